What follows belongs to an exercise in optimizing a design on an open flow for small area, a short achievable clock period and few clock cycles; a production flow would make more cautious choices.
RTL that was checked went through simulation tests only; none was proved equivalent to the original.
The runs stand in the order in which they began. Some may have run side by side, so a run need not build on the results above it, and the first need not be the original design.
Not every run is shown, and edits may drop behaviour that the tests do not exercise.
For runs 2 to 5, 10, 13, 22 to 24, 26, 34 to 36 and 42, only the layout was checked, not whether the RTL still works.

===== design/flow/design.v =====
module geofence( clk,reset,X,Y,valid,is_inside);
input clk;
input reset;  
input [9:0] X; 
input [9:0] Y;
output reg valid;  
output reg is_inside;  
parameter [2:0] IDLE = 3'd0,Geofence = 3'd1,Sort = 3'd2,Cal_IsInside = 3'd3,Delay1clk = 3'd4;
reg [2:0] state,next_state;
reg [9:0] object_X,object_Y;
reg [9:0] geofence_X[0:5],geofence_Y[0:5];
reg [2:0] geofence_counter,Cal_IsInside_counter;  
reg [1:0] inner_counter,outer_counter;  
wire [2:0] counter_A,counter_B,counter_cal_A,counter_cal_B;  
reg signed [10:0] vectorA_x,vectorB_x,vectorA_y,vectorB_y;
wire signed [20:0] AxBy,BxAy;
assign AxBy = vectorA_x*vectorB_y;
assign BxAy = vectorB_x*vectorA_y;
assign counter_A = inner_counter + 3'd1;  
assign counter_B = inner_counter + 3'd2;  
assign counter_cal_A = Cal_IsInside_counter; 
assign counter_cal_B = (Cal_IsInside_counter == 3'd5)? 3'd0 : Cal_IsInside_counter + 3'd1;
always @(posedge clk or posedge reset) begin
    if(reset) state <= IDLE;
    else state <= next_state;
end
always @(*) begin
    case(state)
        IDLE : next_state = Geofence;
        Geofence : next_state = (geofence_counter == 3'd6)? Sort : Geofence;
        Sort : next_state = (outer_counter == 2'd3)? Cal_IsInside : Sort;   
        Cal_IsInside : next_state = (Cal_IsInside_counter == 3'd6)? Delay1clk : Cal_IsInside;
        Delay1clk : next_state = IDLE;
        default : next_state = IDLE;
    endcase
end
always @(posedge clk) begin
    if(state == IDLE) {object_X,object_Y} <= {X,Y};
    else;
end
always @(posedge clk) begin
    if(state == Geofence) geofence_counter <= geofence_counter + 3'd1;
    else geofence_counter <= 3'd0;  
end
always @(posedge clk) begin
    if(state == Geofence) {geofence_X[geofence_counter],geofence_Y[geofence_counter]} <= {X,Y};
    else if(state == Sort) begin
        if(AxBy > BxAy) begin  
            geofence_X[counter_A] <= geofence_X[counter_B];
            geofence_Y[counter_A] <= geofence_Y[counter_B];
            geofence_X[counter_B] <= geofence_X[counter_A];
            geofence_Y[counter_B] <= geofence_Y[counter_A];
        end
        else;
    end
    else;
end
always @(posedge clk) begin
    if(state == Sort) inner_counter <= (inner_counter == (2'd3 - outer_counter))? 2'd0 : inner_counter + 2'd1;
    else inner_counter <= 2'd0; 
end
always @(posedge clk) begin
    if(state == Sort) begin
        if(inner_counter == (2'd3 - outer_counter)) outer_counter <= outer_counter + 2'd1;
        else;
    end
    else outer_counter <= 2'd0;
end
always @(*) begin
    if(state == Sort) begin
        vectorA_x = geofence_X[0] - geofence_X[counter_A];
        vectorA_y = geofence_Y[0] - geofence_Y[counter_A];
        vectorB_x = geofence_X[0] - geofence_X[counter_B];
        vectorB_y = geofence_Y[0] - geofence_Y[counter_B];
    end
    else if(state == Cal_IsInside) begin
        vectorA_x = geofence_X[counter_cal_A] - object_X;
        vectorA_y = geofence_Y[counter_cal_A] - object_Y;
        vectorB_x = geofence_X[counter_cal_B] - geofence_X[counter_cal_A];
        vectorB_y = geofence_Y[counter_cal_B] - geofence_Y[counter_cal_A];
    end
    else {vectorA_x,vectorA_y,vectorB_x,vectorB_y} = 44'd0;
end
always @(posedge clk) begin
    if(state == Cal_IsInside) Cal_IsInside_counter <= Cal_IsInside_counter + 3'd1;
    else Cal_IsInside_counter <= 3'd0;
end
reg [5:0] match_array;
always @(posedge clk)begin
    if(state == Cal_IsInside) begin
        if(AxBy > BxAy) match_array[Cal_IsInside_counter] <= 1'b1; 
        else match_array[Cal_IsInside_counter] <= 1'b0;
    end
    else;
end
always @(posedge clk or posedge reset) begin
    if(reset) {valid,is_inside} <= 2'd0;
    else if(state == Cal_IsInside && Cal_IsInside_counter == 3'd6) begin
        valid <= 1'b1;
        if( match_array[0] == 1'd0 && match_array[1] == 1'd0 && match_array[2] == 1'd0 && match_array[3] == 1'd0 && match_array[4] == 1'd0 && match_array[5] == 1'd0 ) is_inside <= 1'd1;
		else if( match_array[0] == 1'd1 && match_array[1] == 1'd1 && match_array[2] == 1'd1 && match_array[3] == 1'd1 && match_array[4] == 1'd1 && match_array[5] == 1'd1 ) is_inside <= 1'd1;
		else is_inside <= 1'd0;
    end
    else {valid,is_inside} <= 2'd0;
end
endmodule

===== design/flow/run.sh =====
#!/bin/bash
# synth_recipe.tcl (not shown) runs the flow's synth.tcl, then flattens the netlist and writes it again
# the make line also repeats each setting of config.mk as NAME=value (left out here)
make -C /OpenROAD-flow-scripts/flow DESIGN_CONFIG=/design/flow/config.mk WORK_HOME=/design/flow/orfs CLKGATE_MAP_FILE= SYNTH_SCRIPT=/design/flow/synth_recipe.tcl finish

===== design/flow/config.mk =====
export PLATFORM = sky130hd
export DESIGN_NAME = geofence
export DESIGN_NICKNAME = geofence
export VERILOG_FILES = /design/flow/design.v
export SDC_FILE = /design/flow/constraint.sdc
export NUM_CORES = 4
export LEC_CHECK = 0
export CAP_MARGIN = 20
export CORE_MARGIN = 2
export CORE_UTILIZATION = 40
export PLACE_DENSITY = 0.6
export SLEW_MARGIN = 20

===== design/flow/constraint.sdc =====
create_clock -name core_clock -period 12.0 [get_ports {clk}]
set_input_delay 2.4000 -clock core_clock [delete_from_list [all_inputs] [get_ports {clk}]]
set_output_delay 2.4000 -clock core_clock [all_outputs]
set_load 0.01 [all_outputs]

==> out/metrics.yaml, run 1 <==
synth:
  syn-instance-count: 2460
  synth-simple-area-share: 0.111
  synthArstFlopShare: 0.0250
  synth.net_count: 2919
  yosysMostFrequentCell: "inv_1"
  synth_warnings: 1
  synth_area_mm2: 0.0234
  synth_top_family_by_area: "adder cells"
  synth_xor_area_frac: 0.0393
  muxShareOfSynthArea: 0.132
  synthTopCellsByArea: "fa_1 (20%), edfxtp_1 (19%), ha_1 (11%)"
  syn_avg_cell_area_um2: 9.52
  synth_seq_area_share: 0.200
  ys_ff_latch: 160
  synth_adder_area_share: 0.309
  synth_cell_types: 75
  synth_edf_count: 146
  synthFlopType: "edfxtp_1"
  synth_top_area_share: 0.200
  synth_compound_gate_area_share: 0.125
  synth_common_cells: "inv_1 (397), fa_1 (234), nand2_1 (224)"
  synth_top_area_cell: "fa_1"
drt:
  vias: 18300
  wirelength_mm: 71.1
  drtPass1Iterations: 8
  drc: 0
  routedWlPerCell_um: 21.8
  drtAntennaViolNets: 0
  viasPerCell: 5.64
  drt_iter0_markers: 1740
sta:
  fmax_mhz: 86.7
  drv_slew: 0
  hold_viol: 0
  period_share: 0.961
  slew_headroom: 0.240
  clock-skew-final_ns: 0.0128
  tightest_slew_ns: 1.14
  finalSetupViolations: 0
  period_needed_ns: 11.53
layout:
  layout.nets: 2934
  drive_above_1_share: 0.112
  postLayoutCoreUtil: 0.443
  final_area_mm2: 0.0256
  syn2layout_area_growth_pct: 9.48
clock_network:
  cts.sinks: 160
  cts_root_buf: "clkbuf_16"
  clk_pin_slew_ns: 0.07
  clk_latency_ns: 0.45
  clk_path_buf_depth: 2
  cts_made_buffers: 17
  h-tree-depth: 4
  postCtsHoldBufs: 0
  cts_tree: "yes"
flow_run:
  drv_cap: 0
worst_setup_path:
  cp_slowest_stage_delay_ns: 0.60
  cp.arrival_ns: 11.73
  crit_buf_inv: 7
  cp-start-kind: "flop"
  cpLargestDelayFamily: "adder cells"
  critPathSlowestCell: "fa_1"
  crit_fanout: 27
  r2r_end: "geofence_Y[4][2]"
  rrSetupSlack_ns: 0.47
  timing.rr.start: "inner_counter[0]"
  worstSetupPathType: "flop to flop"
  crit_required_ns: 12.20
  critPathCaptureType: "flop"
  reg2reg_depth: 38
place:
  hpwl_mm: 55.7
  postPlaceCellArea_mm2: 0.0248
  gp_congestion: 0.922
  io_buffers: 23
die:
  die_w_um: 246
  num_rows: 88
  io_pins: 24
  die_area_mm2: 0.0605
  die_y_um: 246
  coreArea_mm2: 0.0578
  initial_utilization: 0.405
global_route:
  antenna_found_initial: 0
  grt_max_degree: 69
  track_usage: 0.238
  first_global_vias: 18600
  grt_overflow: 0
  grt_pass1_wl_mm: 110
hold_path:
  holdPathEnd: "inner_counter[0]"
  hold_depth: 1
  hold_path_class: "flop to flop"
  worstHoldStart: "outer_counter[0]"
status:
  status: "timing/DRC/antenna clean"
[logic make-up after synthesis]
group | count (synthesis)
multiplexers | 224
XOR/XNOR | 105
flip-flops | 160
adder cells (fa/ha/maj) | 437
AND/OR/NAND/NOR | 587
AO/OA/AOI/OAI | 446
buffers and inverters | 501
[layout by cell type (no fill, tap or decap), types with 38 or more instances in the layout]
cell / instances
a21o_1: 38
a21oi_1: 115
buf_4: 62
edfxtp_1: 146
fa_1: 234
ha_1: 201
inv_1: 396
mux2_2: 75
mux2i_1: 85
mux4_2: 60
nand2_1: 223
nor2_1: 182
o21ai_0: 107
xnor2_1: 68
[metrics by stage]
| step | instances | setup WS (ns) | TNS [ns] | hold WS (ns) |
|---|---|---|---|---|
| finish | 3254 | 0.466 | 0 | 0.540 |
| detailed placement | 3206 | 0.0393 | 0 | 0.531 |
| floorplan | 2460 | 0.190 | 0 | 0.492 |
| CTS | 3238 | 0.0226 | 0 | 0.546 |
| global route | 3253 | -0.0351 | -0.488 | 0.593 |
| global placement | 3204 | 0.156 | 0 | 0.516 |
[repair_timing]
action | in CTS | in global routing
pin swaps | 0 | 3
setup buffers | 0 | 14
resized for setup | 1 | 14
setup endpoints to repair | 49 | 240
gates cloned | 0 | 1
[metal layers]
layer,vias up,GRT usage,routed length [um]
met4,0,0.0677,1700
met3,77,0.0302,5010
met1,9114,0.335,31500
li1,8458,-,-
met2,689,0.384,32900
met5,-,0,0
[how the worst max path moves through the flow]
stage	from	endpoint	slack [ns]	cells after the start
finish	inner_counter[0]	geofence_Y[4][2]	0.47	38
global route	Cal_IsInside_counter[0]	geofence_Y[0][2]	-0.04	45
CTS	Cal_IsInside_counter[0]	geofence_Y[1][3]	0.02	38
detailed placement	Cal_IsInside_counter[1]	geofence_Y[0][3]	0.04	39
global placement	Cal_IsInside_counter[1]	geofence_Y[0][1]	0.16	39
floorplan	Cal_IsInside_counter[1]	geofence_X[0][0]	0.19	42
[final cells by class]
class,count,area [um2]
clock buffer,21,480
timing repair buffer,99,941
tap,765,957
inverter,398,1490
fill,5593,32200
antenna,1,2.50
multi-input combinational,1799,16900
clock inverter,11,150
sequential,160,4690
[flip-flops by register name, indices dropped and copies added (netlist names), named ones only]
signal,count
state,2
object_Y,10
object_X,10
geofence_Y,60
geofence_counter,3
Cal_IsInside_counter,3
inner_counter,2
is_inside,1
valid,1
geofence_X,60
outer_counter,2
Testbench counts, summed over its fixed seeds: cycles 208,000.
Power of run 1 is not shown: the default activity estimate is doubtful for this run.
==> inputs of run 2 (changes only) <==
==> design/flow/design.v (replaced) <==
module geofence(clk, reset, X, Y, valid, is_inside);
input clk;
input reset;
input [9:0] X;
input [9:0] Y;
output reg valid;
output reg is_inside;
reg [3:0] phase;             
reg [9:0] px, py;            
reg signed [10:0] wx, wy;    
reg wz;                      
reg signed [10:0] lx, ly, rx, ry;
reg ins;
wire signed [10:0] dx = {1'b0, X} - {1'b0, px};
wire signed [10:0] dy = {1'b0, Y} - {1'b0, py};
wire signed [21:0] a1 = lx * wy;
wire signed [21:0] a2 = ly * wx;
wire signed [21:0] b1 = wx * ry;
wire signed [21:0] b2 = wy * rx;
wire an = a1 < a2;
wire az = a1 == a2;
wire ap = !an && !az;
wire bn = b1 < b2;
wire bz = b1 == b2;
wire bp = !bn && !bz;
wire opp = ((wx != 0) && (wx[10] ^ lx[10])) || ((wy != 0) && (wy[10] ^ ly[10]));
wire hit = wz || (an && (bn || bz)) || (az && bn) || (az && bz && opp);
always @(posedge clk or posedge reset) begin
    if (reset) phase <= 4'd0;
    else if (phase == 4'd8) phase <= 4'd0;
    else phase <= phase + 4'd1;
end
always @(posedge clk) begin
    if (phase == 4'd0) begin
        px <= X;
        py <= Y;
    end
    if (phase >= 4'd1 && phase <= 4'd6) begin
        wx <= dx;
        wy <= dy;
        wz <= (X == px) && (Y == py);
    end
    if (phase == 4'd2) begin
        lx <= wx; ly <= wy; rx <= wx; ry <= wy;
        ins <= wz;
    end else if (phase >= 4'd3 && phase <= 4'd7) begin
        if (hit) ins <= 1'b1;
        if (an && bp) begin lx <= wx; ly <= wy; end
        if (ap && bn) begin rx <= wx; ry <= wy; end
    end
end
always @(posedge clk or posedge reset) begin
    if (reset) begin
        valid <= 1'b0;
        is_inside <= 1'b0;
    end else begin
        valid <= phase == 4'd7;
        is_inside <= (phase == 4'd7) && (ins || hit);
    end
end
endmodule
==> run 2 against run 1 <==
Against the previous run: global-route usage is 5.5 points lower; non-clock buffer count shrank 58; sequential share of layout area down 7.3 points; critical path type unchanged; routed wire length fell by 24%; register-to-register slack improved by 2.8 ns; via count fell by 11%; design area is 1.0% lower; first-iteration DRC count is 47% lower; synthesized cell count grew 5.2%; final cell count grew 2.2%.
==> out/metrics.yaml, run 2 <==
sta:
  period_share: 0.726
  slew_headroom: 0.240
  period_needed_ns: 8.72
  rsz0062_at_grt: "false"
  setup_tns_ns: 0
  finalSetupViolations: 0
  tightest_slew_ns: 1.14
  clock-skew-final_ns: 0.0101
  drv_slew: 0
  hold_viol: 0
  fmax_mhz: 115
global_route:
  grt_overflow: 0
  antenna_found_initial: 0
  grt_pass1_wl_mm: 92.0
  grt_max_degree: 26
  track_usage: 0.184
  first_global_vias: 17900
synth:
  synthFlopType: "edfxtp_1"
  syn-instance-count: 2589
  synthArstFlopShare: 0.0638
  ys_ff_latch: 94
  synth_edf_count: 88
  synth_top_area_cell: "fa_1"
  synth_area_mm2: 0.0241
  synth_seq_area_share: 0.116
  synth_common_cells: "inv_1 (668), fa_1 (470), nand2_1 (261)"
  synthTopCellsByArea: "fa_1 (39%), ha_1 (13%), edfxtp_1 (11%)"
  synth_warnings: 1
  synth_top_area_share: 0.390
  synth_cell_types: 72
  yosysMostFrequentCell: "inv_1"
  syn_avg_cell_area_um2: 9.31
  synth.net_count: 3338
hold_path:
  hold_path_class: "flop to flop"
  hold_depth: 1
flow_run:
  drv_cap: 0
layout:
  most-common-layout-cells: "inv_1 (668), fa_1 (470), nand2_1 (261)"
  final_common_cell: "inv_1"
  antenna_cells: 0
  drive_above_1_share: 0.0231
  syn2layout_area_growth_pct: 5.32
  layout.nets: 3299
drt:
  wirelength_mm: 54.2
  drtPass1Iterations: 5
  routedWlPerCell_um: 16.3
  viasPerCell: 4.88
  drc: 0
  vias: 16300
  drt_iter0_markers: 924
  drtAntennaViolNets: 0
clock_network:
  h-tree-depth: 3
  clk_latency_ns: 0.34
  cts.sinks: 94
  cts_made_buffers: 9
  ctsResizeCount: 0
  cts_root_buf: "clkbuf_16"
  cts_setup_buffers: 0
  clk_pin_slew_ns: 0.06
  postCtsHoldBufs: 0
  cts_tree: "yes"
  clk_path_buf_depth: 2
worst_setup_path:
  path_common_cell: "fa_1"
  path_depth: 24
  cp-start-kind: "flop"
  crit_chain: "nand2_1 > fa_1 > inv_1 > fa_1 > fa_1 > inv_1 > fa_1 > inv_1 > fa_1 > xor2_1 > xnor2_1 > xnor2_1 > xnor2_1 > nor4_1 > a2111oi_2 > o211ai_1 > ha_1 > nand4_1 > or3_4 > nor2_1 > nor4_2 > a21o_2 > a21oi_1 > a31o_2"
  reg2reg_depth: 24
  crit_buf_inv: 3
  critPathSlowestCell: "edfxtp_1"
  crit_fanout: 22
  cpLargestDelayFamily: "adder cells"
  cp_slowest_stage_delay_ns: 0.97
  cp.arrival_ns: 8.70
  crit_required_ns: 11.98
  worstSetupPathType: "flop to flop"
  critPathCaptureType: "flop"
die:
  coreArea_mm2: 0.0592
  die_y_um: 249
  die_area_mm2: 0.0622
  initial_utilization: 0.407
  num_rows: 89
  die_w_um: 249
  io_pins: 24
status:
  status: "timing/DRC/antenna clean"
place:
  io_buffers: 23
  gp_congestion: 0.859
  hpwl_mm: 45.1
==> run 2: changes by cell type in the layout (fill, tap and decap cells not counted), sizes merged, moves of 66 or more <==
cell / previous run / this run
o21ai: 113 / 41
nor2: 183 / 102
inv: 401 / 668
mux2: 78 / 0
fa: 234 / 470
and2: 22 / 216
mux2i: 86 / 1
a21oi: 117 / 51
==> run 2: path summary, 6_finish.rpt <==
| check | startpoint | endpoint | slack (ns) |
|---|---|---|---|
| worst max register to register | wx[10] | lx[4] | 3.28 |
| worst min register to register | phase[0] | phase[0] | 0.53 |
| min in group asynchronous | reset | phase[3] | 2.27 |
| worst max-delay path | wx[10] | lx[4] | 3.28 |
| worst min-delay path | phase[0] | phase[0] | 0.53 |
| max in group asynchronous | reset | phase[0] | 9.54 |
==> run 2: metal layers <==
| metal | vias to the layer above | track usage | share of wire |
|---|---|---|---|
| li1 | 7703 | - | - |
| met4 | 0 | 0.0528 | 0.024 |
| met2 | 270 | 0.330 | 0.51 |
| met3 | 52 | 0.0157 | 0.029 |
| met1 | 8227 | 0.236 | 0.44 |
| met5 | - | 0 | 0 |
==> run 2: final cells by class <==
| class | count | area [um2] |
|---|---|---|
| clock buffers | 13 | 250 |
| well taps | 773 | 967 |
| repair buffers | 41 | 408 |
| inverters | 670 | 2510 |
| multi-input cells | 1734 | 18400 |
| flip-flops and latches | 94 | 2790 |
| clock inverters | 2 | 8.76 |
| fillers | 5818 | 33900 |
==> run 2: metrics by stage <==
stage	utilization	worst slack (ns)	instances	hold WS, ns	instance area, um2
2_1_floorplan	-	4.00	2589	0.444	24100
3_3_place_gp	0.423	3.26	3307	0.505	25000
3_5_place_dp	0.423	3.12	3307	0.519	25000
4_1_cts	0.427	3.09	3322	0.529	25300
5_1_grt	0.428	2.79	3327	0.567	25400
6_report	0.428	3.28	3327	0.535	25400
==> run 2: cell families after synthesis <==
family                   Yosys count  synth area share
buffers and inverters            761             0.120
adder cells (fa/ha/maj)          727             0.524
flip-flops                        94             0.116
AO/OA/AOI/OAI                    204            0.0581
multiplexers                       1          0.000415
AND/OR/NAND/NOR                  698             0.144
XOR/XNOR                         104            0.0378
Power of run 2 is not shown: default switching activity piles up to over one toggle a cycle in this logic, so the estimate is an artifact.
## Run 3: large edit since run 2, in outline
design/flow/design.v: 61 -> 445 lines; modules unchanged: 0
  geofence: edited, 61 -> 71 lines
  xsgn: new, 374 lines, shown in part
==> module geofence as of run 3 <==
module geofence(clk, reset, X, Y, valid, is_inside);
input clk;
input reset;
input [9:0] X;
input [9:0] Y;
output reg valid;
output reg is_inside;
reg [3:0] phase;             
reg [9:0] px, py;            
reg sx, sy;                  
reg [9:0] mx, my;            
reg lsx, lsy, rsx, rsy;
reg [9:0] lmx, lmy, rmx, rmy;
reg ins;
wire [10:0] dx = {1'b0, X} - {1'b0, px};
wire [10:0] dy = {1'b0, Y} - {1'b0, py};
wire [9:0] ax = (dx[9:0] ^ {10{dx[10]}}) + {9'd0, dx[10]};
wire [9:0] ay = (dy[9:0] ^ {10{dy[10]}}) + {9'd0, dy[10]};
wire zx = mx == 10'd0, zy = my == 10'd0;
wire zlx = lmx == 10'd0, zly = lmy == 10'd0;
wire zrx = rmx == 10'd0, zry = rmy == 10'd0;
wire a_dn, a_dz;
xsgn ua(.a(lmx), .b(my), .c(lmy), .d(mx), .neg(a_dn), .zero(a_dz));
wire a_s1 = lsx ^ sy, a_s2 = lsy ^ sx;
wire a_nz = !(zlx || zy) || !(zly || zx);
wire an = (a_s1 == a_s2) ? (a_s1 ? !(a_dn || a_dz) : a_dn) : (a_s1 && a_nz);
wire az = (a_s1 == a_s2) ? a_dz : !a_nz;
wire ap = !an && !az;
wire b_dn, b_dz;
xsgn ub(.a(mx), .b(rmy), .c(my), .d(rmx), .neg(b_dn), .zero(b_dz));
wire b_s1 = sx ^ rsy, b_s2 = sy ^ rsx;
wire b_nz = !(zx || zry) || !(zy || zrx);
wire bn = (b_s1 == b_s2) ? (b_s1 ? !(b_dn || b_dz) : b_dn) : (b_s1 && b_nz);
wire bz = (b_s1 == b_s2) ? b_dz : !b_nz;
wire bp = !bn && !bz;
wire opp = (!zx && (sx ^ lsx)) || (!zy && (sy ^ lsy));
wire hit = (zx && zy) || (an && (bn || bz)) || (az && bn) || (az && bz && opp);
always @(posedge clk or posedge reset) begin
    if (reset) phase <= 4'd0;
    else if (phase == 4'd8) phase <= 4'd0;
    else phase <= phase + 4'd1;
end
always @(posedge clk) begin
    if (phase == 4'd0) begin
        px <= X;
        py <= Y;
    end
    if (phase >= 4'd1 && phase <= 4'd6) begin
        sx <= dx[10]; mx <= ax;
        sy <= dy[10]; my <= ay;
    end
    if (phase == 4'd2) begin
        lsx <= sx; lmx <= mx; lsy <= sy; lmy <= my;
        rsx <= sx; rmx <= mx; rsy <= sy; rmy <= my;
        ins <= zx && zy;
    end else if (phase >= 4'd3 && phase <= 4'd7) begin
        if (hit) ins <= 1'b1;
        if (an && bp) begin lsx <= sx; lmx <= mx; lsy <= sy; lmy <= my; end
        if (ap && bn) begin rsx <= sx; rmx <= mx; rsy <= sy; rmy <= my; end
    end
end
always @(posedge clk or posedge reset) begin
    if (reset) begin
        valid <= 1'b0;
        is_inside <= 1'b0;
    end else begin
        valid <= phase == 4'd7;
        is_inside <= (phase == 4'd7) && (ins || hit);
    end
end
endmodule
==> module xsgn as of run 3, first 23 of 374 lines <==
module xsgn(input [9:0] a, input [9:0] b, input [9:0] c, input [9:0] d, output neg, output zero);
wire t1 = (a[0] & b[9]) ^ ~(c[0] & d[9]) ^ (a[1] & b[8]);
wire t2 = ((a[0] & b[9]) & ~(c[0] & d[9])) | ((a[0] & b[9]) & (a[1] & b[8])) | (~(c[0] & d[9]) & (a[1] & b[8]));
wire t3 = (a[1] & b[9]) ^ ~(c[1] & d[9]);
wire t4 = (a[1] & b[9]) & ~(c[1] & d[9]);
wire t5 = (a[0] & b[6]) ^ ~(c[0] & d[6]) ^ (a[1] & b[5]);
wire t6 = ((a[0] & b[6]) & ~(c[0] & d[6])) | ((a[0] & b[6]) & (a[1] & b[5])) | (~(c[0] & d[6]) & (a[1] & b[5]));
wire t7 = (a[0] & b[7]) ^ ~(c[0] & d[7]) ^ (a[1] & b[6]);
wire t8 = ((a[0] & b[7]) & ~(c[0] & d[7])) | ((a[0] & b[7]) & (a[1] & b[6])) | (~(c[0] & d[7]) & (a[1] & b[6]));
wire t9 = ~(c[1] & d[6]) ^ (a[2] & b[5]) ^ ~(c[2] & d[5]);
wire t10 = (~(c[1] & d[6]) & (a[2] & b[5])) | (~(c[1] & d[6]) & ~(c[2] & d[5])) | ((a[2] & b[5]) & ~(c[2] & d[5]));
wire t11 = (a[3] & b[4]) ^ ~(c[3] & d[4]);
wire t12 = (a[3] & b[4]) & ~(c[3] & d[4]);
wire t13 = (a[0] & b[8]) ^ ~(c[0] & d[8]) ^ (a[1] & b[7]);
wire t14 = ((a[0] & b[8]) & ~(c[0] & d[8])) | ((a[0] & b[8]) & (a[1] & b[7])) | (~(c[0] & d[8]) & (a[1] & b[7]));
wire t15 = ~(c[1] & d[7]) ^ (a[2] & b[6]) ^ ~(c[2] & d[6]);
wire t16 = (~(c[1] & d[7]) & (a[2] & b[6])) | (~(c[1] & d[7]) & ~(c[2] & d[6])) | ((a[2] & b[6]) & ~(c[2] & d[6]));
wire t17 = (a[3] & b[5]) ^ ~(c[3] & d[5]) ^ (a[4] & b[4]);
wire t18 = ((a[3] & b[5]) & ~(c[3] & d[5])) | ((a[3] & b[5]) & (a[4] & b[4])) | (~(c[3] & d[5]) & (a[4] & b[4]));
wire t19 = ~(c[4] & d[4]) ^ (a[5] & b[3]) ^ ~(c[5] & d[3]);
wire t20 = (~(c[4] & d[4]) & (a[5] & b[3])) | (~(c[4] & d[4]) & ~(c[5] & d[3])) | ((a[5] & b[3]) & ~(c[5] & d[3]));
wire t21 = (a[6] & b[2]) ^ ~(c[6] & d[2]);
wire t22 = (a[6] & b[2]) & ~(c[6] & d[2]);
==> run 3 against run 2 <==
Against the previous run: highest routed layer unchanged; core utilization rose by 0.53 points; critical path type unchanged; non-clock buffer count down 1; first-iteration DRC count shrank 26%; die area down 28%; routed wire length is 23% lower; setup slack gained 1.1 ns.
==> out/metrics.yaml, run 3 <==
global_route:
  grt_busiest_layer: "met2"
  grt_max_degree: 24
  grt.met2_usage: 0.340
  grt_util_met1: 0.271
  antenna_found_initial: 1
  track_usage: 0.200
  grt_pass1_wl_mm: 69.3
  met3_usage: 0.0216
  first_global_vias: 13200
  grt_overflow: 0
sta:
  tightest_slew_ns: 1.10
  slew_headroom: 0.265
  period_share: 0.632
  period_needed_ns: 7.59
  layout_setup_ws_ns: 4.41
  fmax_mhz: 132
  finalSetupViolations: 0
  rsz0062_at_grt: "false"
  hold_viol: 0
  hold_ws_ns: 0.520
  clock-skew-final_ns: 0.00814
  setup_tns_ns: 0
  drv_slew: 0
layout:
  most-common-layout-cells: "inv_1 (427), fa_1 (328), nand2_1 (229)"
  postLayoutCoreUtil: 0.434
  num-fill-cells: 4053
  layout.nets: 2264
  final_common_cell: "inv_1"
  antenna_cells: 0
  syn2layout_area_growth_pct: 6.37
  drive_above_1_share: 0.0270
synth:
  synth_seq_area_share: 0.161
  ys_ff_latch: 93
  synthTopCellsByArea: "fa_1 (38%), edfxtp_1 (15%), ha_1 (10%)"
  syn_avg_cell_area_um2: 9.50
  synth_edf_count: 87
  synth_top_area_cell: "fa_1"
  synthFlopType: "edfxtp_1"
  synth.net_count: 2297
  syn-instance-count: 1808
  yosysMostFrequentCell: "inv_1"
  synth_common_cells: "inv_1 (427), fa_1 (328), nand2_1 (229)"
  synth_cell_types: 54
  synth_warnings: 1
  synth_top_area_share: 0.382
  synthArstFlopShare: 0.0645
  synth_area_mm2: 0.0172
hold_path:
  worstHoldStart: "phase[0]"
  hold_path_class: "flop to flop"
drt:
  viasPerCell: 5.10
  drtPass1Iterations: 5
  vias: 11800
  drtAntennaViolNets: 0
  drc: 0
  drt_iter0_markers: 681
  wirelength_mm: 41.9
  routedWlPerCell_um: 18.0
place:
  dp_slack_ns: 4.44
  io_buffers: 23
  gp_congestion: 0.863
  hpwl_mm: 31.9
worst_setup_path:
  critPathSlowestCell: "edfxtp_1"
  cp_slowest_stage_delay_ns: 1.08
  path_depth: 18
  crit_required_ns: 11.96
  worstSetupPathType: "flop to flop"
  reg2reg_depth: 18
  cp.arrival_ns: 7.54
  crit_fanout: 23
  rrSetupSlack_ns: 4.41
  crit_buf_inv: 2
  critPathCaptureType: "flop"
  startpoint: "mx[3]"
  path_common_cell: "fa_1"
  timing.rr.start: "mx[3]"
  cp-start-kind: "flop"
  cpLargestDelayFamily: "adder cells"
  crit_chain: "nand2_1 > fa_1 > inv_1 > fa_1 > fa_1 > inv_1 > fa_1 > fa_1 > fa_1 > ha_1 > a211oi_1 > o21bai_1 > a211oi_1 > o221ai_1 > or2_2 > a22oi_1 > nand4_1 > nand2_1"
  r2r_end: "rmx[5]"
  crit_end: "rmx[5]"
clock_network:
  clk_latency_ns: 0.34
  cts.sinks: 93
  cts_made_buffers: 9
  cts_setup_buffers: 0
  clk_pin_slew_ns: 0.07
  ctsResizeCount: 0
  clk_path_buf_depth: 2
  cts_tree: "yes"
  h-tree-depth: 3
  postCtsHoldBufs: 0
  cts_root_buf: "clkbuf_16"
die:
  die_y_um: 211
  initial_utilization: 0.408
  die_area_mm2: 0.0446
  num_rows: 75
  coreArea_mm2: 0.0421
  io_pins: 24
  die_w_um: 211
status:
  status: "timing/DRC/antenna clean"
flow_run:
  drv_cap: 0
-- run 3: logic make-up (layout without fill, tap and decap cells) --
kind of cell / count (synthesis) / count (layout) / share of synthesized area
XOR/XNOR: 76 / 76 / 0.0387
AO/OA/AOI/OAI: 106 / 106 / 0.0412
multiplexers: 4 / 4 / 0.00240
flip-flops: 93 / 93 / 0.161
buffers and inverters: 511 / 483 / 0.112
AND/OR/NAND/NOR: 551 / 551 / 0.162
adder cells (fa/ha/maj): 467 / 467 / 0.483
-- run 3: worst min-delay path by stage --
stage	end	depth (start not counted)	slack [ns]
3_3_place_gp	phase[0]	1	0.51
2_1_floorplan	phase[0]	1	0.47
5_1_grt	phase[0]	1	0.56
3_5_place_dp	phase[0]	1	0.51
6_report	phase[0]	1	0.52
4_1_cts	phase[0]	1	0.52
-- run 3: worst reg2reg max path, stage by stage (launching register included) --
cell and delay [ns]:
edfxtp_1 1.08, nand2_1 0.19, fa_1 0.54, inv_1 0.05
fa_1 0.45, fa_1 0.49, inv_1 0.05, fa_1 0.38
fa_1 0.53, fa_1 0.43, ha_1 0.35, a211oi_1 0.24
o21bai_1 0.11, a211oi_1 0.41, o221ai_1 0.31, or2_2 0.34
a22oi_1 0.35, nand4_1 0.16, nand2_1 0.74
-- run 3: layout make-up --
| class | instances | area [um2] | share of cell area |
|---|---|---|---|
| Multi-Input combinational cell | 1204 | 12500 | 0.685 |
| Clock inverter | 7 | 114 | 0.00623 |
| Clock buffer | 9 | 225 | 0.0123 |
| Tap cell | 539 | 674 | 0.0369 |
| Sequential cell | 93 | 2760 | 0.151 |
| Inverter | 427 | 1600 | 0.0877 |
| Timing Repair Buffer | 40 | 369 | 0.0202 |
-- run 3: routing by layer --
layer,part of all wire,vias up
li1,-,5339
met1,0.43,6015
met2,0.48,379
met3,0.055,88
met4,0.030,0
met5,0,-
-- run 3: per-stage QoR --
| stage | cell area [um2] | std cells |
|---|---|---|
| floorplan | 17200 | 1808 |
| global placement | 17900 | 2301 |
| detailed placement | 17900 | 2301 |
| CTS | 18200 | 2317 |
| global route | 18300 | 2319 |
| finish | 18300 | 2319 |
Power of run 3 is left out for the same reason.
==> inputs of run 4 (changes only) <==
--- a/design/flow/config.mk
+++ b/design/flow/config.mk
@@ -11,2 +11,3 @@
 export PLACE_DENSITY = 0.6
+export SETUP_SLACK_MARGIN = 5
 export SLEW_MARGIN = 20
==> run 4 against run 3 <==
Against the previous run: still clean on timing, DRC and antenna; synthesized area is the same; clock skew grew 0.0031 ns; final cell count grew 2.1%; setup slack gained 0.90 ns; sequential share of layout area shrank 0.31 points; global-route usage grew 0.54 points; die area is the same; critical path depth grew 1; first-iteration DRC count grew 12%; core utilization grew 0.91 points; non-clock buffer count grew 47; via count grew 2.0%.
==> out/metrics.yaml, run 4 <==
status:
  status: "timing/DRC/antenna clean"
die:
  coreArea_mm2: 0.0421
  num_rows: 75
  die_w_um: 211
  initial_utilization: 0.408
  io_pins: 24
  die_area_mm2: 0.0446
  die_y_um: 211
global_route:
  antenna_found_initial: 0
  track_usage: 0.206
  grt_busiest_layer: "met2"
  grt_util_met1: 0.269
  grt_overflow: 0
  grt_max_degree: 24
  grt_pass1_wl_mm: 70.0
  grt.met2_usage: 0.348
  met3_usage: 0.0335
  first_global_vias: 12900
sta:
  rsz0062_at_grt: "false"
  period_needed_ns: 6.68
  clock-skew-final_ns: 0.0113
  finalSetupViolations: 0
  layout_setup_ws_ns: 5.32
  fmax_mhz: 150
  setup_tns_ns: 0
  slew_headroom: 0.394
  tightest_slew_ns: 0.909
  period_share: 0.557
  drv_slew: 0
  hold_viol: 0
synth:
  synth_top_area_share: 0.382
  ys_ff_latch: 93
  syn-instance-count: 1808
  synthTopCellsByArea: "fa_1 (38%), edfxtp_1 (15%), ha_1 (10%)"
  synth_cell_types: 54
  synthArstFlopShare: 0.0645
  synth_top_area_cell: "fa_1"
  synth_warnings: 1
  syn_avg_cell_area_um2: 9.50
  synth_edf_count: 87
  synth_seq_area_share: 0.161
  synthFlopType: "edfxtp_1"
  synth_area_mm2: 0.0172
  synth_common_cells: "inv_1 (427), fa_1 (328), nand2_1 (229)"
  synth.net_count: 2297
  yosysMostFrequentCell: "inv_1"
drt:
  wirelength_mm: 43.1
  viasPerCell: 5.09
  drt_iter0_markers: 763
  drtAntennaViolNets: 0
  routedWlPerCell_um: 18.2
  vias: 12100
  drtPass1Iterations: 5
  drc: 0
layout:
  most-common-layout-cells: "inv_1 (427), fa_1 (328), nand2_1 (228)"
  layout.nets: 2313
  postLayoutCoreUtil: 0.443
  num-fill-cells: 3995
  syn2layout_area_growth_pct: 8.60
  drive_above_1_share: 0.0542
  final_common_cell: "inv_1"
  antenna_cells: 0
place:
  dp_slack_ns: 4.52
  io_buffers: 23
  gp_congestion: 0.857
  hpwl_mm: 31.8
clock_network:
  cts_made_buffers: 9
  clk_pin_slew_ns: 0.06
  cts_tree: "yes"
  clk_latency_ns: 0.34
  h-tree-depth: 3
  clk_path_buf_depth: 2
  cts_root_buf: "clkbuf_16"
  cts.sinks: 93
worst_setup_path:
  worstSetupPathType: "flop to flop"
  crit_fanout: 11
  cp-start-kind: "flop"
  crit_required_ns: 12.10
  critPathCaptureType: "flop"
  cp.arrival_ns: 6.79
hold_path:
  hold_path_class: "flop to flop"
flow_run:
  drv_cap: 0
run 4: kinds of logic after synthesis:
group / share of synthesized area
compound gates: 0.0412
xor+xnor: 0.0387
fa+ha+maj: 0.483
buf+inv: 0.112
flops: 0.161
mux: 0.00240
simple gates: 0.162
run 4: layout make-up:
type                       instances  area [um2]  area share
sequential                        93        2760       0.148
multi-input combinational       1206       12600       0.674
clock buffer                      10         229      0.0123
tap                              539         674      0.0361
inverter                         427        1600      0.0859
timing repair buffer              87         734      0.0394
clock inverter                     5        76.3     0.00409
run 4: path summary, 6_finish.rpt:
check / to / startpoint / slack (ns) / cells after the start
max reg2reg: lmx[8] / rmy[3] / 5.32 / 19
min in group asynchronous: is_inside / reset / 2.27 / 2
max: lmx[8] / rmy[3] / 5.32 / 19
min reg2reg: phase[0] / phase[0] / 0.52 / 1
max in group asynchronous: phase[1] / reset / 9.54 / 2
min: phase[0] / phase[0] / 0.52 / 1
run 4: critical path: stages, from the launching register on:
cell	delay, ns
edfxtp_1	0.67
and2_1	0.30
fa_1	0.54
inv_1	0.05
fa_1	0.41
fa_1	0.53
inv_1	0.06
fa_1	0.41
fa_1	0.53
fa_1	0.44
ha_1	0.35
nand4_1	0.17
nor3_1	0.09
o41ai_2	0.40
nand3_1	0.30
nand3_1	0.14
o21ai_0	0.09
mux2i_1	0.60
o31ai_4	0.17
buf_12	0.18
run 4: metal layers:
metal	wire length [um]	vias to the layer above	share of wire
li1	-	5440	-
met1	17700	6127	0.41
met2	21200	418	0.49
met3	3110	69	0.072
met4	1130	0	0.026
met5	0	-	0
run 4: timing repair:
action	CTS	global route
resized for setup	3	4
setup endpoints to repair	44	46
pin swaps	2	1
hold buffers	0	0
buffers inserted	9	39
gates cloned	1	1
run 4: stage by stage:
step | hold WS [ns] | std cells | area [um2]
2_1_floorplan | 0.473 | 1808 | 17200
3_3_place_gp | 0.508 | 2302 | 17900
3_5_place_dp | 0.509 | 2302 | 17900
4_1_cts | 0.519 | 2327 | 18300
5_1_grt | 0.571 | 2367 | 18700
6_report | 0.517 | 2367 | 18700
Power of run 4 is left out for the same reason.
==> inputs of run 5 (changes only) <==
--- a/design/flow/config.mk
+++ b/design/flow/config.mk
@@ -7,2 +7,3 @@
 export LEC_CHECK = 0
+export ABC_CLOCK_PERIOD_IN_PS = 5000
 export CAP_MARGIN = 20
==> run 5 against run 4 <==
Against the previous run: still clean on timing, DRC and antenna; routed wire length unchanged; design area unchanged; maximum frequency stayed put; register-to-register slack about the same; critical path type unchanged; critical endpoint unchanged; largest cell class unchanged.
==> out/metrics.yaml, run 5 <==
status:
  status: "timing/DRC/antenna clean"
worst_setup_path:
  cp-start-kind: "flop"
  worstSetupPathType: "flop to flop"
  cp_slowest_stage_delay_ns: 0.67
  crit_buf_inv: 3
  crit_chain: "and2_1 > fa_1 > inv_1 > fa_1 > fa_1 > inv_1 > fa_1 > fa_1 > fa_1 > ha_1 > nand4_1 > nor3_1 > o41ai_2 > nand3_1 > nand3_1 > o21ai_0 > mux2i_1 > o31ai_4 > buf_12"
  rrSetupSlack_ns: 5.32
  critPathSlowestCell: "edfxtp_1"
  r2r_end: "lmx[8]"
  crit_fanout: 11
  crit_required_ns: 12.10
  cp.arrival_ns: 6.79
  critPathCaptureType: "flop"
  path_common_cell: "fa_1"
  reg2reg_depth: 19
  cpLargestDelayFamily: "adder cells"
  timing.rr.start: "rmy[3]"
layout:
  num-fill-cells: 3995
  most-common-layout-cells: "inv_1 (427), fa_1 (328), nand2_1 (228)"
  final_common_cell: "inv_1"
  syn2layout_area_growth_pct: 8.60
  antenna_cells: 0
  layout.nets: 2313
  drive_above_1_share: 0.0542
synth:
  synth_area_mm2: 0.0172
  synth_common_cells: "inv_1 (427), fa_1 (328), nand2_1 (229)"
  syn_avg_cell_area_um2: 9.50
  synthFlopType: "edfxtp_1"
  synth.net_count: 2297
  synthArstFlopShare: 0.0645
  synth_cell_types: 54
  synth_seq_area_share: 0.161
  synth_top_area_cell: "fa_1"
  yosysMostFrequentCell: "inv_1"
  synth_top_area_share: 0.382
  synth_warnings: 1
  synth_edf_count: 87
  syn-instance-count: 1808
  synthTopCellsByArea: "fa_1 (38%), edfxtp_1 (15%), ha_1 (10%)"
  ys_ff_latch: 93
clock_network:
  h-tree-depth: 3
  cts.sinks: 93
  clk_latency_ns: 0.34
  cts_tree: "yes"
  postCtsHoldBufs: 0
  clk_pin_slew_ns: 0.06
  cts_made_buffers: 9
  cts_root_buf: "clkbuf_16"
  clk_path_buf_depth: 2
die:
  die_w_um: 211
  io_pins: 24
  initial_utilization: 0.408
  die_y_um: 211
  num_rows: 75
  die_area_mm2: 0.0446
  coreArea_mm2: 0.0421
sta:
  fmax_mhz: 150
  slew_headroom: 0.394
  period_needed_ns: 6.68
  tightest_slew_ns: 0.909
  clock-skew-final_ns: 0.0113
  setup_tns_ns: 0
  drv_slew: 0
  hold_viol: 0
  finalSetupViolations: 0
  layout_setup_ws_ns: 5.32
  rsz0062_at_grt: "false"
  period_share: 0.557
drt:
  wirelength_mm: 43.1
  drt_iter0_markers: 763
  drtAntennaViolNets: 0
  drtPass1Iterations: 5
  viasPerCell: 5.09
  vias: 12100
  drc: 0
  routedWlPerCell_um: 18.2
place:
  gp_congestion: 0.857
  hpwl_mm: 31.8
  dp_slack_ns: 4.52
  io_buffers: 23
hold_path:
  hold_path_class: "flop to flop"
  worstHoldStart: "phase[0]"
  holdPathEnd: "phase[0]"
  hold_depth: 1
global_route:
  grt_pass1_wl_mm: 70.0
  track_usage: 0.206
  grt_overflow: 0
  antenna_found_initial: 0
  first_global_vias: 12900
  grt_max_degree: 24
flow_run:
  drv_cap: 0
-- run 5: cells by family (layout without fill, tap and decap cells) --
group | Yosys count | after routing | share of synthesized area
xor gates and xnor gates | 76 | 76 | 0.0387
AOI/OAI and AO/OA | 106 | 107 | 0.0412
muxes | 4 | 4 | 0.00240
buffers and inverters | 511 | 529 | 0.112
DFF | 93 | 93 | 0.161
adders and majority gates | 467 | 467 | 0.483
and+or+nand+nor | 551 | 552 | 0.162
-- run 5: layer usage --
layer  vias up  share of wire  GRT usage
met5         -              0          0
met4         0          0.026     0.0712
met3        69          0.072     0.0335
met2       418           0.49      0.348
met1      6127           0.41      0.269
li1       5440              -          -
-- run 5: worst max-delay path by stage --
stage              to  slack, ns  cells after the start    from
6_report       lmx[8]       5.32                     19  rmy[3]
3_3_place_gp   lmx[6]       4.67                     16   mx[0]
3_5_place_dp   lmx[6]       4.52                     18   mx[2]
4_1_cts        rmx[7]       5.04                     19  lmx[0]
2_1_floorplan  lmx[0]       5.41                     19   mx[2]
5_1_grt           rsx       5.06                     20   mx[8]
-- run 5: final cells by class --
cell class                 instances  area [um2]  area share
timing repair buffer              87         734      0.0394
tap                              539         674      0.0361
clock buffer                      10         229      0.0123
multi-input combinational       1206       12600       0.674
inverter                         427        1600      0.0859
sequential                        93        2760       0.148
clock inverter                     5        76.3     0.00409
-- run 5: metrics by stage --
stage	util	hold slack, ns	area (um2)	cells
4_1_cts	0.435	0.519	18300	2327
3_3_place_gp	0.425	0.508	17900	2302
6_report	0.443	0.517	18700	2367
5_1_grt	0.443	0.571	18700	2367
2_1_floorplan	-	0.473	17200	1808
3_5_place_dp	0.425	0.509	17900	2302
-- run 5: worst reg2reg max path: stages (launching register included) --
cell      delay [ns]
edfxtp_1        0.67
and2_1          0.31
fa_1            0.54
inv_1           0.05
fa_1            0.41
fa_1            0.53
inv_1           0.06
fa_1            0.41
fa_1            0.53
fa_1            0.44
ha_1            0.35
nand4_1         0.17
nor3_1          0.09
o41ai_2         0.40
nand3_1         0.30
nand3_1         0.14
o21ai_0         0.09
mux2i_1         0.60
o31ai_4         0.17
buf_12          0.18
-- run 5: what timing repair did --
item | CTS | global route
pin swaps | 2 | 1
endpoints found under the setup margin | 44 | 46
setup buffers | 9 | 39
resized for setup | 3 | 4
cloned | 1 | 1
Power of run 5 is left out for the same reason.
==> inputs of run 6 (changes only) <==
--- a/design/flow/design.v
+++ b/design/flow/design.v
@@ -40,2 +40,3 @@
     else if (phase == 4'd8) phase <= 4'd0;
+    else if (phase == 4'd6 && (ins || hit)) phase <= 4'd8;   
     else phase <= phase + 4'd1;
@@ -43,2 +44,6 @@
 always @(posedge clk) begin
+    sx <= dx[10]; mx <= ax;
+    sy <= dy[10]; my <= ay;
+end
+always @(posedge clk) begin
     if (phase == 4'd0) begin
@@ -47,6 +52,2 @@
     end
-    if (phase >= 4'd1 && phase <= 4'd6) begin
-        sx <= dx[10]; mx <= ax;
-        sy <= dy[10]; my <= ay;
-    end
     if (phase == 4'd2) begin
@@ -66,4 +67,4 @@
     end else begin
-        valid <= phase == 4'd7;
-        is_inside <= (phase == 4'd7) && (ins || hit);
+        valid <= (phase == 4'd7) || (phase == 4'd6 && (ins || hit));
+        is_inside <= (phase == 4'd6 || phase == 4'd7) && (ins || hit);
     end
--- a/design/flow/config.mk
+++ b/design/flow/config.mk
@@ -7,3 +7,2 @@
 export LEC_CHECK = 0
-export ABC_CLOCK_PERIOD_IN_PS = 5000
 export CAP_MARGIN = 20
==> run 6 against run 5 <==
Against the previous run: design area decreased by 3.5%; highest routed layer unchanged; register-to-register slack got worse by 0.28 ns; critical path type unchanged; core utilization decreased by 1.3 points; clock skew decreased by 0.0013 ns; clock-buffer cell count increased by 1; critical endpoint unchanged; still clean on timing, DRC and antenna; synthesized area decreased by 1.1%.
==> out/metrics.yaml, run 6 <==
worst_setup_path:
  timing.rr.start: "my[8]"
  worstSetupPathType: "flop to flop"
  reg2reg_depth: 19
  rrSetupSlack_ns: 5.04
  r2r_end: "lmx[8]"
  crit_fanout: 22
  critPathCaptureType: "flop"
  crit_required_ns: 11.96
  cp.arrival_ns: 6.92
  cp-start-kind: "flop"
layout:
  final_common_cell: "inv_1"
  layout.nets: 2254
  most-common-layout-cells: "inv_1 (423), fa_1 (328), nand2_1 (233)"
  drive_above_1_share: 0.0344
  antenna_cells: 0
  syn2layout_area_growth_pct: 5.98
synth:
  yosysMostFrequentCell: "inv_1"
  synthArstFlopShare: 0.0645
  synthFlopType: "edfxtp_1"
  synth.net_count: 2288
  synth_warnings: 1
  synth_area_mm2: 0.0170
  synth_edf_count: 65
  synth_common_cells: "inv_1 (423), fa_1 (328), nand2_1 (234)"
  ys_ff_latch: 93
  synth_cell_types: 68
  synth_top_area_cell: "fa_1"
  synth_top_area_share: 0.386
  synthTopCellsByArea: "fa_1 (39%), edfxtp_1 (11%), ha_1 (10%)"
  synth_seq_area_share: 0.150
  syn_avg_cell_area_um2: 9.44
  syn-instance-count: 1801
clock_network:
  cts_made_buffers: 9
  clk_pin_slew_ns: 0.06
  cts.sinks: 93
  clk_path_buf_depth: 2
  h-tree-depth: 3
  clk_latency_ns: 0.34
  cts_tree: "yes"
  cts_root_buf: "clkbuf_16"
  postCtsHoldBufs: 0
sta:
  period_share: 0.580
  slew_headroom: 0.318
  finalSetupViolations: 0
  tightest_slew_ns: 1.02
  drv_slew: 0
  clock-skew-final_ns: 0.00992
  period_needed_ns: 6.96
  setup_tns_ns: 0
  hold_viol: 0
  rsz0062_at_grt: "true"
  fmax_mhz: 144
global_route:
  grt_pass1_wl_mm: 67.7
  grt_max_degree: 24
  track_usage: 0.198
  grt_overflow: 0
  first_global_vias: 12700
  antenna_found_initial: 0
die:
  die_area_mm2: 0.0441
  num_rows: 75
  initial_utilization: 0.405
  io_pins: 24
  die_y_um: 210
  coreArea_mm2: 0.0419
  die_w_um: 210
hold_path:
  hold_depth: 1
  worstHoldStart: "phase[0]"
  hold_path_class: "flop to flop"
  holdPathEnd: "phase[0]"
drt:
  drtAntennaViolNets: 0
  routedWlPerCell_um: 17.9
  vias: 11700
  viasPerCell: 5.05
  drtPass1Iterations: 5
  wirelength_mm: 41.3
  drc: 0
  drt_iter0_markers: 763
place:
  io_buffers: 23
  hpwl_mm: 31.2
  gp_congestion: 0.850
flow_run:
  drv_cap: 0
status:
  status: "timing/DRC/antenna clean"
-- run 6: changes by cell type in the layout (fill, tap and decap cells not counted), sizes merged, moves of 6 or more --
| cell | previous run | this run |
|---|---|---|
| buf | 64 | 14 |
| dfxtp | 0 | 22 |
| edfxtp | 87 | 65 |
| nor2 | 28 | 39 |
| nand3 | 25 | 19 |
-- run 6: final cells by class --
cell class	instances	area [um2]
clock buffer	11	233
clock inverter	5	51.3
fill	3992	23900
inverter	424	1590
multi-input combinational	1202	12600
sequential	93	2550
tap	539	674
timing repair buffer	37	335
-- run 6: per-stage QoR --
step | setup WS [ns] | hold WS, ns | instances | area, um2 | util
4_1_cts | 5.08 | 0.519 | 2311 | 18000 | 0.429
3_5_place_dp | 4.69 | 0.508 | 2295 | 17700 | 0.422
2_1_floorplan | 5.44 | 0.466 | 1801 | 17000 | -
5_1_grt | 4.75 | 0.559 | 2311 | 18000 | 0.429
6_report | 5.04 | 0.518 | 2311 | 18000 | 0.429
3_3_place_gp | 4.86 | 0.513 | 2295 | 17700 | 0.422
-- run 6: repair_timing --
action | 4_1_cts | 5_1_grt
buffers inserted | 0 | 0
pin swaps | 0 | 1
resized for setup | 7 | 4
endpoints found under the setup margin | 49 | 50
-- run 6: logic make-up (layout without fill, tap and decap cells) --
family	Yosys count	in the layout	share of synthesized area
XOR/XNOR	80	80	0.0412
buffers and inverters	506	477	0.112
flip-flops	93	93	0.150
adder cells (fa/ha/maj)	465	465	0.487
AND/OR/NAND/NOR	552	552	0.163
AO/OA/AOI/OAI	102	102	0.0454
multiplexers	3	3	0.00184
-- run 6: critical path, stage by stage, from the launching register on --
cell,delay [ns]
dfxtp_1,0.63
buf_4,0.34
nand2_1,0.11
fa_1,0.57
inv_1,0.05
fa_1,0.47
inv_1,0.05
fa_1,0.50
inv_1,0.05
fa_1,0.39
fa_1,0.53
fa_1,0.45
ha_1,0.35
nand4_1,0.11
a211o_1,0.29
a31oi_1,0.23
o2111ai_1,0.18
a31oi_1,0.23
a21oi_2,0.11
o31ai_4,0.90
-- run 6: metal layers --
layer | up-vias | global-route usage | part of all wire
met4 | 0 | 0.0518 | 0.018
li1 | 5277 | - | -
met2 | 396 | 0.333 | 0.49
met5 | - | 0 | 0
met3 | 78 | 0.0277 | 0.065
met1 | 5917 | 0.269 | 0.43
-- run 6: how the worst max path moves through the flow --
stage	end	slack [ns]	cells after the start	startpoint
floorplan	lmx[0]	5.44	19	mx[2]
finish	lmx[8]	5.04	19	my[8]
CTS	lmx[8]	5.08	19	my[8]
global route	lsx	4.75	19	my[8]
detailed placement	rmx[7]	4.69	20	mx[2]
global placement	ins	4.86	22	my[0]
Testbench counts for the RTL of run 6, summed over its fixed seeds: cycles 70,999.
Power of run 6 is left out for the same reason.
==> inputs of run 7 (changes only) <==
==> design/flow/flow/run.sh (new file) <==
#!/bin/bash
set -euo pipefail
bash standard.sh SETUP_SLACK_MARGIN=7 synth > synth.log 2>&1
bash standard.sh SETUP_SLACK_MARGIN=7 finish > layout.log 2>&1
==> design/flow/standard.sh (new file) <==
#!/bin/bash
# synth_recipe.tcl (not shown) runs the flow's synth.tcl, then flattens the netlist and writes it again
# the make line also repeats each setting of config.mk as NAME=value (left out here)
make -C /OpenROAD-flow-scripts/flow DESIGN_CONFIG=/design/flow/config.mk WORK_HOME=/design/flow/orfs CLKGATE_MAP_FILE= SYNTH_SCRIPT=/design/flow/synth_recipe.tcl "${@:-finish}"
--- a/design/flow/config.mk
+++ b/design/flow/config.mk
@@ -11,3 +11,2 @@
 export PLACE_DENSITY = 0.6
-export SETUP_SLACK_MARGIN = 5
 export SLEW_MARGIN = 20
removed: design/flow/run.sh
==> run 7 against run 6 <==
Against the previous run: non-clock buffer count grew 140; global-route usage up 3.6 points; critical path depth up 2; setup slack improved by 0.76 ns; register-to-register slack better by 0.76 ns; sequential share of layout area fell by 1.4 points.
==> out/metrics.yaml, run 7 <==
status:
  status: "timing/DRC/antenna clean"
die:
  io_pins: 24
  die_w_um: 210
  coreArea_mm2: 0.0419
  initial_utilization: 0.405
  die_area_mm2: 0.0441
  num_rows: 75
  die_y_um: 210
layout:
  layout.nets: 2398
  multi_input_area_mm2: 0.0132
  syn2layout_area_growth_pct: 18.4
  antenna_cells: 0
  final_common_cell: "inv_1"
  most-common-layout-cells: "inv_1 (409), fa_1 (280), nand2_1 (232)"
  area.sequential_mm2: 0.00258
  postLayoutCoreUtil: 0.479
  num-fill-cells: 3846
  drive_above_1_share: 0.173
synth:
  synth_edf_count: 65
  syn-instance-count: 1801
  synth_common_cells: "inv_1 (423), fa_1 (328), nand2_1 (234)"
  synth_seq_area_share: 0.150
  synth_warnings: 1
  yosysMostFrequentCell: "inv_1"
  synthTopCellsByArea: "fa_1 (39%), edfxtp_1 (11%), ha_1 (10%)"
  synth_top_area_share: 0.386
  synth_top_area_cell: "fa_1"
  ys_ff_latch: 93
  synth_cell_types: 68
  synthArstFlopShare: 0.0645
  synth.net_count: 2288
  syn_avg_cell_area_um2: 9.44
  synth_area_mm2: 0.0170
  synthFlopType: "edfxtp_1"
worst_setup_path:
  critPathSlowestCell: "fa_2"
  crit_required_ns: 12.06
  path_common_cell: "fa_2"
  crit_buf_inv: 6
  cp.arrival_ns: 6.27
  worstSetupPathType: "flop to flop"
  cpLargestDelayFamily: "adder cells"
  critPathCaptureType: "flop"
  reg2reg_depth: 21
  crit_chain: "and2_4 > fa_1 > inv_1 > fa_1 > inv_2 > fa_2 > inv_2 > fa_2 > fa_2 > fa_2 > ha_4 > nand4_1 > a211o_1 > a31oi_4 > o2111ai_2 > a31oi_2 > a21oi_4 > buf_12 > buf_4 > o31ai_4 > buf_12"
  crit_fanout: 11
  cp-start-kind: "flop"
  cp_slowest_stage_delay_ns: 0.56
  path_depth: 21
global_route:
  grt_overflow: 0
  track_usage: 0.233
  first_global_vias: 14000
  grt_pass1_wl_mm: 78.7
  antenna_found_initial: 1
  grt_max_degree: 24
sta:
  slew_headroom: 0.297
  setup_tns_ns: 0
  clock-skew-final_ns: 0.0235
  rsz0062_at_grt: "true"
  fmax_mhz: 161
  drv_slew: 0
  tightest_slew_ns: 1.05
  hold_viol: 0
  hold_ws_ns: 0.542
  finalSetupViolations: 0
  period_needed_ns: 6.20
  period_share: 0.517
clock_network:
  clk_path_buf_depth: 2
  clk_pin_slew_ns: 0.07
  cts_root_buf: "clkbuf_16"
  cts.sinks: 93
  cts_tree: "yes"
  cts_made_buffers: 9
  clk_latency_ns: 0.36
  h-tree-depth: 3
drt:
  viasPerCell: 5.23
  drt_iter0_markers: 843
  routedWlPerCell_um: 20.2
  wirelength_mm: 49.7
  drtAntennaViolNets: 0
  drtPass1Iterations: 5
  drc: 0
  vias: 12800
hold_path:
  hold_depth: 1
  hold_path_class: "flop to flop"
place:
  io_buffers: 23
  gp_congestion: 0.914
  hpwl_mm: 33.6
flow_run:
  drv_cap: 0
run 7: cell counts after synthesis:
Identical to the previous run, type by type.
run 7: repair_timing:
| action | CTS | global route |
|---|---|---|
| gates resized for setup | 99 | 40 |
| buffers inserted | 114 | 18 |
| setup endpoints to repair | 61 | 58 |
| hold buffers | 0 | 0 |
| pin swaps | 39 | 37 |
| gates cloned | 9 | 2 |
run 7: path summary, 6_finish.rpt:
| kind | from | to | slack [ns] |
|---|---|---|---|
| max reg2reg | lmy[0] | lmy[5] | 5.80 |
| min | phase[0] | phase[0] | 0.54 |
| max in group asynchronous | reset | phase[2] | 9.55 |
| min reg2reg | phase[0] | phase[0] | 0.54 |
| min in group asynchronous | reset | is_inside | 2.25 |
| max | lmy[0] | lmy[5] | 5.80 |
run 7: logic make-up (layout without fill, tap and decap cells):
kind of cell / count (synthesis) / after routing / synth area share
buffers and inverters: 506 / 617 / 0.112
and+or+nand+nor: 552 / 555 / 0.163
AOI/OAI and AO/OA: 102 / 103 / 0.0454
DFF: 93 / 93 / 0.150
muxes: 3 / 3 / 0.00184
adders and majority gates: 465 / 465 / 0.487
xor gates and xnor gates: 80 / 80 / 0.0412
run 7: worst reg2reg max path, cell delays in order (launching register included):
cell       delay [ns]
edfxtp_1         0.53
and2_4           0.23
fa_1             0.51
inv_1            0.06
fa_1             0.49
inv_2            0.04
fa_2             0.53
inv_2            0.04
fa_2             0.35
fa_2             0.56
fa_2             0.46
ha_4             0.28
nand4_1          0.10
a211o_1          0.28
a31oi_4          0.20
o2111ai_2        0.18
a31oi_2          0.27
a21oi_4          0.06
buf_12           0.19
buf_4            0.14
o31ai_4          0.26
buf_12           0.17
run 7: area by class of cell:
type                    instances  area share
repair buffers                177      0.0890
clock buffers                   9      0.0112
inverters                     424      0.0791
flip-flops and latches         93       0.128
well taps                     539      0.0335
multi-input cells            1206       0.655
clock inverters                 7     0.00336
run 7: routing by layer:
layer  vias to the layer above  GRT usage  share of wire
met2                       609      0.381           0.47
li1                       5586          -              -
met1                      6491      0.304           0.40
met3                       144     0.0542          0.098
met4                         0     0.0861          0.040
met5                         -          0              0
run 7: stage by stage:
stage | instance area (um2) | instances | setup slack (ns)
floorplan | 17400 | 1801 | 6.11
global placement | 18000 | 2296 | 4.88
detailed placement | 18000 | 2296 | 4.80
CTS | 19800 | 2435 | 5.88
global route | 20100 | 2455 | 5.67
finish | 20100 | 2455 | 5.80
Power of run 7 is left out for the same reason.
==> inputs of run 8 (changes only) <==
==> design/flow/flow/run.sh (replaced) <==
#!/bin/bash
# The standard layout, with one extra step between synthesis and floorplan:
# invopt.py removes the inverters that Yosys's full-adder extraction leaves between
# adders (see invopt.py). Each tool's output goes to a log of its own.
set -euo pipefail
R=orfs/results/$FLOW_PLATFORM/geofence/base
LIB=$FLOW_HOME/platforms/$FLOW_PLATFORM/lib/sky130_fd_sc_hd__tt_025C_1v80.lib
bash standard.sh synth > synth.log 2>&1
cp $R/1_2_yosys.v 1_2_yosys.synth.v
python3 flow/invopt.py $LIB 1_2_yosys.synth.v 1_2_yosys.invopt.v > invopt.log 2>&1
cp 1_2_yosys.invopt.v $R/1_2_yosys.v
bash standard.sh finish > layout.log 2>&1
==> design/flow/flow/invopt.py (new file) <==
#!/usr/bin/env python3
"""Polarity clean-up of a mapped sky130hd netlist (Yosys write_verilog output).

Yosys's extract_fa maps many full adders in inverted form (inverted inputs and outputs),
which leaves inverters between adders. A full adder is self-dual: FA(~a,~b,~c) gives
(~sum, ~cout). This script removes every inverter, then picks for each full adder whether
to use it inverted, and for some single-output gates whether to swap them for their
complement (and2 <-> nand2, ...), so that as few inverters as possible are needed; it
then adds one inverter per signal whose complement is still needed. The function of the
netlist and its registers are unchanged.

usage: invopt.py lib in.v out.v"""
import re, sys, random

lib_path, src, dst = sys.argv[1:4]
P = "sky130_fd_sc_hd__"

# cell areas and pin directions from the liberty file
areas, pins, cur, curpin = {}, {}, None, None
for line in open(lib_path):
    m = re.match(r'\s*cell \("(\w+)"\)', line)
    if m:
        cur = m.group(1); pins[cur] = {}; continue
    m = re.match(r'\s*area\s*:\s*([0-9.]+)', line)
    if m and cur and cur not in areas:
        areas[cur] = float(m.group(1))
    m = re.match(r'\s*pin \("(\w+)"\)', line)
    if m and cur:
        curpin = m.group(1); continue
    m = re.match(r'\s*direction\s*:\s*"?(\w+)"?', line)
    if m and cur and curpin:
        pins[cur][curpin] = m.group(1); curpin = None

PAIRS = [("and2", "nand2"), ("or2", "nor2"), ("xor2", "xnor2"), ("and3", "nand3"),
         ("or3", "nor3"), ("and4", "nand4"), ("or4", "nor4"), ("a21o", "a21oi"),
         ("o21a", "o21ai"), ("a22o", "a22oi"), ("o22a", "o22ai"), ("a211o", "a211oi"),
         ("o211a", "o211ai"), ("a31o", "a31oi"), ("o31a", "o31ai"), ("xor3", "xnor3"),
         ("buf", "inv"), ("clkbuf", "inv"), ("a221o", "a221oi"), ("o221a", "o221ai"),
         ("a41o", "a41oi"), ("o41a", "o41ai"), ("a32o", "a32oi"), ("o32a", "o32ai"),
         ("mux2", "mux2i")]
COMP = {}
for a, b in PAIRS:
    x, y = P + a + "_1", P + b + "_1"
    if x in pins and y in pins:
        ix = sorted(p for p, d in pins[x].items() if d == "input")
        iy = sorted(p for p, d in pins[y].items() if d == "input")
        ox = [p for p, d in pins[x].items() if d == "output"]
        oy = [p for p, d in pins[y].items() if d == "output"]
        if ix == iy and len(ox) == 1 and len(oy) == 1:
            if a != "clkbuf":
                COMP[y] = (x, oy[0], ox[0])
            COMP[x] = (y, ox[0], oy[0])
INV = re.compile(P + r"(inv|clkinv)_\d+$")
FA = P + "fa_1"
HA = P + "ha_1"

text = open(src).read()
mod = re.search(r"module\s+(\w+)\s*\((.*?)\);(.*)endmodule", text, re.S)
body = mod.group(3)
outputs = set()
for m in re.finditer(r"^\s*output\s+(\[[^\]]*\]\s*)?(\w+)\s*;", body, re.M):
    outputs.add(m.group(2))
inputs = set()
for m in re.finditer(r"^\s*input\s+(\[[^\]]*\]\s*)?(\w+)\s*;", body, re.M):
    inputs.add(m.group(2))

cell_re = re.compile(r"^\s*(" + P + r"\w+)\s+(\S+)\s*\((.*?)\);", re.M | re.S)
pin_re = re.compile(r"\.(\w+)\(\s*(.*?)\s*\)\s*(?:,|$)", re.S)
cells = []
for m in cell_re.finditer(body):
    t, name, conns = m.group(1), m.group(2), m.group(3)
    pc = [(p, n.strip()) for p, n in pin_re.findall(conns)]
    cells.append([t, name, pc])
if re.search(r"^\s*assign\s", body, re.M):
    sys.exit("netlist has assign statements")
other = cell_re.sub("", body)

def is_out(t, p):
    return pins[t].get(p) == "output"

# nets driven by inverters: net -> input net
inv_of = {}
for t, name, pc in cells:
    if INV.match(t):
        d = dict(pc); inv_of[d["Y"]] = d["A"]
def base(n):
    pol = 0
    while n in inv_of:
        n = inv_of[n]; pol ^= 1
    return n, pol

for o in outputs:
    if base(o)[1] or o in inv_of:
        sys.exit("output port driven by an inverter")

# variables: full adders (flip all pins) and complementable gates (flip the output)
var_of_cell = {}
driver_var = {}   # base net -> var index (its physical polarity)
nvar = 0
ctype = []
for i, (t, name, pc) in enumerate(cells):
    if INV.match(t):
        continue
    if t == FA or t in COMP or t == HA:
        var_of_cell[i] = nvar; ctype.append(t); nvar += 1
        if t != HA:
            for p, n in pc:
                if is_out(t, p):
                    driver_var[n] = var_of_cell[i]
val = [0] * nvar

# loads: (cell index, pin, base net, literal polarity, var of load or None)
loads = {}
for i, (t, name, pc) in enumerate(cells):
    if INV.match(t):
        continue
    for p, n in pc:
        if is_out(t, p):
            continue
        b, pol = base(n)
        v = var_of_cell[i] if t in (FA, HA) else None
        loads.setdefault(b, []).append((i, p, pol, v))
for o in outputs:
    loads.setdefault(o, []).append((None, o, 0, None))

sig_of_var = {}
for b in loads:
    if b in driver_var:
        sig_of_var.setdefault(driver_var[b], []).append(b)
for_var_loads = {}
for b, ls in loads.items():
    for (i, p, pol, v) in ls:
        if v is not None:
            for_var_loads.setdefault(v, set()).add(b)

inv_area = areas[P + "inv_1"]
def sig_cost(b):
    ph = val[driver_var[b]] if b in driver_var else 0
    need = False
    for (i, p, pol, v) in loads[b]:
        req = pol ^ (val[v] if v is not None else 0)
        if req != ph:
            need = True; break
    return inv_area if need else 0.0
def var_cost(v):
    t = ctype[v]
    if t == FA:
        return 0.0
    if t == HA:
        return (areas[P + "xor2_1"] + areas[P + "nor2_1"]) if val[v] else areas[t]
    return areas[COMP[t][0]] if val[v] else areas[t]
def touched(v):
    s = set(sig_of_var.get(v, [])) | for_var_loads.get(v, set())
    return s

total = sum(sig_cost(b) for b in loads) + sum(var_cost(v) for v in range(nvar))
start = total + inv_area * 0
orig = sum(areas[t] for t, n, pc in cells if INV.match(t) or t == FA or t in COMP)
order = list(range(nvar))
rng = random.Random(1)
def delta(v):
    ss = touched(v)
    before = sum(sig_cost(b) for b in ss) + var_cost(v)
    val[v] ^= 1
    after = sum(sig_cost(b) for b in ss) + var_cost(v)
    val[v] ^= 1
    return after - before
def descend():
    global total
    improved = True
    while improved:
        improved = False
        rng.shuffle(order)
        for v in order:
            d = delta(v)
            if d < -1e-9 or (d < 1e-9 and rng.random() < 0.3):
                val[v] ^= 1; total += d
                if d < -1e-9:
                    improved = True
descend()
best, best_val = total, list(val)
for it in range(300):
    for v in rng.sample(range(nvar), max(1, nvar // 30)):
        total += delta(v); val[v] ^= 1
    descend()
    if total < best - 1e-9:
        best, best_val = total, list(val)
    else:
        val[:] = best_val; total = best

# rewrite
def W(n):
    return n + " " if n.startswith("\\") else n
new_cells = []
inv_net = {}
k = 0
for b in sorted(loads):
    ph = val[driver_var[b]] if b in driver_var else 0
    for (i, p, pol, v) in loads[b]:
        req = pol ^ (val[v] if v is not None else 0)
        if req != ph and b not in inv_net:
            k += 1
            inv_net[b] = f"invopt_{k}"
            new_cells.append(f"  {P}inv_1 invopt_c{k} (\n    .A({W(b)}),\n    .Y({inv_net[b]})\n  );")
conn = {}
for b, ls in loads.items():
    ph = val[driver_var[b]] if b in driver_var else 0
    for (i, p, pol, v) in ls:
        req = pol ^ (val[v] if v is not None else 0)
        net = b if req == ph else inv_net[b]
        if i is None:
            if net != p:
                sys.exit("output port polarity")
            continue
        conn[(i, p)] = net
conn = {k: W(n) for k, n in conn.items()}
out_cells = []
for i, (t, name, pc) in enumerate(cells):
    if INV.match(t):
        continue
    if t == HA and val[var_of_cell[i]]:
        d = dict(pc)
        a, b = conn[(i, "A")], conn[(i, "B")]
        if "SUM" in d:
            out_cells.append(f"  {P}xor2_1 {name}_s (\n    .A({a}),\n    .B({b}),\n    .X({W(d['SUM'])})\n  );")
        if "COUT" in d:
            out_cells.append(f"  {P}nor2_1 {name}_c (\n    .A({a}),\n    .B({b}),\n    .Y({W(d['COUT'])})\n  );")
        continue
    nt = t
    opin = {}
    if i in var_of_cell and t != FA and val[var_of_cell[i]]:
        nt, po, pn = COMP[t]
        opin[po] = pn
    items = []
    for p, n in pc:
        if is_out(t, p):
            items.append(f"    .{opin.get(p, p)}({W(n)})")
        else:
            items.append(f"    .{p}({conn[(i, p)]})")
    out_cells.append(f"  {nt} {name} (\n" + ",\n".join(items) + "\n  );")
decl = "\n".join(f"  wire {inv_net[b]};" for b in sorted(inv_net, key=lambda b: inv_net[b]))
newbody = other.rstrip() + "\n" + decl + "\n" + "\n".join(out_cells + new_cells) + "\n"
out = text[:mod.start(3)] + newbody + text[mod.end(3):]
open(dst, "w").write(out)
ninv0 = sum(1 for t, n, pc in cells if INV.match(t))
nflip = sum(1 for v in range(nvar) if val[v] and ctype[v] in (FA, HA))
ncomp = sum(1 for v in range(nvar) if val[v] and ctype[v] != FA)
sys.stderr.write(f"invopt: inverters {ninv0} -> {k}, adders flipped {nflip}, gates swapped {ncomp}, "
                 f"area of touched cells {orig:.1f} -> {total:.1f}\n")
--- a/design/flow/config.mk
+++ b/design/flow/config.mk
@@ -11,2 +11,3 @@
 export PLACE_DENSITY = 0.6
+export SETUP_SLACK_MARGIN = 5
 export SLEW_MARGIN = 20
==> run 8 against run 7 <==
Against the previous run: design area fell by 19%; maximum frequency shrank 7.7%; via count decreased by 17%; clock skew is 0.015 ns lower; die area is 9.3% lower; register-to-register slack got worse by 0.52 ns; routed wire length shrank 21%; final cell count shrank 20%; worst hold slack improved by 0.037 ns; critical path type unchanged; global-route usage shrank 2.2 points; non-clock buffer count shrank 139; largest cell class unchanged.
==> out/metrics.yaml, run 8 <==
sta:
  fmax_mhz: 149
  layout_setup_ws_ns: 5.28
  period_share: 0.560
  tightest_slew_ns: 1.05
  slew_headroom: 0.298
  period_needed_ns: 6.72
  hold_viol: 0
  setup_tns_ns: 0
  finalSetupViolations: 0
  clock-skew-final_ns: 0.00879
  drv_slew: 0
  rsz0062_at_grt: "true"
worst_setup_path:
  startpoint: "rmy[3]"
  crit_fanout: 11
  r2r_end: "ins"
  crit_end: "ins"
  crit_required_ns: 12.05
  timing.rr.start: "rmy[3]"
  worstSetupPathType: "flop to flop"
  cp.arrival_ns: 6.77
  cp-start-kind: "flop"
  rrSetupSlack_ns: 5.28
  critPathCaptureType: "flop"
  reg2reg_depth: 17
clock_network:
  postCtsHoldBufs: 0
  cts_tree: "yes"
  clk_pin_slew_ns: 0.07
  cts_made_buffers: 9
  cts_root_buf: "clkbuf_16"
  cts.sinks: 93
  cts_setup_buffers: 0
  clk_path_buf_depth: 2
  clk_latency_ns: 0.35
  h-tree-depth: 3
layout:
  layout.nets: 1868
  num-fill-cells: 3537
  most-common-layout-cells: "fa_1 (328), nand2_1 (230), and2_1 (197)"
  syn2layout_area_growth_pct: 6.62
  final_common_cell: "fa_1"
  drive_above_1_share: 0.0427
  antenna_cells: 0
drt:
  drt_iter0_markers: 774
  drtAntennaViolNets: 0
  viasPerCell: 5.40
  wirelength_mm: 39.0
  vias: 10600
  routedWlPerCell_um: 19.9
  drc: 0
  drtPass1Iterations: 5
status:
  status: "timing/DRC/antenna clean"
die:
  io_pins: 24
  die_w_um: 200
  die_area_mm2: 0.0400
  initial_utilization: 0.407
  num_rows: 71
  coreArea_mm2: 0.0378
  die_y_um: 200
synth:
  synth_warnings: 1
  syn-instance-count: 1479
  syn_avg_cell_area_um2: 10.4
  synth.net_count: 1901
  synth_area_mm2: 0.0154
global_route:
  track_usage: 0.211
  grt_overflow: 0
  grt_max_degree: 24
  first_global_vias: 11600
  antenna_found_initial: 0
  grt_pass1_wl_mm: 63.8
place:
  io_buffers: 23
  hpwl_mm: 29.3
  gp_congestion: 0.855
  dp_slack_ns: 5.00
hold_path:
  hold_depth: 0
  hold_path_class: "flop to flop"
flow_run:
  drv_cap: 0
## run 8: worst min-delay path by stage
stage	from	endpoint	slack (ns)
after detailed placement	sx	lsx	0.57
after global placement	sx	lsx	0.57
after global routing	sx	rsx	0.58
after floorplan	mx[1]	lmx[1]	0.47
final	sx	lsx	0.58
after CTS	sx	lsx	0.57
## run 8: worst max-delay path, cell delays in order, from the launching register on
cell and delay (ns):
edfxtp_1 0.64, and2_1 0.29, fa_1 0.45, fa_1 0.45, fa_1 0.46, fa_1 0.44
fa_1 0.57, fa_1 0.44, ha_1 0.36, xor2_1 0.30, nand4_1 0.14, nor3_1 0.30
nand4_1 0.27, a31oi_1 0.27, a2bb2oi_1 0.31, a21boi_2 0.44, nor2_1 0.07, o21ai_0 0.20
## run 8: metrics by stage
stage          area (um2)   util  cells  hold slack (ns)
2_1_floorplan       15400      -   1479            0.466
3_3_place_gp        16100  0.425   1946            0.568
3_5_place_dp        16100  0.425   1946            0.568
4_1_cts             16400  0.434   1962            0.571
5_1_grt             16400  0.434   1962            0.581
6_report            16400  0.434   1962            0.579
## run 8: area by class of cell
cell class / instances / area (um2) / share of cell area
inverter: 72 / 270 / 0.0165
sequential: 93 / 2550 / 0.155
tap: 511 / 639 / 0.0390
clock buffer: 9 / 225 / 0.0137
multi-input combinational: 1232 / 12300 / 0.748
timing repair buffer: 38 / 343 / 0.0209
clock inverter: 7 / 98.8 / 0.00603
## run 8: metal layers
metal	up-vias	share of wire	global-route usage
li1	4637	-	-
met2	393	0.49	0.354
met5	-	0	0
met3	75	0.067	0.0287
met4	0	0.024	0.0639
met1	5489	0.42	0.287
## run 8: timing repair
item | CTS | global route
pin swaps | 1 | 1
gates cloned | 0 | 0
resized for setup | 1 | 5
endpoints found under the setup margin | 23 | 51
Power of run 8 is left out for the same reason.
==> inputs of run 9 (changes only) <==
--- a/design/flow/config.mk
+++ b/design/flow/config.mk
@@ -9,4 +9,4 @@
 export CORE_MARGIN = 2
-export CORE_UTILIZATION = 40
-export PLACE_DENSITY = 0.6
+export CORE_UTILIZATION = 60
+export PLACE_DENSITY = 0.75
 export SETUP_SLACK_MARGIN = 5
==> run 9 against run 8 <==
Against the previous run: global-route usage increased by 9.1 points; maximum frequency down 0.93%; clock skew about the same; highest routed layer unchanged; still clean on timing, DRC and antenna.
==> out/metrics.yaml, run 9 <==
global_route:
  grt_pass1_wl_mm: 61.5
  grt_max_degree: 24
  first_global_vias: 12000
  antenna_found_initial: 0
  track_usage: 0.302
  grt_overflow: 0
drt:
  drtPass1Iterations: 5
  routedWlPerCell_um: 21.0
  drt_iter0_markers: 861
  viasPerCell: 6.04
  wirelength_mm: 37.3
  vias: 10800
  drc: 0
  drtAntennaViolNets: 0
clock_network:
  cts_tree: "yes"
  postCtsHoldBufs: 0
  cts_made_buffers: 9
  clk_path_buf_depth: 2
  cts.sinks: 93
  clk_latency_ns: 0.35
  clk_pin_slew_ns: 0.07
  h-tree-depth: 3
  cts_root_buf: "clkbuf_16"
die:
  initial_utilization: 0.611
  coreArea_mm2: 0.0252
  die_area_mm2: 0.0269
  num_rows: 58
  die_w_um: 164
  die_y_um: 164
  io_pins: 24
sta:
  fmax_mhz: 147
  finalSetupViolations: 0
  rsz0062_at_grt: "true"
  clock-skew-final_ns: 0.00903
  slew_headroom: 0.333
  period_needed_ns: 6.79
  hold_viol: 0
  period_share: 0.565
  drv_slew: 0
  setup_tns_ns: 0
  tightest_slew_ns: 1.00
worst_setup_path:
  cp_slowest_stage_delay_ns: 0.59
  critPathCaptureType: "flop"
  cp-start-kind: "flop"
  crit_required_ns: 12.04
  cpLargestDelayFamily: "adder cells"
  crit_fanout: 16
  worstSetupPathType: "flop to flop"
  crit_buf_inv: 1
  critPathSlowestCell: "dfxtp_1"
  cp.arrival_ns: 6.83
  crit_chain: "buf_4 > and2_1 > fa_1 > fa_1 > fa_1 > fa_1 > fa_1 > fa_1 > ha_1 > xor2_1 > nand4_1 > nor3_1 > nand4_1 > a31oi_1 > a2bb2oi_1 > a21boi_4 > nor2_1 > o21ai_0"
  path_common_cell: "fa_1"
synth:
  synth_area_mm2: 0.0154
  syn_avg_cell_area_um2: 10.4
  syn-instance-count: 1479
  synth.net_count: 1901
  synth_warnings: 1
hold_path:
  hold_path_class: "flop to flop"
place:
  hpwl_mm: 28.1
  io_buffers: 23
  gp_congestion: 0.939
layout:
  most-common-layout-cells: "fa_1 (328), nand2_1 (230), and2_1 (197)"
  syn2layout_area_growth_pct: 5.09
  antenna_cells: 0
  drive_above_1_share: 0.0468
  layout.nets: 1869
  final_common_cell: "fa_1"
status:
  status: "timing/DRC/antenna clean"
flow_run:
  drv_cap: 0
==> run 9: worst min-delay path: stages (launching register included) <==
cell and delay (ns):
edfxtp_1 0.33, ha_1 0.13, inv_1 0.05
==> run 9: layer usage <==
metal / up-vias / global-route usage / routed length, um
met2: 538 / 0.499 / 18400
met1: 5424 / 0.396 / 14200
met5: - / 0 / 0
met3: 141 / 0.0452 / 2900
li1: 4658 / - / -
met4: 0 / 0.144 / 1830
==> run 9: area by class of cell <==
type | count | area (um2)
clock buffers | 9 | 225
clock inverters | 7 | 65.1
fillers | 1963 | 9020
inverters | 72 | 270
multi-input cells | 1232 | 12300
flip-flops and latches | 93 | 2560
well taps | 330 | 413
repair buffers | 39 | 350
==> run 9: metrics by stage <==
stage,setup WS [ns],instances,util,hold WS (ns),area (um2)
3_5_place_dp,4.87,1760,0.627,0.544,15800
6_report,5.21,1782,0.642,0.547,16200
4_1_cts,5.03,1776,0.639,0.554,16100
5_1_grt,4.95,1782,0.642,0.578,16200
3_3_place_gp,5.01,1760,0.627,0.537,15800
2_1_floorplan,5.56,1479,-,0.466,15400
==> run 9: path summary, 6_finish.rpt <==
check                            from  endpoint  slack, ns  cells after the start
worst max-delay path            mx[7]       ins       5.21                     18
worst min-delay path            px[0]     mx[0]       0.55                      2
worst max register to register  mx[7]       ins       5.21                     18
worst min register to register  px[0]     mx[0]       0.55                      2
max in group asynchronous       reset  phase[1]       9.55                      2
min in group asynchronous       reset     valid       2.26                      2
==> run 9: timing repair <==
action | in CTS | in global routing
gates cloned | 0 | 0
pin swaps | 0 | 1
setup buffers | 0 | 6
gates resized for setup | 7 | 7
setup endpoints to repair | 45 | 51
Power of run 9 is left out for the same reason.
==> inputs of run 10 (changes only) <==
--- a/design/flow/design.v
+++ b/design/flow/design.v
@@ -21,18 +21,18 @@
 wire zrx = rmx == 10'd0, zry = rmy == 10'd0;
-wire a_dn, a_dz;
-xsgn ua(.a(lmx), .b(my), .c(lmy), .d(mx), .neg(a_dn), .zero(a_dz));
+wire a_le, a_lt;              
+xsgn ua(.a(lmx), .b(my), .c(lmy), .d(mx), .le(a_le), .lt(a_lt));
 wire a_s1 = lsx ^ sy, a_s2 = lsy ^ sx;
 wire a_nz = !(zlx || zy) || !(zly || zx);
-wire an = (a_s1 == a_s2) ? (a_s1 ? !(a_dn || a_dz) : a_dn) : (a_s1 && a_nz);
-wire az = (a_s1 == a_s2) ? a_dz : !a_nz;
-wire ap = !an && !az;
-wire b_dn, b_dz;
-xsgn ub(.a(mx), .b(rmy), .c(my), .d(rmx), .neg(b_dn), .zero(b_dz));
+wire an  = (a_s1 == a_s2) ? (a_s1 ? !a_le : a_lt) : (a_s1 && a_nz);    
+wire anz = (a_s1 == a_s2) ? (a_s1 ? !a_lt : a_le) : (a_s1 || !a_nz);   
+wire b_le, b_lt;
+xsgn ub(.a(mx), .b(rmy), .c(my), .d(rmx), .le(b_le), .lt(b_lt));
 wire b_s1 = sx ^ rsy, b_s2 = sy ^ rsx;
 wire b_nz = !(zx || zry) || !(zy || zrx);
-wire bn = (b_s1 == b_s2) ? (b_s1 ? !(b_dn || b_dz) : b_dn) : (b_s1 && b_nz);
-wire bz = (b_s1 == b_s2) ? b_dz : !b_nz;
-wire bp = !bn && !bz;
+wire bn  = (b_s1 == b_s2) ? (b_s1 ? !b_le : b_lt) : (b_s1 && b_nz);
+wire bnz = (b_s1 == b_s2) ? (b_s1 ? !b_lt : b_le) : (b_s1 || !b_nz);
 wire opp = (!zx && (sx ^ lsx)) || (!zy && (sy ^ lsy));
-wire hit = (zx && zy) || (an && (bn || bz)) || (az && bn) || (az && bz && opp);
+wire hit = (zx && zy) || (an && bnz) || (anz && bn) || (anz && !an && bnz && !bn && opp);
+wire newl = an && !bnz;       
+wire newr = !anz && bn;       
 always @(posedge clk or posedge reset) begin
@@ -58,4 +58,4 @@
         if (hit) ins <= 1'b1;
-        if (an && bp) begin lsx <= sx; lmx <= mx; lsy <= sy; lmy <= my; end
-        if (ap && bn) begin rsx <= sx; rmx <= mx; rsy <= sy; rmy <= my; end
+        if (newl) begin lsx <= sx; lmx <= mx; lsy <= sy; lmy <= my; end
+        if (newr) begin rsx <= sx; rmx <= mx; rsy <= sy; rmy <= my; end
     end
@@ -72,3 +72,3 @@
 endmodule
-module xsgn(input [9:0] a, input [9:0] b, input [9:0] c, input [9:0] d, output neg, output zero);
+module xsgn(input [9:0] a, input [9:0] b, input [9:0] c, input [9:0] d, output le, output lt);
 wire t1 = (a[0] & b[9]) ^ ~(c[0] & d[9]) ^ (a[1] & b[8]);
@@ -401,46 +401,83 @@
 wire t328 = ((a[9] & b[9]) & ~(c[9] & d[9])) | ((a[9] & b[9]) & t290) | (~(c[9] & d[9]) & t290);
-wire t329 = (a[0] & b[0]) ^ ~(c[0] & d[0]);
-wire t330 = (a[0] & b[0]) & ~(c[0] & d[0]);
-wire t331 = 1'b1 ^ t227 ^ t293;
-wire t332 = (1'b1 & t227) | (1'b1 & t293) | (t227 & t293);
-wire t333 = t231 ^ t294 ^ t295;
-wire t334 = (t231 & t294) | (t231 & t295) | (t294 & t295);
-wire t335 = t235 ^ t296 ^ t297;
-wire t336 = (t235 & t296) | (t235 & t297) | (t296 & t297);
-wire t337 = t239 ^ t298 ^ t299;
-wire t338 = (t239 & t298) | (t239 & t299) | (t298 & t299);
-wire t339 = t243 ^ t300 ^ t301;
-wire t340 = (t243 & t300) | (t243 & t301) | (t300 & t301);
-wire t341 = t247 ^ t302 ^ t303;
-wire t342 = (t247 & t302) | (t247 & t303) | (t302 & t303);
-wire t343 = t251 ^ t304 ^ t305;
-wire t344 = (t251 & t304) | (t251 & t305) | (t304 & t305);
-wire t345 = t255 ^ t306 ^ t307;
-wire t346 = (t255 & t306) | (t255 & t307) | (t306 & t307);
-wire t347 = t259 ^ t308 ^ t309;
-wire t348 = (t259 & t308) | (t259 & t309) | (t308 & t309);
-wire t349 = t263 ^ t310 ^ t311;
-wire t350 = (t263 & t310) | (t263 & t311) | (t310 & t311);
-wire t351 = t267 ^ t312 ^ t313;
-wire t352 = (t267 & t312) | (t267 & t313) | (t312 & t313);
-wire t353 = t271 ^ t314 ^ t315;
-wire t354 = (t271 & t314) | (t271 & t315) | (t314 & t315);
-wire t355 = t275 ^ t316 ^ t317;
-wire t356 = (t275 & t316) | (t275 & t317) | (t316 & t317);
-wire t357 = t279 ^ t318 ^ t319;
-wire t358 = (t279 & t318) | (t279 & t319) | (t318 & t319);
-wire t359 = t283 ^ t320 ^ t321;
-wire t360 = (t283 & t320) | (t283 & t321) | (t320 & t321);
-wire t361 = t287 ^ t322 ^ t323;
-wire t362 = (t287 & t322) | (t287 & t323) | (t322 & t323);
-wire t363 = t291 ^ t324 ^ t325;
-wire t364 = (t291 & t324) | (t291 & t325) | (t324 & t325);
-wire t365 = t292 ^ t326 ^ t327;
-wire t366 = (t292 & t326) | (t292 & t327) | (t326 & t327);
-wire [20:0] x = {1'b1, t328, t364, t362, t360, t358, t356, t354, t352, t350, t348, t346, t344, t342, t340, t338, t336, t334, t332, t330, 1'b1};
-wire [20:0] y = {1'b0, t366, t365, t363, t361, t359, t357, t355, t353, t351, t349, t347, t345, t343, t341, t339, t337, t335, t333, t331, t329};
-wire [20:0] s = x + y;
-assign neg = s[20];
-wire [20:0] cz = {x[19:0] | y[19:0], 1'b0};
-assign zero = ~|(x ^ y ^ cz);
+wire t329 = 1'b1 ^ t227;
+wire t330 = 1'b1 & t227;
+wire t331 = t231 ^ t294 ^ t295;
+wire t332 = (t231 & t294) | (t231 & t295) | (t294 & t295);
+wire t333 = t235 ^ t296 ^ t297;
+wire t334 = (t235 & t296) | (t235 & t297) | (t296 & t297);
+wire t335 = t239 ^ t298 ^ t299;
+wire t336 = (t239 & t298) | (t239 & t299) | (t298 & t299);
+wire t337 = t243 ^ t300 ^ t301;
+wire t338 = (t243 & t300) | (t243 & t301) | (t300 & t301);
+wire t339 = t247 ^ t302 ^ t303;
+wire t340 = (t247 & t302) | (t247 & t303) | (t302 & t303);
+wire t341 = t251 ^ t304 ^ t305;
+wire t342 = (t251 & t304) | (t251 & t305) | (t304 & t305);
+wire t343 = t255 ^ t306 ^ t307;
+wire t344 = (t255 & t306) | (t255 & t307) | (t306 & t307);
+wire t345 = t259 ^ t308 ^ t309;
+wire t346 = (t259 & t308) | (t259 & t309) | (t308 & t309);
+wire t347 = t263 ^ t310 ^ t311;
+wire t348 = (t263 & t310) | (t263 & t311) | (t310 & t311);
+wire t349 = t267 ^ t312 ^ t313;
+wire t350 = (t267 & t312) | (t267 & t313) | (t312 & t313);
+wire t351 = t271 ^ t314 ^ t315;
+wire t352 = (t271 & t314) | (t271 & t315) | (t314 & t315);
+wire t353 = t275 ^ t316 ^ t317;
+wire t354 = (t275 & t316) | (t275 & t317) | (t316 & t317);
+wire t355 = t279 ^ t318 ^ t319;
+wire t356 = (t279 & t318) | (t279 & t319) | (t318 & t319);
+wire t357 = t283 ^ t320 ^ t321;
+wire t358 = (t283 & t320) | (t283 & t321) | (t320 & t321);
+wire t359 = t287 ^ t322 ^ t323;
+wire t360 = (t287 & t322) | (t287 & t323) | (t322 & t323);
+wire t361 = t291 ^ t324 ^ t325;
+wire t362 = (t291 & t324) | (t291 & t325) | (t324 & t325);
+wire t363 = t292 ^ t326 ^ t327;
+wire t364 = (t292 & t326) | (t292 & t327) | (t326 & t327);
+wire [20:0] x = {1'b1, t328, t362, t360, t358, t356, t354, t352, t350, t348, t346, t344, t342, t340, t338, t336, t334, t332, t330, t293, (a[0] & b[0])};
+wire [20:0] y = {1'b0, t364, t363, t361, t359, t357, t355, t353, t351, t349, t347, t345, t343, t341, t339, t337, t335, t333, t331, t329, ~(c[0] & d[0])};
+wire [19:0] g = x[19:0] & y[19:0];
+wire [19:0] p = x[19:0] | y[19:0];
+wire G1 = g[1] | (p[1] & g[0]);
+wire P1 = p[1] & p[0];
+wire G2 = g[4] | (p[4] & g[3]);
+wire P2 = p[4] & p[3];
+wire G3 = G2 | (P2 & g[2]);
+wire P3 = P2 & p[2];
+wire G4 = G3 | (P3 & G1);
+wire P4 = P3 & P1;
+wire G5 = g[6] | (p[6] & g[5]);
+wire P5 = p[6] & p[5];
+wire G6 = g[9] | (p[9] & g[8]);
+wire P6 = p[9] & p[8];
+wire G7 = G6 | (P6 & g[7]);
+wire P7 = P6 & p[7];
+wire G8 = G7 | (P7 & G5);
+wire P8 = P7 & P5;
+wire G9 = G8 | (P8 & G4);
+wire P9 = P8 & P4;
+wire G10 = g[11] | (p[11] & g[10]);
+wire P10 = p[11] & p[10];
+wire G11 = g[14] | (p[14] & g[13]);
+wire P11 = p[14] & p[13];
+wire G12 = G11 | (P11 & g[12]);
+wire P12 = P11 & p[12];
+wire G13 = G12 | (P12 & G10);
+wire P13 = P12 & P10;
+wire G14 = g[16] | (p[16] & g[15]);
+wire P14 = p[16] & p[15];
+wire G15 = g[19] | (p[19] & g[18]);
+wire P15 = p[19] & p[18];
+wire G16 = G15 | (P15 & g[17]);
+wire P16 = P15 & p[17];
+wire G17 = G16 | (P16 & G14);
+wire P17 = P16 & P14;
+wire G18 = G17 | (P17 & G13);
+wire P18 = P17 & P13;
+wire G19 = G18 | (P18 & G9);
+wire P19 = P18 & P9;
+wire top = x[20] ^ y[20];
+assign le = top ^ G19;
+assign lt = top ^ (G19 | P19);
 endmodule
--- a/design/flow/config.mk
+++ b/design/flow/config.mk
@@ -9,4 +9,4 @@
 export CORE_MARGIN = 2
-export CORE_UTILIZATION = 60
-export PLACE_DENSITY = 0.75
+export CORE_UTILIZATION = 40
+export PLACE_DENSITY = 0.6
 export SETUP_SLACK_MARGIN = 5
==> run 10 against run 9 <==
Against the previous run: still clean; critical path depth grew 2; design area shrank 2.6%; maximum frequency grew 1.6%; synthesized cell count shrank 4.2%; synthesized area shrank 4.9%; non-clock buffer count grew 13; flip-flop and latch count is the same; global-route usage shrank 9.2 points; core utilization shrank 21 points; worst hold slack gained 0.042 ns; sequential share of layout area grew 0.34 points; clock skew grew 0.0055 ns.
==> out/metrics.yaml, run 10 <==
worst_setup_path:
  crit_chain: "buf_4 > nand2_1 > fa_1 > fa_1 > inv_1 > fa_1 > fa_1 > fa_1 > inv_1 > fa_1 > a22oi_1 > nand3_1 > a2111oi_4 > o21ai_0 > o211a_1 > mux2i_1 > a22oi_1 > or3_2 > a21oi_4 > buf_12"
  r2r_end: "rmx[0]"
  reg2reg_depth: 20
  rrSetupSlack_ns: 5.32
  timing.rr.start: "my[1]"
  crit_fanout: 15
  path_depth: 20
  path_common_cell: "fa_1"
  cp.arrival_ns: 6.74
  critPathCaptureType: "flop"
  cpLargestDelayFamily: "adder cells"
  crit_required_ns: 12.06
  worstSetupPathType: "flop to flop"
  critPathSlowestCell: "or3_2"
  cp_slowest_stage_delay_ns: 0.58
  cp-start-kind: "flop"
  crit_buf_inv: 4
layout:
  antenna_cells: 0
  layout.nets: 1784
  num-fill-cells: 3407
  final_area_mm2: 0.0157
  drive_above_1_share: 0.0506
  most-common-layout-cells: "fa_1 (328), nand2_1 (226), and2_1 (195)"
  final_common_cell: "fa_1"
  syn2layout_area_growth_pct: 7.62
place:
  dp_slack_ns: 3.93
  io_buffers: 23
  gp_congestion: 0.859
  postPlaceCellArea_mm2: 0.0153
  hpwl_mm: 27.6
global_route:
  met3_usage: 0.0413
  track_usage: 0.211
  grt_busiest_layer: "met2"
  grt_max_degree: 26
  first_global_vias: 11200
  grt_util_met1: 0.271
  grt.met2_usage: 0.361
  antenna_found_initial: 0
  grt_overflow: 0
  grt_pass1_wl_mm: 61.2
sta:
  layout_setup_ws_ns: 5.32
  hold_viol: 0
  fmax_mhz: 150
  tightest_slew_ns: 0.644
  period_needed_ns: 6.68
  period_share: 0.557
  slew_headroom: 0.571
  rsz0062_at_grt: "false"
  setup_tns_ns: 0
  clock-skew-final_ns: 0.0145
  finalSetupViolations: 0
  drv_slew: 0
clock_network:
  clk_path_buf_depth: 2
  h-tree-depth: 3
  cts_made_buffers: 9
  cts_tree: "yes"
  clk_pin_slew_ns: 0.07
  cts.sinks: 93
  cts_root_buf: "clkbuf_16"
  clk_latency_ns: 0.35
  postCtsHoldBufs: 0
drt:
  wirelength_mm: 37.5
  routedWlPerCell_um: 20.1
  drt_iter0_markers: 759
  drtPass1Iterations: 5
  vias: 10100
  viasPerCell: 5.38
  drtAntennaViolNets: 0
  drc: 0
die:
  num_rows: 70
  die_area_mm2: 0.0381
  die_w_um: 195
  initial_utilization: 0.402
  coreArea_mm2: 0.0363
  die_y_um: 195
  io_pins: 24
synth:
  synth_warnings: 1
  syn_avg_cell_area_um2: 10.3
  synth_area_mm2: 0.0146
  syn-instance-count: 1417
  synth.net_count: 1804
flow_run:
  drv_cap: 0
status:
  status: "timing/DRC/antenna clean"
hold_path:
  worstHoldStart: "sx"
  hold_depth: 0
  hold_path_class: "flop to flop"
  holdPathEnd: "rsx"
==> run 10: cell count changes in the layout (fill, tap and decap cells not counted), moves of 5 or more <==
cell     previous run  this run
inv_1              72       111
ha_1               72        37
nor2_1            104        69
xor2_1             68        33
xnor2_1            42        29
buf_4              16        27
a21oi_1            24        34
dfxtp_1            12        20
nor2b_1             4        12
dfxtp_2             8         1
nor4_1             19        13
maj3_1              0         5
nand3_1            19        14
o31ai_1             0         5
==> run 10: what timing repair did <==
item                                    CTS  global route
gates cloned                              1             0
endpoints found under the setup margin   51            44
gates resized for setup                   6             5
setup buffers                             0             7
hold endpoints to repair                  0             0
pin swaps                                 1             2
==> run 10: stage by stage <==
stage / instances / hold WS (ns) / utilization
floorplan: 1417 / 0.466 / -
global placement: 1846 / 0.576 / 0.421
detailed placement: 1846 / 0.585 / 0.421
CTS: 1863 / 0.595 / 0.430
global route: 1870 / 0.615 / 0.433
finish: 1870 / 0.590 / 0.433
==> run 10: area by class of cell <==
type,instances,area [um2],area share
clock inverter,5,47.5,0.00302
tap,468,586,0.0372
multi-input combinational,1130,11400,0.725
sequential,93,2550,0.162
clock buffer,11,254,0.0161
timing repair buffer,52,473,0.0300
inverter,111,417,0.0265
==> run 10: worst max-delay path by stage <==
stage	from	to	slack [ns]
3_5_place_dp	mx[8]	rmy[3]	3.93
3_3_place_gp	mx[8]	rmy[6]	4.19
5_1_grt	my[1]	rmx[0]	5.07
2_1_floorplan	mx[0]	lmx[0]	5.02
6_report	my[1]	rmx[0]	5.32
4_1_cts	rmx[7]	rmx[0]	5.03
==> run 10: layer usage <==
layer  vias up  part of all wire  wire length (um)
li1       4429                 -                 -
met4         0             0.027              1010
met2       385              0.50             18600
met1      5188              0.40             14900
met5         -                 0                 0
met3        67             0.079              2960
Power of run 10 is left out for the same reason.
==> inputs of run 11 (changes only) <==
--- a/design/flow/design.v
+++ b/design/flow/design.v
@@ -21,18 +21,20 @@
 wire zrx = rmx == 10'd0, zry = rmy == 10'd0;
-wire a_le, a_lt;              
-xsgn ua(.a(lmx), .b(my), .c(lmy), .d(mx), .le(a_le), .lt(a_lt));
+wire a_le, a_dn;
+xsgn ua(.a(lmx), .b(my), .c(lmy), .d(mx), .le(a_le), .lt(a_dn));
+wire a_dz = a_le && !a_dn;
 wire a_s1 = lsx ^ sy, a_s2 = lsy ^ sx;
 wire a_nz = !(zlx || zy) || !(zly || zx);
-wire an  = (a_s1 == a_s2) ? (a_s1 ? !a_le : a_lt) : (a_s1 && a_nz);    
-wire anz = (a_s1 == a_s2) ? (a_s1 ? !a_lt : a_le) : (a_s1 || !a_nz);   
-wire b_le, b_lt;
-xsgn ub(.a(mx), .b(rmy), .c(my), .d(rmx), .le(b_le), .lt(b_lt));
+wire an = (a_s1 == a_s2) ? (a_s1 ? !(a_dn || a_dz) : a_dn) : (a_s1 && a_nz);
+wire az = (a_s1 == a_s2) ? a_dz : !a_nz;
+wire ap = !an && !az;
+wire b_le, b_dn;
+xsgn ub(.a(mx), .b(rmy), .c(my), .d(rmx), .le(b_le), .lt(b_dn));
+wire b_dz = b_le && !b_dn;
 wire b_s1 = sx ^ rsy, b_s2 = sy ^ rsx;
 wire b_nz = !(zx || zry) || !(zy || zrx);
-wire bn  = (b_s1 == b_s2) ? (b_s1 ? !b_le : b_lt) : (b_s1 && b_nz);
-wire bnz = (b_s1 == b_s2) ? (b_s1 ? !b_lt : b_le) : (b_s1 || !b_nz);
+wire bn = (b_s1 == b_s2) ? (b_s1 ? !(b_dn || b_dz) : b_dn) : (b_s1 && b_nz);
+wire bz = (b_s1 == b_s2) ? b_dz : !b_nz;
+wire bp = !bn && !bz;
 wire opp = (!zx && (sx ^ lsx)) || (!zy && (sy ^ lsy));
-wire hit = (zx && zy) || (an && bnz) || (anz && bn) || (anz && !an && bnz && !bn && opp);
-wire newl = an && !bnz;       
-wire newr = !anz && bn;       
+wire hit = (zx && zy) || (an && (bn || bz)) || (az && bn) || (az && bz && opp);
 always @(posedge clk or posedge reset) begin
@@ -58,4 +60,4 @@
         if (hit) ins <= 1'b1;
-        if (newl) begin lsx <= sx; lmx <= mx; lsy <= sy; lmy <= my; end
-        if (newr) begin rsx <= sx; rmx <= mx; rsy <= sy; rmy <= my; end
+        if (an && bp) begin lsx <= sx; lmx <= mx; lsy <= sy; lmy <= my; end
+        if (ap && bn) begin rsx <= sx; rmx <= mx; rsy <= sy; rmy <= my; end
     end
--- a/design/flow/flow/run.sh
+++ b/design/flow/flow/run.sh
@@ -11,2 +11,2 @@
 cp 1_2_yosys.invopt.v $R/1_2_yosys.v
-bash standard.sh finish > layout.log 2>&1
+bash standard.sh "BUFFER_PORTS_ARGS=-buffer_cell sky130_fd_sc_hd__buf_1" finish > layout.log 2>&1
==> run 11 against run 10 <==
Against the previous run: critical path type unchanged; flip-flop and latch count is the same; register-to-register slack lost 0.09 ns; setup slack lost 0.092 ns; global-route usage shrank 0.29 points; first-iteration DRC count grew 10%; clock-buffer cell count shrank 1; critical path depth shrank 2; worst hold slack lost 0.029 ns; via count shrank 0.95%; core utilization shrank 0.67 points; die area is essentially flat.
==> out/metrics.yaml, run 11 <==
status:
  status: "timing/DRC/antenna clean"
die:
  die_area_mm2: 0.0381
  die_y_um: 195
  coreArea_mm2: 0.0363
  num_rows: 70
  io_pins: 24
  initial_utilization: 0.403
  die_w_um: 195
layout:
  num-fill-cells: 3410
  most-common-layout-cells: "fa_1 (328), nand2_1 (221), and2_1 (201)"
  final_common_cell: "fa_1"
  drive_above_1_share: 0.0360
  layout.nets: 1767
  antenna_cells: 0
  syn2layout_area_growth_pct: 5.91
drt:
  drtAntennaViolNets: 0
  viasPerCell: 5.37
  drt_iter0_markers: 838
  drc: 0
  drtPass1Iterations: 5
  routedWlPerCell_um: 20.0
  vias: 9973
  wirelength_mm: 37.2
global_route:
  met3_usage: 0.0263
  antenna_found_initial: 0
  grt_max_degree: 26
  grt_overflow: 0
  grt.met2_usage: 0.346
  grt_util_met1: 0.289
  grt_pass1_wl_mm: 60.9
  grt_busiest_layer: "met2"
  first_global_vias: 11000
  track_usage: 0.208
worst_setup_path:
  cp.arrival_ns: 6.74
  crit_fanout: 22
  crit_required_ns: 11.97
  cp-start-kind: "flop"
  critPathCaptureType: "flop"
  worstSetupPathType: "flop to flop"
clock_network:
  clk_path_buf_depth: 2
  cts_root_buf: "clkbuf_16"
  cts_made_buffers: 9
  cts_tree: "yes"
  h-tree-depth: 3
  clk_latency_ns: 0.34
  clk_pin_slew_ns: 0.07
  postCtsHoldBufs: 0
  cts.sinks: 93
synth:
  synth_warnings: 1
  syn-instance-count: 1410
  synth_area_mm2: 0.0146
  synth.net_count: 1793
  syn_avg_cell_area_um2: 10.4
sta:
  tightest_slew_ns: 0.889
  drv_slew: 0
  clock-skew-final_ns: 0.0115
  period_share: 0.564
  rsz0062_at_grt: "false"
  fmax_mhz: 148
  finalSetupViolations: 0
  hold_viol: 0
  period_needed_ns: 6.77
  setup_tns_ns: 0
  slew_headroom: 0.407
hold_path:
  hold_path_class: "flop to flop"
place:
  io_buffers: 23
  hpwl_mm: 27.3
  gp_congestion: 0.837
flow_run:
  drv_cap: 0
run 11: changes by cell type in the layout (fill, tap and decap cells not counted), moves of 6 or more:
cell and delta:
buf_1 +23, a211oi_1 +9, nor2_1 -9, and2_1 +6
clkdlybuf4s50_1 -23, a21oi_1 -16, o21ai_0 -9, buf_4 -7
run 11: per-stage QoR:
step                      cells  utilization  hold WS, ns  setup slack, ns  instance area [um2]
after floorplan            1410            -        0.460             5.05                14600
after global placement     1837        0.416        0.560             4.98                15100
after detailed placement   1837        0.416        0.554             4.87                15100
after CTS                  1853        0.425        0.562             5.11                15400
after global routing       1857        0.426        0.561             5.00                15500
final                      1857        0.426        0.561             5.23                15500
run 11: layout make-up:
| type | count | area (um2) | area share |
|---|---|---|---|
| sequential | 93 | 2550 | 0.164 |
| tap | 468 | 586 | 0.0378 |
| multi-input combinational | 1121 | 11400 | 0.735 |
| inverter | 116 | 435 | 0.0281 |
| clock buffer | 10 | 229 | 0.0148 |
| timing repair buffer | 43 | 236 | 0.0153 |
| clock inverter | 6 | 75.1 | 0.00484 |
run 11: per-layer routing:
layer	share of wire	vias to the layer above
li1	-	4418
met1	0.43	5131
met2	0.48	355
met3	0.070	69
met4	0.024	0
met5	0	-
run 11: critical path: stages (launching register included):
cell	delay, ns
dfxtp_1	0.62
buf_4	0.35
nand2_1	0.10
fa_1	0.41
ha_1	0.21
inv_1	0.07
fa_1	0.43
fa_1	0.42
fa_1	0.41
fa_1	0.54
inv_1	0.05
fa_1	0.52
a211oi_1	0.42
nor2_1	0.10
o211ai_1	0.57
a21oi_1	0.16
o21ai_1	0.24
nand3b_1	0.17
o21ai_4	0.57
run 11: final timing paths:
kind	to	slack (ns)	startpoint	depth (start not counted)
max reg2reg	rmy[8]	5.23	my[8]	18
max	rmy[8]	5.23	my[8]	18
min in group asynchronous	is_inside	1.94	reset	2
max in group asynchronous	phase[2]	9.85	reset	2
min reg2reg	lsx	0.56	sx	0
min	lsx	0.56	sx	0
run 11: timing repair:
item,4_1_cts,5_1_grt
cloned,0,1
resized for setup,1,5
setup endpoints to repair,22,44
buffers inserted,0,3
Testbench counts for the RTL of run 11, summed over its fixed seeds: cycles 70,999.
Power of run 11 is left out for the same reason.
==> inputs of run 12 (changes only) <==
--- a/design/flow/flow/run.sh
+++ b/design/flow/flow/run.sh
@@ -11,2 +11,2 @@
 cp 1_2_yosys.invopt.v $R/1_2_yosys.v
-bash standard.sh "BUFFER_PORTS_ARGS=-buffer_cell sky130_fd_sc_hd__buf_1" finish > layout.log 2>&1
+bash standard.sh finish > layout.log 2>&1
==> run 12 against run 11 <==
Against the previous run: routed wire length down 2.8%; core utilization up 0.27 points; die area unchanged; register-to-register slack better by 0.22 ns; critical path type unchanged; largest cell class unchanged.
==> out/metrics.yaml, run 12 <==
worst_setup_path:
  crit_required_ns: 12.00
  cp_slowest_stage_delay_ns: 0.61
  path_common_cell: "fa_1"
  crit_buf_inv: 1
  cp.arrival_ns: 6.55
  startpoint: "rmy[9]"
  timing.rr.start: "rmy[9]"
  critPathSlowestCell: "or4_1"
  worstSetupPathType: "flop to flop"
  crit_chain: "and2_1 > fa_1 > fa_1 > fa_1 > fa_1 > fa_1 > inv_1 > fa_1 > a22o_1 > a211oi_1 > o2111ai_1 > or4_1 > o2111a_1 > a21oi_2 > nand2_1 > o21ai_4"
  cpLargestDelayFamily: "adder cells"
  critPathCaptureType: "flop"
  rrSetupSlack_ns: 5.45
  cp-start-kind: "flop"
  crit_fanout: 11
drt:
  drtAntennaViolNets: 0
  routedWlPerCell_um: 19.5
  vias: 9963
  wirelength_mm: 36.2
  drc: 0
  drtPass1Iterations: 5
  viasPerCell: 5.38
  drt_iter0_markers: 711
synth:
  synth_area_mm2: 0.0146
  syn-instance-count: 1410
  syn_avg_cell_area_um2: 10.4
  synth.net_count: 1793
  synth_warnings: 1
sta:
  clock-skew-final_ns: 0.0103
  rsz0062_at_grt: "false"
  setup_tns_ns: 0
  tightest_slew_ns: 0.903
  drv_slew: 0
  hold_viol: 0
  fmax_mhz: 153
  finalSetupViolations: 0
  period_share: 0.546
  period_needed_ns: 6.55
  slew_headroom: 0.398
clock_network:
  h-tree-depth: 3
  cts_root_buf: "clkbuf_16"
  clk_latency_ns: 0.34
  cts_tree: "yes"
  clk_path_buf_depth: 2
  cts.sinks: 93
  clk_pin_slew_ns: 0.07
  cts_made_buffers: 9
  cts_setup_buffers: 0
global_route:
  track_usage: 0.203
  met3_usage: 0.0364
  grt_pass1_wl_mm: 60.1
  grt_busiest_layer: "met2"
  antenna_found_initial: 0
  grt_max_degree: 26
  grt.met2_usage: 0.330
  first_global_vias: 11100
  grt_overflow: 0
  grt_util_met1: 0.278
die:
  die_y_um: 195
  num_rows: 70
  coreArea_mm2: 0.0363
  die_w_um: 195
  die_area_mm2: 0.0381
  initial_utilization: 0.403
  io_pins: 24
layout:
  layout.nets: 1762
  most-common-layout-cells: "fa_1 (328), nand2_1 (221), and2_1 (201)"
  antenna_cells: 0
  multi_input_area_mm2: 0.0114
  drive_above_1_share: 0.0354
  final_common_cell: "fa_1"
  area.sequential_mm2: 0.00255
  syn2layout_area_growth_pct: 6.57
  num-fill-cells: 3388
place:
  hpwl_mm: 26.6
  gp_congestion: 0.839
  io_buffers: 23
hold_path:
  hold_path_class: "flop to flop"
  worstHoldStart: "px[0]"
status:
  status: "timing/DRC/antenna clean"
flow_run:
  drv_cap: 0
run 12: layout make-up:
type,instances,area share
multi-input cells,1121,0.730
well taps,468,0.0376
repair buffers,38,0.0220
inverters,116,0.0279
clock inverters,7,0.00409
flip-flops and latches,93,0.164
clock buffers,9,0.0144
run 12: layer usage:
metal  vias to the layer above  part of all wire
met2                       390              0.48
met1                      5102              0.42
met4                         0             0.028
met3                        75             0.073
li1                       4396                 -
met5                         -                 0
run 12: final timing paths:
check	endpoint	depth (start not counted)
setup / recovery	lmx[0]	16
hold reg to reg	mx[0]	2
hold / removal	mx[0]	2
setup reg to reg	lmx[0]	16
min in group asynchronous	is_inside	2
max in group asynchronous	phase[2]	2
run 12: metrics by stage:
step	std cells	hold WS (ns)	worst slack (ns)	util	cell area, um2
2_1_floorplan	1410	0.460	5.05	-	14600
3_3_place_gp	1835	0.555	4.89	0.420	15300
3_5_place_dp	1835	0.551	4.79	0.420	15300
4_1_cts	1851	0.568	5.01	0.428	15600
5_1_grt	1852	0.579	5.12	0.429	15600
6_report	1852	0.563	5.45	0.429	15600
run 12: what timing repair did:
item                                   4_1_cts  5_1_grt
gates cloned                                 0        1
pin swaps                                    0        1
setup endpoints to repair                   22       51
endpoints found under the hold margin        0        0
resized for setup                            1        8
hold buffers                                 0        0
run 12: worst reg2reg max path: cells and delay by family (launching register included):
family	cells	cell delay [ns]
compound gates	6	1.76
fa+ha+maj	6	2.73
buf+inv	1	0.08
flops	1	0.57
simple gates	3	1.07
Power of run 12 is left out for the same reason.
==> inputs of run 13 (changes only) <==
--- a/design/flow/design.v
+++ b/design/flow/design.v
@@ -10,5 +10,6 @@
 reg sx, sy;                  
-reg [9:0] mx, my;            
+reg [9:0] mxn, my;           
 reg lsx, lsy, rsx, rsy;
-reg [9:0] lmx, lmy, rmx, rmy;
+reg [9:0] lmx, lmyn, rmx, rmyn;    
+wire [9:0] mx = ~mxn, lmy = ~lmyn, rmy = ~rmyn;
 reg ins;
@@ -21,20 +22,18 @@
 wire zrx = rmx == 10'd0, zry = rmy == 10'd0;
-wire a_le, a_dn;
-xsgn ua(.a(lmx), .b(my), .c(lmy), .d(mx), .le(a_le), .lt(a_dn));
-wire a_dz = a_le && !a_dn;
+wire a_le, a_lt;              
+xsgn ua(.a(lmx), .b(my), .c(lmy), .d(mx), .le(a_le), .lt(a_lt));
 wire a_s1 = lsx ^ sy, a_s2 = lsy ^ sx;
 wire a_nz = !(zlx || zy) || !(zly || zx);
-wire an = (a_s1 == a_s2) ? (a_s1 ? !(a_dn || a_dz) : a_dn) : (a_s1 && a_nz);
-wire az = (a_s1 == a_s2) ? a_dz : !a_nz;
-wire ap = !an && !az;
-wire b_le, b_dn;
-xsgn ub(.a(mx), .b(rmy), .c(my), .d(rmx), .le(b_le), .lt(b_dn));
-wire b_dz = b_le && !b_dn;
+wire an  = (a_s1 == a_s2) ? (a_s1 ? !a_le : a_lt) : (a_s1 && a_nz);    
+wire anz = (a_s1 == a_s2) ? (a_s1 ? !a_lt : a_le) : (a_s1 || !a_nz);   
+wire b_le, b_lt;
+xsgn ub(.a(mx), .b(rmy), .c(my), .d(rmx), .le(b_le), .lt(b_lt));
 wire b_s1 = sx ^ rsy, b_s2 = sy ^ rsx;
 wire b_nz = !(zx || zry) || !(zy || zrx);
-wire bn = (b_s1 == b_s2) ? (b_s1 ? !(b_dn || b_dz) : b_dn) : (b_s1 && b_nz);
-wire bz = (b_s1 == b_s2) ? b_dz : !b_nz;
-wire bp = !bn && !bz;
+wire bn  = (b_s1 == b_s2) ? (b_s1 ? !b_le : b_lt) : (b_s1 && b_nz);
+wire bnz = (b_s1 == b_s2) ? (b_s1 ? !b_lt : b_le) : (b_s1 || !b_nz);
 wire opp = (!zx && (sx ^ lsx)) || (!zy && (sy ^ lsy));
-wire hit = (zx && zy) || (an && (bn || bz)) || (az && bn) || (az && bz && opp);
+wire hit = (zx && zy) || (an && bnz) || (anz && bn) || (anz && !an && bnz && !bn && opp);
+wire newl = an && !bnz;       
+wire newr = !anz && bn;       
 always @(posedge clk or posedge reset) begin
@@ -46,3 +45,3 @@
 always @(posedge clk) begin
-    sx <= dx[10]; mx <= ax;
+    sx <= dx[10]; mxn <= ~ax;
     sy <= dy[10]; my <= ay;
@@ -55,4 +54,4 @@
     if (phase == 4'd2) begin
-        lsx <= sx; lmx <= mx; lsy <= sy; lmy <= my;
-        rsx <= sx; rmx <= mx; rsy <= sy; rmy <= my;
+        lsx <= sx; lmx <= mx; lsy <= sy; lmyn <= ~my;
+        rsx <= sx; rmx <= mx; rsy <= sy; rmyn <= ~my;
         ins <= zx && zy;
@@ -60,4 +59,4 @@
         if (hit) ins <= 1'b1;
-        if (an && bp) begin lsx <= sx; lmx <= mx; lsy <= sy; lmy <= my; end
-        if (ap && bn) begin rsx <= sx; rmx <= mx; rsy <= sy; rmy <= my; end
+        if (newl) begin lsx <= sx; lmx <= mx; lsy <= sy; lmyn <= ~my; end
+        if (newr) begin rsx <= sx; rmx <= mx; rsy <= sy; rmyn <= ~my; end
     end
--- a/design/flow/flow/invopt.py
+++ b/design/flow/flow/invopt.py
@@ -41,4 +41,7 @@
 COMP = {}
-for a, b in PAIRS:
-    x, y = P + a + "_1", P + b + "_1"
+for a, b, d in [(a, b, d) for a, b in PAIRS for d in ("_4", "_2", "_1")] + \
+        [(b, a, d) for a, b in PAIRS for d in ("_4", "_2", "_1")]:
+    x, y = P + a + d, P + b + "_1"
+    if a == "inv":
+        continue
     if x in pins and y in pins:
@@ -49,4 +52,2 @@
         if ix == iy and len(ox) == 1 and len(oy) == 1:
-            if a != "clkbuf":
-                COMP[y] = (x, oy[0], ox[0])
             COMP[x] = (y, ox[0], oy[0])
==> run 13 against run 12 <==
Against the previous run: still clean on timing, DRC and antenna; design area down 0.12%; highest routed layer unchanged; synthesized area down 0.75%; non-clock buffer count up 3; setup slack worse by 0.25 ns; routed wire length up 7.6%; synthesized cell count up 3.8%.
==> out/metrics.yaml, run 13 <==
die:
  die_area_mm2: 0.0378
  initial_utilization: 0.407
  num_rows: 69
  die_w_um: 195
  die_y_um: 195
  coreArea_mm2: 0.0357
  io_pins: 24
drt:
  viasPerCell: 5.48
  vias: 10500
  drt_iter0_markers: 806
  drtAntennaViolNets: 0
  wirelength_mm: 38.9
  drc: 0
  routedWlPerCell_um: 20.4
  drtPass1Iterations: 4
worst_setup_path:
  crit_required_ns: 12.03
  reg2reg_depth: 20
  timing.rr.start: "mxn[4]"
  critPathCaptureType: "flop"
  rrSetupSlack_ns: 5.20
  r2r_end: "lmyn[2]"
  cp-start-kind: "flop"
  worstSetupPathType: "flop to flop"
  crit_chain: "inv_1 > clkinvlp_4 > nor2_1 > fa_1 > fa_1 > fa_1 > fa_1 > inv_1 > fa_1 > fa_1 > a22o_1 > a221o_1 > nor3_2 > o21ai_1 > o211ai_2 > o21a_1 > mux2i_1 > or3_1 > a21oi_2 > buf_6"
  startpoint: "mxn[4]"
  cp.arrival_ns: 6.83
  cpLargestDelayFamily: "adder cells"
  path_common_cell: "fa_1"
  crit_fanout: 22
  cp_slowest_stage_delay_ns: 0.59
  critPathSlowestCell: "dfxtp_2"
  crit_buf_inv: 4
sta:
  fmax_mhz: 147
  period_share: 0.567
  slew_headroom: 0.535
  finalSetupViolations: 0
  setup_tns_ns: 0
  tightest_slew_ns: 0.697
  clock-skew-final_ns: 0.0101
  period_needed_ns: 6.80
  drv_slew: 0
  rsz0062_at_grt: "false"
  hold_viol: 0
synth:
  synth_area_mm2: 0.0145
  synth.net_count: 1846
  synth_warnings: 1
  syn-instance-count: 1463
  syn_avg_cell_area_um2: 9.93
layout:
  antenna_cells: 0
  num-fill-cells: 3435
  layout.nets: 1829
  drive_above_1_share: 0.0641
  final_common_cell: "fa_1"
  syn2layout_area_growth_pct: 7.25
  most-common-layout-cells: "fa_1 (328), nor2_1 (223), nand2_1 (195)"
clock_network:
  clk_latency_ns: 0.35
  postCtsHoldBufs: 0
  cts_tree: "yes"
  cts_made_buffers: 9
  clk_path_buf_depth: 2
  h-tree-depth: 3
  clk_pin_slew_ns: 0.07
  cts.sinks: 93
  cts_root_buf: "clkbuf_16"
hold_path:
  hold_path_class: "flop to flop"
  worstHoldStart: "sx"
  hold_depth: 0
  holdPathEnd: "lsx"
global_route:
  grt_overflow: 0
  first_global_vias: 11500
  grt_pass1_wl_mm: 62.7
  track_usage: 0.217
  grt_max_degree: 23
  antenna_found_initial: 0
place:
  hpwl_mm: 29.3
  io_buffers: 23
  gp_congestion: 0.863
status:
  status: "timing/DRC/antenna clean"
flow_run:
  drv_cap: 0
## run 13: worst max path at each step
| stage | end | slack [ns] | depth (start not counted) |
|---|---|---|---|
| 2_1_floorplan | lmx[0] | 5.17 | 16 |
| 3_3_place_gp | lmyn[0] | 4.49 | 20 |
| 3_5_place_dp | lmyn[0] | 4.48 | 20 |
| 4_1_cts | lmyn[2] | 5.05 | 16 |
| 5_1_grt | lmyn[2] | 5.01 | 20 |
| 6_report | lmyn[2] | 5.20 | 20 |
## run 13: repair_timing
action                     in CTS  in global routing
setup endpoints to repair      51                 45
buffers inserted                0                  4
gates resized for setup        13                  8
## run 13: area by class of cell
type	instances	area (um2)	area share
multi-input combinational	1145	11200	0.716
sequential	93	2560	0.164
inverter	156	612	0.0393
tap	461	577	0.0370
timing repair buffer	41	373	0.0239
clock buffer	11	264	0.0170
clock inverter	5	36.3	0.00233
## run 13: per-stage QoR
stage / hold WS, ns / setup slack [ns] / instances / utilization / instance area [um2]
finish: 0.590 / 5.20 / 1912 / 0.437 / 15600
global route: 0.601 / 5.01 / 1912 / 0.437 / 15600
CTS: 0.586 / 5.05 / 1908 / 0.435 / 15500
detailed placement: 0.559 / 4.48 / 1892 / 0.426 / 15200
global placement: 0.557 / 4.49 / 1892 / 0.426 / 15200
floorplan: 0.458 / 5.17 / 1463 / - / 14500
## run 13: layer usage
layer / routed length, um / global-route usage / vias up
met5: 0 / 0 / -
met4: 1520 / 0.0855 / 0
met3: 3110 / 0.0396 / 105
met2: 19100 / 0.369 / 467
met1: 15200 / 0.276 / 5359
li1: - / - / 4539
## run 13: worst register-to-register path: cells and delay by family, from the launching register on
kind	cells	cell delay, ns
adders and majority gates	6	2.79
AOI/OAI and AO/OA	6	1.42
and+or+nand+nor	3	0.80
buffers and inverters	4	0.75
DFF	1	0.59
muxes	1	0.10
Power of run 13 is left out for the same reason.
==> inputs of run 14 (changes only) <==
==> design/flow/design.v: back to that of run 11 <==
--- a/design/flow/flow/invopt.py
+++ b/design/flow/flow/invopt.py
@@ -41,7 +41,4 @@
 COMP = {}
-for a, b, d in [(a, b, d) for a, b in PAIRS for d in ("_4", "_2", "_1")] + \
-        [(b, a, d) for a, b in PAIRS for d in ("_4", "_2", "_1")]:
-    x, y = P + a + d, P + b + "_1"
-    if a == "inv":
-        continue
+for a, b in PAIRS:
+    x, y = P + a + "_1", P + b + "_1"
     if x in pins and y in pins:
@@ -52,2 +49,4 @@
         if ix == iy and len(ox) == 1 and len(oy) == 1:
+            if a != "clkbuf":
+                COMP[y] = (x, oy[0], ox[0])
             COMP[x] = (y, ox[0], oy[0])
--- a/design/flow/config.mk
+++ b/design/flow/config.mk
@@ -10,2 +10,5 @@
 export CORE_UTILIZATION = 40
+export CTS_BUF_LIST = sky130_fd_sc_hd__clkbuf_4 sky130_fd_sc_hd__clkbuf_8
+export CTS_CLUSTER_DIAMETER = 100
+export CTS_CLUSTER_SIZE = 30
 export PLACE_DENSITY = 0.6
==> run 14 against run 13 <==
Against the previous run: still clean; flip-flop and latch count did not move; global-route usage fell by 1.4 points; design area decreased by 0.53%; critical path depth down 4; first-iteration DRC count is 7.8% lower; via count shrank 4.8%; critical path type unchanged; critical endpoint is now lmy[8]; highest routed layer unchanged.
==> out/metrics.yaml, run 14 <==
drt:
  routedWlPerCell_um: 19.5
  drtAntennaViolNets: 0
  viasPerCell: 5.38
  drtPass1Iterations: 5
  wirelength_mm: 36.1
  drc: 0
  drt_iter0_markers: 743
  vias: 9971
worst_setup_path:
  path_common_cell: "fa_1"
  timing.rr.start: "rmy[9]"
  critPathCaptureType: "flop"
  crit_required_ns: 12.03
  cp_slowest_stage_delay_ns: 0.60
  crit_chain: "and2_1 > fa_1 > fa_1 > fa_1 > fa_1 > fa_1 > inv_1 > fa_1 > a22o_1 > a211oi_1 > o2111ai_1 > or4_1 > o2111a_1 > a21oi_2 > nand2_1 > o21ai_4"
  r2r_end: "lmy[8]"
  rrSetupSlack_ns: 5.44
  crit_fanout: 11
  worstSetupPathType: "flop to flop"
  cp.arrival_ns: 6.58
  reg2reg_depth: 16
  critPathSlowestCell: "or4_1"
  startpoint: "rmy[9]"
  cp-start-kind: "flop"
die:
  num_rows: 70
  die_w_um: 195
  coreArea_mm2: 0.0363
  io_pins: 24
  initial_utilization: 0.403
  die_y_um: 195
  die_area_mm2: 0.0381
synth:
  synth.net_count: 1793
  synth_area_mm2: 0.0146
  synth_warnings: 1
  syn_avg_cell_area_um2: 10.4
  syn-instance-count: 1410
place:
  hpwl_mm: 26.6
  io_buffers: 23
  postPlaceCellArea_mm2: 0.0153
  gp_congestion: 0.839
clock_network:
  cts_tree: "yes"
  clk_path_buf_depth: 2
  h-tree-depth: 3
  cts_made_buffers: 9
  cts_setup_buffers: 0
  cts_root_buf: "clkbuf_8"
  clk_latency_ns: 0.36
  clk_pin_slew_ns: 0.10
  postCtsHoldBufs: 0
  cts.sinks: 93
sta:
  period_needed_ns: 6.56
  rsz0062_at_grt: "false"
  clock-skew-final_ns: 0.0126
  tightest_slew_ns: 0.903
  finalSetupViolations: 0
  period_share: 0.546
  slew_headroom: 0.398
  setup_tns_ns: 0
  fmax_mhz: 152
  drv_slew: 0
  hold_viol: 0
layout:
  area.sequential_mm2: 0.00255
  layout.nets: 1762
  syn2layout_area_growth_pct: 5.87
  multi_input_area_mm2: 0.0114
  final_common_cell: "fa_1"
  final_area_mm2: 0.0155
  antenna_cells: 0
  num-fill-cells: 3402
  most-common-layout-cells: "fa_1 (328), nand2_1 (221), and2_1 (201)"
  drive_above_1_share: 0.0354
global_route:
  first_global_vias: 11000
  track_usage: 0.203
  grt_max_degree: 26
  grt_overflow: 0
  grt_pass1_wl_mm: 60.1
  antenna_found_initial: 0
flow_run:
  drv_cap: 0
hold_path:
  hold_depth: 2
  worstHoldStart: "px[0]"
  holdPathEnd: "mx[0]"
  hold_path_class: "flop to flop"
status:
  status: "timing/DRC/antenna clean"
==> run 14: timing repair <==
item | CTS | global route
resized for setup | 1 | 8
gates cloned | 0 | 1
pin swaps | 0 | 1
setup endpoints to repair | 22 | 51
==> run 14: layout make-up <==
type,instances,share of cell area
inverters,116,0.0281
well taps,468,0.0378
clock buffers,9,0.00800
repair buffers,38,0.0221
multi-input cells,1121,0.735
clock inverters,7,0.00412
flip-flops and latches,93,0.165
==> run 14: worst max path at each step <==
stage	end	slack (ns)	cells after the start
after CTS	rmx[8]	5.00	16
after floorplan	lmx[0]	5.05	17
after global routing	rmy[5]	5.12	17
after global placement	lmx[6]	4.89	16
final	lmy[8]	5.44	16
after detailed placement	lmy[4]	4.79	16
==> run 14: stage by stage <==
step	hold slack, ns	utilization	std cells	setup slack, ns
after floorplan	0.460	-	1410	5.05
after global placement	0.555	0.420	1835	4.89
after detailed placement	0.551	0.420	1835	4.79
final	0.566	0.426	1852	5.44
after global routing	0.585	0.426	1852	5.12
after CTS	0.576	0.425	1851	5.00
==> run 14: worst max-delay path, delay by kind of cell (launching register included) <==
kind	cells	cell delay, ns
adder cells (fa/ha/maj)	6	2.73
AND/OR/NAND/NOR	3	1.05
buffers and inverters	1	0.08
flip-flops	1	0.59
AO/OA/AOI/OAI	6	1.76
==> run 14: routing by layer <==
metal  GRT usage  wire length [um]
met1       0.278             15200
met2       0.329             17300
met3      0.0366              2700
met4      0.0664               994
met5           0                 0
Testbench counts for the RTL of run 14, summed over its fixed seeds: cycles 70,999.
Power of run 14 is left out for the same reason.
==> inputs of run 15 (changes only) <==
--- a/design/flow/config.mk
+++ b/design/flow/config.mk
@@ -7,3 +7,3 @@
 export LEC_CHECK = 0
-export CAP_MARGIN = 20
+export CAP_MARGIN = 0
 export CORE_MARGIN = 2
@@ -15,2 +15,2 @@
 export SETUP_SLACK_MARGIN = 5
-export SLEW_MARGIN = 20
+export SLEW_MARGIN = 0
==> run 15 against run 14 <==
Against the previous run: clock-buffer cell count is the same; design area is the same; largest cell class unchanged; sequential share of layout area unchanged; highest routed layer unchanged; final cell count unchanged; setup slack gained 0.0049 ns; non-clock buffer count is the same.
==> out/metrics.yaml, run 15 <==
sta:
  fmax_mhz: 153
  setup_tns_ns: 0
  rsz0062_at_grt: "false"
  tightest_slew_ns: 0.904
  hold_viol: 0
  finalSetupViolations: 0
  period_share: 0.546
  slew_headroom: 0.397
  clock-skew-final_ns: 0.0128
  period_needed_ns: 6.55
  drv_slew: 0
  layout_setup_ws_ns: 5.45
global_route:
  first_global_vias: 11000
  grt_pass1_wl_mm: 60.1
  antenna_found_initial: 0
  track_usage: 0.203
  grt_overflow: 0
  grt_max_degree: 26
drt:
  drtPass1Iterations: 5
  vias: 9968
  routedWlPerCell_um: 19.5
  drt_iter0_markers: 719
  drtAntennaViolNets: 0
  wirelength_mm: 36.1
  drc: 0
  viasPerCell: 5.38
flow_run:
  drv_cap: 0
layout:
  most-common-layout-cells: "fa_1 (328), nand2_1 (221), and2_1 (201)"
  layout.nets: 1762
  syn2layout_area_growth_pct: 5.87
  drive_above_1_share: 0.0354
  postLayoutCoreUtil: 0.426
  num-fill-cells: 3402
  antenna_cells: 0
  final_area_mm2: 0.0155
  final_common_cell: "fa_1"
hold_path:
  hold_depth: 2
  worstHoldStart: "px[0]"
  hold_path_class: "flop to flop"
  holdPathEnd: "mx[0]"
die:
  num_rows: 70
  io_pins: 24
  coreArea_mm2: 0.0363
  die_w_um: 195
  die_y_um: 195
  initial_utilization: 0.403
  die_area_mm2: 0.0381
worst_setup_path:
  cp.arrival_ns: 6.58
  cp_slowest_stage_delay_ns: 0.60
  cpLargestDelayFamily: "adder cells"
  crit_fanout: 11
  crit_chain: "and2_1 > fa_1 > fa_1 > fa_1 > fa_1 > fa_1 > inv_1 > fa_1 > a22o_1 > a211oi_1 > o2111ai_1 > or4_1 > o2111a_1 > a21oi_2 > nand2_1 > o21ai_4"
  worstSetupPathType: "flop to flop"
  rrSetupSlack_ns: 5.45
  critPathCaptureType: "flop"
  critPathSlowestCell: "or4_1"
  reg2reg_depth: 16
  crit_buf_inv: 1
  cp-start-kind: "flop"
  path_common_cell: "fa_1"
  crit_required_ns: 12.03
  r2r_end: "lmy[3]"
  timing.rr.start: "rmy[9]"
place:
  hpwl_mm: 26.6
  postPlaceCellArea_mm2: 0.0153
  io_buffers: 23
  gp_congestion: 0.839
  dp_slack_ns: 4.79
synth:
  syn_avg_cell_area_um2: 10.4
  synth.net_count: 1793
  synth_area_mm2: 0.0146
  synth_warnings: 1
  syn-instance-count: 1410
clock_network:
  clk_pin_slew_ns: 0.10
  cts_tree: "yes"
  cts_made_buffers: 9
  cts_setup_buffers: 0
  cts.sinks: 93
  clk_latency_ns: 0.36
  clk_path_buf_depth: 2
  cts_root_buf: "clkbuf_8"
  h-tree-depth: 3
status:
  status: "timing/DRC/antenna clean"
-- run 15: final cells by class --
class,instances,area (um2),share of cell area
clock inverters,7,63.8,0.00412
repair buffers,38,343,0.0221
well taps,468,586,0.0378
multi-input cells,1121,11400,0.735
flip-flops and latches,93,2550,0.165
clock buffers,9,124,0.00800
inverters,116,435,0.0281
-- run 15: how the worst max path moves through the flow --
stage,startpoint,to,slack [ns],depth (start not counted)
2_1_floorplan,my[0],lmx[0],5.05,17
3_3_place_gp,mx[3],lmx[6],4.89,16
3_5_place_dp,mx[3],lmy[4],4.79,16
4_1_cts,mx[3],rmx[8],5.00,16
5_1_grt,lmx[0],rmy[5],5.12,17
6_report,rmy[9],lmy[3],5.45,16
-- run 15: metrics by stage --
| step | std cells | hold WS [ns] |
|---|---|---|
| after global routing | 1852 | 0.585 |
| final | 1852 | 0.566 |
| after global placement | 1835 | 0.555 |
| after floorplan | 1410 | 0.460 |
| after detailed placement | 1835 | 0.551 |
| after CTS | 1851 | 0.576 |
-- run 15: repair_timing --
action / CTS / global route
resized for setup: 1 / 9
hold buffers: 0 / 0
gates cloned: 0 / 1
pin swaps: 0 / 1
endpoints found under the hold margin: 0 / 0
endpoints found under the setup margin: 22 / 51
-- run 15: metal layers --
layer | global-route usage | up-vias | share of wire
li1 | - | 4397 | -
met1 | 0.278 | 5119 | 0.42
met2 | 0.329 | 380 | 0.48
met3 | 0.0366 | 72 | 0.071
met4 | 0.0664 | 0 | 0.028
met5 | 0 | - | 0
-- run 15: worst reg2reg max path: cells and delay by family (launching register included) --
family                     cells  cell delay (ns)
AOI/OAI and AO/OA              6             1.76
DFF                            1             0.59
adders and majority gates      6             2.73
and+or+nand+nor                3             1.05
buffers and inverters          1             0.08
Power of run 15 is left out for the same reason.
==> inputs of run 16 (changes only) <==
--- a/design/flow/flow/run.sh
+++ b/design/flow/flow/run.sh
@@ -11,2 +11,2 @@
 cp 1_2_yosys.invopt.v $R/1_2_yosys.v
-bash standard.sh finish > layout.log 2>&1
+bash standard.sh SETUP_SLACK_MARGIN=6 "CTS_ARGS=-sink_clustering_enable -repair_clock_nets -buf_list {sky130_fd_sc_hd__clkbuf_4 sky130_fd_sc_hd__clkbuf_8} -sink_clustering_size 30 -sink_clustering_max_diameter 100 -dont_use_dummy_load" finish > layout.log 2>&1
--- a/design/flow/config.mk
+++ b/design/flow/config.mk
@@ -7,3 +7,3 @@
 export LEC_CHECK = 0
-export CAP_MARGIN = 0
+export CAP_MARGIN = 20
 export CORE_MARGIN = 2
@@ -15,2 +15,2 @@
 export SETUP_SLACK_MARGIN = 5
-export SLEW_MARGIN = 0
+export SLEW_MARGIN = 20
==> run 16 against run 15 <==
Against the previous run: still clean on timing, DRC and antenna; final cell count up 5.0%; global-route usage up 1.2 points; worst hold slack worse by 0.017 ns; clock skew up 0.023 ns.
==> out/metrics.yaml, run 16 <==
layout:
  syn2layout_area_growth_pct: 12.7
  most-common-layout-cells: "fa_1 (314), nand2_1 (220), and2_1 (198)"
  antenna_cells: 0
  layout.nets: 1862
  postLayoutCoreUtil: 0.454
  final_area_mm2: 0.0165
  final_common_cell: "fa_1"
  drive_above_1_share: 0.128
sta:
  hold_viol: 0
  period_needed_ns: 6.25
  clock-skew-final_ns: 0.0359
  drv_slew: 0
  rsz0062_at_grt: "true"
  finalSetupViolations: 0
  tightest_slew_ns: 0.877
  setup_tns_ns: 0
  slew_headroom: 0.415
  period_share: 0.521
  fmax_mhz: 160
die:
  num_rows: 70
  initial_utilization: 0.403
  coreArea_mm2: 0.0363
  die_y_um: 195
  die_w_um: 195
  die_area_mm2: 0.0381
  io_pins: 24
drt:
  routedWlPerCell_um: 20.0
  vias: 10500
  drt_iter0_markers: 797
  drtPass1Iterations: 7
  viasPerCell: 5.41
  wirelength_mm: 38.9
  drc: 0
  drtAntennaViolNets: 0
global_route:
  grt_pass1_wl_mm: 63.5
  first_global_vias: 11800
  grt_overflow: 0
  antenna_found_initial: 0
  track_usage: 0.215
  grt_max_degree: 26
place:
  io_buffers: 23
  gp_congestion: 0.836
  postPlaceCellArea_mm2: 0.0153
  hpwl_mm: 27.3
clock_network:
  cts_made_buffers: 9
  cts_root_buf: "clkbuf_8"
  cts.sinks: 93
  cts_tree: "yes"
  clk_path_buf_depth: 2
  h-tree-depth: 3
  postCtsHoldBufs: 0
  clk_latency_ns: 0.36
  clk_pin_slew_ns: 0.10
worst_setup_path:
  worstSetupPathType: "flop to flop"
  cp.arrival_ns: 6.55
  crit_required_ns: 12.30
  crit_fanout: 6
  cp-start-kind: "flop"
  critPathCaptureType: "flop"
flow_run:
  drv_cap: 0
synth:
  synth_area_mm2: 0.0146
  syn_avg_cell_area_um2: 10.4
  synth_warnings: 1
  synth.net_count: 1793
  syn-instance-count: 1410
hold_path:
  hold_path_class: "flop to flop"
status:
  status: "timing/DRC/antenna clean"
-- run 16: routing by layer --
layer  up-vias  wire length [um]  global-route usage
met5         -                 0                   0
met4         0              1030              0.0659
met3        77              3240              0.0416
met2       479             18900               0.356
met1      5366             15800               0.288
li1       4599                 -                   -
-- run 16: final cells by class --
cell class	instances	area, um2
Sequential cell	93	2580
Multi-Input combinational cell	1122	11600
Fill cell	3345	19900
Inverter	116	439
Clock buffer	9	124
Tap cell	468	586
Timing Repair Buffer	137	1200
-- run 16: stage by stage --
stage | std cells | hold WS, ns | setup slack, ns
after floorplan | 1410 | 0.443 | 6.00
after global placement | 1830 | 0.560 | 4.95
after detailed placement | 1830 | 0.568 | 4.93
after CTS | 1925 | 0.563 | 5.76
after global routing | 1945 | 0.593 | 5.59
final | 1945 | 0.549 | 5.75
-- run 16: final timing paths --
path / slack, ns / to / from / cells past startpoint
setup / recovery: 5.75 / phase[1] / rmy[5] / 17
hold / removal: 0.55 / mx[0] / px[0] / 2
setup reg to reg: 5.75 / phase[1] / rmy[5] / 17
hold reg to reg: 0.55 / mx[0] / px[0] / 2
max in group asynchronous: 9.57 / valid / reset / 2
min in group asynchronous: 2.24 / phase[1] / reset / 2
-- run 16: worst max-delay path: stages, from the launching register on --
cell and delay [ns]:
edfxtp_1 0.55, and2_4 0.24, fa_1 0.51, fa_1 0.57
fa_2 0.45, fa_2 0.35, fa_1 0.47, fa_2 0.58
nor2_2 0.05, or4_4 0.51, or3_4 0.40, or4_4 0.43
o2111a_1 0.16, a21oi_2 0.18, a22oi_2 0.08, buf_6 0.15
o311ai_4 0.31, and3_1 0.22
-- run 16: repair_timing --
| action | in CTS | in global routing |
|---|---|---|
| pin swaps | 10 | 12 |
| cloned | 3 | 0 |
| endpoints found under the setup margin | 51 | 55 |
| buffers inserted | 83 | 20 |
| resized for setup | 44 | 33 |
Power of run 16 is left out for the same reason.
==> inputs of run 17 (changes only) <==
--- a/design/flow/flow/run.sh
+++ b/design/flow/flow/run.sh
@@ -11,2 +11,2 @@
 cp 1_2_yosys.invopt.v $R/1_2_yosys.v
-bash standard.sh SETUP_SLACK_MARGIN=6 "CTS_ARGS=-sink_clustering_enable -repair_clock_nets -buf_list {sky130_fd_sc_hd__clkbuf_4 sky130_fd_sc_hd__clkbuf_8} -sink_clustering_size 30 -sink_clustering_max_diameter 100 -dont_use_dummy_load" finish > layout.log 2>&1
+bash standard.sh SETUP_SLACK_MARGIN=5.7 "CTS_ARGS=-sink_clustering_enable -repair_clock_nets -buf_list {sky130_fd_sc_hd__clkbuf_4 sky130_fd_sc_hd__clkbuf_8} -sink_clustering_size 30 -sink_clustering_max_diameter 100 -dont_use_dummy_load" finish > layout.log 2>&1
==> run 17 against run 16 <==
Against the previous run: synthesized area unchanged; largest cell class unchanged; worst hold slack worse by 0.010 ns; flip-flop and latch count unchanged; clock-buffer cell count unchanged; final cell count down 0.10%; register-to-register slack worse by 0.05 ns; first-iteration DRC count down 11%; critical path depth unchanged; design area down 0.42%; clock skew down 0.0042 ns; critical path type unchanged.
==> out/metrics.yaml, run 17 <==
place:
  hpwl_mm: 26.7
  io_buffers: 23
  dp_slack_ns: 5.07
  gp_congestion: 0.815
die:
  io_pins: 24
  num_rows: 70
  die_w_um: 195
  die_area_mm2: 0.0381
  initial_utilization: 0.403
  die_y_um: 195
  coreArea_mm2: 0.0363
sta:
  hold_ws_ns: 0.539
  period_needed_ns: 6.30
  drv_slew: 0
  finalSetupViolations: 0
  setup_tns_ns: 0
  rsz0062_at_grt: "true"
  fmax_mhz: 159
  clock-skew-final_ns: 0.0317
  period_share: 0.525
  slew_headroom: 0.359
  tightest_slew_ns: 0.962
  layout_setup_ws_ns: 5.70
  hold_viol: 0
worst_setup_path:
  worstSetupPathType: "flop to flop"
  crit_required_ns: 12.11
  reg2reg_depth: 17
  rrSetupSlack_ns: 5.70
  cp.arrival_ns: 6.40
  crit_fanout: 5
  timing.rr.start: "rmy[5]"
  path_common_cell: "fa_1"
  startpoint: "rmy[5]"
  cp-start-kind: "flop"
  critPathCaptureType: "flop"
  r2r_end: "rmx[7]"
  critPathSlowestCell: "fa_1"
  cp_slowest_stage_delay_ns: 0.55
  crit_chain: "buf_6 > and2_4 > fa_1 > fa_1 > fa_2 > fa_2 > fa_1 > fa_1 > nor2_2 > or4_4 > or3_4 > or4_1 > o2111a_1 > a21oi_2 > nand3b_1 > o21ai_4 > clkbuf_16"
global_route:
  grt_max_degree: 26
  grt_util_met1: 0.285
  antenna_found_initial: 1
  first_global_vias: 11400
  met3_usage: 0.0288
  grt_busiest_layer: "met2"
  track_usage: 0.209
  grt.met2_usage: 0.349
  grt_pass1_wl_mm: 61.7
  grt_overflow: 0
drt:
  viasPerCell: 5.31
  vias: 10300
  drc: 0
  routedWlPerCell_um: 19.3
  wirelength_mm: 37.6
  drtAntennaViolNets: 0
  drtPass1Iterations: 5
  drt_iter0_markers: 712
hold_path:
  hold_depth: 2
  holdPathEnd: "mx[0]"
  hold_path_class: "flop to flop"
  worstHoldStart: "px[0]"
status:
  status: "timing/DRC/antenna clean"
layout:
  antenna_cells: 0
  final_common_cell: "fa_1"
  layout.nets: 1860
  most-common-layout-cells: "fa_1 (314), nand2_1 (220), and2_1 (198)"
  drive_above_1_share: 0.112
  syn2layout_area_growth_pct: 12.3
clock_network:
  cts_root_buf: "clkbuf_8"
  cts.sinks: 93
  cts_made_buffers: 9
  clk_pin_slew_ns: 0.10
  clk_latency_ns: 0.36
  clk_path_buf_depth: 2
  cts_tree: "yes"
  h-tree-depth: 3
synth:
  syn-instance-count: 1410
  syn_avg_cell_area_um2: 10.4
  synth_area_mm2: 0.0146
  synth_warnings: 1
  synth.net_count: 1793
flow_run:
  drv_cap: 0
run 17: final cells by class:
type / count / area (um2)
Fill cell: 3361 / 19900
Multi-Input combinational cell: 1122 / 11500
Sequential cell: 93 / 2550
Timing Repair Buffer: 135 / 1220
Tap cell: 468 / 586
Inverter: 116 / 435
Clock buffer: 9 / 124
run 17: stage by stage:
step           instances   util  instance area [um2]
2_1_floorplan       1410      -                14700
3_3_place_gp        1837  0.421                15300
3_5_place_dp        1837  0.421                15300
4_1_cts             1912  0.440                16000
5_1_grt             1943  0.452                16400
6_report            1943  0.452                16400
run 17: how the worst max path moves through the flow:
stage               slack, ns  cells after the start  endpoint
detailed placement       5.07                     15    lmy[8]
floorplan                5.76                     17    lmx[0]
global placement         5.13                     15    lmy[8]
CTS                      5.71                     16    lmy[3]
global route             5.55                     17    rmx[4]
finish                   5.70                     17    rmx[7]
run 17: layer usage:
| layer | up-vias | part of all wire |
|---|---|---|
| li1 | 4584 | - |
| met1 | 5293 | 0.42 |
| met2 | 396 | 0.49 |
| met3 | 47 | 0.069 |
| met4 | 0 | 0.021 |
| met5 | - | 0 |
run 17: timing repair:
action	4_1_cts	5_1_grt
resized for setup	17	48
buffers inserted	64	29
hold buffers	0	0
setup endpoints to repair	51	51
gates cloned	2	2
pin swaps	3	17
run 17: critical path, delay by kind of cell (launching register included):
| family | cells | cell delay [ns] |
|---|---|---|
| fa+ha+maj | 6 | 2.85 |
| simple gates | 6 | 1.89 |
| compound gates | 3 | 0.48 |
| flops | 1 | 0.46 |
| buf+inv | 2 | 0.36 |
Power of run 17 is left out for the same reason.
==> inputs of run 18 (changes only) <==
--- a/design/flow/flow/run.sh
+++ b/design/flow/flow/run.sh
@@ -11,2 +11,2 @@
 cp 1_2_yosys.invopt.v $R/1_2_yosys.v
-bash standard.sh SETUP_SLACK_MARGIN=5.7 "CTS_ARGS=-sink_clustering_enable -repair_clock_nets -buf_list {sky130_fd_sc_hd__clkbuf_4 sky130_fd_sc_hd__clkbuf_8} -sink_clustering_size 30 -sink_clustering_max_diameter 100 -dont_use_dummy_load" finish > layout.log 2>&1
+bash standard.sh "CTS_ARGS=-sink_clustering_enable -repair_clock_nets -buf_list {sky130_fd_sc_hd__clkbuf_4 sky130_fd_sc_hd__clkbuf_8} -sink_clustering_size 30 -sink_clustering_max_diameter 100 -dont_use_dummy_load" finish > layout.log 2>&1
--- a/design/flow/config.mk
+++ b/design/flow/config.mk
@@ -14,3 +14,3 @@
 export PLACE_DENSITY = 0.6
-export SETUP_SLACK_MARGIN = 5
+export SETUP_SLACK_MARGIN = 4.5
 export SLEW_MARGIN = 20
==> run 18 against run 17 <==
Against the previous run: critical path depth down 2; design area shrank 6.2%; final cell count decreased by 5.1%; largest cell class unchanged.
==> out/metrics.yaml, run 18 <==
die:
  coreArea_mm2: 0.0363
  die_y_um: 195
  die_w_um: 195
  initial_utilization: 0.403
  num_rows: 70
  io_pins: 24
  die_area_mm2: 0.0381
drt:
  drc: 0
  vias: 9929
  routedWlPerCell_um: 19.5
  drt_iter0_markers: 671
  wirelength_mm: 36.0
  drtPass1Iterations: 5
  viasPerCell: 5.38
  drtAntennaViolNets: 0
clock_network:
  h-tree-depth: 3
  clk_pin_slew_ns: 0.09
  postCtsHoldBufs: 0
  clk_path_buf_depth: 2
  cts_made_buffers: 9
  cts.sinks: 93
  cts_root_buf: "clkbuf_8"
  clk_latency_ns: 0.36
  cts_setup_buffers: 0
  cts_tree: "yes"
  ctsResizeCount: 0
sta:
  period_needed_ns: 7.03
  finalSetupViolations: 0
  drv_slew: 0
  fmax_mhz: 142
  setup_tns_ns: 0
  slew_headroom: 0.325
  rsz0062_at_grt: "false"
  tightest_slew_ns: 1.01
  hold_viol: 0
  period_share: 0.586
  clock-skew-final_ns: 0.0293
synth:
  synth_area_mm2: 0.0146
  synth_warnings: 1
  syn_avg_cell_area_um2: 10.4
  synth.net_count: 1793
  syn-instance-count: 1410
place:
  hpwl_mm: 26.6
  gp_congestion: 0.839
  io_buffers: 23
layout:
  num-fill-cells: 3410
  syn2layout_area_growth_pct: 5.27
  antenna_cells: 0
  final_common_cell: "fa_1"
  layout.nets: 1761
  drive_above_1_share: 0.0254
  most-common-layout-cells: "fa_1 (328), nand2_1 (221), and2_1 (201)"
global_route:
  track_usage: 0.203
  grt_max_degree: 26
  first_global_vias: 11000
  antenna_found_initial: 0
  grt_pass1_wl_mm: 60.1
  grt_overflow: 0
worst_setup_path:
  crit_required_ns: 12.00
  critPathCaptureType: "flop"
  cp-start-kind: "flop"
  worstSetupPathType: "flop to flop"
  cp.arrival_ns: 7.03
  crit_fanout: 23
status:
  status: "timing/DRC/antenna clean"
flow_run:
  drv_cap: 0
hold_path:
  hold_path_class: "flop to flop"
-- run 18: final timing paths --
check | from | cells past startpoint | slack [ns] | endpoint
worst max-delay path | mx[2] | 15 | 4.97 | lmy[5]
min in group asynchronous | reset | 2 | 2.25 | is_inside
worst min register to register | px[0] | 2 | 0.56 | mx[0]
worst max register to register | mx[2] | 15 | 4.97 | lmy[5]
max in group asynchronous | reset | 2 | 9.52 | phase[2]
worst min-delay path | px[0] | 2 | 0.56 | mx[0]
-- run 18: cell type report --
class                           instances  area, um2  area share
Timing Repair Buffer                   38        343      0.0223
Tap cell                              468        586      0.0380
Sequential cell                        93       2540       0.165
Clock buffer                            9        124     0.00804
Multi-Input combinational cell       1120      11400       0.738
Inverter                              116        435      0.0283
-- run 18: layer usage --
layer | routed length, um | vias up | GRT usage | share of wire
li1 | - | 4383 | - | -
met2 | 17200 | 390 | 0.329 | 0.48
met5 | 0 | - | 0 | 0
met4 | 976 | 0 | 0.0622 | 0.027
met1 | 15200 | 5087 | 0.278 | 0.42
met3 | 2630 | 69 | 0.0371 | 0.073
-- run 18: worst max-delay path, stage by stage, from the launching register on --
cell and delay, ns:
dfxtp_1 1.00, nand2_1 0.19, fa_1 0.49, fa_1 0.48, fa_1 0.57, inv_1 0.06, fa_1 0.39, fa_1 0.48
fa_1 0.52, nor2_1 0.08, a221o_1 0.29, a31o_2 0.26, a311o_1 0.38, a2111oi_0 0.58, o22ai_1 0.26, o21ai_4 0.62
-- run 18: metrics by stage --
step	area [um2]	std cells	utilization	setup WS (ns)	hold WS, ns
2_1_floorplan	14600	1410	-	5.05	0.460
6_report	15400	1844	0.424	4.97	0.557
3_3_place_gp	15300	1835	0.420	4.89	0.555
5_1_grt	15400	1844	0.424	4.61	0.567
3_5_place_dp	15300	1835	0.420	4.79	0.551
4_1_cts	15400	1844	0.423	4.77	0.559
Power of run 18 is left out for the same reason.
==> inputs of run 19 (changes only) <==
--- a/design/flow/config.mk
+++ b/design/flow/config.mk
@@ -14,3 +14,3 @@
 export PLACE_DENSITY = 0.6
-export SETUP_SLACK_MARGIN = 4.5
+export SETUP_SLACK_MARGIN = 4
 export SLEW_MARGIN = 20
==> run 19 against run 18 <==
Against the previous run: core utilization is essentially flat; non-clock buffer count unchanged; die area unchanged; sequential share of layout area hardly changed; via count increased by 0.13%; routed wire length decreased by 0.14%; critical path depth did not move; first-iteration DRC count fell by 1.9%; flip-flop and latch count unchanged; maximum frequency down 3.1%.
==> out/metrics.yaml, run 19 <==
sta:
  fmax_mhz: 138
  hold_ws_ns: 0.557
  hold_viol: 0
  tightest_slew_ns: 1.07
  rsz0062_at_grt: "false"
  clock-skew-final_ns: 0.0275
  finalSetupViolations: 0
  setup_tns_ns: 0
  drv_slew: 0
  slew_headroom: 0.289
  period_needed_ns: 7.26
  period_share: 0.605
synth:
  synth_area_mm2: 0.0146
  synth.net_count: 1793
  synth_warnings: 1
  syn-instance-count: 1410
  syn_avg_cell_area_um2: 10.4
die:
  io_pins: 24
  die_w_um: 195
  num_rows: 70
  initial_utilization: 0.403
  coreArea_mm2: 0.0363
  die_area_mm2: 0.0381
  die_y_um: 195
layout:
  syn2layout_area_growth_pct: 5.22
  final_common_cell: "fa_1"
  most-common-layout-cells: "fa_1 (328), nand2_1 (221), and2_1 (201)"
  drive_above_1_share: 0.0254
  layout.nets: 1761
  num-fill-cells: 3412
  antenna_cells: 0
global_route:
  grt_overflow: 0
  first_global_vias: 11000
  track_usage: 0.203
  grt_pass1_wl_mm: 60.1
  grt_max_degree: 26
  antenna_found_initial: 0
worst_setup_path:
  cp.arrival_ns: 7.24
  worstSetupPathType: "flop to flop"
  timing.rr.start: "mx[3]"
  startpoint: "mx[3]"
  crit_fanout: 23
  crit_required_ns: 11.99
  cp-start-kind: "flop"
  critPathCaptureType: "flop"
place:
  gp_congestion: 0.839
  io_buffers: 23
  hpwl_mm: 26.6
drt:
  drtPass1Iterations: 5
  wirelength_mm: 36.0
  vias: 9942
  viasPerCell: 5.39
  drc: 0
  drt_iter0_markers: 658
  routedWlPerCell_um: 19.5
  highest_layer: "met4"
  routedLengthMet1_mm: 14.9
  wl_met3_mm: 2.90
  drtAntennaViolNets: 0
  wl_met2_mm: 17.2
clock_network:
  cts.sinks: 93
  cts_root_buf: "clkbuf_8"
  clk_latency_ns: 0.36
  cts_setup_buffers: 0
  cts_made_buffers: 9
  postCtsHoldBufs: 0
  cts_tree: "yes"
  h-tree-depth: 3
  clk_path_buf_depth: 2
  clk_pin_slew_ns: 0.09
  ctsResizeCount: 0
flow_run:
  drv_cap: 0
status:
  status: "timing/DRC/antenna clean"
hold_path:
  worstHoldStart: "px[0]"
  hold_path_class: "flop to flop"
==> run 19: final cells by class <==
cell class              instances  area (um2)  share of cell area
repair buffers                 38         343              0.0223
inverters                     116         435              0.0283
well taps                     468         586              0.0380
clock buffers                   9         124             0.00805
flip-flops and latches         93        2540               0.165
multi-input cells            1120       11400               0.738
==> run 19: critical path, cell delays in order, from the launching register on <==
cell and delay, ns:
dfxtp_1 0.99, nand2_1 0.18, fa_1 0.48, fa_1 0.51, fa_1 0.57, inv_1 0.06
fa_1 0.39, fa_1 0.48, fa_1 0.52, nor2_1 0.08, a221o_1 0.29, a31o_2 0.26
a311o_1 0.38, a2111oi_0 0.58, o22ai_1 0.22, o21ai_2 0.88
==> run 19: path summary, 6_finish.rpt <==
| path | end | slack, ns | cells past startpoint |
|---|---|---|---|
| setup / recovery | lmy[5] | 4.74 | 15 |
| hold reg to reg | mx[0] | 0.56 | 2 |
| setup reg to reg | lmy[5] | 4.74 | 15 |
| hold / removal | mx[0] | 0.56 | 2 |
| min in group asynchronous | is_inside | 2.25 | 2 |
| max in group asynchronous | phase[2] | 9.52 | 2 |
==> run 19: metal layers <==
layer,track usage,vias to the layer above
met5,0,-
met4,0.0622,0
met2,0.329,397
met1,0.278,5085
met3,0.0371,75
li1,-,4385
==> run 19: metrics by stage <==
| stage | setup WS [ns] | area (um2) | utilization | instances |
|---|---|---|---|---|
| 6_report | 4.74 | 15400 | 0.424 | 1844 |
| 5_1_grt | 4.33 | 15400 | 0.424 | 1844 |
| 4_1_cts | 4.77 | 15400 | 0.423 | 1844 |
| 3_5_place_dp | 4.79 | 15300 | 0.420 | 1835 |
| 3_3_place_gp | 4.89 | 15300 | 0.420 | 1835 |
| 2_1_floorplan | 5.05 | 14600 | - | 1410 |
Power of run 19 is left out for the same reason.
==> inputs of run 20 (changes only) <==
--- a/design/flow/config.mk
+++ b/design/flow/config.mk
@@ -14,3 +14,3 @@
 export PLACE_DENSITY = 0.6
-export SETUP_SLACK_MARGIN = 4
+export SETUP_SLACK_MARGIN = 5
 export SLEW_MARGIN = 20
==> run 20 against run 19 <==
Against the previous run: sequential share of layout area hardly changed; global-route usage hardly changed; clock skew is essentially flat; clock-buffer cell count is the same; setup slack better by 0.73 ns; design area up 0.27%; register-to-register slack better by 0.73 ns; core utilization is 0.11 points higher; flip-flop and latch count stayed put; non-clock buffer count did not move; critical path type unchanged; critical path depth grew 1; die area stayed put.
==> out/metrics.yaml, run 20 <==
flow_run:
  drv_cap: 0
die:
  die_w_um: 195
  initial_utilization: 0.403
  num_rows: 70
  io_pins: 24
  die_area_mm2: 0.0381
  die_y_um: 195
  coreArea_mm2: 0.0363
sta:
  period_needed_ns: 6.53
  hold_viol: 0
  fmax_mhz: 153
  tightest_slew_ns: 0.909
  hold_ws_ns: 0.557
  slew_headroom: 0.394
  period_share: 0.544
  finalSetupViolations: 0
  setup_tns_ns: 0
  rsz0062_at_grt: "false"
  drv_slew: 0
  clock-skew-final_ns: 0.0272
clock_network:
  clk_path_buf_depth: 2
  cts_root_buf: "clkbuf_8"
  cts_made_buffers: 9
  cts_tree: "yes"
  clk_pin_slew_ns: 0.09
  cts_setup_buffers: 0
  h-tree-depth: 3
  cts.sinks: 93
  postCtsHoldBufs: 0
  clk_latency_ns: 0.36
drt:
  drc: 0
  vias: 9970
  routedWlPerCell_um: 19.6
  drtAntennaViolNets: 0
  viasPerCell: 5.40
  drtPass1Iterations: 5
  drt_iter0_markers: 770
  wirelength_mm: 36.1
synth:
  synth_area_mm2: 0.0146
  syn_avg_cell_area_um2: 10.4
  synth.net_count: 1793
  synth_warnings: 1
  syn-instance-count: 1410
worst_setup_path:
  worstSetupPathType: "flop to flop"
  cp.arrival_ns: 6.56
  r2r_end: "lmy[5]"
  cp-start-kind: "flop"
  rrSetupSlack_ns: 5.47
  reg2reg_depth: 16
  timing.rr.start: "rmy[9]"
  crit_required_ns: 12.03
  crit_fanout: 11
  critPathCaptureType: "flop"
layout:
  num-fill-cells: 3409
  syn2layout_area_growth_pct: 5.50
  final_common_cell: "fa_1"
  antenna_cells: 0
  most-common-layout-cells: "fa_1 (328), nand2_1 (221), and2_1 (201)"
  postLayoutCoreUtil: 0.425
  multi_input_area_mm2: 0.0114
  drive_above_1_share: 0.0312
  area.sequential_mm2: 0.00255
  fin_cells: 1846
  layout.nets: 1763
global_route:
  grt_max_degree: 26
  first_global_vias: 11000
  grt_overflow: 0
  track_usage: 0.203
  antenna_found_initial: 0
  grt_pass1_wl_mm: 60.1
place:
  gp_congestion: 0.839
  io_buffers: 23
  placed_cells: 1835
  hpwl_mm: 26.6
status:
  status: "timing/DRC/antenna clean"
hold_path:
  hold_path_class: "flop to flop"
  hold_depth: 2
  holdPathEnd: "mx[0]"
  worstHoldStart: "px[0]"
==> run 20: worst max path at each step <==
stage	startpoint	to	slack, ns
floorplan	my[0]	lmx[0]	5.05
global placement	mx[3]	lmx[6]	4.89
detailed placement	mx[3]	lmy[4]	4.79
CTS	mx[3]	lmy[5]	5.02
global route	lmx[0]	rmx[1]	5.13
finish	rmy[9]	lmy[5]	5.47
==> run 20: layout make-up <==
cell class,count,share of cell area
Multi-Input combinational cell,1122,0.738
Sequential cell,93,0.165
Clock buffer,9,0.00802
Timing Repair Buffer,38,0.0222
Tap cell,468,0.0379
Inverter,116,0.0282
==> run 20: repair_timing <==
action | CTS | global route
pin swaps | 0 | 2
endpoints found under the setup margin | 31 | 51
resized for setup | 2 | 8
cloned | 0 | 2
==> run 20: routing by layer <==
layer  track usage  vias up  part of all wire
met5             0        -                 0
met1         0.277     5131              0.43
met2         0.329      375              0.48
met4        0.0622        0             0.028
li1              -     4392                 -
met3        0.0394       72             0.068
==> run 20: critical path: stages (launching register included) <==
cell       delay (ns)
edfxtp_1         0.59
and2_1           0.27
fa_1             0.50
fa_1             0.46
fa_1             0.46
fa_1             0.47
fa_1             0.42
inv_1            0.08
fa_1             0.42
a22o_1           0.21
a211oi_1         0.45
o2111ai_1        0.38
or4_1            0.60
o2111a_1         0.16
a21oi_2          0.16
nand2_1          0.17
o21ai_4          0.39
==> run 20: through the flow <==
step / area, um2 / setup WS, ns
5_1_grt: 15400 / 5.13
6_report: 15400 / 5.47
4_1_cts: 15400 / 5.02
3_3_place_gp: 15300 / 4.89
3_5_place_dp: 15300 / 4.79
2_1_floorplan: 14600 / 5.05
Power of run 20 is left out for the same reason.
==> inputs of run 21 (changes only) <==
--- a/design/flow/flow/run.sh
+++ b/design/flow/flow/run.sh
@@ -11,2 +11,2 @@
 cp 1_2_yosys.invopt.v $R/1_2_yosys.v
-bash standard.sh "CTS_ARGS=-sink_clustering_enable -repair_clock_nets -buf_list {sky130_fd_sc_hd__clkbuf_4 sky130_fd_sc_hd__clkbuf_8} -sink_clustering_size 30 -sink_clustering_max_diameter 100 -dont_use_dummy_load" finish > layout.log 2>&1
+bash standard.sh "BUFFER_PORTS_ARGS=-buffer_cell sky130_fd_sc_hd__buf_1" "CTS_ARGS=-sink_clustering_enable -repair_clock_nets -buf_list {sky130_fd_sc_hd__clkbuf_4 sky130_fd_sc_hd__clkbuf_8} -sink_clustering_size 30 -sink_clustering_max_diameter 100 -dont_use_dummy_load" finish > layout.log 2>&1
--- a/design/flow/flow/invopt.py
+++ b/design/flow/flow/invopt.py
@@ -41,4 +41,7 @@
 COMP = {}
-for a, b in PAIRS:
-    x, y = P + a + "_1", P + b + "_1"
+for a, b, d in [(a, b, d) for a, b in PAIRS for d in ("_4", "_2", "_1")] + \
+        [(b, a, d) for a, b in PAIRS for d in ("_4", "_2", "_1")]:
+    x, y = P + a + d, P + b + "_1"
+    if a == "inv":
+        continue
     if x in pins and y in pins:
@@ -49,4 +52,2 @@
         if ix == iy and len(ox) == 1 and len(oy) == 1:
-            if a != "clkbuf":
-                COMP[y] = (x, oy[0], ox[0])
             COMP[x] = (y, ox[0], oy[0])
==> run 21 against run 20 <==
Against the previous run: global-route usage decreased by 0.28 points; synthesized area decreased by 0.27%; still clean on timing, DRC and antenna; worst hold slack improved by 0.0071 ns; via count decreased by 1.3%; highest routed layer unchanged; maximum frequency decreased by 1.8%.
==> out/metrics.yaml, run 21 <==
place:
  hpwl_mm: 27.3
  placed_cells: 1822
  gp_congestion: 0.852
  dp_slack_ns: 4.78
  io_buffers: 23
worst_setup_path:
  crit_fanout: 22
  critPathCaptureType: "flop"
  crit_required_ns: 11.97
  timing.rr.start: "mx[6]"
  startpoint: "mx[6]"
  cp.arrival_ns: 6.61
  worstSetupPathType: "flop to flop"
  cp-start-kind: "flop"
synth:
  synth_area_mm2: 0.0146
  synth_warnings: 1
  syn-instance-count: 1402
  synth.net_count: 1784
  syn_avg_cell_area_um2: 10.4
sta:
  clock-skew-final_ns: 0.0298
  tightest_slew_ns: 1.03
  drv_slew: 0
  layout_setup_ws_ns: 5.35
  fmax_mhz: 150
  setup_tns_ns: 0
  hold_ws_ns: 0.564
  rsz0062_at_grt: "false"
  finalSetupViolations: 0
  period_share: 0.554
  hold_viol: 0
  slew_headroom: 0.313
  period_needed_ns: 6.65
clock_network:
  postCtsHoldBufs: 0
  clk_pin_slew_ns: 0.09
  h-tree-depth: 3
  cts.sinks: 93
  cts_tree: "yes"
  cts_setup_buffers: 0
  cts_root_buf: "clkbuf_8"
  clk_latency_ns: 0.36
  cts_made_buffers: 9
  clk_path_buf_depth: 2
drt:
  drtAntennaViolNets: 0
  vias: 9844
  drtPass1Iterations: 5
  viasPerCell: 5.37
  routedWlPerCell_um: 19.7
  drt_iter0_markers: 876
  drc: 0
  wirelength_mm: 36.1
layout:
  fin_cells: 1832
  layout.nets: 1755
  num-fill-cells: 3435
  antenna_cells: 0
  most-common-layout-cells: "fa_1 (328), nand2_1 (221), and2_1 (201)"
  final_common_cell: "fa_1"
  drive_above_1_share: 0.0292
  syn2layout_area_growth_pct: 4.48
global_route:
  first_global_vias: 10800
  track_usage: 0.200
  grt_pass1_wl_mm: 59.5
  grt_max_degree: 26
  antenna_found_initial: 0
  grt_overflow: 0
die:
  die_area_mm2: 0.0380
  die_y_um: 195
  io_pins: 24
  num_rows: 69
  die_w_um: 195
  initial_utilization: 0.408
  coreArea_mm2: 0.0357
hold_path:
  worstHoldStart: "sx"
  hold_path_class: "flop to flop"
flow_run:
  drv_cap: 0
status:
  status: "timing/DRC/antenna clean"
run 21: critical path: stages, from the launching register on:
cell and delay [ns]:
dfxtp_1 0.68, buf_4 0.32, and2_1 0.19, fa_1 0.42, fa_1 0.51, inv_1 0.06
fa_1 0.45, fa_1 0.40, fa_1 0.49, fa_1 0.54, nand2b_1 0.17, o2111ai_1 0.17
nor3_1 0.44, a311o_1 0.34, a21oi_1 0.11, o21ai_1 0.24, nand3b_1 0.15, o21ai_4 0.58
run 21: metal layers:
layer | global-route usage | routed length (um) | vias up
li1 | - | - | 4373
met1 | 0.277 | 15500 | 5035
met2 | 0.333 | 17400 | 374
met3 | 0.0247 | 2210 | 62
met4 | 0.0591 | 939 | 0
met5 | 0 | 0 | -
run 21: path summary, 6_finish.rpt:
| path | end | slack, ns | depth (start not counted) |
|---|---|---|---|
| max in group asynchronous | phase[2] | 9.84 | 2 |
| min in group asynchronous | valid | 1.94 | 2 |
| setup reg to reg | rmy[5] | 5.35 | 17 |
| hold reg to reg | lsx | 0.56 | 0 |
| hold / removal | lsx | 0.56 | 0 |
| setup / recovery | rmy[5] | 5.35 | 17 |
run 21: layout make-up:
type	instances	area [um2]	share of cell area
Sequential cell	93	2550	0.167
Tap cell	461	577	0.0378
Clock buffer	9	124	0.00812
Multi-Input combinational cell	1122	11400	0.747
Timing Repair Buffer	40	214	0.0140
Inverter	107	402	0.0263
run 21: timing repair:
item                       4_1_cts  5_1_grt
pin swaps                        0        1
setup endpoints to repair       32       48
gates resized for setup          3        4
cloned                           0        1
run 21: metrics by stage:
step | util | area [um2]
after floorplan | - | 14600
after global placement | 0.422 | 15100
after detailed placement | 0.422 | 15100
after CTS | 0.426 | 15200
after global routing | 0.427 | 15200
final | 0.427 | 15200
Power of run 21 is left out for the same reason.
==> inputs of run 22 (changes only) <==
--- a/design/flow/design.v
+++ b/design/flow/design.v
@@ -21,20 +21,18 @@
 wire zrx = rmx == 10'd0, zry = rmy == 10'd0;
-wire a_le, a_dn;
-xsgn ua(.a(lmx), .b(my), .c(lmy), .d(mx), .le(a_le), .lt(a_dn));
-wire a_dz = a_le && !a_dn;
+wire a_le, a_lt;              
+xsgn ua(.a(lmx), .b(my), .c(lmy), .d(mx), .le(a_le), .lt(a_lt));
 wire a_s1 = lsx ^ sy, a_s2 = lsy ^ sx;
 wire a_nz = !(zlx || zy) || !(zly || zx);
-wire an = (a_s1 == a_s2) ? (a_s1 ? !(a_dn || a_dz) : a_dn) : (a_s1 && a_nz);
-wire az = (a_s1 == a_s2) ? a_dz : !a_nz;
-wire ap = !an && !az;
-wire b_le, b_dn;
-xsgn ub(.a(mx), .b(rmy), .c(my), .d(rmx), .le(b_le), .lt(b_dn));
-wire b_dz = b_le && !b_dn;
+wire an  = (a_s1 == a_s2) ? (a_s1 ? !a_le : a_lt) : (a_s1 && a_nz);    
+wire anz = (a_s1 == a_s2) ? (a_s1 ? !a_lt : a_le) : (a_s1 || !a_nz);   
+wire b_le, b_lt;
+xsgn ub(.a(mx), .b(rmy), .c(my), .d(rmx), .le(b_le), .lt(b_lt));
 wire b_s1 = sx ^ rsy, b_s2 = sy ^ rsx;
 wire b_nz = !(zx || zry) || !(zy || zrx);
-wire bn = (b_s1 == b_s2) ? (b_s1 ? !(b_dn || b_dz) : b_dn) : (b_s1 && b_nz);
-wire bz = (b_s1 == b_s2) ? b_dz : !b_nz;
-wire bp = !bn && !bz;
+wire bn  = (b_s1 == b_s2) ? (b_s1 ? !b_le : b_lt) : (b_s1 && b_nz);
+wire bnz = (b_s1 == b_s2) ? (b_s1 ? !b_lt : b_le) : (b_s1 || !b_nz);
 wire opp = (!zx && (sx ^ lsx)) || (!zy && (sy ^ lsy));
-wire hit = (zx && zy) || (an && (bn || bz)) || (az && bn) || (az && bz && opp);
+wire hit = (zx && zy) || (an && bnz) || (anz && bn) || (anz && !an && bnz && !bn && opp);
+wire newl = an && !bnz;       
+wire newr = !anz && bn;       
 always @(posedge clk or posedge reset) begin
@@ -60,4 +58,4 @@
         if (hit) ins <= 1'b1;
-        if (an && bp) begin lsx <= sx; lmx <= mx; lsy <= sy; lmy <= my; end
-        if (ap && bn) begin rsx <= sx; rmx <= mx; rsy <= sy; rmy <= my; end
+        if (newl) begin lsx <= sx; lmx <= mx; lsy <= sy; lmy <= my; end
+        if (newr) begin rsx <= sx; rmx <= mx; rsy <= sy; rmy <= my; end
     end
--- a/design/flow/flow/run.sh
+++ b/design/flow/flow/run.sh
@@ -11,2 +11,2 @@
 cp 1_2_yosys.invopt.v $R/1_2_yosys.v
-bash standard.sh "BUFFER_PORTS_ARGS=-buffer_cell sky130_fd_sc_hd__buf_1" "CTS_ARGS=-sink_clustering_enable -repair_clock_nets -buf_list {sky130_fd_sc_hd__clkbuf_4 sky130_fd_sc_hd__clkbuf_8} -sink_clustering_size 30 -sink_clustering_max_diameter 100 -dont_use_dummy_load" finish > layout.log 2>&1
+bash standard.sh "CTS_ARGS=-sink_clustering_enable -repair_clock_nets -buf_list {sky130_fd_sc_hd__clkbuf_4 sky130_fd_sc_hd__clkbuf_8} -sink_clustering_size 30 -sink_clustering_max_diameter 100 -dont_use_dummy_load" finish > layout.log 2>&1
--- a/design/flow/flow/invopt.py
+++ b/design/flow/flow/invopt.py
@@ -41,7 +41,4 @@
 COMP = {}
-for a, b, d in [(a, b, d) for a, b in PAIRS for d in ("_4", "_2", "_1")] + \
-        [(b, a, d) for a, b in PAIRS for d in ("_4", "_2", "_1")]:
-    x, y = P + a + d, P + b + "_1"
-    if a == "inv":
-        continue
+for a, b in PAIRS:
+    x, y = P + a + "_1", P + b + "_1"
     if x in pins and y in pins:
@@ -52,2 +49,4 @@
         if ix == iy and len(ox) == 1 and len(oy) == 1:
+            if a != "clkbuf":
+                COMP[y] = (x, oy[0], ox[0])
             COMP[x] = (y, ox[0], oy[0])
==> run 22 against run 21 <==
Against the previous run: core utilization rose by 0.20 points; flip-flop and latch count did not move; setup slack got worse by 0.040 ns; clock-buffer cell count did not move; register-to-register slack got worse by 0.04 ns; clock skew rose by 0.0014 ns; die area rose by 0.22%.
==> out/metrics.yaml, run 22 <==
worst_setup_path:
  crit_buf_inv: 4
  timing.rr.start: "my[1]"
  cp.arrival_ns: 6.77
  crit_fanout: 15
  critPathSlowestCell: "or3_2"
  worstSetupPathType: "flop to flop"
  path_common_cell: "fa_1"
  critPathCaptureType: "flop"
  crit_chain: "buf_4 > nand2_1 > fa_1 > fa_1 > inv_1 > fa_1 > fa_1 > fa_1 > inv_1 > fa_1 > a22oi_1 > nand3_1 > a2111oi_4 > o21ai_0 > o211a_1 > mux2i_1 > a22oi_1 > or3_2 > a21oi_4 > buf_4"
  cpLargestDelayFamily: "adder cells"
  cp_slowest_stage_delay_ns: 0.57
  startpoint: "my[1]"
  crit_required_ns: 12.08
  cp-start-kind: "flop"
global_route:
  grt_overflow: 0
  grt_max_degree: 26
  antenna_found_initial: 0
  track_usage: 0.210
  first_global_vias: 11200
  grt_pass1_wl_mm: 61.0
drt:
  drc: 0
  wirelength_mm: 37.4
  drtAntennaViolNets: 0
  drt_iter0_markers: 786
  viasPerCell: 5.39
  vias: 10100
  routedWlPerCell_um: 20.0
  drtPass1Iterations: 6
die:
  die_y_um: 195
  coreArea_mm2: 0.0363
  initial_utilization: 0.402
  die_area_mm2: 0.0381
  die_w_um: 195
  num_rows: 70
  io_pins: 24
sta:
  fmax_mhz: 150
  slew_headroom: 0.575
  tightest_slew_ns: 0.637
  finalSetupViolations: 0
  setup_tns_ns: 0
  drv_slew: 0
  period_needed_ns: 6.69
  rsz0062_at_grt: "false"
  hold_viol: 0
  period_share: 0.557
  clock-skew-final_ns: 0.0312
clock_network:
  clk_pin_slew_ns: 0.09
  cts.sinks: 93
  h-tree-depth: 3
  cts_root_buf: "clkbuf_8"
  clk_path_buf_depth: 2
  cts_tree: "yes"
  cts_made_buffers: 9
  clk_latency_ns: 0.36
  postCtsHoldBufs: 0
synth:
  synth_area_mm2: 0.0146
  synth_warnings: 1
  syn-instance-count: 1417
  syn_avg_cell_area_um2: 10.3
  synth.net_count: 1804
layout:
  layout.nets: 1786
  most-common-layout-cells: "fa_1 (328), nand2_1 (226), and2_1 (195)"
  final_common_cell: "fa_1"
  num-fill-cells: 3425
  syn2layout_area_growth_pct: 6.53
  antenna_cells: 0
  drive_above_1_share: 0.0480
place:
  gp_congestion: 0.859
  hpwl_mm: 27.6
  io_buffers: 23
hold_path:
  worstHoldStart: "sx"
  hold_path_class: "flop to flop"
flow_run:
  drv_cap: 0
status:
  status: "timing/DRC/antenna clean"
[run 22: worst paths after layout]
kind	endpoint	slack, ns	cells past startpoint
setup / recovery	rsx	5.31	20
hold / removal	lsx	0.59	0
setup reg to reg	rsx	5.31	20
hold reg to reg	lsx	0.59	0
max in group asynchronous	phase[2]	9.57	2
min in group asynchronous	valid	2.24	2
[run 22: layout make-up]
class	instances	area, um2	area share
timing repair buffer	54	488	0.0313
sequential	93	2550	0.164
multi-input combinational	1130	11400	0.733
tap	468	586	0.0376
clock buffer	9	124	0.00795
inverter	111	417	0.0267
[run 22: stage by stage]
stage | area (um2) | setup slack, ns | hold slack [ns] | std cells | utilization
after floorplan | 14600 | 5.02 | 0.466 | 1417 | -
after global placement | 15300 | 4.19 | 0.576 | 1846 | 0.421
after detailed placement | 15300 | 3.93 | 0.585 | 1846 | 0.421
after CTS | 15500 | 5.01 | 0.598 | 1856 | 0.425
after global routing | 15600 | 5.07 | 0.617 | 1865 | 0.429
final | 15600 | 5.31 | 0.594 | 1865 | 0.429
[run 22: repair_timing]
item                       CTS  global route
pin swaps                    1             2
setup endpoints to repair   51            44
gates resized for setup      6             6
gates cloned                 1             0
buffers inserted             0             9
[run 22: worst register-to-register path: stages (launching register included)]
cell and delay (ns):
dfxtp_1 0.56, buf_4 0.32, nand2_1 0.10, fa_1 0.42, fa_1 0.55, inv_1 0.08, fa_1 0.47, fa_1 0.40
fa_1 0.51, inv_1 0.05, fa_1 0.45, a22oi_1 0.24, nand3_1 0.15, a2111oi_4 0.38, o21ai_0 0.18, o211a_1 0.32
mux2i_1 0.18, a22oi_1 0.10, or3_2 0.58, a21oi_4 0.22, buf_4 0.17
[run 22: metal layers]
metal  wire length (um)  up-vias  part of all wire  GRT usage
met5                  0        -                 0          0
met4               1040        0             0.028     0.0599
met3               2600       74             0.070     0.0408
met2              18600      370              0.50      0.361
met1              15200     5185              0.41      0.270
li1                   -     4431                 -          -
Power of run 22 is left out for the same reason.
==> inputs of run 23 (changes only) <==
--- a/design/flow/design.v
+++ b/design/flow/design.v
@@ -10,5 +10,6 @@
 reg sx, sy;                  
-reg [9:0] mx, my;            
+reg [9:0] mxn, my;           
 reg lsx, lsy, rsx, rsy;
-reg [9:0] lmx, lmy, rmx, rmy;
+reg [9:0] lmx, lmyn, rmx, rmyn;    
+wire [9:0] mx = ~mxn, lmy = ~lmyn, rmy = ~rmyn;
 reg ins;
@@ -44,3 +45,3 @@
 always @(posedge clk) begin
-    sx <= dx[10]; mx <= ax;
+    sx <= dx[10]; mxn <= ~ax;
     sy <= dy[10]; my <= ay;
@@ -53,4 +54,4 @@
     if (phase == 4'd2) begin
-        lsx <= sx; lmx <= mx; lsy <= sy; lmy <= my;
-        rsx <= sx; rmx <= mx; rsy <= sy; rmy <= my;
+        lsx <= sx; lmx <= mx; lsy <= sy; lmyn <= ~my;
+        rsx <= sx; rmx <= mx; rsy <= sy; rmyn <= ~my;
         ins <= zx && zy;
@@ -58,4 +59,4 @@
         if (hit) ins <= 1'b1;
-        if (newl) begin lsx <= sx; lmx <= mx; lsy <= sy; lmy <= my; end
-        if (newr) begin rsx <= sx; rmx <= mx; rsy <= sy; rmy <= my; end
+        if (newl) begin lsx <= sx; lmx <= mx; lsy <= sy; lmyn <= ~my; end
+        if (newr) begin rsx <= sx; rmx <= mx; rsy <= sy; rmyn <= ~my; end
     end
--- a/design/flow/flow/invopt.py
+++ b/design/flow/flow/invopt.py
@@ -41,4 +41,7 @@
 COMP = {}
-for a, b in PAIRS:
-    x, y = P + a + "_1", P + b + "_1"
+for a, b, d in [(a, b, d) for a, b in PAIRS for d in ("_4", "_2", "_1")] + \
+        [(b, a, d) for a, b in PAIRS for d in ("_4", "_2", "_1")]:
+    x, y = P + a + d, P + b + "_1"
+    if a == "inv":
+        continue
     if x in pins and y in pins:
@@ -49,4 +52,2 @@
         if ix == iy and len(ox) == 1 and len(oy) == 1:
-            if a != "clkbuf":
-                COMP[y] = (x, oy[0], ox[0])
             COMP[x] = (y, ox[0], oy[0])
==> run 23 against run 22 <==
Against the previous run: design area fell by 1.1%; core utilization grew 0.35 points; synthesized area fell by 0.71%; global-route usage rose by 0.76 points; via count grew 3.5%; clock-buffer cell count did not move; final cell count grew 2.1%; routed wire length rose by 4.0%; synthesized cell count up 3.2%; critical path depth did not move; register-to-register slack worse by 0.05 ns.
==> out/metrics.yaml, run 23 <==
global_route:
  grt_overflow: 0
  grt_pass1_wl_mm: 62.6
  met3_usage: 0.0403
  antenna_found_initial: 0
  grt_max_degree: 23
  first_global_vias: 11500
  track_usage: 0.217
  grt_busiest_layer: "met2"
  grt.met2_usage: 0.368
  grt_util_met1: 0.276
clock_network:
  clk_pin_slew_ns: 0.08
  postCtsHoldBufs: 0
  h-tree-depth: 3
  clk_path_buf_depth: 2
  clk_latency_ns: 0.38
  cts.sinks: 93
  cts_made_buffers: 9
  cts_tree: "yes"
  cts_root_buf: "clkbuf_8"
hold_path:
  hold_path_class: "flop to flop"
sta:
  period_needed_ns: 6.73
  rsz0062_at_grt: "false"
  drv_slew: 0
  fmax_mhz: 149
  period_share: 0.561
  slew_headroom: 0.551
  setup_tns_ns: 0
  hold_viol: 0
  hold_ws_ns: 0.607
  clock-skew-final_ns: 0.0297
  finalSetupViolations: 0
  tightest_slew_ns: 0.674
synth:
  synth_warnings: 1
  synth_area_mm2: 0.0145
  synth.net_count: 1846
  syn_avg_cell_area_um2: 9.93
  syn-instance-count: 1463
die:
  die_w_um: 195
  io_pins: 24
  initial_utilization: 0.407
  die_area_mm2: 0.0378
  num_rows: 69
  coreArea_mm2: 0.0357
  die_y_um: 195
status:
  status: "timing/DRC/antenna clean"
layout:
  postLayoutCoreUtil: 0.432
  syn2layout_area_growth_pct: 6.10
  fin_cells: 1905
  most-common-layout-cells: "fa_1 (328), nor2_1 (223), nand2_1 (195)"
  num-fill-cells: 3452
  final_common_cell: "fa_1"
  area.sequential_mm2: 0.00256
  layout.nets: 1829
  multi_input_area_mm2: 0.0112
  antenna_cells: 0
  drive_above_1_share: 0.0616
worst_setup_path:
  cp.arrival_ns: 6.78
  worstSetupPathType: "flop to flop"
  crit_fanout: 22
  cp-start-kind: "flop"
  critPathCaptureType: "flop"
  crit_required_ns: 12.05
drt:
  wirelength_mm: 38.9
  vias: 10400
  drc: 0
  drtAntennaViolNets: 0
  viasPerCell: 5.47
  routedWlPerCell_um: 20.4
  drtPass1Iterations: 7
  drt_iter0_markers: 748
place:
  placed_cells: 1892
  hpwl_mm: 29.3
  gp_congestion: 0.863
  io_buffers: 23
flow_run:
  drv_cap: 0
-- run 23: final timing paths --
check / startpoint / end / slack [ns] / cells after the start
setup / recovery: my[6] / lmx[2] / 5.27 / 20
hold / removal: py[0] / my[0] / 0.61 / 3
setup reg to reg: my[6] / lmx[2] / 5.27 / 20
hold reg to reg: py[0] / my[0] / 0.61 / 3
max in group asynchronous: reset / phase[2] / 9.60 / 2
min in group asynchronous: reset / is_inside / 2.21 / 2
-- run 23: what timing repair did --
item / CTS / global route
buffers inserted: 0 / 4
setup endpoints to repair: 51 / 45
resized for setup: 13 / 11
-- run 23: area by class of cell --
class,instances,area share
multi-input combinational,1145,0.724
tap,461,0.0374
sequential,93,0.166
inverter,156,0.0402
timing repair buffer,41,0.0242
clock buffer,9,0.00804
-- run 23: worst max-delay path: stages (launching register included) --
cell	delay (ns)
dfxtp_2	0.58
inv_1	0.17
clkinvlp_4	0.26
nand2_1	0.12
fa_1	0.45
fa_1	0.42
fa_1	0.48
fa_1	0.52
inv_1	0.05
fa_1	0.39
fa_1	0.47
a22o_1	0.22
a221o_1	0.35
nor3_2	0.28
o21ai_1	0.22
o211ai_2	0.30
o21a_1	0.17
mux2i_1	0.10
or3_1	0.41
a21oi_2	0.16
buf_6	0.25
-- run 23: metrics by stage --
stage | setup slack (ns) | cell area (um2)
2_1_floorplan | 5.17 | 14500
3_3_place_gp | 4.49 | 15200
3_5_place_dp | 4.48 | 15200
4_1_cts | 5.06 | 15300
5_1_grt | 5.03 | 15400
6_report | 5.27 | 15400
-- run 23: routing by layer --
metal | wire (um) | part of all wire
met1 | 15200 | 0.39
met2 | 18900 | 0.49
met3 | 3060 | 0.079
met4 | 1670 | 0.043
met5 | 0 | 0
Power of run 23 is left out for the same reason.
--- run 24: outline of the changes from run 23 ---
design/flow/design.v: 484 -> 355 lines; modules unchanged: 0
  geofence: edited, 73 -> 77 lines
  xsgn: edited, 411 -> 278 lines, shown in part
==> module geofence as of run 24 <==
module geofence(clk, reset, X, Y, valid, is_inside);
input clk;
input reset;
input [9:0] X;
input [9:0] Y;
output reg valid;
output reg is_inside;
reg [3:0] phase;             
reg [9:0] px, py;            
reg sx, sy;                  
reg [9:0] mx, my;            
reg [11:0] mx3, my3;         
reg lsx, lsy, rsx, rsy;
reg [9:0] lmx, lmy, rmx, rmy;
reg ins;
wire [10:0] dx = {1'b0, X} - {1'b0, px};
wire [10:0] dy = {1'b0, Y} - {1'b0, py};
wire [9:0] ax = (dx[9:0] ^ {10{dx[10]}}) + {9'd0, dx[10]};
wire [9:0] ay = (dy[9:0] ^ {10{dy[10]}}) + {9'd0, dy[10]};
wire [11:0] ax3 = {2'b00, ax} + {1'b0, ax, 1'b0};
wire [11:0] ay3 = {2'b00, ay} + {1'b0, ay, 1'b0};
wire zx = mx == 10'd0, zy = my == 10'd0;
wire zlx = lmx == 10'd0, zly = lmy == 10'd0;
wire zrx = rmx == 10'd0, zry = rmy == 10'd0;
wire a_le, a_dn;
xsgn ua(.a(lmx), .b(my), .b3(my3), .c(lmy), .d(mx), .d3(mx3), .le(a_le), .lt(a_dn));
wire a_dz = a_le && !a_dn;
wire a_s1 = lsx ^ sy, a_s2 = lsy ^ sx;
wire a_nz = !(zlx || zy) || !(zly || zx);
wire an = (a_s1 == a_s2) ? (a_s1 ? !(a_dn || a_dz) : a_dn) : (a_s1 && a_nz);
wire az = (a_s1 == a_s2) ? a_dz : !a_nz;
wire ap = !an && !az;
wire b_le, b_dn;
xsgn ub(.a(rmy), .b(mx), .b3(mx3), .c(rmx), .d(my), .d3(my3), .le(b_le), .lt(b_dn));
wire b_dz = b_le && !b_dn;
wire b_s1 = sx ^ rsy, b_s2 = sy ^ rsx;
wire b_nz = !(zx || zry) || !(zy || zrx);
wire bn = (b_s1 == b_s2) ? (b_s1 ? !(b_dn || b_dz) : b_dn) : (b_s1 && b_nz);
wire bz = (b_s1 == b_s2) ? b_dz : !b_nz;
wire bp = !bn && !bz;
wire opp = (!zx && (sx ^ lsx)) || (!zy && (sy ^ lsy));
wire hit = (zx && zy) || (an && (bn || bz)) || (az && bn) || (az && bz && opp);
always @(posedge clk or posedge reset) begin
    if (reset) phase <= 4'd0;
    else if (phase == 4'd8) phase <= 4'd0;
    else if (phase == 4'd6 && (ins || hit)) phase <= 4'd8;   
    else phase <= phase + 4'd1;
end
always @(posedge clk) begin
    sx <= dx[10]; mx <= ax; mx3 <= ax3;
    sy <= dy[10]; my <= ay; my3 <= ay3;
end
always @(posedge clk) begin
    if (phase == 4'd0) begin
        px <= X;
        py <= Y;
    end
    if (phase == 4'd2) begin
        lsx <= sx; lmx <= mx; lsy <= sy; lmy <= my;
        rsx <= sx; rmx <= mx; rsy <= sy; rmy <= my;
        ins <= zx && zy;
    end else if (phase >= 4'd3 && phase <= 4'd7) begin
        if (hit) ins <= 1'b1;
        if (an && bp) begin lsx <= sx; lmx <= mx; lsy <= sy; lmy <= my; end
        if (ap && bn) begin rsx <= sx; rmx <= mx; rsy <= sy; rmy <= my; end
    end
end
always @(posedge clk or posedge reset) begin
    if (reset) begin
        valid <= 1'b0;
        is_inside <= 1'b0;
    end else begin
        valid <= (phase == 4'd7) || (phase == 4'd6 && (ins || hit));
        is_inside <= (phase == 4'd6 || phase == 4'd7) && (ins || hit);
    end
end
endmodule
==> module xsgn as of run 24, first 35 of 278 lines <==
module xsgn(input [9:0] a, input [9:0] b, input [11:0] b3,
            input [9:0] c, input [9:0] d, input [11:0] d3, output le, output lt);
wire aq1_0 = ~a[1] & a[0];
wire aq2_0 = a[1] & ~a[0];
wire aq3_0 = a[1] & a[0];
wire cq1_0 = ~c[1] & c[0];
wire cq2_0 = c[1] & ~c[0];
wire cq3_0 = c[1] & c[0];
wire aq1_1 = ~a[3] & a[2];
wire aq2_1 = a[3] & ~a[2];
wire aq3_1 = a[3] & a[2];
wire cq1_1 = ~c[3] & c[2];
wire cq2_1 = c[3] & ~c[2];
wire cq3_1 = c[3] & c[2];
wire aq1_2 = ~a[5] & a[4];
wire aq2_2 = a[5] & ~a[4];
wire aq3_2 = a[5] & a[4];
wire cq1_2 = ~c[5] & c[4];
wire cq2_2 = c[5] & ~c[4];
wire cq3_2 = c[5] & c[4];
wire aq1_3 = ~a[7] & a[6];
wire aq2_3 = a[7] & ~a[6];
wire aq3_3 = a[7] & a[6];
wire cq1_3 = ~c[7] & c[6];
wire cq2_3 = c[7] & ~c[6];
wire cq3_3 = c[7] & c[6];
wire aq1_4 = ~a[9] & a[8];
wire aq2_4 = a[9] & ~a[8];
wire aq3_4 = a[9] & a[8];
wire cq1_4 = ~c[9] & c[8];
wire cq2_4 = c[9] & ~c[8];
wire cq3_4 = c[9] & c[8];
wire t1 = ((aq1_0 & b[8]) | (aq2_0 & b[7]) | (aq3_0 & b3[8])) ^ ~((cq1_0 & d[8]) | (cq2_0 & d[7]) | (cq3_0 & d3[8])) ^ ((aq1_1 & b[6]) | (aq2_1 & b[5]) | (aq3_1 & b3[6]));
wire t2 = (((aq1_0 & b[8]) | (aq2_0 & b[7]) | (aq3_0 & b3[8])) & ~((cq1_0 & d[8]) | (cq2_0 & d[7]) | (cq3_0 & d3[8]))) | (((aq1_0 & b[8]) | (aq2_0 & b[7]) | (aq3_0 & b3[8])) & ((aq1_1 & b[6]) | (aq2_1 & b[5]) | (aq3_1 & b3[6]))) | (~((cq1_0 & d[8]) | (cq2_0 & d[7]) | (cq3_0 & d3[8])) & ((aq1_1 & b[6]) | (aq2_1 & b[5]) | (aq3_1 & b3[6])));
wire t3 = ((aq1_0 & b[9]) | (aq2_0 & b[8]) | (aq3_0 & b3[9])) ^ ~((cq1_0 & d[9]) | (cq2_0 & d[8]) | (cq3_0 & d3[9])) ^ ((aq1_1 & b[7]) | (aq2_1 & b[6]) | (aq3_1 & b3[7]));
==> run 24 against run 23 <==
Against the previous run: sequential share of layout area grew 1.7 points; first-iteration DRC count grew 30%; critical path type unchanged; maximum frequency shrank 1.3%; still clean; worst hold slack lost 0.050 ns; flip-flop and latch count grew 22; global-route usage grew 0.34 points; critical endpoint is now lmx[4]; register-to-register slack lost 0.09 ns; via count grew 11%; critical path depth shrank 2; clock skew shrank 0.0093 ns; synthesized area grew 1.4%; non-clock buffer count grew 74.
==> out/metrics.yaml, run 24 <==
worst_setup_path:
  path_common_cell: "fa_1"
  startpoint: "lmx[2]"
  reg2reg_depth: 18
  cp-start-kind: "flop"
  rrSetupSlack_ns: 5.17
  r2r_end: "lmx[4]"
  crit_chain: "buf_4 > mux2_2 > a22o_1 > fa_1 > fa_1 > fa_1 > fa_1 > fa_1 > inv_1 > a22oi_1 > nand2_1 > a2111oi_2 > nand3_1 > a211oi_1 > and4b_1 > or3_1 > a21oi_2 > buf_4"
  critPathSlowestCell: "a2111oi_2"
  cp.arrival_ns: 6.92
  timing.rr.start: "lmx[2]"
  critPathCaptureType: "flop"
  crit_end: "lmx[4]"
  worstSetupPathType: "flop to flop"
  crit_fanout: 22
  crit_required_ns: 12.09
  cp_slowest_stage_delay_ns: 0.59
synth:
  synth_area_mm2: 0.0147
  synth_warnings: 1
  syn_avg_cell_area_um2: 10.2
  syn-instance-count: 1449
  synth.net_count: 1689
layout:
  final_common_cell: "mux2_2"
  drive_above_1_share: 0.237
  layout.nets: 1717
  antenna_cells: 0
  syn2layout_area_growth_pct: 10.6
  reg.largest.list: "mx3 (12), my3 (12)"
  most-common-layout-cells: "mux2_2 (190), fa_1 (168), inv_1 (115)"
  postLayoutCoreUtil: 0.447
die:
  initial_utilization: 0.404
  die_w_um: 196
  die_area_mm2: 0.0384
  io_pins: 24
  coreArea_mm2: 0.0364
  die_y_um: 196
  num_rows: 70
global_route:
  track_usage: 0.221
  first_global_vias: 11500
  grt_max_degree: 25
  grt_pass1_wl_mm: 65.3
  grt_overflow: 0
  antenna_found_initial: 0
sta:
  slew_headroom: 0.309
  period_needed_ns: 6.83
  fmax_mhz: 147
  tightest_slew_ns: 1.04
  clock-skew-final_ns: 0.0204
  setup_tns_ns: 0
  period_share: 0.569
  hold_ws_ns: 0.557
  layout_setup_ws_ns: 5.17
  rsz0062_at_grt: "true"
  hold_viol: 0
  finalSetupViolations: 0
  drv_slew: 0
clock_network:
  clk_path_buf_depth: 2
  postCtsHoldBufs: 0
  cts_tree: "yes"
  clk_latency_ns: 0.44
  cts_made_buffers: 17
  cts_root_buf: "clkbuf_8"
  h-tree-depth: 4
  clk_pin_slew_ns: 0.07
  cts.sinks: 115
drt:
  routedWlPerCell_um: 21.7
  viasPerCell: 5.96
  vias: 11600
  drc: 0
  drtPass1Iterations: 5
  drt_iter0_markers: 971
  drtAntennaViolNets: 0
  wirelength_mm: 42.2
hold_path:
  worstHoldStart: "sy"
  hold_path_class: "flop to flop"
flow_run:
  drv_cap: 0
place:
  dp_slack_ns: 3.79
  io_buffers: 23
  hpwl_mm: 29.7
  gp_congestion: 0.910
status:
  status: "timing/DRC/antenna clean"
[run 24: cell type report]
| class | count | area (um2) |
|---|---|---|
| Clock buffer | 17 | 234 |
| Fill cell | 3483 | 20100 |
| Inverter | 116 | 435 |
| Multi-Input combinational cell | 1112 | 11100 |
| Sequential cell | 115 | 2980 |
| Tap cell | 468 | 586 |
| Timing Repair Buffer | 115 | 958 |
[run 24: critical path: cells and delay by family (launching register included)]
family | cells | cell delay [ns]
fa+ha+maj | 5 | 2.35
flops | 1 | 0.49
mux | 1 | 0.32
compound gates | 5 | 1.50
buf+inv | 3 | 0.54
simple gates | 4 | 1.27
[run 24: what timing repair did]
item                                    CTS  global route
endpoints found under the setup margin   54            54
gates resized for setup                  13            35
pin swaps                                 4            10
buffers inserted                          2            66
cloned                                    1             0
[run 24: worst min path at each step]
stage | slack, ns | to | cells after the start
2_1_floorplan | 0.46 | lmx[8] | 0
3_3_place_gp | 0.56 | lsy | 0
3_5_place_dp | 0.56 | lsy | 0
4_1_cts | 0.56 | rsy | 0
5_1_grt | 0.58 | rsy | 0
6_report | 0.56 | rsy | 0
[run 24: stage by stage]
stage                     instances  instance area (um2)
after detailed placement       1857                15300
final                          1943                16300
after CTS                      1877                15600
after global placement         1857                15300
after global routing           1943                16300
after floorplan                1449                14700
[run 24: per-layer routing]
layer / wire (um) / global-route usage
met3: 3130 / 0.0431
met2: 19400 / 0.355
met4: 1340 / 0.0786
met1: 18400 / 0.297
met5: 0 / 0
Power of run 24 is left out for the same reason.
==> inputs of run 25 (changes only) <==
==> design/flow/design.v: back to that of run 11 <==
==> run 25 against run 24 <==
Against the previous run: synthesized area is 0.94% lower; still clean on timing, DRC and antenna; final cell count decreased by 5.7%; routed wire length is 14% lower; first-iteration DRC count decreased by 14%; critical path depth decreased by 2; flip-flop and latch count is 22 lower; design area down 5.6%; synthesized cell count decreased by 3.2%; critical endpoint is now lsy; clock-buffer cell count down 8.
==> out/metrics.yaml, run 25 <==
status:
  status: "timing/DRC/antenna clean"
global_route:
  first_global_vias: 11100
  grt_pass1_wl_mm: 60.7
  antenna_found_initial: 0
  track_usage: 0.204
  grt_overflow: 0
  grt_max_degree: 26
sta:
  finalSetupViolations: 0
  fmax_mhz: 150
  rsz0062_at_grt: "false"
  period_share: 0.556
  drv_slew: 0
  hold_viol: 0
  clock-skew-final_ns: 0.0260
  slew_headroom: 0.394
  tightest_slew_ns: 0.909
  period_needed_ns: 6.67
  setup_tns_ns: 0
clock_network:
  clk_pin_slew_ns: 0.09
  cts_made_buffers: 9
  clk_path_buf_depth: 2
  postCtsHoldBufs: 0
  cts_root_buf: "clkbuf_8"
  cts.sinks: 93
  h-tree-depth: 3
  cts_setup_buffers: 0
  cts_tree: "yes"
  clk_latency_ns: 0.37
die:
  coreArea_mm2: 0.0357
  num_rows: 69
  initial_utilization: 0.408
  die_w_um: 195
  die_area_mm2: 0.0380
  io_pins: 24
  die_y_um: 195
layout:
  layout.nets: 1755
  final_common_cell: "fa_1"
  syn2layout_area_growth_pct: 5.48
  most-common-layout-cells: "fa_1 (328), nand2_1 (221), and2_1 (201)"
  antenna_cells: 0
  final_area_mm2: 0.0154
  num-fill-cells: 3467
  drive_above_1_share: 0.0306
synth:
  synth_area_mm2: 0.0146
  synth_warnings: 1
  synth.net_count: 1784
  syn-instance-count: 1402
  syn_avg_cell_area_um2: 10.4
worst_setup_path:
  critPathCaptureType: "flop"
  worstSetupPathType: "flop to flop"
  crit_required_ns: 12.02
  cp.arrival_ns: 6.70
  cp-start-kind: "flop"
  crit_fanout: 13
flow_run:
  drv_cap: 0
drt:
  drc: 0
  drtAntennaViolNets: 0
  vias: 9898
  viasPerCell: 5.40
  drtPass1Iterations: 5
  drt_iter0_markers: 831
  wirelength_mm: 36.5
  routedWlPerCell_um: 19.9
place:
  io_buffers: 23
  gp_congestion: 0.835
  hpwl_mm: 27.3
  postPlaceCellArea_mm2: 0.0152
hold_path:
  hold_path_class: "flop to flop"
==> run 25: path summary, 6_finish.rpt <==
kind | from | end | slack [ns] | cells after the start
worst max-delay path | mx[9] | lsy | 5.33 | 16
worst min-delay path | sx | rsx | 0.57 | 0
worst max register to register | mx[9] | lsy | 5.33 | 16
worst min register to register | sx | rsx | 0.57 | 0
max in group asynchronous | reset | is_inside | 9.49 | 2
min in group asynchronous | reset | valid | 2.28 | 2
==> run 25: metal layers <==
layer	wire, um	up-vias	global-route usage
met5	0	-	0
met4	1050	0	0.0633
met3	2390	71	0.0306
met2	17500	350	0.341
met1	15500	5104	0.277
li1	-	4373	-
==> run 25: layout make-up <==
cell class	count	area, um2	share of cell area
multi-input combinational	1122	11400	0.740
tap	461	577	0.0375
sequential	93	2550	0.166
timing repair buffer	40	358	0.0232
clock buffer	9	124	0.00805
inverter	107	402	0.0261
==> run 25: worst max-delay path, cell delays in order (launching register included) <==
cell and delay [ns]:
dfxtp_1 0.76, buf_4 0.33, and2_1 0.16, fa_1 0.43, fa_1 0.41, fa_1 0.44, fa_1 0.43, fa_1 0.54
inv_1 0.05, fa_1 0.47, a222oi_1 0.39, o2111ai_1 0.38, or4_1 0.63, o2111a_1 0.16, a21oi_2 0.16, nand2_1 0.18
o21ai_4 0.40
==> run 25: through the flow <==
step / setup WS, ns / utilization / hold WS, ns / cells
floorplan: 5.20 / - / 0.460 / 1402
detailed placement: 4.74 / 0.426 / 0.573 / 1822
CTS: 5.05 / 0.430 / 0.571 / 1831
global placement: 4.91 / 0.426 / 0.561 / 1822
finish: 5.33 / 0.431 / 0.566 / 1832
global route: 5.09 / 0.431 / 0.576 / 1832
==> run 25: what timing repair did <==
item	CTS	global route
gates resized for setup	5	3
pin swaps	0	1
cloned	0	1
endpoints found under the setup margin	44	45
Testbench counts for the RTL of run 25, summed over its fixed seeds: cycles 70,999.
Power of run 25 is left out for the same reason.
==> inputs of run 26 (changes only) <==
==> design/flow/design.v: back to that of run 13 <==
--- a/design/flow/flow/invopt.py
+++ b/design/flow/flow/invopt.py
@@ -182,11 +182,18 @@
 best, best_val = total, list(val)
-for it in range(300):
-    for v in rng.sample(range(nvar), max(1, nvar // 30)):
-        total += delta(v); val[v] ^= 1
-    descend()
-    if total < best - 1e-9:
-        best, best_val = total, list(val)
-    else:
-        val[:] = best_val; total = best
-
+# simulated annealing over single flips, then a final descent from the best state
+import math, os
+steps = int(os.environ.get("SA_STEPS", "3000000"))
+t0, t1 = 3.0, 0.05
+for it in range(steps):
+    T = t0 * (t1 / t0) ** (it / steps)
+    v = rng.randrange(nvar)
+    d = delta(v)
+    if d < 1e-9 or rng.random() < math.exp(-d / T):
+        val[v] ^= 1
+        total += d
+        if total < best - 1e-9:
+            best, best_val = total, list(val)
+val[:] = best_val
+total = best
+descend()
 # rewrite
==> run 26 against run 25 <==
Against the previous run: design area down 1.3%; largest cell class unchanged; core utilization down 0.15 points; sequential share of layout area up 0.36 points; still clean; critical path depth up 4.
==> out/metrics.yaml, run 26 <==
place:
  placed_cells: 1880
  gp_congestion: 0.880
  io_buffers: 23
  dp_slack_ns: 4.35
  hpwl_mm: 28.6
sta:
  hold_ws_ns: 0.579
  slew_headroom: 0.387
  tightest_slew_ns: 0.910
  layout_setup_ws_ns: 5.30
  rsz0062_at_grt: "false"
  finalSetupViolations: 0
  period_share: 0.558
  drv_slew: 0
  hold_viol: 0
  period_needed_ns: 6.70
  setup_tns_ns: 0
  fmax_mhz: 149
  clock-skew-final_ns: 0.0391
clock_network:
  postCtsHoldBufs: 0
  clk_latency_ns: 0.38
  clk_path_buf_depth: 2
  cts_tree: "yes"
  cts_root_buf: "clkbuf_8"
  h-tree-depth: 3
  clk_pin_slew_ns: 0.10
  cts_made_buffers: 9
  cts.sinks: 93
drt:
  routedWlPerCell_um: 20.0
  vias: 10400
  drtAntennaViolNets: 0
  viasPerCell: 5.47
  wirelength_mm: 37.8
  drt_iter0_markers: 773
  drtPass1Iterations: 5
  drc: 0
global_route:
  track_usage: 0.218
  grt_max_degree: 23
  grt_pass1_wl_mm: 60.8
  first_global_vias: 11200
  grt_overflow: 0
  antenna_found_initial: 0
die:
  die_area_mm2: 0.0373
  initial_utilization: 0.404
  coreArea_mm2: 0.0354
  die_y_um: 193
  die_w_um: 193
  num_rows: 69
  io_pins: 24
synth:
  synth.net_count: 1833
  synth_area_mm2: 0.0143
  synth_warnings: 1
  syn-instance-count: 1454
  syn_avg_cell_area_um2: 9.83
worst_setup_path:
  cp_slowest_stage_delay_ns: 0.54
  cpLargestDelayFamily: "adder cells"
  startpoint: "my[3]"
  crit_buf_inv: 4
  cp-start-kind: "flop"
  crit_required_ns: 12.03
  cp.arrival_ns: 6.73
  path_common_cell: "fa_1"
  crit_fanout: 22
  timing.rr.start: "my[3]"
  critPathSlowestCell: "dfxtp_4"
  crit_chain: "inv_1 > clkinvlp_4 > nand2_1 > fa_1 > fa_1 > fa_1 > fa_1 > fa_1 > fa_1 > inv_1 > a22o_1 > a221o_1 > nor3_2 > o21ai_2 > o211ai_2 > o21a_1 > mux2i_1 > or3_1 > a21oi_2 > buf_6"
  critPathCaptureType: "flop"
  worstSetupPathType: "flop to flop"
layout:
  most-common-layout-cells: "fa_1 (328), nor2_1 (265), nand2_1 (233)"
  final_common_cell: "fa_1"
  layout.nets: 1815
  antenna_cells: 0
  fin_cells: 1895
  syn2layout_area_growth_pct: 6.31
  drive_above_1_share: 0.0474
status:
  status: "timing/DRC/antenna clean"
flow_run:
  drv_cap: 0
hold_path:
  hold_path_class: "flop to flop"
  worstHoldStart: "px[0]"
==> run 26: changes by cell type in the layout (fill, tap and decap cells not counted), sizes merged, moves of 8 or more <==
cell / change
nand2: +12
clkinvlp: +8
a21oi: +11
inv: +26
and2: -198
nor2: +204
o21ai: +9
nor4: -8
==> run 26: per-stage QoR <==
step | cell area [um2] | util
2_1_floorplan | 14300 | -
3_3_place_gp | 14900 | 0.422
3_5_place_dp | 14900 | 0.422
4_1_cts | 15100 | 0.426
5_1_grt | 15200 | 0.429
6_report | 15200 | 0.429
==> run 26: path summary, 6_finish.rpt <==
path	to	slack, ns	cells past startpoint
max	lmyn[6]	5.30	20
min	mxn[0]	0.58	2
max reg2reg	lmyn[6]	5.30	20
min reg2reg	mxn[0]	0.58	2
max in group asynchronous	is_inside	9.54	2
min in group asynchronous	phase[1]	2.24	2
==> run 26: repair_timing <==
action                                  4_1_cts  5_1_grt
pin swaps                                     0        0
gates cloned                                  0        0
endpoints found under the hold margin         0        0
endpoints found under the setup margin       51       46
setup buffers                                 0        6
resized for setup                            17       12
==> run 26: layout make-up <==
| cell class | count | area (um2) |
|---|---|---|
| flip-flops and latches | 93 | 2570 |
| clock buffers | 9 | 124 |
| inverters | 141 | 559 |
| well taps | 461 | 577 |
| fillers | 3406 | 20200 |
| multi-input cells | 1149 | 11000 |
| repair buffers | 42 | 389 |
==> run 26: routing by layer <==
metal,GRT usage,wire length [um]
met1,0.283,14700
met2,0.365,18400
met3,0.0387,3410
met4,0.0790,1420
met5,0,0
==> run 26: worst reg2reg max path: cells and delay by family (launching register included) <==
family	cells	cell delay (ns)
and+or+nand+nor	3	0.83
muxes	1	0.13
buffers and inverters	4	0.71
AOI/OAI and AO/OA	6	1.36
DFF	1	0.54
adders and majority gates	6	2.77
Power of run 26 is left out for the same reason.
==> inputs of run 27 (changes only) <==
--- a/design/flow/design.v
+++ b/design/flow/design.v
@@ -10,7 +10,7 @@
 reg sx, sy;                  
-reg [9:0] mxn, my;           
+reg [9:0] mx, my;            
 reg lsx, lsy, rsx, rsy;
-reg [9:0] lmx, lmyn, rmx, rmyn;    
-wire [9:0] mx = ~mxn, lmy = ~lmyn, rmy = ~rmyn;
+reg [9:0] lmx, lmy, rmx, rmy;
 reg ins;
+reg [3:0] hp;                
 wire [10:0] dx = {1'b0, X} - {1'b0, px};
@@ -19,2 +19,4 @@
 wire [9:0] ay = (dy[9:0] ^ {10{dy[10]}}) + {9'd0, dy[10]};
+wire [3:0] side = {dy[10], !dy[10] && dy != 11'd0, dx[10], !dx[10] && dx != 11'd0};
+wire early_out = |(hp & side);
 wire zx = mx == 10'd0, zy = my == 10'd0;
@@ -22,18 +24,20 @@
 wire zrx = rmx == 10'd0, zry = rmy == 10'd0;
-wire a_le, a_lt;              
-xsgn ua(.a(lmx), .b(my), .c(lmy), .d(mx), .le(a_le), .lt(a_lt));
+wire a_le, a_dn;
+xsgn ua(.a(lmx), .b(my), .c(lmy), .d(mx), .le(a_le), .lt(a_dn));
+wire a_dz = a_le && !a_dn;
 wire a_s1 = lsx ^ sy, a_s2 = lsy ^ sx;
 wire a_nz = !(zlx || zy) || !(zly || zx);
-wire an  = (a_s1 == a_s2) ? (a_s1 ? !a_le : a_lt) : (a_s1 && a_nz);    
-wire anz = (a_s1 == a_s2) ? (a_s1 ? !a_lt : a_le) : (a_s1 || !a_nz);   
-wire b_le, b_lt;
-xsgn ub(.a(mx), .b(rmy), .c(my), .d(rmx), .le(b_le), .lt(b_lt));
+wire an = (a_s1 == a_s2) ? (a_s1 ? !(a_dn || a_dz) : a_dn) : (a_s1 && a_nz);
+wire az = (a_s1 == a_s2) ? a_dz : !a_nz;
+wire ap = !an && !az;
+wire b_le, b_dn;
+xsgn ub(.a(mx), .b(rmy), .c(my), .d(rmx), .le(b_le), .lt(b_dn));
+wire b_dz = b_le && !b_dn;
 wire b_s1 = sx ^ rsy, b_s2 = sy ^ rsx;
 wire b_nz = !(zx || zry) || !(zy || zrx);
-wire bn  = (b_s1 == b_s2) ? (b_s1 ? !b_le : b_lt) : (b_s1 && b_nz);
-wire bnz = (b_s1 == b_s2) ? (b_s1 ? !b_lt : b_le) : (b_s1 || !b_nz);
+wire bn = (b_s1 == b_s2) ? (b_s1 ? !(b_dn || b_dz) : b_dn) : (b_s1 && b_nz);
+wire bz = (b_s1 == b_s2) ? b_dz : !b_nz;
+wire bp = !bn && !bz;
 wire opp = (!zx && (sx ^ lsx)) || (!zy && (sy ^ lsy));
-wire hit = (zx && zy) || (an && bnz) || (anz && bn) || (anz && !an && bnz && !bn && opp);
-wire newl = an && !bnz;       
-wire newr = !anz && bn;       
+wire hit = (zx && zy) || (an && (bn || bz)) || (az && bn) || (az && bz && opp);
 always @(posedge clk or posedge reset) begin
@@ -41,3 +45,3 @@
     else if (phase == 4'd8) phase <= 4'd0;
-    else if (phase == 4'd6 && (ins || hit)) phase <= 4'd8;   
+    else if (phase == 4'd6 && (ins || hit || early_out)) phase <= 4'd8;   
     else phase <= phase + 4'd1;
@@ -45,3 +49,3 @@
 always @(posedge clk) begin
-    sx <= dx[10]; mxn <= ~ax;
+    sx <= dx[10]; mx <= ax;
     sy <= dy[10]; my <= ay;
@@ -53,5 +57,7 @@
     end
+    if (phase == 4'd1) hp <= side;
+    else if (phase <= 4'd5) hp <= hp & side;
     if (phase == 4'd2) begin
-        lsx <= sx; lmx <= mx; lsy <= sy; lmyn <= ~my;
-        rsx <= sx; rmx <= mx; rsy <= sy; rmyn <= ~my;
+        lsx <= sx; lmx <= mx; lsy <= sy; lmy <= my;
+        rsx <= sx; rmx <= mx; rsy <= sy; rmy <= my;
         ins <= zx && zy;
@@ -59,4 +65,4 @@
         if (hit) ins <= 1'b1;
-        if (newl) begin lsx <= sx; lmx <= mx; lsy <= sy; lmyn <= ~my; end
-        if (newr) begin rsx <= sx; rmx <= mx; rsy <= sy; rmyn <= ~my; end
+        if (an && bp) begin lsx <= sx; lmx <= mx; lsy <= sy; lmy <= my; end
+        if (ap && bn) begin rsx <= sx; rmx <= mx; rsy <= sy; rmy <= my; end
     end
@@ -68,3 +74,3 @@
     end else begin
-        valid <= (phase == 4'd7) || (phase == 4'd6 && (ins || hit));
+        valid <= (phase == 4'd7) || (phase == 4'd6 && (ins || hit || early_out));
         is_inside <= (phase == 4'd6 || phase == 4'd7) && (ins || hit);
--- a/design/flow/flow/invopt.py
+++ b/design/flow/flow/invopt.py
@@ -41,7 +41,4 @@
 COMP = {}
-for a, b, d in [(a, b, d) for a, b in PAIRS for d in ("_4", "_2", "_1")] + \
-        [(b, a, d) for a, b in PAIRS for d in ("_4", "_2", "_1")]:
-    x, y = P + a + d, P + b + "_1"
-    if a == "inv":
-        continue
+for a, b in PAIRS:
+    x, y = P + a + "_1", P + b + "_1"
     if x in pins and y in pins:
@@ -52,2 +49,4 @@
         if ix == iy and len(ox) == 1 and len(oy) == 1:
+            if a != "clkbuf":
+                COMP[y] = (x, oy[0], ox[0])
             COMP[x] = (y, ox[0], oy[0])
@@ -182,18 +181,11 @@
 best, best_val = total, list(val)
-# simulated annealing over single flips, then a final descent from the best state
-import math, os
-steps = int(os.environ.get("SA_STEPS", "3000000"))
-t0, t1 = 3.0, 0.05
-for it in range(steps):
-    T = t0 * (t1 / t0) ** (it / steps)
-    v = rng.randrange(nvar)
-    d = delta(v)
-    if d < 1e-9 or rng.random() < math.exp(-d / T):
-        val[v] ^= 1
-        total += d
-        if total < best - 1e-9:
-            best, best_val = total, list(val)
-val[:] = best_val
-total = best
-descend()
+for it in range(300):
+    for v in rng.sample(range(nvar), max(1, nvar // 30)):
+        total += delta(v); val[v] ^= 1
+    descend()
+    if total < best - 1e-9:
+        best, best_val = total, list(val)
+    else:
+        val[:] = best_val; total = best
+
 # rewrite
==> run 27 against run 26 <==
Against the previous run: register-to-register slack worse by 0.07 ns; clock-buffer cell count is the same; die area up 4.4%; worst hold slack got worse by 0.023 ns; routed wire length up 1.7%; critical path depth down 2; largest cell class unchanged; sequential share of layout area about the same; critical endpoint is now lsy; clock skew up 0.0070 ns; synthesized cell count decreased by 0.41%; global-route usage is 0.55 points lower.
==> out/metrics.yaml, run 27 <==
place:
  hpwl_mm: 28.6
  gp_congestion: 0.845
  placed_cells: 1873
  io_buffers: 23
global_route:
  grt_max_degree: 26
  grt_util_met1: 0.290
  grt_overflow: 0
  track_usage: 0.212
  grt.met2_usage: 0.353
  grt_pass1_wl_mm: 63.3
  first_global_vias: 11500
  met3_usage: 0.0292
  grt_busiest_layer: "met2"
  antenna_found_initial: 0
worst_setup_path:
  cp-start-kind: "flop"
  cpLargestDelayFamily: "adder cells"
  crit_chain: "buf_4 > and2_1 > fa_1 > fa_1 > fa_1 > fa_1 > fa_1 > fa_1 > inv_1 > a2111o_1 > o221a_1 > o31ai_2 > a211o_2 > mux2_1 > o21ai_1 > or4_1 > a21oi_4 > buf_4"
  worstSetupPathType: "flop to flop"
  crit_required_ns: 12.08
  cp_slowest_stage_delay_ns: 0.64
  path_common_cell: "fa_1"
  crit_buf_inv: 3
  cp.arrival_ns: 6.85
  crit_fanout: 15
  critPathCaptureType: "flop"
  critPathSlowestCell: "dfxtp_1"
status:
  status: "timing/DRC/antenna clean"
sta:
  drv_slew: 0
  rsz0062_at_grt: "false"
  setup_tns_ns: 0
  fmax_mhz: 148
  tightest_slew_ns: 0.962
  hold_viol: 0
  slew_headroom: 0.358
  clock-skew-final_ns: 0.0461
  period_share: 0.564
  period_needed_ns: 6.77
  finalSetupViolations: 0
flow_run:
  drv_cap: 0
layout:
  drive_above_1_share: 0.0457
  most-common-layout-cells: "fa_1 (328), nand2_1 (231), and2_1 (201)"
  final_common_cell: "fa_1"
  layout.nets: 1808
  syn2layout_area_growth_pct: 6.14
  antenna_cells: 0
  num-fill-cells: 3451
  fin_cells: 1889
drt:
  drc: 0
  routedWlPerCell_um: 20.4
  viasPerCell: 5.46
  drtAntennaViolNets: 0
  drt_iter0_markers: 846
  vias: 10300
  wirelength_mm: 38.5
  drtPass1Iterations: 5
clock_network:
  clk_pin_slew_ns: 0.10
  h-tree-depth: 3
  cts_root_buf: "clkbuf_8"
  cts.sinks: 97
  clk_latency_ns: 0.39
  cts_tree: "yes"
  postCtsHoldBufs: 0
  cts_made_buffers: 9
  clk_path_buf_depth: 2
die:
  die_area_mm2: 0.0389
  coreArea_mm2: 0.0367
  die_w_um: 197
  io_pins: 24
  initial_utilization: 0.407
  die_y_um: 197
  num_rows: 70
synth:
  syn-instance-count: 1448
  synth.net_count: 1833
  syn_avg_cell_area_um2: 10.3
  synth_area_mm2: 0.0149
  synth_warnings: 1
hold_path:
  hold_path_class: "flop to flop"
[run 27: path summary, 6_finish.rpt]
check,from,endpoint,slack [ns],cells past startpoint
max,my[5],lsy,5.23,18
max reg2reg,my[5],lsy,5.23,18
min,sx,rsx,0.56,0
max in group asynchronous,reset,phase[2],9.46,2
min in group asynchronous,reset,phase[1],2.33,2
min reg2reg,sx,rsx,0.56,0
[run 27: layout make-up]
cell class / count / area [um2] / share of cell area
multi-input cells: 1161 / 11600 / 0.732
clock buffers: 9 / 124 / 0.00781
flip-flops and latches: 97 / 2680 / 0.169
repair buffers: 46 / 453 / 0.0286
well taps: 468 / 586 / 0.0369
inverters: 108 / 405 / 0.0256
[run 27: repair_timing]
action / 4_1_cts / 5_1_grt
pin swaps: 1 / 3
setup endpoints to repair: 31 / 44
gates resized for setup: 6 / 10
cloned: 1 / 1
setup buffers: 0 / 5
endpoints found under the hold margin: 0 / 0
[run 27: routing by layer]
layer / part of all wire / wire length (um) / vias up
met2: 0.48 / 18300 / 427
li1: - / - / 4548
met3: 0.073 / 2810 / 91
met5: 0 / 0 / -
met4: 0.032 / 1230 / 0
met1: 0.42 / 16100 / 5256
[run 27: worst register-to-register path, stage by stage, from the launching register on]
cell	delay [ns]
dfxtp_1	0.64
buf_4	0.36
and2_1	0.20
fa_1	0.44
fa_1	0.51
fa_1	0.45
fa_1	0.40
fa_1	0.48
fa_1	0.49
inv_1	0.05
a2111o_1	0.45
o221a_1	0.31
o31ai_2	0.39
a211o_2	0.22
mux2_1	0.14
o21ai_1	0.06
or4_1	0.54
a21oi_4	0.24
buf_4	0.16
[run 27: through the flow]
stage                     instance area [um2]   util  hold WS [ns]  setup slack (ns)
final                                   15900  0.432         0.556              5.23
after global placement                  15600  0.424         0.554              4.49
after floorplan                         14900      -         0.459              5.25
after global routing                    15900  0.432         0.569              5.00
after CTS                               15700  0.428         0.553              5.08
after detailed placement                15600  0.424         0.568              4.22
Testbench counts for the RTL of run 27, summed over its fixed seeds: cycles 65,240.
Power of run 27 is left out for the same reason.
==> inputs of run 28 (changes only) <==
--- a/design/flow/flow/invopt.py
+++ b/design/flow/flow/invopt.py
@@ -41,4 +41,7 @@
 COMP = {}
-for a, b in PAIRS:
-    x, y = P + a + "_1", P + b + "_1"
+for a, b, d in [(a, b, d) for a, b in PAIRS for d in ("_4", "_2", "_1")] + \
+        [(b, a, d) for a, b in PAIRS for d in ("_4", "_2", "_1")]:
+    x, y = P + a + d, P + b + "_1"
+    if a == "inv":
+        continue
     if x in pins and y in pins:
@@ -49,4 +52,2 @@
         if ix == iy and len(ox) == 1 and len(oy) == 1:
-            if a != "clkbuf":
-                COMP[y] = (x, oy[0], ox[0])
             COMP[x] = (y, ox[0], oy[0])
@@ -181,11 +182,18 @@
 best, best_val = total, list(val)
-for it in range(300):
-    for v in rng.sample(range(nvar), max(1, nvar // 30)):
-        total += delta(v); val[v] ^= 1
-    descend()
-    if total < best - 1e-9:
-        best, best_val = total, list(val)
-    else:
-        val[:] = best_val; total = best
-
+# simulated annealing over single flips, then a final descent from the best state
+import math, os
+steps = int(os.environ.get("SA_STEPS", "3000000"))
+t0, t1 = 3.0, 0.05
+for it in range(steps):
+    T = t0 * (t1 / t0) ** (it / steps)
+    v = rng.randrange(nvar)
+    d = delta(v)
+    if d < 1e-9 or rng.random() < math.exp(-d / T):
+        val[v] ^= 1
+        total += d
+        if total < best - 1e-9:
+            best, best_val = total, list(val)
+val[:] = best_val
+total = best
+descend()
 # rewrite
==> run 28 against run 27 <==
Against the previous run: worst hold slack got worse by 0.0056 ns; critical path type unchanged; final cell count decreased by 0.74%; still clean; critical endpoint is now lmx[5]; core utilization decreased by 0.27 points; flip-flop and latch count unchanged; design area decreased by 0.85%; largest cell class unchanged; routed wire length decreased by 1.1%; critical path depth decreased by 2; highest routed layer unchanged; clock skew decreased by 0.012 ns.
==> out/metrics.yaml, run 28 <==
drt:
  drtAntennaViolNets: 0
  drc: 0
  routedWlPerCell_um: 20.3
  viasPerCell: 5.51
  vias: 10300
  drt_iter0_markers: 692
  wirelength_mm: 38.0
  drtPass1Iterations: 5
clock_network:
  cts_tree: "yes"
  cts_root_buf: "clkbuf_8"
  cts.sinks: 97
  clk_path_buf_depth: 2
  clk_latency_ns: 0.38
  postCtsHoldBufs: 0
  clk_pin_slew_ns: 0.10
  cts_made_buffers: 9
  h-tree-depth: 3
sta:
  layout_setup_ws_ns: 5.31
  drv_slew: 0
  rsz0062_at_grt: "false"
  period_needed_ns: 6.69
  hold_viol: 0
  tightest_slew_ns: 0.949
  period_share: 0.557
  setup_tns_ns: 0
  clock-skew-final_ns: 0.0336
  fmax_mhz: 150
  finalSetupViolations: 0
  slew_headroom: 0.367
worst_setup_path:
  worstSetupPathType: "flop to flop"
  critPathSlowestCell: "or4_1"
  cp-start-kind: "flop"
  timing.rr.start: "rmx[7]"
  crit_chain: "and2_1 > fa_1 > fa_1 > fa_1 > fa_1 > fa_1 > fa_1 > inv_1 > nor2_1 > a2111oi_2 > nor3b_1 > a221o_1 > a2111o_1 > o31ai_1 > or4_1 > a21oi_4"
  path_common_cell: "fa_1"
  startpoint: "rmx[7]"
  critPathCaptureType: "flop"
  crit_required_ns: 12.05
  crit_fanout: 11
  cp_slowest_stage_delay_ns: 0.67
  cp.arrival_ns: 6.74
die:
  io_pins: 24
  die_w_um: 197
  die_area_mm2: 0.0387
  num_rows: 70
  coreArea_mm2: 0.0366
  initial_utilization: 0.405
  die_y_um: 197
status:
  status: "timing/DRC/antenna clean"
layout:
  antenna_cells: 0
  layout.nets: 1795
  drive_above_1_share: 0.0398
  final_common_cell: "fa_1"
  syn2layout_area_growth_pct: 5.89
  most-common-layout-cells: "fa_1 (328), nand2_1 (232), and2_1 (200)"
place:
  gp_congestion: 0.854
  io_buffers: 23
  dp_slack_ns: 4.33
  hpwl_mm: 27.9
global_route:
  track_usage: 0.209
  first_global_vias: 11300
  grt_overflow: 0
  grt_pass1_wl_mm: 62.3
  grt_max_degree: 26
  antenna_found_initial: 0
flow_run:
  drv_cap: 0
synth:
  syn-instance-count: 1432
  synth_area_mm2: 0.0148
  synth_warnings: 1
  syn_avg_cell_area_um2: 10.4
  synth.net_count: 1818
hold_path:
  worstHoldStart: "sx"
  hold_path_class: "flop to flop"
==> run 28: per-layer routing <==
layer	track usage	routed length [um]	vias up
met2	0.354	18600	381
li1	-	-	4535
met4	0.0537	871	0
met5	0	0	-
met1	0.283	16200	5350
met3	0.0322	2390	70
==> run 28: worst max-delay path, delay by kind of cell, from the launching register on <==
kind	cells	cell delay, ns
fa+ha+maj	6	2.90
compound gates	5	1.42
flops	1	0.62
simple gates	4	1.32
buf+inv	1	0.11
==> run 28: layout make-up <==
type / instances / area (um2)
Sequential cell: 97 / 2670
Tap cell: 468 / 586
Timing Repair Buffer: 47 / 423
Clock buffer: 9 / 124
Fill cell: 3462 / 20900
Multi-Input combinational cell: 1159 / 11600
Inverter: 95 / 357
==> run 28: through the flow <==
stage,area (um2),utilization,hold WS [ns],cells
finish,15700,0.429,0.550,1875
global route,15700,0.429,0.563,1875
CTS,15600,0.427,0.552,1866
detailed placement,15500,0.422,0.565,1856
global placement,15500,0.422,0.552,1856
floorplan,14800,-,0.459,1432
==> run 28: path summary, 6_finish.rpt <==
kind,cells past startpoint,slack (ns),endpoint
hold / removal,0,0.55,rsx
setup / recovery,16,5.31,lmx[5]
min in group asynchronous,2,2.34,valid
hold reg to reg,0,0.55,rsx
max in group asynchronous,2,9.45,phase[2]
setup reg to reg,16,5.31,lmx[5]
==> run 28: what timing repair did <==
action,in CTS,in global routing
setup endpoints to repair,44,44
cloned,1,1
pin swaps,1,2
buffers inserted,0,8
gates resized for setup,7,6
Power of run 28 is left out for the same reason.
==> inputs of run 29 (changes only) <==
--- a/design/flow/flow/run.sh
+++ b/design/flow/flow/run.sh
@@ -11,2 +11,2 @@
 cp 1_2_yosys.invopt.v $R/1_2_yosys.v
-bash standard.sh "CTS_ARGS=-sink_clustering_enable -repair_clock_nets -buf_list {sky130_fd_sc_hd__clkbuf_4 sky130_fd_sc_hd__clkbuf_8} -sink_clustering_size 30 -sink_clustering_max_diameter 100 -dont_use_dummy_load" finish > layout.log 2>&1
+bash standard.sh "CTS_ARGS=-sink_clustering_enable -repair_clock_nets -buf_list {sky130_fd_sc_hd__clkbuf_4 sky130_fd_sc_hd__clkbuf_8} -sink_clustering_size 20 -sink_clustering_max_diameter 60 -dont_use_dummy_load" finish > layout.log 2>&1
--- a/design/flow/config.mk
+++ b/design/flow/config.mk
@@ -11,4 +11,4 @@
 export CTS_BUF_LIST = sky130_fd_sc_hd__clkbuf_4 sky130_fd_sc_hd__clkbuf_8
-export CTS_CLUSTER_DIAMETER = 100
-export CTS_CLUSTER_SIZE = 30
+export CTS_CLUSTER_DIAMETER = 60
+export CTS_CLUSTER_SIZE = 20
 export PLACE_DENSITY = 0.6
==> run 29 against run 28 <==
Against the previous run: die area unchanged; final cell count unchanged; non-clock buffer count unchanged; worst hold slack stayed put; clock skew stayed put; critical path depth unchanged; routed wire length unchanged; clock-buffer cell count unchanged.
==> out/metrics.yaml, run 29 <==
clock_network:
  h-tree-depth: 3
  cts_made_buffers: 9
  clk_latency_ns: 0.38
  clk_path_buf_depth: 2
  cts.sinks: 97
  cts_root_buf: "clkbuf_8"
  clk_pin_slew_ns: 0.10
  cts_tree: "yes"
  postCtsHoldBufs: 0
worst_setup_path:
  rrSetupSlack_ns: 5.31
  crit_chain: "and2_1 > fa_1 > fa_1 > fa_1 > fa_1 > fa_1 > fa_1 > inv_1 > nor2_1 > a2111oi_2 > nor3b_1 > a221o_1 > a2111o_1 > o31ai_1 > or4_1 > a21oi_4"
  cp.arrival_ns: 6.74
  cpLargestDelayFamily: "adder cells"
  r2r_end: "lmx[5]"
  reg2reg_depth: 16
  worstSetupPathType: "flop to flop"
  cp-start-kind: "flop"
  crit_buf_inv: 1
  cp_slowest_stage_delay_ns: 0.67
  critPathSlowestCell: "or4_1"
  crit_required_ns: 12.05
  crit_fanout: 11
  critPathCaptureType: "flop"
  path_common_cell: "fa_1"
  timing.rr.start: "rmx[7]"
global_route:
  grt_max_degree: 26
  grt_pass1_wl_mm: 62.3
  antenna_found_initial: 0
  track_usage: 0.209
  first_global_vias: 11300
  grt_overflow: 0
sta:
  clock-skew-final_ns: 0.0336
  slew_headroom: 0.367
  rsz0062_at_grt: "false"
  period_needed_ns: 6.69
  drv_slew: 0
  hold_viol: 0
  tightest_slew_ns: 0.949
  hold_ws_ns: 0.550
  fmax_mhz: 150
  setup_tns_ns: 0
  finalSetupViolations: 0
  period_share: 0.557
status:
  status: "timing/DRC/antenna clean"
synth:
  synth.net_count: 1818
  syn-instance-count: 1432
  synth_area_mm2: 0.0148
  syn_avg_cell_area_um2: 10.4
  synth_warnings: 1
drt:
  drt_iter0_markers: 692
  drtPass1Iterations: 5
  vias: 10300
  drtAntennaViolNets: 0
  routedWlPerCell_um: 20.3
  wirelength_mm: 38.0
  viasPerCell: 5.51
  drc: 0
layout:
  postLayoutCoreUtil: 0.429
  drive_above_1_share: 0.0398
  antenna_cells: 0
  num-fill-cells: 3462
  most-common-layout-cells: "fa_1 (328), nand2_1 (232), and2_1 (200)"
  layout.nets: 1795
  syn2layout_area_growth_pct: 5.89
  final_common_cell: "fa_1"
  fin_cells: 1875
place:
  placed_cells: 1856
  io_buffers: 23
  gp_congestion: 0.854
  hpwl_mm: 27.9
hold_path:
  hold_depth: 0
  hold_path_class: "flop to flop"
  worstHoldStart: "sx"
  holdPathEnd: "rsx"
die:
  io_pins: 24
  num_rows: 70
  die_w_um: 197
  die_area_mm2: 0.0387
  coreArea_mm2: 0.0366
  initial_utilization: 0.405
  die_y_um: 197
flow_run:
  drv_cap: 0
run 29: repair_timing:
action / CTS / global route
pin swaps: 1 / 2
resized for setup: 7 / 6
gates cloned: 1 / 1
setup buffers: 0 / 8
setup endpoints to repair: 44 / 44
run 29: how the worst max path moves through the flow:
stage                     endpoint  cells after the start    from  slack (ns)
after CTS                   lmx[5]                     17   mx[6]        5.02
final                       lmx[5]                     16  rmx[7]        5.31
after global placement      lmx[8]                     17   mx[0]        4.40
after floorplan             rmx[0]                     18   mx[0]        5.22
after global routing        rmx[9]                     16  rmx[7]        5.01
after detailed placement       lsy                     17   mx[0]        4.33
run 29: area by class of cell:
cell class | count | area, um2 | share of cell area
Multi-Input combinational cell | 1159 | 11600 | 0.735
Sequential cell | 97 | 2670 | 0.170
Tap cell | 468 | 586 | 0.0373
Timing Repair Buffer | 47 | 423 | 0.0269
Inverter | 95 | 357 | 0.0227
Clock buffer | 9 | 124 | 0.00788
run 29: layer usage:
layer,track usage,vias up,part of all wire
met5,0,-,0
met4,0.0537,0,0.023
met3,0.0322,70,0.063
met2,0.354,381,0.49
met1,0.283,5350,0.43
li1,-,4535,-
run 29: through the flow:
step	setup slack (ns)	area [um2]
floorplan	5.22	14800
global placement	4.40	15500
detailed placement	4.33	15500
CTS	5.02	15600
global route	5.01	15700
finish	5.31	15700
run 29: worst register-to-register path, cell delays in order, from the launching register on:
cell and delay (ns):
edfxtp_1 0.62, and2_1 0.29, fa_1 0.52, fa_1 0.57
fa_1 0.43, fa_1 0.41, fa_1 0.55, fa_1 0.42
inv_1 0.11, nor2_1 0.08, a2111oi_2 0.51, nor3b_1 0.29
a221o_1 0.22, a2111o_1 0.14, o31ai_1 0.14, or4_1 0.68
a21oi_4 0.41
Power of run 29 is left out for the same reason.
==> inputs of run 30 (changes only) <==
--- a/design/flow/design.v
+++ b/design/flow/design.v
@@ -7,4 +7,5 @@
 output reg is_inside;
-reg [3:0] phase;             
+reg [3:0] t;
 reg [9:0] px, py;            
+reg [19:0] buf0, buf1, buf2;   
 reg sx, sy;                  
@@ -15,7 +16,12 @@
 reg [3:0] hp;                
-wire [10:0] dx = {1'b0, X} - {1'b0, px};
-wire [10:0] dy = {1'b0, Y} - {1'b0, py};
+reg [12:0] ahx, ahy, bhx, bhy;   
+reg aglo, aplo, bglo, bplo;
+wire s0 = t == 4'd2 || t == 4'd3 || t == 4'd5 || t == 4'd7 || t == 4'd9 || t == 4'd11;
+wire s2 = t == 4'd5 || t == 4'd7 || t == 4'd9 || t == 4'd11 || t == 4'd13;
+wire [19:0] vin = (t == 4'd2 || t == 4'd7) ? buf0 : (t == 4'd3 || t == 4'd9) ? buf1 : buf2;
+wire [10:0] dx = {1'b0, vin[19:10]} - {1'b0, px};
+wire [10:0] dy = {1'b0, vin[9:0]} - {1'b0, py};
 wire [9:0] ax = (dx[9:0] ^ {10{dx[10]}}) + {9'd0, dx[10]};
 wire [9:0] ay = (dy[9:0] ^ {10{dy[10]}}) + {9'd0, dy[10]};
-wire [3:0] side = {dy[10], !dy[10] && dy != 11'd0, dx[10], !dx[10] && dx != 11'd0};
+wire [3:0] side = {Y < py, Y > py, X < px, X > px};
 wire early_out = |(hp & side);
@@ -24,4 +30,6 @@
 wire zrx = rmx == 10'd0, zry = rmy == 10'd0;
-wire a_le, a_dn;
-xsgn ua(.a(lmx), .b(my), .c(lmy), .d(mx), .le(a_le), .lt(a_dn));
+wire [12:0] ahx_d, ahy_d;
+wire aglo_d, aplo_d, a_le, a_dn;
+xs1 ua1(.a(lmx), .b(my), .c(lmy), .d(mx), .hx(ahx_d), .hy(ahy_d), .glo(aglo_d), .plo(aplo_d));
+xs2 ua2(.hx(ahx), .hy(ahy), .glo(aglo), .plo(aplo), .le(a_le), .lt(a_dn));
 wire a_dz = a_le && !a_dn;
@@ -32,4 +40,6 @@
 wire ap = !an && !az;
-wire b_le, b_dn;
-xsgn ub(.a(mx), .b(rmy), .c(my), .d(rmx), .le(b_le), .lt(b_dn));
+wire [12:0] bhx_d, bhy_d;
+wire bglo_d, bplo_d, b_le, b_dn;
+xs1 ub1(.a(mx), .b(rmy), .c(my), .d(rmx), .hx(bhx_d), .hy(bhy_d), .glo(bglo_d), .plo(bplo_d));
+xs2 ub2(.hx(bhx), .hy(bhy), .glo(bglo), .plo(bplo), .le(b_le), .lt(b_dn));
 wire b_dz = b_le && !b_dn;
@@ -42,14 +52,19 @@
 wire hit = (zx && zy) || (an && (bn || bz)) || (az && bn) || (az && bz && opp);
+wire early = t == 4'd6 && (ins || early_out);
+wire last = s2 && t != 4'd5 && (ins || hit || t == 4'd13);
 always @(posedge clk or posedge reset) begin
-    if (reset) phase <= 4'd0;
-    else if (phase == 4'd8) phase <= 4'd0;
-    else if (phase == 4'd6 && (ins || hit || early_out)) phase <= 4'd8;   
-    else phase <= phase + 4'd1;
+    if (reset) t <= 4'd0;
+    else if (valid) t <= 4'd0;
+    else t <= t + 4'd1;
 end
 always @(posedge clk) begin
-    sx <= dx[10]; mx <= ax;
-    sy <= dy[10]; my <= ay;
+    ahx <= ahx_d; ahy <= ahy_d; aglo <= aglo_d; aplo <= aplo_d;
+    bhx <= bhx_d; bhy <= bhy_d; bglo <= bglo_d; bplo <= bplo_d;
+    if (s0) begin
+        sx <= dx[10]; mx <= ax;
+        sy <= dy[10]; my <= ay;
+    end
 end
 always @(posedge clk) begin
-    if (phase == 4'd0) begin
+    if (t == 4'd0) begin
         px <= X;
@@ -57,5 +72,8 @@
     end
-    if (phase == 4'd1) hp <= side;
-    else if (phase <= 4'd5) hp <= hp & side;
-    if (phase == 4'd2) begin
+    if (t == 4'd1 || t == 4'd4) buf0 <= {X, Y};
+    if (t == 4'd2 || t == 4'd5) buf1 <= {X, Y};
+    if (t == 4'd3 || t == 4'd6) buf2 <= {X, Y};
+    if (t == 4'd1) hp <= side;
+    else if (t <= 4'd5) hp <= hp & side;
+    if (t == 4'd3) begin
         lsx <= sx; lmx <= mx; lsy <= sy; lmy <= my;
@@ -63,3 +81,3 @@
         ins <= zx && zy;
-    end else if (phase >= 4'd3 && phase <= 4'd7) begin
+    end else if (s2) begin
         if (hit) ins <= 1'b1;
@@ -74,4 +92,4 @@
     end else begin
-        valid <= (phase == 4'd7) || (phase == 4'd6 && (ins || hit || early_out));
-        is_inside <= (phase == 4'd6 || phase == 4'd7) && (ins || hit);
+        valid <= !valid && (early || last);
+        is_inside <= early ? ins : (ins || hit);
     end
@@ -79,3 +97,4 @@
 endmodule
-module xsgn(input [9:0] a, input [9:0] b, input [9:0] c, input [9:0] d, output le, output lt);
+module xs1(input [9:0] a, input [9:0] b, input [9:0] c, input [9:0] d,
+           output [12:0] hx, output [12:0] hy, output glo, output plo);
 wire t1 = (a[0] & b[9]) ^ ~(c[0] & d[9]) ^ (a[1] & b[8]);
@@ -446,45 +465,53 @@
 wire [20:0] y = {1'b0, t364, t363, t361, t359, t357, t355, t353, t351, t349, t347, t345, t343, t341, t339, t337, t335, t333, t331, t329, ~(c[0] & d[0])};
-wire [19:0] g = x[19:0] & y[19:0];
-wire [19:0] p = x[19:0] | y[19:0];
-wire G1 = g[1] | (p[1] & g[0]);
-wire P1 = p[1] & p[0];
-wire G2 = g[4] | (p[4] & g[3]);
-wire P2 = p[4] & p[3];
-wire G3 = G2 | (P2 & g[2]);
-wire P3 = P2 & p[2];
-wire G4 = G3 | (P3 & G1);
-wire P4 = P3 & P1;
-wire G5 = g[6] | (p[6] & g[5]);
-wire P5 = p[6] & p[5];
-wire G6 = g[9] | (p[9] & g[8]);
-wire P6 = p[9] & p[8];
-wire G7 = G6 | (P6 & g[7]);
-wire P7 = P6 & p[7];
-wire G8 = G7 | (P7 & G5);
-wire P8 = P7 & P5;
-wire G9 = G8 | (P8 & G4);
-wire P9 = P8 & P4;
-wire G10 = g[11] | (p[11] & g[10]);
-wire P10 = p[11] & p[10];
-wire G11 = g[14] | (p[14] & g[13]);
-wire P11 = p[14] & p[13];
-wire G12 = G11 | (P11 & g[12]);
-wire P12 = P11 & p[12];
-wire G13 = G12 | (P12 & G10);
-wire P13 = P12 & P10;
-wire G14 = g[16] | (p[16] & g[15]);
-wire P14 = p[16] & p[15];
-wire G15 = g[19] | (p[19] & g[18]);
-wire P15 = p[19] & p[18];
-wire G16 = G15 | (P15 & g[17]);
-wire P16 = P15 & p[17];
-wire G17 = G16 | (P16 & G14);
-wire P17 = P16 & P14;
-wire G18 = G17 | (P17 & G13);
-wire P18 = P17 & P13;
-wire G19 = G18 | (P18 & G9);
-wire P19 = P18 & P9;
-wire top = x[20] ^ y[20];
-assign le = top ^ G19;
-assign lt = top ^ (G19 | P19);
+assign hx = x[20:8];
+assign hy = y[20:8];
+wire [7:0] g = x[7:0] & y[7:0];
+wire [7:0] p = x[7:0] | y[7:0];
+wire lG1 = g[1] | (p[1] & g[0]);
+wire lP1 = p[1] & p[0];
+wire lG2 = g[3] | (p[3] & g[2]);
+wire lP2 = p[3] & p[2];
+wire lG3 = lG2 | (lP2 & lG1);
+wire lP3 = lP2 & lP1;
+wire lG4 = g[5] | (p[5] & g[4]);
+wire lP4 = p[5] & p[4];
+wire lG5 = g[7] | (p[7] & g[6]);
+wire lP5 = p[7] & p[6];
+wire lG6 = lG5 | (lP5 & lG4);
+wire lP6 = lP5 & lP4;
+wire lG7 = lG6 | (lP6 & lG3);
+wire lP7 = lP6 & lP3;
+assign glo = lG7;
+assign plo = lP7;
+endmodule
+module xs2(input [12:0] hx, input [12:0] hy, input glo, input plo, output le, output lt);
+wire [11:0] g = hx[11:0] & hy[11:0];
+wire [11:0] p = hx[11:0] | hy[11:0];
+wire hG1 = g[2] | (p[2] & g[1]);
+wire hP1 = p[2] & p[1];
+wire hG2 = hG1 | (hP1 & g[0]);
+wire hP2 = hP1 & p[0];
+wire hG3 = g[5] | (p[5] & g[4]);
+wire hP3 = p[5] & p[4];
+wire hG4 = hG3 | (hP3 & g[3]);
+wire hP4 = hP3 & p[3];
+wire hG5 = hG4 | (hP4 & hG2);
+wire hP5 = hP4 & hP2;
+wire hG6 = g[8] | (p[8] & g[7]);
+wire hP6 = p[8] & p[7];
+wire hG7 = hG6 | (hP6 & g[6]);
+wire hP7 = hP6 & p[6];
+wire hG8 = g[11] | (p[11] & g[10]);
+wire hP8 = p[11] & p[10];
+wire hG9 = hG8 | (hP8 & g[9]);
+wire hP9 = hP8 & p[9];
+wire hG10 = hG9 | (hP9 & hG7);
+wire hP10 = hP9 & hP7;
+wire hG11 = hG10 | (hP10 & hG5);
+wire hP11 = hP10 & hP5;
+wire top = hx[12] ^ hy[12];
+wire gall = hG11 | (hP11 & glo);
+wire pall = hP11 & plo;
+assign le = top ^ gall;
+assign lt = top ^ (gall | pall);
 endmodule
==> run 30 against run 29 <==
Against the previous run: routed wire length is 14% higher; synthesized area grew 26%; still clean on timing, DRC and antenna; die area increased by 26%; worst hold slack better by 0.024 ns; core utilization is essentially flat; register-to-register slack better by 1.5 ns; critical path depth grew 5; maximum frequency is 30% higher; sequential share of layout area up 12 points; synthesized cell count rose by 16%; first-iteration DRC count is 4.2% higher.
==> out/metrics.yaml, run 30 <==
status:
  status: "timing/DRC/antenna clean"
worst_setup_path:
  reg2reg_depth: 21
  crit_end: "my[8]"
  cp.arrival_ns: 5.50
  crit_fanout: 20
  r2r_end: "my[8]"
  cp-start-kind: "flop"
  critPathCaptureType: "flop"
  startpoint: "t[1]"
  worstSetupPathType: "flop to flop"
  rrSetupSlack_ns: 6.84
  timing.rr.start: "t[1]"
  crit_required_ns: 12.33
drt:
  viasPerCell: 5.32
  wl_met3_mm: 2.44
  drc: 0
  vias: 12000
  drt_iter0_markers: 721
  drtAntennaViolNets: 0
  drtPass1Iterations: 5
  wirelength_mm: 43.3
  routedWlPerCell_um: 19.2
  highest_layer: "met4"
  wl_met2_mm: 21.5
  routedLengthMet1_mm: 18.0
synth:
  synth.net_count: 2066
  synth_warnings: 1
  syn_avg_cell_area_um2: 11.2
  syn-instance-count: 1664
  synth_area_mm2: 0.0187
clock_network:
  h-tree-depth: 1
  cts_made_buffers: 24
  cts_root_buf: "clkbuf_8"
  cts.sinks: 209
  postCtsHoldBufs: 0
  cts_tree: "yes"
  clk_latency_ns: 0.64
  clk_path_buf_depth: 3
  cts_setup_buffers: 0
  ctsResizeCount: 0
  clk_pin_slew_ns: 0.09
place:
  gp_congestion: 0.815
  hpwl_mm: 31.0
  io_buffers: 23
sta:
  tightest_slew_ns: 1.02
  hold_viol: 0
  setup_tns_ns: 0
  period_share: 0.430
  finalSetupViolations: 0
  clock-skew-final_ns: 0.127
  drv_slew: 0
  period_needed_ns: 5.16
  fmax_mhz: 194
  rsz0062_at_grt: "false"
  slew_headroom: 0.317
die:
  die_y_um: 220
  io_pins: 24
  die_area_mm2: 0.0485
  initial_utilization: 0.404
  num_rows: 79
  die_w_um: 220
  coreArea_mm2: 0.0464
global_route:
  track_usage: 0.190
  grt_overflow: 0
  first_global_vias: 13100
  grt_pass1_wl_mm: 71.3
  antenna_found_initial: 0
  grt_max_degree: 41
layout:
  antenna_cells: 0
  reg.largest.list: "buf0 (20), buf1 (20), buf2 (20)"
  syn2layout_area_growth_pct: 6.39
  drive_above_1_share: 0.0438
  final_common_cell: "fa_1"
  layout.nets: 2049
  num-fill-cells: 4309
  most-common-layout-cells: "fa_1 (328), nand2_1 (245), and2_1 (200)"
hold_path:
  worstHoldStart: "valid"
  hold_path_class: "flop to flop"
flow_run:
  drv_cap: 0
[run 30: through the flow]
| step | util | worst slack [ns] | std cells | cell area [um2] | hold WS (ns) |
|---|---|---|---|---|---|
| 5_1_grt | 0.430 | 6.31 | 2252 | 19900 | 0.602 |
| 2_1_floorplan | - | 7.69 | 1664 | 18700 | 0.461 |
| 3_3_place_gp | 0.422 | 6.97 | 2228 | 19600 | 0.536 |
| 4_1_cts | 0.429 | 6.80 | 2252 | 19900 | 0.572 |
| 6_report | 0.430 | 6.84 | 2252 | 19900 | 0.574 |
| 3_5_place_dp | 0.422 | 6.82 | 2228 | 19600 | 0.547 |
[run 30: layer usage]
layer | track usage | vias to the layer above
met5 | 0 | -
met3 | 0.0283 | 81
met1 | 0.250 | 6167
met2 | 0.326 | 332
met4 | 0.0564 | 0
li1 | - | 5406
[run 30: worst min path at each step]
stage	endpoint	slack, ns	depth (start not counted)
after floorplan	is_inside	0.46	2
after global placement	is_inside	0.54	2
after detailed placement	is_inside	0.55	2
after CTS	t[2]	0.57	1
after global routing	t[1]	0.60	1
final	t[2]	0.57	1
[run 30: area by class of cell]
type	instances	area (um2)	area share
Clock buffer	24	330	0.0166
Inverter	82	308	0.0155
Multi-Input combinational cell	1282	12400	0.621
Sequential cell	209	5730	0.288
Tap cell	607	759	0.0381
Timing Repair Buffer	48	418	0.0210
[run 30: critical path, stage by stage (launching register included)]
cell and delay (ns):
dfrtp_1 0.44, inv_1 0.09, ha_1 0.39, nand2_1 0.12, a21oi_2 0.16, buf_4 0.39, mux2i_1 0.23, nor2_1 0.06
a21oi_1 0.14, ha_1 0.18, inv_1 0.06, fa_1 0.39, a21oi_1 0.21, o211ai_1 0.14, o41a_1 0.32, inv_1 0.13
o21a_1 0.45, xnor2_1 0.18, nor2_1 0.29, o21ai_1 0.17, nor3b_2 0.22, xnor2_1 0.08
Testbench counts for the RTL of run 30, summed over its fixed seeds: cycles 75,647.
Power of run 30 is left out for the same reason.
==> inputs of run 31 (changes only) <==
--- a/design/flow/flow/run.sh
+++ b/design/flow/flow/run.sh
@@ -11,2 +11,2 @@
 cp 1_2_yosys.invopt.v $R/1_2_yosys.v
-bash standard.sh "CTS_ARGS=-sink_clustering_enable -repair_clock_nets -buf_list {sky130_fd_sc_hd__clkbuf_4 sky130_fd_sc_hd__clkbuf_8} -sink_clustering_size 20 -sink_clustering_max_diameter 60 -dont_use_dummy_load" finish > layout.log 2>&1
+bash standard.sh SETUP_SLACK_MARGIN=8 "CTS_ARGS=-sink_clustering_enable -repair_clock_nets -buf_list {sky130_fd_sc_hd__clkbuf_4 sky130_fd_sc_hd__clkbuf_8} -sink_clustering_size 20 -sink_clustering_max_diameter 60 -dont_use_dummy_load" finish > layout.log 2>&1
==> run 31 against run 30 <==
Against the previous run: flip-flop and latch count unchanged; core utilization is 4.6 points higher; die area is the same; routed wire length increased by 12%; setup slack gained 1.1 ns; worst hold slack got worse by 0.073 ns; largest cell class unchanged.
==> out/metrics.yaml, run 31 <==
layout:
  reg.largest.list: "buf0 (20), buf1 (20), buf2 (20)"
  fin_cells: 2395
  antenna_cells: 0
  most-common-layout-cells: "fa_1 (290), nand2_1 (240), and2_1 (194)"
  num-fill-cells: 4094
  syn2layout_area_growth_pct: 17.7
  area.sequential_mm2: 0.00573
  drive_above_1_share: 0.197
  layout.nets: 2192
  final_common_cell: "fa_1"
  multi_input_area_mm2: 0.0130
synth:
  synth.net_count: 2066
  synth_warnings: 1
  synth_area_mm2: 0.0187
  syn-instance-count: 1664
  syn_avg_cell_area_um2: 11.2
clock_network:
  clk_pin_slew_ns: 0.09
  cts_tree: "yes"
  postCtsHoldBufs: 0
  clk_path_buf_depth: 3
  h-tree-depth: 1
  cts_root_buf: "clkbuf_8"
  clk_latency_ns: 0.64
  cts.sinks: 209
  cts_made_buffers: 24
drt:
  wirelength_mm: 48.4
  viasPerCell: 5.36
  drc: 0
  routedWlPerCell_um: 20.2
  drtAntennaViolNets: 0
  vias: 12800
  drt_iter0_markers: 989
  drtPass1Iterations: 7
die:
  num_rows: 79
  die_w_um: 220
  initial_utilization: 0.404
  die_area_mm2: 0.0485
  coreArea_mm2: 0.0464
  io_pins: 24
  die_y_um: 220
sta:
  tightest_slew_ns: 1.14
  fmax_mhz: 247
  hold_viol: 0
  period_share: 0.337
  period_needed_ns: 4.04
  setup_tns_ns: 0
  finalSetupViolations: 0
  slew_headroom: 0.232
  clock-skew-final_ns: 0.114
  drv_slew: 0
  rsz0062_at_grt: "true"
place:
  io_buffers: 23
  placed_cells: 2228
  gp_congestion: 0.829
  hpwl_mm: 31.1
global_route:
  grt_overflow: 0
  track_usage: 0.203
  first_global_vias: 13800
  antenna_found_initial: 1
  grt_pass1_wl_mm: 75.6
  grt_max_degree: 26
status:
  status: "timing/DRC/antenna clean"
worst_setup_path:
  worstSetupPathType: "flop to flop"
  crit_fanout: 3
  critPathCaptureType: "flop"
  cp.arrival_ns: 4.45
  cp-start-kind: "flop"
  crit_required_ns: 12.41
flow_run:
  drv_cap: 0
hold_path:
  hold_path_class: "flop to flop"
-- run 31: cell count changes in the layout (fill, tap and decap cells not counted), moves of 9 or more --
cell | previous run | this run
o21ai_0 | 35 | 25
clkdlybuf4s50_1 | 23 | 1
buf_4 | 25 | 121
buf_6 | 0 | 18
fa_1 | 328 | 290
clkbuf_2 | 0 | 14
ha_1 | 52 | 37
ha_4 | 0 | 11
fa_2 | 0 | 38
a21oi_1 | 44 | 35
buf_12 | 0 | 15
-- run 31: timing repair --
action	in CTS	in global routing
setup buffers	63	69
resized for setup	106	145
endpoints found under the setup margin	58	36
cloned	7	4
pin swaps	33	97
-- run 31: area by class of cell --
type / count / share of cell area
well taps: 607 / 0.0345
multi-input cells: 1282 / 0.589
clock buffers: 24 / 0.0150
inverters: 82 / 0.0143
repair buffers: 191 / 0.0872
flip-flops and latches: 209 / 0.260
-- run 31: routing by layer --
layer / vias up / global-route usage / share of wire
li1: 5690 / - / -
met2: 454 / 0.344 / 0.50
met5: - / 0 / 0.00019
met4: 2 / 0.0689 / 0.036
met1: 6584 / 0.265 / 0.39
met3: 114 / 0.0337 / 0.073
-- run 31: stage by stage --
| step | utilization | worst slack (ns) | hold slack (ns) | cell area [um2] |
|---|---|---|---|---|
| floorplan | - | 7.94 | 0.471 | 18800 |
| global placement | 0.424 | 7.03 | 0.532 | 19700 |
| detailed placement | 0.424 | 6.92 | 0.542 | 19700 |
| CTS | 0.453 | 7.93 | 0.507 | 21000 |
| global route | 0.475 | 7.76 | 0.549 | 22000 |
| finish | 0.475 | 7.96 | 0.502 | 22000 |
-- run 31: critical path: stages, from the launching register on --
cell and delay, ns:
edfxtp_1 0.45, buf_12 0.17, and2_4 0.13, fa_1 0.58, fa_2 0.46, fa_2 0.37
fa_1 0.54, fa_1 0.43, inv_2 0.07, nand2b_1 0.06, o221ai_2 0.10, o221ai_2 0.15
maj3_2 0.30
-- run 31: final timing paths --
check                      cells past startpoint   end  startpoint  slack, ns
max                                           12  aglo       my[3]       7.96
min                                            1  t[0]       valid       0.50
max reg2reg                                   12  aglo       my[3]       7.96
min reg2reg                                    1  t[0]       valid       0.50
max in group asynchronous                      2  t[3]       reset       9.75
min in group asynchronous                      2  t[0]       reset       1.99
Power of run 31 is left out for the same reason.
==> inputs of run 32 (changes only) <==
--- a/design/flow/flow/run.sh
+++ b/design/flow/flow/run.sh
@@ -11,2 +11,2 @@
 cp 1_2_yosys.invopt.v $R/1_2_yosys.v
-bash standard.sh SETUP_SLACK_MARGIN=8 "CTS_ARGS=-sink_clustering_enable -repair_clock_nets -buf_list {sky130_fd_sc_hd__clkbuf_4 sky130_fd_sc_hd__clkbuf_8} -sink_clustering_size 20 -sink_clustering_max_diameter 60 -dont_use_dummy_load" finish > layout.log 2>&1
+bash standard.sh SETUP_SLACK_MARGIN=8.5 "CTS_ARGS=-sink_clustering_enable -repair_clock_nets -buf_list {sky130_fd_sc_hd__clkbuf_4 sky130_fd_sc_hd__clkbuf_8} -sink_clustering_size 20 -sink_clustering_max_diameter 60 -dont_use_dummy_load" finish > layout.log 2>&1
==> run 32 against run 31 <==
Against the previous run: synthesized area unchanged; clock-buffer cell count up 3; final cell count up 3.3%; register-to-register slack worse by 0.02 ns; first-iteration DRC count down 8.1%; flip-flop and latch count unchanged.
==> out/metrics.yaml, run 32 <==
status:
  status: "timing/DRC/antenna clean"
sta:
  slew_headroom: 0.526
  setup_tns_ns: 0
  drv_slew: 0
  finalSetupViolations: 0
  fmax_mhz: 246
  clock-skew-final_ns: 0.107
  period_needed_ns: 4.06
  rsz0062_at_grt: "true"
  tightest_slew_ns: 0.706
  hold_viol: 0
  period_share: 0.339
global_route:
  track_usage: 0.212
  grt_pass1_wl_mm: 78.2
  met3_usage: 0.0487
  grt_busiest_layer: "met2"
  grt_overflow: 0
  first_global_vias: 14300
  grt_max_degree: 41
  grt.met2_usage: 0.356
  antenna_found_initial: 0
  grt_util_met1: 0.263
worst_setup_path:
  reg2reg_depth: 22
  critPathCaptureType: "flop"
  crit_fanout: 5
  cp-start-kind: "flop"
  worstSetupPathType: "flop to flop"
  cp.arrival_ns: 4.40
  r2r_end: "mx[8]"
  rrSetupSlack_ns: 7.94
  crit_required_ns: 12.34
  timing.rr.start: "t[0]"
die:
  initial_utilization: 0.404
  die_y_um: 220
  die_w_um: 220
  num_rows: 79
  coreArea_mm2: 0.0464
  io_pins: 24
  die_area_mm2: 0.0485
place:
  io_buffers: 23
  hpwl_mm: 31.2
  gp_congestion: 0.808
synth:
  syn-instance-count: 1664
  synth.net_count: 2066
  syn_avg_cell_area_um2: 11.2
  synth_area_mm2: 0.0187
  synth_warnings: 1
layout:
  drive_above_1_share: 0.329
  syn2layout_area_growth_pct: 25.9
  layout.nets: 2270
  most-common-layout-cells: "nand2_1 (228), fa_1 (175), buf_4 (165)"
  antenna_cells: 0
  reg.largest.list: "buf0 (20), buf1 (20), buf2 (20)"
  final_common_cell: "nand2_1"
clock_network:
  cts_root_buf: "clkbuf_8"
  cts.sinks: 209
  clk_path_buf_depth: 3
  h-tree-depth: 1
  cts_made_buffers: 27
  clk_pin_slew_ns: 0.09
  clk_latency_ns: 0.65
  cts_tree: "yes"
  postCtsHoldBufs: 0
drt:
  vias: 13300
  routedWlPerCell_um: 20.5
  drt_iter0_markers: 909
  drc: 0
  drtPass1Iterations: 5
  drtAntennaViolNets: 0
  wirelength_mm: 50.6
  viasPerCell: 5.36
hold_path:
  hold_depth: 2
  worstHoldStart: "hp[1]"
  holdPathEnd: "hp[1]"
  hold_path_class: "flop to flop"
flow_run:
  drv_cap: 0
-- run 32: cell count changes in the layout (fill, tap and decap cells not counted), moves of 19 or more --
cell / previous run / this run
and2_4: 6 / 38
buf_6: 18 / 37
and2_1: 194 / 162
buf_4: 121 / 165
fa_2: 38 / 153
fa_1: 290 / 175
-- run 32: area by class of cell --
cell class	count	area [um2]
fillers	3954	22800
multi-input cells	1282	13600
flip-flops and latches	209	5730
repair buffers	266	2800
well taps	607	759
clock buffers	27	372
inverters	82	315
-- run 32: stage by stage --
stage          instance area [um2]  setup WS (ns)  instances  hold WS [ns]   util
2_1_floorplan                19500           7.94       1664         0.471      -
3_3_place_gp                 20000           7.11       2230         0.539  0.431
3_5_place_dp                 20000           7.03       2230         0.529  0.431
4_1_cts                      22600           7.92       2410         0.584  0.487
5_1_grt                      23600           7.69       2473         0.621  0.508
6_report                     23600           7.94       2473         0.588  0.508
-- run 32: worst max path at each step --
stage / cells after the start / startpoint / endpoint
finish: 22 / t[0] / mx[8]
global route: 24 / t[0] / my[4]
CTS: 23 / t[1] / mx[8]
detailed placement: 12 / Y[3] / valid
global placement: 12 / Y[3] / valid
floorplan: 11 / Y[3] / valid
-- run 32: worst max-delay path: stages (launching register included) --
cell      delay, ns
dfrtp_2        0.44
buf_6          0.12
ha_4           0.15
nand2_4        0.06
a21oi_4        0.21
buf_12         0.16
buf_4          0.11
mux2i_1        0.16
o21ai_0        0.09
ha_1           0.40
and3_1         0.24
a21oi_2        0.17
a31oi_4        0.11
a21o_1         0.20
nand2_2        0.08
nand2b_4       0.09
inv_8          0.08
xnor2_4        0.12
ha_4           0.18
nand4_1        0.12
nor3_2         0.23
o22ai_2        0.11
xnor2_1        0.15
-- run 32: routing by layer --
layer	routed length [um]	vias up
met4	2410	2
met5	92	-
li1	-	5866
met1	19600	6721
met3	4010	153
met2	24500	511
-- run 32: repair_timing --
item,CTS,global route
buffers inserted,141,59
endpoints found under the hold margin,0,0
resized for setup,291,114
endpoints found under the setup margin,73,91
gates cloned,12,4
pin swaps,142,113
Power of run 32 is left out for the same reason.
==> inputs of run 33 (changes only) <==
--- a/design/flow/flow/run.sh
+++ b/design/flow/flow/run.sh
@@ -11,2 +11,2 @@
 cp 1_2_yosys.invopt.v $R/1_2_yosys.v
-bash standard.sh SETUP_SLACK_MARGIN=8.5 "CTS_ARGS=-sink_clustering_enable -repair_clock_nets -buf_list {sky130_fd_sc_hd__clkbuf_4 sky130_fd_sc_hd__clkbuf_8} -sink_clustering_size 20 -sink_clustering_max_diameter 60 -dont_use_dummy_load" finish > layout.log 2>&1
+bash standard.sh SETUP_SLACK_MARGIN=7.5 "CTS_ARGS=-sink_clustering_enable -repair_clock_nets -buf_list {sky130_fd_sc_hd__clkbuf_4 sky130_fd_sc_hd__clkbuf_8} -sink_clustering_size 20 -sink_clustering_max_diameter 60 -dont_use_dummy_load" finish > layout.log 2>&1
==> run 33 against run 32 <==
Against the previous run: still clean; maximum frequency down 6.7%; synthesized area unchanged; setup slack lost 0.29 ns; critical endpoint is now valid; highest routed layer is now met4.
==> out/metrics.yaml, run 33 <==
clock_network:
  cts_made_buffers: 24
  cts_root_buf: "clkbuf_8"
  h-tree-depth: 1
  clk_pin_slew_ns: 0.10
  cts.sinks: 209
  clk_latency_ns: 0.64
  cts_tree: "yes"
  clk_path_buf_depth: 3
layout:
  final_common_cell: "fa_1"
  drive_above_1_share: 0.0645
  layout.nets: 2062
  antenna_cells: 0
  num-fill-cells: 4285
  syn2layout_area_growth_pct: 8.16
  reg.largest.list: "buf0 (20), buf1 (20), buf2 (20)"
  most-common-layout-cells: "fa_1 (327), nand2_1 (245), and2_1 (200)"
  fin_cells: 2265
sta:
  rsz0062_at_grt: "true"
  setup_tns_ns: 0
  drv_slew: 0
  period_share: 0.363
  slew_headroom: 0.310
  hold_viol: 0
  period_needed_ns: 4.35
  tightest_slew_ns: 1.04
  clock-skew-final_ns: 0.129
  finalSetupViolations: 0
  fmax_mhz: 230
status:
  status: "timing/DRC/antenna clean"
global_route:
  grt_max_degree: 41
  grt_pass1_wl_mm: 71.8
  antenna_found_initial: 0
  track_usage: 0.191
  first_global_vias: 13200
  grt_overflow: 0
worst_setup_path:
  critPathCaptureType: "flop"
  r2r_end: "aglo"
  reg2reg_depth: 12
  cp-start-kind: "primary input"
  worstSetupPathType: "primary input to flop"
  crit_fanout: 5
  crit_required_ns: 12.58
  rrSetupSlack_ns: 7.76
  cp.arrival_ns: 4.93
  timing.rr.start: "my[4]"
die:
  die_w_um: 220
  die_y_um: 220
  die_area_mm2: 0.0485
  num_rows: 79
  initial_utilization: 0.404
  coreArea_mm2: 0.0464
  io_pins: 24
drt:
  drt_iter0_markers: 713
  vias: 12100
  drtPass1Iterations: 5
  drc: 0
  wirelength_mm: 44.0
  drtAntennaViolNets: 0
  viasPerCell: 5.33
  routedWlPerCell_um: 19.4
flow_run:
  drv_cap: 0
place:
  io_buffers: 23
  hpwl_mm: 31.0
  gp_congestion: 0.815
  placed_cells: 2228
synth:
  syn-instance-count: 1664
  synth_area_mm2: 0.0187
  syn_avg_cell_area_um2: 11.2
  synth.net_count: 2066
  synth_warnings: 1
hold_path:
  worstHoldStart: "valid"
  hold_path_class: "flop to flop"
  holdPathEnd: "t[0]"
  hold_depth: 1
-- run 33: area by class of cell --
class | instances | area [um2] | share of cell area
timing repair buffer | 61 | 608 | 0.0300
inverter | 82 | 310 | 0.0153
clock buffer | 24 | 330 | 0.0163
tap | 607 | 759 | 0.0375
multi-input combinational | 1282 | 12500 | 0.618
sequential | 209 | 5730 | 0.283
-- run 33: worst max-delay path by stage --
stage | endpoint | startpoint | depth (start not counted) | slack [ns]
after floorplan | mx[6] | t[0] | 21 | 7.69
after global placement | valid | Y[3] | 12 | 6.97
after detailed placement | mx[6] | t[1] | 24 | 6.82
after CTS | mx[6] | t[2] | 20 | 7.53
after global routing | mx[6] | t[0] | 21 | 7.47
final | valid | X[3] | 12 | 7.65
-- run 33: critical path: stages --
cell             delay (ns)
clkdlybuf4s50_1        0.49
ha_1                   0.36
a21o_1                 0.17
a21o_1                 0.18
a21oi_1                0.14
o211ai_1               0.17
o21ai_0                0.11
o21ai_0                0.12
a311oi_2               0.36
a311oi_1               0.08
a211o_1                0.31
inv_1                  0.05
-- run 33: timing repair --
item                                    CTS  global route
setup buffers                             3             8
endpoints found under the hold margin     0             0
hold buffers                              0             0
pin swaps                                 2             7
gates resized for setup                  20            20
gates cloned                              1             1
endpoints found under the setup margin   14            14
-- run 33: stage by stage --
stage | util | instance area, um2 | setup WS, ns | hold slack [ns]
6_report | 0.437 | 20200 | 7.65 | 0.574
5_1_grt | 0.437 | 20200 | 7.47 | 0.599
4_1_cts | 0.432 | 20000 | 7.53 | 0.563
3_5_place_dp | 0.422 | 19600 | 6.82 | 0.547
3_3_place_gp | 0.422 | 19600 | 6.97 | 0.536
2_1_floorplan | - | 18700 | 7.69 | 0.461
-- run 33: layer usage --
layer,wire [um],share of wire,up-vias,global-route usage
met3,2410,0.055,88,0.0283
met1,18200,0.41,6234,0.251
met4,1470,0.033,0,0.0564
met2,21900,0.50,314,0.329
met5,0,0,-,0
li1,-,-,5429,-
Power of run 33 is left out for the same reason.
==> inputs of run 34 (changes only) <==
--- a/design/flow/design.v
+++ b/design/flow/design.v
@@ -16,2 +16,3 @@
 reg [3:0] hp;                
+reg [3:0] qo;                
 reg [12:0] ahx, ahy, bhx, bhy;   
@@ -27,2 +28,4 @@
 wire early_out = |(hp & side);
+wire [3:0] quad = {side[0] & side[3], side[1] & side[3], side[1] & side[2], side[0] & side[2]};
+wire early_in = &(qo | quad);
 wire zx = mx == 10'd0, zy = my == 10'd0;
@@ -52,3 +55,3 @@
 wire hit = (zx && zy) || (an && (bn || bz)) || (az && bn) || (az && bz && opp);
-wire early = t == 4'd6 && (ins || early_out);
+wire early = t == 4'd6 && (ins || early_in || early_out);
 wire last = s2 && t != 4'd5 && (ins || hit || t == 4'd13);
@@ -75,4 +78,4 @@
     if (t == 4'd3 || t == 4'd6) buf2 <= {X, Y};
-    if (t == 4'd1) hp <= side;
-    else if (t <= 4'd5) hp <= hp & side;
+    if (t == 4'd1) begin hp <= side; qo <= quad; end
+    else if (t <= 4'd5) begin hp <= hp & side; qo <= qo | quad; end
     if (t == 4'd3) begin
@@ -93,3 +96,3 @@
         valid <= !valid && (early || last);
-        is_inside <= early ? ins : (ins || hit);
+        is_inside <= early ? (ins || early_in) : (ins || hit);
     end
==> run 34 against run 33 <==
Against the previous run: still clean; die area rose by 1.2%; global-route usage rose by 0.34 points; final cell count rose by 0.93%; sequential share of layout area rose by 0.19 points; routed wire length rose by 5.2%; via count rose by 2.4%; critical endpoint unchanged.
==> out/metrics.yaml, run 34 <==
sta:
  rsz0062_at_grt: "true"
  tightest_slew_ns: 1.06
  hold_ws_ns: 0.571
  slew_headroom: 0.295
  hold_viol: 0
  clock-skew-final_ns: 0.144
  finalSetupViolations: 0
  fmax_mhz: 224
  period_needed_ns: 4.46
  setup_tns_ns: 0
  drv_slew: 0
  period_share: 0.372
drt:
  drtPass1Iterations: 5
  wirelength_mm: 46.3
  vias: 12400
  drtAntennaViolNets: 0
  drt_iter0_markers: 782
  viasPerCell: 5.41
  routedWlPerCell_um: 20.2
  drc: 0
worst_setup_path:
  cpLargestDelayFamily: "compound AO/OA/AOI/OAI gates"
  crit_fanout: 5
  critPathSlowestCell: "clkdlybuf4s50_1"
  startpoint: "X[2]"
  cp.arrival_ns: 5.01
  crit_chain: "clkdlybuf4s50_1 > ha_1 > a221o_1 > a2111oi_4 > buf_4 > inv_1 > o41a_1 > a211oi_2 > a311oi_2 > o32ai_1"
  timing.rr.start: "my[7]"
  critPathCaptureType: "flop"
  cp_slowest_stage_delay_ns: 0.48
  worstSetupPathType: "primary input to flop"
  crit_required_ns: 12.54
  crit_buf_inv: 3
  cp-start-kind: "primary input"
die:
  num_rows: 79
  io_pins: 24
  coreArea_mm2: 0.0467
  initial_utilization: 0.406
  die_y_um: 222
  die_area_mm2: 0.0491
  die_w_um: 222
flow_run:
  drv_cap: 0
synth:
  syn-instance-count: 1679
  synth.net_count: 2087
  synth_warnings: 1
  syn_avg_cell_area_um2: 11.3
  synth_area_mm2: 0.0189
global_route:
  grt_overflow: 0
  first_global_vias: 13400
  antenna_found_initial: 0
  track_usage: 0.195
  grt_pass1_wl_mm: 75.4
  grt_max_degree: 41
clock_network:
  cts.sinks: 213
  clk_latency_ns: 0.64
  cts_made_buffers: 22
  cts_tree: "yes"
  h-tree-depth: 1
  cts_root_buf: "clkbuf_8"
  clk_path_buf_depth: 3
  clk_pin_slew_ns: 0.12
layout:
  final_common_cell: "fa_1"
  fin_cells: 2286
  multi_input_area_mm2: 0.0126
  drive_above_1_share: 0.0709
  syn2layout_area_growth_pct: 8.28
  num-fill-cells: 4330
  reg.largest.list: "buf0 (20), buf1 (20), buf2 (20)"
  final_area_mm2: 0.0205
  most-common-layout-cells: "fa_1 (327), nand2_1 (253), and2_1 (201)"
  layout.nets: 2089
  area.sequential_mm2: 0.00585
  antenna_cells: 0
place:
  gp_congestion: 0.841
  io_buffers: 23
  placed_cells: 2245
  hpwl_mm: 32.1
  postPlaceCellArea_mm2: 0.0199
hold_path:
  worstHoldStart: "hp[3]"
  hold_path_class: "flop to flop"
status:
  status: "timing/DRC/antenna clean"
==> run 34: final cells by class <==
type                       instances  share of cell area
timing repair buffer              67              0.0308
inverter                          87              0.0161
tap                              607              0.0370
clock buffer                      22              0.0148
multi-input combinational       1290               0.616
sequential                       213               0.285
==> run 34: stage by stage <==
step	worst slack, ns	util
floorplan	7.46	-
global placement	6.61	0.426
detailed placement	6.57	0.426
CTS	7.50	0.436
global route	7.44	0.440
finish	7.54	0.440
==> run 34: worst register-to-register path, cell delays in order, from the launching register on <==
cell      delay (ns)
edfxtp_1        0.56
buf_4           0.29
and2_1          0.18
fa_1            0.57
fa_1            0.45
fa_1            0.55
fa_1            0.45
fa_1            0.55
inv_1           0.06
maj3_1          0.34
o21ai_0         0.10
==> run 34: final timing paths <==
check	to	slack, ns	cells past startpoint
max	valid	7.54	10
min	hp[3]	0.57	1
max reg2reg	aglo	7.75	10
min reg2reg	hp[3]	0.57	1
max in group asynchronous	t[1]	9.68	2
min in group asynchronous	t[2]	2.01	2
==> run 34: what timing repair did <==
action / CTS / global route
hold buffers: 0 / 0
pin swaps: 4 / 9
resized for setup: 18 / 26
gates cloned: 1 / 0
setup endpoints to repair: 15 / 14
buffers inserted: 10 / 7
hold endpoints to repair: 0 / 0
==> run 34: metal layers <==
| layer | GRT usage | part of all wire | vias to the layer above | wire length [um] |
|---|---|---|---|---|
| met5 | 0 | 0 | - | 0 |
| met4 | 0.0506 | 0.026 | 0 | 1200 |
| met3 | 0.0359 | 0.062 | 73 | 2860 |
| met2 | 0.335 | 0.50 | 373 | 23000 |
| met1 | 0.253 | 0.41 | 6380 | 19200 |
| li1 | - | - | 5532 | - |
Power of run 34 is left out for the same reason.
==> inputs of run 35 (changes only) <==
--- a/design/flow/flow/run.sh
+++ b/design/flow/flow/run.sh
@@ -11,2 +11,2 @@
 cp 1_2_yosys.invopt.v $R/1_2_yosys.v
-bash standard.sh SETUP_SLACK_MARGIN=7.5 "CTS_ARGS=-sink_clustering_enable -repair_clock_nets -buf_list {sky130_fd_sc_hd__clkbuf_4 sky130_fd_sc_hd__clkbuf_8} -sink_clustering_size 20 -sink_clustering_max_diameter 60 -dont_use_dummy_load" finish > layout.log 2>&1
+bash standard.sh SETUP_SLACK_MARGIN=8 "CTS_ARGS=-sink_clustering_enable -repair_clock_nets -buf_list {sky130_fd_sc_hd__clkbuf_4 sky130_fd_sc_hd__clkbuf_8} -sink_clustering_size 20 -sink_clustering_max_diameter 60 -dont_use_dummy_load" finish > layout.log 2>&1
==> run 35 against run 34 <==
Against the previous run: register-to-register slack better by 0.14 ns; via count is 7.3% higher; routed wire length is 13% higher; core utilization is 4.7 points higher; setup slack better by 0.13 ns; still clean; clock skew is 0.061 ns lower.
==> out/metrics.yaml, run 35 <==
status:
  status: "timing/DRC/antenna clean"
layout:
  final_common_cell: "fa_1"
  antenna_cells: 0
  layout.nets: 2233
  reg.largest.list: "buf0 (20), buf1 (20), buf2 (20)"
  syn2layout_area_growth_pct: 19.8
  fin_cells: 2430
  drive_above_1_share: 0.221
  most-common-layout-cells: "fa_1 (266), nand2_1 (250), and2_1 (193)"
clock_network:
  cts_root_buf: "clkbuf_8"
  clk_path_buf_depth: 3
  cts_tree: "yes"
  postCtsHoldBufs: 0
  h-tree-depth: 1
  clk_latency_ns: 0.60
  clk_pin_slew_ns: 0.07
  cts.sinks: 213
  cts_made_buffers: 23
drt:
  drc: 0
  viasPerCell: 5.46
  wirelength_mm: 52.1
  routedWlPerCell_um: 21.4
  drtPass1Iterations: 5
  drt_iter0_markers: 997
  drtAntennaViolNets: 0
  vias: 13300
sta:
  clock-skew-final_ns: 0.0825
  finalSetupViolations: 0
  tightest_slew_ns: 1.02
  drv_slew: 0
  period_needed_ns: 4.33
  rsz0062_at_grt: "true"
  hold_ws_ns: 0.555
  setup_tns_ns: 0
  hold_viol: 0
  fmax_mhz: 231
  slew_headroom: 0.316
  period_share: 0.361
global_route:
  grt_overflow: 0
  track_usage: 0.204
  grt_max_degree: 25
  antenna_found_initial: 0
  first_global_vias: 13800
  grt_pass1_wl_mm: 78.1
synth:
  synth_area_mm2: 0.0189
  syn_avg_cell_area_um2: 11.3
  syn-instance-count: 1679
  synth_warnings: 1
  synth.net_count: 2087
die:
  die_w_um: 222
  io_pins: 24
  num_rows: 79
  die_area_mm2: 0.0491
  coreArea_mm2: 0.0467
  initial_utilization: 0.406
  die_y_um: 222
place:
  io_buffers: 23
  hpwl_mm: 32.5
  gp_congestion: 0.836
  placed_cells: 2247
worst_setup_path:
  rrSetupSlack_ns: 7.89
  worstSetupPathType: "primary input to flop"
  critPathCaptureType: "flop"
  reg2reg_depth: 22
  cp-start-kind: "primary input"
  crit_required_ns: 12.46
  crit_fanout: 3
  r2r_end: "mx[8]"
  timing.rr.start: "t[0]"
  cp.arrival_ns: 4.80
hold_path:
  hold_depth: 1
  hold_path_class: "flop to flop"
  holdPathEnd: "hp[3]"
  worstHoldStart: "hp[3]"
flow_run:
  drv_cap: 0
run 35: final cells by class:
class                           count  area [um2]
Clock buffer                       23         317
Fill cell                        4174       24000
Inverter                           87         334
Multi-Input combinational cell   1290       13200
Sequential cell                   213        5850
Tap cell                          607         759
Timing Repair Buffer              210        2220
run 35: routing by layer:
metal / global-route usage / up-vias / wire length [um]
met5: 0 / - / 0
met4: 0.0639 / 0 / 1860
met3: 0.0395 / 119 / 4220
met2: 0.342 / 535 / 25000
met1: 0.267 / 6789 / 21000
li1: - / 5820 / -
run 35: critical path, cell delays in order:
cell and delay (ns):
buf_8 0.10, ha_4 0.21, and3_4 0.17, a221o_1 0.36
a2111oi_4 0.43, buf_4 0.20, o31ai_2 0.07, o41a_1 0.45
a311oi_2 0.29, o32ai_2 0.12
run 35: worst max-delay path by stage:
| stage | start | end | slack (ns) | cells after the start |
|---|---|---|---|---|
| finish | X[4] | valid | 7.67 | 10 |
| global route | X[4] | valid | 7.65 | 10 |
| CTS | X[4] | valid | 7.81 | 10 |
| detailed placement | X[5] | valid | 6.58 | 10 |
| global placement | X[5] | valid | 6.59 | 10 |
| floorplan | X[5] | valid | 7.46 | 9 |
run 35: metrics by stage:
stage                util  area (um2)  setup WS [ns]
floorplan               -       19000           7.46
global placement    0.427       19900           6.59
detailed placement  0.427       19900           6.58
CTS                 0.457       21300           7.81
global route        0.486       22700           7.65
finish              0.486       22700           7.67
run 35: timing repair:
action	in CTS	in global routing
buffers inserted	72	75
resized for setup	114	191
pin swaps	43	135
gates cloned	7	6
setup endpoints to repair	37	61
Power of run 35 is left out for the same reason.
==> inputs of run 36 (changes only) <==
--- a/design/flow/design.v
+++ b/design/flow/design.v
@@ -7,3 +7,3 @@
 output reg is_inside;
-reg [3:0] t;
+reg [4:0] t;
 reg [9:0] px, py;            
@@ -17,7 +17,10 @@
 reg [3:0] qo;                
-reg [12:0] ahx, ahy, bhx, bhy;   
-reg aglo, aplo, bglo, bplo;
-wire s0 = t == 4'd2 || t == 4'd3 || t == 4'd5 || t == 4'd7 || t == 4'd9 || t == 4'd11;
-wire s2 = t == 4'd5 || t == 4'd7 || t == 4'd9 || t == 4'd11 || t == 4'd13;
-wire [19:0] vin = (t == 4'd2 || t == 4'd7) ? buf0 : (t == 4'd3 || t == 4'd9) ? buf1 : buf2;
+reg [12:0] hx, hy;           
+reg glo, plo;
+reg an_r, anz_r;             
+wire s0 = t == 5'd2 || t == 5'd3 || t == 5'd5 || t == 5'd8 || t == 5'd11 || t == 5'd14;
+wire s2 = t == 5'd5 || t == 5'd8 || t == 5'd11 || t == 5'd14 || t == 5'd17;
+wire tr = t == 5'd7 || t == 5'd10 || t == 5'd13 || t == 5'd16;    
+wire cr = t == 5'd8 || t == 5'd11 || t == 5'd14 || t == 5'd17;    
+wire [19:0] vin = (t == 5'd2 || t == 5'd8) ? buf0 : (t == 5'd3 || t == 5'd11) ? buf1 : buf2;
 wire [10:0] dx = {1'b0, vin[19:10]} - {1'b0, px};
@@ -33,34 +36,29 @@
 wire zrx = rmx == 10'd0, zry = rmy == 10'd0;
-wire [12:0] ahx_d, ahy_d;
-wire aglo_d, aplo_d, a_le, a_dn;
-xs1 ua1(.a(lmx), .b(my), .c(lmy), .d(mx), .hx(ahx_d), .hy(ahy_d), .glo(aglo_d), .plo(aplo_d));
-xs2 ua2(.hx(ahx), .hy(ahy), .glo(aglo), .plo(aplo), .le(a_le), .lt(a_dn));
-wire a_dz = a_le && !a_dn;
-wire a_s1 = lsx ^ sy, a_s2 = lsy ^ sx;
-wire a_nz = !(zlx || zy) || !(zly || zx);
-wire an = (a_s1 == a_s2) ? (a_s1 ? !(a_dn || a_dz) : a_dn) : (a_s1 && a_nz);
-wire az = (a_s1 == a_s2) ? a_dz : !a_nz;
-wire ap = !an && !az;
-wire [12:0] bhx_d, bhy_d;
-wire bglo_d, bplo_d, b_le, b_dn;
-xs1 ub1(.a(mx), .b(rmy), .c(my), .d(rmx), .hx(bhx_d), .hy(bhy_d), .glo(bglo_d), .plo(bplo_d));
-xs2 ub2(.hx(bhx), .hy(bhy), .glo(bglo), .plo(bplo), .le(b_le), .lt(b_dn));
-wire b_dz = b_le && !b_dn;
-wire b_s1 = sx ^ rsy, b_s2 = sy ^ rsx;
-wire b_nz = !(zx || zry) || !(zy || zrx);
-wire bn = (b_s1 == b_s2) ? (b_s1 ? !(b_dn || b_dz) : b_dn) : (b_s1 && b_nz);
-wire bz = (b_s1 == b_s2) ? b_dz : !b_nz;
-wire bp = !bn && !bz;
+wire [9:0] umx = tr ? rmx : lmx, umy = tr ? rmy : lmy;
+wire [12:0] hx_d, hy_d;
+wire glo_d, plo_d, c_le, c_lt;
+xs1 u1(.a(umx), .b(my), .c(umy), .d(mx), .hx(hx_d), .hy(hy_d), .glo(glo_d), .plo(plo_d));
+xs2 u2(.hx(hx), .hy(hy), .glo(glo), .plo(plo), .le(c_le), .lt(c_lt));
+wire c_s1 = (cr ? rsx : lsx) ^ sy, c_s2 = (cr ? rsy : lsy) ^ sx;
+wire c_nz = cr ? (!(zrx || zy) || !(zry || zx)) : (!(zlx || zy) || !(zly || zx));
+wire cn  = (c_s1 == c_s2) ? (c_s1 ? !c_le : c_lt) : (c_s1 && c_nz);    
+wire cnz = (c_s1 == c_s2) ? (c_s1 ? !c_lt : c_le) : (c_s1 || !c_nz);   
+wire an  = cr ? an_r : cn;
+wire anz = cr ? anz_r : cnz;
+wire bn  = !cnz;             
+wire bnz = !cn;
 wire opp = (!zx && (sx ^ lsx)) || (!zy && (sy ^ lsy));
-wire hit = (zx && zy) || (an && (bn || bz)) || (az && bn) || (az && bz && opp);
-wire early = t == 4'd6 && (ins || early_in || early_out);
-wire last = s2 && t != 4'd5 && (ins || hit || t == 4'd13);
+wire hit = (zx && zy) || (an && bnz) || (anz && bn) || (anz && !an && bnz && !bn && opp);
+wire newl = an && !bnz;       
+wire newr = !anz && bn;       
+wire early = t == 5'd6 && (ins || early_in || early_out);
+wire last = s2 && t != 5'd5 && (ins || hit || t == 5'd17);
 always @(posedge clk or posedge reset) begin
-    if (reset) t <= 4'd0;
-    else if (valid) t <= 4'd0;
-    else t <= t + 4'd1;
+    if (reset) t <= 5'd0;
+    else if (valid) t <= 5'd0;
+    else t <= t + 5'd1;
 end
 always @(posedge clk) begin
-    ahx <= ahx_d; ahy <= ahy_d; aglo <= aglo_d; aplo <= aplo_d;
-    bhx <= bhx_d; bhy <= bhy_d; bglo <= bglo_d; bplo <= bplo_d;
+    hx <= hx_d; hy <= hy_d; glo <= glo_d; plo <= plo_d;
+    an_r <= cn; anz_r <= cnz;
     if (s0) begin
@@ -71,3 +69,3 @@
 always @(posedge clk) begin
-    if (t == 4'd0) begin
+    if (t == 5'd0) begin
         px <= X;
@@ -75,8 +73,8 @@
     end
-    if (t == 4'd1 || t == 4'd4) buf0 <= {X, Y};
-    if (t == 4'd2 || t == 4'd5) buf1 <= {X, Y};
-    if (t == 4'd3 || t == 4'd6) buf2 <= {X, Y};
-    if (t == 4'd1) begin hp <= side; qo <= quad; end
-    else if (t <= 4'd5) begin hp <= hp & side; qo <= qo | quad; end
-    if (t == 4'd3) begin
+    if (t == 5'd1 || t == 5'd4) buf0 <= {X, Y};
+    if (t == 5'd2 || t == 5'd5) buf1 <= {X, Y};
+    if (t == 5'd3 || t == 5'd6) buf2 <= {X, Y};
+    if (t == 5'd1) begin hp <= side; qo <= quad; end
+    else if (t <= 5'd5) begin hp <= hp & side; qo <= qo | quad; end
+    if (t == 5'd3) begin
         lsx <= sx; lmx <= mx; lsy <= sy; lmy <= my;
@@ -86,4 +84,4 @@
         if (hit) ins <= 1'b1;
-        if (an && bp) begin lsx <= sx; lmx <= mx; lsy <= sy; lmy <= my; end
-        if (ap && bn) begin rsx <= sx; rmx <= mx; rsy <= sy; rmy <= my; end
+        if (newl) begin lsx <= sx; lmx <= mx; lsy <= sy; lmy <= my; end
+        if (newr) begin rsx <= sx; rmx <= mx; rsy <= sy; rmy <= my; end
     end
--- a/design/flow/flow/run.sh
+++ b/design/flow/flow/run.sh
@@ -11,2 +11,2 @@
 cp 1_2_yosys.invopt.v $R/1_2_yosys.v
-bash standard.sh SETUP_SLACK_MARGIN=8 "CTS_ARGS=-sink_clustering_enable -repair_clock_nets -buf_list {sky130_fd_sc_hd__clkbuf_4 sky130_fd_sc_hd__clkbuf_8} -sink_clustering_size 20 -sink_clustering_max_diameter 60 -dont_use_dummy_load" finish > layout.log 2>&1
+bash standard.sh SETUP_SLACK_MARGIN=7.5 "CTS_ARGS=-sink_clustering_enable -repair_clock_nets -buf_list {sky130_fd_sc_hd__clkbuf_4 sky130_fd_sc_hd__clkbuf_8} -sink_clustering_size 20 -sink_clustering_max_diameter 60 -dont_use_dummy_load" finish > layout.log 2>&1
==> run 36 against run 35 <==
Against the previous run: still clean; maximum frequency decreased by 16%; non-clock buffer count decreased by 130; highest routed layer unchanged; clock skew decreased by 0.039 ns; core utilization decreased by 1.6 points; synthesized cell count decreased by 29%.
==> out/metrics.yaml, run 36 <==
status:
  status: "timing/DRC/antenna clean"
worst_setup_path:
  timing.rr.start: "t[0]"
  cpLargestDelayFamily: "adder cells"
  cp.arrival_ns: 5.53
  crit_required_ns: 12.39
  crit_end: "glo"
  r2r_end: "glo"
  critPathSlowestCell: "fa_1"
  critPathCaptureType: "flop"
  cp-start-kind: "flop"
  crit_chain: "inv_4 > nor2_4 > nand2_2 > o21ai_4 > a21oi_2 > o22ai_4 > buf_6 > buf_12 > mux2_4 > and2_1 > fa_1 > inv_1 > fa_1 > fa_2 > fa_1 > fa_1 > inv_2 > nand2_2 > o221ai_2 > or3_4 > o221ai_2"
  worstSetupPathType: "flop to flop"
  reg2reg_depth: 21
  crit_fanout: 5
  startpoint: "t[0]"
  crit_buf_inv: 5
  path_common_cell: "fa_1"
  rrSetupSlack_ns: 6.86
  cp_slowest_stage_delay_ns: 0.56
  path_depth: 21
sta:
  clock-skew-final_ns: 0.0431
  rsz0062_at_grt: "true"
  fmax_mhz: 195
  slew_headroom: 0.324
  hold_viol: 0
  layout_setup_ws_ns: 6.86
  period_share: 0.428
  drv_slew: 0
  finalSetupViolations: 0
  period_needed_ns: 5.14
  tightest_slew_ns: 1.01
  setup_tns_ns: 0
clock_network:
  cts_made_buffers: 17
  cts_tree: "yes"
  clk_pin_slew_ns: 0.11
  postCtsHoldBufs: 0
  clk_latency_ns: 0.48
  cts_root_buf: "clkbuf_8"
  cts.sinks: 190
  clk_path_buf_depth: 2
  h-tree-depth: 4
synth:
  syn-instance-count: 1192
  syn_avg_cell_area_um2: 11.5
  synth.net_count: 1428
  synth_area_mm2: 0.0138
  synth_warnings: 1
drt:
  vias: 9117
  wl_met2_mm: 16.3
  wirelength_mm: 32.7
  drc: 0
  drtPass1Iterations: 5
  drtAntennaViolNets: 0
  highest_layer: "met4"
  drt_iter0_markers: 611
  routedLengthMet1_mm: 14.2
  routedWlPerCell_um: 19.2
  wl_met3_mm: 1.67
  viasPerCell: 5.34
place:
  hpwl_mm: 22.7
  io_buffers: 23
  dp_slack_ns: 6.26
  gp_congestion: 0.812
hold_path:
  hold_path_class: "flop to flop"
global_route:
  first_global_vias: 9740
  grt_overflow: 0
  grt_max_degree: 41
  grt_pass1_wl_mm: 52.7
  antenna_found_initial: 0
  track_usage: 0.191
die:
  coreArea_mm2: 0.0337
  num_rows: 67
  io_pins: 24
  initial_utilization: 0.408
  die_area_mm2: 0.0359
  die_w_um: 189
  die_y_um: 189
flow_run:
  drv_cap: 0
layout:
  antenna_cells: 0
  syn2layout_area_growth_pct: 15.1
  reg.largest.list: "buf0 (20), buf1 (20), buf2 (20)"
  num-fill-cells: 3058
  area.sequential_mm2: 0.00539
  layout.nets: 1496
  final_common_cell: "edfxtp_1"
  drive_above_1_share: 0.192
  multi_input_area_mm2: 0.00847
  most-common-layout-cells: "edfxtp_1 (155), nand2_1 (144), fa_1 (101)"
-- run 36: routing by layer --
metal,GRT usage,vias up
met4,0.0519,0
met5,0,-
met2,0.330,252
met3,0.0332,42
met1,0.249,4645
li1,-,4178
-- run 36: worst min-delay path by stage --
stage	startpoint	end	slack, ns	cells after the start
final	sx	rsx	0.54	0
after global routing	sx	rsx	0.57	0
after CTS	sx	rsx	0.54	0
after detailed placement	t[0]	t[0]	0.54	1
after global placement	t[0]	t[0]	0.53	1
after floorplan	mx[2]	lmx[2]	0.47	0
-- run 36: cell type report --
class,count,area share
multi-input combinational,874,0.535
sequential,190,0.341
timing repair buffer,80,0.0510
tap,448,0.0354
inverter,97,0.0233
clock buffer,17,0.0148
-- run 36: repair_timing --
action | 4_1_cts | 5_1_grt
gates resized for setup | 59 | 96
pin swaps | 25 | 38
setup endpoints to repair | 37 | 36
gates cloned | 4 | 2
setup buffers | 32 | 16
endpoints found under the hold margin | 0 | 0
-- run 36: worst reg2reg max path: stages (launching register included) --
cell	delay, ns
dfrtp_2	0.48
inv_4	0.11
nor2_4	0.05
nand2_2	0.08
o21ai_4	0.07
a21oi_2	0.19
o22ai_4	0.12
buf_6	0.15
buf_12	0.12
mux2_4	0.33
and2_1	0.19
fa_1	0.52
inv_1	0.06
fa_1	0.45
fa_2	0.37
fa_1	0.51
fa_1	0.56
inv_2	0.05
nand2_2	0.05
o221ai_2	0.09
or3_4	0.35
o221ai_2	0.16
-- run 36: per-stage QoR --
| step | utilization | hold WS (ns) | area (um2) | cells |
|---|---|---|---|---|
| 6_report | 0.470 | 0.541 | 15800 | 1706 |
| 5_1_grt | 0.470 | 0.569 | 15800 | 1706 |
| 4_1_cts | 0.457 | 0.542 | 15400 | 1688 |
| 3_5_place_dp | 0.433 | 0.543 | 14600 | 1635 |
| 3_3_place_gp | 0.433 | 0.533 | 14600 | 1635 |
| 2_1_floorplan | - | 0.467 | 13900 | 1192 |
Power of run 36 is left out for the same reason.
==> inputs of run 37 (changes only) <==
--- a/design/flow/design.v
+++ b/design/flow/design.v
@@ -20,6 +20,17 @@
 reg an_r, anz_r;             
-wire s0 = t == 5'd2 || t == 5'd3 || t == 5'd5 || t == 5'd8 || t == 5'd11 || t == 5'd14;
-wire s2 = t == 5'd5 || t == 5'd8 || t == 5'd11 || t == 5'd14 || t == 5'd17;
-wire tr = t == 5'd7 || t == 5'd10 || t == 5'd13 || t == 5'd16;    
-wire cr = t == 5'd8 || t == 5'd11 || t == 5'd14 || t == 5'd17;    
+reg s0;                      
+reg s2;                      
+reg tr;                      
+reg cr;                      
+wire [4:0] tn = t + 5'd1;
+always @(posedge clk or posedge reset) begin
+    if (reset) begin
+        s0 <= 1'b0; s2 <= 1'b0; tr <= 1'b0; cr <= 1'b0;
+    end else begin
+        s0 <= !valid && (tn == 5'd2 || tn == 5'd3 || tn == 5'd5 || tn == 5'd8 || tn == 5'd11 || tn == 5'd14);
+        s2 <= !valid && (tn == 5'd5 || tn == 5'd8 || tn == 5'd11 || tn == 5'd14 || tn == 5'd17);
+        tr <= !valid && (tn == 5'd7 || tn == 5'd10 || tn == 5'd13 || tn == 5'd16);
+        cr <= !valid && tr;
+    end
+end
 wire [19:0] vin = (t == 5'd2 || t == 5'd8) ? buf0 : (t == 5'd3 || t == 5'd11) ? buf1 : buf2;
==> run 37 against run 36 <==
Against the previous run: design area fell by 2.8%; die area rose by 1.0%; non-clock buffer count fell by 21; via count fell by 1.2%; still clean.
==> out/metrics.yaml, run 37 <==
status:
  status: "timing/DRC/antenna clean"
die:
  die_y_um: 190
  initial_utilization: 0.405
  num_rows: 68
  io_pins: 24
  coreArea_mm2: 0.0344
  die_w_um: 190
  die_area_mm2: 0.0363
clock_network:
  cts_made_buffers: 17
  clk_latency_ns: 0.50
  cts_root_buf: "clkbuf_8"
  cts_tree: "yes"
  h-tree-depth: 4
  clk_path_buf_depth: 2
  clk_pin_slew_ns: 0.09
  cts.sinks: 194
worst_setup_path:
  reg2reg_depth: 14
  startpoint: "tr"
  r2r_end: "glo"
  timing.rr.start: "tr"
  critPathCaptureType: "flop"
  cp.arrival_ns: 4.96
  worstSetupPathType: "flop to flop"
  crit_end: "glo"
  crit_required_ns: 12.41
  rrSetupSlack_ns: 7.45
  cp-start-kind: "flop"
  crit_fanout: 6
layout:
  final_common_cell: "fa_1"
  most-common-layout-cells: "fa_1 (159), edfxtp_1 (155), nand2_1 (146)"
  antenna_cells: 0
  layout.nets: 1468
  num-fill-cells: 3182
  reg.largest.list: "buf0 (20), buf1 (20), buf2 (20)"
  fin_cells: 1689
  syn2layout_area_growth_pct: 10.7
  drive_above_1_share: 0.111
sta:
  rsz0062_at_grt: "true"
  clock-skew-final_ns: 0.0426
  layout_setup_ws_ns: 7.45
  period_share: 0.379
  tightest_slew_ns: 0.941
  period_needed_ns: 4.55
  slew_headroom: 0.373
  drv_slew: 0
  finalSetupViolations: 0
  fmax_mhz: 220
  setup_tns_ns: 0
  hold_viol: 0
drt:
  wirelength_mm: 32.7
  viasPerCell: 5.33
  wl_met2_mm: 16.0
  vias: 9010
  drtPass1Iterations: 5
  drc: 0
  wl_met3_mm: 1.48
  routedLengthMet1_mm: 14.4
  highest_layer: "met4"
  drtAntennaViolNets: 0
  routedWlPerCell_um: 19.4
  drt_iter0_markers: 628
global_route:
  grt_max_degree: 41
  grt_pass1_wl_mm: 50.6
  first_global_vias: 9115
  track_usage: 0.184
  grt_overflow: 0
  antenna_found_initial: 0
place:
  hpwl_mm: 22.9
  gp_congestion: 0.818
  placed_cells: 1645
  dp_slack_ns: 6.51
  io_buffers: 23
synth:
  syn-instance-count: 1195
  synth.net_count: 1427
  syn_avg_cell_area_um2: 11.6
  synth_warnings: 1
  synth_area_mm2: 0.0139
hold_path:
  hold_path_class: "flop to flop"
flow_run:
  drv_cap: 0
-- run 37: critical path, cell delays in order, from the launching register on --
cell	delay, ns
dfrtp_4	0.53
buf_8	0.15
buf_12	0.12
mux2_4	0.32
and2_4	0.17
fa_1	0.60
fa_2	0.47
fa_2	0.35
fa_1	0.47
fa_1	0.56
inv_2	0.04
nand2_2	0.05
o221ai_2	0.09
or3_4	0.40
o221ai_2	0.16
-- run 37: cell type report --
cell class | instances | area (um2) | area share
multi-input combinational | 897 | 8280 | 0.538
inverter | 67 | 258 | 0.0167
timing repair buffer | 59 | 553 | 0.0359
tap | 455 | 569 | 0.0370
clock buffer | 17 | 234 | 0.0152
sequential | 194 | 5500 | 0.357
-- run 37: worst min-delay path by stage --
stage | from | end | slack, ns | cells past startpoint
floorplan | mx[2] | lmx[2] | 0.47 | 0
global placement | sy | lsy | 0.54 | 0
detailed placement | sy | lsy | 0.56 | 0
CTS | sy | rsy | 0.58 | 0
global route | t[0] | t[0] | 0.59 | 1
finish | t[0] | t[0] | 0.56 | 1
-- run 37: metrics by stage --
| step | utilization | hold WS (ns) | area (um2) |
|---|---|---|---|
| 2_1_floorplan | - | 0.467 | 13900 |
| 3_3_place_gp | 0.427 | 0.539 | 14700 |
| 3_5_place_dp | 0.427 | 0.559 | 14700 |
| 4_1_cts | 0.439 | 0.580 | 15100 |
| 5_1_grt | 0.448 | 0.589 | 15400 |
| 6_report | 0.448 | 0.560 | 15400 |
-- run 37: per-layer routing --
metal | global-route usage | vias to the layer above
met5 | 0 | -
met4 | 0.0635 | 0
met3 | 0.0307 | 42
met2 | 0.300 | 238
met1 | 0.248 | 4558
li1 | - | 4172
-- run 37: what timing repair did --
item                                    4_1_cts  5_1_grt
gates resized for setup                      39       47
buffers inserted                             11       14
hold buffers                                  0        0
pin swaps                                    10       22
gates cloned                                  0        2
endpoints found under the setup margin       27       12
Testbench counts for the RTL of run 37, summed over its fixed seeds: cycles 79,733.
Power of run 37 is left out for the same reason.
==> inputs of run 38 (changes only) <==
--- a/design/flow/flow/run.sh
+++ b/design/flow/flow/run.sh
@@ -11,2 +11,2 @@
 cp 1_2_yosys.invopt.v $R/1_2_yosys.v
-bash standard.sh SETUP_SLACK_MARGIN=7.5 "CTS_ARGS=-sink_clustering_enable -repair_clock_nets -buf_list {sky130_fd_sc_hd__clkbuf_4 sky130_fd_sc_hd__clkbuf_8} -sink_clustering_size 20 -sink_clustering_max_diameter 60 -dont_use_dummy_load" finish > layout.log 2>&1
+bash standard.sh SETUP_SLACK_MARGIN=7 "CTS_ARGS=-sink_clustering_enable -repair_clock_nets -buf_list {sky130_fd_sc_hd__clkbuf_4 sky130_fd_sc_hd__clkbuf_8} -sink_clustering_size 20 -sink_clustering_max_diameter 60 -dont_use_dummy_load" finish > layout.log 2>&1
==> run 38 against run 37 <==
Against the previous run: still clean; maximum frequency shrank 5.9%; synthesized cell count did not move; first-iteration DRC count up 5.3%; die area did not move; routed wire length down 3.5%; design area is 3.0% lower; setup slack worse by 0.29 ns; core utilization is 1.3 points lower; critical path depth is 4 lower; clock-buffer cell count did not move; final cell count shrank 1.4%; critical endpoint is now valid.
==> out/metrics.yaml, run 38 <==
worst_setup_path:
  critPathSlowestCell: "nor4_1"
  crit_chain: "clkdlybuf4s50_1 > ha_1 > a21o_1 > a21oi_1 > nor3b_1 > nor4_1 > nand3_1 > a311oi_1 > nor3_1 > o32ai_1"
  startpoint: "Y[3]"
  cp-start-kind: "primary input"
  crit_fanout: 5
  timing.rr.start: "tr"
  critPathCaptureType: "flop"
  worstSetupPathType: "primary input to flop"
  cp.arrival_ns: 5.22
  cp_slowest_stage_delay_ns: 0.68
  crit_required_ns: 12.39
drt:
  viasPerCell: 5.28
  drc: 0
  vias: 8791
  drtAntennaViolNets: 0
  routedWlPerCell_um: 19.0
  drtPass1Iterations: 5
  drt_iter0_markers: 661
  wirelength_mm: 31.6
flow_run:
  drv_cap: 0
global_route:
  grt_max_degree: 41
  grt_overflow: 0
  track_usage: 0.185
  antenna_found_initial: 0
  grt_pass1_wl_mm: 50.9
  first_global_vias: 9202
synth:
  synth_area_mm2: 0.0139
  syn_avg_cell_area_um2: 11.6
  synth_warnings: 1
  synth.net_count: 1427
  syn-instance-count: 1195
clock_network:
  clk_path_buf_depth: 2
  cts.sinks: 194
  clk_pin_slew_ns: 0.09
  cts_tree: "yes"
  postCtsHoldBufs: 0
  clk_latency_ns: 0.50
  h-tree-depth: 4
  cts_made_buffers: 17
  cts_root_buf: "clkbuf_8"
layout:
  antenna_cells: 0
  layout.nets: 1444
  fin_cells: 1665
  num-fill-cells: 3247
  drive_above_1_share: 0.0587
  syn2layout_area_growth_pct: 7.39
  most-common-layout-cells: "fa_1 (165), edfxtp_1 (155), nand2_1 (147)"
  reg.largest.list: "buf0 (20), buf1 (20), buf2 (20)"
  final_common_cell: "fa_1"
die:
  initial_utilization: 0.405
  num_rows: 68
  die_area_mm2: 0.0363
  coreArea_mm2: 0.0344
  die_w_um: 190
  io_pins: 24
  die_y_um: 190
sta:
  finalSetupViolations: 0
  rsz0062_at_grt: "false"
  period_needed_ns: 4.83
  setup_tns_ns: 0
  tightest_slew_ns: 0.866
  period_share: 0.403
  fmax_mhz: 207
  hold_viol: 0
  drv_slew: 0
  slew_headroom: 0.422
  clock-skew-final_ns: 0.0530
hold_path:
  hold_path_class: "flop to flop"
  worstHoldStart: "ins"
place:
  gp_congestion: 0.825
  placed_cells: 1646
  io_buffers: 23
  hpwl_mm: 23.0
status:
  status: "timing/DRC/antenna clean"
==> run 38: layout make-up <==
type / instances / area [um2] / share of cell area
flip-flops and latches: 194 / 5490 / 0.368
multi-input cells: 897 / 8060 / 0.540
clock buffers: 17 / 234 / 0.0157
well taps: 455 / 569 / 0.0381
inverters: 67 / 255 / 0.0171
repair buffers: 35 / 320 / 0.0215
==> run 38: final timing paths <==
| path | endpoint | slack (ns) | cells past startpoint |
|---|---|---|---|
| setup / recovery | valid | 7.17 | 10 |
| hold / removal | is_inside | 0.53 | 2 |
| setup reg to reg | glo | 7.27 | 12 |
| hold reg to reg | is_inside | 0.53 | 2 |
| max in group asynchronous | tr | 9.42 | 2 |
| min in group asynchronous | t[2] | 2.22 | 2 |
==> run 38: metal layers <==
layer | vias up | share of wire | global-route usage
li1 | 4128 | - | -
met1 | 4427 | 0.45 | 0.252
met2 | 194 | 0.48 | 0.301
met3 | 42 | 0.042 | 0.0326
met4 | 0 | 0.025 | 0.0623
met5 | - | 0 | 0
==> run 38: through the flow <==
step | hold WS, ns | setup slack [ns] | utilization | area [um2]
3_5_place_dp | 0.538 | 6.50 | 0.427 | 14700
2_1_floorplan | 0.467 | 7.11 | - | 13900
5_1_grt | 0.560 | 7.00 | 0.434 | 14900
6_report | 0.535 | 7.17 | 0.434 | 14900
4_1_cts | 0.542 | 7.03 | 0.433 | 14900
3_3_place_gp | 0.540 | 6.55 | 0.427 | 14700
==> run 38: timing repair <==
| action | 4_1_cts | 5_1_grt |
|---|---|---|
| setup buffers | 0 | 2 |
| hold endpoints to repair | 0 | 0 |
| setup endpoints to repair | 2 | 7 |
| gates resized for setup | 1 | 5 |
==> run 38: critical path, delay by kind of cell <==
kind | cells | cell delay [ns]
AO/OA/AOI/OAI | 4 | 0.96
adder cells (fa/ha/maj) | 1 | 0.33
buffers and inverters | 1 | 0.47
AND/OR/NAND/NOR | 4 | 1.05
Power of run 38 is left out for the same reason.
==> inputs of run 39 (changes only) <==
--- a/design/flow/flow/run.sh
+++ b/design/flow/flow/run.sh
@@ -11,2 +11,2 @@
 cp 1_2_yosys.invopt.v $R/1_2_yosys.v
-bash standard.sh SETUP_SLACK_MARGIN=7 "CTS_ARGS=-sink_clustering_enable -repair_clock_nets -buf_list {sky130_fd_sc_hd__clkbuf_4 sky130_fd_sc_hd__clkbuf_8} -sink_clustering_size 20 -sink_clustering_max_diameter 60 -dont_use_dummy_load" finish > layout.log 2>&1
+bash standard.sh SETUP_SLACK_MARGIN=7.8 "CTS_ARGS=-sink_clustering_enable -repair_clock_nets -buf_list {sky130_fd_sc_hd__clkbuf_4 sky130_fd_sc_hd__clkbuf_8} -sink_clustering_size 20 -sink_clustering_max_diameter 60 -dont_use_dummy_load" finish > layout.log 2>&1
==> run 39 against run 38 <==
Against the previous run: still clean on timing, DRC and antenna; clock skew is 0.010 ns lower; final cell count grew 4.2%; via count up 5.8%; critical path depth grew 3; die area did not move; first-iteration DRC count is 4.8% lower; core utilization rose by 3.7 points; clock-buffer cell count did not move; worst hold slack improved by 0.048 ns; maximum frequency grew 10%; register-to-register slack better by 0.34 ns; design area increased by 8.6%; critical endpoint is now glo.
==> out/metrics.yaml, run 39 <==
status:
  status: "timing/DRC/antenna clean"
sta:
  layout_setup_ws_ns: 7.61
  finalSetupViolations: 0
  tightest_slew_ns: 0.877
  clock-skew-final_ns: 0.0429
  setup_tns_ns: 0
  fmax_mhz: 228
  drv_slew: 0
  hold_viol: 0
  rsz0062_at_grt: "true"
  slew_headroom: 0.415
  period_share: 0.366
  period_needed_ns: 4.39
drt:
  drtAntennaViolNets: 0
  wirelength_mm: 34.5
  drtPass1Iterations: 5
  vias: 9297
  viasPerCell: 5.36
  routedWlPerCell_um: 19.9
  drt_iter0_markers: 629
  drc: 0
global_route:
  grt_overflow: 0
  first_global_vias: 9528
  grt_pass1_wl_mm: 54.1
  antenna_found_initial: 0
  grt_max_degree: 23
  track_usage: 0.198
die:
  die_w_um: 190
  io_pins: 24
  initial_utilization: 0.405
  die_area_mm2: 0.0363
  coreArea_mm2: 0.0344
  num_rows: 68
  die_y_um: 190
worst_setup_path:
  cp.arrival_ns: 4.80
  path_common_cell: "fa_1"
  cp-start-kind: "flop"
  startpoint: "tr"
  critPathCaptureType: "flop"
  crit_fanout: 7
  cp_slowest_stage_delay_ns: 0.55
  crit_required_ns: 12.41
  timing.rr.start: "tr"
  cpLargestDelayFamily: "adder cells"
  crit_buf_inv: 2
  rrSetupSlack_ns: 7.61
  crit_chain: "buf_8 > mux2_4 > and2_4 > fa_1 > fa_1 > fa_1 > fa_1 > fa_1 > inv_1 > nand2_1 > o221ai_2 > or3_1 > o221ai_1"
  worstSetupPathType: "flop to flop"
  critPathSlowestCell: "dfrtp_4"
layout:
  layout.nets: 1514
  antenna_cells: 0
  final_common_cell: "edfxtp_1"
  final_area_mm2: 0.0162
  postLayoutCoreUtil: 0.472
  syn2layout_area_growth_pct: 16.6
  most-common-layout-cells: "edfxtp_1 (155), nand2_1 (147), fa_1 (107)"
  drive_above_1_share: 0.225
  reg.largest.list: "buf0 (20), buf1 (20), buf2 (20)"
synth:
  synth_warnings: 1
  syn-instance-count: 1195
  synth_area_mm2: 0.0139
  synth.net_count: 1427
  syn_avg_cell_area_um2: 11.6
clock_network:
  cts_tree: "yes"
  postCtsHoldBufs: 0
  clk_pin_slew_ns: 0.10
  cts.sinks: 194
  cts_root_buf: "clkbuf_8"
  clk_path_buf_depth: 2
  cts_made_buffers: 17
  h-tree-depth: 4
  clk_latency_ns: 0.50
hold_path:
  worstHoldStart: "sy"
  hold_path_class: "flop to flop"
place:
  io_buffers: 23
  gp_congestion: 0.806
  postPlaceCellArea_mm2: 0.0148
  hpwl_mm: 23.2
  dp_slack_ns: 6.78
flow_run:
  drv_cap: 0
==> run 39: cell count changes in the layout (fill, tap and decap cells not counted), sizes merged <==
cell	change
buf	+75
clkdlybuf4s50	-20
clkbuf	+7
dlygate4sd2	+6
bufbuf	+2
clkinvlp	-1
inv	+1
==> run 39: stage by stage <==
stage | std cells | hold WS (ns)
after floorplan | 1195 | 0.467
after global placement | 1646 | 0.546
after detailed placement | 1646 | 0.532
after CTS | 1699 | 0.579
after global routing | 1735 | 0.597
final | 1735 | 0.583
==> run 39: what timing repair did <==
item                                    4_1_cts  5_1_grt
pin swaps                                    61       61
endpoints found under the setup margin       38       30
hold endpoints to repair                      0        0
resized for setup                           155       85
buffers inserted                             34       34
gates cloned                                  2        2
==> run 39: worst reg2reg max path, stage by stage, from the launching register on <==
cell and delay, ns:
dfrtp_4 0.55, buf_8 0.17, mux2_4 0.34, and2_4 0.17, fa_1 0.46, fa_1 0.55
fa_1 0.43, fa_1 0.47, fa_1 0.49, inv_1 0.05, nand2_1 0.06, o221ai_2 0.09
or3_1 0.34, o221ai_1 0.19
==> run 39: cell type report <==
| type | count | area [um2] |
|---|---|---|
| Tap cell | 455 | 569 |
| Inverter | 67 | 254 |
| Multi-Input combinational cell | 897 | 8700 |
| Clock buffer | 17 | 234 |
| Fill cell | 3116 | 18200 |
| Sequential cell | 194 | 5500 |
| Timing Repair Buffer | 105 | 956 |
==> run 39: metal layers <==
metal  track usage  part of all wire  up-vias
met5             0                 0        -
met4        0.0599             0.021        0
met3        0.0287             0.042       47
met2         0.334              0.50      209
met1         0.265              0.44     4768
li1              -                 -     4273
==> run 39: final timing paths <==
| check | endpoint | cells past startpoint |
|---|---|---|
| hold / removal | lsy | 0 |
| setup reg to reg | glo | 13 |
| max in group asynchronous | t[2] | 2 |
| hold reg to reg | lsy | 0 |
| setup / recovery | glo | 13 |
| min in group asynchronous | t[0] | 2 |
Power of run 39 is left out for the same reason.
==> inputs of run 40 (changes only) <==
--- a/design/flow/flow/run.sh
+++ b/design/flow/flow/run.sh
@@ -11,2 +11,2 @@
 cp 1_2_yosys.invopt.v $R/1_2_yosys.v
-bash standard.sh SETUP_SLACK_MARGIN=7.8 "CTS_ARGS=-sink_clustering_enable -repair_clock_nets -buf_list {sky130_fd_sc_hd__clkbuf_4 sky130_fd_sc_hd__clkbuf_8} -sink_clustering_size 20 -sink_clustering_max_diameter 60 -dont_use_dummy_load" finish > layout.log 2>&1
+bash standard.sh SETUP_SLACK_MARGIN=7.5 "BUFFER_PORTS_ARGS=-buffer_cell sky130_fd_sc_hd__buf_2" "CTS_ARGS=-sink_clustering_enable -repair_clock_nets -buf_list {sky130_fd_sc_hd__clkbuf_4 sky130_fd_sc_hd__clkbuf_8} -sink_clustering_size 20 -sink_clustering_max_diameter 60 -dont_use_dummy_load" finish > layout.log 2>&1
==> run 40 against run 39 <==
Against the previous run: setup slack worse by 0.14 ns; clock skew down 0.0098 ns; register-to-register slack worse by 0.14 ns; still clean on timing, DRC and antenna; die area unchanged; critical path type unchanged; design area down 6.5%.
==> out/metrics.yaml, run 40 <==
flow_run:
  drv_cap: 0
sta:
  setup_tns_ns: 0
  tightest_slew_ns: 1.09
  period_needed_ns: 4.53
  rsz0062_at_grt: "true"
  hold_ws_ns: 0.577
  fmax_mhz: 221
  drv_slew: 0
  hold_viol: 0
  period_share: 0.378
  slew_headroom: 0.261
  clock-skew-final_ns: 0.0331
  finalSetupViolations: 0
place:
  io_buffers: 23
  hpwl_mm: 23.3
  gp_congestion: 0.839
die:
  io_pins: 24
  num_rows: 68
  die_area_mm2: 0.0363
  coreArea_mm2: 0.0344
  die_w_um: 190
  initial_utilization: 0.405
  die_y_um: 190
layout:
  final_common_cell: "fa_1"
  drive_above_1_share: 0.113
  reg.largest.list: "buf0 (20), buf1 (20), buf2 (20)"
  layout.nets: 1462
  num-fill-cells: 3201
  antenna_cells: 0
  syn2layout_area_growth_pct: 9.07
  most-common-layout-cells: "fa_1 (161), edfxtp_1 (155), nand2_1 (147)"
global_route:
  grt_pass1_wl_mm: 52.6
  track_usage: 0.191
  first_global_vias: 9369
  grt_overflow: 0
  grt_max_degree: 41
  antenna_found_initial: 1
drt:
  routedWlPerCell_um: 19.7
  viasPerCell: 5.34
  vias: 8984
  drtPass1Iterations: 5
  wirelength_mm: 33.1
  drc: 0
  drtAntennaViolNets: 0
  drt_iter0_markers: 555
clock_network:
  cts_tree: "yes"
  clk_latency_ns: 0.48
  cts.sinks: 194
  h-tree-depth: 4
  cts_root_buf: "clkbuf_8"
  postCtsHoldBufs: 0
  clk_pin_slew_ns: 0.10
  clk_path_buf_depth: 2
  cts_made_buffers: 17
worst_setup_path:
  crit_end: "glo"
  cpLargestDelayFamily: "adder cells"
  crit_chain: "buf_6 > mux2_4 > and2_4 > fa_1 > fa_1 > fa_1 > fa_1 > fa_1 > inv_2 > nand2_1 > o221ai_2 > or3_4 > o221ai_2"
  crit_buf_inv: 2
  reg2reg_depth: 13
  rrSetupSlack_ns: 7.47
  critPathCaptureType: "flop"
  crit_required_ns: 12.41
  cp_slowest_stage_delay_ns: 0.55
  path_common_cell: "fa_1"
  path_depth: 13
  cp-start-kind: "flop"
  crit_fanout: 6
  worstSetupPathType: "flop to flop"
  cp.arrival_ns: 4.94
  r2r_end: "glo"
  startpoint: "tr"
  timing.rr.start: "tr"
  critPathSlowestCell: "fa_1"
synth:
  syn_avg_cell_area_um2: 11.6
  synth_warnings: 1
  syn-instance-count: 1195
  synth_area_mm2: 0.0139
  synth.net_count: 1427
hold_path:
  hold_path_class: "flop to flop"
  hold_depth: 0
status:
  status: "timing/DRC/antenna clean"
## run 40: metal layers
| metal | global-route usage | up-vias | part of all wire | wire length, um |
|---|---|---|---|---|
| met5 | 0 | - | 0.00054 | 18 |
| met4 | 0.0617 | 2 | 0.022 | 731 |
| met3 | 0.0374 | 40 | 0.054 | 1780 |
| met2 | 0.318 | 253 | 0.49 | 16200 |
| met1 | 0.253 | 4519 | 0.43 | 14300 |
| li1 | - | 4170 | - | - |
## run 40: metrics by stage
step	utilization	setup WS, ns	area (um2)	cells
6_report	0.441	7.47	15200	1683
2_1_floorplan	-	7.50	13900	1195
3_3_place_gp	0.423	6.95	14600	1643
3_5_place_dp	0.423	6.85	14600	1643
4_1_cts	0.434	7.46	14900	1667
5_1_grt	0.441	7.33	15200	1683
## run 40: what timing repair did
| item | 4_1_cts | 5_1_grt |
|---|---|---|
| pin swaps | 4 | 13 |
| gates cloned | 0 | 2 |
| buffers inserted | 7 | 14 |
| gates resized for setup | 20 | 35 |
| endpoints found under the setup margin | 29 | 12 |
| hold endpoints to repair | 0 | 0 |
## run 40: how the worst min path moves through the flow
stage	from	to	slack [ns]
after global routing	sy	lsy	0.58
final	sx	lsx	0.58
after detailed placement	ins	is_inside	0.54
after global placement	sx	lsx	0.54
after CTS	sx	lsx	0.57
after floorplan	mx[2]	lmx[2]	0.47
## run 40: area by class of cell
class / count / area, um2 / share of cell area
clock buffer: 17 / 234 / 0.0154
sequential: 194 / 5500 / 0.363
multi-input combinational: 898 / 8230 / 0.543
inverter: 67 / 258 / 0.0170
tap: 455 / 569 / 0.0375
timing repair buffer: 52 / 374 / 0.0247
Power of run 40 is left out for the same reason.
==> inputs of run 41 (changes only) <==
--- a/design/flow/design.v
+++ b/design/flow/design.v
@@ -17,3 +17,3 @@
 reg [3:0] qo;                
-reg [12:0] hx, hy;           
+reg [16:0] hx, hy;           
 reg glo, plo;
@@ -48,3 +48,3 @@
 wire [9:0] umx = tr ? rmx : lmx, umy = tr ? rmy : lmy;
-wire [12:0] hx_d, hy_d;
+wire [16:0] hx_d, hy_d;
 wire glo_d, plo_d, c_le, c_lt;
@@ -110,3 +110,3 @@
 module xs1(input [9:0] a, input [9:0] b, input [9:0] c, input [9:0] d,
-           output [12:0] hx, output [12:0] hy, output glo, output plo);
+           output [16:0] hx, output [16:0] hy, output glo, output plo);
 wire t1 = (a[0] & b[9]) ^ ~(c[0] & d[9]) ^ (a[1] & b[8]);
@@ -477,6 +477,6 @@
 wire [20:0] y = {1'b0, t364, t363, t361, t359, t357, t355, t353, t351, t349, t347, t345, t343, t341, t339, t337, t335, t333, t331, t329, ~(c[0] & d[0])};
-assign hx = x[20:8];
-assign hy = y[20:8];
-wire [7:0] g = x[7:0] & y[7:0];
-wire [7:0] p = x[7:0] | y[7:0];
+assign hx = x[20:4];
+assign hy = y[20:4];
+wire [3:0] g = x[3:0] & y[3:0];
+wire [3:0] p = x[3:0] | y[3:0];
 wire lG1 = g[1] | (p[1] & g[0]);
@@ -487,41 +487,41 @@
 wire lP3 = lP2 & lP1;
-wire lG4 = g[5] | (p[5] & g[4]);
-wire lP4 = p[5] & p[4];
-wire lG5 = g[7] | (p[7] & g[6]);
-wire lP5 = p[7] & p[6];
-wire lG6 = lG5 | (lP5 & lG4);
-wire lP6 = lP5 & lP4;
-wire lG7 = lG6 | (lP6 & lG3);
-wire lP7 = lP6 & lP3;
-assign glo = lG7;
-assign plo = lP7;
+assign glo = lG3;
+assign plo = lP3;
 endmodule
-module xs2(input [12:0] hx, input [12:0] hy, input glo, input plo, output le, output lt);
-wire [11:0] g = hx[11:0] & hy[11:0];
-wire [11:0] p = hx[11:0] | hy[11:0];
-wire hG1 = g[2] | (p[2] & g[1]);
-wire hP1 = p[2] & p[1];
-wire hG2 = hG1 | (hP1 & g[0]);
-wire hP2 = hP1 & p[0];
-wire hG3 = g[5] | (p[5] & g[4]);
-wire hP3 = p[5] & p[4];
-wire hG4 = hG3 | (hP3 & g[3]);
-wire hP4 = hP3 & p[3];
-wire hG5 = hG4 | (hP4 & hG2);
-wire hP5 = hP4 & hP2;
-wire hG6 = g[8] | (p[8] & g[7]);
-wire hP6 = p[8] & p[7];
-wire hG7 = hG6 | (hP6 & g[6]);
-wire hP7 = hP6 & p[6];
-wire hG8 = g[11] | (p[11] & g[10]);
-wire hP8 = p[11] & p[10];
-wire hG9 = hG8 | (hP8 & g[9]);
-wire hP9 = hP8 & p[9];
-wire hG10 = hG9 | (hP9 & hG7);
-wire hP10 = hP9 & hP7;
-wire hG11 = hG10 | (hP10 & hG5);
-wire hP11 = hP10 & hP5;
-wire top = hx[12] ^ hy[12];
-wire gall = hG11 | (hP11 & glo);
-wire pall = hP11 & plo;
+module xs2(input [16:0] hx, input [16:0] hy, input glo, input plo, output le, output lt);
+wire [15:0] g = hx[15:0] & hy[15:0];
+wire [15:0] p = hx[15:0] | hy[15:0];
+wire hG1 = g[1] | (p[1] & g[0]);
+wire hP1 = p[1] & p[0];
+wire hG2 = g[3] | (p[3] & g[2]);
+wire hP2 = p[3] & p[2];
+wire hG3 = hG2 | (hP2 & hG1);
+wire hP3 = hP2 & hP1;
+wire hG4 = g[5] | (p[5] & g[4]);
+wire hP4 = p[5] & p[4];
+wire hG5 = g[7] | (p[7] & g[6]);
+wire hP5 = p[7] & p[6];
+wire hG6 = hG5 | (hP5 & hG4);
+wire hP6 = hP5 & hP4;
+wire hG7 = hG6 | (hP6 & hG3);
+wire hP7 = hP6 & hP3;
+wire hG8 = g[9] | (p[9] & g[8]);
+wire hP8 = p[9] & p[8];
+wire hG9 = g[11] | (p[11] & g[10]);
+wire hP9 = p[11] & p[10];
+wire hG10 = hG9 | (hP9 & hG8);
+wire hP10 = hP9 & hP8;
+wire hG11 = g[13] | (p[13] & g[12]);
+wire hP11 = p[13] & p[12];
+wire hG12 = g[15] | (p[15] & g[14]);
+wire hP12 = p[15] & p[14];
+wire hG13 = hG12 | (hP12 & hG11);
+wire hP13 = hP12 & hP11;
+wire hG14 = hG13 | (hP13 & hG10);
+wire hP14 = hP13 & hP10;
+wire hG15 = hG14 | (hP14 & hG7);
+wire hP15 = hP14 & hP7;
+wire top = hx[16] ^ hy[16];
+wire gall = hG15 | (hP15 & glo);
+wire pall = hP15 & plo;
 assign le = top ^ gall;
--- a/design/flow/flow/run.sh
+++ b/design/flow/flow/run.sh
@@ -11,2 +11,2 @@
 cp 1_2_yosys.invopt.v $R/1_2_yosys.v
-bash standard.sh SETUP_SLACK_MARGIN=7.5 "BUFFER_PORTS_ARGS=-buffer_cell sky130_fd_sc_hd__buf_2" "CTS_ARGS=-sink_clustering_enable -repair_clock_nets -buf_list {sky130_fd_sc_hd__clkbuf_4 sky130_fd_sc_hd__clkbuf_8} -sink_clustering_size 20 -sink_clustering_max_diameter 60 -dont_use_dummy_load" finish > layout.log 2>&1
+bash standard.sh SETUP_SLACK_MARGIN=7.5 "CTS_ARGS=-sink_clustering_enable -repair_clock_nets -buf_list {sky130_fd_sc_hd__clkbuf_4 sky130_fd_sc_hd__clkbuf_8} -sink_clustering_size 20 -sink_clustering_max_diameter 60 -dont_use_dummy_load" finish > layout.log 2>&1
==> run 41 against run 40 <==
Against the previous run: global-route usage is 1.6 points lower; synthesized area is 1.3% higher; setup slack better by 0.12 ns; worst hold slack worse by 0.026 ns; first-iteration DRC count is 6.7% lower; clock-buffer cell count is 5 higher; register-to-register slack better by 0.12 ns; clock skew is 0.085 ns higher; synthesized cell count is 0.25% higher; highest routed layer is now met4.
==> out/metrics.yaml, run 41 <==
synth:
  synth_area_mm2: 0.0141
  syn_avg_cell_area_um2: 11.8
  syn-instance-count: 1198
  synth_warnings: 1
  synth.net_count: 1430
worst_setup_path:
  cp_slowest_stage_delay_ns: 0.57
  worstSetupPathType: "flop to flop"
  critPathSlowestCell: "fa_1"
  rrSetupSlack_ns: 7.58
  timing.rr.start: "tr"
  cp.arrival_ns: 4.79
  critPathCaptureType: "flop"
  cp-start-kind: "flop"
  crit_fanout: 10
  crit_buf_inv: 1
  cpLargestDelayFamily: "adder cells"
  r2r_end: "hy[7]"
  crit_chain: "buf_12 > mux2_4 > and2_1 > fa_1 > fa_1 > fa_1 > fa_1 > fa_1 > fa_1"
  crit_required_ns: 12.37
  reg2reg_depth: 9
  path_common_cell: "fa_1"
drt:
  vias: 9018
  drc: 0
  drtPass1Iterations: 5
  routedWlPerCell_um: 18.8
  drt_iter0_markers: 518
  wirelength_mm: 32.0
  viasPerCell: 5.29
  drtAntennaViolNets: 0
layout:
  reg.largest.list: "buf0 (20), buf1 (20), buf2 (20)"
  final_common_cell: "fa_1"
  drive_above_1_share: 0.114
  antenna_cells: 0
  most-common-layout-cells: "fa_1 (164), edfxtp_1 (155), nand2_1 (145)"
  layout.nets: 1483
  syn2layout_area_growth_pct: 11.8
sta:
  finalSetupViolations: 0
  tightest_slew_ns: 0.867
  rsz0062_at_grt: "true"
  period_share: 0.368
  fmax_mhz: 226
  hold_viol: 0
  setup_tns_ns: 0
  period_needed_ns: 4.42
  clock-skew-final_ns: 0.118
  slew_headroom: 0.422
  drv_slew: 0
clock_network:
  clk_latency_ns: 0.60
  cts_made_buffers: 22
  cts.sinks: 202
  cts_tree: "yes"
  clk_path_buf_depth: 3
  h-tree-depth: 1
  postCtsHoldBufs: 0
  clk_pin_slew_ns: 0.08
  cts_root_buf: "clkbuf_8"
hold_path:
  holdPathEnd: "is_inside"
  hold_depth: 1
  hold_path_class: "flop to flop"
  worstHoldStart: "ins"
global_route:
  grt_overflow: 0
  grt.met2_usage: 0.287
  antenna_found_initial: 0
  grt_busiest_layer: "met2"
  track_usage: 0.175
  grt_pass1_wl_mm: 49.9
  first_global_vias: 9044
  met3_usage: 0.0312
  grt_max_degree: 41
  grt_util_met1: 0.237
die:
  initial_utilization: 0.407
  coreArea_mm2: 0.0346
  num_rows: 68
  die_y_um: 192
  die_w_um: 192
  die_area_mm2: 0.0367
  io_pins: 24
flow_run:
  drv_cap: 0
place:
  hpwl_mm: 22.2
  gp_congestion: 0.789
  io_buffers: 23
status:
  status: "timing/DRC/antenna clean"
run 41: timing repair:
| item | CTS | global route |
|---|---|---|
| pin swaps | 1 | 15 |
| gates resized for setup | 21 | 65 |
| gates cloned | 0 | 4 |
| endpoints found under the setup margin | 31 | 21 |
| buffers inserted | 1 | 32 |
run 41: worst max path at each step:
stage,to,depth (start not counted),slack (ns),start
after global placement,is_inside,10,6.64,Y[7]
after global routing,mx[8],21,7.42,t[0]
after floorplan,is_inside,10,7.43,X[7]
after CTS,mx[8],24,7.39,t[0]
final,hy[7],9,7.58,tr
after detailed placement,is_inside,10,6.57,Y[7]
run 41: metal layers:
| layer | wire, um | vias up |
|---|---|---|
| met5 | 0 | - |
| met4 | 1050 | 0 |
| met3 | 1480 | 59 |
| met2 | 15200 | 198 |
| met1 | 14300 | 4548 |
| li1 | - | 4213 |
run 41: layout make-up:
cell class,count,area [um2]
Clock buffer,22,303
Fill cell,3163,18900
Inverter,62,240
Multi-Input combinational cell,897,8330
Sequential cell,202,5660
Tap cell,455,569
Timing Repair Buffer,66,653
run 41: per-stage QoR:
stage	hold slack, ns	instances	util	worst slack [ns]	instance area [um2]
2_1_floorplan	0.465	1198	-	7.43	14100
3_3_place_gp	0.538	1645	0.428	6.64	14800
3_5_place_dp	0.520	1645	0.428	6.57	14800
6_report	0.552	1704	0.455	7.58	15800
5_1_grt	0.588	1704	0.455	7.42	15800
4_1_cts	0.553	1668	0.439	7.39	15200
run 41: worst reg2reg max path, stage by stage (launching register included):
cell	delay [ns]
dfrtp_4	0.54
buf_12	0.17
mux2_4	0.37
and2_1	0.21
fa_1	0.51
fa_1	0.57
fa_1	0.44
fa_1	0.40
fa_1	0.56
fa_1	0.42
Testbench counts for the RTL of run 41, summed over its fixed seeds: cycles 79,733.
Power of run 41 is left out for the same reason.
==> inputs of run 42 (changes only) <==
--- a/design/flow/design.v
+++ b/design/flow/design.v
@@ -87,4 +87,4 @@
     if (t == 5'd3 || t == 5'd6) buf2 <= {X, Y};
-    if (t == 5'd1) begin hp <= side; qo <= quad; end
-    else if (t <= 5'd5) begin hp <= hp & side; qo <= qo | quad; end
+    hp <= (t == 5'd1) ? side : hp & side;
+    qo <= (t == 5'd1) ? quad : qo | quad;
     if (t == 5'd3) begin
--- a/design/flow/flow/run.sh
+++ b/design/flow/flow/run.sh
@@ -11,2 +11,2 @@
 cp 1_2_yosys.invopt.v $R/1_2_yosys.v
-bash standard.sh SETUP_SLACK_MARGIN=7.5 "CTS_ARGS=-sink_clustering_enable -repair_clock_nets -buf_list {sky130_fd_sc_hd__clkbuf_4 sky130_fd_sc_hd__clkbuf_8} -sink_clustering_size 20 -sink_clustering_max_diameter 60 -dont_use_dummy_load" finish > layout.log 2>&1
+bash standard.sh SETUP_SLACK_MARGIN=7.5 "BUFFER_PORTS_ARGS=-buffer_cell sky130_fd_sc_hd__buf_2" "CTS_ARGS=-sink_clustering_enable -repair_clock_nets -buf_list {sky130_fd_sc_hd__clkbuf_4 sky130_fd_sc_hd__clkbuf_8} -sink_clustering_size 20 -sink_clustering_max_diameter 60 -dont_use_dummy_load" finish > layout.log 2>&1
==> run 42 against run 41 <==
Against the previous run: clock skew is 0.048 ns lower; die area shrank 1.8%; clock-buffer cell count decreased by 1; core utilization is 1.5 points lower; non-clock buffer count fell by 24; maximum frequency rose by 0.83%; largest cell class unchanged; still clean on timing, DRC and antenna; worst hold slack got worse by 0.074 ns.
==> out/metrics.yaml, run 42 <==
status:
  status: "timing/DRC/antenna clean"
sta:
  clock-skew-final_ns: 0.0705
  setup_tns_ns: 0
  rsz0062_at_grt: "true"
  hold_viol: 0
  fmax_mhz: 228
  slew_headroom: 0.311
  drv_slew: 0
  period_needed_ns: 4.38
  layout_setup_ws_ns: 7.62
  tightest_slew_ns: 1.03
  hold_ws_ns: 0.477
  finalSetupViolations: 0
  period_share: 0.365
synth:
  synth.net_count: 1408
  syn_avg_cell_area_um2: 11.8
  syn-instance-count: 1177
  synth_warnings: 1
  synth_area_mm2: 0.0138
global_route:
  grt_overflow: 0
  first_global_vias: 9240
  antenna_found_initial: 0
  grt_pass1_wl_mm: 50.4
  track_usage: 0.179
  grt_max_degree: 41
die:
  initial_utilization: 0.404
  die_w_um: 190
  io_pins: 24
  num_rows: 68
  die_area_mm2: 0.0361
  die_y_um: 190
  coreArea_mm2: 0.0343
place:
  gp_congestion: 0.813
  dp_slack_ns: 6.58
  io_buffers: 23
  hpwl_mm: 22.6
  placed_cells: 1623
hold_path:
  hold_path_class: "flop to flop"
layout:
  reg.largest.list: "buf0 (20), buf1 (20), buf2 (20)"
  syn2layout_area_growth_pct: 8.90
  drive_above_1_share: 0.0997
  num-fill-cells: 3173
  final_common_cell: "fa_1"
  layout.nets: 1437
  area.sequential_mm2: 0.00558
  fin_cells: 1659
  most-common-layout-cells: "fa_1 (161), edfxtp_1 (147), nand2_1 (135)"
  antenna_cells: 0
  multi_input_area_mm2: 0.00806
clock_network:
  h-tree-depth: 1
  cts_root_buf: "clkbuf_8"
  clk_latency_ns: 0.57
  cts.sinks: 202
  clk_pin_slew_ns: 0.09
  cts_made_buffers: 21
  clk_path_buf_depth: 3
  cts_tree: "yes"
worst_setup_path:
  cp.arrival_ns: 4.65
  crit_required_ns: 12.27
  worstSetupPathType: "flop to flop"
  critPathCaptureType: "flop"
  cp-start-kind: "flop"
  crit_fanout: 20
drt:
  drtPass1Iterations: 5
  viasPerCell: 5.29
  wirelength_mm: 31.7
  drc: 0
  routedWlPerCell_um: 19.1
  drt_iter0_markers: 543
  drtAntennaViolNets: 0
  vias: 8768
flow_run:
  drv_cap: 0
## run 42: per-stage QoR
stage	util	instance area (um2)
floorplan	-	13800
global placement	0.421	14400
detailed placement	0.422	14500
CTS	0.433	14800
global route	0.440	15100
finish	0.440	15100
## run 42: critical path, stage by stage (launching register included)
cell and delay [ns]:
dfrtp_2 0.47, inv_1 0.10, ha_2 0.23, mux2i_2 0.10, nor3_4 0.22, clkbuf_16 0.22, a21oi_1 0.08, ha_1 0.21
fa_1 0.40, nor2b_1 0.13, o21ai_1 0.08, a21oi_1 0.21, o21ai_2 0.09, a21oi_2 0.19, a21o_1 0.18, a21oi_4 0.08
xnor2_1 0.15, ha_1 0.21, nand2_1 0.09, nor4_2 0.22, a21oi_1 0.13, a21oi_1 0.17, xor2_1 0.09
## run 42: area by class of cell
cell class              instances  area share
multi-input cells             874       0.535
flip-flops and latches        202       0.370
well taps                     455      0.0378
repair buffers                 42      0.0216
clock buffers                  21      0.0192
inverters                      65      0.0164
## run 42: worst paths after layout
kind                       startpoint    end  slack [ns]  cells after the start
min reg2reg                     hp[2]  hp[2]        0.48                      1
max                              t[0]  mx[8]        7.62                     22
min                             hp[2]  hp[2]        0.48                      1
max reg2reg                      t[0]  mx[8]        7.62                     22
max in group asynchronous       reset     tr        9.85                      2
min in group asynchronous       reset     s0        1.81                      2
## run 42: what timing repair did
item,4_1_cts,5_1_grt
resized for setup,16,30
cloned,0,2
hold buffers,0,0
pin swaps,1,4
buffers inserted,4,9
endpoints found under the setup margin,31,22
## run 42: layer usage
| metal | share of wire | global-route usage | up-vias | wire, um |
|---|---|---|---|---|
| met3 | 0.038 | 0.0231 | 48 | 1220 |
| met4 | 0.025 | 0.0453 | 0 | 783 |
| met5 | 0 | 0 | - | 0 |
| met1 | 0.44 | 0.236 | 4476 | 13900 |
| li1 | - | - | 4056 | - |
| met2 | 0.50 | 0.313 | 188 | 15800 |
Power of run 42 is left out for the same reason.
==> inputs of run 43 (changes only) <==
--- a/design/flow/design.v
+++ b/design/flow/design.v
@@ -87,4 +87,4 @@
     if (t == 5'd3 || t == 5'd6) buf2 <= {X, Y};
-    hp <= (t == 5'd1) ? side : hp & side;
-    qo <= (t == 5'd1) ? quad : qo | quad;
+    if (t == 5'd1) begin hp <= side; qo <= quad; end
+    else if (t <= 5'd5) begin hp <= hp & side; qo <= qo | quad; end
     if (t == 5'd3) begin
==> run 43 against run 42 <==
Against the previous run: flip-flop and latch count is the same; design area up 2.9%; worst hold slack better by 0.083 ns; synthesized area rose by 1.8%; register-to-register slack barely moved; routed wire length rose by 1.5%; final cell count rose by 2.5%; first-iteration DRC count grew 3.5%; synthesized cell count increased by 1.8%; sequential share of layout area is 0.53 points lower; via count increased by 3.1%; maximum frequency barely moved; critical endpoint is now hy[7].
==> out/metrics.yaml, run 43 <==
worst_setup_path:
  cp-start-kind: "flop"
  rrSetupSlack_ns: 7.62
  crit_required_ns: 12.39
  cp.arrival_ns: 4.78
  crit_fanout: 10
  r2r_end: "hy[7]"
  critPathCaptureType: "flop"
  worstSetupPathType: "flop to flop"
  reg2reg_depth: 9
  timing.rr.start: "tr"
sta:
  period_needed_ns: 4.38
  finalSetupViolations: 0
  setup_tns_ns: 0
  fmax_mhz: 228
  rsz0062_at_grt: "true"
  clock-skew-final_ns: 0.0754
  hold_viol: 0
  slew_headroom: 0.400
  tightest_slew_ns: 0.900
  drv_slew: 0
  period_share: 0.365
die:
  io_pins: 24
  die_area_mm2: 0.0367
  die_w_um: 192
  initial_utilization: 0.407
  die_y_um: 192
  coreArea_mm2: 0.0346
  num_rows: 68
drt:
  drtPass1Iterations: 5
  vias: 9038
  drc: 0
  drtAntennaViolNets: 0
  drt_iter0_markers: 562
  wirelength_mm: 32.2
  viasPerCell: 5.31
  routedWlPerCell_um: 18.9
place:
  hpwl_mm: 22.5
  io_buffers: 23
  gp_congestion: 0.791
layout:
  num-fill-cells: 3181
  reg.largest.list: "buf0 (20), buf1 (20), buf2 (20)"
  drive_above_1_share: 0.125
  final_common_cell: "fa_1"
  most-common-layout-cells: "fa_1 (164), edfxtp_1 (155), nand2_1 (145)"
  layout.nets: 1480
  antenna_cells: 0
  syn2layout_area_growth_pct: 10.1
global_route:
  grt_overflow: 0
  first_global_vias: 9543
  grt_pass1_wl_mm: 51.4
  track_usage: 0.180
  antenna_found_initial: 1
  grt_max_degree: 41
clock_network:
  cts_made_buffers: 21
  cts.sinks: 202
  clk_pin_slew_ns: 0.08
  h-tree-depth: 1
  clk_path_buf_depth: 3
  cts_root_buf: "clkbuf_8"
  clk_latency_ns: 0.57
  cts_tree: "yes"
synth:
  syn-instance-count: 1198
  synth_warnings: 1
  syn_avg_cell_area_um2: 11.8
  synth_area_mm2: 0.0141
  synth.net_count: 1430
hold_path:
  worstHoldStart: "hp[0]"
  hold_depth: 1
  holdPathEnd: "hp[0]"
  hold_path_class: "flop to flop"
status:
  status: "timing/DRC/antenna clean"
flow_run:
  drv_cap: 0
-- run 43: worst max path at each step --
stage / to / slack, ns / startpoint / cells past startpoint
CTS: mx[8] / 7.40 / t[0] / 24
detailed placement: mx[8] / 6.86 / t[0] / 23
floorplan: is_inside / 7.43 / X[7] / 10
global route: mx[8] / 7.41 / t[1] / 23
finish: hy[7] / 7.62 / tr / 9
global placement: mx[8] / 7.05 / t[0] / 24
-- run 43: metal layers --
layer  global-route usage  routed length (um)
met5                    0                   0
met4               0.0607                1170
met3               0.0312                1430
met2                0.304               15500
met1                0.235               14100
-- run 43: final cells by class --
| cell class | count | area, um2 | area share |
|---|---|---|---|
| multi-input cells | 896 | 8220 | 0.530 |
| flip-flops and latches | 202 | 5660 | 0.365 |
| well taps | 455 | 569 | 0.0367 |
| repair buffers | 65 | 544 | 0.0351 |
| clock buffers | 21 | 289 | 0.0186 |
| inverters | 62 | 233 | 0.0150 |
-- run 43: repair_timing --
item                                    CTS  global route
cloned                                    1             3
endpoints found under the setup margin   30            20
pin swaps                                 2             8
resized for setup                        19            28
buffers inserted                          5            26
hold buffers                              0             0
-- run 43: critical path, cell delays in order (launching register included) --
cell and delay [ns]:
dfrtp_4 0.55, buf_12 0.16, mux2_2 0.40, and2_1 0.23
fa_1 0.51, fa_1 0.57, fa_1 0.44, fa_1 0.42
fa_1 0.53, fa_1 0.40
-- run 43: through the flow --
step,std cells,hold slack [ns],area [um2],utilization,setup WS [ns]
after floorplan,1198,0.465,14100,-,7.43
after global placement,1645,0.546,14700,0.425,7.05
after detailed placement,1645,0.536,14700,0.425,6.86
after CTS,1672,0.564,15200,0.438,7.40
after global routing,1701,0.582,15500,0.448,7.41
final,1701,0.561,15500,0.448,7.62
Testbench counts for the RTL of run 43, summed over its fixed seeds: cycles 79,733.
Power of run 43 is left out for the same reason.
==> inputs of run 44 (changes only) <==
--- a/design/flow/design.v
+++ b/design/flow/design.v
@@ -24,2 +24,3 @@
 reg cr;                      
+reg sel0, sel1;              
 wire [4:0] tn = t + 5'd1;
@@ -27,3 +28,3 @@
     if (reset) begin
-        s0 <= 1'b0; s2 <= 1'b0; tr <= 1'b0; cr <= 1'b0;
+        s0 <= 1'b0; s2 <= 1'b0; tr <= 1'b0; cr <= 1'b0; sel0 <= 1'b0; sel1 <= 1'b0;
     end else begin
@@ -33,5 +34,7 @@
         cr <= !valid && tr;
+        sel0 <= tn == 5'd2 || tn == 5'd8;
+        sel1 <= tn == 5'd3 || tn == 5'd11;
     end
 end
-wire [19:0] vin = (t == 5'd2 || t == 5'd8) ? buf0 : (t == 5'd3 || t == 5'd11) ? buf1 : buf2;
+wire [19:0] vin = sel0 ? buf0 : sel1 ? buf1 : buf2;
 wire [10:0] dx = {1'b0, vin[19:10]} - {1'b0, px};
@@ -87,4 +90,4 @@
     if (t == 5'd3 || t == 5'd6) buf2 <= {X, Y};
-    if (t == 5'd1) begin hp <= side; qo <= quad; end
-    else if (t <= 5'd5) begin hp <= hp & side; qo <= qo | quad; end
+    hp <= (t == 5'd1) ? side : hp & side;
+    qo <= (t == 5'd1) ? quad : qo | quad;
     if (t == 5'd3) begin
==> run 44 against run 43 <==
Against the previous run: global-route usage down 0.62 points; synthesized area down 0.81%; flip-flop and latch count up 2; first-iteration DRC count down 6.4%; largest cell class unchanged; critical endpoint unchanged; via count down 3.8%; critical path depth unchanged; register-to-register slack about the same; core utilization down 1.3 points.
==> out/metrics.yaml, run 44 <==
status:
  status: "timing/DRC/antenna clean"
clock_network:
  postCtsHoldBufs: 0
  cts_tree: "yes"
  h-tree-depth: 1
  cts_root_buf: "clkbuf_8"
  cts.sinks: 204
  clk_path_buf_depth: 3
  clk_pin_slew_ns: 0.07
  cts_made_buffers: 22
  clk_latency_ns: 0.60
worst_setup_path:
  crit_required_ns: 12.35
  cp_slowest_stage_delay_ns: 0.59
  crit_buf_inv: 1
  cp.arrival_ns: 4.75
  cp-start-kind: "flop"
  path_common_cell: "fa_1"
  crit_chain: "buf_4 > mux2_2 > and2_1 > fa_1 > fa_1 > fa_1 > fa_1 > fa_1 > fa_1"
  critPathSlowestCell: "fa_1"
  worstSetupPathType: "flop to flop"
  critPathCaptureType: "flop"
  crit_fanout: 12
  cpLargestDelayFamily: "adder cells"
die:
  num_rows: 68
  die_w_um: 191
  coreArea_mm2: 0.0345
  die_y_um: 191
  io_pins: 24
  initial_utilization: 0.406
  die_area_mm2: 0.0365
place:
  hpwl_mm: 22.3
  gp_congestion: 0.782
  io_buffers: 23
  postPlaceCellArea_mm2: 0.0146
sta:
  period_needed_ns: 4.40
  setup_tns_ns: 0
  tightest_slew_ns: 0.878
  rsz0062_at_grt: "true"
  fmax_mhz: 227
  drv_slew: 0
  hold_ws_ns: 0.451
  hold_viol: 0
  period_share: 0.366
  slew_headroom: 0.415
  clock-skew-final_ns: 0.134
  finalSetupViolations: 0
synth:
  synth_area_mm2: 0.0140
  synth.net_count: 1411
  syn_avg_cell_area_um2: 11.9
  syn-instance-count: 1175
  synth_warnings: 1
global_route:
  grt_pass1_wl_mm: 49.4
  grt_overflow: 0
  grt_util_met1: 0.233
  met3_usage: 0.0217
  first_global_vias: 9144
  track_usage: 0.174
  antenna_found_initial: 0
  grt.met2_usage: 0.297
  grt_busiest_layer: "met2"
  grt_max_degree: 41
layout:
  final_common_cell: "fa_1"
  final_area_mm2: 0.0150
  num-fill-cells: 3197
  antenna_cells: 0
  reg.largest.list: "buf0 (20), buf1 (20), buf2 (20)"
  drive_above_1_share: 0.0835
  layout.nets: 1436
  postLayoutCoreUtil: 0.435
  most-common-layout-cells: "fa_1 (165), edfxtp_1 (147), nand2_1 (142)"
  syn2layout_area_growth_pct: 7.23
drt:
  drt_iter0_markers: 526
  drtPass1Iterations: 5
  viasPerCell: 5.26
  wirelength_mm: 30.8
  vias: 8694
  routedWlPerCell_um: 18.6
  drc: 0
  drtAntennaViolNets: 0
flow_run:
  drv_cap: 0
hold_path:
  hold_path_class: "flop to flop"
[run 44: per-stage QoR]
| step | cells | worst slack (ns) |
|---|---|---|
| final | 1653 | 7.60 |
| after CTS | 1648 | 7.50 |
| after global routing | 1653 | 7.48 |
| after global placement | 1626 | 7.19 |
| after floorplan | 1175 | 7.56 |
| after detailed placement | 1626 | 7.15 |
[run 44: timing repair]
item,4_1_cts,5_1_grt
buffers inserted,0,5
setup endpoints to repair,19,13
resized for setup,2,10
[run 44: final timing paths]
| path | endpoint | slack [ns] | start | cells after the start |
|---|---|---|---|---|
| max reg2reg | hy[7] | 7.60 | tr | 9 |
| min reg2reg | qo[2] | 0.45 | qo[2] | 1 |
| min in group asynchronous | t[2] | 1.85 | reset | 2 |
| min | qo[2] | 0.45 | qo[2] | 1 |
| max in group asynchronous | tr | 9.74 | reset | 2 |
| max | hy[7] | 7.60 | tr | 9 |
[run 44: per-layer routing]
layer,wire length [um],up-vias,part of all wire
li1,-,4060,-
met1,13700,4414,0.45
met2,15100,173,0.49
met3,1100,47,0.036
met4,774,0,0.025
met5,0,-,0
[run 44: area by class of cell]
| class | instances | area, um2 | area share |
|---|---|---|---|
| repair buffers | 36 | 223 | 0.0149 |
| inverters | 57 | 214 | 0.0143 |
| well taps | 455 | 569 | 0.0380 |
| clock buffers | 22 | 303 | 0.0202 |
| multi-input cells | 879 | 8060 | 0.537 |
| flip-flops and latches | 204 | 5620 | 0.375 |
Testbench counts for the RTL of run 44, summed over its fixed seeds: cycles 79,733.
Power of run 44 is left out for the same reason.
==> inputs of run 45 (changes only) <==
--- a/design/flow/config.mk
+++ b/design/flow/config.mk
@@ -16 +16,2 @@
 export SLEW_MARGIN = 20
+export TNS_END_PERCENT = 10
==> run 45 against run 44 <==
Against the previous run: still clean on timing, DRC and antenna; clock-buffer cell count did not move; first-iteration DRC count rose by 7.2%; synthesized area did not move; flip-flop and latch count did not move; worst hold slack barely moved; via count fell by 0.32%; global-route usage did not move; non-clock buffer count fell by 4; critical path type unchanged.
==> out/metrics.yaml, run 45 <==
sta:
  finalSetupViolations: 0
  clock-skew-final_ns: 0.136
  period_needed_ns: 4.44
  setup_tns_ns: 0
  rsz0062_at_grt: "true"
  slew_headroom: 0.425
  hold_viol: 0
  fmax_mhz: 225
  period_share: 0.370
  drv_slew: 0
  tightest_slew_ns: 0.863
die:
  die_y_um: 191
  num_rows: 68
  die_area_mm2: 0.0365
  die_w_um: 191
  initial_utilization: 0.406
  coreArea_mm2: 0.0345
  io_pins: 24
clock_network:
  cts_tree: "yes"
  cts.sinks: 204
  clk_latency_ns: 0.60
  cts_made_buffers: 22
  postCtsHoldBufs: 0
  h-tree-depth: 1
  clk_path_buf_depth: 3
  cts_root_buf: "clkbuf_8"
  clk_pin_slew_ns: 0.07
place:
  gp_congestion: 0.782
  postPlaceCellArea_mm2: 0.0146
  io_buffers: 23
  hpwl_mm: 22.3
worst_setup_path:
  path_common_cell: "fa_1"
  critPathCaptureType: "flop"
  crit_buf_inv: 1
  timing.rr.start: "tr"
  critPathSlowestCell: "dfrtp_4"
  cp-start-kind: "flop"
  cp_slowest_stage_delay_ns: 0.58
  cpLargestDelayFamily: "adder cells"
  crit_required_ns: 12.35
  worstSetupPathType: "flop to flop"
  cp.arrival_ns: 4.79
  crit_chain: "clkbuf_8 > mux2_2 > nand2_1 > fa_1 > fa_1 > fa_1 > fa_1 > fa_1 > fa_1"
  startpoint: "tr"
  crit_fanout: 12
drt:
  drt_iter0_markers: 564
  viasPerCell: 5.26
  drc: 0
  wirelength_mm: 30.8
  drtAntennaViolNets: 0
  drtPass1Iterations: 5
  routedWlPerCell_um: 18.7
  vias: 8666
global_route:
  grt_busiest_layer: "met2"
  grt_overflow: 0
  first_global_vias: 9144
  antenna_found_initial: 0
  track_usage: 0.174
  grt_pass1_wl_mm: 49.4
  grt.met2_usage: 0.297
  grt_util_met1: 0.233
  met3_usage: 0.0217
  grt_max_degree: 41
layout:
  postLayoutCoreUtil: 0.434
  antenna_cells: 0
  layout.nets: 1432
  syn2layout_area_growth_pct: 6.91
  num-fill-cells: 3199
  final_common_cell: "fa_1"
  most-common-layout-cells: "fa_1 (165), edfxtp_1 (147), nand2_1 (142)"
  reg.largest.list: "buf0 (20), buf1 (20), buf2 (20)"
  drive_above_1_share: 0.0804
  final_area_mm2: 0.0149
synth:
  synth_area_mm2: 0.0140
  synth.net_count: 1411
  syn-instance-count: 1175
  syn_avg_cell_area_um2: 11.9
  synth_warnings: 1
flow_run:
  drv_cap: 0
hold_path:
  hold_path_class: "flop to flop"
  worstHoldStart: "qo[2]"
status:
  status: "timing/DRC/antenna clean"
run 45: final cells by class:
type	instances	area, um2	share of cell area
multi-input cells	879	8040	0.538
flip-flops and latches	204	5620	0.376
well taps	455	569	0.0381
clock buffers	22	303	0.0203
inverters	57	214	0.0143
repair buffers	32	193	0.0129
run 45: layer usage:
metal | share of wire | vias up
met5 | 0 | -
met3 | 0.037 | 45
met1 | 0.44 | 4386
li1 | - | 4052
met2 | 0.49 | 183
met4 | 0.024 | 0
run 45: timing repair:
| item | 4_1_cts | 5_1_grt |
|---|---|---|
| gates resized for setup | 2 | 6 |
| gates cloned | 0 | 0 |
| setup buffers | 0 | 1 |
| setup endpoints to repair | 19 | 13 |
run 45: final timing paths:
check | to | slack [ns] | cells past startpoint
worst min-delay path | qo[2] | 0.45 | 1
worst max register to register | hy[7] | 7.56 | 9
max in group asynchronous | tr | 9.74 | 2
min in group asynchronous | t[2] | 1.85 | 2
worst min register to register | qo[2] | 0.45 | 1
worst max-delay path | hy[7] | 7.56 | 9
run 45: stage by stage:
step / hold slack [ns] / std cells / worst slack [ns]
after detailed placement: 0.433 / 1626 / 7.15
after CTS: 0.457 / 1648 / 7.50
final: 0.452 / 1649 / 7.56
after floorplan: 0.419 / 1175 / 7.56
after global routing: 0.465 / 1649 / 7.45
after global placement: 0.436 / 1626 / 7.19
run 45: worst register-to-register path: stages (launching register included):
cell      delay [ns]
dfrtp_4         0.58
clkbuf_8        0.22
mux2_2          0.44
nand2_1         0.13
fa_1            0.54
fa_1            0.56
fa_1            0.43
fa_1            0.40
fa_1            0.53
fa_1            0.40
Power of run 45 is left out for the same reason.
==> inputs of run 46 (changes only) <==
--- a/design/flow/design.v
+++ b/design/flow/design.v
@@ -27,12 +27,11 @@
 always @(posedge clk or posedge reset) begin
-    if (reset) begin
-        s0 <= 1'b0; s2 <= 1'b0; tr <= 1'b0; cr <= 1'b0; sel0 <= 1'b0; sel1 <= 1'b0;
-    end else begin
-        s0 <= !valid && (tn == 5'd2 || tn == 5'd3 || tn == 5'd5 || tn == 5'd8 || tn == 5'd11 || tn == 5'd14);
-        s2 <= !valid && (tn == 5'd5 || tn == 5'd8 || tn == 5'd11 || tn == 5'd14 || tn == 5'd17);
-        tr <= !valid && (tn == 5'd7 || tn == 5'd10 || tn == 5'd13 || tn == 5'd16);
-        cr <= !valid && tr;
-        sel0 <= tn == 5'd2 || tn == 5'd8;
-        sel1 <= tn == 5'd3 || tn == 5'd11;
-    end
+    if (reset) s2 <= 1'b0;
+    else s2 <= !valid && (tn == 5'd5 || tn == 5'd8 || tn == 5'd11 || tn == 5'd14 || tn == 5'd17);
+end
+always @(posedge clk) begin
+    s0 <= !valid && (tn == 5'd2 || tn == 5'd3 || tn == 5'd5 || tn == 5'd8 || tn == 5'd11 || tn == 5'd14);
+    tr <= !valid && (tn == 5'd7 || tn == 5'd10 || tn == 5'd13 || tn == 5'd16);
+    cr <= !valid && tr;
+    sel0 <= tn == 5'd2 || tn == 5'd8;
+    sel1 <= tn == 5'd3 || tn == 5'd11;
 end
--- a/design/flow/config.mk
+++ b/design/flow/config.mk
@@ -16,2 +16 @@
 export SLEW_MARGIN = 20
-export TNS_END_PERCENT = 10
==> run 46 against run 45 <==
Against the previous run: first-iteration DRC count decreased by 3.2%; still clean on timing, DRC and antenna; synthesized area down 0.18%; flip-flop and latch count stayed put; die area decreased by 0.18%; core utilization fell by 0.25 points; synthesized cell count down 0.17%; clock-buffer cell count shrank 2.
==> out/metrics.yaml, run 46 <==
status:
  status: "timing/DRC/antenna clean"
sta:
  period_needed_ns: 4.33
  slew_headroom: 0.399
  layout_setup_ws_ns: 7.67
  fmax_mhz: 231
  setup_tns_ns: 0
  clock-skew-final_ns: 0.0739
  tightest_slew_ns: 0.900
  period_share: 0.361
  hold_ws_ns: 0.460
  finalSetupViolations: 0
  hold_viol: 0
  drv_slew: 0
  rsz0062_at_grt: "false"
global_route:
  antenna_found_initial: 1
  first_global_vias: 9339
  grt_pass1_wl_mm: 49.6
  track_usage: 0.174
  grt_max_degree: 41
  grt_overflow: 0
worst_setup_path:
  crit_fanout: 21
  cpLargestDelayFamily: "adder cells"
  critPathSlowestCell: "dfxtp_4"
  cp-start-kind: "flop"
  crit_buf_inv: 0
  cp.arrival_ns: 4.71
  path_common_cell: "fa_1"
  critPathCaptureType: "flop"
  worstSetupPathType: "flop to flop"
  crit_chain: "mux2_2 > and2_1 > fa_1 > fa_1 > fa_1 > fa_1 > fa_1 > fa_1"
  cp_slowest_stage_delay_ns: 0.53
  crit_required_ns: 12.39
clock_network:
  clk_path_buf_depth: 3
  cts_made_buffers: 20
  cts_tree: "yes"
  h-tree-depth: 1
  cts.sinks: 204
  clk_latency_ns: 0.56
  cts_root_buf: "clkbuf_8"
  postCtsHoldBufs: 0
  clk_pin_slew_ns: 0.11
layout:
  antenna_cells: 0
  final_area_mm2: 0.0149
  final_common_cell: "fa_1"
  syn2layout_area_growth_pct: 6.49
  layout.nets: 1424
  reg.largest.list: "buf0 (20), buf1 (20), buf2 (20)"
  drive_above_1_share: 0.0783
  most-common-layout-cells: "fa_1 (165), edfxtp_1 (147), nand2_1 (143)"
die:
  coreArea_mm2: 0.0345
  num_rows: 68
  die_y_um: 191
  initial_utilization: 0.405
  die_w_um: 191
  io_pins: 24
  die_area_mm2: 0.0364
place:
  io_buffers: 23
  gp_congestion: 0.802
  hpwl_mm: 22.1
  postPlaceCellArea_mm2: 0.0146
  dp_slack_ns: 7.13
drt:
  viasPerCell: 5.25
  drc: 0
  routedWlPerCell_um: 18.3
  drt_iter0_markers: 546
  vias: 8626
  drtPass1Iterations: 5
  wirelength_mm: 30.0
  drtAntennaViolNets: 0
hold_path:
  hold_path_class: "flop to flop"
flow_run:
  drv_cap: 0
synth:
  syn-instance-count: 1173
  synth_warnings: 1
  synth.net_count: 1408
  synth_area_mm2: 0.0140
  syn_avg_cell_area_um2: 11.9
## run 46: per-stage QoR
step	instances	utilization
after global routing	1642	0.431
after detailed placement	1622	0.423
final	1642	0.431
after floorplan	1173	-
after global placement	1622	0.423
after CTS	1642	0.431
## run 46: repair_timing
action,CTS,global route
buffers inserted,0,0
resized for setup,1,3
endpoints found under the setup margin,19,14
## run 46: layer usage
metal | part of all wire | vias up | GRT usage
li1 | - | 4048 | -
met1 | 0.45 | 4348 | 0.228
met2 | 0.49 | 173 | 0.302
met3 | 0.037 | 57 | 0.0234
met4 | 0.028 | 0 | 0.0513
met5 | 0 | - | 0
## run 46: final timing paths
kind	from	end	slack, ns	cells past startpoint
max	tr	hy[5]	7.67	8
min	qo[2]	qo[2]	0.46	1
max reg2reg	tr	hy[5]	7.67	8
min reg2reg	qo[2]	qo[2]	0.46	1
max in group asynchronous	reset	t[3]	9.92	2
min in group asynchronous	reset	t[2]	1.77	2
## run 46: cell type report
cell class                 instances  area, um2
multi-input combinational        877       8030
tap                              455        569
clock buffer                      20        275
fill                            3226      19600
inverter                          56        210
sequential                       204       5600
timing repair buffer              30        171
## run 46: worst register-to-register path: stages (launching register included)
cell and delay (ns):
dfxtp_4 0.53, mux2_2 0.47, and2_1 0.20, fa_1 0.52
fa_1 0.52, fa_1 0.53, fa_1 0.46, fa_1 0.53
fa_1 0.40
Testbench counts for the RTL of run 46, summed over its fixed seeds: cycles 79,733.
Power of run 46 is left out for the same reason.

==> what the ideal ports hide <==
The flow's constraints put no driver on any port. The routed layouts listed below were extracted and timed again, unchanged, in two steps. Step 1 sets driving cells, clkbuf_16 on the clock port and buf_2 on the other inputs (assumed; they add their load-dependent delay and slew). Step 2 times the ports against the registers' clock, not the clock port: input delays grow and output delays shrink by t, the midpoint of the rising clock arrivals with the driver on. Slacks: no drivers / after step 1 / after step 2; pairs: no drivers / after step 1.
run | t, ns | slack for setup (ns) | hold WS [ns]
run 1 | 0.497 | 0.466 / 0.466 / 0.466 | 0.540 / 0.540 / 0.540
run 2 | 0.380 | 3.284 / 3.284 / 3.284 | 0.535 / 0.535 / 0.535
run 3 | 0.370 | 4.414 / 4.414 / 4.414 | 0.520 / 0.520 / 0.520
run 4 | 0.378 | 5.318 / 5.318 / 5.318 | 0.517 / 0.517 / 0.517
run 5 | 0.378 | 5.318 / 5.318 / 5.318 | 0.517 / 0.517 / 0.517
run 6 | 0.380 | 5.036 / 5.036 / 5.036 | 0.518 / 0.518 / 0.518
run 7 | 0.388 | 5.797 / 5.797 / 5.797 | 0.542 / 0.542 / 0.542
run 8 | 0.384 | 5.278 / 5.278 / 5.278 | 0.579 / 0.579 / 0.579
run 9 | 0.385 | 5.214 / 5.214 / 5.214 | 0.547 / 0.547 / 0.547
run 10 | 0.386 | 5.319 / 5.319 / 5.319 | 0.590 / 0.590 / 0.590
run 11 | 0.374 | 5.227 / 5.227 / 5.227 | 0.561 / 0.561 / 0.561
run 12 | 0.371 | 5.446 / 5.446 / 5.446 | 0.563 / 0.563 / 0.563
run 13 | 0.390 | 5.199 / 5.199 / 5.199 | 0.590 / 0.590 / 0.590
run 14 | 0.397 | 5.442 / 5.442 / 5.442 | 0.566 / 0.566 / 0.566
run 15 | 0.397 | 5.447 / 5.447 / 5.447 | 0.566 / 0.566 / 0.566
run 16 | 0.367 | 5.754 / 5.754 / 5.754 | 0.549 / 0.549 / 0.549
run 17 | 0.374 | 5.704 / 5.704 / 5.678 | 0.539 / 0.539 / 0.539
run 18 | 0.376 | 4.970 / 4.970 / 4.970 | 0.557 / 0.557 / 0.557
run 19 | 0.374 | 4.743 / 4.743 / 4.743 | 0.557 / 0.557 / 0.557
run 20 | 0.376 | 5.469 / 5.469 / 5.469 | 0.557 / 0.557 / 0.557
run 21 | 0.382 | 5.353 / 5.353 / 5.353 | 0.564 / 0.564 / 0.564
run 22 | 0.383 | 5.313 / 5.313 / 5.313 | 0.594 / 0.594 / 0.594
run 23 | 0.410 | 5.266 / 5.266 / 5.266 | 0.607 / 0.607 / 0.607
run 24 | 0.464 | 5.175 / 5.175 / 4.834 | 0.557 / 0.557 / 0.557
run 25 | 0.384 | 5.326 / 5.326 / 5.326 | 0.566 / 0.566 / 0.566
run 26 | 0.398 | 5.303 / 5.303 / 5.303 | 0.579 / 0.579 / 0.579
run 27 | 0.398 | 5.231 / 5.231 / 5.231 | 0.556 / 0.556 / 0.556
run 28 | 0.399 | 5.311 / 5.311 / 5.311 | 0.550 / 0.550 / 0.550
run 29 | 0.399 | 5.311 / 5.311 / 5.311 | 0.550 / 0.550 / 0.550
run 30 | 0.631 | 6.836 / 6.836 / 6.836 | 0.574 / 0.574 / 0.574
run 31 | 0.635 | 7.956 / 7.956 / 7.470 | 0.502 / 0.502 / 0.502
run 32 | 0.642 | 7.937 / 7.937 / 7.589 | 0.588 / 0.588 / 0.588
run 33 | 0.628 | 7.647 / 7.675 / 7.046 | 0.574 / 0.574 / 0.574
run 34 | 0.614 | 7.538 / 7.566 / 6.952 | 0.571 / 0.571 / 0.571
run 35 | 0.623 | 7.668 / 7.680 / 7.058 | 0.555 / 0.555 / 0.555
run 36 | 0.506 | 6.859 / 6.859 / 6.859 | 0.541 / 0.541 / 0.541
run 37 | 0.528 | 7.452 / 7.452 / 7.074 | 0.560 / 0.560 / 0.560
run 38 | 0.520 | 7.167 / 7.189 / 6.668 | 0.535 / 0.535 / 0.535
run 39 | 0.522 | 7.611 / 7.611 / 7.336 | 0.583 / 0.583 / 0.583
run 40 | 0.513 | 7.466 / 7.466 / 7.160 | 0.577 / 0.577 / 0.577
run 41 | 0.596 | 7.585 / 7.585 / 7.039 | 0.552 / 0.552 / 0.552
run 42 | 0.586 | 7.621 / 7.621 / 7.224 | 0.477 / 0.477 / 0.477
run 43 | 0.593 | 7.618 / 7.618 / 7.088 | 0.561 / 0.561 / 0.561
run 44 | 0.585 | 7.604 / 7.604 / 7.211 | 0.451 / 0.451 / 0.451
run 45 | 0.585 | 7.557 / 7.557 / 7.188 | 0.452 / 0.452 / 0.452
run 46 | 0.569 | 7.674 / 7.674 / 7.172 | 0.460 / 0.460 / 0.460
After both steps setup and hold are still met in every run listed. The setup slack of run 35, which loses most, moves by +0.012 ns with the drivers and by -0.610 ns with both steps.
